Background: an optimization exercise with open tools, aiming at small area, a short achievable clock period and few clock cycles per item. Do not read the settings as production practice. RTL that was checked went through simulation tests only; none was proved equivalent to the original. The runs stand in the order in which they began. Some may have run side by side, so a run need not build on the results above it, and the first need not be the original design. Some runs may be left out. An edit can pass the tests and still lose a function that they never use. Function not checked in runs 4 to 10, 13 to 16, 18, 21 to 24, 27 and 28: the RTL went through the layout flow alone.

`design/flow/config.mk`:
```
export PLATFORM = sky130hd
export DESIGN_NAME = ysyx_041461_MUL
export DESIGN_NICKNAME = ysyx_041461_MUL
export VERILOG_FILES = /design/flow/design.v
export SDC_FILE = /design/flow/constraint.sdc
export NUM_CORES = 4
export LEC_CHECK = 0
export CAP_MARGIN = 20
export CELL_PAD_IN_SITES_DETAIL_PLACEMENT = 1
export CELL_PAD_IN_SITES_GLOBAL_PLACEMENT = 2
export CORE_MARGIN = 2
export CORE_UTILIZATION = 30
export SLEW_MARGIN = 20
```
`design/flow/constraint.sdc`:
```
create_clock -name core_clock -period 8.0 [get_ports {clk}]
set_input_delay 1.6000 -clock core_clock [delete_from_list [all_inputs] [get_ports {clk}]]
set_output_delay 1.6000 -clock core_clock [all_outputs]
set_load 0.01 [all_outputs]
```
`design/flow/design.v`:
```
module ysyx_041461_CSA(
    input  wire [0:0] a   ,
    input  wire [0:0] b   ,
    input  wire [0:0] cin ,
    output wire [0:0] cout,
    output wire [0:0] s
);
assign s = a ^ b ^ cin;
assign cout = a & b | b & cin | a & cin;
endmodule
module ysyx_041461_Booth_core(
    input  wire  [2:0]    Booth_core_src,
    input  wire  [127:0]  Booth_core_x  ,
    output reg   [127:0]  Booth_core_p  ,
    output reg   [0:0]    Booth_core_c
);
wire [0:0] y_add;
wire [0:0] y;
wire [0:0] y_sub;
wire [0:0] sel_negative;
wire [0:0] sel_double_negative;
wire [0:0] sel_positive;
wire [0:0] sel_double_positive;
assign y_add = Booth_core_src[2:2];
assign y = Booth_core_src[1:1];
assign y_sub = Booth_core_src[0:0];
assign sel_negative =  y_add & (y & ~y_sub | ~y & y_sub);
assign sel_positive = ~y_add & (y & ~y_sub | ~y & y_sub);
assign sel_double_negative =  y_add & ~y & ~y_sub;
assign sel_double_positive = ~y_add &  y &  y_sub;
always@(*) begin
    if(sel_negative == 1'b1) begin
        Booth_core_p = ~Booth_core_x;
        Booth_core_c = 1'b1;
    end
    else if(sel_positive == 1'b1) begin
        Booth_core_p = Booth_core_x;
        Booth_core_c = 1'b0;
    end
    else if(sel_double_negative == 1'b1) begin
        Booth_core_p = ~(Booth_core_x << 1);
        Booth_core_c = 1'b1;
    end
    else if(sel_double_positive == 1'b1) begin
        Booth_core_p = Booth_core_x << 1;
        Booth_core_c = 1'b0;
    end
    else begin
        Booth_core_p = 128'b0;
        Booth_core_c = 1'b0;
    end
end
endmodule
module ysyx_041461_Walloc_33bits(
    input  wire   [0:0]  clk               ,
    input  wire   [0:0]  rst               ,
    input  wire   [32:0] Walloc_33bits_src ,
    input  wire   [10:0] Walloc_33bits_cin2,
    input  wire   [6:0]  Walloc_33bits_cin3,
    input  wire   [4:0]  Walloc_33bits_cin4,
    input  wire   [2:0]  Walloc_33bits_cin5,
    input  wire   [1:0]  Walloc_33bits_cin6,
    input  wire   [1:0]  Walloc_33bits_cin7,
    input  wire   [0:0]  Walloc_33bits_cin8,
    output wire   [10:0] Walloc_33bits_cout1,
    output wire   [6:0]  Walloc_33bits_cout2,
    output wire   [4:0]  Walloc_33bits_cout3,
    output wire   [2:0]  Walloc_33bits_cout4,
    output wire   [1:0]  Walloc_33bits_cout5,
    output wire   [1:0]  Walloc_33bits_cout6,
    output wire   [0:0]  Walloc_33bits_cout7,
    output wire   [0:0]  Walloc_33bits_cout ,
    output wire   [0:0]  Walloc_33bits_sout
);
wire [10:0] sout1;
genvar i;
generate
    for(i = 0; i < 11; i = i + 1) begin: first
        ysyx_041461_CSA CSA(
            .a    (Walloc_33bits_src[3*i:3*i]),
            .b    (Walloc_33bits_src[3*i + 1:3*i + 1]),
            .cin  (Walloc_33bits_src[3*i + 2:3*i + 2]),
            .cout (Walloc_33bits_cout1[i:i]),
            .s    (sout1[i:i])
        );
    end
endgenerate
wire [21:0] src2;
wire [7:0] sout2;
assign src2 = {Walloc_33bits_cin2, sout1};
assign sout2[7:7] = src2[21:21];
genvar j;
generate
    for(j = 0; j < 7; j = j + 1) begin: second
        ysyx_041461_CSA CSA(
            .a    (src2[3*j:3*j]),
            .b    (src2[3*j + 1:3*j + 1]),
            .cin  (src2[3*j + 2:3*j + 2]),
            .cout (Walloc_33bits_cout2[j:j]),
            .s    (sout2[j:j])
        );
    end
endgenerate
reg  [14:0] src3;
wire [4:0] sout3;
always@(posedge clk or posedge rst) begin
    if(rst == 1'b1) begin
        src3 <= 15'b0;
    end
    else begin
        src3 <= {Walloc_33bits_cin3, sout2};
    end
end
genvar k;
generate
    for(k = 0; k < 5; k = k + 1) begin: thrid
        ysyx_041461_CSA CSA(
            .a    (src3[3*k:3*k]),
            .b    (src3[3*k + 1:3*k + 1]),
            .cin  (src3[3*k + 2:3*k + 2]),
            .cout (Walloc_33bits_cout3[k:k]),
            .s    (sout3[k:k])
        );
    end
endgenerate
wire [9:0] src4;
wire [3:0] sout4;
assign src4 = {Walloc_33bits_cin4, sout3};
assign sout4[3:3] = src4[9:9];
genvar m;
generate
    for(m = 0; m < 3; m = m + 1) begin: fourth
        ysyx_041461_CSA CSA(
            .a    (src4[3*m:3*m]),
            .b    (src4[3*m + 1:3*m + 1]),
            .cin  (src4[3*m + 2:3*m + 2]),
            .cout (Walloc_33bits_cout4[m:m]),
            .s    (sout4[m:m])
        );
    end
endgenerate
reg  [6:0] src5;
wire [2:0] sout5;
assign sout5[2:2] = src5[6:6];
always@(posedge clk or posedge rst) begin
    if(rst == 1'b1) begin
        src5 <= 7'b0;
    end
    else begin
        src5 <= {Walloc_33bits_cin5, sout4};
    end
end
genvar n;
generate
    for(n = 0; n < 2; n = n + 1) begin: fifth
        ysyx_041461_CSA CSA(
            .a    (src5[3*n:3*n]),
            .b    (src5[3*n + 1:3*n + 1]),
            .cin  (src5[3*n + 2:3*n + 2]),
            .cout (Walloc_33bits_cout5[n:n]),
            .s    (sout5[n:n])
        );
    end
endgenerate
wire [5:0] src6;
wire [1:0] sout6;
assign src6 = {Walloc_33bits_cin6, sout5, 1'b0};
genvar r;
generate
    for(r = 0; r < 2; r = r + 1) begin: sixth
        ysyx_041461_CSA CSA(
            .a    (src6[3*r:3*r]),
            .b    (src6[3*r + 1:3*r + 1]),
            .cin  (src6[3*r + 2:3*r + 2]),
            .cout (Walloc_33bits_cout6[r:r]),
            .s    (sout6[r:r])
        );
    end
endgenerate
reg  [3:0] src7;
wire [1:0] sout7;
assign sout7[1:1] = src7[3:3];
always@(posedge clk or posedge rst) begin
    if(rst == 1'b1) begin
        src7 <= 4'b0;
    end
    else begin
        src7 <= {Walloc_33bits_cin7, sout6};
    end
end
ysyx_041461_CSA CSA7(
    .a    (src7[0:0]),
    .b    (src7[1:1]),
    .cin  (src7[2:2]),
    .cout (Walloc_33bits_cout7),
    .s    (sout7[0:0])
);
wire [2:0] src8;
assign src8 = {Walloc_33bits_cin8, sout7};
ysyx_041461_CSA CSA8(
    .a    (src8[0:0]),
    .b    (src8[1:1]),
    .cin  (src8[2:2]),
    .cout (Walloc_33bits_cout),
    .s    (Walloc_33bits_sout)
);
endmodule
module ysyx_041461_MUL(
    input  wire   [0:0]  clk             ,
    input  wire   [0:0]  rst             ,
    input  wire   [0:0]  MUL_valid_in    ,
    input  wire   [1:0]  MUL_signed      ,
    input  wire   [63:0] MUL_multiplicand,
    input  wire   [63:0] MUL_multiplier  ,
    output reg    [0:0]  MUL_valid_out   ,
    output wire   [63:0] MUL_result_hi   ,
    output wire   [63:0] MUL_result_lo
);
reg [127:0] multiplicand;
reg [65:0] multiplier;
always@(*) begin
    case(MUL_signed)
        2'b00: begin
            multiplicand = {64'b0, MUL_multiplicand};
            multiplier = {2'b0, MUL_multiplier};
        end
        2'b10: begin
            multiplicand = {{64{MUL_multiplicand[63:63]}}, MUL_multiplicand};
            multiplier = {2'b0, MUL_multiplier};
        end
        2'b11: begin
            multiplicand = {{64{MUL_multiplicand[63:63]}}, MUL_multiplicand};
            multiplier = {{2{MUL_multiplier[63:63]}}, MUL_multiplier};
        end
        default: begin
            multiplicand = 128'b0;
            multiplier = 66'b0;
        end
    endcase
end
wire [127:0] Booth_core_p [32:0];
wire [0:0] Booth_core_c [32:0];
ysyx_041461_Booth_core Booth_core0(
    .Booth_core_src ({multiplier[1:0], 1'b0}),
    .Booth_core_x   (multiplicand),
    .Booth_core_p   (Booth_core_p[0]),
    .Booth_core_c   (Booth_core_c[0])
);
genvar i;
generate  
    for(i = 2; i < 65; i = i + 2) begin: Booth_core
        ysyx_041461_Booth_core Booth_core(
            .Booth_core_src (multiplier[i + 1:i - 1]),
            .Booth_core_x   (multiplicand << i      ),
            .Booth_core_p   (Booth_core_p[i / 2]),
            .Booth_core_c   (Booth_core_c[i / 2])
        );
   	end 
endgenerate
reg [32:0] switch_out [127:0];
reg [32:0] switch_c;
genvar j, k, m;
generate
    for(j = 0; j < 128; j = j + 1) begin: switch1
        for(k = 0; k < 33; k = k + 1) begin: switch2
            always@(posedge clk or posedge rst) begin
                if(rst == 1'b1) begin
                    switch_out[j][k] <= 1'b0;
                end
                else begin
                    switch_out[j][k] <= Booth_core_p[k][j];
                end
            end
        end
    end
endgenerate
generate
    for(m = 0; m < 33; m = m + 1) begin: switch3
        always@(posedge clk or posedge rst) begin
            if(rst == 1'b1) begin
                switch_c[m] <= 1'b0;
            end
            else begin
                switch_c[m] <= Booth_core_c[m];
            end
        end
    end
endgenerate
wire   [10:0] Walloc_33bits_cout1 [127:0];
wire   [6:0]  Walloc_33bits_cout2 [127:0];
wire   [4:0]  Walloc_33bits_cout3 [127:0];
wire   [2:0]  Walloc_33bits_cout4 [127:0];
wire   [1:0]  Walloc_33bits_cout5 [127:0];
wire   [1:0]  Walloc_33bits_cout6 [127:0];
wire   [0:0]  Walloc_33bits_cout7 [127:0];
wire   [0:0]  Walloc_33bits_cout  [127:0];
wire   [0:0]  Walloc_33bits_sout  [127:0];
ysyx_041461_Walloc_33bits Walloc0(
    .clk                 (clk),
    .rst                 (rst),
    .Walloc_33bits_src   (switch_out[0]  ),
    .Walloc_33bits_cin2  (switch_c[10:0] ),
    .Walloc_33bits_cin3  (switch_c[17:11]),
    .Walloc_33bits_cin4  (switch_c[22:18]),
    .Walloc_33bits_cin5  (switch_c[25:23]),
    .Walloc_33bits_cin6  (switch_c[27:26]),
    .Walloc_33bits_cin7  (switch_c[29:28]),
    .Walloc_33bits_cin8  (switch_c[30:30]),
    .Walloc_33bits_cout1 (Walloc_33bits_cout1[0]),
    .Walloc_33bits_cout2 (Walloc_33bits_cout2[0]),
    .Walloc_33bits_cout3 (Walloc_33bits_cout3[0]),
    .Walloc_33bits_cout4 (Walloc_33bits_cout4[0]),
    .Walloc_33bits_cout5 (Walloc_33bits_cout5[0]),
    .Walloc_33bits_cout6 (Walloc_33bits_cout6[0]),
    .Walloc_33bits_cout7 (Walloc_33bits_cout7[0]),
    .Walloc_33bits_cout  (Walloc_33bits_cout [0]),
    .Walloc_33bits_sout  (Walloc_33bits_sout [0])
);
genvar t;
generate  
    for(t = 1; t < 128; t = t + 1) begin: Walloc
        ysyx_041461_Walloc_33bits Walloc(
            .clk                 (clk),
            .rst                 (rst),
            .Walloc_33bits_src   (switch_out[t]  ),
            .Walloc_33bits_cin2  (Walloc_33bits_cout1[t-1]),
            .Walloc_33bits_cin3  (Walloc_33bits_cout2[t-1]),
            .Walloc_33bits_cin4  (Walloc_33bits_cout3[t-1]),
            .Walloc_33bits_cin5  (Walloc_33bits_cout4[t-1]),
            .Walloc_33bits_cin6  (Walloc_33bits_cout5[t-1]),
            .Walloc_33bits_cin7  (Walloc_33bits_cout6[t-1]),
            .Walloc_33bits_cin8  (Walloc_33bits_cout7[t-1]),
            .Walloc_33bits_cout1 (Walloc_33bits_cout1[t]),
            .Walloc_33bits_cout2 (Walloc_33bits_cout2[t]),
            .Walloc_33bits_cout3 (Walloc_33bits_cout3[t]),
            .Walloc_33bits_cout4 (Walloc_33bits_cout4[t]),
            .Walloc_33bits_cout5 (Walloc_33bits_cout5[t]),
            .Walloc_33bits_cout6 (Walloc_33bits_cout6[t]),
            .Walloc_33bits_cout7 (Walloc_33bits_cout7[t]),
            .Walloc_33bits_cout  (Walloc_33bits_cout [t]),
            .Walloc_33bits_sout  (Walloc_33bits_sout [t])
        );
   	end 
endgenerate
reg [127:0] adder_src1;
reg [127:0] adder_src2;
integer r;
always@(posedge clk or posedge rst) begin
    if(rst == 1'b1) begin
        adder_src1 <= 128'b0;
        adder_src2 <= 128'b0;
    end
    else begin
        adder_src1[0:0] <= switch_c[31:31];
        adder_src2[0:0] <= Walloc_33bits_sout[0];
        for(r = 1; r < 128; r = r + 1) begin
            adder_src1[r] <= Walloc_33bits_cout[r - 1];
            adder_src2[r] <= Walloc_33bits_sout[r];
        end
    end
end
assign {MUL_result_hi, MUL_result_lo} = adder_src1 + adder_src2 + {127'b0, switch_c[32:32]};
reg [2:0] state; 
always@(posedge clk or posedge rst) begin
    if(rst == 1'b1) begin
        state <= 3'b0;
    end
    else begin
        if(state == 3'b0) begin
            if(MUL_valid_in == 1'b1) begin
                state <= state + 1'b1;
            end
            else begin
                state <= state;
            end
        end
        else if(state == 3'd5) begin
            state <= 3'b0;
        end
        else begin
            state <= state + 1'b1;
        end
    end
end
always@(*) begin
    if(state == 3'd5) begin
        MUL_valid_out = 1'b1;
    end
    else begin
        MUL_valid_out = 1'b0;
    end
end
endmodule
```
`design/flow/run.sh`:
```
#!/bin/bash
# synth_recipe.tcl (not shown) runs the flow's synth.tcl, then flattens the netlist and writes it again
# the make line also repeats each setting of config.mk as NAME=value (left out here)
make -C /OpenROAD-flow-scripts/flow DESIGN_CONFIG=/design/flow/config.mk WORK_HOME=/design/flow/orfs CLKGATE_MAP_FILE= SYNTH_SCRIPT=/design/flow/synth_recipe.tcl finish
```
==> reports/qor.txt, run 1 <==
# hold bufs at CTS: 0
Async SR Flop Fraction: 1.000
Register bit count reported by yosys: 5201
Drt total wl: 1287 mm
R2R Path Start: switch_c[31]$_DFF_PP0_
Width of the die: 971.5 um
Avg Synthesized Cell Area: 11.17 um2
Tot GR Track Use: 0.2719
CP Capture Point: MUL_result_hi[43]
First-pass DRT Iterations: 6
Netlist cell types: 86
Reg2reg path depth: 5
Crit path max fanout: 3
Post-synth design cell area: 280800 um2
Fin. Hold Viols: 0
Layout cell share with drive strength beyond 1: 0.07458
Fmax: 128.7 MHz
Status: timing/DRC/antenna clean
Initial Util: 0.3008
Clock-pin slew on the worst setup and hold paths: 0.06 ns
Worst-case clock skew: 0.09223 ns
Synth warn: 5
Routed vias: 192200
CTS tree: done
First-pass GRT wire length: 1772 mm
Crit Path Category: flip-flop to output pin
Crit end category: output pin
Slew Limit Headroom: 0.02096
EDFF count, synth: 0
Fin crit share: 0.9716
GRT overflow: 0
Largest net degree at the start of global routing: 168
Count leader, synth: dfrtp_1
DRT antenna net count: 0
WP data required: 6.40 ns
Vias in the first global route: 207000
Hold Crit Class: flip-flop to flip-flop
Synth cell count leaders: dfrtp_1 (5201), inv_1 (4818), nor2_1 (4143)
Placer Congestion: 0.9208
Crit path launch: adder_src1[0]$_DFF_PP0_
Pre-CTS WS: 0.7615 ns
Layout filler cell count: 101500
Minimum clock period: 7.773 ns
Critical Path AT: 6.17 ns
Cell count after synthesis: 25130
Die H: 971.5 um
Sequential area share after synthesis: 0.4635
Synth-to-layout area growth: 13.99%
DP HPWL: 912.4 mm
# nets final: 28110
Setup Buffers After CTS: 0
Drt initial violations: 18570
Core Footprint: 933700 um2
Clock tree sinks: 5201
Worst r2r dst: Walloc[36].Walloc.src3[3]$_DFF_PP0_
# setup viols final: 0
R2R setup slack: 3.97 ns
Ranking of synthesized cells by area: dfrtp_1 (46%), fa_1 (22%), inv_1 (6.4%)
WL/cell: 34.06 um
Number of port buffers: 261
Max-cap viol count: 0
Slew at the pin closest to its max-slew limit: 1.469 ns
Final WS setup: 0.2273 ns
Residual DRC: 0
CTS buffer count: 645
Deepest clock path buffer count: 5
Setup TNS: 0 ns
Vias per cell: 5.087
Final Max Tran Viols: 0
Unrepaired setup endpoints after global routing: no
Setup crit start kind: flip-flop
Final Hold Slack: 0.3842 ns
Area fraction of the dominant cell type after synthesis: 0.4635
Worst Hold Launch: switch_c[12]$_DFF_PP0_
Antenna violations before repair: 285
Io pins: 262
H-tree depth: 6
Later-pin clock latency in the skew report: 1.11 ns
Die ar.: 943700 um2
Leading area contributor after synthesis: dfrtp_1
Num rows: 355
Ys flop type: dfrtp_1
CTS root buffer: clkbuf_16
-- cell type report --
cell class | count | area, um2 | share of cell area
timing repair buffer | 840 | 8315 | 0.02598
clock inverter | 181 | 2266 | 0.007079
tap | 12500 | 15630 | 0.04884
sequential | 5201 | 130200 | 0.4066
antenna | 147 | 367.9 | 0.001149
multi-input combinational | 13180 | 126400 | 0.3950
clock buffer | 922 | 18820 | 0.05881
inverter | 4820 | 18100 | 0.05655
-- metrics by stage --
stage | instance area, um2 | utilization | instances
floorplan | 280800 | - | 25130
global placement | 298500 | 0.3197 | 36530
detailed placement | 298600 | 0.3198 | 36530
CTS | 319700 | 0.3424 | 37640
global route | 319900 | 0.3426 | 37710
finish | 320100 | 0.3428 | 37780
-- flip-flops by register name, indices dropped and copies added, names as in the netlist --
register and flops:
switch_c 33, adder_src2 128, Walloc.Walloc.src5 883, Walloc0.src5 7
Walloc0.src7 4, Walloc.Walloc.src3 1318, Walloc0.src3 13, switch_out 2176
Walloc.Walloc.src7 508, state 3, adder_src1 128
-- cells in the final DEF, fill, tap and decap left out, drive strengths merged, types with 13 or more instances in the layout --
master / n
a211oi: 88
a21boi: 15
a21o: 63
a21oi: 409
a221oi: 1969
a31oi: 19
and3: 62
buf: 678
bufinv: 49
clkbuf: 922
clkdlybuf4s50: 162
clkinv: 111
clkinvlp: 14
dfrtp: 5201
diode: 147
fa: 3042
ha: 254
inv: 4827
nand2: 211
nand3: 30
nand4: 63
nor2: 4143
nor3: 123
nor4: 30
o211ai: 13
o21a: 23
o21ai: 174
o21bai: 41
o22ai: 23
or2: 50
xnor2: 161
xor2: 2038
-- critical path, cell delays in order (launching register included) --
cell and delay (ns):
dfrtp_1 0.38, fa_1 0.51, a211oi_1 0.44, o211ai_2 0.16, nand3b_1 0.21, a21oi_1 0.16, o311ai_4 0.67, a31oi_1 0.41
buf_4 0.30, o21ai_0 0.50, nand2_1 0.21, a21oi_1 0.26, xnor2_1 0.28, clkdlybuf4s50_1 0.63
-- cell families (layout without fill, tap and decap cells) --
logic type / after synthesis / after routing / share of synthesized area
multiplexers: 2 / 2 / 0.00007130
flip-flops: 5201 / 5201 / 0.4635
buffers and inverters: 6756 / 6763 / 0.09049
AO/OA/AOI/OAI: 2913 / 2913 / 0.08221
other: 1 / 148 / 0.00001335
XOR/XNOR: 2199 / 2199 / 0.06859
AND/OR/NAND/NOR: 4765 / 4765 / 0.06694
adder cells (fa/ha/maj): 3296 / 3296 / 0.2282
-- timing repair --
item,4_1_cts,5_1_grt
resized for setup,7,1
pin swaps,0,0
endpoints found under the setup margin,9,2
-- worst min path at each step --
stage	slack [ns]	depth (start not counted)	to
after floorplan	0.35	0	Walloc0.src3[9]$_DFF_PP0_
after global placement	0.38	0	Walloc0.src3[9]$_DFF_PP0_
after detailed placement	0.37	0	Walloc0.src3[9]$_DFF_PP0_
after CTS	0.39	0	Walloc0.src3[9]$_DFF_PP0_
after global routing	0.41	0	Walloc0.src3[9]$_DFF_PP0_
final	0.38	0	Walloc0.src3[9]$_DFF_PP0_
-- routing by layer --
layer	wire length, um	share of wire	GRT usage
met1	557700	0.43	0.3738
met2	561500	0.44	0.4083
met3	96070	0.075	0.06207
met5	999	0.00078	0
met4	70750	0.055	0.1278
Testbench counts, summed over its fixed seeds: cycles 14,400, items 2,400.
Power of run 1 is not shown: the default activity estimate is doubtful for this run.
==> run 2, diff against run 1 <==
==> design/flow/design.v (replaced) <==
module ysyx_041461_MUL(
    input  wire   [0:0]  clk             ,
    input  wire   [0:0]  rst             ,
    input  wire   [0:0]  MUL_valid_in    ,
    input  wire   [1:0]  MUL_signed      ,
    input  wire   [63:0] MUL_multiplicand,
    input  wire   [63:0] MUL_multiplier  ,
    output wire   [0:0]  MUL_valid_out   ,
    output wire   [63:0] MUL_result_hi   ,
    output wire   [63:0] MUL_result_lo
);
reg        idle;
reg [10:1] ph;
always @(posedge clk or posedge rst) begin
    if (rst) begin
        idle <= 1'b1;
        ph   <= 10'b0;
    end else begin
        idle <= (idle & ~MUL_valid_in) | ph[10];
        ph   <= {ph[9:1], idle & MUL_valid_in};
    end
end
assign MUL_valid_out = ph[10];
wire first = ph[1];
wire m01_in = ~MUL_signed[1] & MUL_signed[0];
reg [64:0] X;
reg        m01_r, ext_r;
always @(posedge clk) begin
    X     <= {MUL_signed[1] & MUL_multiplicand[63], MUL_multiplicand};
    m01_r <= m01_in;
    ext_r <= MUL_signed[1] & MUL_signed[0] & MUL_multiplier[63];
end
reg [63:0] Q;
wire [7:0] chunk;
always @(posedge clk) begin
    if (idle) Q <= MUL_multiplier;
    else      Q <= {chunk, Q[63:8]};
end
wire [8:0] win_in = {MUL_multiplier[8:1], 1'b0};
wire [8:0] win_q  = {ph[7] ? ext_r : Q[16], Q[15:8]};
wire [8:0] win    = idle ? win_in : win_q;
wire       mz     = idle ? m01_in : m01_r;
reg [3:0] sel_neg, sel_one, sel_two;
integer e;
always @(posedge clk) begin
    for (e = 0; e < 4; e = e + 1) begin
        sel_neg[e] <= ~mz & win[2*e+2];
        sel_one[e] <= ~mz & (win[2*e+1] ^ win[2*e]);
        sel_two[e] <= ~mz & ((win[2*e+2] & ~win[2*e+1] & ~win[2*e]) |
                             (~win[2*e+2] & win[2*e+1] & win[2*e]));
    end
end
wire [65:0] pp0;
wire [65:0] pp1;
wire [65:0] pp2;
wire [65:0] pp3;
wire [65:0] Xs = {X[64], X};
wire [65:0] X2 = {X, 1'b0};
assign pp0[64:0] = ((Xs[64:0] & {65{sel_one[0]}}) | (X2[64:0] & {65{sel_two[0]}})) ^ {65{sel_neg[0]}};
assign pp0[65] = ~((X[64] & (sel_one[0] | sel_two[0])) ^ sel_neg[0]);
assign pp1[64:0] = ((Xs[64:0] & {65{sel_one[1]}}) | (X2[64:0] & {65{sel_two[1]}})) ^ {65{sel_neg[1]}};
assign pp1[65] = ~((X[64] & (sel_one[1] | sel_two[1])) ^ sel_neg[1]);
assign pp2[64:0] = ((Xs[64:0] & {65{sel_one[2]}}) | (X2[64:0] & {65{sel_two[2]}})) ^ {65{sel_neg[2]}};
assign pp2[65] = ~((X[64] & (sel_one[2] | sel_two[2])) ^ sel_neg[2]);
assign pp3[64:0] = ((Xs[64:0] & {65{sel_one[3]}}) | (X2[64:0] & {65{sel_two[3]}})) ^ {65{sel_neg[3]}};
assign pp3[65] = ~((X[64] & (sel_one[3] | sel_two[3])) ^ sel_neg[3]);
reg [74:0] S, C;
reg        n3, rc;
wire       b0 = Q[0] & ~m01_r;
wire       q0 = b0 & X[64];
wire [66:0] b0row = {~q0, q0, q0, X[63:0] & {64{b0}}};
wire [66:0] s_in = S[74:8] & {67{~first}};
wire [66:0] c_in = first ? b0row : C[74:8];
wire [71:0] A, B;
assign A[6:0] = S[6:0];
assign B[7:0] = {1'b0, C[6:0]};
assign A[7] = S[7] ^ C[7] ^ n3;
assign B[8] = (S[7] & C[7]) | (S[7] & n3) | (C[7] & n3);
assign A[71:8] = S[71:8] ^ C[71:8];
assign B[71:9] = S[70:8] & C[70:8];
wire [71:0] V = A + B + {71'b0, rc};
wire [8:0] low = A[7:0] + B[7:0] + {7'b0, rc};
assign chunk = V[7:0];
wire inj = B[8] & ~first;
reg [63:0] hi;
always @(posedge clk) begin
    hi <= V[71:8];
end
assign MUL_result_hi = hi;
assign MUL_result_lo = Q;
wire t1, t2;
assign t1 = s_in[0] ^ c_in[0];
assign t2 = s_in[0] & c_in[0];
wire t3, t4;
assign t3 = s_in[1] ^ c_in[1] ^ sel_neg[0];
assign t4 = (s_in[1] & c_in[1]) | (s_in[1] & sel_neg[0]) | (c_in[1] & sel_neg[0]);
wire t5, t6;
assign t5 = t2 ^ pp0[0];
assign t6 = t2 & pp0[0];
wire t7, t8;
assign t7 = s_in[2] ^ c_in[2] ^ pp0[1];
assign t8 = (s_in[2] & c_in[2]) | (s_in[2] & pp0[1]) | (c_in[2] & pp0[1]);
wire t9, t10;
assign t9 = t4 ^ t6;
assign t10 = t4 & t6;
wire t11, t12;
assign t11 = s_in[3] ^ c_in[3] ^ sel_neg[1];
assign t12 = (s_in[3] & c_in[3]) | (s_in[3] & sel_neg[1]) | (c_in[3] & sel_neg[1]);
wire t13, t14;
assign t13 = pp0[2] ^ pp1[0] ^ t11;
assign t14 = (pp0[2] & pp1[0]) | (pp0[2] & t11) | (pp1[0] & t11);
wire t15, t16;
assign t15 = t8 ^ t10;
assign t16 = t8 & t10;
wire t17, t18;
assign t17 = s_in[4] ^ c_in[4] ^ pp0[3];
assign t18 = (s_in[4] & c_in[4]) | (s_in[4] & pp0[3]) | (c_in[4] & pp0[3]);
wire t19, t20;
assign t19 = pp1[1] ^ t12 ^ t14;
assign t20 = (pp1[1] & t12) | (pp1[1] & t14) | (t12 & t14);
wire t21, t22;
assign t21 = t17 ^ t16;
assign t22 = t17 & t16;
wire t23, t24;
assign t23 = s_in[5] ^ c_in[5] ^ sel_neg[2];
assign t24 = (s_in[5] & c_in[5]) | (s_in[5] & sel_neg[2]) | (c_in[5] & sel_neg[2]);
wire t25, t26;
assign t25 = pp0[4] ^ pp1[2] ^ pp2[0];
assign t26 = (pp0[4] & pp1[2]) | (pp0[4] & pp2[0]) | (pp1[2] & pp2[0]);
wire t27, t28;
assign t27 = t23 ^ t18 ^ t25;
assign t28 = (t23 & t18) | (t23 & t25) | (t18 & t25);
wire t29, t30;
assign t29 = t20 ^ t22;
assign t30 = t20 & t22;
wire t31, t32;
assign t31 = s_in[6] ^ c_in[6] ^ pp0[5];
assign t32 = (s_in[6] & c_in[6]) | (s_in[6] & pp0[5]) | (c_in[6] & pp0[5]);
wire t33, t34;
assign t33 = pp1[3] ^ pp2[1] ^ t24;
assign t34 = (pp1[3] & pp2[1]) | (pp1[3] & t24) | (pp2[1] & t24);
wire t35, t36;
assign t35 = t26 ^ t31 ^ t33;
assign t36 = (t26 & t31) | (t26 & t33) | (t31 & t33);
wire t37, t38;
assign t37 = t28 ^ t35;
assign t38 = t28 & t35;
wire t39, t40;
assign t39 = s_in[7] ^ c_in[7] ^ pp0[6];
assign t40 = (s_in[7] & c_in[7]) | (s_in[7] & pp0[6]) | (c_in[7] & pp0[6]);
wire t41, t42;
assign t41 = pp1[4] ^ pp2[2] ^ pp3[0];
assign t42 = (pp1[4] & pp2[2]) | (pp1[4] & pp3[0]) | (pp2[2] & pp3[0]);
wire t43, t44;
assign t43 = t32 ^ t34 ^ t39;
assign t44 = (t32 & t34) | (t32 & t39) | (t34 & t39);
wire t45, t46;
assign t45 = t41 ^ t36 ^ t43;
assign t46 = (t41 & t36) | (t41 & t43) | (t36 & t43);
wire t47, t48;
assign t47 = s_in[8] ^ c_in[8] ^ pp0[7];
assign t48 = (s_in[8] & c_in[8]) | (s_in[8] & pp0[7]) | (c_in[8] & pp0[7]);
wire t49, t50;
assign t49 = pp1[5] ^ pp2[3] ^ pp3[1];
assign t50 = (pp1[5] & pp2[3]) | (pp1[5] & pp3[1]) | (pp2[3] & pp3[1]);
wire t51, t52;
assign t51 = t40 ^ t42 ^ t47;
assign t52 = (t40 & t42) | (t40 & t47) | (t42 & t47);
wire t53, t54;
assign t53 = t49 ^ t44 ^ t51;
assign t54 = (t49 & t44) | (t49 & t51) | (t44 & t51);
wire t55, t56;
assign t55 = s_in[9] ^ c_in[9] ^ pp0[8];
assign t56 = (s_in[9] & c_in[9]) | (s_in[9] & pp0[8]) | (c_in[9] & pp0[8]);
wire t57, t58;
assign t57 = pp1[6] ^ pp2[4] ^ pp3[2];
assign t58 = (pp1[6] & pp2[4]) | (pp1[6] & pp3[2]) | (pp2[4] & pp3[2]);
wire t59, t60;
assign t59 = t48 ^ t50 ^ t55;
assign t60 = (t48 & t50) | (t48 & t55) | (t50 & t55);
wire t61, t62;
assign t61 = t57 ^ t52 ^ t59;
assign t62 = (t57 & t52) | (t57 & t59) | (t52 & t59);
wire t63, t64;
assign t63 = s_in[10] ^ c_in[10] ^ pp0[9];
assign t64 = (s_in[10] & c_in[10]) | (s_in[10] & pp0[9]) | (c_in[10] & pp0[9]);
wire t65, t66;
assign t65 = pp1[7] ^ pp2[5] ^ pp3[3];
assign t66 = (pp1[7] & pp2[5]) | (pp1[7] & pp3[3]) | (pp2[5] & pp3[3]);
wire t67, t68;
assign t67 = t56 ^ t58 ^ t63;
assign t68 = (t56 & t58) | (t56 & t63) | (t58 & t63);
wire t69, t70;
assign t69 = t65 ^ t60 ^ t67;
assign t70 = (t65 & t60) | (t65 & t67) | (t60 & t67);
wire t71, t72;
assign t71 = s_in[11] ^ c_in[11] ^ pp0[10];
assign t72 = (s_in[11] & c_in[11]) | (s_in[11] & pp0[10]) | (c_in[11] & pp0[10]);
wire t73, t74;
assign t73 = pp1[8] ^ pp2[6] ^ pp3[4];
assign t74 = (pp1[8] & pp2[6]) | (pp1[8] & pp3[4]) | (pp2[6] & pp3[4]);
wire t75, t76;
assign t75 = t64 ^ t66 ^ t71;
assign t76 = (t64 & t66) | (t64 & t71) | (t66 & t71);
wire t77, t78;
assign t77 = t73 ^ t68 ^ t75;
assign t78 = (t73 & t68) | (t73 & t75) | (t68 & t75);
wire t79, t80;
assign t79 = s_in[12] ^ c_in[12] ^ pp0[11];
assign t80 = (s_in[12] & c_in[12]) | (s_in[12] & pp0[11]) | (c_in[12] & pp0[11]);
wire t81, t82;
assign t81 = pp1[9] ^ pp2[7] ^ pp3[5];
assign t82 = (pp1[9] & pp2[7]) | (pp1[9] & pp3[5]) | (pp2[7] & pp3[5]);
wire t83, t84;
assign t83 = t72 ^ t74 ^ t79;
assign t84 = (t72 & t74) | (t72 & t79) | (t74 & t79);
wire t85, t86;
assign t85 = t81 ^ t76 ^ t83;
assign t86 = (t81 & t76) | (t81 & t83) | (t76 & t83);
wire t87, t88;
assign t87 = s_in[13] ^ c_in[13] ^ pp0[12];
assign t88 = (s_in[13] & c_in[13]) | (s_in[13] & pp0[12]) | (c_in[13] & pp0[12]);
wire t89, t90;
assign t89 = pp1[10] ^ pp2[8] ^ pp3[6];
assign t90 = (pp1[10] & pp2[8]) | (pp1[10] & pp3[6]) | (pp2[8] & pp3[6]);
wire t91, t92;
assign t91 = t80 ^ t82 ^ t87;
assign t92 = (t80 & t82) | (t80 & t87) | (t82 & t87);
wire t93, t94;
assign t93 = t89 ^ t84 ^ t91;
assign t94 = (t89 & t84) | (t89 & t91) | (t84 & t91);
wire t95, t96;
assign t95 = s_in[14] ^ c_in[14] ^ pp0[13];
assign t96 = (s_in[14] & c_in[14]) | (s_in[14] & pp0[13]) | (c_in[14] & pp0[13]);
wire t97, t98;
assign t97 = pp1[11] ^ pp2[9] ^ pp3[7];
assign t98 = (pp1[11] & pp2[9]) | (pp1[11] & pp3[7]) | (pp2[9] & pp3[7]);
wire t99, t100;
assign t99 = t88 ^ t90 ^ t95;
assign t100 = (t88 & t90) | (t88 & t95) | (t90 & t95);
wire t101, t102;
assign t101 = t97 ^ t92 ^ t99;
assign t102 = (t97 & t92) | (t97 & t99) | (t92 & t99);
wire t103, t104;
assign t103 = s_in[15] ^ c_in[15] ^ pp0[14];
assign t104 = (s_in[15] & c_in[15]) | (s_in[15] & pp0[14]) | (c_in[15] & pp0[14]);
wire t105, t106;
assign t105 = pp1[12] ^ pp2[10] ^ pp3[8];
assign t106 = (pp1[12] & pp2[10]) | (pp1[12] & pp3[8]) | (pp2[10] & pp3[8]);
wire t107, t108;
assign t107 = t96 ^ t98 ^ t103;
assign t108 = (t96 & t98) | (t96 & t103) | (t98 & t103);
wire t109, t110;
assign t109 = t105 ^ t100 ^ t107;
assign t110 = (t105 & t100) | (t105 & t107) | (t100 & t107);
wire t111, t112;
assign t111 = s_in[16] ^ c_in[16] ^ pp0[15];
assign t112 = (s_in[16] & c_in[16]) | (s_in[16] & pp0[15]) | (c_in[16] & pp0[15]);
wire t113, t114;
assign t113 = pp1[13] ^ pp2[11] ^ pp3[9];
assign t114 = (pp1[13] & pp2[11]) | (pp1[13] & pp3[9]) | (pp2[11] & pp3[9]);
wire t115, t116;
assign t115 = t104 ^ t106 ^ t111;
assign t116 = (t104 & t106) | (t104 & t111) | (t106 & t111);
wire t117, t118;
assign t117 = t113 ^ t108 ^ t115;
assign t118 = (t113 & t108) | (t113 & t115) | (t108 & t115);
wire t119, t120;
assign t119 = s_in[17] ^ c_in[17] ^ pp0[16];
assign t120 = (s_in[17] & c_in[17]) | (s_in[17] & pp0[16]) | (c_in[17] & pp0[16]);
wire t121, t122;
assign t121 = pp1[14] ^ pp2[12] ^ pp3[10];
assign t122 = (pp1[14] & pp2[12]) | (pp1[14] & pp3[10]) | (pp2[12] & pp3[10]);
wire t123, t124;
assign t123 = t112 ^ t114 ^ t119;
assign t124 = (t112 & t114) | (t112 & t119) | (t114 & t119);
wire t125, t126;
assign t125 = t121 ^ t116 ^ t123;
assign t126 = (t121 & t116) | (t121 & t123) | (t116 & t123);
wire t127, t128;
assign t127 = s_in[18] ^ c_in[18] ^ pp0[17];
assign t128 = (s_in[18] & c_in[18]) | (s_in[18] & pp0[17]) | (c_in[18] & pp0[17]);
wire t129, t130;
assign t129 = pp1[15] ^ pp2[13] ^ pp3[11];
assign t130 = (pp1[15] & pp2[13]) | (pp1[15] & pp3[11]) | (pp2[13] & pp3[11]);
wire t131, t132;
assign t131 = t120 ^ t122 ^ t127;
assign t132 = (t120 & t122) | (t120 & t127) | (t122 & t127);
wire t133, t134;
assign t133 = t129 ^ t124 ^ t131;
assign t134 = (t129 & t124) | (t129 & t131) | (t124 & t131);
wire t135, t136;
assign t135 = s_in[19] ^ c_in[19] ^ pp0[18];
assign t136 = (s_in[19] & c_in[19]) | (s_in[19] & pp0[18]) | (c_in[19] & pp0[18]);
wire t137, t138;
assign t137 = pp1[16] ^ pp2[14] ^ pp3[12];
assign t138 = (pp1[16] & pp2[14]) | (pp1[16] & pp3[12]) | (pp2[14] & pp3[12]);
wire t139, t140;
assign t139 = t128 ^ t130 ^ t135;
assign t140 = (t128 & t130) | (t128 & t135) | (t130 & t135);
wire t141, t142;
assign t141 = t137 ^ t132 ^ t139;
assign t142 = (t137 & t132) | (t137 & t139) | (t132 & t139);
wire t143, t144;
assign t143 = s_in[20] ^ c_in[20] ^ pp0[19];
assign t144 = (s_in[20] & c_in[20]) | (s_in[20] & pp0[19]) | (c_in[20] & pp0[19]);
wire t145, t146;
assign t145 = pp1[17] ^ pp2[15] ^ pp3[13];
assign t146 = (pp1[17] & pp2[15]) | (pp1[17] & pp3[13]) | (pp2[15] & pp3[13]);
wire t147, t148;
assign t147 = t136 ^ t138 ^ t143;
assign t148 = (t136 & t138) | (t136 & t143) | (t138 & t143);
wire t149, t150;
assign t149 = t145 ^ t140 ^ t147;
assign t150 = (t145 & t140) | (t145 & t147) | (t140 & t147);
wire t151, t152;
assign t151 = s_in[21] ^ c_in[21] ^ pp0[20];
assign t152 = (s_in[21] & c_in[21]) | (s_in[21] & pp0[20]) | (c_in[21] & pp0[20]);
wire t153, t154;
assign t153 = pp1[18] ^ pp2[16] ^ pp3[14];
assign t154 = (pp1[18] & pp2[16]) | (pp1[18] & pp3[14]) | (pp2[16] & pp3[14]);
wire t155, t156;
assign t155 = t144 ^ t146 ^ t151;
assign t156 = (t144 & t146) | (t144 & t151) | (t146 & t151);
wire t157, t158;
assign t157 = t153 ^ t148 ^ t155;
assign t158 = (t153 & t148) | (t153 & t155) | (t148 & t155);
wire t159, t160;
assign t159 = s_in[22] ^ c_in[22] ^ pp0[21];
assign t160 = (s_in[22] & c_in[22]) | (s_in[22] & pp0[21]) | (c_in[22] & pp0[21]);
wire t161, t162;
assign t161 = pp1[19] ^ pp2[17] ^ pp3[15];
assign t162 = (pp1[19] & pp2[17]) | (pp1[19] & pp3[15]) | (pp2[17] & pp3[15]);
wire t163, t164;
assign t163 = t152 ^ t154 ^ t159;
assign t164 = (t152 & t154) | (t152 & t159) | (t154 & t159);
wire t165, t166;
assign t165 = t161 ^ t156 ^ t163;
assign t166 = (t161 & t156) | (t161 & t163) | (t156 & t163);
wire t167, t168;
assign t167 = s_in[23] ^ c_in[23] ^ pp0[22];
assign t168 = (s_in[23] & c_in[23]) | (s_in[23] & pp0[22]) | (c_in[23] & pp0[22]);
wire t169, t170;
assign t169 = pp1[20] ^ pp2[18] ^ pp3[16];
assign t170 = (pp1[20] & pp2[18]) | (pp1[20] & pp3[16]) | (pp2[18] & pp3[16]);
wire t171, t172;
assign t171 = t160 ^ t162 ^ t167;
assign t172 = (t160 & t162) | (t160 & t167) | (t162 & t167);
wire t173, t174;
assign t173 = t169 ^ t164 ^ t171;
assign t174 = (t169 & t164) | (t169 & t171) | (t164 & t171);
wire t175, t176;
assign t175 = s_in[24] ^ c_in[24] ^ pp0[23];
assign t176 = (s_in[24] & c_in[24]) | (s_in[24] & pp0[23]) | (c_in[24] & pp0[23]);
wire t177, t178;
assign t177 = pp1[21] ^ pp2[19] ^ pp3[17];
assign t178 = (pp1[21] & pp2[19]) | (pp1[21] & pp3[17]) | (pp2[19] & pp3[17]);
wire t179, t180;
assign t179 = t168 ^ t170 ^ t175;
assign t180 = (t168 & t170) | (t168 & t175) | (t170 & t175);
wire t181, t182;
assign t181 = t177 ^ t172 ^ t179;
assign t182 = (t177 & t172) | (t177 & t179) | (t172 & t179);
wire t183, t184;
assign t183 = s_in[25] ^ c_in[25] ^ pp0[24];
assign t184 = (s_in[25] & c_in[25]) | (s_in[25] & pp0[24]) | (c_in[25] & pp0[24]);
wire t185, t186;
assign t185 = pp1[22] ^ pp2[20] ^ pp3[18];
assign t186 = (pp1[22] & pp2[20]) | (pp1[22] & pp3[18]) | (pp2[20] & pp3[18]);
wire t187, t188;
assign t187 = t176 ^ t178 ^ t183;
assign t188 = (t176 & t178) | (t176 & t183) | (t178 & t183);
wire t189, t190;
assign t189 = t185 ^ t180 ^ t187;
assign t190 = (t185 & t180) | (t185 & t187) | (t180 & t187);
wire t191, t192;
assign t191 = s_in[26] ^ c_in[26] ^ pp0[25];
assign t192 = (s_in[26] & c_in[26]) | (s_in[26] & pp0[25]) | (c_in[26] & pp0[25]);
wire t193, t194;
assign t193 = pp1[23] ^ pp2[21] ^ pp3[19];
assign t194 = (pp1[23] & pp2[21]) | (pp1[23] & pp3[19]) | (pp2[21] & pp3[19]);
wire t195, t196;
assign t195 = t184 ^ t186 ^ t191;
assign t196 = (t184 & t186) | (t184 & t191) | (t186 & t191);
wire t197, t198;
assign t197 = t193 ^ t188 ^ t195;
assign t198 = (t193 & t188) | (t193 & t195) | (t188 & t195);
wire t199, t200;
assign t199 = s_in[27] ^ c_in[27] ^ pp0[26];
assign t200 = (s_in[27] & c_in[27]) | (s_in[27] & pp0[26]) | (c_in[27] & pp0[26]);
wire t201, t202;
assign t201 = pp1[24] ^ pp2[22] ^ pp3[20];
assign t202 = (pp1[24] & pp2[22]) | (pp1[24] & pp3[20]) | (pp2[22] & pp3[20]);
wire t203, t204;
assign t203 = t192 ^ t194 ^ t199;
assign t204 = (t192 & t194) | (t192 & t199) | (t194 & t199);
wire t205, t206;
assign t205 = t201 ^ t196 ^ t203;
assign t206 = (t201 & t196) | (t201 & t203) | (t196 & t203);
wire t207, t208;
assign t207 = s_in[28] ^ c_in[28] ^ pp0[27];
assign t208 = (s_in[28] & c_in[28]) | (s_in[28] & pp0[27]) | (c_in[28] & pp0[27]);
wire t209, t210;
assign t209 = pp1[25] ^ pp2[23] ^ pp3[21];
assign t210 = (pp1[25] & pp2[23]) | (pp1[25] & pp3[21]) | (pp2[23] & pp3[21]);
wire t211, t212;
assign t211 = t200 ^ t202 ^ t207;
assign t212 = (t200 & t202) | (t200 & t207) | (t202 & t207);
wire t213, t214;
assign t213 = t209 ^ t204 ^ t211;
assign t214 = (t209 & t204) | (t209 & t211) | (t204 & t211);
wire t215, t216;
assign t215 = s_in[29] ^ c_in[29] ^ pp0[28];
assign t216 = (s_in[29] & c_in[29]) | (s_in[29] & pp0[28]) | (c_in[29] & pp0[28]);
wire t217, t218;
assign t217 = pp1[26] ^ pp2[24] ^ pp3[22];
assign t218 = (pp1[26] & pp2[24]) | (pp1[26] & pp3[22]) | (pp2[24] & pp3[22]);
wire t219, t220;
assign t219 = t208 ^ t210 ^ t215;
assign t220 = (t208 & t210) | (t208 & t215) | (t210 & t215);
wire t221, t222;
assign t221 = t217 ^ t212 ^ t219;
assign t222 = (t217 & t212) | (t217 & t219) | (t212 & t219);
wire t223, t224;
assign t223 = s_in[30] ^ c_in[30] ^ pp0[29];
assign t224 = (s_in[30] & c_in[30]) | (s_in[30] & pp0[29]) | (c_in[30] & pp0[29]);
wire t225, t226;
assign t225 = pp1[27] ^ pp2[25] ^ pp3[23];
assign t226 = (pp1[27] & pp2[25]) | (pp1[27] & pp3[23]) | (pp2[25] & pp3[23]);
wire t227, t228;
assign t227 = t216 ^ t218 ^ t223;
assign t228 = (t216 & t218) | (t216 & t223) | (t218 & t223);
wire t229, t230;
assign t229 = t225 ^ t220 ^ t227;
assign t230 = (t225 & t220) | (t225 & t227) | (t220 & t227);
wire t231, t232;
assign t231 = s_in[31] ^ c_in[31] ^ pp0[30];
assign t232 = (s_in[31] & c_in[31]) | (s_in[31] & pp0[30]) | (c_in[31] & pp0[30]);
wire t233, t234;
assign t233 = pp1[28] ^ pp2[26] ^ pp3[24];
assign t234 = (pp1[28] & pp2[26]) | (pp1[28] & pp3[24]) | (pp2[26] & pp3[24]);
wire t235, t236;
assign t235 = t224 ^ t226 ^ t231;
assign t236 = (t224 & t226) | (t224 & t231) | (t226 & t231);
wire t237, t238;
assign t237 = t233 ^ t228 ^ t235;
assign t238 = (t233 & t228) | (t233 & t235) | (t228 & t235);
wire t239, t240;
assign t239 = s_in[32] ^ c_in[32] ^ pp0[31];
assign t240 = (s_in[32] & c_in[32]) | (s_in[32] & pp0[31]) | (c_in[32] & pp0[31]);
wire t241, t242;
assign t241 = pp1[29] ^ pp2[27] ^ pp3[25];
assign t242 = (pp1[29] & pp2[27]) | (pp1[29] & pp3[25]) | (pp2[27] & pp3[25]);
wire t243, t244;
assign t243 = t232 ^ t234 ^ t239;
assign t244 = (t232 & t234) | (t232 & t239) | (t234 & t239);
wire t245, t246;
assign t245 = t241 ^ t236 ^ t243;
assign t246 = (t241 & t236) | (t241 & t243) | (t236 & t243);
wire t247, t248;
assign t247 = s_in[33] ^ c_in[33] ^ pp0[32];
assign t248 = (s_in[33] & c_in[33]) | (s_in[33] & pp0[32]) | (c_in[33] & pp0[32]);
wire t249, t250;
assign t249 = pp1[30] ^ pp2[28] ^ pp3[26];
assign t250 = (pp1[30] & pp2[28]) | (pp1[30] & pp3[26]) | (pp2[28] & pp3[26]);
wire t251, t252;
assign t251 = t240 ^ t242 ^ t247;
assign t252 = (t240 & t242) | (t240 & t247) | (t242 & t247);
wire t253, t254;
assign t253 = t249 ^ t244 ^ t251;
assign t254 = (t249 & t244) | (t249 & t251) | (t244 & t251);
wire t255, t256;
assign t255 = s_in[34] ^ c_in[34] ^ pp0[33];
assign t256 = (s_in[34] & c_in[34]) | (s_in[34] & pp0[33]) | (c_in[34] & pp0[33]);
wire t257, t258;
assign t257 = pp1[31] ^ pp2[29] ^ pp3[27];
assign t258 = (pp1[31] & pp2[29]) | (pp1[31] & pp3[27]) | (pp2[29] & pp3[27]);
wire t259, t260;
assign t259 = t248 ^ t250 ^ t255;
assign t260 = (t248 & t250) | (t248 & t255) | (t250 & t255);
wire t261, t262;
assign t261 = t257 ^ t252 ^ t259;
assign t262 = (t257 & t252) | (t257 & t259) | (t252 & t259);
wire t263, t264;
assign t263 = s_in[35] ^ c_in[35] ^ pp0[34];
assign t264 = (s_in[35] & c_in[35]) | (s_in[35] & pp0[34]) | (c_in[35] & pp0[34]);
wire t265, t266;
assign t265 = pp1[32] ^ pp2[30] ^ pp3[28];
assign t266 = (pp1[32] & pp2[30]) | (pp1[32] & pp3[28]) | (pp2[30] & pp3[28]);
wire t267, t268;
assign t267 = t256 ^ t258 ^ t263;
assign t268 = (t256 & t258) | (t256 & t263) | (t258 & t263);
wire t269, t270;
assign t269 = t265 ^ t260 ^ t267;
assign t270 = (t265 & t260) | (t265 & t267) | (t260 & t267);
wire t271, t272;
assign t271 = s_in[36] ^ c_in[36] ^ pp0[35];
assign t272 = (s_in[36] & c_in[36]) | (s_in[36] & pp0[35]) | (c_in[36] & pp0[35]);
wire t273, t274;
assign t273 = pp1[33] ^ pp2[31] ^ pp3[29];
assign t274 = (pp1[33] & pp2[31]) | (pp1[33] & pp3[29]) | (pp2[31] & pp3[29]);
wire t275, t276;
assign t275 = t264 ^ t266 ^ t271;
assign t276 = (t264 & t266) | (t264 & t271) | (t266 & t271);
wire t277, t278;
assign t277 = t273 ^ t268 ^ t275;
assign t278 = (t273 & t268) | (t273 & t275) | (t268 & t275);
wire t279, t280;
assign t279 = s_in[37] ^ c_in[37] ^ pp0[36];
assign t280 = (s_in[37] & c_in[37]) | (s_in[37] & pp0[36]) | (c_in[37] & pp0[36]);
wire t281, t282;
assign t281 = pp1[34] ^ pp2[32] ^ pp3[30];
assign t282 = (pp1[34] & pp2[32]) | (pp1[34] & pp3[30]) | (pp2[32] & pp3[30]);
wire t283, t284;
assign t283 = t272 ^ t274 ^ t279;
assign t284 = (t272 & t274) | (t272 & t279) | (t274 & t279);
wire t285, t286;
assign t285 = t281 ^ t276 ^ t283;
assign t286 = (t281 & t276) | (t281 & t283) | (t276 & t283);
wire t287, t288;
assign t287 = s_in[38] ^ c_in[38] ^ pp0[37];
assign t288 = (s_in[38] & c_in[38]) | (s_in[38] & pp0[37]) | (c_in[38] & pp0[37]);
wire t289, t290;
assign t289 = pp1[35] ^ pp2[33] ^ pp3[31];
assign t290 = (pp1[35] & pp2[33]) | (pp1[35] & pp3[31]) | (pp2[33] & pp3[31]);
wire t291, t292;
assign t291 = t280 ^ t282 ^ t287;
assign t292 = (t280 & t282) | (t280 & t287) | (t282 & t287);
wire t293, t294;
assign t293 = t289 ^ t284 ^ t291;
assign t294 = (t289 & t284) | (t289 & t291) | (t284 & t291);
wire t295, t296;
assign t295 = s_in[39] ^ c_in[39] ^ pp0[38];
assign t296 = (s_in[39] & c_in[39]) | (s_in[39] & pp0[38]) | (c_in[39] & pp0[38]);
wire t297, t298;
assign t297 = pp1[36] ^ pp2[34] ^ pp3[32];
assign t298 = (pp1[36] & pp2[34]) | (pp1[36] & pp3[32]) | (pp2[34] & pp3[32]);
wire t299, t300;
assign t299 = t288 ^ t290 ^ t295;
assign t300 = (t288 & t290) | (t288 & t295) | (t290 & t295);
wire t301, t302;
assign t301 = t297 ^ t292 ^ t299;
assign t302 = (t297 & t292) | (t297 & t299) | (t292 & t299);
wire t303, t304;
assign t303 = s_in[40] ^ c_in[40] ^ pp0[39];
assign t304 = (s_in[40] & c_in[40]) | (s_in[40] & pp0[39]) | (c_in[40] & pp0[39]);
wire t305, t306;
assign t305 = pp1[37] ^ pp2[35] ^ pp3[33];
assign t306 = (pp1[37] & pp2[35]) | (pp1[37] & pp3[33]) | (pp2[35] & pp3[33]);
wire t307, t308;
assign t307 = t296 ^ t298 ^ t303;
assign t308 = (t296 & t298) | (t296 & t303) | (t298 & t303);
wire t309, t310;
assign t309 = t305 ^ t300 ^ t307;
assign t310 = (t305 & t300) | (t305 & t307) | (t300 & t307);
wire t311, t312;
assign t311 = s_in[41] ^ c_in[41] ^ pp0[40];
assign t312 = (s_in[41] & c_in[41]) | (s_in[41] & pp0[40]) | (c_in[41] & pp0[40]);
wire t313, t314;
assign t313 = pp1[38] ^ pp2[36] ^ pp3[34];
assign t314 = (pp1[38] & pp2[36]) | (pp1[38] & pp3[34]) | (pp2[36] & pp3[34]);
wire t315, t316;
assign t315 = t304 ^ t306 ^ t311;
assign t316 = (t304 & t306) | (t304 & t311) | (t306 & t311);
wire t317, t318;
assign t317 = t313 ^ t308 ^ t315;
assign t318 = (t313 & t308) | (t313 & t315) | (t308 & t315);
wire t319, t320;
assign t319 = s_in[42] ^ c_in[42] ^ pp0[41];
assign t320 = (s_in[42] & c_in[42]) | (s_in[42] & pp0[41]) | (c_in[42] & pp0[41]);
wire t321, t322;
assign t321 = pp1[39] ^ pp2[37] ^ pp3[35];
assign t322 = (pp1[39] & pp2[37]) | (pp1[39] & pp3[35]) | (pp2[37] & pp3[35]);
wire t323, t324;
assign t323 = t312 ^ t314 ^ t319;
assign t324 = (t312 & t314) | (t312 & t319) | (t314 & t319);
wire t325, t326;
assign t325 = t321 ^ t316 ^ t323;
assign t326 = (t321 & t316) | (t321 & t323) | (t316 & t323);
wire t327, t328;
assign t327 = s_in[43] ^ c_in[43] ^ pp0[42];
assign t328 = (s_in[43] & c_in[43]) | (s_in[43] & pp0[42]) | (c_in[43] & pp0[42]);
wire t329, t330;
assign t329 = pp1[40] ^ pp2[38] ^ pp3[36];
assign t330 = (pp1[40] & pp2[38]) | (pp1[40] & pp3[36]) | (pp2[38] & pp3[36]);
wire t331, t332;
assign t331 = t320 ^ t322 ^ t327;
assign t332 = (t320 & t322) | (t320 & t327) | (t322 & t327);
wire t333, t334;
assign t333 = t329 ^ t324 ^ t331;
assign t334 = (t329 & t324) | (t329 & t331) | (t324 & t331);
wire t335, t336;
assign t335 = s_in[44] ^ c_in[44] ^ pp0[43];
assign t336 = (s_in[44] & c_in[44]) | (s_in[44] & pp0[43]) | (c_in[44] & pp0[43]);
wire t337, t338;
assign t337 = pp1[41] ^ pp2[39] ^ pp3[37];
assign t338 = (pp1[41] & pp2[39]) | (pp1[41] & pp3[37]) | (pp2[39] & pp3[37]);
wire t339, t340;
assign t339 = t328 ^ t330 ^ t335;
assign t340 = (t328 & t330) | (t328 & t335) | (t330 & t335);
wire t341, t342;
assign t341 = t337 ^ t332 ^ t339;
assign t342 = (t337 & t332) | (t337 & t339) | (t332 & t339);
wire t343, t344;
assign t343 = s_in[45] ^ c_in[45] ^ pp0[44];
assign t344 = (s_in[45] & c_in[45]) | (s_in[45] & pp0[44]) | (c_in[45] & pp0[44]);
wire t345, t346;
assign t345 = pp1[42] ^ pp2[40] ^ pp3[38];
assign t346 = (pp1[42] & pp2[40]) | (pp1[42] & pp3[38]) | (pp2[40] & pp3[38]);
wire t347, t348;
assign t347 = t336 ^ t338 ^ t343;
assign t348 = (t336 & t338) | (t336 & t343) | (t338 & t343);
wire t349, t350;
assign t349 = t345 ^ t340 ^ t347;
assign t350 = (t345 & t340) | (t345 & t347) | (t340 & t347);
wire t351, t352;
assign t351 = s_in[46] ^ c_in[46] ^ pp0[45];
assign t352 = (s_in[46] & c_in[46]) | (s_in[46] & pp0[45]) | (c_in[46] & pp0[45]);
wire t353, t354;
assign t353 = pp1[43] ^ pp2[41] ^ pp3[39];
assign t354 = (pp1[43] & pp2[41]) | (pp1[43] & pp3[39]) | (pp2[41] & pp3[39]);
wire t355, t356;
assign t355 = t344 ^ t346 ^ t351;
assign t356 = (t344 & t346) | (t344 & t351) | (t346 & t351);
wire t357, t358;
assign t357 = t353 ^ t348 ^ t355;
assign t358 = (t353 & t348) | (t353 & t355) | (t348 & t355);
wire t359, t360;
assign t359 = s_in[47] ^ c_in[47] ^ pp0[46];
assign t360 = (s_in[47] & c_in[47]) | (s_in[47] & pp0[46]) | (c_in[47] & pp0[46]);
wire t361, t362;
assign t361 = pp1[44] ^ pp2[42] ^ pp3[40];
assign t362 = (pp1[44] & pp2[42]) | (pp1[44] & pp3[40]) | (pp2[42] & pp3[40]);
wire t363, t364;
assign t363 = t352 ^ t354 ^ t359;
assign t364 = (t352 & t354) | (t352 & t359) | (t354 & t359);
wire t365, t366;
assign t365 = t361 ^ t356 ^ t363;
assign t366 = (t361 & t356) | (t361 & t363) | (t356 & t363);
wire t367, t368;
assign t367 = s_in[48] ^ c_in[48] ^ pp0[47];
assign t368 = (s_in[48] & c_in[48]) | (s_in[48] & pp0[47]) | (c_in[48] & pp0[47]);
wire t369, t370;
assign t369 = pp1[45] ^ pp2[43] ^ pp3[41];
assign t370 = (pp1[45] & pp2[43]) | (pp1[45] & pp3[41]) | (pp2[43] & pp3[41]);
wire t371, t372;
assign t371 = t360 ^ t362 ^ t367;
assign t372 = (t360 & t362) | (t360 & t367) | (t362 & t367);
wire t373, t374;
assign t373 = t369 ^ t364 ^ t371;
assign t374 = (t369 & t364) | (t369 & t371) | (t364 & t371);
wire t375, t376;
assign t375 = s_in[49] ^ c_in[49] ^ pp0[48];
assign t376 = (s_in[49] & c_in[49]) | (s_in[49] & pp0[48]) | (c_in[49] & pp0[48]);
wire t377, t378;
assign t377 = pp1[46] ^ pp2[44] ^ pp3[42];
assign t378 = (pp1[46] & pp2[44]) | (pp1[46] & pp3[42]) | (pp2[44] & pp3[42]);
wire t379, t380;
assign t379 = t368 ^ t370 ^ t375;
assign t380 = (t368 & t370) | (t368 & t375) | (t370 & t375);
wire t381, t382;
assign t381 = t377 ^ t372 ^ t379;
assign t382 = (t377 & t372) | (t377 & t379) | (t372 & t379);
wire t383, t384;
assign t383 = s_in[50] ^ c_in[50] ^ pp0[49];
assign t384 = (s_in[50] & c_in[50]) | (s_in[50] & pp0[49]) | (c_in[50] & pp0[49]);
wire t385, t386;
assign t385 = pp1[47] ^ pp2[45] ^ pp3[43];
assign t386 = (pp1[47] & pp2[45]) | (pp1[47] & pp3[43]) | (pp2[45] & pp3[43]);
wire t387, t388;
assign t387 = t376 ^ t378 ^ t383;
assign t388 = (t376 & t378) | (t376 & t383) | (t378 & t383);
wire t389, t390;
assign t389 = t385 ^ t380 ^ t387;
assign t390 = (t385 & t380) | (t385 & t387) | (t380 & t387);
wire t391, t392;
assign t391 = s_in[51] ^ c_in[51] ^ pp0[50];
assign t392 = (s_in[51] & c_in[51]) | (s_in[51] & pp0[50]) | (c_in[51] & pp0[50]);
wire t393, t394;
assign t393 = pp1[48] ^ pp2[46] ^ pp3[44];
assign t394 = (pp1[48] & pp2[46]) | (pp1[48] & pp3[44]) | (pp2[46] & pp3[44]);
wire t395, t396;
assign t395 = t384 ^ t386 ^ t391;
assign t396 = (t384 & t386) | (t384 & t391) | (t386 & t391);
wire t397, t398;
assign t397 = t393 ^ t388 ^ t395;
assign t398 = (t393 & t388) | (t393 & t395) | (t388 & t395);
wire t399, t400;
assign t399 = s_in[52] ^ c_in[52] ^ pp0[51];
assign t400 = (s_in[52] & c_in[52]) | (s_in[52] & pp0[51]) | (c_in[52] & pp0[51]);
wire t401, t402;
assign t401 = pp1[49] ^ pp2[47] ^ pp3[45];
assign t402 = (pp1[49] & pp2[47]) | (pp1[49] & pp3[45]) | (pp2[47] & pp3[45]);
wire t403, t404;
assign t403 = t392 ^ t394 ^ t399;
assign t404 = (t392 & t394) | (t392 & t399) | (t394 & t399);
wire t405, t406;
assign t405 = t401 ^ t396 ^ t403;
assign t406 = (t401 & t396) | (t401 & t403) | (t396 & t403);
wire t407, t408;
assign t407 = s_in[53] ^ c_in[53] ^ pp0[52];
assign t408 = (s_in[53] & c_in[53]) | (s_in[53] & pp0[52]) | (c_in[53] & pp0[52]);
wire t409, t410;
assign t409 = pp1[50] ^ pp2[48] ^ pp3[46];
assign t410 = (pp1[50] & pp2[48]) | (pp1[50] & pp3[46]) | (pp2[48] & pp3[46]);
wire t411, t412;
assign t411 = t400 ^ t402 ^ t407;
assign t412 = (t400 & t402) | (t400 & t407) | (t402 & t407);
wire t413, t414;
assign t413 = t409 ^ t404 ^ t411;
assign t414 = (t409 & t404) | (t409 & t411) | (t404 & t411);
wire t415, t416;
assign t415 = s_in[54] ^ c_in[54] ^ pp0[53];
assign t416 = (s_in[54] & c_in[54]) | (s_in[54] & pp0[53]) | (c_in[54] & pp0[53]);
wire t417, t418;
assign t417 = pp1[51] ^ pp2[49] ^ pp3[47];
assign t418 = (pp1[51] & pp2[49]) | (pp1[51] & pp3[47]) | (pp2[49] & pp3[47]);
wire t419, t420;
assign t419 = t408 ^ t410 ^ t415;
assign t420 = (t408 & t410) | (t408 & t415) | (t410 & t415);
wire t421, t422;
assign t421 = t417 ^ t412 ^ t419;
assign t422 = (t417 & t412) | (t417 & t419) | (t412 & t419);
wire t423, t424;
assign t423 = s_in[55] ^ c_in[55] ^ pp0[54];
assign t424 = (s_in[55] & c_in[55]) | (s_in[55] & pp0[54]) | (c_in[55] & pp0[54]);
wire t425, t426;
assign t425 = pp1[52] ^ pp2[50] ^ pp3[48];
assign t426 = (pp1[52] & pp2[50]) | (pp1[52] & pp3[48]) | (pp2[50] & pp3[48]);
wire t427, t428;
assign t427 = t416 ^ t418 ^ t423;
assign t428 = (t416 & t418) | (t416 & t423) | (t418 & t423);
wire t429, t430;
assign t429 = t425 ^ t420 ^ t427;
assign t430 = (t425 & t420) | (t425 & t427) | (t420 & t427);
wire t431, t432;
assign t431 = s_in[56] ^ c_in[56] ^ pp0[55];
assign t432 = (s_in[56] & c_in[56]) | (s_in[56] & pp0[55]) | (c_in[56] & pp0[55]);
wire t433, t434;
assign t433 = pp1[53] ^ pp2[51] ^ pp3[49];
assign t434 = (pp1[53] & pp2[51]) | (pp1[53] & pp3[49]) | (pp2[51] & pp3[49]);
wire t435, t436;
assign t435 = t424 ^ t426 ^ t431;
assign t436 = (t424 & t426) | (t424 & t431) | (t426 & t431);
wire t437, t438;
assign t437 = t433 ^ t428 ^ t435;
assign t438 = (t433 & t428) | (t433 & t435) | (t428 & t435);
wire t439, t440;
assign t439 = s_in[57] ^ c_in[57] ^ pp0[56];
assign t440 = (s_in[57] & c_in[57]) | (s_in[57] & pp0[56]) | (c_in[57] & pp0[56]);
wire t441, t442;
assign t441 = pp1[54] ^ pp2[52] ^ pp3[50];
assign t442 = (pp1[54] & pp2[52]) | (pp1[54] & pp3[50]) | (pp2[52] & pp3[50]);
wire t443, t444;
assign t443 = t432 ^ t434 ^ t439;
assign t444 = (t432 & t434) | (t432 & t439) | (t434 & t439);
wire t445, t446;
assign t445 = t441 ^ t436 ^ t443;
assign t446 = (t441 & t436) | (t441 & t443) | (t436 & t443);
wire t447, t448;
assign t447 = s_in[58] ^ c_in[58] ^ pp0[57];
assign t448 = (s_in[58] & c_in[58]) | (s_in[58] & pp0[57]) | (c_in[58] & pp0[57]);
wire t449, t450;
assign t449 = pp1[55] ^ pp2[53] ^ pp3[51];
assign t450 = (pp1[55] & pp2[53]) | (pp1[55] & pp3[51]) | (pp2[53] & pp3[51]);
wire t451, t452;
assign t451 = t440 ^ t442 ^ t447;
assign t452 = (t440 & t442) | (t440 & t447) | (t442 & t447);
wire t453, t454;
assign t453 = t449 ^ t444 ^ t451;
assign t454 = (t449 & t444) | (t449 & t451) | (t444 & t451);
wire t455, t456;
assign t455 = s_in[59] ^ c_in[59] ^ pp0[58];
assign t456 = (s_in[59] & c_in[59]) | (s_in[59] & pp0[58]) | (c_in[59] & pp0[58]);
wire t457, t458;
assign t457 = pp1[56] ^ pp2[54] ^ pp3[52];
assign t458 = (pp1[56] & pp2[54]) | (pp1[56] & pp3[52]) | (pp2[54] & pp3[52]);
wire t459, t460;
assign t459 = t448 ^ t450 ^ t455;
assign t460 = (t448 & t450) | (t448 & t455) | (t450 & t455);
wire t461, t462;
assign t461 = t457 ^ t452 ^ t459;
assign t462 = (t457 & t452) | (t457 & t459) | (t452 & t459);
wire t463, t464;
assign t463 = s_in[60] ^ c_in[60] ^ pp0[59];
assign t464 = (s_in[60] & c_in[60]) | (s_in[60] & pp0[59]) | (c_in[60] & pp0[59]);
wire t465, t466;
assign t465 = pp1[57] ^ pp2[55] ^ pp3[53];
assign t466 = (pp1[57] & pp2[55]) | (pp1[57] & pp3[53]) | (pp2[55] & pp3[53]);
wire t467, t468;
assign t467 = t456 ^ t458 ^ t463;
assign t468 = (t456 & t458) | (t456 & t463) | (t458 & t463);
wire t469, t470;
assign t469 = t465 ^ t460 ^ t467;
assign t470 = (t465 & t460) | (t465 & t467) | (t460 & t467);
wire t471, t472;
assign t471 = s_in[61] ^ c_in[61] ^ pp0[60];
assign t472 = (s_in[61] & c_in[61]) | (s_in[61] & pp0[60]) | (c_in[61] & pp0[60]);
wire t473, t474;
assign t473 = pp1[58] ^ pp2[56] ^ pp3[54];
assign t474 = (pp1[58] & pp2[56]) | (pp1[58] & pp3[54]) | (pp2[56] & pp3[54]);
wire t475, t476;
assign t475 = t464 ^ t466 ^ t471;
assign t476 = (t464 & t466) | (t464 & t471) | (t466 & t471);
wire t477, t478;
assign t477 = t473 ^ t468 ^ t475;
assign t478 = (t473 & t468) | (t473 & t475) | (t468 & t475);
wire t479, t480;
assign t479 = s_in[62] ^ c_in[62] ^ pp0[61];
assign t480 = (s_in[62] & c_in[62]) | (s_in[62] & pp0[61]) | (c_in[62] & pp0[61]);
wire t481, t482;
assign t481 = pp1[59] ^ pp2[57] ^ pp3[55];
assign t482 = (pp1[59] & pp2[57]) | (pp1[59] & pp3[55]) | (pp2[57] & pp3[55]);
wire t483, t484;
assign t483 = t472 ^ t474 ^ t479;
assign t484 = (t472 & t474) | (t472 & t479) | (t474 & t479);
wire t485, t486;
assign t485 = t481 ^ t476 ^ t483;
assign t486 = (t481 & t476) | (t481 & t483) | (t476 & t483);
wire t487, t488;
assign t487 = s_in[63] ^ c_in[63] ^ pp0[62];
assign t488 = (s_in[63] & c_in[63]) | (s_in[63] & pp0[62]) | (c_in[63] & pp0[62]);
wire t489, t490;
assign t489 = pp1[60] ^ pp2[58] ^ pp3[56];
assign t490 = (pp1[60] & pp2[58]) | (pp1[60] & pp3[56]) | (pp2[58] & pp3[56]);
wire t491, t492;
assign t491 = t480 ^ t482 ^ t487;
assign t492 = (t480 & t482) | (t480 & t487) | (t482 & t487);
wire t493, t494;
assign t493 = t489 ^ t484 ^ t491;
assign t494 = (t489 & t484) | (t489 & t491) | (t484 & t491);
wire t495, t496;
assign t495 = s_in[64] ^ c_in[64] ^ pp0[63];
assign t496 = (s_in[64] & c_in[64]) | (s_in[64] & pp0[63]) | (c_in[64] & pp0[63]);
wire t497, t498;
assign t497 = pp1[61] ^ pp2[59] ^ pp3[57];
assign t498 = (pp1[61] & pp2[59]) | (pp1[61] & pp3[57]) | (pp2[59] & pp3[57]);
wire t499, t500;
assign t499 = t488 ^ t490 ^ t495;
assign t500 = (t488 & t490) | (t488 & t495) | (t490 & t495);
wire t501, t502;
assign t501 = t497 ^ t492 ^ t499;
assign t502 = (t497 & t492) | (t497 & t499) | (t492 & t499);
wire t503, t504;
assign t503 = s_in[65] ^ c_in[65] ^ pp0[64];
assign t504 = (s_in[65] & c_in[65]) | (s_in[65] & pp0[64]) | (c_in[65] & pp0[64]);
wire t505, t506;
assign t505 = pp1[62] ^ pp2[60] ^ pp3[58];
assign t506 = (pp1[62] & pp2[60]) | (pp1[62] & pp3[58]) | (pp2[60] & pp3[58]);
wire t507, t508;
assign t507 = t496 ^ t498 ^ t503;
assign t508 = (t496 & t498) | (t496 & t503) | (t498 & t503);
wire t509, t510;
assign t509 = t505 ^ t500 ^ t507;
assign t510 = (t505 & t500) | (t505 & t507) | (t500 & t507);
wire t511, t512;
assign t511 = s_in[66] ^ c_in[66] ^ pp0[65];
assign t512 = (s_in[66] & c_in[66]) | (s_in[66] & pp0[65]) | (c_in[66] & pp0[65]);
wire t513, t514;
assign t513 = pp1[63] ^ pp2[61] ^ pp3[59];
assign t514 = (pp1[63] & pp2[61]) | (pp1[63] & pp3[59]) | (pp2[61] & pp3[59]);
wire t515, t516;
assign t515 = t504 ^ t506 ^ t511;
assign t516 = (t504 & t506) | (t504 & t511) | (t506 & t511);
wire t517, t518;
assign t517 = t513 ^ t508 ^ t515;
assign t518 = (t513 & t508) | (t513 & t515) | (t508 & t515);
wire t519, t520;
assign t519 = 1'b1 ^ pp1[64] ^ pp2[62];
assign t520 = (1'b1 & pp1[64]) | (1'b1 & pp2[62]) | (pp1[64] & pp2[62]);
wire t521, t522;
assign t521 = pp3[60] ^ t512 ^ t514;
assign t522 = (pp3[60] & t512) | (pp3[60] & t514) | (t512 & t514);
wire t523, t524;
assign t523 = t519 ^ t516 ^ t521;
assign t524 = (t519 & t516) | (t519 & t521) | (t516 & t521);
wire t525, t526;
assign t525 = pp1[65] ^ pp2[63] ^ pp3[61];
assign t526 = (pp1[65] & pp2[63]) | (pp1[65] & pp3[61]) | (pp2[63] & pp3[61]);
wire t527, t528;
assign t527 = t520 ^ t525 ^ t522;
assign t528 = (t520 & t525) | (t520 & t522) | (t525 & t522);
wire t529, t530;
assign t529 = 1'b1 ^ pp2[64] ^ pp3[62];
assign t530 = (1'b1 & pp2[64]) | (1'b1 & pp3[62]) | (pp2[64] & pp3[62]);
wire t531, t532;
assign t531 = t526 ^ t529;
assign t532 = t526 & t529;
wire t533, t534;
assign t533 = pp2[65] ^ pp3[63] ^ t530;
assign t534 = (pp2[65] & pp3[63]) | (pp2[65] & t530) | (pp3[63] & t530);
wire t535, t536;
assign t535 = 1'b1 ^ pp3[64];
assign t536 = 1'b1 & pp3[64];
wire [74:0] Sn, Cn;
assign Sn[0] = t1;
assign Cn[0] = inj;
assign Sn[1] = t3;
assign Cn[1] = t5;
assign Sn[2] = t7;
assign Cn[2] = t9;
assign Sn[3] = t13;
assign Cn[3] = t15;
assign Sn[4] = t19;
assign Cn[4] = t21;
assign Sn[5] = t27;
assign Cn[5] = t29;
assign Sn[6] = t30;
assign Cn[6] = t37;
assign Sn[7] = t38;
assign Cn[7] = t45;
assign Sn[8] = t46;
assign Cn[8] = t53;
assign Sn[9] = t54;
assign Cn[9] = t61;
assign Sn[10] = t62;
assign Cn[10] = t69;
assign Sn[11] = t70;
assign Cn[11] = t77;
assign Sn[12] = t78;
assign Cn[12] = t85;
assign Sn[13] = t86;
assign Cn[13] = t93;
assign Sn[14] = t94;
assign Cn[14] = t101;
assign Sn[15] = t102;
assign Cn[15] = t109;
assign Sn[16] = t110;
assign Cn[16] = t117;
assign Sn[17] = t118;
assign Cn[17] = t125;
assign Sn[18] = t126;
assign Cn[18] = t133;
assign Sn[19] = t134;
assign Cn[19] = t141;
assign Sn[20] = t142;
assign Cn[20] = t149;
assign Sn[21] = t150;
assign Cn[21] = t157;
assign Sn[22] = t158;
assign Cn[22] = t165;
assign Sn[23] = t166;
assign Cn[23] = t173;
assign Sn[24] = t174;
assign Cn[24] = t181;
assign Sn[25] = t182;
assign Cn[25] = t189;
assign Sn[26] = t190;
assign Cn[26] = t197;
assign Sn[27] = t198;
assign Cn[27] = t205;
assign Sn[28] = t206;
assign Cn[28] = t213;
assign Sn[29] = t214;
assign Cn[29] = t221;
assign Sn[30] = t222;
assign Cn[30] = t229;
assign Sn[31] = t230;
assign Cn[31] = t237;
assign Sn[32] = t238;
assign Cn[32] = t245;
assign Sn[33] = t246;
assign Cn[33] = t253;
assign Sn[34] = t254;
assign Cn[34] = t261;
assign Sn[35] = t262;
assign Cn[35] = t269;
assign Sn[36] = t270;
assign Cn[36] = t277;
assign Sn[37] = t278;
assign Cn[37] = t285;
assign Sn[38] = t286;
assign Cn[38] = t293;
assign Sn[39] = t294;
assign Cn[39] = t301;
assign Sn[40] = t302;
assign Cn[40] = t309;
assign Sn[41] = t310;
assign Cn[41] = t317;
assign Sn[42] = t318;
assign Cn[42] = t325;
assign Sn[43] = t326;
assign Cn[43] = t333;
assign Sn[44] = t334;
assign Cn[44] = t341;
assign Sn[45] = t342;
assign Cn[45] = t349;
assign Sn[46] = t350;
assign Cn[46] = t357;
assign Sn[47] = t358;
assign Cn[47] = t365;
assign Sn[48] = t366;
assign Cn[48] = t373;
assign Sn[49] = t374;
assign Cn[49] = t381;
assign Sn[50] = t382;
assign Cn[50] = t389;
assign Sn[51] = t390;
assign Cn[51] = t397;
assign Sn[52] = t398;
assign Cn[52] = t405;
assign Sn[53] = t406;
assign Cn[53] = t413;
assign Sn[54] = t414;
assign Cn[54] = t421;
assign Sn[55] = t422;
assign Cn[55] = t429;
assign Sn[56] = t430;
assign Cn[56] = t437;
assign Sn[57] = t438;
assign Cn[57] = t445;
assign Sn[58] = t446;
assign Cn[58] = t453;
assign Sn[59] = t454;
assign Cn[59] = t461;
assign Sn[60] = t462;
assign Cn[60] = t469;
assign Sn[61] = t470;
assign Cn[61] = t477;
assign Sn[62] = t478;
assign Cn[62] = t485;
assign Sn[63] = t486;
assign Cn[63] = t493;
assign Sn[64] = t494;
assign Cn[64] = t501;
assign Sn[65] = t502;
assign Cn[65] = t509;
assign Sn[66] = t510;
assign Cn[66] = t517;
assign Sn[67] = t518;
assign Cn[67] = t523;
assign Sn[68] = t524;
assign Cn[68] = t527;
assign Sn[69] = t531;
assign Cn[69] = t528;
assign Sn[70] = t532;
assign Cn[70] = t533;
assign Sn[71] = t535;
assign Cn[71] = t534;
assign Sn[72] = pp3[65];
assign Cn[72] = t536;
assign Sn[73] = 1'b1;
assign Cn[73] = 1'b0;
assign Sn[74] = 1'b0;
assign Cn[74] = 1'b0;
always @(posedge clk) begin
    S  <= Sn;
    C  <= Cn;
    n3 <= sel_neg[3];
    rc <= low[8] & ~first;
end
endmodule
==> reports/qor.txt, run 2 <==
Final Max Tran Viols: 0
# nets final: 3226
DP HPWL: 68.48 mm
Register bit count reported by yosys: 366
Pre-CTS WS: 3.379 ns
Synth-to-layout area growth: 19.64%
Slew at the pin closest to its max-slew limit: 1.056 ns
Crit path cell chain: ha_1 -> ha_1 -> a21oi_1 -> o21ai_0 -> a211oi_1 -> nand3_1 -> a2111oi_2 -> buf_4 -> nor3_1 -> a31oi_1 -> o21bai_1 -> xor2_1
Num rows: 107
Placed cell areas: 28990 um2
Vias in the first global route: 21900
Drt total wl: 92.77 mm
Ranking of synthesized cells by area: dfxtp_1 (28%), fa_1 (20%), xnor2_1 (8.2%)
Minimum clock period: 4.650 ns
Setup TNS: 0 ns
Cell count after synthesis: 2578
Hold Crit Class: flip-flop to flip-flop
DRT antenna net count: 0
Placed Cells: 3786
WP data required: 8.50 ns
Io pins: 262
# resized after CTS: 0
Deepest clock path buffer count: 3
Core Footprint: 84880 um2
Fin area: 30640 um2
Worst-case clock skew: 0.02677 ns
Leading area contributor after synthesis: dfxtp_1
EDFF count, synth: 0
N_diodes: 0
Post-synth design cell area: 25610 um2
Vias per cell: 5.015
Count leader, synth: dfxtp_1
First-pass GRT wire length: 140.7 mm
Async SR Flop Fraction: 0.03005
Netlist cell types: 75
Clock-pin slew on the worst setup and hold paths: 0.06 ns
First-pass DRT Iterations: 5
Max-cap viol count: 0
Commonest non-fill, non-tap cell in the layout: dfxtp_1
Critical Path AT: 5.15 ns
H-tree depth: 2
Fin crit share: 0.5812
Fmax: 215.1 MHz
Setup crit start kind: flip-flop
# setup viols final: 0
Critical Path Max Stage Delay: 0.86 ns
Fin. Hold Viols: 0
Initial Util: 0.3018
Drt initial violations: 907
Layout cell share with drive strength beyond 1: 0.06664
Synth cell count leaders: dfxtp_1 (355), fa_1 (258), a22oi_1 (257)
Largest net degree at the start of global routing: 89
Layout Cells excl Fill: 3875
Synth warn: 1
Final WS setup: 3.350 ns
Crit end category: flip-flop
R2R setup slack: 3.35 ns
Top flop regs: C (73), S (73), X (65)
Avg Synthesized Cell Area: 9.935 um2
CP max stage cell: a2111oi_2
Clock tree sinks: 366
GRT overflow: 0
Number of port buffers: 261
Crit Path Category: flip-flop to flip-flop
Most frequent CP cell: ha_1
WL/cell: 23.94 um
Most frequent cells in the layout: dfxtp_1 (343), clkdlybuf4s50_1 (261), fa_1 (258)
Crit path max fanout: 6
Die ar.: 87730 um2
Die H: 296.2 um
Antenna violations before repair: 4
Sequential area share after synthesis: 0.2883
Tot GR Track Use: 0.2127
# hold bufs at CTS: 0
CTS tree: done
Setup Buffers After CTS: 0
Ys flop type: dfxtp_1
Slew Limit Headroom: 0.2960
Residual DRC: 0
CTS buffer count: 48
Placer Congestion: 0.9469
Later-pin clock latency in the skew report: 0.62 ns
Width of the die: 296.2 um
Unrepaired setup endpoints after global routing: no
Routed vias: 19440
CTS root buffer: clkbuf_16
Status: timing/DRC/antenna clean
Area fraction of the dominant cell type after synthesis: 0.2775
[run 2: changes by cell type in the layout (fill, tap and decap cells not counted), moves of 529 or more]
cell       previous run  this run
xor2_1             2006        93
inv_1              4804       226
clkbuf_16           655        48
dfrtp_1            5198         9
nor2_1             4111        58
a221oi_1           1969         2
fa_1               3040       258
buf_4               547        18
[run 2: per-layer routing]
metal,vias to the layer above,part of all wire,routed length [um],GRT usage
li1,8860,-,-,-
met1,9958,0.44,40430,0.2719
met2,472,0.50,46210,0.3749
met3,143,0.037,3451,0.02308
met4,2,0.029,2670,0.06553
met5,-,0.00014,13,0
[run 2: worst paths after layout]
path	startpoint	end	cells past startpoint
setup / recovery	C[48]$_DFF_P_	hi[57]$_DFF_P_	12
hold / removal	ph[8]$_DFF_PP0_	ph[9]$_DFF_PP0_	0
setup reg to reg	C[48]$_DFF_P_	hi[57]$_DFF_P_	12
hold reg to reg	ph[8]$_DFF_PP0_	ph[9]$_DFF_PP0_	0
max in group asynchronous	rst[0]	ph[1]$_DFF_PP0_	2
min in group asynchronous	rst[0]	ph[4]$_DFF_PP0_	2
[run 2: cell type report]
type | count | area [um2]
timing repair buffer | 279 | 2748
multi-input combinational | 1769 | 16550
clock inverter | 19 | 256.5
clock buffer | 70 | 1394
inverter | 228 | 855.8
sequential | 366 | 7412
fill | 9455 | 54230
tap | 1144 | 1431
[run 2: worst max-delay path: cells and delay by family, from the launching register on]
kind / cells / cell delay, ns
flip-flops: 1 / 0.31
AO/OA/AOI/OAI: 6 / 2.59
AND/OR/NAND/NOR: 2 / 0.50
adder cells (fa/ha/maj): 2 / 0.70
buffers and inverters: 1 / 0.25
XOR/XNOR: 1 / 0.16
[run 2: metrics by stage]
| step | utilization | hold slack [ns] |
|---|---|---|
| 2_1_floorplan | - | 0.3290 |
| 3_3_place_gp | 0.3415 | 0.3361 |
| 3_5_place_dp | 0.3416 | 0.3363 |
| 4_1_cts | 0.3610 | 0.3575 |
| 5_1_grt | 0.3610 | 0.3638 |
| 6_report | 0.3610 | 0.3541 |
[run 2: logic make-up after synthesis]
logic type / count (synthesis) / share of synthesized area
AND/OR/NAND/NOR: 384 / 0.07933
AO/OA/AOI/OAI: 592 / 0.1554
multiplexers: 59 / 0.02565
buffers and inverters: 443 / 0.06600
adder cells (fa/ha/maj): 401 / 0.2715
XOR/XNOR: 333 / 0.1139
flip-flops: 366 / 0.2883
Testbench counts for the RTL of run 2, summed over its fixed seeds: cycles 26,400, items 2,400.
Power of run 2 is left out: the tool's default activity adds up to more than one toggle a clock period on the data nets, which glitch-free logic cannot reach.
==> run 3, diff against run 2 <==
--- a/design/flow/config.mk
+++ b/design/flow/config.mk
@@ -5,9 +5,11 @@
 export SDC_FILE = /design/flow/constraint.sdc
 export NUM_CORES = 4
 export LEC_CHECK = 0
+export ABC_CLOCK_PERIOD_IN_PS = 1500
 export CAP_MARGIN = 20
 export CELL_PAD_IN_SITES_DETAIL_PLACEMENT = 1
 export CELL_PAD_IN_SITES_GLOBAL_PLACEMENT = 2
 export CORE_MARGIN = 2
 export CORE_UTILIZATION = 30
+export SETUP_SLACK_MARGIN = 5
 export SLEW_MARGIN = 20
==> reports/qor.txt, run 3 <==
Status: timing/DRC/antenna clean
# nets final: 3339
Netlist cell types: 75
Routed vias: 20350
Fin crit share: 0.4345
Placer Congestion: 0.9276
Synth-to-layout area growth: 31.98%
Drt initial violations: 1107
Area fraction of the dominant cell type after synthesis: 0.2775
Layout filler cell count: 9289
Max-cap viol count: 0
Width of the die: 296.2 um
Synth warn: 1
WL/cell: 25.63 um
Slew at the pin closest to its max-slew limit: 0.9892 ns
Count leader, synth: dfxtp_1
Num rows: 107
Clock-pin slew on the worst setup and hold paths: 0.06 ns
Slew Limit Headroom: 0.3405
DP HPWL: 69.37 mm
Post-synth design cell area: 25610 um2
Die H: 296.2 um
DRT antenna net count: 0
Crit path max fanout: 4
Fin. Hold Viols: 0
Worst-case clock skew: 0.05552 ns
# hold bufs at CTS: 0
Critical Path AT: 3.99 ns
Worst r2r dst: hi[62]$_DFF_P_
Cell count after synthesis: 2578
CTS root buffer: clkbuf_16
Minimum clock period: 3.476 ns
Number of port buffers: 261
CTS tree: done
Tot GR Track Use: 0.2272
Initial Util: 0.3018
Deepest clock path buffer count: 3
Ranking of synthesized cells by area: dfxtp_1 (28%), fa_1 (20%), xnor2_1 (8.2%)
H-tree depth: 2
Antenna violations before repair: 3
Synth cell count leaders: dfxtp_1 (355), fa_1 (258), a22oi_1 (257)
Reg2reg path depth: 16
First-pass GRT wire length: 149.1 mm
R2R Path Start: rc$_DFF_P_
Residual DRC: 0
Commonest non-fill, non-tap cell in the layout: dfxtp_1
Sequential area share after synthesis: 0.2883
Avg Synthesized Cell Area: 9.935 um2
Setup TNS: 0 ns
Crit Path Category: flip-flop to flip-flop
Leading area contributor after synthesis: dfxtp_1
Layout cell share with drive strength beyond 1: 0.1964
Setup crit start kind: flip-flop
First-pass DRT Iterations: 5
Die ar.: 87730 um2
Hold EP: ph[9]$_DFF_PP0_
Final Max Tran Viols: 0
Fmax: 287.7 MHz
Vias per cell: 5.098
Ys flop type: dfxtp_1
Register bit count reported by yosys: 366
Core Footprint: 84880 um2
Hold Crit Class: flip-flop to flip-flop
Io pins: 262
Hold-critical path depth: 0
Clock tree sinks: 366
WP data required: 8.52 ns
Largest net degree at the start of global routing: 80
Vias in the first global route: 22350
GRT overflow: 0
CTS buffer count: 49
Crit end category: flip-flop
EDFF count, synth: 0
Unrepaired setup endpoints after global routing: yes
Drt total wl: 102.3 mm
Async SR Flop Fraction: 0.03005
Later-pin clock latency in the skew report: 0.65 ns
# setup viols final: 0
Most frequent cells in the layout: dfxtp_1 (323), a22oi_1 (256), xnor2_1 (237)
R2R setup slack: 4.52 ns
Worst Hold Launch: ph[8]$_DFF_PP0_
Top flop regs: C (73), S (73), X (65)
## run 3: cell types whose count changed in the layout (fill, tap and decap cells not counted), moves of 22 or more
cell / before / now
a21oi_1: 156 / 112
a21oi_2: 1 / 38
buf_12: 0 / 22
buf_4: 18 / 62
buf_6: 0 / 22
clkdlybuf4s50_1: 261 / 132
dlygate4sd2_1: 0 / 126
fa_1: 258 / 230
fa_2: 0 / 28
ha_1: 143 / 97
ha_4: 0 / 37
nor2b_1: 74 / 42
## run 3: worst max-delay path by stage
stage / from / to / slack (ns) / cells past startpoint
after global routing: rc$_DFF_P_ / hi[62]$_DFF_P_ / 4.36 / 16
after global placement: C[22]$_DFF_P_ / hi[61]$_DFF_P_ / 3.35 / 11
after detailed placement: C[22]$_DFF_P_ / hi[61]$_DFF_P_ / 3.32 / 11
after floorplan: ph[1]$_DFF_PP0_ / C[7]$_DFF_P_ / 4.95 / 9
after CTS: S[22]$_DFF_P_ / hi[61]$_DFF_P_ / 4.46 / 14
final: rc$_DFF_P_ / hi[62]$_DFF_P_ / 4.52 / 16
## run 3: cell families (layout without fill, tap and decap cells)
group                      count (synthesis)  in the layout  synth area share
xor gates and xnor gates                 333            333            0.1139
and+or+nand+nor                          384            386           0.07933
DFF                                      366            366            0.2883
adders and majority gates                401            401            0.2715
AOI/OAI and AO/OA                        592            592            0.1554
other                                      0              1                 0
buffers and inverters                    443            709           0.06600
muxes                                     59             59           0.02565
## run 3: per-layer routing
metal  vias up  global-route usage  share of wire
met5         -                   0       0.000088
met4         2             0.06307          0.027
met3       136             0.02825          0.045
met2       550              0.3918           0.49
met1     10550              0.2979           0.43
li1       9107                   -              -
## run 3: timing repair
action                     4_1_cts  5_1_grt
hold endpoints to repair         0        0
pin swaps                       72      117
setup endpoints to repair      306      136
resized for setup              350      196
buffers inserted                64       34
gates cloned                     5       11
## run 3: cell type report
class	count	area, um2	share of cell area
Multi-Input combinational cell	1771	18140	0.5366
Sequential cell	366	7450	0.2204
Timing Repair Buffer	389	4163	0.1231
Tap cell	1144	1431	0.04234
Clock buffer	67	1425	0.04216
Inverter	228	859.6	0.02543
Clock inverter	25	335.3	0.009919
Antenna cell	1	2.502	0.00007402
## run 3: stage by stage
stage | area [um2] | cells | worst slack (ns) | hold WS [ns] | util
after floorplan | 25670 | 2578 | 4.953 | 0.3290 | -
after global placement | 29030 | 3784 | 3.352 | 0.3365 | 0.3420
after detailed placement | 29030 | 3784 | 3.319 | 0.3387 | 0.3420
after CTS | 32420 | 3945 | 4.459 | 0.3492 | 0.3820
after global routing | 33800 | 3991 | 4.358 | 0.3645 | 0.3983
final | 33800 | 3991 | 4.524 | 0.3473 | 0.3983
## run 3: worst max-delay path, stage by stage, from the launching register on
cell and delay (ns):
dfxtp_2 0.32, fa_2 0.39, inv_2 0.06, fa_2 0.23, nor2b_4 0.05, o31a_1 0.31, buf_4 0.17, a21oi_4 0.18
o32ai_4 0.12, buf_12 0.16, a221oi_4 0.26, nand2_4 0.12, a21oi_4 0.24, o41ai_4 0.09, buf_6 0.16, o2111a_1 0.22
a211o_1 0.23
Power of run 3 is left out for the same reason.
## Run 4: large edit since run 3, in outline
design/flow/design.v: 1052 -> 1721 lines; modules unchanged: 0
  ysyx_041461_MUL: edited, 1052 -> 1721 lines, shown in part
==> module ysyx_041461_MUL, changes in run 4, first 48 of 2109 lines <==
@@ -21,7 +21,17 @@
     end
 end
 assign MUL_valid_out = ph[10];
-wire first = ph[1];
+wire [2:0] first;
+assign first[0] = ph[1];
+reg first_r1;
+always @(posedge clk) first_r1 <= idle & MUL_valid_in;
+assign first[1] = first_r1;
+reg first_r2;
+always @(posedge clk or posedge rst) begin
+    if (rst) first_r2 <= {1{1'b1}};
+    else     first_r2 <= idle & MUL_valid_in;
+end
+assign first[2] = first_r2;
 wire m01_in = ~MUL_signed[1] & MUL_signed[0];
 reg [64:0] X;
 reg        m01_r, ext_r;
@@ -40,15 +50,25 @@
 wire [8:0] win_q  = {ph[7] ? ext_r : Q[16], Q[15:8]};
 wire [8:0] win    = idle ? win_in : win_q;
 wire       mz     = idle ? m01_in : m01_r;
-reg [3:0] sel_neg, sel_one, sel_two;
-integer e;
-always @(posedge clk) begin
-    for (e = 0; e < 4; e = e + 1) begin
-        sel_neg[e] <= ~mz & win[2*e+2];
-        sel_one[e] <= ~mz & (win[2*e+1] ^ win[2*e]);
-        sel_two[e] <= ~mz & ((win[2*e+2] & ~win[2*e+1] & ~win[2*e]) |
-                             (~win[2*e+2] & win[2*e+1] & win[2*e]));
-    end
+wire [3:0] enc_neg, enc_one, enc_two;
+genvar e;
+generate for (e = 0; e < 4; e = e + 1) begin : enc
+    assign enc_neg[e] = ~mz & win[2*e+2];
+    assign enc_one[e] = ~mz & (win[2*e+1] ^ win[2*e]);
+    assign enc_two[e] = ~mz & ((win[2*e+2] & ~win[2*e+1] & ~win[2*e]) |
+                               (~win[2*e+2] & win[2*e+1] & win[2*e]));
+end endgenerate
+reg [3:0] sel_neg0, sel_one0, sel_two0;
+always @(posedge clk) {sel_neg0, sel_one0, sel_two0} <= {enc_neg, enc_one, enc_two};
+reg [3:0] sel_neg1, sel_one1, sel_two1;
+always @(posedge clk or posedge rst) begin
+    if (rst) {sel_neg1, sel_one1, sel_two1} <= {12{1'b0}};
+    else     {sel_neg1, sel_one1, sel_two1} <= {enc_neg, enc_one, enc_two};
+end
+reg [3:0] sel_neg2, sel_one2, sel_two2;
==> reports/qor.txt, run 4 <==
Status: timing/DRC/antenna clean
Drt total wl: 107.5 mm
Num rows: 111
Width of the die: 309.0 um
Io pins: 262
Top flop regs: C (73), S (73), X (65)
Minimum clock period: 3.273 ns
Slew Limit Headroom: 0.3998
Sequential area share after synthesis: 0.2876
Most frequent cells in the layout: xnor2_1 (664), dfxtp_1 (292), a22oi_1 (263)
Post-synth design cell area: 27900 um2
First-pass DRT Iterations: 5
Initial Util: 0.3035
Clock tree sinks: 391
Count leader, synth: xnor2_1
Commonest non-fill, non-tap cell in the layout: xnor2_1
Number of port buffers: 261
Crit path max fanout: 5
First-pass GRT wire length: 161.9 mm
Final WS setup: 4.727 ns
Deepest clock path buffer count: 3
Vias per cell: 5.202
Crit end category: flip-flop
Worst-case clock skew: 0.04582 ns
Largest net degree at the start of global routing: 94
Antenna violations before repair: 3
Placer Congestion: 0.8158
DP HPWL: 78.79 mm
Leading area contributor after synthesis: dfxtp_1
Final Core Density: 0.3841
Synth-to-layout area growth: 26.57%
Crit Path Category: flip-flop to flip-flop
Layout filler cell count: 10430
# setup viols final: 0
Busiest layer in global routing: met2
H-tree depth: 2
WL/cell: 23.27 um
Async SR Flop Fraction: 0.09207
# hold bufs at CTS: 0
CTS buffer count: 53
Met3 Resource Use GR: 0.03364
Setup crit start kind: flip-flop
Clock-pin slew on the worst setup and hold paths: 0.06 ns
Setup TNS: 0 ns
Fin. Hold Viols: 0
Layout cell share with drive strength beyond 1: 0.1497
Slew at the pin closest to its max-slew limit: 0.9003 ns
CTS root buffer: clkbuf_16
WP data required: 8.57 ns
Critical Path AT: 3.84 ns
Synth cell count leaders: xnor2_1 (669), dfxtp_1 (355), a22oi_1 (264)
Max-cap viol count: 0
Synth warn: 1
# nets final: 3606
Routed vias: 24020
CTS tree: done
Drt initial violations: 1235
EDFF count, synth: 0
Area fraction of the dominant cell type after synthesis: 0.2547
Ranking of synthesized cells by area: dfxtp_1 (25%), xnor2_1 (21%), a22oi_1 (7.1%)
Register bit count reported by yosys: 391
Hold Crit Class: flip-flop to flip-flop
Final Max Tran Viols: 0
Tot GR Track Use: 0.2215
Netlist cell types: 69
GRT overflow: 0
Cell count after synthesis: 3147
Avg Synthesized Cell Area: 8.867 um2
Fmax: 305.5 MHz
Ys flop type: dfxtp_1
Later-pin clock latency in the skew report: 0.67 ns
Fin crit share: 0.4092
Residual DRC: 0
Global-route met1 utilization: 0.2842
Vias in the first global route: 25720
Die ar.: 95470 um2
Die H: 309.0 um
Core Footprint: 91940 um2
Unrepaired setup endpoints after global routing: yes
Met2 usage: 0.3825
Pre-CTS WS: 3.855 ns
DRT antenna net count: 0
-- run 4: cell count changes in the layout (fill, tap and decap cells not counted), moves of 31 or more --
cell and change:
o21ai_0 +102, xnor2_1 +427, nor2_1 +63, maj3_1 +186, dfxtp_1 -31, inv_1 -184
xor2_1 +78, nand2b_1 -41, nor2b_1 -34, nand3_1 +104, nand2_1 +101, fa_1 -230
-- run 4: worst max-delay path, stage by stage (launching register included) --
cell	delay [ns]
dfxtp_4	0.35
ha_4	0.25
ha_4	0.30
nand2_4	0.07
or4_4	0.53
or4_4	0.51
a21oi_4	0.16
nor2_4	0.09
o31ai_4	0.19
buf_6	0.16
a21oi_4	0.08
o41ai_4	0.35
xor2_1	0.16
-- run 4: final timing paths --
path | start | endpoint | slack [ns] | cells after the start
hold reg to reg | ph[8]$_DFF_PP0_ | ph[9]$_DFF_PP0_ | 0.35 | 0
min in group asynchronous | rst[0] | ph[10]$_DFF_PP0_ | 1.34 | 3
hold / removal | ph[8]$_DFF_PP0_ | ph[9]$_DFF_PP0_ | 0.35 | 0
setup / recovery | S[23]$_DFF_P_ | hi[58]$_DFF_P_ | 4.73 | 12
max in group asynchronous | rst[0] | sel_two1[0]$_DFF_PP0_ | 6.26 | 3
setup reg to reg | S[23]$_DFF_P_ | hi[58]$_DFF_P_ | 4.73 | 12
-- run 4: metal layers --
metal / wire length [um] / part of all wire
met3: 4421 / 0.041
met5: 0 / 0
met1: 48510 / 0.45
met2: 51800 / 0.48
met4: 2720 / 0.025
-- run 4: cells by family (layout without fill, tap and decap cells) --
logic type / after synthesis / in the layout / share of synthesized area
flops: 391 / 391 / 0.2876
mux: 61 / 61 / 0.02430
other cells: 0 / 2 / 0
simple gates: 533 / 534 / 0.08636
compound gates: 727 / 727 / 0.1699
buf+inv: 263 / 488 / 0.03551
fa+ha+maj: 331 / 331 / 0.1323
xor+xnor: 841 / 841 / 0.2640
-- run 4: what timing repair did --
action,in CTS,in global routing
resized for setup,302,130
cloned,1,0
pin swaps,53,53
endpoints found under the setup margin,268,80
buffers inserted,34,33
-- run 4: per-stage QoR --
stage,instance area (um2),cells,hold WS (ns)
2_1_floorplan,28200,3147,0.3290
3_3_place_gp,31710,4448,0.3382
3_5_place_dp,31720,4448,0.3363
4_1_cts,34520,4583,0.3526
5_1_grt,35310,4616,0.3557
6_report,35320,4618,0.3541
-- run 4: area by class of cell --
type	instances	area, um2	area share
clock inverters	33	494.2	0.01399
diodes	2	5.005	0.0001417
inverters	36	135.1	0.003826
repair buffers	352	3218	0.09112
multi-input cells	2494	20250	0.5732
flip-flops and latches	391	8164	0.2312
well taps	1243	1555	0.04404
clock buffers	67	1500	0.04248
Power of run 4 is left out for the same reason.
## Run 5: large edit since run 4, in outline
design/flow/design.v: 1721 -> 1461 lines; modules unchanged: 0
  ysyx_041461_MUL: edited, 1721 -> 1461 lines, shown in part
==> module ysyx_041461_MUL, changes in run 5, first 52 of 1587 lines <==
@@ -499,1066 +499,806 @@
 assign MUL_result_hi = hi;
 assign MUL_result_lo = Q;
 wire t1, t2;
-wire t1x = s_in[0] ^ c_in[0];
-assign t1 = t1x ^ inj;
-assign t2 = t1x ? inj : s_in[0];
+assign t1 = s_in[0] ^ c_in[0] ^ inj;
+assign t2 = (s_in[0] & c_in[0]) | (s_in[0] & inj) | (c_in[0] & inj);
 wire t3, t4;
-wire t3x = s_in[1] ^ c_in[1];
-assign t3 = t3x ^ sel_neg0[0];
-assign t4 = t3x ? sel_neg0[0] : s_in[1];
+assign t3 = s_in[1] ^ c_in[1] ^ sel_neg0[0];
+assign t4 = (s_in[1] & c_in[1]) | (s_in[1] & sel_neg0[0]) | (c_in[1] & sel_neg0[0]);
 wire t5, t6;
 assign t5 = pp0[0] ^ t3;
 assign t6 = pp0[0] & t3;
 wire t7, t8;
-wire t7x = s_in[2] ^ c_in[2];
-assign t7 = t7x ^ pp0[1];
-assign t8 = t7x ? pp0[1] : s_in[2];
+assign t7 = s_in[2] ^ c_in[2] ^ pp0[1];
+assign t8 = (s_in[2] & c_in[2]) | (s_in[2] & pp0[1]) | (c_in[2] & pp0[1]);
 wire t9, t10;
 assign t9 = t4 ^ t6;
 assign t10 = t4 & t6;
 wire t11, t12;
-wire t11x = s_in[3] ^ c_in[3];
-assign t11 = t11x ^ sel_neg0[1];
-assign t12 = t11x ? sel_neg0[1] : s_in[3];
+assign t11 = s_in[3] ^ c_in[3] ^ sel_neg0[1];
+assign t12 = (s_in[3] & c_in[3]) | (s_in[3] & sel_neg0[1]) | (c_in[3] & sel_neg0[1]);
 wire t13, t14;
-wire t13x = pp0[2] ^ pp1[0];
-assign t13 = t13x ^ t11;
-assign t14 = t13x ? t11 : pp0[2];
+assign t13 = pp0[2] ^ pp1[0] ^ t11;
+assign t14 = (pp0[2] & pp1[0]) | (pp0[2] & t11) | (pp1[0] & t11);
 wire t15, t16;
 assign t15 = t8 ^ t10;
 assign t16 = t8 & t10;
 wire t17, t18;
-wire t17x = s_in[4] ^ c_in[4];
-assign t17 = t17x ^ pp0[3];
-assign t18 = t17x ? pp0[3] : s_in[4];
+assign t17 = s_in[4] ^ c_in[4] ^ pp0[3];
+assign t18 = (s_in[4] & c_in[4]) | (s_in[4] & pp0[3]) | (c_in[4] & pp0[3]);
 wire t19, t20;
-wire t19x = pp1[1] ^ t12;
-assign t19 = t19x ^ t14;
-assign t20 = t19x ? t14 : pp1[1];
==> reports/qor.txt, run 5 <==
Status: timing/DRC/antenna clean
Die ar.: 89470 um2
R2R setup slack: 4.96 ns
Final Hold Slack: 0.3477 ns
Sequential area share after synthesis: 0.3071
Initial Util: 0.3021
Die H: 299.1 um
Complex-gate fraction of the synthesized area: 0.1512
Netlist cell types: 70
Avg Synthesized Cell Area: 10.18 um2
Critical Path AT: 3.56 ns
Footprint of the multi-input gates: 17390 um2
Synth warn: 1
Setup TNS: 0 ns
Drt initial violations: 1056
CTS root buffer: clkbuf_16
Ranking of synthesized cells by area: dfxtp_1 (27%), fa_1 (20%), xnor2_1 (8.6%)
DRT antenna net count: 0
Metal2 WL: 42.82 mm
Count leader, synth: dfxtp_1
Most frequent cells in the layout: dfxtp_1 (323), a22oi_1 (256), fa_1 (256)
Commonest non-fill, non-tap cell in the layout: dfxtp_1
Routed vias: 19450
Reg area: 8132 um2
Synth Area in Adders: 0.2661
DP HPWL: 68.54 mm
Vias per cell: 4.958
Clock-pin slew on the worst setup and hold paths: 0.06 ns
Deepest clock path buffer count: 3
Io pins: 262
Placer Congestion: 0.8758
Mux share of post-synthesis cell area: 0.02519
Post-Synth XOR/XNOR Area: 0.1126
Cell count after synthesis: 2567
Unrepaired setup endpoints after global routing: yes
Crit Path Category: flip-flop to flip-flop
Fmax: 328.8 MHz
Fin area: 32510 um2
H-tree depth: 2
Ys flop type: dfxtp_1
Later-pin clock latency in the skew report: 0.63 ns
Tot GR Track Use: 0.2008
Fin. Hold Viols: 0
Vias in the first global route: 21480
Core Footprint: 86480 um2
Met3 WL: 4.106 mm
Leading area contributor after synthesis: dfxtp_1
Layout filler cell count: 9528
# setup viols final: 0
Fin crit share: 0.3801
Top flop regs: C (73), S (73), X (65)
Combinational family with the most area after synthesis: adder cells
# nets final: 3257
Post-synth design cell area: 26130 um2
WL/cell: 23.16 um
Simple-Gate Fraction of Synth Area: 0.07336
CTS tree: done
Async SR Flop Fraction: 0.09207
Worst-case clock skew: 0.02471 ns
CTS buffer count: 51
Area fraction of the dominant cell type after synthesis: 0.2720
Width of the die: 299.1 um
Antenna violations before repair: 8
First-pass GRT wire length: 137.6 mm
Synth-to-layout area growth: 24.41%
Drt total wl: 90.87 mm
Crit end category: flip-flop
Layout cell share with drive strength beyond 1: 0.1403
Minimum clock period: 3.041 ns
Largest net degree at the start of global routing: 80
M1 WL: 42.56 mm
GRT overflow: 0
Final Max Tran Viols: 0
EDFF count, synth: 0
DR top layer: met4
Hold Crit Class: flip-flop to flip-flop
Num rows: 108
First-pass DRT Iterations: 5
Slew Limit Headroom: 0.4177
Placed cell areas: 29480 um2
WP data required: 8.52 ns
Register bit count reported by yosys: 391
Clock tree sinks: 391
Synth cell count leaders: dfxtp_1 (355), fa_1 (258), a22oi_1 (256), xnor2_1 (256), inv_1 (233)
Max-cap viol count: 0
Crit path max fanout: 5
Number of port buffers: 261
Residual DRC: 0
Setup crit start kind: flip-flop
Slew at the pin closest to its max-slew limit: 0.8734 ns
[run 5: cell type report]
| class | count | share of cell area |
|---|---|---|
| clock inverters | 32 | 0.009661 |
| flip-flops and latches | 391 | 0.2502 |
| diodes | 3 | 0.0002309 |
| repair buffers | 311 | 0.09030 |
| inverters | 234 | 0.02710 |
| well taps | 1155 | 0.04446 |
| multi-input cells | 1734 | 0.5350 |
| clock buffers | 63 | 0.04311 |
[run 5: logic make-up after synthesis]
family	Yosys count
and+or+nand+nor	356
AOI/OAI and AO/OA	580
DFF	391
muxes	59
xor gates and xnor gates	336
buffers and inverters	444
adders and majority gates	401
[run 5: final timing paths]
check	start	endpoint	cells past startpoint
worst max-delay path	C[32]$_DFF_P_	hi[62]$_DFF_P_	11
worst min-delay path	ph[2]$_DFF_PP0_	ph[3]$_DFF_PP0_	0
worst max register to register	C[32]$_DFF_P_	hi[62]$_DFF_P_	11
worst min register to register	ph[2]$_DFF_PP0_	ph[3]$_DFF_PP0_	0
max in group asynchronous	rst[0]	sel_one1[3]$_DFF_PP0_	3
min in group asynchronous	rst[0]	sel_two1[1]$_DFF_PP0_	3
[run 5: per-stage QoR]
step | std cells | utilization | setup slack (ns)
detailed placement | 3785 | 0.3408 | 4.167
finish | 3923 | 0.3759 | 4.959
CTS | 3906 | 0.3701 | 4.873
global placement | 3785 | 0.3408 | 4.163
floorplan | 2567 | - | 5.001
global route | 3921 | 0.3758 | 4.842
[run 5: critical path, cell delays in order, from the launching register on]
cell       delay (ns)
dfxtp_1          0.33
ha_1             0.34
ha_4             0.29
buf_4            0.14
nand2_1          0.09
or3_1            0.42
or4_1            0.47
a2bb2oi_4        0.22
o311ai_4         0.24
buf_6            0.16
a31oi_2          0.10
xnor2_1          0.15
[run 5: repair_timing]
| action | 4_1_cts | 5_1_grt |
|---|---|---|
| hold buffers | 0 | 0 |
| pin swaps | 40 | 21 |
| cloned | 1 | 2 |
| setup endpoints to repair | 301 | 99 |
| setup buffers | 25 | 12 |
| resized for setup | 308 | 70 |
[run 5: metal layers]
layer | GRT usage | vias to the layer above
li1 | - | 8908
met1 | 0.2814 | 10040
met2 | 0.3298 | 424
met3 | 0.02979 | 82
met4 | 0.03905 | 0
met5 | 0 | -
Power of run 5 is left out for the same reason.
--- run 6: outline of the changes from run 5 ---
design/flow/design.v: 1461 -> 1473 lines; modules unchanged: 0
  ysyx_041461_MUL: edited, 1461 -> 1473 lines, shown in part
==> module ysyx_041461_MUL, changes in run 6, first 42 of 1905 lines <==
@@ -340,1119 +340,1131 @@
 assign pp3[63] = ((Xs[63] & sel_one2[3]) | (X2[63] & sel_two2[3])) ^ sel_neg2[3];
 assign pp3[64] = ((Xs[64] & sel_one2[3]) | (X2[64] & sel_two2[3])) ^ sel_neg2[3];
 assign pp3[65] = ~((X[64] & (sel_one2[3] | sel_two2[3])) ^ sel_neg2[3]);
-reg [74:0] S, C;
+wire [2:0] neg_in = sel_neg0[2:0];
+reg [75:0] S, C;
 reg        n3;
 wire       b0 = Q[0] & ~m01_r;
 wire       q0 = b0 & X[64];
 wire [66:0] b0row = {~q0, q0, q0, X[63:0] & {64{b0}}};
-wire [66:0] s_in, c_in;
+wire [69:0] s_in, c_in;
 assign s_in[0] = S[8] & ~first[0];
-assign c_in[0] = first[0] ? b0row[0] : C[8];
+assign c_in[0] = first[0] ? 1'b0 : C[8];
 assign s_in[1] = S[9] & ~first[0];
-assign c_in[1] = first[0] ? b0row[1] : C[9];
+assign c_in[1] = first[0] ? 1'b0 : C[9];
 assign s_in[2] = S[10] & ~first[0];
-assign c_in[2] = first[0] ? b0row[2] : C[10];
+assign c_in[2] = first[0] ? b0row[0] : C[10];
 assign s_in[3] = S[11] & ~first[0];
-assign c_in[3] = first[0] ? b0row[3] : C[11];
+assign c_in[3] = first[0] ? b0row[1] : C[11];
 assign s_in[4] = S[12] & ~first[0];
-assign c_in[4] = first[0] ? b0row[4] : C[12];
+assign c_in[4] = first[0] ? b0row[2] : C[12];
 assign s_in[5] = S[13] & ~first[0];
-assign c_in[5] = first[0] ? b0row[5] : C[13];
+assign c_in[5] = first[0] ? b0row[3] : C[13];
 assign s_in[6] = S[14] & ~first[0];
-assign c_in[6] = first[0] ? b0row[6] : C[14];
+assign c_in[6] = first[0] ? b0row[4] : C[14];
 assign s_in[7] = S[15] & ~first[0];
-assign c_in[7] = first[0] ? b0row[7] : C[15];
+assign c_in[7] = first[0] ? b0row[5] : C[15];
 assign s_in[8] = S[16] & ~first[0];
-assign c_in[8] = first[0] ? b0row[8] : C[16];
+assign c_in[8] = first[0] ? b0row[6] : C[16];
 assign s_in[9] = S[17] & ~first[0];
-assign c_in[9] = first[0] ? b0row[9] : C[17];
--- a/design/flow/config.mk
+++ b/design/flow/config.mk
@@ -10,6 +10,6 @@
 export CELL_PAD_IN_SITES_DETAIL_PLACEMENT = 1
 export CELL_PAD_IN_SITES_GLOBAL_PLACEMENT = 2
 export CORE_MARGIN = 2
-export CORE_UTILIZATION = 30
+export CORE_UTILIZATION = 55
 export SETUP_SLACK_MARGIN = 5
 export SLEW_MARGIN = 20
==> reports/qor.txt, run 6 <==
CP max stage cell: a2111oi_1
Pre-CTS WS: 4.225 ns
Width of the die: 225.7 um
Post-synth design cell area: 27030 um2
Deepest clock path buffer count: 3
Clock-pin slew on the worst setup and hold paths: 0.06 ns
# hold bufs at CTS: 0
First-pass DRT Iterations: 7
Later-pin clock latency in the skew report: 0.62 ns
Setup TNS: 0 ns
Most frequent cells in the layout: inv_1 (398), dfxtp_1 (345), a22oi_1 (255)
Minimum clock period: 3.135 ns
Drt total wl: 96.13 mm
Tot GR Track Use: 0.3612
Critical Path AT: 3.68 ns
Register bit count reported by yosys: 396
H-tree depth: 2
Fin. Hold Viols: 0
Final Core Density: 0.6540
CTS root buffer: clkbuf_16
Status: timing/DRC/antenna clean
Number of port buffers: 261
Commonest non-fill, non-tap cell in the layout: inv_1
Max-cap viol count: 0
DRT antenna net count: 0
Largest net degree at the start of global routing: 79
Setup crit start kind: flip-flop
Ranking of synthesized cells by area: dfxtp_1 (27%), fa_1 (19%), a22oi_1 (7.1%)
Avg Synthesized Cell Area: 9.476 um2
Crit Path Category: flip-flop to flip-flop
Num rows: 81
Hold Crit Class: flip-flop to flip-flop
Fin crit share: 0.3919
Vias in the first global route: 23750
Routed vias: 21870
Sequential area share after synthesis: 0.3006
Die ar.: 50940 um2
Final WS setup: 4.865 ns
First-pass GRT wire length: 140.3 mm
Worst r2r dst: hi[61]$_DFF_P_
Count leader, synth: inv_1
Antenna violations before repair: 3
# nets final: 3413
Synth-to-layout area growth: 17.93%
Worst-case clock skew: 0.01896 ns
Slew at the pin closest to its max-slew limit: 0.8972 ns
Area fraction of the dominant cell type after synthesis: 0.2666
Cell count after synthesis: 2853
Residual DRC: 0
Crit path max fanout: 8
Layout cell share with drive strength beyond 1: 0.1116
Critical Path Max Stage Delay: 0.54 ns
Crit path launch: C[40]$_DFF_P_
Core Footprint: 48750 um2
Slew Limit Headroom: 0.4018
Leading area contributor after synthesis: dfxtp_1
Async SR Flop Fraction: 0.09091
WP data required: 8.55 ns
R2R Path Start: C[40]$_DFF_P_
Die H: 225.7 um
CTS buffer count: 47
Layout filler cell count: 5271
Vias per cell: 6.009
Synth cell count leaders: inv_1 (402), dfxtp_1 (360), fa_1 (257)
Crit end category: flip-flop
Top flop regs: C (75), S (75), hi (66)
Initial Util: 0.5546
Reg2reg path depth: 10
WL/cell: 26.41 um
Synth warn: 1
EDFF count, synth: 0
Netlist cell types: 73
Clock tree sinks: 396
# setup viols final: 0
Fmax: 319.0 MHz
Io pins: 262
Final Max Tran Viols: 0
Drt initial violations: 1750
Placer Congestion: 0.9163
CTS tree: done
R2R setup slack: 4.87 ns
Ys flop type: dfxtp_1
Unrepaired setup endpoints after global routing: yes
CP Capture Point: hi[61]$_DFF_P_
GRT overflow: 0
DP HPWL: 65.90 mm
Crit path cell chain: ha_2 -> a21o_1 -> o21bai_1 -> a2111oi_1 -> a2bb2oi_1 -> nor3_4 -> nor3_2 -> nand3b_4 -> a41oi_2 -> xnor2_1
## run 6: cell count changes after synthesis, sizes merged, moves of 13 or more
cell    before  now
nand2b      68   15
nand2       78  149
xor2        80  196
a21o        36   49
xnor2      256  135
a21oi      143  106
ha         143   86
o21ai       60  119
buf         82  128
clkbuf     128  152
inv        234  402
nor2        41   60
## run 6: final cells by class
cell class / instances / area, um2 / share of cell area
timing repair buffer: 314 / 3013 / 0.09450
clock inverter: 21 / 306.5 / 0.009615
clock buffer: 66 / 1378 / 0.04321
inverter: 402 / 1509 / 0.04733
antenna: 1 / 2.502 / 0.00007849
sequential: 396 / 8218 / 0.2578
tap: 664 / 830.8 / 0.02606
multi-input combinational: 1776 / 16620 / 0.5214
## run 6: worst min-delay path by stage
stage	start	to	slack [ns]	depth (start not counted)
finish	ph[8]$_DFF_PP0_	ph[9]$_DFF_PP0_	0.35	0
floorplan	sel_neg0[3]$_DFF_P_	n3$_DFF_P_	0.33	0
CTS	ph[8]$_DFF_PP0_	ph[9]$_DFF_PP0_	0.36	0
detailed placement	ph[9]$_DFF_PP0_	ph[10]$_DFF_PP0_	0.34	0
global placement	ph[8]$_DFF_PP0_	ph[9]$_DFF_PP0_	0.34	0
global route	ph[8]$_DFF_PP0_	ph[9]$_DFF_PP0_	0.37	0
## run 6: critical path: cells and delay by family (launching register included)
family	cells	cell delay [ns]
compound gates	5	1.58
simple gates	3	0.64
flops	1	0.36
fa+ha+maj	1	0.36
xor+xnor	1	0.13
## run 6: per-layer routing
| metal | part of all wire | global-route usage | vias up | wire length (um) |
|---|---|---|---|---|
| li1 | - | - | 9390 | - |
| met2 | 0.49 | 0.6244 | 989 | 47520 |
| met4 | 0.051 | 0.1636 | 4 | 4906 |
| met3 | 0.067 | 0.06831 | 278 | 6412 |
| met1 | 0.39 | 0.4365 | 11210 | 37260 |
| met5 | 0.00028 | 0 | - | 27 |
## run 6: cell families after synthesis
group                      count (synthesis)  synth area share
adders and majority gates                343            0.2301
AOI/OAI and AO/OA                        622            0.1552
and+or+nand+nor                          418           0.07729
buffers and inverters                    682            0.1046
xor gates and xnor gates                 331            0.1072
muxes                                     61           0.02504
DFF                                      396            0.3006
## run 6: through the flow
stage | hold slack [ns] | std cells | instance area, um2
3_5_place_dp | 0.3371 | 3507 | 29240
5_1_grt | 0.3682 | 3639 | 31880
6_report | 0.3541 | 3640 | 31880
2_1_floorplan | 0.3290 | 2853 | 27040
3_3_place_gp | 0.3352 | 3507 | 29230
4_1_cts | 0.3550 | 3616 | 31230
## run 6: repair_timing
item / 4_1_cts / 5_1_grt
cloned: 2 / 3
gates resized for setup: 205 / 116
pin swaps: 17 / 32
buffers inserted: 20 / 20
endpoints found under the setup margin: 289 / 95
Power of run 6 is left out for the same reason.
==> run 7, diff against run 6 <==
--- a/design/flow/config.mk
+++ b/design/flow/config.mk
@@ -10,6 +10,6 @@
 export CELL_PAD_IN_SITES_DETAIL_PLACEMENT = 1
 export CELL_PAD_IN_SITES_GLOBAL_PLACEMENT = 2
 export CORE_MARGIN = 2
-export CORE_UTILIZATION = 55
+export CORE_UTILIZATION = 30
 export SETUP_SLACK_MARGIN = 5
 export SLEW_MARGIN = 20
==> reports/qor.txt, run 7 <==
Status: timing/DRC/antenna clean
Routed vias: 20590
Antenna violations before repair: 3
Critical Path AT: 3.56 ns
# hold bufs at CTS: 0
Netlist cell types: 73
# nets final: 3425
Tot GR Track Use: 0.2106
Layout cell share with drive strength beyond 1: 0.1211
Fin area: 32900 um2
Synth-to-layout area growth: 21.69%
DRT antenna net count: 0
Register bit count reported by yosys: 396
Ys flop type: dfxtp_1
Area fraction of the dominant cell type after synthesis: 0.2666
Most frequent cells in the layout: inv_1 (398), dfxtp_1 (345), a22oi_1 (256)
Crit Path Category: flip-flop to flip-flop
Crit path max fanout: 7
Unrepaired setup endpoints after global routing: yes
Io pins: 262
CTS buffer count: 52
Buf/Inv on CP: 1
CTS tree: done
Post-synth design cell area: 27030 um2
Fin. Hold Viols: 0
Die ar.: 92530 um2
Slew at the pin closest to its max-slew limit: 0.9840 ns
Worst-case clock skew: 0.04413 ns
CP max stage cell: o41ai_2
Largest net degree at the start of global routing: 79
H-tree depth: 2
R2R setup slack: 5.04 ns
Worst Hold Launch: ph[2]$_DFF_PP0_
GRT overflow: 0
CTS root buffer: clkbuf_16
Worst r2r dst: hi[50]$_DFF_P_
Leading area contributor after synthesis: dfxtp_1
Final Hold Slack: 0.3475 ns
Initial Util: 0.3017
Vias in the first global route: 23080
Sequential area share after synthesis: 0.3006
Vias per cell: 4.941
Die H: 304.2 um
Core Footprint: 89600 um2
Clock-pin slew on the worst setup and hold paths: 0.06 ns
Clock tree sinks: 396
DP HPWL: 72.28 mm
Width of the die: 304.2 um
Later-pin clock latency in the skew report: 0.67 ns
First-pass GRT wire length: 149.0 mm
Residual DRC: 0
Drt initial violations: 1122
Critical Path Max Stage Delay: 0.38 ns
Reg2reg path depth: 12
Synth cell count leaders: inv_1 (402), dfxtp_1 (360), fa_1 (257)
Ranking of synthesized cells by area: dfxtp_1 (27%), fa_1 (19%), a22oi_1 (7.1%)
EDFF count, synth: 0
Max-cap viol count: 0
Layout filler cell count: 9948
Async SR Flop Fraction: 0.09091
CP delay by family, top: compound AO/OA/AOI/OAI gates
# setup viols final: 0
Minimum clock period: 2.965 ns
R2R Path Start: C[0]$_DFF_P_
Commonest non-fill, non-tap cell in the layout: inv_1
Synth warn: 1
Drt total wl: 97.51 mm
Fmax: 337.3 MHz
Number of port buffers: 261
Top flop regs: C (75), S (75), hi (66)
Placed cell areas: 29910 um2
Setup TNS: 0 ns
WP data required: 8.59 ns
Count leader, synth: inv_1
Hold-critical path depth: 0
WL/cell: 23.40 um
Hold Crit Class: flip-flop to flip-flop
Deepest clock path buffer count: 3
Num rows: 110
Most frequent CP cell: o31a_1
First-pass DRT Iterations: 5
Crit path cell chain: ha_4 -> inv_2 -> fa_2 -> nor2b_2 -> o31a_1 -> o31a_1 -> a21oi_4 -> o2111ai_4 -> and2_4 -> a31oi_4 -> o41ai_2 -> xor2_1
Final Max Tran Viols: 0
Slew Limit Headroom: 0.3440
Cell count after synthesis: 2853
Crit end category: flip-flop
Avg Synthesized Cell Area: 9.476 um2
Placer Congestion: 0.8303
Hold EP: ph[3]$_DFF_PP0_
Setup crit start kind: flip-flop
Fin crit share: 0.3706
run 7: cell counts after synthesis:
No cell type changed its count.
run 7: final cells by class:
type	instances	area, um2	share of cell area
diodes	2	5.005	0.0001521
flip-flops and latches	396	8212	0.2496
multi-input cells	1776	16810	0.5110
repair buffers	321	3144	0.09558
clock buffers	69	1455	0.04423
inverters	402	1509	0.04587
clock inverters	25	290.3	0.008824
well taps	1176	1471	0.04473
run 7: through the flow:
stage          cells  setup WS, ns    util
2_1_floorplan   2853         5.108       -
3_3_place_gp    4021         4.200  0.3336
3_5_place_dp    4022         4.107  0.3338
4_1_cts         4139         4.914  0.3606
5_1_grt         4165         4.890  0.3671
6_report        4167         5.035  0.3672
run 7: routing by layer:
layer  global-route usage  wire [um]
met5                    0         13
met4              0.07150       2961
met3              0.02904       4275
met2               0.3684      48430
met1               0.2658      41830
run 7: how the worst max path moves through the flow:
stage	start	end	slack (ns)	cells after the start
after global placement	first_r2$_DFF_PP1_	C[59]$_DFF_P_	4.20	8
final	C[0]$_DFF_P_	hi[50]$_DFF_P_	5.04	12
after detailed placement	first_r2$_DFF_PP1_	C[49]$_DFF_P_	4.11	8
after floorplan	Q[0]$_DFF_P_	C[9]$_DFF_P_	5.11	11
after global routing	C[17]$_DFF_P_	hi[46]$_DFF_P_	4.89	10
after CTS	S[0]$_DFF_P_	hi[50]$_DFF_P_	4.91	12
run 7: cells by family after synthesis:
group | Yosys count | synth area share
buffers and inverters | 682 | 0.1046
AOI/OAI and AO/OA | 622 | 0.1552
and+or+nand+nor | 418 | 0.07729
DFF | 396 | 0.3006
adders and majority gates | 343 | 0.2301
xor gates and xnor gates | 331 | 0.1072
muxes | 61 | 0.02504
run 7: repair_timing:
| action | in CTS | in global routing |
|---|---|---|
| pin swaps | 30 | 36 |
| gates cloned | 4 | 0 |
| gates resized for setup | 271 | 78 |
| setup endpoints to repair | 295 | 90 |
| buffers inserted | 19 | 26 |
Power of run 7 is left out for the same reason.
--- run 8: outline of the changes from run 7 ---
design/flow/design.v: 1473 -> 1220 lines; modules unchanged: 0
  ysyx_041461_CSA: new, 10 lines
  ysyx_041461_HA: new, 9 lines
  ysyx_041461_MUL: edited, 1473 -> 1201 lines, shown in part
==> module ysyx_041461_CSA as of run 8 <==
module ysyx_041461_CSA(
    input  wire [0:0] a   ,
    input  wire [0:0] b   ,
    input  wire [0:0] cin ,
    output wire [0:0] cout,
    output wire [0:0] s
);
assign s = a ^ b ^ cin;
assign cout = a & b | b & cin | a & cin;
endmodule
==> module ysyx_041461_HA as of run 8 <==
module ysyx_041461_HA(
    input  wire [0:0] a   ,
    input  wire [0:0] b   ,
    output wire [0:0] cout,
    output wire [0:0] s
);
assign s = a ^ b;
assign cout = a & b;
endmodule
==> module ysyx_041461_MUL, changes in run 8, first 42 of 1094 lines <==
@@ -497,821 +497,549 @@
 assign MUL_result_hi = hi[65:2];
 assign MUL_result_lo = {hi[1:0], Q[63:2]};
 wire t1, t2;
-assign t1 = s_in[0] ^ c_in[0];
-assign t2 = s_in[0] & c_in[0];
+ysyx_041461_HA ut1 (.a(s_in[0]), .b(c_in[0]), .cout(t2), .s(t1));
 wire t3, t4;
-assign t3 = s_in[1] ^ c_in[1] ^ n3_in;
-assign t4 = (s_in[1] & c_in[1]) | (s_in[1] & n3_in) | (c_in[1] & n3_in);
+ysyx_041461_CSA ut3 (.a(s_in[1]), .b(c_in[1]), .cin(n3_in), .cout(t4), .s(t3));
 wire t5, t6;
-assign t5 = s_in[2] ^ c_in[2];
-assign t6 = s_in[2] & c_in[2];
+ysyx_041461_HA ut5 (.a(s_in[2]), .b(c_in[2]), .cout(t6), .s(t5));
 wire t7, t8;
-assign t7 = s_in[3] ^ c_in[3] ^ neg_in[0];
-assign t8 = (s_in[3] & c_in[3]) | (s_in[3] & neg_in[0]) | (c_in[3] & neg_in[0]);
+ysyx_041461_CSA ut7 (.a(s_in[3]), .b(c_in[3]), .cin(neg_in[0]), .cout(t8), .s(t7));
 wire t9, t10;
-assign t9 = t6 ^ pp0[0];
-assign t10 = t6 & pp0[0];
+ysyx_041461_HA ut9 (.a(t6), .b(pp0[0]), .cout(t10), .s(t9));
 wire t11, t12;
-assign t11 = s_in[4] ^ c_in[4] ^ pp0[1];
-assign t12 = (s_in[4] & c_in[4]) | (s_in[4] & pp0[1]) | (c_in[4] & pp0[1]);
+ysyx_041461_CSA ut11 (.a(s_in[4]), .b(c_in[4]), .cin(pp0[1]), .cout(t12), .s(t11));
 wire t13, t14;
-assign t13 = t8 ^ t10;
-assign t14 = t8 & t10;
+ysyx_041461_HA ut13 (.a(t8), .b(t10), .cout(t14), .s(t13));
 wire t15, t16;
-assign t15 = s_in[5] ^ c_in[5] ^ neg_in[1];
-assign t16 = (s_in[5] & c_in[5]) | (s_in[5] & neg_in[1]) | (c_in[5] & neg_in[1]);
+ysyx_041461_CSA ut15 (.a(s_in[5]), .b(c_in[5]), .cin(neg_in[1]), .cout(t16), .s(t15));
 wire t17, t18;
-assign t17 = pp0[2] ^ pp1[0] ^ t15;
-assign t18 = (pp0[2] & pp1[0]) | (pp0[2] & t15) | (pp1[0] & t15);
+ysyx_041461_CSA ut17 (.a(pp0[2]), .b(pp1[0]), .cin(t15), .cout(t18), .s(t17));
 wire t19, t20;
-assign t19 = t12 ^ t14;
-assign t20 = t12 & t14;
--- a/design/flow/config.mk
+++ b/design/flow/config.mk
@@ -13,3 +13,4 @@
 export CORE_UTILIZATION = 30
 export SETUP_SLACK_MARGIN = 5
 export SLEW_MARGIN = 20
+export SYNTH_HIERARCHICAL = 1
==> reports/qor.txt, run 8 <==
Minimum clock period: 3.272 ns
Vias per cell: 5.028
Fin. Hold Viols: 0
Placer Congestion: 0.8477
Sequential area share after synthesis: 0.3166
# setup viols final: 0
Final Max Tran Viols: 0
M1 WL: 41.80 mm
Residual DRC: 0
Slew Limit Headroom: 0.3936
Area fraction of the dominant cell type after synthesis: 0.2809
Netlist cell types: 76
Complex-gate fraction of the synthesized area: 0.1687
DRT antenna net count: 0
WP data required: 8.51 ns
Avg Synthesized Cell Area: 10.44 um2
Mux share of post-synthesis cell area: 0.02521
Clock tree sinks: 396
Io pins: 262
Later-pin clock latency in the skew report: 0.61 ns
WP depth: 16
Layout cell share with drive strength beyond 1: 0.1388
Ranking of synthesized cells by area: dfxtp_1 (28%), fa_1 (21%), xnor2_1 (10%)
Setup TNS: 0 ns
Die ar.: 87890 um2
Hold-critical path depth: 0
Vias in the first global route: 20770
Simple-Gate Fraction of Synth Area: 0.06802
Status: timing/DRC/antenna clean
H-tree depth: 2
Slew at the pin closest to its max-slew limit: 0.9083 ns
Num rows: 107
Synth cell count leaders: dfxtp_1 (360), xnor2_1 (301), fa_1 (263)
Hold Crit Class: flip-flop to flip-flop
Synth Area in Adders: 0.2456
Register bit count reported by yosys: 396
Fin crit share: 0.4089
Final Hold Slack: 0.3495 ns
Unrepaired setup endpoints after global routing: yes
CP delay by family, top: compound AO/OA/AOI/OAI gates
Post-Synth XOR/XNOR Area: 0.1143
Max-cap viol count: 0
Fin area: 31490 um2
Width of the die: 296.5 um
Crit path max fanout: 3
Critical Path AT: 3.78 ns
Drt total wl: 90.50 mm
DP HPWL: 66.80 mm
Top flop regs: C (75), S (75), hi (66)
Routed vias: 18870
Buf/Inv on CP: 4
Core Footprint: 85010 um2
Count leader, synth: dfxtp_1
CTS buffer count: 51
Ys flop type: dfxtp_1
Placed cell areas: 28550 um2
Synth-to-layout area growth: 22.72%
Post-synth design cell area: 25660 um2
Leading area contributor after synthesis: dfxtp_1
Layout filler cell count: 9296
Commonest non-fill, non-tap cell in the layout: dfxtp_1
Die H: 296.5 um
Crit path cell chain: ha_4 -> inv_2 -> fa_2 -> nor2b_2 -> o31a_1 -> o21a_1 -> o211ai_1 -> buf_4 -> a2111oi_4 -> o21ai_2 -> buf_6 -> buf_8 -> nor3_4 -> nor2_2 -> o21ai_1 -> xor2_1
Setup crit start kind: flip-flop
CTS root buffer: clkbuf_16
Crit end category: flip-flop
EDFF count, synth: 0
Async SR Flop Fraction: 0.09091
Synth warn: 7
DR top layer: met4
Tot GR Track Use: 0.2054
Largest net degree at the start of global routing: 80
Drt initial violations: 1054
Cell count after synthesis: 2458
First-pass DRT Iterations: 5
Reg2reg path depth: 16
Worst-case clock skew: 0.01681 ns
WL/cell: 24.12 um
Most frequent cells in the layout: dfxtp_1 (346), xnor2_1 (299), fa_1 (260)
Critical Path Max Stage Delay: 0.40 ns
Clock-pin slew on the worst setup and hold paths: 0.06 ns
First-pass GRT wire length: 136.1 mm
Antenna violations before repair: 4
CTS tree: done
Met3 WL: 4.638 mm
CP max stage cell: a2111oi_4
Combinational family with the most area after synthesis: adder cells
Deepest clock path buffer count: 3
# nets final: 3046
Fmax: 305.7 MHz
Crit Path Category: flip-flop to flip-flop
Initial Util: 0.3018
Metal2 WL: 42.26 mm
GRT overflow: 0
Number of port buffers: 261
N_diodes: 0
==> run 8: cell types whose count changed after synthesis, moves of 11 or more <==
cell and delta:
o21ai_0 -20, nand2_1 -28, inv_1 -327, a21o_1 +23, xnor2_1 +166, nand2b_1 -11
a22o_1 +19, nor2_1 -18, xor2_1 -162
==> run 8: layer usage <==
metal  track usage  vias up
li1              -     8560
met1        0.2869     9747
met2        0.3346      446
met3       0.03205      113
met4       0.04410        0
met5             0        -
==> run 8: metrics by stage <==
| step | instances | utilization | setup WS (ns) |
|---|---|---|---|
| 3_5_place_dp | 3604 | 0.3358 | 4.247 |
| 2_1_floorplan | 2462 | - | 5.159 |
| 3_3_place_gp | 3604 | 0.3358 | 4.225 |
| 5_1_grt | 3752 | 0.3704 | 4.614 |
| 6_report | 3752 | 0.3704 | 4.728 |
| 4_1_cts | 3730 | 0.3645 | 4.529 |
==> run 8: area by class of cell <==
| class | instances | area [um2] | area share |
|---|---|---|---|
| sequential | 396 | 8178 | 0.2597 |
| tap | 1144 | 1431 | 0.04545 |
| timing repair inverter | 1 | 7.507 | 0.0002384 |
| inverter | 75 | 285.3 | 0.009059 |
| clock buffer | 65 | 1390 | 0.04414 |
| clock inverter | 29 | 394.1 | 0.01252 |
| multi-input combinational | 1714 | 16720 | 0.5309 |
| timing repair buffer | 328 | 3087 | 0.09802 |
==> run 8: kinds of logic after synthesis <==
logic type,count (synthesis)
AO/OA/AOI/OAI,622
flip-flops,396
buffers and inverters,353
adder cells (fa/ha/maj),346
AND/OR/NAND/NOR,346
XOR/XNOR,335
multiplexers,58
other,2
==> run 8: final timing paths <==
| check | slack, ns | end | from |
|---|---|---|---|
| min in group asynchronous | 1.44 | sel_one1[1]$_DFF_PP0_ | rst[0] |
| max in group asynchronous | 6.19 | sel_two1[0]$_DFF_PP0_ | rst[0] |
| hold reg to reg | 0.35 | ph[10]$_DFF_PP0_ | ph[9]$_DFF_PP0_ |
| setup / recovery | 4.73 | hi[42]$_DFF_P_ | C[0]$_DFF_P_ |
| hold / removal | 0.35 | ph[10]$_DFF_PP0_ | ph[9]$_DFF_PP0_ |
| setup reg to reg | 4.73 | hi[42]$_DFF_P_ | C[0]$_DFF_P_ |
==> run 8: per-module statistics from Yosys, one instance, submodules excluded <==
module / cells / area (um2) / flops+latches
ysyx_041461_MUL: 2186 / 20290 / 396
ysyx_041461_CSA: 1 / 20.02 / 0
ysyx_041461_HA: 1 / 12.51 / 0
==> run 8: repair_timing <==
item / CTS / global route
hold buffers: 0 / 0
gates cloned: 3 / 1
pin swaps: 45 / 47
buffers inserted: 29 / 21
setup endpoints to repair: 289 / 117
resized for setup: 255 / 76
Power of run 8 is left out for the same reason.
==> run 9, diff against run 8 <==
--- a/design/flow/config.mk
+++ b/design/flow/config.mk
@@ -5,7 +5,7 @@
 export SDC_FILE = /design/flow/constraint.sdc
 export NUM_CORES = 4
 export LEC_CHECK = 0
-export ABC_CLOCK_PERIOD_IN_PS = 1500
+export ABC_CLOCK_PERIOD_IN_PS = 600
 export CAP_MARGIN = 20
 export CELL_PAD_IN_SITES_DETAIL_PLACEMENT = 1
 export CELL_PAD_IN_SITES_GLOBAL_PLACEMENT = 2
==> reports/qor.txt, run 9 <==
Crit Path Category: flip-flop to flip-flop
Residual DRC: 0
Largest net degree at the start of global routing: 80
Cell count after synthesis: 2458
Later-pin clock latency in the skew report: 0.61 ns
Crit end category: flip-flop
Hold Crit Class: flip-flop to flip-flop
Status: timing/DRC/antenna clean
Fin crit share: 0.4089
First-pass DRT Iterations: 5
Synth Area in Adders: 0.2456
DP HPWL: 66.80 mm
Deepest clock path buffer count: 3
Drt initial violations: 1054
Vias per cell: 5.028
Drt total wl: 90.50 mm
Post-Synth XOR/XNOR Area: 0.1143
N_diodes: 0
WL/cell: 24.12 um
Top flop regs: C (75), S (75), hi (66)
Async SR Flop Fraction: 0.09091
Sequential area share after synthesis: 0.3166
Avg Synthesized Cell Area: 10.44 um2
Complex-gate fraction of the synthesized area: 0.1687
Reg2reg path depth: 16
Placer Congestion: 0.8477
Area fraction of the dominant cell type after synthesis: 0.2809
Placed Cells: 3604
First-pass GRT wire length: 136.1 mm
Unrepaired setup endpoints after global routing: yes
# hold bufs at CTS: 0
Leading area contributor after synthesis: dfxtp_1
Die H: 296.5 um
# nets final: 3046
Vias in the first global route: 20770
M1 WL: 41.80 mm
Io pins: 262
Ys flop type: dfxtp_1
Crit path launch: C[0]$_DFF_P_
Post-synth design cell area: 25660 um2
R2R Path Start: C[0]$_DFF_P_
Synth warn: 7
Final Core Density: 0.3704
Worst-case clock skew: 0.01681 ns
Final Hold Slack: 0.3495 ns
Layout cell share with drive strength beyond 1: 0.1388
Most frequent cells in the layout: dfxtp_1 (346), xnor2_1 (299), fa_1 (260)
Max-cap viol count: 0
Commonest non-fill, non-tap cell in the layout: dfxtp_1
GRT overflow: 0
CTS buffer count: 51
Count leader, synth: dfxtp_1
Final Max Tran Viols: 0
Crit path cell chain: ha_4 -> inv_2 -> fa_2 -> nor2b_2 -> o31a_1 -> o21a_1 -> o211ai_1 -> buf_4 -> a2111oi_4 -> o21ai_2 -> buf_6 -> buf_8 -> nor3_4 -> nor2_2 -> o21ai_1 -> xor2_1
Layout Cells excl Fill: 3752
Clock tree sinks: 396
Num rows: 107
Fmax: 305.7 MHz
Worst r2r dst: hi[42]$_DFF_P_
Clock-pin slew on the worst setup and hold paths: 0.06 ns
Reg area: 8178 um2
Met3 WL: 4.638 mm
Antenna violations before repair: 4
Netlist cell types: 76
R2R setup slack: 4.73 ns
# setup viols final: 0
Register bit count reported by yosys: 396
Ranking of synthesized cells by area: dfxtp_1 (28%), fa_1 (21%), xnor2_1 (10%)
Slew Limit Headroom: 0.3936
Width of the die: 296.5 um
Setup TNS: 0 ns
Synth cell count leaders: dfxtp_1 (360), xnor2_1 (301), fa_1 (263)
Synth-to-layout area growth: 22.72%
Critical Path AT: 3.78 ns
CP Capture Point: hi[42]$_DFF_P_
WP data required: 8.51 ns
Layout filler cell count: 9296
Simple-Gate Fraction of Synth Area: 0.06802
Crit path max fanout: 3
CTS tree: done
EDFF count, synth: 0
Minimum clock period: 3.272 ns
Die ar.: 87890 um2
Mux share of post-synthesis cell area: 0.02521
Buf/Inv on CP: 4
Fin. Hold Viols: 0
CTS root buffer: clkbuf_16
Initial Util: 0.3018
Combinational family with the most area after synthesis: adder cells
Tot GR Track Use: 0.2054
CP delay by family, top: compound AO/OA/AOI/OAI gates
H-tree depth: 2
DR top layer: met4
CP max stage cell: a2111oi_4
Routed vias: 18870
Slew at the pin closest to its max-slew limit: 0.9083 ns
DRT antenna net count: 0
Number of port buffers: 261
Metal2 WL: 42.26 mm
Critical Path Max Stage Delay: 0.40 ns
WP depth: 16
Setup crit start kind: flip-flop
Core Footprint: 85010 um2
Footprint of the multi-input gates: 16720 um2
-- run 9: cell counts after synthesis --
No cell type changed its count.
-- run 9: worst min-delay path by stage --
stage	from	to	slack, ns	cells after the start
final	ph[9]$_DFF_PP0_	ph[10]$_DFF_PP0_	0.35	0
after detailed placement	ph[9]$_DFF_PP0_	ph[10]$_DFF_PP0_	0.34	0
after global placement	ph[6]$_DFF_PP0_	ph[7]$_DFF_PP0_	0.34	0
after CTS	ph[9]$_DFF_PP0_	ph[10]$_DFF_PP0_	0.35	0
after floorplan	sel_neg0[3]$_DFF_P_	n3$_DFF_P_	0.33	0
after global routing	ph[9]$_DFF_PP0_	ph[10]$_DFF_PP0_	0.35	0
-- run 9: kinds of logic after synthesis --
logic type | count (synthesis)
fa+ha+maj | 346
other cells | 2
flops | 396
xor+xnor | 335
compound gates | 622
mux | 58
buf+inv | 353
simple gates | 346
-- run 9: final cells by class --
class                           instances  share of cell area
Sequential cell                       396              0.2597
Timing Repair inverter                  1           0.0002384
Tap cell                             1144             0.04545
Clock inverter                         29             0.01252
Multi-Input combinational cell       1714              0.5309
Timing Repair Buffer                  328             0.09802
Clock buffer                           65             0.04414
Inverter                               75            0.009059
-- run 9: Yosys stat by module, one instance, submodules excluded --
module	flip-flops and latches	copies in the design
ysyx_041461_MUL	396	1
ysyx_041461_CSA	0	262
ysyx_041461_HA	0	10
-- run 9: metal layers --
layer | vias up | track usage
met2 | 446 | 0.3346
li1 | 8560 | -
met3 | 113 | 0.03205
met1 | 9747 | 0.2869
met5 | - | 0
met4 | 0 | 0.04410
-- run 9: timing repair --
item / 4_1_cts / 5_1_grt
cloned: 3 / 1
setup endpoints to repair: 289 / 117
pin swaps: 45 / 47
buffers inserted: 29 / 21
resized for setup: 255 / 76
-- run 9: worst reg2reg max path, cell delays in order (launching register included) --
cell       delay [ns]
dfxtp_2          0.34
ha_4             0.14
inv_2            0.04
fa_2             0.34
nor2b_2          0.14
o31a_1           0.19
o21a_1           0.20
o211ai_1         0.10
buf_4            0.19
a2111oi_4        0.40
o21ai_2          0.12
buf_6            0.15
buf_8            0.15
nor3_4           0.24
nor2_2           0.07
o21ai_1          0.15
xor2_1           0.23
-- run 9: stage by stage --
step                setup WS, ns  cell area [um2]
global route               4.614            31490
global placement           4.225            28550
detailed placement         4.247            28550
floorplan                  5.159            25680
CTS                        4.529            30990
finish                     4.728            31490
Power of run 9 is left out for the same reason.
==> run 10, diff against run 9 <==
==> design/flow/design.v: back to that of run 6 <==
--- a/design/flow/config.mk
+++ b/design/flow/config.mk
@@ -13,4 +13,4 @@
 export CORE_UTILIZATION = 30
 export SETUP_SLACK_MARGIN = 5
 export SLEW_MARGIN = 20
-export SYNTH_HIERARCHICAL = 1
+export SYNTH_HIERARCHICAL = 0
==> reports/qor.txt, run 10 <==
# setup viols final: 0
Max-cap viol count: 0
Synth Area in Adders: 0.2301
Fin. Hold Viols: 0
Complex-gate fraction of the synthesized area: 0.1552
Crit Path Category: flip-flop to flip-flop
Number of port buffers: 261
H-tree depth: 2
Synth warn: 1
Crit path launch: C[0]$_DFF_P_
CP max stage cell: o41ai_2
Critical Path Max Stage Delay: 0.38 ns
Minimum clock period: 2.965 ns
Vias per cell: 4.941
Register bit count reported by yosys: 396
First-pass GRT wire length: 149.0 mm
Antenna violations before repair: 3
Synth cell count leaders: inv_1 (402), dfxtp_1 (360), fa_1 (257)
Die H: 304.2 um
Num rows: 110
Io pins: 262
Ranking of synthesized cells by area: dfxtp_1 (27%), fa_1 (19%), a22oi_1 (7.1%)
Area fraction of the dominant cell type after synthesis: 0.2666
Final Hold Slack: 0.3475 ns
Initial Util: 0.3017
EDFF count, synth: 0
Layout filler cell count: 9948
Fin crit share: 0.3706
Crit path max fanout: 7
CP delay by family, top: compound AO/OA/AOI/OAI gates
# nets final: 3425
Combinational family with the most area after synthesis: adder cells
CTS buffer count: 52
Avg Synthesized Cell Area: 9.476 um2
CTS tree: done
Netlist cell types: 73
Count leader, synth: inv_1
Worst Hold Launch: ph[2]$_DFF_PP0_
WL/cell: 23.40 um
Final WS setup: 5.035 ns
WP data required: 8.59 ns
Top flop regs: C (75), S (75), hi (66)
Post-Synth XOR/XNOR Area: 0.1072
Post-synth design cell area: 27030 um2
Deepest clock path buffer count: 3
First-pass DRT Iterations: 5
Core Footprint: 89600 um2
Setup TNS: 0 ns
Setup crit start kind: flip-flop
Vias in the first global route: 23080
Unrepaired setup endpoints after global routing: yes
Sequential area share after synthesis: 0.3006
Worst-case clock skew: 0.04413 ns
CTS root buffer: clkbuf_16
Clock-pin slew on the worst setup and hold paths: 0.06 ns
Critical Path AT: 3.56 ns
Layout cell share with drive strength beyond 1: 0.1211
DP HPWL: 72.28 mm
Tot GR Track Use: 0.2106
DRT antenna net count: 0
Drt initial violations: 1122
Async SR Flop Fraction: 0.09091
Later-pin clock latency in the skew report: 0.67 ns
Slew at the pin closest to its max-slew limit: 0.9840 ns
Residual DRC: 0
Commonest non-fill, non-tap cell in the layout: inv_1
Status: timing/DRC/antenna clean
Synth-to-layout area growth: 21.69%
Mux share of post-synthesis cell area: 0.02504
Routed vias: 20590
Buf/Inv on CP: 1
Pre-CTS WS: 4.107 ns
Die ar.: 92530 um2
Cell count after synthesis: 2853
Hold Crit Class: flip-flop to flip-flop
Width of the die: 304.2 um
R2R Path Start: C[0]$_DFF_P_
Largest net degree at the start of global routing: 79
Placer Congestion: 0.8303
Drt total wl: 97.51 mm
Crit end category: flip-flop
GRT overflow: 0
Slew Limit Headroom: 0.3440
Crit path cell chain: ha_4 -> inv_2 -> fa_2 -> nor2b_2 -> o31a_1 -> o31a_1 -> a21oi_4 -> o2111ai_4 -> and2_4 -> a31oi_4 -> o41ai_2 -> xor2_1
Fmax: 337.3 MHz
Most frequent CP cell: o31a_1
Ys flop type: dfxtp_1
Most frequent cells in the layout: inv_1 (398), dfxtp_1 (345), a22oi_1 (256)
Clock tree sinks: 396
Leading area contributor after synthesis: dfxtp_1
Final Max Tran Viols: 0
Simple-Gate Fraction of Synth Area: 0.07729
## run 10: kinds of logic (layout without fill, tap and decap cells)
family	count (synthesis)	after routing
buf+inv	682	817
compound gates	622	622
other cells	0	2
xor+xnor	331	331
fa+ha+maj	343	343
simple gates	418	419
mux	61	61
flops	396	396
## run 10: area by class of cell
class / count / area, um2 / share of cell area
Tap cell: 1176 / 1471 / 0.04473
Multi-Input combinational cell: 1776 / 16810 / 0.5110
Antenna cell: 2 / 5.005 / 0.0001521
Inverter: 402 / 1509 / 0.04587
Timing Repair Buffer: 321 / 3144 / 0.09558
Sequential cell: 396 / 8212 / 0.2496
Clock buffer: 69 / 1455 / 0.04423
Clock inverter: 25 / 290.3 / 0.008824
## run 10: repair_timing
| item | 4_1_cts | 5_1_grt |
|---|---|---|
| hold buffers | 0 | 0 |
| pin swaps | 30 | 36 |
| setup endpoints to repair | 295 | 90 |
| gates resized for setup | 271 | 78 |
| buffers inserted | 19 | 26 |
| gates cloned | 4 | 0 |
## run 10: final timing paths
kind	to	cells after the start	slack [ns]
min reg2reg	ph[3]$_DFF_PP0_	0	0.35
min in group asynchronous	ph[8]$_DFF_PP0_	3	1.40
max reg2reg	hi[50]$_DFF_P_	12	5.04
max in group asynchronous	sel_two1[0]$_DFF_PP0_	3	6.24
max	hi[50]$_DFF_P_	12	5.04
min	ph[3]$_DFF_PP0_	0	0.35
## run 10: per-layer routing
layer  wire length [um]  vias to the layer above  share of wire  track usage
li1                   -                     9408              -            -
met1              41830                    10500           0.43       0.2658
met2              48430                      544           0.50       0.3684
met3               4275                      137          0.044      0.02904
met4               2961                        2          0.030      0.07150
met5                 13                        -        0.00013            0
## run 10: stage by stage
step | instance area, um2 | utilization | std cells
5_1_grt | 32890 | 0.3671 | 4165
3_3_place_gp | 29890 | 0.3336 | 4021
6_report | 32900 | 0.3672 | 4167
2_1_floorplan | 27040 | - | 2853
3_5_place_dp | 29910 | 0.3338 | 4022
4_1_cts | 32310 | 0.3606 | 4139
Power of run 10 is left out for the same reason.
==> run 11: too many edits to list; what changed since run 10 <==
design/flow/design.v: 1473 -> 1855 lines; modules unchanged: 0
  ysyx_041461_CSA: new, 10 lines
  ysyx_041461_PGn: new, 11 lines
  ysyx_041461_PGp: new, 11 lines
  ysyx_041461_HA: new, 9 lines
  ysyx_041461_MUL: edited, 1473 -> 1814 lines, not shown
==> module ysyx_041461_CSA as of run 11 <==
module ysyx_041461_CSA(
    input  wire [0:0] a   ,
    input  wire [0:0] b   ,
    input  wire [0:0] cin ,
    output wire [0:0] cout,
    output wire [0:0] s
);
assign s = a ^ b ^ cin;
assign cout = a & b | b & cin | a & cin;
endmodule
==> module ysyx_041461_PGn as of run 11 <==
module ysyx_041461_PGn(
    input  wire [0:0] gh,
    input  wire [0:0] ph,
    input  wire [0:0] gl,
    input  wire [0:0] pl,
    output wire [0:0] g ,
    output wire [0:0] p
);
assign g = ~(gh | ph & gl);
assign p = ~(ph & pl);
endmodule
==> module ysyx_041461_PGp as of run 11 <==
module ysyx_041461_PGp(
    input  wire [0:0] gh,
    input  wire [0:0] ph,
    input  wire [0:0] gl,
    input  wire [0:0] pl,
    output wire [0:0] g ,
    output wire [0:0] p
);
assign g = ~(gh & (ph | gl));
assign p = ~(ph | pl);
endmodule
==> module ysyx_041461_HA as of run 11 <==
module ysyx_041461_HA(
    input  wire [0:0] a   ,
    input  wire [0:0] b   ,
    output wire [0:0] cout,
    output wire [0:0] s
);
assign s = a ^ b;
assign cout = a & b;
endmodule
--- a/design/flow/config.mk
+++ b/design/flow/config.mk
@@ -5,7 +5,6 @@
 export SDC_FILE = /design/flow/constraint.sdc
 export NUM_CORES = 4
 export LEC_CHECK = 0
-export ABC_CLOCK_PERIOD_IN_PS = 600
 export CAP_MARGIN = 20
 export CELL_PAD_IN_SITES_DETAIL_PLACEMENT = 1
 export CELL_PAD_IN_SITES_GLOBAL_PLACEMENT = 2
@@ -13,4 +12,4 @@
 export CORE_UTILIZATION = 30
 export SETUP_SLACK_MARGIN = 5
 export SLEW_MARGIN = 20
-export SYNTH_HIERARCHICAL = 0
+export SYNTH_HIERARCHICAL = 1
==> reports/qor.txt, run 11 <==
Cell count after synthesis: 2248
Number of port buffers: 261
Placed Cells: 3362
Initial Util: 0.3018
Final Hold Slack: 0.3484 ns
Synth-to-layout area growth: 19.13%
Fin area: 29990 um2
Setup crit start kind: flip-flop
Slew Limit Headroom: 0.3869
Num rows: 106
Top flop regs: C (75), S (75), hi (66)
Die ar.: 86260 um2
Critical Path AT: 1.33 ns
Crit path cell chain: dlygate4sd2_1
Layout Cells excl Fill: 3480
Width of the die: 293.7 um
Commonest non-fill, non-tap cell in the layout: dfxtp_1
CP delay by family, top: flip-flops
Placed cell areas: 28040 um2
WP data required: 6.40 ns
Fmax: 341.6 MHz
DRT antenna net count: 0
GRT overflow: 0
Worst-case clock skew: 0.04638 ns
Synth warn: 7
Fin. Hold Viols: 0
Hold-critical path depth: 0
Final Max Tran Viols: 0
Antenna violations before repair: 6
Fin crit share: 0.3659
CTS root buffer: clkbuf_16
Hold Crit Class: flip-flop to flip-flop
# nets final: 2835
Tot GR Track Use: 0.1984
Critical Path Max Stage Delay: 0.40 ns
Minimum clock period: 2.927 ns
Clock-pin slew on the worst setup and hold paths: 0.06 ns
Drt initial violations: 891
WL/cell: 24.66 um
Crit Path Category: flip-flop to output pin
# setup viols final: 0
First-pass GRT wire length: 128.8 mm
Later-pin clock latency in the skew report: 0.62 ns
Crit path max fanout: 2
WP depth: 1
Layout cell share with drive strength beyond 1: 0.1822
Clock tree sinks: 396
Core Footprint: 83420 um2
Buf/Inv on CP: 1
Avg Synthesized Cell Area: 11.20 um2
Io pins: 262
Layout filler cell count: 9011
Placer Congestion: 0.8408
Residual DRC: 0
Crit end category: output pin
DP HPWL: 66.02 mm
Deepest clock path buffer count: 3
Unrepaired setup endpoints after global routing: no
Vias in the first global route: 19360
Die H: 293.7 um
CP max stage cell: dfxtp_1
H-tree depth: 2
Vias per cell: 4.990
Setup TNS: 0 ns
Slew at the pin closest to its max-slew limit: 0.9196 ns
Routed vias: 17370
Reg2reg path depth: 5
Most frequent cells in the layout: dfxtp_1 (346), xnor2_1 (309), fa_1 (259)
Largest net degree at the start of global routing: 80
First-pass DRT Iterations: 5
CTS buffer count: 51
Drt total wl: 85.82 mm
Max-cap viol count: 0
Status: timing/DRC/antenna clean
Post-synth design cell area: 25180 um2
CTS tree: done
run 11: layout make-up:
class / count / area (um2) / share of cell area
clock buffers: 75 / 1466 / 0.04889
repair buffers: 288 / 2729 / 0.09099
well taps: 1080 / 1351 / 0.04505
diodes: 2 / 5.005 / 0.0001669
flip-flops and latches: 396 / 8178 / 0.2727
clock inverters: 20 / 297.8 / 0.009929
multi-input cells: 1584 / 15810 / 0.5272
inverters: 32 / 131.4 / 0.004380
repair inverters: 3 / 22.52 / 0.0007509
run 11: what timing repair did:
item                                    in CTS  in global routing
hold buffers                                 0                  0
cloned                                       6                  0
buffers inserted                            11                  4
pin swaps                                    2                  1
resized for setup                          176                 10
endpoints found under the setup margin     259                 42
run 11: per-stage QoR:
step	utilization	setup slack, ns
after global routing	0.3595	5.001
after CTS	0.3585	4.956
after global placement	0.3362	4.471
final	0.3595	5.073
after floorplan	-	5.116
after detailed placement	0.3362	4.350
run 11: path summary, 6_finish.rpt:
path | start | end | slack, ns
worst max-delay path | Q[40]$_DFF_P_ | MUL_result_lo[38] | 5.07
worst min-delay path | ph[4]$_DFF_PP0_ | ph[5]$_DFF_PP0_ | 0.35
worst max register to register | sel_one2[2]$_DFF_PP1_ | C[56]$_DFF_P_ | 5.08
worst min register to register | ph[4]$_DFF_PP0_ | ph[5]$_DFF_PP0_ | 0.35
max in group asynchronous | rst[0] | sel_neg2[1]$_DFF_PP1_ | 6.26
min in group asynchronous | rst[0] | ph[7]$_DFF_PP0_ | 1.39
run 11: layer usage:
layer	global-route usage	part of all wire	vias up
met2	0.3503	0.51	345
met4	0.04455	0.019	0
li1	-	-	7809
met5	0	0	-
met3	0.02243	0.031	91
met1	0.2594	0.44	9120
Testbench counts for the RTL of run 11, summed over its fixed seeds: cycles 26,400, items 2,400.
Power of run 11 is left out for the same reason.
==> run 12, diff against run 11 <==
--- a/design/flow/config.mk
+++ b/design/flow/config.mk
@@ -10,6 +10,8 @@
 export CELL_PAD_IN_SITES_GLOBAL_PLACEMENT = 2
 export CORE_MARGIN = 2
 export CORE_UTILIZATION = 30
+export CTS_CLUSTER_DIAMETER = 100
+export CTS_CLUSTER_SIZE = 25
 export SETUP_SLACK_MARGIN = 5
 export SLEW_MARGIN = 20
 export SYNTH_HIERARCHICAL = 1
==> reports/qor.txt, run 12 <==
Status: timing/DRC/antenna clean
Worst Hold Launch: ph[2]$_DFF_PP0_
Placer Congestion: 0.8408
Fmax: 339.7 MHz
Vias per cell: 5.006
Crit path max fanout: 2
Die H: 293.7 um
CP delay by family, top: flip-flops
DP HPWL: 66.02 mm
Number of port buffers: 261
Critical Path Max Stage Delay: 0.41 ns
Crit Path Category: flip-flop to output pin
Crit path cell chain: dlygate4sd2_1
CTS tree: done
Clock-pin slew on the worst setup and hold paths: 0.10 ns
Crit end category: output pin
First-pass GRT wire length: 127.3 mm
Critical Path AT: 1.34 ns
CTS root buffer: clkbuf_16
Layout cell share with drive strength beyond 1: 0.1695
Io pins: 262
First-pass DRT Iterations: 5
Initial Util: 0.3018
WP data required: 6.40 ns
Max-cap viol count: 0
GRT overflow: 0
Avg Synthesized Cell Area: 11.20 um2
DRT antenna net count: 0
Slew at the pin closest to its max-slew limit: 0.9086 ns
Deepest clock path buffer count: 3
Setup crit start kind: flip-flop
Width of the die: 293.7 um
Synth warn: 7
Hold Crit Class: flip-flop to flip-flop
Vias in the first global route: 19060
Synth-to-layout area growth: 15.61%
Post-synth design cell area: 25180 um2
Slew Limit Headroom: 0.3943
Die ar.: 86260 um2
Drt total wl: 85.13 mm
Final Max Tran Viols: 0
WL/cell: 24.82 um
Later-pin clock latency in the skew report: 0.63 ns
# hold bufs at CTS: 0
# setup viols final: 0
Worst-case clock skew: 0.04755 ns
Clock tree sinks: 396
Minimum clock period: 2.944 ns
Residual DRC: 0
Placed Cells: 3362
Setup TNS: 0 ns
CP max stage cell: dfxtp_1
Top flop regs: C (75), S (75), hi (66)
Drt initial violations: 1094
Core Footprint: 83420 um2
Crit path launch: Q[40]$_DFF_P_
R2R Path Start: ph[1]$_DFF_PP0_
Most frequent cells in the layout: dfxtp_1 (346), xnor2_1 (309), fa_1 (259)
Fin. Hold Viols: 0
Buf/Inv on CP: 1
# nets final: 2808
CTS buffer count: 26
Largest net degree at the start of global routing: 80
H-tree depth: 1
Fin crit share: 0.3680
Tot GR Track Use: 0.1958
Commonest non-fill, non-tap cell in the layout: dfxtp_1
Layout Cells excl Fill: 3430
Cell count after synthesis: 2248
Routed vias: 17170
Num rows: 106
Antenna violations before repair: 6
Unrepaired setup endpoints after global routing: yes
-- run 12: routing by layer --
| layer | part of all wire | up-vias | GRT usage |
|---|---|---|---|
| met2 | 0.51 | 371 | 0.3477 |
| li1 | - | 7731 | - |
| met3 | 0.032 | 78 | 0.01828 |
| met1 | 0.44 | 8991 | 0.2586 |
| met5 | 0 | - | 0 |
| met4 | 0.020 | 0 | 0.03982 |
-- run 12: area by class of cell --
cell class	count	area [um2]
inverter	32	131.4
multi-input combinational	1584	15800
clock inverter	18	237.7
timing repair inverter	3	22.52
sequential	396	8178
fill	9066	54320
tap	1080	1351
timing repair buffer	286	2715
antenna	2	5.005
clock buffer	29	661.9
-- run 12: final timing paths --
check / end / slack [ns] / cells after the start
max: MUL_result_lo[38] / 5.06 / 1
min: ph[3]$_DFF_PP0_ / 0.35 / 0
max reg2reg: C[9]$_DFF_P_ / 5.06 / 8
min reg2reg: ph[3]$_DFF_PP0_ / 0.35 / 0
max in group asynchronous: sel_two2[2]$_DFF_PP1_ / 6.26 / 3
min in group asynchronous: ph[10]$_DFF_PP0_ / 1.38 / 3
-- run 12: per-stage QoR --
step,area (um2),util,hold WS [ns],worst slack [ns]
2_1_floorplan,25190,-,0.3290,5.116
3_3_place_gp,28040,0.3362,0.3331,4.471
3_5_place_dp,28040,0.3362,0.3357,4.350
4_1_cts,29030,0.3480,0.3595,4.987
5_1_grt,29100,0.3489,0.3699,4.963
6_report,29110,0.3489,0.3545,5.056
-- run 12: what timing repair did --
| action | CTS | global route |
|---|---|---|
| buffers inserted | 10 | 3 |
| endpoints found under the setup margin | 259 | 30 |
| gates cloned | 6 | 0 |
| pin swaps | 2 | 2 |
| gates resized for setup | 177 | 8 |
-- run 12: worst reg2reg max path, delay by kind of cell (launching register included) --
family | cells | cell delay, ns
buffers and inverters | 2 | 0.30
adder cells (fa/ha/maj) | 4 | 1.66
AO/OA/AOI/OAI | 1 | 0.22
flip-flops | 1 | 0.43
AND/OR/NAND/NOR | 1 | 0.17
Power of run 12 is left out for the same reason.
==> run 13, diff against run 12 <==
--- a/design/flow/design.v
+++ b/design/flow/design.v
@@ -75,22 +75,29 @@
 assign first[2] = first_r2;
 wire m01_in = ~MUL_signed[1] & MUL_signed[0];
 reg [64:0] X;
-reg        m01_r, ext_r;
+reg        m01_r, ext_r, b0_r;
 always @(posedge clk) begin
     X     <= {MUL_signed[1] & MUL_multiplicand[63], MUL_multiplicand};
     m01_r <= m01_in;
+    b0_r  <= MUL_multiplier[0] & ~m01_in;
     ext_r <= MUL_signed[1] & MUL_signed[0] & MUL_multiplier[63];
 end
 reg [63:0] Q;
 wire [7:0] chunk;
 always @(posedge clk) begin
-    if (idle) Q <= MUL_multiplier;
-    else      Q <= {chunk, Q[63:8]};
+    Q <= {chunk, Q[63:8]};
 end
 wire [8:0] win_in = {MUL_multiplier[8:1], 1'b0};
-wire [8:0] win_q  = {ph[7] ? ext_r : Q[16], Q[15:8]};
-wire [8:0] win    = idle ? win_in : win_q;
-wire       mz     = idle ? m01_in : m01_r;
+wire [64:0] Bx = {MUL_signed[1] & MUL_signed[0] & MUL_multiplier[63], MUL_multiplier};
+wire [8:0] win    = ({9{idle}} & win_in) |
+                     ({9{ph[1]}} & Bx[16:8]) |
+                     ({9{ph[2]}} & Bx[24:16]) |
+                     ({9{ph[3]}} & Bx[32:24]) |
+                     ({9{ph[4]}} & Bx[40:32]) |
+                     ({9{ph[5]}} & Bx[48:40]) |
+                     ({9{ph[6]}} & Bx[56:48]) |
+                     ({9{ph[7]}} & Bx[64:56]);
+wire       mz     = m01_in;
 wire [3:0] enc_neg, enc_one, enc_two;
 genvar e;
 generate for (e = 0; e < 4; e = e + 1) begin : enc
@@ -384,7 +391,7 @@
 wire [2:0] neg_in = sel_neg0[2:0];
 reg [75:0] S, C;
 reg        n3;
-wire       b0 = Q[0] & ~m01_r;
+wire       b0 = b0_r;
 wire       q0 = b0 & X[64];
 wire [66:0] b0row = {~q0, q0, q0, X[63:0] & {64{b0}}};
 wire [69:0] s_in, c_in;
--- a/design/flow/config.mk
+++ b/design/flow/config.mk
@@ -10,8 +10,6 @@
 export CELL_PAD_IN_SITES_GLOBAL_PLACEMENT = 2
 export CORE_MARGIN = 2
 export CORE_UTILIZATION = 30
-export CTS_CLUSTER_DIAMETER = 100
-export CTS_CLUSTER_SIZE = 25
 export SETUP_SLACK_MARGIN = 5
 export SLEW_MARGIN = 20
 export SYNTH_HIERARCHICAL = 1
==> reports/qor.txt, run 13 <==
Status: timing/DRC/antenna clean
Largest net degree at the start of global routing: 62
# setup viols final: 0
Fin. Hold Viols: 0
WL/cell: 24.01 um
Minimum clock period: 2.903 ns
Die H: 289.5 um
CP delay by family, top: adder cells
Layout cell share with drive strength beyond 1: 0.1518
Later-pin clock latency in the skew report: 0.59 ns
Clock-pin slew on the worst setup and hold paths: 0.06 ns
H-tree depth: 2
Crit end category: flip-flop
Antenna violations before repair: 1
Crit path max fanout: 22
Placer Congestion: 0.8109
Vias per cell: 4.983
Critical Path AT: 3.36 ns
Cell count after synthesis: 2233
Footprint of the multi-input gates: 15380 um2
Core Footprint: 80680 um2
Crit path cell chain: a22oi_1 -> xnor2_1 -> fa_1 -> fa_1 -> fa_1
Drt total wl: 83.83 mm
Synth-to-layout area growth: 20.51%
Top flop regs: C (75), S (75), hi (66)
DP HPWL: 64.82 mm
Synth warn: 7
Deepest clock path buffer count: 3
CTS buffer count: 49
Final WS setup: 5.097 ns
Most frequent cells in the layout: dfxtp_1 (357), xnor2_1 (315), a22oi_1 (287)
Tot GR Track Use: 0.1999
Residual DRC: 0
Post-synth design cell area: 24460 um2
First-pass GRT wire length: 126.5 mm
Final Hold Slack: 0.3443 ns
Reg area: 8145 um2
Max-cap viol count: 0
Fmax: 344.5 MHz
Routed vias: 17400
Slew Limit Headroom: 0.4664
Final Max Tran Viols: 0
DRT antenna net count: 0
Clock tree sinks: 395
GRT overflow: 0
Num rows: 104
Slew at the pin closest to its max-slew limit: 0.8005 ns
Setup crit start kind: flip-flop
Io pins: 262
Critical Path Max Stage Delay: 0.85 ns
CTS tree: done
WP data required: 8.46 ns
Setup TNS: 0 ns
Commonest non-fill, non-tap cell in the layout: dfxtp_1
Final Core Density: 0.3653
Initial Util: 0.3032
First-pass DRT Iterations: 5
Pre-CTS WS: 4.503 ns
Crit Path Category: flip-flop to flip-flop
Layout filler cell count: 8795
Number of port buffers: 261
Hold Crit Class: flip-flop to flip-flop
CP max stage cell: dfstp_2
Drt initial violations: 850
Avg Synthesized Cell Area: 10.95 um2
Die ar.: 83830 um2
CTS root buffer: clkbuf_16
Width of the die: 289.5 um
Worst-case clock skew: 0.01513 ns
Fin crit share: 0.3628
# hold bufs at CTS: 0
Most frequent CP cell: fa_1
Buf/Inv on CP: 0
Unrepaired setup endpoints after global routing: yes
# nets final: 2869
Vias in the first global route: 19280
run 13: per-layer routing:
layer | global-route usage | up-vias | share of wire
met5 | 0 | - | 0
met3 | 0.03061 | 83 | 0.048
met1 | 0.2627 | 9008 | 0.44
li1 | - | 7864 | -
met4 | 0.04218 | 0 | 0.018
met2 | 0.3475 | 446 | 0.50
run 13: path summary, 6_finish.rpt:
check	to	slack (ns)	start	cells after the start
min in group asynchronous	ph[9]$_DFF_PP0_	1.41	rst[0]	3
min	Q[37]$_DFF_P_	0.34	Q[45]$_DFF_P_	0
max in group asynchronous	sel_one1[1]$_DFF_PP0_	6.19	rst[0]	3
min reg2reg	Q[37]$_DFF_P_	0.34	Q[45]$_DFF_P_	0
max	C[62]$_DFF_P_	5.10	sel_two2[3]$_DFF_PP1_	5
max reg2reg	C[62]$_DFF_P_	5.10	sel_two2[3]$_DFF_PP1_	5
run 13: repair_timing:
item,4_1_cts,5_1_grt
setup buffers,0,0
endpoints found under the setup margin,250,56
gates cloned,0,2
pin swaps,0,2
resized for setup,148,13
run 13: worst reg2reg max path, stage by stage (launching register included):
cell	delay [ns]
dfstp_2	0.85
a22oi_1	0.20
xnor2_1	0.19
fa_1	0.49
fa_1	0.59
fa_1	0.46
run 13: through the flow:
step                      std cells  instance area (um2)
after floorplan                2237                24470
after global placement         3396                27780
after detailed placement       3397                27800
after CTS                      3489                29390
after global routing           3491                29470
final                          3492                29470
run 13: area by class of cell:
type	instances	area share
Timing Repair Buffer	281	0.08991
Multi-Input combinational cell	1595	0.5219
Clock inverter	34	0.01214
Inverter	68	0.008745
Antenna cell	1	0.00008490
Tap cell	1060	0.04500
Clock buffer	58	0.04589
Sequential cell	395	0.2764
Power of run 13 is not shown: the default activity estimate is doubtful for this run.
==> run 14, diff against run 13 <==
--- a/design/flow/config.mk
+++ b/design/flow/config.mk
@@ -10,6 +10,8 @@
 export CELL_PAD_IN_SITES_GLOBAL_PLACEMENT = 2
 export CORE_MARGIN = 2
 export CORE_UTILIZATION = 30
+export CTS_CLUSTER_DIAMETER = 100
+export CTS_CLUSTER_SIZE = 30
 export SETUP_SLACK_MARGIN = 5
 export SLEW_MARGIN = 20
 export SYNTH_HIERARCHICAL = 1
==> reports/qor.txt, run 14 <==
Cell count after synthesis: 2233
Slew Limit Headroom: 0.4527
Clock tree sinks: 395
Fin. Hold Viols: 0
Vias in the first global route: 18910
Initial Util: 0.3032
Clock-pin slew on the worst setup and hold paths: 0.11 ns
# nets final: 2847
Final Core Density: 0.3572
Setup crit start kind: flip-flop
Worst-case clock skew: 0.02632 ns
Most frequent CP cell: fa_1
WP data required: 8.47 ns
Later-pin clock latency in the skew report: 0.62 ns
Vias per cell: 4.988
Crit Path Category: flip-flop to flip-flop
Core Footprint: 80680 um2
Largest net degree at the start of global routing: 62
Critical Path AT: 3.40 ns
Top flop regs: C (75), S (75), hi (66)
Die ar.: 83830 um2
Crit path cell chain: a22oi_1 -> xnor2_1 -> fa_2 -> fa_1 -> fa_1
Drt total wl: 83.16 mm
Max-cap viol count: 0
Placer Congestion: 0.8109
H-tree depth: 1
Fin crit share: 0.3658
Crit end category: flip-flop
Fmax: 341.7 MHz
Hold Crit Class: flip-flop to flip-flop
Minimum clock period: 2.927 ns
Avg Synthesized Cell Area: 10.95 um2
Deepest clock path buffer count: 3
Num rows: 104
Die H: 289.5 um
Placed cell areas: 27800 um2
Fin area: 28820 um2
Io pins: 262
CTS root buffer: clkbuf_16
Post-synth design cell area: 24460 um2
CP delay by family, top: adder cells
Drt initial violations: 965
# hold bufs at CTS: 0
Antenna violations before repair: 1
DP HPWL: 64.82 mm
CTS buffer count: 27
Buf/Inv on CP: 0
First-pass DRT Iterations: 6
Commonest non-fill, non-tap cell in the layout: dfxtp_1
Critical Path Max Stage Delay: 0.85 ns
Width of the die: 289.5 um
Synth-to-layout area growth: 17.83%
First-pass GRT wire length: 125.0 mm
Crit path max fanout: 22
Setup TNS: 0 ns
GRT overflow: 0
# setup viols final: 0
CP max stage cell: dfxtp_2
Synth warn: 7
Unrepaired setup endpoints after global routing: no
Setup Buffers After CTS: 0
Final Max Tran Viols: 0
DRT antenna net count: 0
WL/cell: 24.11 um
Slew at the pin closest to its max-slew limit: 0.8209 ns
CTS tree: done
Most frequent cells in the layout: dfxtp_1 (357), xnor2_1 (315), a22oi_1 (287)
Routed vias: 17200
Tot GR Track Use: 0.1968
Layout cell share with drive strength beyond 1: 0.1366
Number of port buffers: 261
Status: timing/DRC/antenna clean
Residual DRC: 0
run 14: cell types whose count changed in the layout (fill, tap and decap cells not counted), sizes merged:
cell,change
clkbuf,-30
inv,+8
diode,+1
clkinvlp,-9
clkinv,-9
bufinv,-4
run 14: timing repair:
| item | 4_1_cts | 5_1_grt |
|---|---|---|
| cloned | 0 | 2 |
| gates resized for setup | 147 | 14 |
| endpoints found under the setup margin | 252 | 59 |
| pin swaps | 0 | 1 |
run 14: final timing paths:
path                                     startpoint                    end  slack [ns]  cells past startpoint
min in group asynchronous                    rst[0]        ph[9]$_DFF_PP0_        1.39                      3
worst max-delay path            sel_one0[2]$_DFF_P_           C[9]$_DFF_P_        5.07                      5
max in group asynchronous                    rst[0]  sel_one1[0]$_DFF_PP0_        6.24                      3
worst min-delay path                  Q[59]$_DFF_P_          Q[51]$_DFF_P_        0.34                      0
worst min register to register        Q[59]$_DFF_P_          Q[51]$_DFF_P_        0.34                      0
worst max register to register  sel_one0[2]$_DFF_P_           C[9]$_DFF_P_        5.07                      5
run 14: worst register-to-register path, cell delays in order, from the launching register on:
cell     delay, ns
dfxtp_2       0.85
a22oi_1       0.27
xnor2_1       0.25
fa_2          0.49
fa_1          0.40
fa_1          0.53
run 14: final cells by class:
type	instances	area, um2
fillers	8825	51860
multi-input cells	1595	15380
flip-flops and latches	395	8142
repair buffers	281	2650
well taps	1060	1326
clock buffers	28	689.4
clock inverters	20	365.4
inverters	68	257.7
diodes	2	5.005
run 14: stage by stage:
step / hold WS [ns] / std cells / setup WS [ns]
after floorplan: 0.3290 / 2237 / 5.038
after global placement: 0.3359 / 3396 / 4.523
after global routing: 0.3549 / 3447 / 5.000
final: 0.3432 / 3449 / 5.073
after detailed placement: 0.3371 / 3397 / 4.503
after CTS: 0.3461 / 3445 / 5.004
run 14: metal layers:
metal / wire length, um / GRT usage / part of all wire
met1: 36990 / 0.2616 / 0.44
met2: 41520 / 0.3455 / 0.50
met3: 3315 / 0.02520 / 0.040
met4: 1333 / 0.03423 / 0.016
met5: 0 / 0 / 0
Power of run 14 is not shown: the default activity estimate is doubtful for this run.
==> run 15, diff against run 14 <==
--- a/design/flow/config.mk
+++ b/design/flow/config.mk
@@ -11,7 +11,7 @@
 export CORE_MARGIN = 2
 export CORE_UTILIZATION = 30
 export CTS_CLUSTER_DIAMETER = 100
-export CTS_CLUSTER_SIZE = 30
+export CTS_CLUSTER_SIZE = 25
 export SETUP_SLACK_MARGIN = 5
 export SLEW_MARGIN = 20
 export SYNTH_HIERARCHICAL = 1
==> reports/qor.txt, run 15 <==
Most frequent CP cell: fa_1
Minimum clock period: 2.922 ns
Routed vias: 17240
Later-pin clock latency in the skew report: 0.62 ns
CTS root buffer: clkbuf_16
Max-cap viol count: 0
Num rows: 104
Slew Limit Headroom: 0.4639
First-pass DRT Iterations: 5
Critical Path Max Stage Delay: 1.04 ns
Placed Cells: 3397
Placer Congestion: 0.8109
Fin crit share: 0.3652
First-pass GRT wire length: 125.1 mm
Residual DRC: 0
Setup crit start kind: flip-flop
Clock tree sinks: 395
Die ar.: 83830 um2
Antenna violations before repair: 1
Crit path max fanout: 22
Number of port buffers: 261
Synth warn: 7
Drt initial violations: 845
Crit end category: flip-flop
Cell count after synthesis: 2233
Crit Path Category: flip-flop to flip-flop
CTS tree: done
Buf/Inv on CP: 0
CP max stage cell: dfstp_2
Initial Util: 0.3032
Io pins: 262
Most frequent cells in the layout: dfxtp_1 (357), xnor2_1 (315), a22oi_1 (287)
Unrepaired setup endpoints after global routing: yes
Tot GR Track Use: 0.1970
H-tree depth: 1
Placed cell areas: 27800 um2
Hold Crit Class: flip-flop to flip-flop
Crit path cell chain: xnor2_1 -> fa_1 -> fa_1 -> fa_1
DP HPWL: 64.82 mm
DRT antenna net count: 0
Top flop regs: C (75), S (75), hi (66)
Largest net degree at the start of global routing: 62
Slew at the pin closest to its max-slew limit: 0.8042 ns
Global-route met1 utilization: 0.2614
Vias per cell: 4.996
CTS buffer count: 27
Deepest clock path buffer count: 3
Final Max Tran Viols: 0
WP data required: 8.49 ns
WL/cell: 24.19 um
Fin area: 28800 um2
Met3 Resource Use GR: 0.02457
Width of the die: 289.5 um
Commonest non-fill, non-tap cell in the layout: dfxtp_1
Core Footprint: 80680 um2
Layout Cells excl Fill: 3450
Fmax: 342.2 MHz
Critical Path AT: 3.41 ns
Final Hold Slack: 0.3513 ns
Status: timing/DRC/antenna clean
Busiest layer in global routing: met2
Drt total wl: 83.45 mm
Fin. Hold Viols: 0
CP delay by family, top: adder cells
# setup viols final: 0
Die H: 289.5 um
Synth-to-layout area growth: 17.76%
Setup TNS: 0 ns
Post-synth design cell area: 24460 um2
# nets final: 2848
Avg Synthesized Cell Area: 10.95 um2
Vias in the first global route: 18930
Layout cell share with drive strength beyond 1: 0.1365
Worst-case clock skew: 0.02044 ns
GRT overflow: 0
Met2 usage: 0.3475
Clock-pin slew on the worst setup and hold paths: 0.10 ns
-- run 15: cell types whose count changed in the layout (fill, tap and decap cells not counted) --
cell / delta
and2_2: +1
bufinv_16: +1
clkbuf_1: +1
clkbuf_16: +1
clkinv_16: -1
clkinv_8: +4
inv_16: -6
inv_4: -1
inv_6: +2
inv_8: -1
-- run 15: layer usage --
metal  vias up  part of all wire
met1      9001              0.45
met2       373              0.50
met5         -                 0
met3        58             0.040
met4         0             0.013
li1       7803                 -
-- run 15: worst reg2reg max path, cell delays in order (launching register included) --
cell and delay [ns]:
dfstp_2 1.04, xnor2_1 0.24, fa_1 0.52, fa_1 0.58, fa_1 0.42
-- run 15: layout make-up --
type                       instances  area (um2)
fill                            8832       51880
clock inverter                    18       310.3
timing repair buffer             281        2650
tap                             1060        1326
multi-input combinational       1596       15390
inverter                          68       257.7
antenna                            2       5.005
clock buffer                      30       718.2
sequential                       395        8142
-- run 15: repair_timing --
action | 4_1_cts | 5_1_grt
pin swaps | 0 | 2
setup endpoints to repair | 250 | 71
gates resized for setup | 145 | 16
buffers inserted | 0 | 0
cloned | 0 | 3
hold buffers | 0 | 0
hold endpoints to repair | 0 | 0
-- run 15: path summary, 6_finish.rpt --
kind,slack (ns),endpoint,depth (start not counted),from
hold reg to reg,0.35,Q[29]$_DFF_P_,0,Q[37]$_DFF_P_
max in group asynchronous,6.23,sel_one1[0]$_DFF_PP0_,3,rst[0]
min in group asynchronous,1.38,ph[9]$_DFF_PP0_,3,rst[0]
setup / recovery,5.08,C[62]$_DFF_P_,4,sel_neg2[2]$_DFF_PP1_
hold / removal,0.35,Q[29]$_DFF_P_,0,Q[37]$_DFF_P_
setup reg to reg,5.08,C[62]$_DFF_P_,4,sel_neg2[2]$_DFF_PP1_
-- run 15: per-stage QoR --
stage,util,setup slack [ns]
after floorplan,-,5.038
after global placement,0.3443,4.523
after detailed placement,0.3445,4.503
after CTS,0.3557,4.992
after global routing,0.3569,4.960
final,0.3570,5.078
Power of run 15 is not shown: the default activity estimate is doubtful for this run.
==> run 16, diff against run 15 <==
--- a/design/flow/design.v
+++ b/design/flow/design.v
@@ -62,17 +62,11 @@
     end
 end
 assign MUL_valid_out = ph[10];
-wire [2:0] first;
+wire [1:0] first;
 assign first[0] = ph[1];
 reg first_r1;
 always @(posedge clk) first_r1 <= idle & MUL_valid_in;
 assign first[1] = first_r1;
-reg first_r2;
-always @(posedge clk or posedge rst) begin
-    if (rst) first_r2 <= {1{1'b1}};
-    else     first_r2 <= idle & MUL_valid_in;
-end
-assign first[2] = first_r2;
 wire m01_in = ~MUL_signed[1] & MUL_signed[0];
 reg [64:0] X;
 reg        m01_r, ext_r, b0_r;
@@ -113,11 +107,6 @@
     if (rst) {sel_neg1, sel_one1, sel_two1} <= {12{1'b0}};
     else     {sel_neg1, sel_one1, sel_two1} <= {enc_neg, enc_one, enc_two};
 end
-reg [3:0] sel_neg2, sel_one2, sel_two2;
-always @(posedge clk or posedge rst) begin
-    if (rst) {sel_neg2, sel_one2, sel_two2} <= {12{1'b1}};
-    else     {sel_neg2, sel_one2, sel_two2} <= {enc_neg, enc_one, enc_two};
-end
 wire [65:0] pp0;
 wire [65:0] pp1;
 wire [65:0] pp2;
@@ -146,17 +135,17 @@
 assign pp0[19] = ((Xs[19] & sel_one0[0]) | (X2[19] & sel_two0[0])) ^ sel_neg0[0];
 assign pp0[20] = ((Xs[20] & sel_one0[0]) | (X2[20] & sel_two0[0])) ^ sel_neg0[0];
 assign pp0[21] = ((Xs[21] & sel_one0[0]) | (X2[21] & sel_two0[0])) ^ sel_neg0[0];
-assign pp0[22] = ((Xs[22] & sel_one1[0]) | (X2[22] & sel_two1[0])) ^ sel_neg1[0];
-assign pp0[23] = ((Xs[23] & sel_one1[0]) | (X2[23] & sel_two1[0])) ^ sel_neg1[0];
-assign pp0[24] = ((Xs[24] & sel_one1[0]) | (X2[24] & sel_two1[0])) ^ sel_neg1[0];
-assign pp0[25] = ((Xs[25] & sel_one1[0]) | (X2[25] & sel_two1[0])) ^ sel_neg1[0];
-assign pp0[26] = ((Xs[26] & sel_one1[0]) | (X2[26] & sel_two1[0])) ^ sel_neg1[0];
-assign pp0[27] = ((Xs[27] & sel_one1[0]) | (X2[27] & sel_two1[0])) ^ sel_neg1[0];
-assign pp0[28] = ((Xs[28] & sel_one1[0]) | (X2[28] & sel_two1[0])) ^ sel_neg1[0];
-assign pp0[29] = ((Xs[29] & sel_one1[0]) | (X2[29] & sel_two1[0])) ^ sel_neg1[0];
-assign pp0[30] = ((Xs[30] & sel_one1[0]) | (X2[30] & sel_two1[0])) ^ sel_neg1[0];
-assign pp0[31] = ((Xs[31] & sel_one1[0]) | (X2[31] & sel_two1[0])) ^ sel_neg1[0];
-assign pp0[32] = ((Xs[32] & sel_one1[0]) | (X2[32] & sel_two1[0])) ^ sel_neg1[0];
+assign pp0[22] = ((Xs[22] & sel_one0[0]) | (X2[22] & sel_two0[0])) ^ sel_neg0[0];
+assign pp0[23] = ((Xs[23] & sel_one0[0]) | (X2[23] & sel_two0[0])) ^ sel_neg0[0];
+assign pp0[24] = ((Xs[24] & sel_one0[0]) | (X2[24] & sel_two0[0])) ^ sel_neg0[0];
+assign pp0[25] = ((Xs[25] & sel_one0[0]) | (X2[25] & sel_two0[0])) ^ sel_neg0[0];
+assign pp0[26] = ((Xs[26] & sel_one0[0]) | (X2[26] & sel_two0[0])) ^ sel_neg0[0];
+assign pp0[27] = ((Xs[27] & sel_one0[0]) | (X2[27] & sel_two0[0])) ^ sel_neg0[0];
+assign pp0[28] = ((Xs[28] & sel_one0[0]) | (X2[28] & sel_two0[0])) ^ sel_neg0[0];
+assign pp0[29] = ((Xs[29] & sel_one0[0]) | (X2[29] & sel_two0[0])) ^ sel_neg0[0];
+assign pp0[30] = ((Xs[30] & sel_one0[0]) | (X2[30] & sel_two0[0])) ^ sel_neg0[0];
+assign pp0[31] = ((Xs[31] & sel_one0[0]) | (X2[31] & sel_two0[0])) ^ sel_neg0[0];
+assign pp0[32] = ((Xs[32] & sel_one0[0]) | (X2[32] & sel_two0[0])) ^ sel_neg0[0];
 assign pp0[33] = ((Xs[33] & sel_one1[0]) | (X2[33] & sel_two1[0])) ^ sel_neg1[0];
 assign pp0[34] = ((Xs[34] & sel_one1[0]) | (X2[34] & sel_two1[0])) ^ sel_neg1[0];
 assign pp0[35] = ((Xs[35] & sel_one1[0]) | (X2[35] & sel_two1[0])) ^ sel_neg1[0];
@@ -168,28 +157,28 @@
 assign pp0[41] = ((Xs[41] & sel_one1[0]) | (X2[41] & sel_two1[0])) ^ sel_neg1[0];
 assign pp0[42] = ((Xs[42] & sel_one1[0]) | (X2[42] & sel_two1[0])) ^ sel_neg1[0];
 assign pp0[43] = ((Xs[43] & sel_one1[0]) | (X2[43] & sel_two1[0])) ^ sel_neg1[0];
-assign pp0[44] = ((Xs[44] & sel_one2[0]) | (X2[44] & sel_two2[0])) ^ sel_neg2[0];
-assign pp0[45] = ((Xs[45] & sel_one2[0]) | (X2[45] & sel_two2[0])) ^ sel_neg2[0];
-assign pp0[46] = ((Xs[46] & sel_one2[0]) | (X2[46] & sel_two2[0])) ^ sel_neg2[0];
-assign pp0[47] = ((Xs[47] & sel_one2[0]) | (X2[47] & sel_two2[0])) ^ sel_neg2[0];
-assign pp0[48] = ((Xs[48] & sel_one2[0]) | (X2[48] & sel_two2[0])) ^ sel_neg2[0];
-assign pp0[49] = ((Xs[49] & sel_one2[0]) | (X2[49] & sel_two2[0])) ^ sel_neg2[0];
-assign pp0[50] = ((Xs[50] & sel_one2[0]) | (X2[50] & sel_two2[0])) ^ sel_neg2[0];
-assign pp0[51] = ((Xs[51] & sel_one2[0]) | (X2[51] & sel_two2[0])) ^ sel_neg2[0];
-assign pp0[52] = ((Xs[52] & sel_one2[0]) | (X2[52] & sel_two2[0])) ^ sel_neg2[0];
-assign pp0[53] = ((Xs[53] & sel_one2[0]) | (X2[53] & sel_two2[0])) ^ sel_neg2[0];
-assign pp0[54] = ((Xs[54] & sel_one2[0]) | (X2[54] & sel_two2[0])) ^ sel_neg2[0];
-assign pp0[55] = ((Xs[55] & sel_one2[0]) | (X2[55] & sel_two2[0])) ^ sel_neg2[0];
-assign pp0[56] = ((Xs[56] & sel_one2[0]) | (X2[56] & sel_two2[0])) ^ sel_neg2[0];
-assign pp0[57] = ((Xs[57] & sel_one2[0]) | (X2[57] & sel_two2[0])) ^ sel_neg2[0];
-assign pp0[58] = ((Xs[58] & sel_one2[0]) | (X2[58] & sel_two2[0])) ^ sel_neg2[0];
-assign pp0[59] = ((Xs[59] & sel_one2[0]) | (X2[59] & sel_two2[0])) ^ sel_neg2[0];
-assign pp0[60] = ((Xs[60] & sel_one2[0]) | (X2[60] & sel_two2[0])) ^ sel_neg2[0];
-assign pp0[61] = ((Xs[61] & sel_one2[0]) | (X2[61] & sel_two2[0])) ^ sel_neg2[0];
-assign pp0[62] = ((Xs[62] & sel_one2[0]) | (X2[62] & sel_two2[0])) ^ sel_neg2[0];
-assign pp0[63] = ((Xs[63] & sel_one2[0]) | (X2[63] & sel_two2[0])) ^ sel_neg2[0];
-assign pp0[64] = ((Xs[64] & sel_one2[0]) | (X2[64] & sel_two2[0])) ^ sel_neg2[0];
-assign pp0[65] = ~((X[64] & (sel_one2[0] | sel_two2[0])) ^ sel_neg2[0]);
+assign pp0[44] = ((Xs[44] & sel_one1[0]) | (X2[44] & sel_two1[0])) ^ sel_neg1[0];
+assign pp0[45] = ((Xs[45] & sel_one1[0]) | (X2[45] & sel_two1[0])) ^ sel_neg1[0];
+assign pp0[46] = ((Xs[46] & sel_one1[0]) | (X2[46] & sel_two1[0])) ^ sel_neg1[0];
+assign pp0[47] = ((Xs[47] & sel_one1[0]) | (X2[47] & sel_two1[0])) ^ sel_neg1[0];
+assign pp0[48] = ((Xs[48] & sel_one1[0]) | (X2[48] & sel_two1[0])) ^ sel_neg1[0];
+assign pp0[49] = ((Xs[49] & sel_one1[0]) | (X2[49] & sel_two1[0])) ^ sel_neg1[0];
+assign pp0[50] = ((Xs[50] & sel_one1[0]) | (X2[50] & sel_two1[0])) ^ sel_neg1[0];
+assign pp0[51] = ((Xs[51] & sel_one1[0]) | (X2[51] & sel_two1[0])) ^ sel_neg1[0];
+assign pp0[52] = ((Xs[52] & sel_one1[0]) | (X2[52] & sel_two1[0])) ^ sel_neg1[0];
+assign pp0[53] = ((Xs[53] & sel_one1[0]) | (X2[53] & sel_two1[0])) ^ sel_neg1[0];
+assign pp0[54] = ((Xs[54] & sel_one1[0]) | (X2[54] & sel_two1[0])) ^ sel_neg1[0];
+assign pp0[55] = ((Xs[55] & sel_one1[0]) | (X2[55] & sel_two1[0])) ^ sel_neg1[0];
+assign pp0[56] = ((Xs[56] & sel_one1[0]) | (X2[56] & sel_two1[0])) ^ sel_neg1[0];
+assign pp0[57] = ((Xs[57] & sel_one1[0]) | (X2[57] & sel_two1[0])) ^ sel_neg1[0];
+assign pp0[58] = ((Xs[58] & sel_one1[0]) | (X2[58] & sel_two1[0])) ^ sel_neg1[0];
+assign pp0[59] = ((Xs[59] & sel_one1[0]) | (X2[59] & sel_two1[0])) ^ sel_neg1[0];
+assign pp0[60] = ((Xs[60] & sel_one1[0]) | (X2[60] & sel_two1[0])) ^ sel_neg1[0];
+assign pp0[61] = ((Xs[61] & sel_one1[0]) | (X2[61] & sel_two1[0])) ^ sel_neg1[0];
+assign pp0[62] = ((Xs[62] & sel_one1[0]) | (X2[62] & sel_two1[0])) ^ sel_neg1[0];
+assign pp0[63] = ((Xs[63] & sel_one1[0]) | (X2[63] & sel_two1[0])) ^ sel_neg1[0];
+assign pp0[64] = ((Xs[64] & sel_one1[0]) | (X2[64] & sel_two1[0])) ^ sel_neg1[0];
+assign pp0[65] = ~((X[64] & (sel_one1[0] | sel_two1[0])) ^ sel_neg1[0]);
 assign pp1[0] = ((Xs[0] & sel_one0[1]) | (X2[0] & sel_two0[1])) ^ sel_neg0[1];
 assign pp1[1] = ((Xs[1] & sel_one0[1]) | (X2[1] & sel_two0[1])) ^ sel_neg0[1];
 assign pp1[2] = ((Xs[2] & sel_one0[1]) | (X2[2] & sel_two0[1])) ^ sel_neg0[1];
@@ -212,17 +201,17 @@
 assign pp1[19] = ((Xs[19] & sel_one0[1]) | (X2[19] & sel_two0[1])) ^ sel_neg0[1];
 assign pp1[20] = ((Xs[20] & sel_one0[1]) | (X2[20] & sel_two0[1])) ^ sel_neg0[1];
 assign pp1[21] = ((Xs[21] & sel_one0[1]) | (X2[21] & sel_two0[1])) ^ sel_neg0[1];
-assign pp1[22] = ((Xs[22] & sel_one1[1]) | (X2[22] & sel_two1[1])) ^ sel_neg1[1];
-assign pp1[23] = ((Xs[23] & sel_one1[1]) | (X2[23] & sel_two1[1])) ^ sel_neg1[1];
-assign pp1[24] = ((Xs[24] & sel_one1[1]) | (X2[24] & sel_two1[1])) ^ sel_neg1[1];
-assign pp1[25] = ((Xs[25] & sel_one1[1]) | (X2[25] & sel_two1[1])) ^ sel_neg1[1];
-assign pp1[26] = ((Xs[26] & sel_one1[1]) | (X2[26] & sel_two1[1])) ^ sel_neg1[1];
-assign pp1[27] = ((Xs[27] & sel_one1[1]) | (X2[27] & sel_two1[1])) ^ sel_neg1[1];
-assign pp1[28] = ((Xs[28] & sel_one1[1]) | (X2[28] & sel_two1[1])) ^ sel_neg1[1];
-assign pp1[29] = ((Xs[29] & sel_one1[1]) | (X2[29] & sel_two1[1])) ^ sel_neg1[1];
-assign pp1[30] = ((Xs[30] & sel_one1[1]) | (X2[30] & sel_two1[1])) ^ sel_neg1[1];
-assign pp1[31] = ((Xs[31] & sel_one1[1]) | (X2[31] & sel_two1[1])) ^ sel_neg1[1];
-assign pp1[32] = ((Xs[32] & sel_one1[1]) | (X2[32] & sel_two1[1])) ^ sel_neg1[1];
+assign pp1[22] = ((Xs[22] & sel_one0[1]) | (X2[22] & sel_two0[1])) ^ sel_neg0[1];
+assign pp1[23] = ((Xs[23] & sel_one0[1]) | (X2[23] & sel_two0[1])) ^ sel_neg0[1];
+assign pp1[24] = ((Xs[24] & sel_one0[1]) | (X2[24] & sel_two0[1])) ^ sel_neg0[1];
+assign pp1[25] = ((Xs[25] & sel_one0[1]) | (X2[25] & sel_two0[1])) ^ sel_neg0[1];
+assign pp1[26] = ((Xs[26] & sel_one0[1]) | (X2[26] & sel_two0[1])) ^ sel_neg0[1];
+assign pp1[27] = ((Xs[27] & sel_one0[1]) | (X2[27] & sel_two0[1])) ^ sel_neg0[1];
+assign pp1[28] = ((Xs[28] & sel_one0[1]) | (X2[28] & sel_two0[1])) ^ sel_neg0[1];
+assign pp1[29] = ((Xs[29] & sel_one0[1]) | (X2[29] & sel_two0[1])) ^ sel_neg0[1];
+assign pp1[30] = ((Xs[30] & sel_one0[1]) | (X2[30] & sel_two0[1])) ^ sel_neg0[1];
+assign pp1[31] = ((Xs[31] & sel_one0[1]) | (X2[31] & sel_two0[1])) ^ sel_neg0[1];
+assign pp1[32] = ((Xs[32] & sel_one0[1]) | (X2[32] & sel_two0[1])) ^ sel_neg0[1];
 assign pp1[33] = ((Xs[33] & sel_one1[1]) | (X2[33] & sel_two1[1])) ^ sel_neg1[1];
 assign pp1[34] = ((Xs[34] & sel_one1[1]) | (X2[34] & sel_two1[1])) ^ sel_neg1[1];
 assign pp1[35] = ((Xs[35] & sel_one1[1]) | (X2[35] & sel_two1[1])) ^ sel_neg1[1];
@@ -234,28 +223,28 @@
 assign pp1[41] = ((Xs[41] & sel_one1[1]) | (X2[41] & sel_two1[1])) ^ sel_neg1[1];
 assign pp1[42] = ((Xs[42] & sel_one1[1]) | (X2[42] & sel_two1[1])) ^ sel_neg1[1];
 assign pp1[43] = ((Xs[43] & sel_one1[1]) | (X2[43] & sel_two1[1])) ^ sel_neg1[1];
-assign pp1[44] = ((Xs[44] & sel_one2[1]) | (X2[44] & sel_two2[1])) ^ sel_neg2[1];
-assign pp1[45] = ((Xs[45] & sel_one2[1]) | (X2[45] & sel_two2[1])) ^ sel_neg2[1];
-assign pp1[46] = ((Xs[46] & sel_one2[1]) | (X2[46] & sel_two2[1])) ^ sel_neg2[1];
-assign pp1[47] = ((Xs[47] & sel_one2[1]) | (X2[47] & sel_two2[1])) ^ sel_neg2[1];
-assign pp1[48] = ((Xs[48] & sel_one2[1]) | (X2[48] & sel_two2[1])) ^ sel_neg2[1];
-assign pp1[49] = ((Xs[49] & sel_one2[1]) | (X2[49] & sel_two2[1])) ^ sel_neg2[1];
-assign pp1[50] = ((Xs[50] & sel_one2[1]) | (X2[50] & sel_two2[1])) ^ sel_neg2[1];
-assign pp1[51] = ((Xs[51] & sel_one2[1]) | (X2[51] & sel_two2[1])) ^ sel_neg2[1];
-assign pp1[52] = ((Xs[52] & sel_one2[1]) | (X2[52] & sel_two2[1])) ^ sel_neg2[1];
-assign pp1[53] = ((Xs[53] & sel_one2[1]) | (X2[53] & sel_two2[1])) ^ sel_neg2[1];
-assign pp1[54] = ((Xs[54] & sel_one2[1]) | (X2[54] & sel_two2[1])) ^ sel_neg2[1];
-assign pp1[55] = ((Xs[55] & sel_one2[1]) | (X2[55] & sel_two2[1])) ^ sel_neg2[1];
-assign pp1[56] = ((Xs[56] & sel_one2[1]) | (X2[56] & sel_two2[1])) ^ sel_neg2[1];
-assign pp1[57] = ((Xs[57] & sel_one2[1]) | (X2[57] & sel_two2[1])) ^ sel_neg2[1];
-assign pp1[58] = ((Xs[58] & sel_one2[1]) | (X2[58] & sel_two2[1])) ^ sel_neg2[1];
-assign pp1[59] = ((Xs[59] & sel_one2[1]) | (X2[59] & sel_two2[1])) ^ sel_neg2[1];
-assign pp1[60] = ((Xs[60] & sel_one2[1]) | (X2[60] & sel_two2[1])) ^ sel_neg2[1];
-assign pp1[61] = ((Xs[61] & sel_one2[1]) | (X2[61] & sel_two2[1])) ^ sel_neg2[1];
-assign pp1[62] = ((Xs[62] & sel_one2[1]) | (X2[62] & sel_two2[1])) ^ sel_neg2[1];
-assign pp1[63] = ((Xs[63] & sel_one2[1]) | (X2[63] & sel_two2[1])) ^ sel_neg2[1];
-assign pp1[64] = ((Xs[64] & sel_one2[1]) | (X2[64] & sel_two2[1])) ^ sel_neg2[1];
-assign pp1[65] = ~((X[64] & (sel_one2[1] | sel_two2[1])) ^ sel_neg2[1]);
+assign pp1[44] = ((Xs[44] & sel_one1[1]) | (X2[44] & sel_two1[1])) ^ sel_neg1[1];
+assign pp1[45] = ((Xs[45] & sel_one1[1]) | (X2[45] & sel_two1[1])) ^ sel_neg1[1];
+assign pp1[46] = ((Xs[46] & sel_one1[1]) | (X2[46] & sel_two1[1])) ^ sel_neg1[1];
+assign pp1[47] = ((Xs[47] & sel_one1[1]) | (X2[47] & sel_two1[1])) ^ sel_neg1[1];
+assign pp1[48] = ((Xs[48] & sel_one1[1]) | (X2[48] & sel_two1[1])) ^ sel_neg1[1];
+assign pp1[49] = ((Xs[49] & sel_one1[1]) | (X2[49] & sel_two1[1])) ^ sel_neg1[1];
+assign pp1[50] = ((Xs[50] & sel_one1[1]) | (X2[50] & sel_two1[1])) ^ sel_neg1[1];
+assign pp1[51] = ((Xs[51] & sel_one1[1]) | (X2[51] & sel_two1[1])) ^ sel_neg1[1];
+assign pp1[52] = ((Xs[52] & sel_one1[1]) | (X2[52] & sel_two1[1])) ^ sel_neg1[1];
+assign pp1[53] = ((Xs[53] & sel_one1[1]) | (X2[53] & sel_two1[1])) ^ sel_neg1[1];
+assign pp1[54] = ((Xs[54] & sel_one1[1]) | (X2[54] & sel_two1[1])) ^ sel_neg1[1];
+assign pp1[55] = ((Xs[55] & sel_one1[1]) | (X2[55] & sel_two1[1])) ^ sel_neg1[1];
+assign pp1[56] = ((Xs[56] & sel_one1[1]) | (X2[56] & sel_two1[1])) ^ sel_neg1[1];
+assign pp1[57] = ((Xs[57] & sel_one1[1]) | (X2[57] & sel_two1[1])) ^ sel_neg1[1];
+assign pp1[58] = ((Xs[58] & sel_one1[1]) | (X2[58] & sel_two1[1])) ^ sel_neg1[1];
+assign pp1[59] = ((Xs[59] & sel_one1[1]) | (X2[59] & sel_two1[1])) ^ sel_neg1[1];
+assign pp1[60] = ((Xs[60] & sel_one1[1]) | (X2[60] & sel_two1[1])) ^ sel_neg1[1];
+assign pp1[61] = ((Xs[61] & sel_one1[1]) | (X2[61] & sel_two1[1])) ^ sel_neg1[1];
+assign pp1[62] = ((Xs[62] & sel_one1[1]) | (X2[62] & sel_two1[1])) ^ sel_neg1[1];
+assign pp1[63] = ((Xs[63] & sel_one1[1]) | (X2[63] & sel_two1[1])) ^ sel_neg1[1];
+assign pp1[64] = ((Xs[64] & sel_one1[1]) | (X2[64] & sel_two1[1])) ^ sel_neg1[1];
+assign pp1[65] = ~((X[64] & (sel_one1[1] | sel_two1[1])) ^ sel_neg1[1]);
 assign pp2[0] = ((Xs[0] & sel_one0[2]) | (X2[0] & sel_two0[2])) ^ sel_neg0[2];
 assign pp2[1] = ((Xs[1] & sel_one0[2]) | (X2[1] & sel_two0[2])) ^ sel_neg0[2];
 assign pp2[2] = ((Xs[2] & sel_one0[2]) | (X2[2] & sel_two0[2])) ^ sel_neg0[2];
@@ -278,17 +267,17 @@
 assign pp2[19] = ((Xs[19] & sel_one0[2]) | (X2[19] & sel_two0[2])) ^ sel_neg0[2];
 assign pp2[20] = ((Xs[20] & sel_one0[2]) | (X2[20] & sel_two0[2])) ^ sel_neg0[2];
 assign pp2[21] = ((Xs[21] & sel_one0[2]) | (X2[21] & sel_two0[2])) ^ sel_neg0[2];
-assign pp2[22] = ((Xs[22] & sel_one1[2]) | (X2[22] & sel_two1[2])) ^ sel_neg1[2];
-assign pp2[23] = ((Xs[23] & sel_one1[2]) | (X2[23] & sel_two1[2])) ^ sel_neg1[2];
-assign pp2[24] = ((Xs[24] & sel_one1[2]) | (X2[24] & sel_two1[2])) ^ sel_neg1[2];
-assign pp2[25] = ((Xs[25] & sel_one1[2]) | (X2[25] & sel_two1[2])) ^ sel_neg1[2];
-assign pp2[26] = ((Xs[26] & sel_one1[2]) | (X2[26] & sel_two1[2])) ^ sel_neg1[2];
-assign pp2[27] = ((Xs[27] & sel_one1[2]) | (X2[27] & sel_two1[2])) ^ sel_neg1[2];
-assign pp2[28] = ((Xs[28] & sel_one1[2]) | (X2[28] & sel_two1[2])) ^ sel_neg1[2];
-assign pp2[29] = ((Xs[29] & sel_one1[2]) | (X2[29] & sel_two1[2])) ^ sel_neg1[2];
-assign pp2[30] = ((Xs[30] & sel_one1[2]) | (X2[30] & sel_two1[2])) ^ sel_neg1[2];
-assign pp2[31] = ((Xs[31] & sel_one1[2]) | (X2[31] & sel_two1[2])) ^ sel_neg1[2];
-assign pp2[32] = ((Xs[32] & sel_one1[2]) | (X2[32] & sel_two1[2])) ^ sel_neg1[2];
+assign pp2[22] = ((Xs[22] & sel_one0[2]) | (X2[22] & sel_two0[2])) ^ sel_neg0[2];
+assign pp2[23] = ((Xs[23] & sel_one0[2]) | (X2[23] & sel_two0[2])) ^ sel_neg0[2];
+assign pp2[24] = ((Xs[24] & sel_one0[2]) | (X2[24] & sel_two0[2])) ^ sel_neg0[2];
+assign pp2[25] = ((Xs[25] & sel_one0[2]) | (X2[25] & sel_two0[2])) ^ sel_neg0[2];
+assign pp2[26] = ((Xs[26] & sel_one0[2]) | (X2[26] & sel_two0[2])) ^ sel_neg0[2];
+assign pp2[27] = ((Xs[27] & sel_one0[2]) | (X2[27] & sel_two0[2])) ^ sel_neg0[2];
+assign pp2[28] = ((Xs[28] & sel_one0[2]) | (X2[28] & sel_two0[2])) ^ sel_neg0[2];
+assign pp2[29] = ((Xs[29] & sel_one0[2]) | (X2[29] & sel_two0[2])) ^ sel_neg0[2];
+assign pp2[30] = ((Xs[30] & sel_one0[2]) | (X2[30] & sel_two0[2])) ^ sel_neg0[2];
+assign pp2[31] = ((Xs[31] & sel_one0[2]) | (X2[31] & sel_two0[2])) ^ sel_neg0[2];
+assign pp2[32] = ((Xs[32] & sel_one0[2]) | (X2[32] & sel_two0[2])) ^ sel_neg0[2];
 assign pp2[33] = ((Xs[33] & sel_one1[2]) | (X2[33] & sel_two1[2])) ^ sel_neg1[2];
 assign pp2[34] = ((Xs[34] & sel_one1[2]) | (X2[34] & sel_two1[2])) ^ sel_neg1[2];
 assign pp2[35] = ((Xs[35] & sel_one1[2]) | (X2[35] & sel_two1[2])) ^ sel_neg1[2];
@@ -300,28 +289,28 @@
 assign pp2[41] = ((Xs[41] & sel_one1[2]) | (X2[41] & sel_two1[2])) ^ sel_neg1[2];
 assign pp2[42] = ((Xs[42] & sel_one1[2]) | (X2[42] & sel_two1[2])) ^ sel_neg1[2];
 assign pp2[43] = ((Xs[43] & sel_one1[2]) | (X2[43] & sel_two1[2])) ^ sel_neg1[2];
-assign pp2[44] = ((Xs[44] & sel_one2[2]) | (X2[44] & sel_two2[2])) ^ sel_neg2[2];
-assign pp2[45] = ((Xs[45] & sel_one2[2]) | (X2[45] & sel_two2[2])) ^ sel_neg2[2];
-assign pp2[46] = ((Xs[46] & sel_one2[2]) | (X2[46] & sel_two2[2])) ^ sel_neg2[2];
-assign pp2[47] = ((Xs[47] & sel_one2[2]) | (X2[47] & sel_two2[2])) ^ sel_neg2[2];
-assign pp2[48] = ((Xs[48] & sel_one2[2]) | (X2[48] & sel_two2[2])) ^ sel_neg2[2];
-assign pp2[49] = ((Xs[49] & sel_one2[2]) | (X2[49] & sel_two2[2])) ^ sel_neg2[2];
-assign pp2[50] = ((Xs[50] & sel_one2[2]) | (X2[50] & sel_two2[2])) ^ sel_neg2[2];
-assign pp2[51] = ((Xs[51] & sel_one2[2]) | (X2[51] & sel_two2[2])) ^ sel_neg2[2];
-assign pp2[52] = ((Xs[52] & sel_one2[2]) | (X2[52] & sel_two2[2])) ^ sel_neg2[2];
-assign pp2[53] = ((Xs[53] & sel_one2[2]) | (X2[53] & sel_two2[2])) ^ sel_neg2[2];
-assign pp2[54] = ((Xs[54] & sel_one2[2]) | (X2[54] & sel_two2[2])) ^ sel_neg2[2];
-assign pp2[55] = ((Xs[55] & sel_one2[2]) | (X2[55] & sel_two2[2])) ^ sel_neg2[2];
-assign pp2[56] = ((Xs[56] & sel_one2[2]) | (X2[56] & sel_two2[2])) ^ sel_neg2[2];
-assign pp2[57] = ((Xs[57] & sel_one2[2]) | (X2[57] & sel_two2[2])) ^ sel_neg2[2];
-assign pp2[58] = ((Xs[58] & sel_one2[2]) | (X2[58] & sel_two2[2])) ^ sel_neg2[2];
-assign pp2[59] = ((Xs[59] & sel_one2[2]) | (X2[59] & sel_two2[2])) ^ sel_neg2[2];
-assign pp2[60] = ((Xs[60] & sel_one2[2]) | (X2[60] & sel_two2[2])) ^ sel_neg2[2];
-assign pp2[61] = ((Xs[61] & sel_one2[2]) | (X2[61] & sel_two2[2])) ^ sel_neg2[2];
-assign pp2[62] = ((Xs[62] & sel_one2[2]) | (X2[62] & sel_two2[2])) ^ sel_neg2[2];
-assign pp2[63] = ((Xs[63] & sel_one2[2]) | (X2[63] & sel_two2[2])) ^ sel_neg2[2];
-assign pp2[64] = ((Xs[64] & sel_one2[2]) | (X2[64] & sel_two2[2])) ^ sel_neg2[2];
-assign pp2[65] = ~((X[64] & (sel_one2[2] | sel_two2[2])) ^ sel_neg2[2]);
+assign pp2[44] = ((Xs[44] & sel_one1[2]) | (X2[44] & sel_two1[2])) ^ sel_neg1[2];
+assign pp2[45] = ((Xs[45] & sel_one1[2]) | (X2[45] & sel_two1[2])) ^ sel_neg1[2];
+assign pp2[46] = ((Xs[46] & sel_one1[2]) | (X2[46] & sel_two1[2])) ^ sel_neg1[2];
+assign pp2[47] = ((Xs[47] & sel_one1[2]) | (X2[47] & sel_two1[2])) ^ sel_neg1[2];
+assign pp2[48] = ((Xs[48] & sel_one1[2]) | (X2[48] & sel_two1[2])) ^ sel_neg1[2];
+assign pp2[49] = ((Xs[49] & sel_one1[2]) | (X2[49] & sel_two1[2])) ^ sel_neg1[2];
+assign pp2[50] = ((Xs[50] & sel_one1[2]) | (X2[50] & sel_two1[2])) ^ sel_neg1[2];
+assign pp2[51] = ((Xs[51] & sel_one1[2]) | (X2[51] & sel_two1[2])) ^ sel_neg1[2];
+assign pp2[52] = ((Xs[52] & sel_one1[2]) | (X2[52] & sel_two1[2])) ^ sel_neg1[2];
+assign pp2[53] = ((Xs[53] & sel_one1[2]) | (X2[53] & sel_two1[2])) ^ sel_neg1[2];
+assign pp2[54] = ((Xs[54] & sel_one1[2]) | (X2[54] & sel_two1[2])) ^ sel_neg1[2];
+assign pp2[55] = ((Xs[55] & sel_one1[2]) | (X2[55] & sel_two1[2])) ^ sel_neg1[2];
+assign pp2[56] = ((Xs[56] & sel_one1[2]) | (X2[56] & sel_two1[2])) ^ sel_neg1[2];
+assign pp2[57] = ((Xs[57] & sel_one1[2]) | (X2[57] & sel_two1[2])) ^ sel_neg1[2];
+assign pp2[58] = ((Xs[58] & sel_one1[2]) | (X2[58] & sel_two1[2])) ^ sel_neg1[2];
+assign pp2[59] = ((Xs[59] & sel_one1[2]) | (X2[59] & sel_two1[2])) ^ sel_neg1[2];
+assign pp2[60] = ((Xs[60] & sel_one1[2]) | (X2[60] & sel_two1[2])) ^ sel_neg1[2];
+assign pp2[61] = ((Xs[61] & sel_one1[2]) | (X2[61] & sel_two1[2])) ^ sel_neg1[2];
+assign pp2[62] = ((Xs[62] & sel_one1[2]) | (X2[62] & sel_two1[2])) ^ sel_neg1[2];
+assign pp2[63] = ((Xs[63] & sel_one1[2]) | (X2[63] & sel_two1[2])) ^ sel_neg1[2];
+assign pp2[64] = ((Xs[64] & sel_one1[2]) | (X2[64] & sel_two1[2])) ^ sel_neg1[2];
+assign pp2[65] = ~((X[64] & (sel_one1[2] | sel_two1[2])) ^ sel_neg1[2]);
 assign pp3[0] = ((Xs[0] & sel_one0[3]) | (X2[0] & sel_two0[3])) ^ sel_neg0[3];
 assign pp3[1] = ((Xs[1] & sel_one0[3]) | (X2[1] & sel_two0[3])) ^ sel_neg0[3];
 assign pp3[2] = ((Xs[2] & sel_one0[3]) | (X2[2] & sel_two0[3])) ^ sel_neg0[3];
@@ -344,17 +333,17 @@
 assign pp3[19] = ((Xs[19] & sel_one0[3]) | (X2[19] & sel_two0[3])) ^ sel_neg0[3];
 assign pp3[20] = ((Xs[20] & sel_one0[3]) | (X2[20] & sel_two0[3])) ^ sel_neg0[3];
 assign pp3[21] = ((Xs[21] & sel_one0[3]) | (X2[21] & sel_two0[3])) ^ sel_neg0[3];
-assign pp3[22] = ((Xs[22] & sel_one1[3]) | (X2[22] & sel_two1[3])) ^ sel_neg1[3];
-assign pp3[23] = ((Xs[23] & sel_one1[3]) | (X2[23] & sel_two1[3])) ^ sel_neg1[3];
-assign pp3[24] = ((Xs[24] & sel_one1[3]) | (X2[24] & sel_two1[3])) ^ sel_neg1[3];
-assign pp3[25] = ((Xs[25] & sel_one1[3]) | (X2[25] & sel_two1[3])) ^ sel_neg1[3];
-assign pp3[26] = ((Xs[26] & sel_one1[3]) | (X2[26] & sel_two1[3])) ^ sel_neg1[3];
-assign pp3[27] = ((Xs[27] & sel_one1[3]) | (X2[27] & sel_two1[3])) ^ sel_neg1[3];
-assign pp3[28] = ((Xs[28] & sel_one1[3]) | (X2[28] & sel_two1[3])) ^ sel_neg1[3];
-assign pp3[29] = ((Xs[29] & sel_one1[3]) | (X2[29] & sel_two1[3])) ^ sel_neg1[3];
-assign pp3[30] = ((Xs[30] & sel_one1[3]) | (X2[30] & sel_two1[3])) ^ sel_neg1[3];
-assign pp3[31] = ((Xs[31] & sel_one1[3]) | (X2[31] & sel_two1[3])) ^ sel_neg1[3];
-assign pp3[32] = ((Xs[32] & sel_one1[3]) | (X2[32] & sel_two1[3])) ^ sel_neg1[3];
+assign pp3[22] = ((Xs[22] & sel_one0[3]) | (X2[22] & sel_two0[3])) ^ sel_neg0[3];
+assign pp3[23] = ((Xs[23] & sel_one0[3]) | (X2[23] & sel_two0[3])) ^ sel_neg0[3];
+assign pp3[24] = ((Xs[24] & sel_one0[3]) | (X2[24] & sel_two0[3])) ^ sel_neg0[3];
+assign pp3[25] = ((Xs[25] & sel_one0[3]) | (X2[25] & sel_two0[3])) ^ sel_neg0[3];
+assign pp3[26] = ((Xs[26] & sel_one0[3]) | (X2[26] & sel_two0[3])) ^ sel_neg0[3];
+assign pp3[27] = ((Xs[27] & sel_one0[3]) | (X2[27] & sel_two0[3])) ^ sel_neg0[3];
+assign pp3[28] = ((Xs[28] & sel_one0[3]) | (X2[28] & sel_two0[3])) ^ sel_neg0[3];
+assign pp3[29] = ((Xs[29] & sel_one0[3]) | (X2[29] & sel_two0[3])) ^ sel_neg0[3];
+assign pp3[30] = ((Xs[30] & sel_one0[3]) | (X2[30] & sel_two0[3])) ^ sel_neg0[3];
+assign pp3[31] = ((Xs[31] & sel_one0[3]) | (X2[31] & sel_two0[3])) ^ sel_neg0[3];
+assign pp3[32] = ((Xs[32] & sel_one0[3]) | (X2[32] & sel_two0[3])) ^ sel_neg0[3];
 assign pp3[33] = ((Xs[33] & sel_one1[3]) | (X2[33] & sel_two1[3])) ^ sel_neg1[3];
 assign pp3[34] = ((Xs[34] & sel_one1[3]) | (X2[34] & sel_two1[3])) ^ sel_neg1[3];
 assign pp3[35] = ((Xs[35] & sel_one1[3]) | (X2[35] & sel_two1[3])) ^ sel_neg1[3];
@@ -366,28 +355,28 @@
 assign pp3[41] = ((Xs[41] & sel_one1[3]) | (X2[41] & sel_two1[3])) ^ sel_neg1[3];
 assign pp3[42] = ((Xs[42] & sel_one1[3]) | (X2[42] & sel_two1[3])) ^ sel_neg1[3];
 assign pp3[43] = ((Xs[43] & sel_one1[3]) | (X2[43] & sel_two1[3])) ^ sel_neg1[3];
-assign pp3[44] = ((Xs[44] & sel_one2[3]) | (X2[44] & sel_two2[3])) ^ sel_neg2[3];
-assign pp3[45] = ((Xs[45] & sel_one2[3]) | (X2[45] & sel_two2[3])) ^ sel_neg2[3];
-assign pp3[46] = ((Xs[46] & sel_one2[3]) | (X2[46] & sel_two2[3])) ^ sel_neg2[3];
-assign pp3[47] = ((Xs[47] & sel_one2[3]) | (X2[47] & sel_two2[3])) ^ sel_neg2[3];
-assign pp3[48] = ((Xs[48] & sel_one2[3]) | (X2[48] & sel_two2[3])) ^ sel_neg2[3];
-assign pp3[49] = ((Xs[49] & sel_one2[3]) | (X2[49] & sel_two2[3])) ^ sel_neg2[3];
-assign pp3[50] = ((Xs[50] & sel_one2[3]) | (X2[50] & sel_two2[3])) ^ sel_neg2[3];
-assign pp3[51] = ((Xs[51] & sel_one2[3]) | (X2[51] & sel_two2[3])) ^ sel_neg2[3];
-assign pp3[52] = ((Xs[52] & sel_one2[3]) | (X2[52] & sel_two2[3])) ^ sel_neg2[3];
-assign pp3[53] = ((Xs[53] & sel_one2[3]) | (X2[53] & sel_two2[3])) ^ sel_neg2[3];
-assign pp3[54] = ((Xs[54] & sel_one2[3]) | (X2[54] & sel_two2[3])) ^ sel_neg2[3];
-assign pp3[55] = ((Xs[55] & sel_one2[3]) | (X2[55] & sel_two2[3])) ^ sel_neg2[3];
-assign pp3[56] = ((Xs[56] & sel_one2[3]) | (X2[56] & sel_two2[3])) ^ sel_neg2[3];
-assign pp3[57] = ((Xs[57] & sel_one2[3]) | (X2[57] & sel_two2[3])) ^ sel_neg2[3];
-assign pp3[58] = ((Xs[58] & sel_one2[3]) | (X2[58] & sel_two2[3])) ^ sel_neg2[3];
-assign pp3[59] = ((Xs[59] & sel_one2[3]) | (X2[59] & sel_two2[3])) ^ sel_neg2[3];
-assign pp3[60] = ((Xs[60] & sel_one2[3]) | (X2[60] & sel_two2[3])) ^ sel_neg2[3];
-assign pp3[61] = ((Xs[61] & sel_one2[3]) | (X2[61] & sel_two2[3])) ^ sel_neg2[3];
-assign pp3[62] = ((Xs[62] & sel_one2[3]) | (X2[62] & sel_two2[3])) ^ sel_neg2[3];
-assign pp3[63] = ((Xs[63] & sel_one2[3]) | (X2[63] & sel_two2[3])) ^ sel_neg2[3];
-assign pp3[64] = ((Xs[64] & sel_one2[3]) | (X2[64] & sel_two2[3])) ^ sel_neg2[3];
-assign pp3[65] = ~((X[64] & (sel_one2[3] | sel_two2[3])) ^ sel_neg2[3]);
+assign pp3[44] = ((Xs[44] & sel_one1[3]) | (X2[44] & sel_two1[3])) ^ sel_neg1[3];
+assign pp3[45] = ((Xs[45] & sel_one1[3]) | (X2[45] & sel_two1[3])) ^ sel_neg1[3];
+assign pp3[46] = ((Xs[46] & sel_one1[3]) | (X2[46] & sel_two1[3])) ^ sel_neg1[3];
+assign pp3[47] = ((Xs[47] & sel_one1[3]) | (X2[47] & sel_two1[3])) ^ sel_neg1[3];
+assign pp3[48] = ((Xs[48] & sel_one1[3]) | (X2[48] & sel_two1[3])) ^ sel_neg1[3];
+assign pp3[49] = ((Xs[49] & sel_one1[3]) | (X2[49] & sel_two1[3])) ^ sel_neg1[3];
+assign pp3[50] = ((Xs[50] & sel_one1[3]) | (X2[50] & sel_two1[3])) ^ sel_neg1[3];
+assign pp3[51] = ((Xs[51] & sel_one1[3]) | (X2[51] & sel_two1[3])) ^ sel_neg1[3];
+assign pp3[52] = ((Xs[52] & sel_one1[3]) | (X2[52] & sel_two1[3])) ^ sel_neg1[3];
+assign pp3[53] = ((Xs[53] & sel_one1[3]) | (X2[53] & sel_two1[3])) ^ sel_neg1[3];
+assign pp3[54] = ((Xs[54] & sel_one1[3]) | (X2[54] & sel_two1[3])) ^ sel_neg1[3];
+assign pp3[55] = ((Xs[55] & sel_one1[3]) | (X2[55] & sel_two1[3])) ^ sel_neg1[3];
+assign pp3[56] = ((Xs[56] & sel_one1[3]) | (X2[56] & sel_two1[3])) ^ sel_neg1[3];
+assign pp3[57] = ((Xs[57] & sel_one1[3]) | (X2[57] & sel_two1[3])) ^ sel_neg1[3];
+assign pp3[58] = ((Xs[58] & sel_one1[3]) | (X2[58] & sel_two1[3])) ^ sel_neg1[3];
+assign pp3[59] = ((Xs[59] & sel_one1[3]) | (X2[59] & sel_two1[3])) ^ sel_neg1[3];
+assign pp3[60] = ((Xs[60] & sel_one1[3]) | (X2[60] & sel_two1[3])) ^ sel_neg1[3];
+assign pp3[61] = ((Xs[61] & sel_one1[3]) | (X2[61] & sel_two1[3])) ^ sel_neg1[3];
+assign pp3[62] = ((Xs[62] & sel_one1[3]) | (X2[62] & sel_two1[3])) ^ sel_neg1[3];
+assign pp3[63] = ((Xs[63] & sel_one1[3]) | (X2[63] & sel_two1[3])) ^ sel_neg1[3];
+assign pp3[64] = ((Xs[64] & sel_one1[3]) | (X2[64] & sel_two1[3])) ^ sel_neg1[3];
+assign pp3[65] = ~((X[64] & (sel_one1[3] | sel_two1[3])) ^ sel_neg1[3]);
 wire [2:0] neg_in = sel_neg0[2:0];
 reg [75:0] S, C;
 reg        n3;
@@ -443,28 +432,28 @@
 assign c_in[22] = first[0] ? b0row[20] : C[30];
 assign s_in[23] = S[31] & ~first[0];
 assign c_in[23] = first[0] ? b0row[21] : C[31];
-assign s_in[24] = S[32] & ~first[1];
-assign c_in[24] = first[1] ? b0row[22] : C[32];
-assign s_in[25] = S[33] & ~first[1];
-assign c_in[25] = first[1] ? b0row[23] : C[33];
-assign s_in[26] = S[34] & ~first[1];
-assign c_in[26] = first[1] ? b0row[24] : C[34];
-assign s_in[27] = S[35] & ~first[1];
-assign c_in[27] = first[1] ? b0row[25] : C[35];
-assign s_in[28] = S[36] & ~first[1];
-assign c_in[28] = first[1] ? b0row[26] : C[36];
-assign s_in[29] = S[37] & ~first[1];
-assign c_in[29] = first[1] ? b0row[27] : C[37];
-assign s_in[30] = S[38] & ~first[1];
-assign c_in[30] = first[1] ? b0row[28] : C[38];
-assign s_in[31] = S[39] & ~first[1];
-assign c_in[31] = first[1] ? b0row[29] : C[39];
-assign s_in[32] = S[40] & ~first[1];
-assign c_in[32] = first[1] ? b0row[30] : C[40];
-assign s_in[33] = S[41] & ~first[1];
-assign c_in[33] = first[1] ? b0row[31] : C[41];
-assign s_in[34] = S[42] & ~first[1];
-assign c_in[34] = first[1] ? b0row[32] : C[42];
+assign s_in[24] = S[32] & ~first[0];
+assign c_in[24] = first[0] ? b0row[22] : C[32];
+assign s_in[25] = S[33] & ~first[0];
+assign c_in[25] = first[0] ? b0row[23] : C[33];
+assign s_in[26] = S[34] & ~first[0];
+assign c_in[26] = first[0] ? b0row[24] : C[34];
+assign s_in[27] = S[35] & ~first[0];
+assign c_in[27] = first[0] ? b0row[25] : C[35];
+assign s_in[28] = S[36] & ~first[0];
+assign c_in[28] = first[0] ? b0row[26] : C[36];
+assign s_in[29] = S[37] & ~first[0];
+assign c_in[29] = first[0] ? b0row[27] : C[37];
+assign s_in[30] = S[38] & ~first[0];
+assign c_in[30] = first[0] ? b0row[28] : C[38];
+assign s_in[31] = S[39] & ~first[0];
+assign c_in[31] = first[0] ? b0row[29] : C[39];
+assign s_in[32] = S[40] & ~first[0];
+assign c_in[32] = first[0] ? b0row[30] : C[40];
+assign s_in[33] = S[41] & ~first[0];
+assign c_in[33] = first[0] ? b0row[31] : C[41];
+assign s_in[34] = S[42] & ~first[0];
+assign c_in[34] = first[0] ? b0row[32] : C[42];
 assign s_in[35] = S[43] & ~first[1];
 assign c_in[35] = first[1] ? b0row[33] : C[43];
 assign s_in[36] = S[44] & ~first[1];
@@ -489,52 +478,52 @@
 assign c_in[45] = first[1] ? b0row[43] : C[53];
 assign s_in[46] = S[54] & ~first[1];
 assign c_in[46] = first[1] ? b0row[44] : C[54];
-assign s_in[47] = S[55] & ~first[2];
-assign c_in[47] = first[2] ? b0row[45] : C[55];
-assign s_in[48] = S[56] & ~first[2];
-assign c_in[48] = first[2] ? b0row[46] : C[56];
-assign s_in[49] = S[57] & ~first[2];
-assign c_in[49] = first[2] ? b0row[47] : C[57];
-assign s_in[50] = S[58] & ~first[2];
-assign c_in[50] = first[2] ? b0row[48] : C[58];
-assign s_in[51] = S[59] & ~first[2];
-assign c_in[51] = first[2] ? b0row[49] : C[59];
-assign s_in[52] = S[60] & ~first[2];
-assign c_in[52] = first[2] ? b0row[50] : C[60];
-assign s_in[53] = S[61] & ~first[2];
-assign c_in[53] = first[2] ? b0row[51] : C[61];
-assign s_in[54] = S[62] & ~first[2];
-assign c_in[54] = first[2] ? b0row[52] : C[62];
-assign s_in[55] = S[63] & ~first[2];
-assign c_in[55] = first[2] ? b0row[53] : C[63];
-assign s_in[56] = S[64] & ~first[2];
-assign c_in[56] = first[2] ? b0row[54] : C[64];
-assign s_in[57] = S[65] & ~first[2];
-assign c_in[57] = first[2] ? b0row[55] : C[65];
-assign s_in[58] = S[66] & ~first[2];
-assign c_in[58] = first[2] ? b0row[56] : C[66];
-assign s_in[59] = S[67] & ~first[2];
-assign c_in[59] = first[2] ? b0row[57] : C[67];
-assign s_in[60] = S[68] & ~first[2];
-assign c_in[60] = first[2] ? b0row[58] : C[68];
-assign s_in[61] = S[69] & ~first[2];
-assign c_in[61] = first[2] ? b0row[59] : C[69];
-assign s_in[62] = S[70] & ~first[2];
-assign c_in[62] = first[2] ? b0row[60] : C[70];
-assign s_in[63] = S[71] & ~first[2];
-assign c_in[63] = first[2] ? b0row[61] : C[71];
-assign s_in[64] = S[72] & ~first[2];
-assign c_in[64] = first[2] ? b0row[62] : C[72];
-assign s_in[65] = first[2] ? ext_r : S[73];
-assign c_in[65] = first[2] ? b0row[63] : C[73];
-assign s_in[66] = S[74] & ~first[2];
-assign c_in[66] = first[2] ? b0row[64] : C[74];
-assign s_in[67] = S[75] & ~first[2];
-assign c_in[67] = first[2] ? b0row[65] : C[75];
-assign s_in[68] = 1'b0 & ~first[2];
-assign c_in[68] = first[2] ? b0row[66] : 1'b0;
-assign s_in[69] = 1'b0 & ~first[2];
-assign c_in[69] = first[2] ? 1'b0 : 1'b0;
+assign s_in[47] = S[55] & ~first[1];
+assign c_in[47] = first[1] ? b0row[45] : C[55];
+assign s_in[48] = S[56] & ~first[1];
+assign c_in[48] = first[1] ? b0row[46] : C[56];
+assign s_in[49] = S[57] & ~first[1];
+assign c_in[49] = first[1] ? b0row[47] : C[57];
+assign s_in[50] = S[58] & ~first[1];
+assign c_in[50] = first[1] ? b0row[48] : C[58];
+assign s_in[51] = S[59] & ~first[1];
+assign c_in[51] = first[1] ? b0row[49] : C[59];
+assign s_in[52] = S[60] & ~first[1];
+assign c_in[52] = first[1] ? b0row[50] : C[60];
+assign s_in[53] = S[61] & ~first[1];
+assign c_in[53] = first[1] ? b0row[51] : C[61];
+assign s_in[54] = S[62] & ~first[1];
+assign c_in[54] = first[1] ? b0row[52] : C[62];
+assign s_in[55] = S[63] & ~first[1];
+assign c_in[55] = first[1] ? b0row[53] : C[63];
+assign s_in[56] = S[64] & ~first[1];
+assign c_in[56] = first[1] ? b0row[54] : C[64];
+assign s_in[57] = S[65] & ~first[1];
+assign c_in[57] = first[1] ? b0row[55] : C[65];
+assign s_in[58] = S[66] & ~first[1];
+assign c_in[58] = first[1] ? b0row[56] : C[66];
+assign s_in[59] = S[67] & ~first[1];
+assign c_in[59] = first[1] ? b0row[57] : C[67];
+assign s_in[60] = S[68] & ~first[1];
+assign c_in[60] = first[1] ? b0row[58] : C[68];
+assign s_in[61] = S[69] & ~first[1];
+assign c_in[61] = first[1] ? b0row[59] : C[69];
+assign s_in[62] = S[70] & ~first[1];
+assign c_in[62] = first[1] ? b0row[60] : C[70];
+assign s_in[63] = S[71] & ~first[1];
+assign c_in[63] = first[1] ? b0row[61] : C[71];
+assign s_in[64] = S[72] & ~first[1];
+assign c_in[64] = first[1] ? b0row[62] : C[72];
+assign s_in[65] = first[1] ? ext_r : S[73];
+assign c_in[65] = first[1] ? b0row[63] : C[73];
+assign s_in[66] = S[74] & ~first[1];
+assign c_in[66] = first[1] ? b0row[64] : C[74];
+assign s_in[67] = S[75] & ~first[1];
+assign c_in[67] = first[1] ? b0row[65] : C[75];
+assign s_in[68] = 1'b0 & ~first[1];
+assign c_in[68] = first[1] ? b0row[66] : 1'b0;
+assign s_in[69] = 1'b0 & ~first[1];
+assign c_in[69] = first[1] ? 1'b0 : 1'b0;
 wire n3_in = n3 & ~first[0];
 wire [73:0] hp, hg;
 ysyx_041461_HA uh0 (.a(S[0]), .b(C[0]), .cout(hg[0]), .s(hp[0]));
==> reports/qor.txt, run 16 <==
GRT overflow: 0
Fin crit share: 0.3664
Die ar.: 82480 um2
Critical Path Max Stage Delay: 0.56 ns
Reg2reg path depth: 8
Setup TNS: 0 ns
Max-cap viol count: 0
Synth-to-layout area growth: 17.73%
# nets final: 2814
Crit Path Category: flip-flop to flip-flop
Clock tree sinks: 382
First-pass DRT Iterations: 7
DP HPWL: 62.96 mm
Residual DRC: 0
Deepest clock path buffer count: 3
Initial Util: 0.3041
Buf/Inv on CP: 1
Die H: 287.2 um
Final Max Tran Viols: 0
Largest net degree at the start of global routing: 50
CP max stage cell: dfrtp_4
Later-pin clock latency in the skew report: 0.61 ns
Slew at the pin closest to its max-slew limit: 0.9052 ns
Vias per cell: 4.988
Placer Congestion: 0.8154
First-pass GRT wire length: 122.3 mm
Routed vias: 16970
Hold-critical path depth: 0
Post-synth design cell area: 24060 um2
Io pins: 262
Core Footprint: 79130 um2
R2R Path Start: ph[1]$_DFF_PP0_
Drt initial violations: 825
Num rows: 103
Minimum clock period: 2.931 ns
CTS tree: done
Number of port buffers: 261
Crit end category: flip-flop
Cell count after synthesis: 2203
Fmax: 341.1 MHz
DRT antenna net count: 0
CTS buffer count: 27
H-tree depth: 1
Antenna violations before repair: 1
Layout Cells excl Fill: 3403
Setup crit start kind: flip-flop
Critical Path AT: 3.41 ns
Clock-pin slew on the worst setup and hold paths: 0.10 ns
R2R setup slack: 5.07 ns
Worst r2r dst: C[9]$_DFF_P_
Most frequent cells in the layout: dfxtp_1 (354), xnor2_1 (315), a22oi_1 (288)
Synth warn: 7
Crit path max fanout: 32
WP data required: 8.48 ns
CP delay by family, top: adder cells
Placed Cells: 3353
Top flop regs: C (75), S (75), hi (66)
Layout cell share with drive strength beyond 1: 0.1331
Unrepaired setup endpoints after global routing: yes
Tot GR Track Use: 0.1932
Status: timing/DRC/antenna clean
Slew Limit Headroom: 0.3959
WL/cell: 23.53 um
# hold bufs at CTS: 0
Commonest non-fill, non-tap cell in the layout: dfxtp_1
Crit path cell chain: and2_1 -> buf_12 -> nand2_1 -> o21ai_1 -> fa_1 -> fa_2 -> fa_1 -> fa_1
Hold EP: Q[49]$_DFF_P_
Avg Synthesized Cell Area: 10.92 um2
Drt total wl: 80.08 mm
Footprint of the multi-input gates: 15360 um2
Most frequent CP cell: fa_1
Fin. Hold Viols: 0
Width of the die: 287.2 um
Worst Hold Launch: Q[57]$_DFF_P_
# setup viols final: 0
Reg area: 7791 um2
CTS root buffer: clkbuf_16
Worst-case clock skew: 0.02699 ns
Layout filler cell count: 8640
Vias in the first global route: 19090
Hold Crit Class: flip-flop to flip-flop
[run 16: cell count changes in the layout (fill, tap and decap cells not counted), sizes merged, moves of 2 or more]
| cell | previous run | this run |
|---|---|---|
| dfstp | 14 | 1 |
| a22o | 19 | 31 |
| nand2 | 135 | 123 |
| o21ai | 136 | 124 |
| inv | 75 | 64 |
| buf | 19 | 26 |
| and2 | 7 | 4 |
| clkbuf | 31 | 29 |
[run 16: per-layer routing]
layer,up-vias,track usage,wire length [um]
li1,7724,-,-
met1,8823,0.2488,35050
met4,0,0.03802,1413
met5,-,0,0
met3,70,0.02357,2908
met2,356,0.3469,40710
[run 16: worst register-to-register path, cell delays in order, from the launching register on]
cell	delay [ns]
dfrtp_4	0.56
and2_1	0.20
buf_12	0.17
nand2_1	0.10
o21ai_1	0.09
fa_1	0.41
fa_2	0.36
fa_1	0.52
fa_1	0.41
[run 16: through the flow]
step | hold WS (ns) | setup slack (ns) | cell area [um2] | utilization
floorplan | 0.3290 | 5.031 | 24080 | -
global placement | 0.3339 | 4.165 | 27420 | 0.3465
detailed placement | 0.3364 | 4.565 | 27420 | 0.3466
CTS | 0.3525 | 5.007 | 28300 | 0.3576
global route | 0.3585 | 4.960 | 28320 | 0.3579
finish | 0.3505 | 5.069 | 28330 | 0.3580
[run 16: cell type report]
type                       count  area share
multi-input combinational   1581      0.5422
sequential                   382      0.2751
timing repair buffer         287     0.09484
tap                         1050     0.04638
clock buffer                  29     0.02447
clock inverter                17    0.009409
inverter                      56    0.007597
antenna                        1  0.00008834
[run 16: worst max path at each step]
stage / start / endpoint / slack [ns] / depth (start not counted)
final: ph[1]$_DFF_PP0_ / C[9]$_DFF_P_ / 5.07 / 8
after CTS: ph[1]$_DFF_PP0_ / C[9]$_DFF_P_ / 5.01 / 8
after global placement: first_r1$_DFF_P_ / C[46]$_DFF_P_ / 4.17 / 6
after floorplan: ph[1]$_DFF_PP0_ / C[9]$_DFF_P_ / 5.03 / 10
after global routing: ph[1]$_DFF_PP0_ / C[19]$_DFF_P_ / 4.96 / 6
after detailed placement: ph[1]$_DFF_PP0_ / C[9]$_DFF_P_ / 4.57 / 8
[run 16: repair_timing]
action                                  4_1_cts  5_1_grt
gates resized for setup                     147        4
endpoints found under the setup margin      257       25
buffers inserted                              2        1
Power of run 16 is not shown: the default activity estimate is doubtful for this run.
==> run 17, diff against run 16 <==
--- a/design/flow/design.v
+++ b/design/flow/design.v
@@ -62,11 +62,8 @@
     end
 end
 assign MUL_valid_out = ph[10];
-wire [1:0] first;
+wire [0:0] first;
 assign first[0] = ph[1];
-reg first_r1;
-always @(posedge clk) first_r1 <= idle & MUL_valid_in;
-assign first[1] = first_r1;
 wire m01_in = ~MUL_signed[1] & MUL_signed[0];
 reg [64:0] X;
 reg        m01_r, ext_r, b0_r;
@@ -102,11 +99,6 @@
 end endgenerate
 reg [3:0] sel_neg0, sel_one0, sel_two0;
 always @(posedge clk) {sel_neg0, sel_one0, sel_two0} <= {enc_neg, enc_one, enc_two};
-reg [3:0] sel_neg1, sel_one1, sel_two1;
-always @(posedge clk or posedge rst) begin
-    if (rst) {sel_neg1, sel_one1, sel_two1} <= {12{1'b0}};
-    else     {sel_neg1, sel_one1, sel_two1} <= {enc_neg, enc_one, enc_two};
-end
 wire [65:0] pp0;
 wire [65:0] pp1;
 wire [65:0] pp2;
@@ -146,39 +138,39 @@
 assign pp0[30] = ((Xs[30] & sel_one0[0]) | (X2[30] & sel_two0[0])) ^ sel_neg0[0];
 assign pp0[31] = ((Xs[31] & sel_one0[0]) | (X2[31] & sel_two0[0])) ^ sel_neg0[0];
 assign pp0[32] = ((Xs[32] & sel_one0[0]) | (X2[32] & sel_two0[0])) ^ sel_neg0[0];
-assign pp0[33] = ((Xs[33] & sel_one1[0]) | (X2[33] & sel_two1[0])) ^ sel_neg1[0];
-assign pp0[34] = ((Xs[34] & sel_one1[0]) | (X2[34] & sel_two1[0])) ^ sel_neg1[0];
-assign pp0[35] = ((Xs[35] & sel_one1[0]) | (X2[35] & sel_two1[0])) ^ sel_neg1[0];
-assign pp0[36] = ((Xs[36] & sel_one1[0]) | (X2[36] & sel_two1[0])) ^ sel_neg1[0];
-assign pp0[37] = ((Xs[37] & sel_one1[0]) | (X2[37] & sel_two1[0])) ^ sel_neg1[0];
-assign pp0[38] = ((Xs[38] & sel_one1[0]) | (X2[38] & sel_two1[0])) ^ sel_neg1[0];
-assign pp0[39] = ((Xs[39] & sel_one1[0]) | (X2[39] & sel_two1[0])) ^ sel_neg1[0];
-assign pp0[40] = ((Xs[40] & sel_one1[0]) | (X2[40] & sel_two1[0])) ^ sel_neg1[0];
-assign pp0[41] = ((Xs[41] & sel_one1[0]) | (X2[41] & sel_two1[0])) ^ sel_neg1[0];
-assign pp0[42] = ((Xs[42] & sel_one1[0]) | (X2[42] & sel_two1[0])) ^ sel_neg1[0];
-assign pp0[43] = ((Xs[43] & sel_one1[0]) | (X2[43] & sel_two1[0])) ^ sel_neg1[0];
-assign pp0[44] = ((Xs[44] & sel_one1[0]) | (X2[44] & sel_two1[0])) ^ sel_neg1[0];
-assign pp0[45] = ((Xs[45] & sel_one1[0]) | (X2[45] & sel_two1[0])) ^ sel_neg1[0];
-assign pp0[46] = ((Xs[46] & sel_one1[0]) | (X2[46] & sel_two1[0])) ^ sel_neg1[0];
-assign pp0[47] = ((Xs[47] & sel_one1[0]) | (X2[47] & sel_two1[0])) ^ sel_neg1[0];
-assign pp0[48] = ((Xs[48] & sel_one1[0]) | (X2[48] & sel_two1[0])) ^ sel_neg1[0];
-assign pp0[49] = ((Xs[49] & sel_one1[0]) | (X2[49] & sel_two1[0])) ^ sel_neg1[0];
-assign pp0[50] = ((Xs[50] & sel_one1[0]) | (X2[50] & sel_two1[0])) ^ sel_neg1[0];
-assign pp0[51] = ((Xs[51] & sel_one1[0]) | (X2[51] & sel_two1[0])) ^ sel_neg1[0];
-assign pp0[52] = ((Xs[52] & sel_one1[0]) | (X2[52] & sel_two1[0])) ^ sel_neg1[0];
-assign pp0[53] = ((Xs[53] & sel_one1[0]) | (X2[53] & sel_two1[0])) ^ sel_neg1[0];
-assign pp0[54] = ((Xs[54] & sel_one1[0]) | (X2[54] & sel_two1[0])) ^ sel_neg1[0];
-assign pp0[55] = ((Xs[55] & sel_one1[0]) | (X2[55] & sel_two1[0])) ^ sel_neg1[0];
-assign pp0[56] = ((Xs[56] & sel_one1[0]) | (X2[56] & sel_two1[0])) ^ sel_neg1[0];
-assign pp0[57] = ((Xs[57] & sel_one1[0]) | (X2[57] & sel_two1[0])) ^ sel_neg1[0];
-assign pp0[58] = ((Xs[58] & sel_one1[0]) | (X2[58] & sel_two1[0])) ^ sel_neg1[0];
-assign pp0[59] = ((Xs[59] & sel_one1[0]) | (X2[59] & sel_two1[0])) ^ sel_neg1[0];
-assign pp0[60] = ((Xs[60] & sel_one1[0]) | (X2[60] & sel_two1[0])) ^ sel_neg1[0];
-assign pp0[61] = ((Xs[61] & sel_one1[0]) | (X2[61] & sel_two1[0])) ^ sel_neg1[0];
-assign pp0[62] = ((Xs[62] & sel_one1[0]) | (X2[62] & sel_two1[0])) ^ sel_neg1[0];
-assign pp0[63] = ((Xs[63] & sel_one1[0]) | (X2[63] & sel_two1[0])) ^ sel_neg1[0];
-assign pp0[64] = ((Xs[64] & sel_one1[0]) | (X2[64] & sel_two1[0])) ^ sel_neg1[0];
-assign pp0[65] = ~((X[64] & (sel_one1[0] | sel_two1[0])) ^ sel_neg1[0]);
+assign pp0[33] = ((Xs[33] & sel_one0[0]) | (X2[33] & sel_two0[0])) ^ sel_neg0[0];
+assign pp0[34] = ((Xs[34] & sel_one0[0]) | (X2[34] & sel_two0[0])) ^ sel_neg0[0];
+assign pp0[35] = ((Xs[35] & sel_one0[0]) | (X2[35] & sel_two0[0])) ^ sel_neg0[0];
+assign pp0[36] = ((Xs[36] & sel_one0[0]) | (X2[36] & sel_two0[0])) ^ sel_neg0[0];
+assign pp0[37] = ((Xs[37] & sel_one0[0]) | (X2[37] & sel_two0[0])) ^ sel_neg0[0];
+assign pp0[38] = ((Xs[38] & sel_one0[0]) | (X2[38] & sel_two0[0])) ^ sel_neg0[0];
+assign pp0[39] = ((Xs[39] & sel_one0[0]) | (X2[39] & sel_two0[0])) ^ sel_neg0[0];
+assign pp0[40] = ((Xs[40] & sel_one0[0]) | (X2[40] & sel_two0[0])) ^ sel_neg0[0];
+assign pp0[41] = ((Xs[41] & sel_one0[0]) | (X2[41] & sel_two0[0])) ^ sel_neg0[0];
+assign pp0[42] = ((Xs[42] & sel_one0[0]) | (X2[42] & sel_two0[0])) ^ sel_neg0[0];
+assign pp0[43] = ((Xs[43] & sel_one0[0]) | (X2[43] & sel_two0[0])) ^ sel_neg0[0];
+assign pp0[44] = ((Xs[44] & sel_one0[0]) | (X2[44] & sel_two0[0])) ^ sel_neg0[0];
+assign pp0[45] = ((Xs[45] & sel_one0[0]) | (X2[45] & sel_two0[0])) ^ sel_neg0[0];
+assign pp0[46] = ((Xs[46] & sel_one0[0]) | (X2[46] & sel_two0[0])) ^ sel_neg0[0];
+assign pp0[47] = ((Xs[47] & sel_one0[0]) | (X2[47] & sel_two0[0])) ^ sel_neg0[0];
+assign pp0[48] = ((Xs[48] & sel_one0[0]) | (X2[48] & sel_two0[0])) ^ sel_neg0[0];
+assign pp0[49] = ((Xs[49] & sel_one0[0]) | (X2[49] & sel_two0[0])) ^ sel_neg0[0];
+assign pp0[50] = ((Xs[50] & sel_one0[0]) | (X2[50] & sel_two0[0])) ^ sel_neg0[0];
+assign pp0[51] = ((Xs[51] & sel_one0[0]) | (X2[51] & sel_two0[0])) ^ sel_neg0[0];
+assign pp0[52] = ((Xs[52] & sel_one0[0]) | (X2[52] & sel_two0[0])) ^ sel_neg0[0];
+assign pp0[53] = ((Xs[53] & sel_one0[0]) | (X2[53] & sel_two0[0])) ^ sel_neg0[0];
+assign pp0[54] = ((Xs[54] & sel_one0[0]) | (X2[54] & sel_two0[0])) ^ sel_neg0[0];
+assign pp0[55] = ((Xs[55] & sel_one0[0]) | (X2[55] & sel_two0[0])) ^ sel_neg0[0];
+assign pp0[56] = ((Xs[56] & sel_one0[0]) | (X2[56] & sel_two0[0])) ^ sel_neg0[0];
+assign pp0[57] = ((Xs[57] & sel_one0[0]) | (X2[57] & sel_two0[0])) ^ sel_neg0[0];
+assign pp0[58] = ((Xs[58] & sel_one0[0]) | (X2[58] & sel_two0[0])) ^ sel_neg0[0];
+assign pp0[59] = ((Xs[59] & sel_one0[0]) | (X2[59] & sel_two0[0])) ^ sel_neg0[0];
+assign pp0[60] = ((Xs[60] & sel_one0[0]) | (X2[60] & sel_two0[0])) ^ sel_neg0[0];
+assign pp0[61] = ((Xs[61] & sel_one0[0]) | (X2[61] & sel_two0[0])) ^ sel_neg0[0];
+assign pp0[62] = ((Xs[62] & sel_one0[0]) | (X2[62] & sel_two0[0])) ^ sel_neg0[0];
+assign pp0[63] = ((Xs[63] & sel_one0[0]) | (X2[63] & sel_two0[0])) ^ sel_neg0[0];
+assign pp0[64] = ((Xs[64] & sel_one0[0]) | (X2[64] & sel_two0[0])) ^ sel_neg0[0];
+assign pp0[65] = ~((X[64] & (sel_one0[0] | sel_two0[0])) ^ sel_neg0[0]);
 assign pp1[0] = ((Xs[0] & sel_one0[1]) | (X2[0] & sel_two0[1])) ^ sel_neg0[1];
 assign pp1[1] = ((Xs[1] & sel_one0[1]) | (X2[1] & sel_two0[1])) ^ sel_neg0[1];
 assign pp1[2] = ((Xs[2] & sel_one0[1]) | (X2[2] & sel_two0[1])) ^ sel_neg0[1];
@@ -212,39 +204,39 @@
 assign pp1[30] = ((Xs[30] & sel_one0[1]) | (X2[30] & sel_two0[1])) ^ sel_neg0[1];
 assign pp1[31] = ((Xs[31] & sel_one0[1]) | (X2[31] & sel_two0[1])) ^ sel_neg0[1];
 assign pp1[32] = ((Xs[32] & sel_one0[1]) | (X2[32] & sel_two0[1])) ^ sel_neg0[1];
-assign pp1[33] = ((Xs[33] & sel_one1[1]) | (X2[33] & sel_two1[1])) ^ sel_neg1[1];
-assign pp1[34] = ((Xs[34] & sel_one1[1]) | (X2[34] & sel_two1[1])) ^ sel_neg1[1];
-assign pp1[35] = ((Xs[35] & sel_one1[1]) | (X2[35] & sel_two1[1])) ^ sel_neg1[1];
-assign pp1[36] = ((Xs[36] & sel_one1[1]) | (X2[36] & sel_two1[1])) ^ sel_neg1[1];
-assign pp1[37] = ((Xs[37] & sel_one1[1]) | (X2[37] & sel_two1[1])) ^ sel_neg1[1];
-assign pp1[38] = ((Xs[38] & sel_one1[1]) | (X2[38] & sel_two1[1])) ^ sel_neg1[1];
-assign pp1[39] = ((Xs[39] & sel_one1[1]) | (X2[39] & sel_two1[1])) ^ sel_neg1[1];
-assign pp1[40] = ((Xs[40] & sel_one1[1]) | (X2[40] & sel_two1[1])) ^ sel_neg1[1];
-assign pp1[41] = ((Xs[41] & sel_one1[1]) | (X2[41] & sel_two1[1])) ^ sel_neg1[1];
-assign pp1[42] = ((Xs[42] & sel_one1[1]) | (X2[42] & sel_two1[1])) ^ sel_neg1[1];
-assign pp1[43] = ((Xs[43] & sel_one1[1]) | (X2[43] & sel_two1[1])) ^ sel_neg1[1];
-assign pp1[44] = ((Xs[44] & sel_one1[1]) | (X2[44] & sel_two1[1])) ^ sel_neg1[1];
-assign pp1[45] = ((Xs[45] & sel_one1[1]) | (X2[45] & sel_two1[1])) ^ sel_neg1[1];
-assign pp1[46] = ((Xs[46] & sel_one1[1]) | (X2[46] & sel_two1[1])) ^ sel_neg1[1];
-assign pp1[47] = ((Xs[47] & sel_one1[1]) | (X2[47] & sel_two1[1])) ^ sel_neg1[1];
-assign pp1[48] = ((Xs[48] & sel_one1[1]) | (X2[48] & sel_two1[1])) ^ sel_neg1[1];
-assign pp1[49] = ((Xs[49] & sel_one1[1]) | (X2[49] & sel_two1[1])) ^ sel_neg1[1];
-assign pp1[50] = ((Xs[50] & sel_one1[1]) | (X2[50] & sel_two1[1])) ^ sel_neg1[1];
-assign pp1[51] = ((Xs[51] & sel_one1[1]) | (X2[51] & sel_two1[1])) ^ sel_neg1[1];
-assign pp1[52] = ((Xs[52] & sel_one1[1]) | (X2[52] & sel_two1[1])) ^ sel_neg1[1];
-assign pp1[53] = ((Xs[53] & sel_one1[1]) | (X2[53] & sel_two1[1])) ^ sel_neg1[1];
-assign pp1[54] = ((Xs[54] & sel_one1[1]) | (X2[54] & sel_two1[1])) ^ sel_neg1[1];
-assign pp1[55] = ((Xs[55] & sel_one1[1]) | (X2[55] & sel_two1[1])) ^ sel_neg1[1];
-assign pp1[56] = ((Xs[56] & sel_one1[1]) | (X2[56] & sel_two1[1])) ^ sel_neg1[1];
-assign pp1[57] = ((Xs[57] & sel_one1[1]) | (X2[57] & sel_two1[1])) ^ sel_neg1[1];
-assign pp1[58] = ((Xs[58] & sel_one1[1]) | (X2[58] & sel_two1[1])) ^ sel_neg1[1];
-assign pp1[59] = ((Xs[59] & sel_one1[1]) | (X2[59] & sel_two1[1])) ^ sel_neg1[1];
-assign pp1[60] = ((Xs[60] & sel_one1[1]) | (X2[60] & sel_two1[1])) ^ sel_neg1[1];
-assign pp1[61] = ((Xs[61] & sel_one1[1]) | (X2[61] & sel_two1[1])) ^ sel_neg1[1];
-assign pp1[62] = ((Xs[62] & sel_one1[1]) | (X2[62] & sel_two1[1])) ^ sel_neg1[1];
-assign pp1[63] = ((Xs[63] & sel_one1[1]) | (X2[63] & sel_two1[1])) ^ sel_neg1[1];
-assign pp1[64] = ((Xs[64] & sel_one1[1]) | (X2[64] & sel_two1[1])) ^ sel_neg1[1];
-assign pp1[65] = ~((X[64] & (sel_one1[1] | sel_two1[1])) ^ sel_neg1[1]);
+assign pp1[33] = ((Xs[33] & sel_one0[1]) | (X2[33] & sel_two0[1])) ^ sel_neg0[1];
+assign pp1[34] = ((Xs[34] & sel_one0[1]) | (X2[34] & sel_two0[1])) ^ sel_neg0[1];
+assign pp1[35] = ((Xs[35] & sel_one0[1]) | (X2[35] & sel_two0[1])) ^ sel_neg0[1];
+assign pp1[36] = ((Xs[36] & sel_one0[1]) | (X2[36] & sel_two0[1])) ^ sel_neg0[1];
+assign pp1[37] = ((Xs[37] & sel_one0[1]) | (X2[37] & sel_two0[1])) ^ sel_neg0[1];
+assign pp1[38] = ((Xs[38] & sel_one0[1]) | (X2[38] & sel_two0[1])) ^ sel_neg0[1];
+assign pp1[39] = ((Xs[39] & sel_one0[1]) | (X2[39] & sel_two0[1])) ^ sel_neg0[1];
+assign pp1[40] = ((Xs[40] & sel_one0[1]) | (X2[40] & sel_two0[1])) ^ sel_neg0[1];
+assign pp1[41] = ((Xs[41] & sel_one0[1]) | (X2[41] & sel_two0[1])) ^ sel_neg0[1];
+assign pp1[42] = ((Xs[42] & sel_one0[1]) | (X2[42] & sel_two0[1])) ^ sel_neg0[1];
+assign pp1[43] = ((Xs[43] & sel_one0[1]) | (X2[43] & sel_two0[1])) ^ sel_neg0[1];
+assign pp1[44] = ((Xs[44] & sel_one0[1]) | (X2[44] & sel_two0[1])) ^ sel_neg0[1];
+assign pp1[45] = ((Xs[45] & sel_one0[1]) | (X2[45] & sel_two0[1])) ^ sel_neg0[1];
+assign pp1[46] = ((Xs[46] & sel_one0[1]) | (X2[46] & sel_two0[1])) ^ sel_neg0[1];
+assign pp1[47] = ((Xs[47] & sel_one0[1]) | (X2[47] & sel_two0[1])) ^ sel_neg0[1];
+assign pp1[48] = ((Xs[48] & sel_one0[1]) | (X2[48] & sel_two0[1])) ^ sel_neg0[1];
+assign pp1[49] = ((Xs[49] & sel_one0[1]) | (X2[49] & sel_two0[1])) ^ sel_neg0[1];
+assign pp1[50] = ((Xs[50] & sel_one0[1]) | (X2[50] & sel_two0[1])) ^ sel_neg0[1];
+assign pp1[51] = ((Xs[51] & sel_one0[1]) | (X2[51] & sel_two0[1])) ^ sel_neg0[1];
+assign pp1[52] = ((Xs[52] & sel_one0[1]) | (X2[52] & sel_two0[1])) ^ sel_neg0[1];
+assign pp1[53] = ((Xs[53] & sel_one0[1]) | (X2[53] & sel_two0[1])) ^ sel_neg0[1];
+assign pp1[54] = ((Xs[54] & sel_one0[1]) | (X2[54] & sel_two0[1])) ^ sel_neg0[1];
+assign pp1[55] = ((Xs[55] & sel_one0[1]) | (X2[55] & sel_two0[1])) ^ sel_neg0[1];
+assign pp1[56] = ((Xs[56] & sel_one0[1]) | (X2[56] & sel_two0[1])) ^ sel_neg0[1];
+assign pp1[57] = ((Xs[57] & sel_one0[1]) | (X2[57] & sel_two0[1])) ^ sel_neg0[1];
+assign pp1[58] = ((Xs[58] & sel_one0[1]) | (X2[58] & sel_two0[1])) ^ sel_neg0[1];
+assign pp1[59] = ((Xs[59] & sel_one0[1]) | (X2[59] & sel_two0[1])) ^ sel_neg0[1];
+assign pp1[60] = ((Xs[60] & sel_one0[1]) | (X2[60] & sel_two0[1])) ^ sel_neg0[1];
+assign pp1[61] = ((Xs[61] & sel_one0[1]) | (X2[61] & sel_two0[1])) ^ sel_neg0[1];
+assign pp1[62] = ((Xs[62] & sel_one0[1]) | (X2[62] & sel_two0[1])) ^ sel_neg0[1];
+assign pp1[63] = ((Xs[63] & sel_one0[1]) | (X2[63] & sel_two0[1])) ^ sel_neg0[1];
+assign pp1[64] = ((Xs[64] & sel_one0[1]) | (X2[64] & sel_two0[1])) ^ sel_neg0[1];
+assign pp1[65] = ~((X[64] & (sel_one0[1] | sel_two0[1])) ^ sel_neg0[1]);
 assign pp2[0] = ((Xs[0] & sel_one0[2]) | (X2[0] & sel_two0[2])) ^ sel_neg0[2];
 assign pp2[1] = ((Xs[1] & sel_one0[2]) | (X2[1] & sel_two0[2])) ^ sel_neg0[2];
 assign pp2[2] = ((Xs[2] & sel_one0[2]) | (X2[2] & sel_two0[2])) ^ sel_neg0[2];
@@ -278,39 +270,39 @@
 assign pp2[30] = ((Xs[30] & sel_one0[2]) | (X2[30] & sel_two0[2])) ^ sel_neg0[2];
 assign pp2[31] = ((Xs[31] & sel_one0[2]) | (X2[31] & sel_two0[2])) ^ sel_neg0[2];
 assign pp2[32] = ((Xs[32] & sel_one0[2]) | (X2[32] & sel_two0[2])) ^ sel_neg0[2];
-assign pp2[33] = ((Xs[33] & sel_one1[2]) | (X2[33] & sel_two1[2])) ^ sel_neg1[2];
-assign pp2[34] = ((Xs[34] & sel_one1[2]) | (X2[34] & sel_two1[2])) ^ sel_neg1[2];
-assign pp2[35] = ((Xs[35] & sel_one1[2]) | (X2[35] & sel_two1[2])) ^ sel_neg1[2];
-assign pp2[36] = ((Xs[36] & sel_one1[2]) | (X2[36] & sel_two1[2])) ^ sel_neg1[2];
-assign pp2[37] = ((Xs[37] & sel_one1[2]) | (X2[37] & sel_two1[2])) ^ sel_neg1[2];
-assign pp2[38] = ((Xs[38] & sel_one1[2]) | (X2[38] & sel_two1[2])) ^ sel_neg1[2];
-assign pp2[39] = ((Xs[39] & sel_one1[2]) | (X2[39] & sel_two1[2])) ^ sel_neg1[2];
-assign pp2[40] = ((Xs[40] & sel_one1[2]) | (X2[40] & sel_two1[2])) ^ sel_neg1[2];
-assign pp2[41] = ((Xs[41] & sel_one1[2]) | (X2[41] & sel_two1[2])) ^ sel_neg1[2];
-assign pp2[42] = ((Xs[42] & sel_one1[2]) | (X2[42] & sel_two1[2])) ^ sel_neg1[2];
-assign pp2[43] = ((Xs[43] & sel_one1[2]) | (X2[43] & sel_two1[2])) ^ sel_neg1[2];
-assign pp2[44] = ((Xs[44] & sel_one1[2]) | (X2[44] & sel_two1[2])) ^ sel_neg1[2];
-assign pp2[45] = ((Xs[45] & sel_one1[2]) | (X2[45] & sel_two1[2])) ^ sel_neg1[2];
-assign pp2[46] = ((Xs[46] & sel_one1[2]) | (X2[46] & sel_two1[2])) ^ sel_neg1[2];
-assign pp2[47] = ((Xs[47] & sel_one1[2]) | (X2[47] & sel_two1[2])) ^ sel_neg1[2];
-assign pp2[48] = ((Xs[48] & sel_one1[2]) | (X2[48] & sel_two1[2])) ^ sel_neg1[2];
-assign pp2[49] = ((Xs[49] & sel_one1[2]) | (X2[49] & sel_two1[2])) ^ sel_neg1[2];
-assign pp2[50] = ((Xs[50] & sel_one1[2]) | (X2[50] & sel_two1[2])) ^ sel_neg1[2];
-assign pp2[51] = ((Xs[51] & sel_one1[2]) | (X2[51] & sel_two1[2])) ^ sel_neg1[2];
-assign pp2[52] = ((Xs[52] & sel_one1[2]) | (X2[52] & sel_two1[2])) ^ sel_neg1[2];
-assign pp2[53] = ((Xs[53] & sel_one1[2]) | (X2[53] & sel_two1[2])) ^ sel_neg1[2];
-assign pp2[54] = ((Xs[54] & sel_one1[2]) | (X2[54] & sel_two1[2])) ^ sel_neg1[2];
-assign pp2[55] = ((Xs[55] & sel_one1[2]) | (X2[55] & sel_two1[2])) ^ sel_neg1[2];
-assign pp2[56] = ((Xs[56] & sel_one1[2]) | (X2[56] & sel_two1[2])) ^ sel_neg1[2];
-assign pp2[57] = ((Xs[57] & sel_one1[2]) | (X2[57] & sel_two1[2])) ^ sel_neg1[2];
-assign pp2[58] = ((Xs[58] & sel_one1[2]) | (X2[58] & sel_two1[2])) ^ sel_neg1[2];
-assign pp2[59] = ((Xs[59] & sel_one1[2]) | (X2[59] & sel_two1[2])) ^ sel_neg1[2];
-assign pp2[60] = ((Xs[60] & sel_one1[2]) | (X2[60] & sel_two1[2])) ^ sel_neg1[2];
-assign pp2[61] = ((Xs[61] & sel_one1[2]) | (X2[61] & sel_two1[2])) ^ sel_neg1[2];
-assign pp2[62] = ((Xs[62] & sel_one1[2]) | (X2[62] & sel_two1[2])) ^ sel_neg1[2];
-assign pp2[63] = ((Xs[63] & sel_one1[2]) | (X2[63] & sel_two1[2])) ^ sel_neg1[2];
-assign pp2[64] = ((Xs[64] & sel_one1[2]) | (X2[64] & sel_two1[2])) ^ sel_neg1[2];
-assign pp2[65] = ~((X[64] & (sel_one1[2] | sel_two1[2])) ^ sel_neg1[2]);
+assign pp2[33] = ((Xs[33] & sel_one0[2]) | (X2[33] & sel_two0[2])) ^ sel_neg0[2];
+assign pp2[34] = ((Xs[34] & sel_one0[2]) | (X2[34] & sel_two0[2])) ^ sel_neg0[2];
+assign pp2[35] = ((Xs[35] & sel_one0[2]) | (X2[35] & sel_two0[2])) ^ sel_neg0[2];
+assign pp2[36] = ((Xs[36] & sel_one0[2]) | (X2[36] & sel_two0[2])) ^ sel_neg0[2];
+assign pp2[37] = ((Xs[37] & sel_one0[2]) | (X2[37] & sel_two0[2])) ^ sel_neg0[2];
+assign pp2[38] = ((Xs[38] & sel_one0[2]) | (X2[38] & sel_two0[2])) ^ sel_neg0[2];
+assign pp2[39] = ((Xs[39] & sel_one0[2]) | (X2[39] & sel_two0[2])) ^ sel_neg0[2];
+assign pp2[40] = ((Xs[40] & sel_one0[2]) | (X2[40] & sel_two0[2])) ^ sel_neg0[2];
+assign pp2[41] = ((Xs[41] & sel_one0[2]) | (X2[41] & sel_two0[2])) ^ sel_neg0[2];
+assign pp2[42] = ((Xs[42] & sel_one0[2]) | (X2[42] & sel_two0[2])) ^ sel_neg0[2];
+assign pp2[43] = ((Xs[43] & sel_one0[2]) | (X2[43] & sel_two0[2])) ^ sel_neg0[2];
+assign pp2[44] = ((Xs[44] & sel_one0[2]) | (X2[44] & sel_two0[2])) ^ sel_neg0[2];
+assign pp2[45] = ((Xs[45] & sel_one0[2]) | (X2[45] & sel_two0[2])) ^ sel_neg0[2];
+assign pp2[46] = ((Xs[46] & sel_one0[2]) | (X2[46] & sel_two0[2])) ^ sel_neg0[2];
+assign pp2[47] = ((Xs[47] & sel_one0[2]) | (X2[47] & sel_two0[2])) ^ sel_neg0[2];
+assign pp2[48] = ((Xs[48] & sel_one0[2]) | (X2[48] & sel_two0[2])) ^ sel_neg0[2];
+assign pp2[49] = ((Xs[49] & sel_one0[2]) | (X2[49] & sel_two0[2])) ^ sel_neg0[2];
+assign pp2[50] = ((Xs[50] & sel_one0[2]) | (X2[50] & sel_two0[2])) ^ sel_neg0[2];
+assign pp2[51] = ((Xs[51] & sel_one0[2]) | (X2[51] & sel_two0[2])) ^ sel_neg0[2];
+assign pp2[52] = ((Xs[52] & sel_one0[2]) | (X2[52] & sel_two0[2])) ^ sel_neg0[2];
+assign pp2[53] = ((Xs[53] & sel_one0[2]) | (X2[53] & sel_two0[2])) ^ sel_neg0[2];
+assign pp2[54] = ((Xs[54] & sel_one0[2]) | (X2[54] & sel_two0[2])) ^ sel_neg0[2];
+assign pp2[55] = ((Xs[55] & sel_one0[2]) | (X2[55] & sel_two0[2])) ^ sel_neg0[2];
+assign pp2[56] = ((Xs[56] & sel_one0[2]) | (X2[56] & sel_two0[2])) ^ sel_neg0[2];
+assign pp2[57] = ((Xs[57] & sel_one0[2]) | (X2[57] & sel_two0[2])) ^ sel_neg0[2];
+assign pp2[58] = ((Xs[58] & sel_one0[2]) | (X2[58] & sel_two0[2])) ^ sel_neg0[2];
+assign pp2[59] = ((Xs[59] & sel_one0[2]) | (X2[59] & sel_two0[2])) ^ sel_neg0[2];
+assign pp2[60] = ((Xs[60] & sel_one0[2]) | (X2[60] & sel_two0[2])) ^ sel_neg0[2];
+assign pp2[61] = ((Xs[61] & sel_one0[2]) | (X2[61] & sel_two0[2])) ^ sel_neg0[2];
+assign pp2[62] = ((Xs[62] & sel_one0[2]) | (X2[62] & sel_two0[2])) ^ sel_neg0[2];
+assign pp2[63] = ((Xs[63] & sel_one0[2]) | (X2[63] & sel_two0[2])) ^ sel_neg0[2];
+assign pp2[64] = ((Xs[64] & sel_one0[2]) | (X2[64] & sel_two0[2])) ^ sel_neg0[2];
+assign pp2[65] = ~((X[64] & (sel_one0[2] | sel_two0[2])) ^ sel_neg0[2]);
 assign pp3[0] = ((Xs[0] & sel_one0[3]) | (X2[0] & sel_two0[3])) ^ sel_neg0[3];
 assign pp3[1] = ((Xs[1] & sel_one0[3]) | (X2[1] & sel_two0[3])) ^ sel_neg0[3];
 assign pp3[2] = ((Xs[2] & sel_one0[3]) | (X2[2] & sel_two0[3])) ^ sel_neg0[3];
@@ -344,39 +336,39 @@
 assign pp3[30] = ((Xs[30] & sel_one0[3]) | (X2[30] & sel_two0[3])) ^ sel_neg0[3];
 assign pp3[31] = ((Xs[31] & sel_one0[3]) | (X2[31] & sel_two0[3])) ^ sel_neg0[3];
 assign pp3[32] = ((Xs[32] & sel_one0[3]) | (X2[32] & sel_two0[3])) ^ sel_neg0[3];
-assign pp3[33] = ((Xs[33] & sel_one1[3]) | (X2[33] & sel_two1[3])) ^ sel_neg1[3];
-assign pp3[34] = ((Xs[34] & sel_one1[3]) | (X2[34] & sel_two1[3])) ^ sel_neg1[3];
-assign pp3[35] = ((Xs[35] & sel_one1[3]) | (X2[35] & sel_two1[3])) ^ sel_neg1[3];
-assign pp3[36] = ((Xs[36] & sel_one1[3]) | (X2[36] & sel_two1[3])) ^ sel_neg1[3];
-assign pp3[37] = ((Xs[37] & sel_one1[3]) | (X2[37] & sel_two1[3])) ^ sel_neg1[3];
-assign pp3[38] = ((Xs[38] & sel_one1[3]) | (X2[38] & sel_two1[3])) ^ sel_neg1[3];
-assign pp3[39] = ((Xs[39] & sel_one1[3]) | (X2[39] & sel_two1[3])) ^ sel_neg1[3];
-assign pp3[40] = ((Xs[40] & sel_one1[3]) | (X2[40] & sel_two1[3])) ^ sel_neg1[3];
-assign pp3[41] = ((Xs[41] & sel_one1[3]) | (X2[41] & sel_two1[3])) ^ sel_neg1[3];
-assign pp3[42] = ((Xs[42] & sel_one1[3]) | (X2[42] & sel_two1[3])) ^ sel_neg1[3];
-assign pp3[43] = ((Xs[43] & sel_one1[3]) | (X2[43] & sel_two1[3])) ^ sel_neg1[3];
-assign pp3[44] = ((Xs[44] & sel_one1[3]) | (X2[44] & sel_two1[3])) ^ sel_neg1[3];
-assign pp3[45] = ((Xs[45] & sel_one1[3]) | (X2[45] & sel_two1[3])) ^ sel_neg1[3];
-assign pp3[46] = ((Xs[46] & sel_one1[3]) | (X2[46] & sel_two1[3])) ^ sel_neg1[3];
-assign pp3[47] = ((Xs[47] & sel_one1[3]) | (X2[47] & sel_two1[3])) ^ sel_neg1[3];
-assign pp3[48] = ((Xs[48] & sel_one1[3]) | (X2[48] & sel_two1[3])) ^ sel_neg1[3];
-assign pp3[49] = ((Xs[49] & sel_one1[3]) | (X2[49] & sel_two1[3])) ^ sel_neg1[3];
-assign pp3[50] = ((Xs[50] & sel_one1[3]) | (X2[50] & sel_two1[3])) ^ sel_neg1[3];
-assign pp3[51] = ((Xs[51] & sel_one1[3]) | (X2[51] & sel_two1[3])) ^ sel_neg1[3];
-assign pp3[52] = ((Xs[52] & sel_one1[3]) | (X2[52] & sel_two1[3])) ^ sel_neg1[3];
-assign pp3[53] = ((Xs[53] & sel_one1[3]) | (X2[53] & sel_two1[3])) ^ sel_neg1[3];
-assign pp3[54] = ((Xs[54] & sel_one1[3]) | (X2[54] & sel_two1[3])) ^ sel_neg1[3];
-assign pp3[55] = ((Xs[55] & sel_one1[3]) | (X2[55] & sel_two1[3])) ^ sel_neg1[3];
-assign pp3[56] = ((Xs[56] & sel_one1[3]) | (X2[56] & sel_two1[3])) ^ sel_neg1[3];
-assign pp3[57] = ((Xs[57] & sel_one1[3]) | (X2[57] & sel_two1[3])) ^ sel_neg1[3];
-assign pp3[58] = ((Xs[58] & sel_one1[3]) | (X2[58] & sel_two1[3])) ^ sel_neg1[3];
-assign pp3[59] = ((Xs[59] & sel_one1[3]) | (X2[59] & sel_two1[3])) ^ sel_neg1[3];
-assign pp3[60] = ((Xs[60] & sel_one1[3]) | (X2[60] & sel_two1[3])) ^ sel_neg1[3];
-assign pp3[61] = ((Xs[61] & sel_one1[3]) | (X2[61] & sel_two1[3])) ^ sel_neg1[3];
-assign pp3[62] = ((Xs[62] & sel_one1[3]) | (X2[62] & sel_two1[3])) ^ sel_neg1[3];
-assign pp3[63] = ((Xs[63] & sel_one1[3]) | (X2[63] & sel_two1[3])) ^ sel_neg1[3];
-assign pp3[64] = ((Xs[64] & sel_one1[3]) | (X2[64] & sel_two1[3])) ^ sel_neg1[3];
-assign pp3[65] = ~((X[64] & (sel_one1[3] | sel_two1[3])) ^ sel_neg1[3]);
+assign pp3[33] = ((Xs[33] & sel_one0[3]) | (X2[33] & sel_two0[3])) ^ sel_neg0[3];
+assign pp3[34] = ((Xs[34] & sel_one0[3]) | (X2[34] & sel_two0[3])) ^ sel_neg0[3];
+assign pp3[35] = ((Xs[35] & sel_one0[3]) | (X2[35] & sel_two0[3])) ^ sel_neg0[3];
+assign pp3[36] = ((Xs[36] & sel_one0[3]) | (X2[36] & sel_two0[3])) ^ sel_neg0[3];
+assign pp3[37] = ((Xs[37] & sel_one0[3]) | (X2[37] & sel_two0[3])) ^ sel_neg0[3];
+assign pp3[38] = ((Xs[38] & sel_one0[3]) | (X2[38] & sel_two0[3])) ^ sel_neg0[3];
+assign pp3[39] = ((Xs[39] & sel_one0[3]) | (X2[39] & sel_two0[3])) ^ sel_neg0[3];
+assign pp3[40] = ((Xs[40] & sel_one0[3]) | (X2[40] & sel_two0[3])) ^ sel_neg0[3];
+assign pp3[41] = ((Xs[41] & sel_one0[3]) | (X2[41] & sel_two0[3])) ^ sel_neg0[3];
+assign pp3[42] = ((Xs[42] & sel_one0[3]) | (X2[42] & sel_two0[3])) ^ sel_neg0[3];
+assign pp3[43] = ((Xs[43] & sel_one0[3]) | (X2[43] & sel_two0[3])) ^ sel_neg0[3];
+assign pp3[44] = ((Xs[44] & sel_one0[3]) | (X2[44] & sel_two0[3])) ^ sel_neg0[3];
+assign pp3[45] = ((Xs[45] & sel_one0[3]) | (X2[45] & sel_two0[3])) ^ sel_neg0[3];
+assign pp3[46] = ((Xs[46] & sel_one0[3]) | (X2[46] & sel_two0[3])) ^ sel_neg0[3];
+assign pp3[47] = ((Xs[47] & sel_one0[3]) | (X2[47] & sel_two0[3])) ^ sel_neg0[3];
+assign pp3[48] = ((Xs[48] & sel_one0[3]) | (X2[48] & sel_two0[3])) ^ sel_neg0[3];
+assign pp3[49] = ((Xs[49] & sel_one0[3]) | (X2[49] & sel_two0[3])) ^ sel_neg0[3];
+assign pp3[50] = ((Xs[50] & sel_one0[3]) | (X2[50] & sel_two0[3])) ^ sel_neg0[3];
+assign pp3[51] = ((Xs[51] & sel_one0[3]) | (X2[51] & sel_two0[3])) ^ sel_neg0[3];
+assign pp3[52] = ((Xs[52] & sel_one0[3]) | (X2[52] & sel_two0[3])) ^ sel_neg0[3];
+assign pp3[53] = ((Xs[53] & sel_one0[3]) | (X2[53] & sel_two0[3])) ^ sel_neg0[3];
+assign pp3[54] = ((Xs[54] & sel_one0[3]) | (X2[54] & sel_two0[3])) ^ sel_neg0[3];
+assign pp3[55] = ((Xs[55] & sel_one0[3]) | (X2[55] & sel_two0[3])) ^ sel_neg0[3];
+assign pp3[56] = ((Xs[56] & sel_one0[3]) | (X2[56] & sel_two0[3])) ^ sel_neg0[3];
+assign pp3[57] = ((Xs[57] & sel_one0[3]) | (X2[57] & sel_two0[3])) ^ sel_neg0[3];
+assign pp3[58] = ((Xs[58] & sel_one0[3]) | (X2[58] & sel_two0[3])) ^ sel_neg0[3];
+assign pp3[59] = ((Xs[59] & sel_one0[3]) | (X2[59] & sel_two0[3])) ^ sel_neg0[3];
+assign pp3[60] = ((Xs[60] & sel_one0[3]) | (X2[60] & sel_two0[3])) ^ sel_neg0[3];
+assign pp3[61] = ((Xs[61] & sel_one0[3]) | (X2[61] & sel_two0[3])) ^ sel_neg0[3];
+assign pp3[62] = ((Xs[62] & sel_one0[3]) | (X2[62] & sel_two0[3])) ^ sel_neg0[3];
+assign pp3[63] = ((Xs[63] & sel_one0[3]) | (X2[63] & sel_two0[3])) ^ sel_neg0[3];
+assign pp3[64] = ((Xs[64] & sel_one0[3]) | (X2[64] & sel_two0[3])) ^ sel_neg0[3];
+assign pp3[65] = ~((X[64] & (sel_one0[3] | sel_two0[3])) ^ sel_neg0[3]);
 wire [2:0] neg_in = sel_neg0[2:0];
 reg [75:0] S, C;
 reg        n3;
@@ -454,76 +446,76 @@
 assign c_in[33] = first[0] ? b0row[31] : C[41];
 assign s_in[34] = S[42] & ~first[0];
 assign c_in[34] = first[0] ? b0row[32] : C[42];
-assign s_in[35] = S[43] & ~first[1];
-assign c_in[35] = first[1] ? b0row[33] : C[43];
-assign s_in[36] = S[44] & ~first[1];
-assign c_in[36] = first[1] ? b0row[34] : C[44];
-assign s_in[37] = S[45] & ~first[1];
-assign c_in[37] = first[1] ? b0row[35] : C[45];
-assign s_in[38] = S[46] & ~first[1];
-assign c_in[38] = first[1] ? b0row[36] : C[46];
-assign s_in[39] = S[47] & ~first[1];
-assign c_in[39] = first[1] ? b0row[37] : C[47];
-assign s_in[40] = S[48] & ~first[1];
-assign c_in[40] = first[1] ? b0row[38] : C[48];
-assign s_in[41] = S[49] & ~first[1];
-assign c_in[41] = first[1] ? b0row[39] : C[49];
-assign s_in[42] = S[50] & ~first[1];
-assign c_in[42] = first[1] ? b0row[40] : C[50];
-assign s_in[43] = S[51] & ~first[1];
-assign c_in[43] = first[1] ? b0row[41] : C[51];
-assign s_in[44] = S[52] & ~first[1];
-assign c_in[44] = first[1] ? b0row[42] : C[52];
-assign s_in[45] = S[53] & ~first[1];
-assign c_in[45] = first[1] ? b0row[43] : C[53];
-assign s_in[46] = S[54] & ~first[1];
-assign c_in[46] = first[1] ? b0row[44] : C[54];
-assign s_in[47] = S[55] & ~first[1];
-assign c_in[47] = first[1] ? b0row[45] : C[55];
-assign s_in[48] = S[56] & ~first[1];
-assign c_in[48] = first[1] ? b0row[46] : C[56];
-assign s_in[49] = S[57] & ~first[1];
-assign c_in[49] = first[1] ? b0row[47] : C[57];
-assign s_in[50] = S[58] & ~first[1];
-assign c_in[50] = first[1] ? b0row[48] : C[58];
-assign s_in[51] = S[59] & ~first[1];
-assign c_in[51] = first[1] ? b0row[49] : C[59];
-assign s_in[52] = S[60] & ~first[1];
-assign c_in[52] = first[1] ? b0row[50] : C[60];
-assign s_in[53] = S[61] & ~first[1];
-assign c_in[53] = first[1] ? b0row[51] : C[61];
-assign s_in[54] = S[62] & ~first[1];
-assign c_in[54] = first[1] ? b0row[52] : C[62];
-assign s_in[55] = S[63] & ~first[1];
-assign c_in[55] = first[1] ? b0row[53] : C[63];
-assign s_in[56] = S[64] & ~first[1];
-assign c_in[56] = first[1] ? b0row[54] : C[64];
-assign s_in[57] = S[65] & ~first[1];
-assign c_in[57] = first[1] ? b0row[55] : C[65];
-assign s_in[58] = S[66] & ~first[1];
-assign c_in[58] = first[1] ? b0row[56] : C[66];
-assign s_in[59] = S[67] & ~first[1];
-assign c_in[59] = first[1] ? b0row[57] : C[67];
-assign s_in[60] = S[68] & ~first[1];
-assign c_in[60] = first[1] ? b0row[58] : C[68];
-assign s_in[61] = S[69] & ~first[1];
-assign c_in[61] = first[1] ? b0row[59] : C[69];
-assign s_in[62] = S[70] & ~first[1];
-assign c_in[62] = first[1] ? b0row[60] : C[70];
-assign s_in[63] = S[71] & ~first[1];
-assign c_in[63] = first[1] ? b0row[61] : C[71];
-assign s_in[64] = S[72] & ~first[1];
-assign c_in[64] = first[1] ? b0row[62] : C[72];
-assign s_in[65] = first[1] ? ext_r : S[73];
-assign c_in[65] = first[1] ? b0row[63] : C[73];
-assign s_in[66] = S[74] & ~first[1];
-assign c_in[66] = first[1] ? b0row[64] : C[74];
-assign s_in[67] = S[75] & ~first[1];
-assign c_in[67] = first[1] ? b0row[65] : C[75];
-assign s_in[68] = 1'b0 & ~first[1];
-assign c_in[68] = first[1] ? b0row[66] : 1'b0;
-assign s_in[69] = 1'b0 & ~first[1];
-assign c_in[69] = first[1] ? 1'b0 : 1'b0;
+assign s_in[35] = S[43] & ~first[0];
+assign c_in[35] = first[0] ? b0row[33] : C[43];
+assign s_in[36] = S[44] & ~first[0];
+assign c_in[36] = first[0] ? b0row[34] : C[44];
+assign s_in[37] = S[45] & ~first[0];
+assign c_in[37] = first[0] ? b0row[35] : C[45];
+assign s_in[38] = S[46] & ~first[0];
+assign c_in[38] = first[0] ? b0row[36] : C[46];
+assign s_in[39] = S[47] & ~first[0];
+assign c_in[39] = first[0] ? b0row[37] : C[47];
+assign s_in[40] = S[48] & ~first[0];
+assign c_in[40] = first[0] ? b0row[38] : C[48];
+assign s_in[41] = S[49] & ~first[0];
+assign c_in[41] = first[0] ? b0row[39] : C[49];
+assign s_in[42] = S[50] & ~first[0];
+assign c_in[42] = first[0] ? b0row[40] : C[50];
+assign s_in[43] = S[51] & ~first[0];
+assign c_in[43] = first[0] ? b0row[41] : C[51];
+assign s_in[44] = S[52] & ~first[0];
+assign c_in[44] = first[0] ? b0row[42] : C[52];
+assign s_in[45] = S[53] & ~first[0];
+assign c_in[45] = first[0] ? b0row[43] : C[53];
+assign s_in[46] = S[54] & ~first[0];
+assign c_in[46] = first[0] ? b0row[44] : C[54];
+assign s_in[47] = S[55] & ~first[0];
+assign c_in[47] = first[0] ? b0row[45] : C[55];
+assign s_in[48] = S[56] & ~first[0];
+assign c_in[48] = first[0] ? b0row[46] : C[56];
+assign s_in[49] = S[57] & ~first[0];
+assign c_in[49] = first[0] ? b0row[47] : C[57];
+assign s_in[50] = S[58] & ~first[0];
+assign c_in[50] = first[0] ? b0row[48] : C[58];
+assign s_in[51] = S[59] & ~first[0];
+assign c_in[51] = first[0] ? b0row[49] : C[59];
+assign s_in[52] = S[60] & ~first[0];
+assign c_in[52] = first[0] ? b0row[50] : C[60];
+assign s_in[53] = S[61] & ~first[0];
+assign c_in[53] = first[0] ? b0row[51] : C[61];
+assign s_in[54] = S[62] & ~first[0];
+assign c_in[54] = first[0] ? b0row[52] : C[62];
+assign s_in[55] = S[63] & ~first[0];
+assign c_in[55] = first[0] ? b0row[53] : C[63];
+assign s_in[56] = S[64] & ~first[0];
+assign c_in[56] = first[0] ? b0row[54] : C[64];
+assign s_in[57] = S[65] & ~first[0];
+assign c_in[57] = first[0] ? b0row[55] : C[65];
+assign s_in[58] = S[66] & ~first[0];
+assign c_in[58] = first[0] ? b0row[56] : C[66];
+assign s_in[59] = S[67] & ~first[0];
+assign c_in[59] = first[0] ? b0row[57] : C[67];
+assign s_in[60] = S[68] & ~first[0];
+assign c_in[60] = first[0] ? b0row[58] : C[68];
+assign s_in[61] = S[69] & ~first[0];
+assign c_in[61] = first[0] ? b0row[59] : C[69];
+assign s_in[62] = S[70] & ~first[0];
+assign c_in[62] = first[0] ? b0row[60] : C[70];
+assign s_in[63] = S[71] & ~first[0];
+assign c_in[63] = first[0] ? b0row[61] : C[71];
+assign s_in[64] = S[72] & ~first[0];
+assign c_in[64] = first[0] ? b0row[62] : C[72];
+assign s_in[65] = first[0] ? ext_r : S[73];
+assign c_in[65] = first[0] ? b0row[63] : C[73];
+assign s_in[66] = S[74] & ~first[0];
+assign c_in[66] = first[0] ? b0row[64] : C[74];
+assign s_in[67] = S[75] & ~first[0];
+assign c_in[67] = first[0] ? b0row[65] : C[75];
+assign s_in[68] = 1'b0 & ~first[0];
+assign c_in[68] = first[0] ? b0row[66] : 1'b0;
+assign s_in[69] = 1'b0 & ~first[0];
+assign c_in[69] = first[0] ? 1'b0 : 1'b0;
 wire n3_in = n3 & ~first[0];
 wire [73:0] hp, hg;
 ysyx_041461_HA uh0 (.a(S[0]), .b(C[0]), .cout(hg[0]), .s(hp[0]));
--- a/design/flow/config.mk
+++ b/design/flow/config.mk
@@ -5,6 +5,7 @@
 export SDC_FILE = /design/flow/constraint.sdc
 export NUM_CORES = 4
 export LEC_CHECK = 0
+export ABC_AREA = 1
 export CAP_MARGIN = 20
 export CELL_PAD_IN_SITES_DETAIL_PLACEMENT = 1
 export CELL_PAD_IN_SITES_GLOBAL_PLACEMENT = 2
==> reports/qor.txt, run 17 <==
Synth warn: 7
Worst r2r dst: C[69]$_DFF_P_
Routed vias: 17690
CTS tree: done
Most frequent cells in the layout: dfxtp_1 (351), xor2_1 (282), nand2_1 (279)
Worst Hold Launch: Q[35]$_DFF_P_
Setup crit start kind: flip-flop
# setup viols final: 0
First-pass DRT Iterations: 5
Setup TNS: 0 ns
Die ar.: 81410 um2
Reg area: 7466 um2
Hold-critical path depth: 0
Residual DRC: 0
DP HPWL: 62.16 mm
Fin. Hold Viols: 0
Synth-to-layout area growth: 19.99%
GRT overflow: 0
WP data required: 8.47 ns
WL/cell: 23.10 um
Slew Limit Headroom: 0.6359
Cell count after synthesis: 2354
Avg Synthesized Cell Area: 10.09 um2
Commonest non-fill, non-tap cell in the layout: dfxtp_1
Clock-pin slew on the worst setup and hold paths: 0.09 ns
Minimum clock period: 2.964 ns
Number of port buffers: 261
Hold Crit Class: flip-flop to flip-flop
H-tree depth: 1
Clock tree sinks: 369
# nets final: 3047
Max-cap viol count: 0
Width of the die: 285.3 um
Num rows: 103
Crit path max fanout: 36
Io pins: 262
Deepest clock path buffer count: 3
Top flop regs: C (75), S (75), hi (66)
Drt initial violations: 686
DRT antenna net count: 0
Layout cell share with drive strength beyond 1: 0.1318
Critical Path AT: 3.44 ns
First-pass GRT wire length: 126.5 mm
Status: timing/DRC/antenna clean
R2R Path Start: sel_one0[3]$_DFF_P_
Drt total wl: 84.03 mm
Final Max Tran Viols: 0
CTS buffer count: 25
Later-pin clock latency in the skew report: 0.61 ns
Die H: 285.3 um
Reg2reg path depth: 7
Unrepaired setup endpoints after global routing: yes
Largest net degree at the start of global routing: 65
Tot GR Track Use: 0.2028
Vias in the first global route: 19900
Final Hold Slack: 0.3443 ns
Antenna violations before repair: 2
Worst-case clock skew: 0.03254 ns
Fmax: 337.4 MHz
Fin crit share: 0.3705
Layout filler cell count: 8927
Hold EP: Q[27]$_DFF_P_
Crit Path Category: flip-flop to flip-flop
Core Footprint: 78610 um2
R2R setup slack: 5.04 ns
CTS root buffer: clkbuf_16
Vias per cell: 4.865
Slew at the pin closest to its max-slew limit: 0.5462 ns
Placer Congestion: 0.8427
Initial Util: 0.3020
N_diodes: 0
Footprint of the multi-input gates: 15110 um2
Crit end category: flip-flop
Post-synth design cell area: 23740 um2
[run 17: layout make-up]
| type | count | area share |
|---|---|---|
| Multi-Input combinational cell | 1709 | 0.5305 |
| Sequential cell | 369 | 0.2621 |
| Timing Repair Buffer | 291 | 0.1046 |
| Tap cell | 1050 | 0.04611 |
| Inverter | 172 | 0.02473 |
| Clock buffer | 29 | 0.02249 |
| Clock inverter | 17 | 0.009486 |
[run 17: worst max-delay path, stage by stage, from the launching register on]
cell and delay (ns):
dfxtp_1 0.43, inv_8 0.23, buf_8 0.30, o22ai_1 0.15
xor2_1 0.18, fa_1 0.45, fa_1 0.55, fa_1 0.43
[run 17: metal layers]
metal  up-vias  GRT usage  wire length [um]  part of all wire
met4         0    0.03861              1775             0.021
met3        83    0.02616              3119             0.037
met1      9063     0.2758             38370              0.46
met5         -          0                 0                 0
li1       8195          -                 -                 -
met2       353     0.3461             40760              0.49
[run 17: metrics by stage]
step           cells  instance area (um2)  worst slack, ns  utilization
2_1_floorplan   2358                23760            5.274            -
3_3_place_gp    3573                27170            3.754       0.3457
3_5_place_dp    3573                27180            3.667       0.3457
4_1_cts         3631                28340            4.971       0.3605
5_1_grt         3637                28490            4.968       0.3624
6_report        3637                28490            5.036       0.3624
[run 17: worst max path at each step]
| stage | startpoint | endpoint | slack, ns | depth (start not counted) |
|---|---|---|---|---|
| finish | sel_one0[3]$_DFF_P_ | C[69]$_DFF_P_ | 5.04 | 7 |
| global route | sel_one0[2]$_DFF_P_ | C[69]$_DFF_P_ | 4.97 | 7 |
| CTS | ph[1]$_DFF_PP0_ | C[66]$_DFF_P_ | 4.97 | 8 |
| detailed placement | ph[1]$_DFF_PP0_ | C[67]$_DFF_P_ | 3.67 | 8 |
| global placement | ph[1]$_DFF_PP0_ | C[67]$_DFF_P_ | 3.75 | 8 |
| floorplan | ph[1]$_DFF_PP0_ | C[9]$_DFF_P_ | 5.27 | 8 |
[run 17: what timing repair did]
action | CTS | global route
gates cloned | 4 | 3
setup buffers | 8 | 3
resized for setup | 182 | 33
setup endpoints to repair | 268 | 56
hold buffers | 0 | 0
pin swaps | 1 | 2
Testbench counts for the RTL of run 17, summed over its fixed seeds: cycles 26,400, items 2,400.
Power of run 17 is not shown: the default activity estimate is doubtful for this run.
==> run 18, diff against run 17 <==
==> design/flow/design.v: back to that of run 16 <==
==> reports/qor.txt, run 18 <==
Status: timing/DRC/antenna clean
Fin. Hold Viols: 0
Drt total wl: 82.62 mm
Later-pin clock latency in the skew report: 0.63 ns
GRT overflow: 0
Placer Congestion: 0.8490
Crit path max fanout: 2
Post-synth design cell area: 24190 um2
Vias per cell: 4.845
Fmax: 342.9 MHz
Avg Synthesized Cell Area: 10.19 um2
Top flop regs: C (75), S (75), hi (66)
Worst Hold Launch: Q[21]$_DFF_P_
# hold bufs at CTS: 0
Setup crit start kind: flip-flop
Critical Path Max Stage Delay: 0.40 ns
Synth warn: 7
CTS root buffer: clkbuf_16
Deepest clock path buffer count: 3
Number of port buffers: 261
Most frequent cells in the layout: dfxtp_1 (352), o22ai_1 (289), xor2_1 (282)
Final Max Tran Viols: 0
H-tree depth: 1
Unrepaired setup endpoints after global routing: yes
CP delay by family, top: flip-flops
Residual DRC: 0
DRT antenna net count: 0
DP HPWL: 64.75 mm
Crit path launch: ph[10]$_DFF_PP0_
Antenna violations before repair: 2
Minimum clock period: 2.917 ns
First-pass GRT wire length: 125.9 mm
CP max stage cell: dfrtp_1
Hold Crit Class: flip-flop to flip-flop
Core Footprint: 80160 um2
Crit Path Category: flip-flop to output pin
Max-cap viol count: 0
Crit end category: output pin
Cell count after synthesis: 2374
WL/cell: 22.48 um
Setup TNS: 0 ns
Clock-pin slew on the worst setup and hold paths: 0.09 ns
Initial Util: 0.3017
Drt initial violations: 1012
CTS buffer count: 29
Fin crit share: 0.3646
Tot GR Track Use: 0.1990
# nets final: 3072
Reg area: 7790 um2
Largest net degree at the start of global routing: 63
Die H: 287.9 um
Die ar.: 82910 um2
# setup viols final: 0
Crit path cell chain: dlygate4sd2_1
Worst-case clock skew: 0.04036 ns
Num rows: 104
Footprint of the multi-input gates: 15040 um2
Slew Limit Headroom: 0.3900
Layout cell share with drive strength beyond 1: 0.1377
Layout filler cell count: 9053
CTS tree: done
Width of the die: 287.9 um
Buf/Inv on CP: 1
R2R Path Start: first_r1$_DFF_P_
Commonest non-fill, non-tap cell in the layout: dfxtp_1
Routed vias: 17810
WP data required: 6.40 ns
Io pins: 262
Critical Path AT: 1.32 ns
Clock tree sinks: 382
Vias in the first global route: 19950
First-pass DRT Iterations: 4
Synth-to-layout area growth: 19.26%
Slew at the pin closest to its max-slew limit: 0.9141 ns
==> run 18: metal layers <==
layer  vias up  share of wire  GRT usage
met3        88          0.036    0.02322
li1       8267              -          -
met2       386           0.50     0.3502
met4         0          0.026    0.05065
met1      9064           0.44     0.2581
met5         -              0          0
==> run 18: final timing paths <==
kind / end / slack [ns] / cells after the start
setup / recovery: MUL_valid_out[0] / 5.08 / 1
hold / removal: Q[13]$_DFF_P_ / 0.35 / 0
setup reg to reg: C[67]$_DFF_P_ / 5.10 / 7
hold reg to reg: Q[13]$_DFF_P_ / 0.35 / 0
max in group asynchronous: ph[1]$_DFF_PP0_ / 5.85 / 2
min in group asynchronous: sel_two1[2]$_DFF_PP0_ / 1.48 / 2
==> run 18: area by class of cell <==
cell class | count | share of cell area
inverter | 212 | 0.02876
clock inverter | 21 | 0.01063
sequential | 382 | 0.2701
multi-input combinational | 1675 | 0.5213
clock buffer | 31 | 0.02542
tap | 1060 | 0.04598
timing repair buffer | 293 | 0.09773
antenna | 1 | 0.00008675
==> run 18: timing repair <==
action / 4_1_cts / 5_1_grt
gates cloned: 0 / 2
endpoints found under the setup margin: 252 / 68
buffers inserted: 3 / 11
resized for setup: 149 / 18
==> run 18: stage by stage <==
stage | area (um2) | setup WS, ns | util | hold slack (ns) | cells
global placement | 27620 | 3.978 | 0.3446 | 0.3343 | 3604
floorplan | 24200 | 5.162 | - | 0.3258 | 2378
CTS | 28650 | 4.965 | 0.3574 | 0.3513 | 3661
finish | 28850 | 5.083 | 0.3599 | 0.3503 | 3675
global route | 28840 | 4.983 | 0.3598 | 0.3559 | 3674
detailed placement | 27670 | 4.411 | 0.3452 | 0.3368 | 3606
Power of run 18 is not shown: the default activity estimate is doubtful for this run.
==> run 19, diff against run 18 <==
==> design/flow/design.v: back to that of run 17 <==
--- a/design/flow/config.mk
+++ b/design/flow/config.mk
@@ -5,7 +5,6 @@
 export SDC_FILE = /design/flow/constraint.sdc
 export NUM_CORES = 4
 export LEC_CHECK = 0
-export ABC_AREA = 1
 export CAP_MARGIN = 20
 export CELL_PAD_IN_SITES_DETAIL_PLACEMENT = 1
 export CELL_PAD_IN_SITES_GLOBAL_PLACEMENT = 2
==> reports/qor.txt, run 19 <==
Placer Congestion: 0.8049
M1 WL: 36.63 mm
Commonest non-fill, non-tap cell in the layout: dfxtp_1
Metal2 WL: 40.43 mm
DRT antenna net count: 0
Later-pin clock latency in the skew report: 0.61 ns
Crit path max fanout: 65
Num rows: 102
Slew at the pin closest to its max-slew limit: 0.9626 ns
DP HPWL: 59.91 mm
# hold bufs at CTS: 0
Most frequent cells in the layout: dfxtp_1 (346), xnor2_1 (315), a22oi_1 (288)
First-pass GRT wire length: 123.9 mm
Hold Crit Class: flip-flop to flip-flop
Io pins: 262
Synth-to-layout area growth: 18.46%
Setup crit start kind: flip-flop
Reg area: 7472 um2
Fmax: 340.6 MHz
Number of port buffers: 261
Met3 WL: 2.813 mm
Drt total wl: 81.61 mm
CTS tree: done
Routed vias: 16670
Vias in the first global route: 19020
Worst-case clock skew: 0.02806 ns
Unrepaired setup endpoints after global routing: yes
Minimum clock period: 2.936 ns
Setup TNS: 0 ns
Pre-CTS WS: 4.581 ns
Initial Util: 0.3039
Avg Synthesized Cell Area: 11.12 um2
Slew Limit Headroom: 0.3570
Top flop regs: C (75), S (75), hi (66)
Clock tree sinks: 369
Tot GR Track Use: 0.1999
WP data required: 8.47 ns
Final Max Tran Viols: 0
Max-cap viol count: 0
Residual DRC: 0
First-pass DRT Iterations: 4
# nets final: 2735
Fin. Hold Viols: 0
Post-synth design cell area: 23580 um2
Width of the die: 284.3 um
Final Hold Slack: 0.3404 ns
Core Footprint: 77590 um2
GRT overflow: 0
H-tree depth: 1
Crit Path Category: flip-flop to flip-flop
Final WS setup: 5.064 ns
Layout cell share with drive strength beyond 1: 0.1373
Die ar.: 80850 um2
Drt initial violations: 875
Die H: 284.3 um
Antenna violations before repair: 3
Largest net degree at the start of global routing: 85
CTS buffer count: 25
Clock-pin slew on the worst setup and hold paths: 0.10 ns
WL/cell: 24.62 um
Vias per cell: 5.028
CTS root buffer: clkbuf_16
# setup viols final: 0
Critical Path AT: 3.41 ns
Status: timing/DRC/antenna clean
Layout filler cell count: 8505
Footprint of the multi-input gates: 15360 um2
Cell count after synthesis: 2121
Fin crit share: 0.3670
Synth warn: 7
Deepest clock path buffer count: 3
DR top layer: met4
Crit end category: flip-flop
## run 19: critical path, stage by stage (launching register included)
cell	delay [ns]
dfxtp_2	0.33
buf_6	0.41
a22oi_1	0.23
xnor2_1	0.19
fa_1	0.45
fa_1	0.62
fa_1	0.44
## run 19: path summary, 6_finish.rpt
path	start	end	slack (ns)	cells past startpoint
setup reg to reg	sel_two0[0]$_DFF_P_	C[19]$_DFF_P_	5.06	6
hold reg to reg	Q[32]$_DFF_P_	Q[24]$_DFF_P_	0.34	0
hold / removal	Q[32]$_DFF_P_	Q[24]$_DFF_P_	0.34	0
max in group asynchronous	rst[0]	idle$_DFF_PP1_	6.33	2
setup / recovery	sel_two0[0]$_DFF_P_	C[19]$_DFF_P_	5.06	6
min in group asynchronous	rst[0]	ph[1]$_DFF_PP0_	1.32	2
## run 19: stage by stage
stage	util	std cells	area [um2]
after CTS	0.3591	3309	27860
after global placement	0.3468	3256	26910
after detailed placement	0.3468	3256	26910
after floorplan	-	2125	23600
after global routing	0.3599	3313	27930
final	0.3600	3315	27930
## run 19: timing repair
action                                  in CTS  in global routing
endpoints found under the setup margin     261                 57
cloned                                       1                  0
hold endpoints to repair                     0                  0
gates resized for setup                    152                  6
setup buffers                                8                  4
## run 19: metal layers
metal / up-vias / track usage
li1: 7554 / -
met1: 8737 / 0.2664
met2: 301 / 0.3461
met3: 75 / 0.02432
met4: 0 / 0.04342
met5: - / 0
## run 19: area by class of cell
type                            instances  area share
Inverter                               24    0.003225
Tap cell                             1040     0.04659
Sequential cell                       369      0.2675
Clock buffer                           28     0.02316
Multi-Input combinational cell       1549      0.5499
Timing Repair Buffer                  287      0.1014
Antenna cell                            2   0.0001792
Clock inverter                         16    0.007974
Testbench counts for the RTL of run 19, summed over its fixed seeds: cycles 26,400, items 2,400.
Power of run 19 is not shown: the default activity estimate is doubtful for this run.
==> run 20, diff against run 19 <==
--- a/design/flow/config.mk
+++ b/design/flow/config.mk
@@ -5,6 +5,7 @@
 export SDC_FILE = /design/flow/constraint.sdc
 export NUM_CORES = 4
 export LEC_CHECK = 0
+export ABC_CLOCK_PERIOD_IN_PS = 2000
 export CAP_MARGIN = 20
 export CELL_PAD_IN_SITES_DETAIL_PLACEMENT = 1
 export CELL_PAD_IN_SITES_GLOBAL_PLACEMENT = 2
==> reports/qor.txt, run 20 <==
DR top layer: met4
Reg2reg path depth: 6
Antenna violations before repair: 3
Final WS setup: 5.064 ns
R2R Path Start: sel_two0[0]$_DFF_P_
Drt total wl: 81.61 mm
Most frequent cells in the layout: dfxtp_1 (346), xnor2_1 (315), a22oi_1 (288)
First-pass GRT wire length: 123.9 mm
Width of the die: 284.3 um
Synth warn: 7
Vias per cell: 5.028
Later-pin clock latency in the skew report: 0.61 ns
# setup viols final: 0
Vias in the first global route: 19020
Status: timing/DRC/antenna clean
# hold bufs at CTS: 0
Crit path launch: sel_two0[0]$_DFF_P_
Cell count after synthesis: 2121
Num rows: 102
Residual DRC: 0
H-tree depth: 1
Hold Crit Class: flip-flop to flip-flop
Die ar.: 80850 um2
GRT overflow: 0
Clock tree sinks: 369
Max-cap viol count: 0
Critical Path Max Stage Delay: 0.62 ns
First-pass DRT Iterations: 4
Commonest non-fill, non-tap cell in the layout: dfxtp_1
Crit end category: flip-flop
Core Footprint: 77590 um2
Critical Path AT: 3.41 ns
Worst Hold Launch: Q[32]$_DFF_P_
# nets final: 2735
Fmax: 340.6 MHz
Layout cell share with drive strength beyond 1: 0.1373
M1 WL: 36.63 mm
Crit path max fanout: 65
Post-synth design cell area: 23580 um2
Final Core Density: 0.3600
Crit path cell chain: buf_6 -> a22oi_1 -> xnor2_1 -> fa_1 -> fa_1 -> fa_1
Crit Path Category: flip-flop to flip-flop
DP HPWL: 59.91 mm
Slew at the pin closest to its max-slew limit: 0.9626 ns
Tot GR Track Use: 0.1999
Number of port buffers: 261
Top flop regs: C (75), S (75), hi (66)
Hold-critical path depth: 0
Drt initial violations: 875
Fin crit share: 0.3670
Deepest clock path buffer count: 3
Die H: 284.3 um
Unrepaired setup endpoints after global routing: yes
Routed vias: 16670
CTS tree: done
CTS root buffer: clkbuf_16
Setup crit start kind: flip-flop
Fin. Hold Viols: 0
Pre-CTS WS: 4.581 ns
Io pins: 262
Largest net degree at the start of global routing: 85
Setup TNS: 0 ns
Clock-pin slew on the worst setup and hold paths: 0.10 ns
Met3 WL: 2.813 mm
Metal2 WL: 40.43 mm
CTS buffer count: 25
Final Hold Slack: 0.3404 ns
WL/cell: 24.62 um
Placer Congestion: 0.8049
Synth-to-layout area growth: 18.46%
DRT antenna net count: 0
Slew Limit Headroom: 0.3570
Most frequent CP cell: fa_1
WP data required: 8.47 ns
Minimum clock period: 2.936 ns
Worst-case clock skew: 0.02806 ns
Final Max Tran Viols: 0
Initial Util: 0.3039
Avg Synthesized Cell Area: 11.12 um2
CP max stage cell: fa_1
==> run 20: repair_timing <==
item	4_1_cts	5_1_grt
gates resized for setup	152	6
pin swaps	0	0
setup buffers	8	4
endpoints found under the setup margin	261	57
cloned	1	0
hold endpoints to repair	0	0
==> run 20: layout make-up <==
class | instances | area (um2)
fillers | 8505 | 49660
multi-input cells | 1549 | 15360
repair buffers | 287 | 2833
clock inverters | 16 | 222.7
diodes | 2 | 5.005
well taps | 1040 | 1301
flip-flops and latches | 369 | 7472
inverters | 24 | 90.09
clock buffers | 28 | 646.9
==> run 20: metal layers <==
metal  GRT usage  vias up
met2      0.3461      301
met5           0        -
met3     0.02432       75
met1      0.2664     8737
met4     0.04342        0
li1            -     7554
==> run 20: path summary, 6_finish.rpt <==
path / endpoint / slack (ns)
hold reg to reg: Q[24]$_DFF_P_ / 0.34
min in group asynchronous: ph[1]$_DFF_PP0_ / 1.32
hold / removal: Q[24]$_DFF_P_ / 0.34
setup reg to reg: C[19]$_DFF_P_ / 5.06
setup / recovery: C[19]$_DFF_P_ / 5.06
max in group asynchronous: idle$_DFF_PP1_ / 6.33
==> run 20: critical path, delay by kind of cell (launching register included) <==
kind	cells	cell delay, ns
AOI/OAI and AO/OA	1	0.23
xor gates and xnor gates	1	0.19
adders and majority gates	3	1.51
buffers and inverters	1	0.41
DFF	1	0.33
==> run 20: stage by stage <==
step                std cells  area (um2)
global placement         3256       26910
CTS                      3309       27860
detailed placement       3256       26910
finish                   3315       27930
global route             3313       27930
floorplan                2125       23600
Power of run 20 is not shown: the default activity estimate is doubtful for this run.
==> run 21, diff against run 20 <==
--- a/design/flow/design.v
+++ b/design/flow/design.v
@@ -65,10 +65,9 @@
 wire [0:0] first;
 assign first[0] = ph[1];
 wire m01_in = ~MUL_signed[1] & MUL_signed[0];
-reg [64:0] X;
+wire [64:0] X = {MUL_signed[1] & MUL_multiplicand[63], MUL_multiplicand};
 reg        m01_r, ext_r, b0_r;
 always @(posedge clk) begin
-    X     <= {MUL_signed[1] & MUL_multiplicand[63], MUL_multiplicand};
     m01_r <= m01_in;
     b0_r  <= MUL_multiplier[0] & ~m01_in;
     ext_r <= MUL_signed[1] & MUL_signed[0] & MUL_multiplier[63];
--- a/design/flow/config.mk
+++ b/design/flow/config.mk
@@ -5,7 +5,6 @@
 export SDC_FILE = /design/flow/constraint.sdc
 export NUM_CORES = 4
 export LEC_CHECK = 0
-export ABC_CLOCK_PERIOD_IN_PS = 2000
 export CAP_MARGIN = 20
 export CELL_PAD_IN_SITES_DETAIL_PLACEMENT = 1
 export CELL_PAD_IN_SITES_GLOBAL_PLACEMENT = 2
==> reports/qor.txt, run 21 <==
Status: timing/DRC/antenna clean
Vias in the first global route: 19240
Slew Limit Headroom: 0.3989
CTS tree: done
Vias per cell: 5.206
Number of port buffers: 261
Setup crit start kind: primary input
# setup viols final: 0
Cell count after synthesis: 2061
Hold Crit Class: flip-flop to flip-flop
Crit path max fanout: 3
Layout cell share with drive strength beyond 1: 0.3662
WL/cell: 26.45 um
Io pins: 262
CTS root buffer: clkbuf_16
Fmax: 313.0 MHz
Most frequent cells in the layout: dfxtp_1 (279), xnor2_1 (265), a22oi_2 (170)
Drt total wl: 85.24 mm
Final Core Density: 0.3991
Worst Hold Launch: Q[48]$_DFF_P_
Hold EP: Q[40]$_DFF_P_
First-pass DRT Iterations: 4
Largest net degree at the start of global routing: 67
Reg2reg path depth: 8
Final Max Tran Viols: 0
Layout filler cell count: 7739
Width of the die: 276.7 um
Max-cap viol count: 0
Num rows: 99
Avg Synthesized Cell Area: 10.82 um2
Die ar.: 76550 um2
Residual DRC: 0
Routed vias: 16780
N_diodes: 0
Layout Cells excl Fill: 3223
Placed cell areas: 26410 um2
Worst-case clock skew: 0.04758 ns
WP data required: 8.56 ns
DRT antenna net count: 0
Clock-pin slew on the worst setup and hold paths: 0.10 ns
Placer Congestion: 0.7935
Commonest non-fill, non-tap cell in the layout: dfxtp_1
R2R Path Start: ph[1]$_DFF_PP0_
Initial Util: 0.3042
GRT overflow: 0
CTS buffer count: 24
# nets final: 2727
Slew at the pin closest to its max-slew limit: 0.8997 ns
Crit Path Category: primary input to flip-flop
First-pass GRT wire length: 127.9 mm
Unrepaired setup endpoints after global routing: yes
Post-synth design cell area: 22310 um2
R2R setup slack: 4.91 ns
Minimum clock period: 3.194 ns
Top flop regs: C (75), S (75), hi (66)
Later-pin clock latency in the skew report: 0.61 ns
Tot GR Track Use: 0.2202
Antenna violations before repair: 2
Crit end category: flip-flop
Worst r2r dst: C[9]$_DFF_P_
Fin area: 29270 um2
Die H: 276.7 um
Drt initial violations: 899
H-tree depth: 1
Placed Cells: 3118
Core Footprint: 73330 um2
Setup TNS: 0 ns
DP HPWL: 60.52 mm
Fin crit share: 0.3993
Fin. Hold Viols: 0
Critical Path AT: 3.76 ns
Synth warn: 7
Synth-to-layout area growth: 31.21%
Deepest clock path buffer count: 3
Hold-critical path depth: 0
Clock tree sinks: 304
run 21: final cells by class:
type                       count  area [um2]  share of cell area
tap                          959        1200             0.04100
clock buffer                  25       614.3             0.02099
inverter                      25       106.4            0.003634
multi-input combinational   1555       17130              0.5851
clock inverter                17       261.5            0.008934
sequential                   304        6183              0.2113
timing repair buffer         338        3779              0.1291
run 21: how the worst max path moves through the flow:
stage	endpoint	start	slack, ns
5_1_grt	C[66]$_DFF_P_	MUL_signed[1]	4.81
3_3_place_gp	C[9]$_DFF_P_	ph[1]$_DFF_PP0_	3.43
4_1_cts	C[66]$_DFF_P_	MUL_signed[1]	4.79
2_1_floorplan	C[66]$_DFF_P_	MUL_multiplicand[63]	4.27
6_report	C[66]$_DFF_P_	MUL_signed[1]	4.81
3_5_place_dp	C[9]$_DFF_P_	ph[1]$_DFF_PP0_	3.34
run 21: stage by stage:
stage          hold WS [ns]  setup slack [ns]
2_1_floorplan        0.3290             4.266
3_3_place_gp         0.3314             3.430
3_5_place_dp         0.3385             3.339
6_report             0.3441             4.806
4_1_cts              0.3418             4.791
5_1_grt              0.3418             4.813
run 21: what timing repair did:
item,CTS,global route
hold buffers,0,0
setup buffers,47,6
resized for setup,751,105
cloned,8,2
endpoints found under the setup margin,275,84
pin swaps,179,126
run 21: worst max-delay path, cell delays in order:
cell and delay [ns]:
buf_8 0.10, and2_4 0.16, and3_4 0.18, a21o_1 0.19, fa_2 0.56, fa_2 0.45
fa_2 0.53
run 21: layer usage:
layer,GRT usage,share of wire
met1,0.2923,0.45
met2,0.3820,0.49
met3,0.02793,0.036
met4,0.04891,0.021
met5,0,0
Power of run 21 is not shown: the default activity estimate is doubtful for this run.
==> run 22, diff against run 21 <==
--- a/design/flow/design.v
+++ b/design/flow/design.v
@@ -65,9 +65,10 @@
 wire [0:0] first;
 assign first[0] = ph[1];
 wire m01_in = ~MUL_signed[1] & MUL_signed[0];
-wire [64:0] X = {MUL_signed[1] & MUL_multiplicand[63], MUL_multiplicand};
+reg [64:0] X;
 reg        m01_r, ext_r, b0_r;
 always @(posedge clk) begin
+    X     <= ph[9] ? V[72:8] : {MUL_signed[1] & MUL_multiplicand[63], MUL_multiplicand};
     m01_r <= m01_in;
     b0_r  <= MUL_multiplier[0] & ~m01_in;
     ext_r <= MUL_signed[1] & MUL_signed[0] & MUL_multiplier[63];
@@ -1133,8 +1134,9 @@
 wire c8_raw = ~pg_g75;
 assign chunk = V[7:0];
 wire c8 = c8_raw & ~first[0];
-reg [65:0] hi;
-always @(posedge clk) hi <= V[73:8];
+reg hi_top;
+always @(posedge clk) hi_top <= V[73];
+wire [65:0] hi = {hi_top, X};
 assign MUL_result_hi = hi[65:2];
 assign MUL_result_lo = {hi[1:0], Q[63:2]};
 wire t1, t2;
==> reports/qor.txt, run 22 <==
Vias per cell: 5.157
Crit path max fanout: 13
N_diodes: 0
Residual DRC: 0
Die H: 280.9 um
H-tree depth: 1
WP data required: 8.43 ns
Die ar.: 78900 um2
Top flop regs: C (75), S (75), X (65)
Antenna violations before repair: 0
Routed vias: 17320
Crit Path Category: flip-flop to flip-flop
DP HPWL: 60.42 mm
Fin crit share: 0.3711
Drt initial violations: 865
CTS tree: done
CP delay by family, top: adder cells
Io pins: 262
Post-synth design cell area: 23000 um2
Max-cap viol count: 0
Placer Congestion: 0.8271
Later-pin clock latency in the skew report: 0.58 ns
Hold Crit Class: flip-flop to flip-flop
Most frequent cells in the layout: xnor2_1 (334), a22oi_1 (288), fa_1 (256)
Tot GR Track Use: 0.2113
CTS root buffer: clkbuf_16
Drt total wl: 84.65 mm
Unrepaired setup endpoints after global routing: no
# hold bufs at CTS: 0
Minimum clock period: 2.969 ns
Vias in the first global route: 19370
# setup viols final: 0
Cell count after synthesis: 2153
Crit path cell chain: buf_12 -> and2_4 -> buf_16 -> buf_4 -> a22o_1 -> fa_1 -> fa_1 -> fa_1
Clock tree sinks: 304
Setup crit start kind: flip-flop
First-pass GRT wire length: 126.7 mm
Critical Path Max Stage Delay: 0.53 ns
Number of port buffers: 261
Slew Limit Headroom: 0.4084
Synth-to-layout area growth: 21.51%
Largest net degree at the start of global routing: 67
WL/cell: 25.21 um
Synth warn: 7
Fmax: 336.8 MHz
CTS buffer count: 23
Fin. Hold Viols: 0
First-pass DRT Iterations: 5
Avg Synthesized Cell Area: 10.68 um2
Status: timing/DRC/antenna clean
Setup TNS: 0 ns
Critical Path AT: 3.40 ns
Crit end category: flip-flop
Initial Util: 0.3029
DRT antenna net count: 0
Slew at the pin closest to its max-slew limit: 0.8855 ns
Layout cell share with drive strength beyond 1: 0.1997
Width of the die: 280.9 um
GRT overflow: 0
Worst-case clock skew: 0.03104 ns
Clock-pin slew on the worst setup and hold paths: 0.10 ns
Final Max Tran Viols: 0
# nets final: 2793
Commonest non-fill, non-tap cell in the layout: xnor2_1
CP max stage cell: fa_1
Core Footprint: 75950 um2
Most frequent CP cell: fa_1
Num rows: 101
Buf/Inv on CP: 3
Deepest clock path buffer count: 3
[run 22: timing repair]
action | CTS | global route
pin swaps | 0 | 7
gates resized for setup | 290 | 20
setup buffers | 30 | 13
gates cloned | 3 | 3
setup endpoints to repair | 274 | 63
[run 22: path summary, 6_finish.rpt]
kind	startpoint	end	slack, ns	cells past startpoint
worst min register to register	Q[49]$_DFF_P_	Q[41]$_DFF_P_	0.33	0
max in group asynchronous	rst[0]	ph[9]$_DFF_PP0_	6.29	2
worst max-delay path	ph[1]$_DFF_PP0_	C[55]$_DFF_P_	5.03	8
worst max register to register	ph[1]$_DFF_PP0_	C[55]$_DFF_P_	5.03	8
worst min-delay path	Q[49]$_DFF_P_	Q[41]$_DFF_P_	0.33	0
min in group asynchronous	rst[0]	ph[2]$_DFF_PP0_	1.34	2
[run 22: through the flow]
| stage | hold WS (ns) | instance area, um2 | setup slack, ns | utilization | std cells |
|---|---|---|---|---|---|
| global route | 0.3397 | 27950 | 4.995 | 0.3680 | 3358 |
| finish | 0.3271 | 27950 | 5.031 | 0.3680 | 3358 |
| floorplan | 0.3290 | 23020 | 5.039 | - | 2157 |
| global placement | 0.3332 | 26300 | 4.196 | 0.3462 | 3270 |
| detailed placement | 0.3368 | 26300 | 4.187 | 0.3462 | 3270 |
| CTS | 0.3420 | 27700 | 4.918 | 0.3647 | 3342 |
[run 22: cell type report]
cell class	instances	area, um2
clock buffer	23	575.6
clock inverter	16	240.2
fill	8286	48000
inverter	24	93.84
multi-input combinational	1634	16060
sequential	304	6416
tap	1030	1289
timing repair buffer	327	3271
[run 22: routing by layer]
metal / track usage / wire, um
met1: 0.2808 / 37710
met2: 0.3704 / 42210
met3: 0.01779 / 2636
met5: 0 / 0
met4: 0.04923 / 2095
Power of run 22 is not shown: the default activity estimate is doubtful for this run.
==> run 23: too many edits to list; what changed since run 22 <==
design/flow/design.v: 1844 -> 1715 lines; modules unchanged: 4
  ysyx_041461_MUL: edited, 1803 -> 1674 lines, shown in part
==> module ysyx_041461_MUL, changes in run 23, first 29 of 690 lines <==
@@ -27,7 +27,7 @@
 reg [64:0] X;
 reg        m01_r, ext_r, b0_r;
 always @(posedge clk) begin
-    X     <= ph[9] ? V[72:8] : {MUL_signed[1] & MUL_multiplicand[63], MUL_multiplicand};
+    X     <= {MUL_signed[1] & MUL_multiplicand[63], MUL_multiplicand};
     m01_r <= m01_in;
     b0_r  <= MUL_multiplier[0] & ~m01_in;
     ext_r <= MUL_signed[1] & MUL_signed[0] & MUL_multiplier[63];
@@ -626,476 +626,347 @@
 wire pg_g37, pg_p37;
 ysyx_041461_PGn up37 (.gh(hg[73]), .ph(hp[73]), .gl(hg[72]), .pl(hp[72]), .g(pg_g37), .p(pg_p37));
 wire pg_g38, pg_p38;
-ysyx_041461_PGp up38 (.gh(pg_g2), .ph(pg_p2), .gl(pg_g1), .pl(1'b0), .g(pg_g38), .p(pg_p38));
+ysyx_041461_PGp up38 (.gh(pg_g2), .ph(pg_p2), .gl(pg_g1), .pl(pg_p1), .g(pg_g38), .p(pg_p38));
 wire pg_g39, pg_p39;
-ysyx_041461_PGp up39 (.gh(pg_g3), .ph(pg_p3), .gl(pg_g2), .pl(pg_p2), .g(pg_g39), .p(pg_p39));
+ysyx_041461_PGp up39 (.gh(pg_g4), .ph(pg_p4), .gl(pg_g3), .pl(pg_p3), .g(pg_g39), .p(pg_p39));
 wire pg_g40, pg_p40;
-ysyx_041461_PGp up40 (.gh(pg_g4), .ph(pg_p4), .gl(pg_g3), .pl(pg_p3), .g(pg_g40), .p(pg_p40));
+ysyx_041461_PGp up40 (.gh(pg_g6), .ph(pg_p6), .gl(pg_g5), .pl(pg_p5), .g(pg_g40), .p(pg_p40));
 wire pg_g41, pg_p41;
-ysyx_041461_PGp up41 (.gh(pg_g5), .ph(pg_p5), .gl(pg_g4), .pl(pg_p4), .g(pg_g41), .p(pg_p41));
+ysyx_041461_PGp up41 (.gh(pg_g8), .ph(pg_p8), .gl(pg_g7), .pl(pg_p7), .g(pg_g41), .p(pg_p41));
 wire pg_g42, pg_p42;
-ysyx_041461_PGp up42 (.gh(pg_g6), .ph(pg_p6), .gl(pg_g5), .pl(pg_p5), .g(pg_g42), .p(pg_p42));
+ysyx_041461_PGp up42 (.gh(pg_g10), .ph(pg_p10), .gl(pg_g9), .pl(pg_p9), .g(pg_g42), .p(pg_p42));
 wire pg_g43, pg_p43;
-ysyx_041461_PGp up43 (.gh(pg_g7), .ph(pg_p7), .gl(pg_g6), .pl(pg_p6), .g(pg_g43), .p(pg_p43));
--- a/design/flow/config.mk
+++ b/design/flow/config.mk
@@ -9,7 +9,7 @@
 export CELL_PAD_IN_SITES_DETAIL_PLACEMENT = 1
 export CELL_PAD_IN_SITES_GLOBAL_PLACEMENT = 2
 export CORE_MARGIN = 2
-export CORE_UTILIZATION = 30
+export CORE_UTILIZATION = 40
 export CTS_CLUSTER_DIAMETER = 100
 export CTS_CLUSTER_SIZE = 25
 export SETUP_SLACK_MARGIN = 5
==> reports/qor.txt, run 23 <==
GRT overflow: 0
# setup viols final: 0
Crit path max fanout: 31
Synth-to-layout area growth: 18.41%
Synth warn: 7
Vias per cell: 5.633
Layout Cells excl Fill: 2915
Residual DRC: 0
Later-pin clock latency in the skew report: 0.58 ns
Die H: 243.2 um
Hold Crit Class: flip-flop to flip-flop
Fin. Hold Viols: 0
Final Max Tran Viols: 0
Drt total wl: 80.44 mm
Number of port buffers: 261
N_diodes: 0
Width of the die: 243.2 um
Layout cell share with drive strength beyond 1: 0.1339
DRT antenna net count: 0
Placer Congestion: 0.8216
Core Footprint: 56500 um2
Unrepaired setup endpoints after global routing: yes
Worst-case clock skew: 0.02191 ns
Routed vias: 16420
Largest net degree at the start of global routing: 67
Crit Path Category: flip-flop to flip-flop
Setup crit start kind: flip-flop
CTS root buffer: clkbuf_16
CTS buffer count: 22
Initial Util: 0.4052
WP data required: 8.51 ns
Hold-critical path depth: 0
First-pass GRT wire length: 118.0 mm
Deepest clock path buffer count: 3
Layout filler cell count: 5923
Tot GR Track Use: 0.2643
Drt initial violations: 1130
Minimum clock period: 3.031 ns
Most frequent cells in the layout: dfxtp_1 (346), xnor2_1 (307), a22oi_1 (288)
Final Hold Slack: 0.3469 ns
Crit end category: flip-flop
Critical Path AT: 3.54 ns
Clock-pin slew on the worst setup and hold paths: 0.09 ns
Die ar.: 59160 um2
WL/cell: 27.59 um
Fmax: 329.9 MHz
# nets final: 2627
First-pass DRT Iterations: 5
Vias in the first global route: 17830
Antenna violations before repair: 1
R2R setup slack: 4.97 ns
Placed Cells: 2848
Max-cap viol count: 0
H-tree depth: 1
Reg2reg path depth: 7
Post-synth design cell area: 22890 um2
Clock tree sinks: 369
Io pins: 262
Setup TNS: 0 ns
Commonest non-fill, non-tap cell in the layout: dfxtp_1
CTS tree: done
Cell count after synthesis: 2002
Top flop regs: C (75), S (75), hi (66)
Fin crit share: 0.3789
# hold bufs at CTS: 0
Avg Synthesized Cell Area: 11.44 um2
DP HPWL: 50.90 mm
Num rows: 87
Slew at the pin closest to its max-slew limit: 0.6747 ns
Slew Limit Headroom: 0.5502
Status: timing/DRC/antenna clean
## run 23: worst paths after layout
check	from	end
max reg2reg	ph[1]$_DFF_PP0_	C[38]$_DFF_P_
max in group asynchronous	rst[0]	idle$_DFF_PP1_
min reg2reg	Q[50]$_DFF_P_	Q[42]$_DFF_P_
min	Q[50]$_DFF_P_	Q[42]$_DFF_P_
max	ph[1]$_DFF_PP0_	C[38]$_DFF_P_
min in group asynchronous	rst[0]	ph[4]$_DFF_PP0_
## run 23: metrics by stage
step	worst slack [ns]	util	cell area [um2]
floorplan	5.007	-	22910
global placement	4.384	0.4564	25790
detailed placement	4.357	0.4564	25790
CTS	4.950	0.4758	26880
global route	4.924	0.4798	27110
finish	4.969	0.4798	27110
## run 23: layer usage
layer | global-route usage | vias up | wire length (um)
met5 | 0 | - | 0
met4 | 0.07019 | 0 | 2302
met3 | 0.03107 | 108 | 4421
met2 | 0.4392 | 507 | 38810
met1 | 0.3647 | 8654 | 34900
li1 | - | 7151 | -
## run 23: area by class of cell
| type | count | area, um2 | area share |
|---|---|---|---|
| inverter | 23 | 90.09 | 0.003323 |
| clock inverter | 10 | 127.6 | 0.004708 |
| clock buffer | 25 | 593.1 | 0.02188 |
| timing repair buffer | 302 | 3154 | 0.1164 |
| sequential | 369 | 7487 | 0.2762 |
| multi-input combinational | 1430 | 14710 | 0.5426 |
| tap | 756 | 945.9 | 0.03489 |
## run 23: worst max-delay path: stages (launching register included)
cell and delay, ns:
dfrtp_4 0.56, and2_4 0.18, buf_4 0.15, bufbuf_16 0.31
a22o_1 0.23, fa_2 0.55, fa_1 0.43, fa_2 0.53
## run 23: what timing repair did
action	in CTS	in global routing
setup endpoints to repair	274	58
buffers inserted	22	8
cloned	2	0
resized for setup	152	34
pin swaps	1	6
Power of run 23 is not shown: the default activity estimate is doubtful for this run.
==> run 24, diff against run 23 <==
--- a/design/flow/config.mk
+++ b/design/flow/config.mk
@@ -9,7 +9,7 @@
 export CELL_PAD_IN_SITES_DETAIL_PLACEMENT = 1
 export CELL_PAD_IN_SITES_GLOBAL_PLACEMENT = 2
 export CORE_MARGIN = 2
-export CORE_UTILIZATION = 40
+export CORE_UTILIZATION = 30
 export CTS_CLUSTER_DIAMETER = 100
 export CTS_CLUSTER_SIZE = 25
 export SETUP_SLACK_MARGIN = 5
==> reports/qor.txt, run 24 <==
Status: timing/DRC/antenna clean
# nets final: 2638
Crit path launch: ph[1]$_DFF_PP0_
Critical Path Max Stage Delay: 0.56 ns
# setup viols final: 0
Width of the die: 280.2 um
Crit path cell chain: and2_4 -> buf_12 -> a22o_1 -> fa_2 -> fa_2 -> fa_2 -> fa_1
CTS root buffer: clkbuf_16
CTS tree: done
Fin crit share: 0.3757
Most frequent CP cell: fa_2
WL/cell: 27.06 um
Minimum clock period: 3.006 ns
Drt total wl: 85.44 mm
Setup TNS: 0 ns
Antenna violations before repair: 5
Worst Hold Launch: Q[40]$_DFF_P_
Residual DRC: 0
Initial Util: 0.3024
Hold-critical path depth: 0
Drt initial violations: 1083
Critical Path AT: 3.51 ns
Worst-case clock skew: 0.04486 ns
Clock-pin slew on the worst setup and hold paths: 0.10 ns
Core Footprint: 75700 um2
Later-pin clock latency in the skew report: 0.64 ns
R2R Path Start: ph[1]$_DFF_PP0_
Tot GR Track Use: 0.2113
CTS buffer count: 28
Clock tree sinks: 369
Routed vias: 16460
Max-cap viol count: 0
DRT antenna net count: 0
Die ar.: 78540 um2
Hold Crit Class: flip-flop to flip-flop
First-pass GRT wire length: 123.2 mm
Synth warn: 7
Fin. Hold Viols: 0
Slew Limit Headroom: 0.5995
Post-synth design cell area: 22890 um2
WP data required: 8.50 ns
Largest net degree at the start of global routing: 66
Vias in the first global route: 18230
Placer Congestion: 0.7973
First-pass DRT Iterations: 5
Unrepaired setup endpoints after global routing: yes
Crit Path Category: flip-flop to flip-flop
Slew at the pin closest to its max-slew limit: 0.6008 ns
GRT overflow: 0
Fmax: 332.7 MHz
DP HPWL: 55.20 mm
Deepest clock path buffer count: 3
Final Max Tran Viols: 0
Crit path max fanout: 11
Layout cell share with drive strength beyond 1: 0.1368
Vias per cell: 5.211
Setup crit start kind: flip-flop
Die H: 280.2 um
Cell count after synthesis: 2002
CP max stage cell: dfrtp_4
Crit end category: flip-flop
Number of port buffers: 261
Avg Synthesized Cell Area: 11.44 um2
Io pins: 262
Synth-to-layout area growth: 21.28%
Reg2reg path depth: 7
Commonest non-fill, non-tap cell in the layout: dfxtp_1
Num rows: 101
Top flop regs: C (75), S (75), hi (66)
H-tree depth: 1
Most frequent cells in the layout: dfxtp_1 (342), xnor2_1 (305), a22oi_1 (288)
## run 24: final cells by class
| cell class | count | area (um2) |
|---|---|---|
| clock inverter | 22 | 337.8 |
| antenna | 1 | 2.502 |
| timing repair buffer | 306 | 3191 |
| tap | 978 | 1224 |
| fill | 8084 | 47930 |
| inverter | 23 | 95.09 |
| clock buffer | 28 | 700.7 |
| sequential | 369 | 7495 |
| multi-input combinational | 1431 | 14720 |
## run 24: worst paths after layout
check                                  endpoint  slack (ns)
worst min-delay path              Q[32]$_DFF_P_        0.33
worst min register to register    Q[32]$_DFF_P_        0.33
min in group asynchronous       ph[3]$_DFF_PP0_        1.26
max in group asynchronous        idle$_DFF_PP1_        6.42
worst max-delay path               C[9]$_DFF_P_        4.99
worst max register to register     C[9]$_DFF_P_        4.99
## run 24: per-layer routing
layer	share of wire	wire [um]	GRT usage
met1	0.43	36500	0.2749
met2	0.49	41810	0.3626
met5	0.00014	12	0
met3	0.051	4357	0.03006
met4	0.032	2771	0.06335
## run 24: timing repair
action / in CTS / in global routing
setup buffers: 21 / 14
setup endpoints to repair: 278 / 83
pin swaps: 2 / 4
hold buffers: 0 / 0
hold endpoints to repair: 0 / 0
cloned: 2 / 1
gates resized for setup: 159 / 22
## run 24: worst max-delay path: cells and delay by family (launching register included)
| kind | cells | cell delay [ns] |
|---|---|---|
| flops | 1 | 0.56 |
| fa+ha+maj | 4 | 1.75 |
| buf+inv | 1 | 0.15 |
| simple gates | 1 | 0.22 |
| compound gates | 1 | 0.21 |
## run 24: through the flow
step	area (um2)	worst slack, ns	hold slack, ns	utilization	instances
2_1_floorplan	22910	5.007	0.3290	-	2006
6_report	27760	4.994	0.3332	0.3668	3158
3_3_place_gp	26060	4.098	0.3333	0.3443	3069
5_1_grt	27760	4.927	0.3400	0.3668	3157
3_5_place_dp	26060	4.064	0.3375	0.3443	3069
4_1_cts	27460	4.906	0.3318	0.3628	3142
Power of run 24 is not shown: the default activity estimate is doubtful for this run.
==> run 25, diff against run 24 <==
==> design/flow/design.v: back to that of run 17 <==
--- a/design/flow/config.mk
+++ b/design/flow/config.mk
@@ -12,6 +12,7 @@
 export CORE_UTILIZATION = 30
 export CTS_CLUSTER_DIAMETER = 100
 export CTS_CLUSTER_SIZE = 25
+export PLACE_DENSITY = 0.75
 export SETUP_SLACK_MARGIN = 5
 export SLEW_MARGIN = 20
 export SYNTH_HIERARCHICAL = 1
==> reports/qor.txt, run 25 <==
Worst Hold Launch: Q[37]$_DFF_P_
Clock-pin slew on the worst setup and hold paths: 0.10 ns
Fmax: 331.6 MHz
WP data required: 8.47 ns
DR top layer: met4
Slew at the pin closest to its max-slew limit: 0.9022 ns
Placer Congestion: 0.8312
Residual DRC: 0
Width of the die: 284.3 um
Antenna violations before repair: 5
Top flop regs: C (75), S (75), hi (66)
Cell count after synthesis: 2121
Unrepaired setup endpoints after global routing: yes
First-pass DRT Iterations: 5
# nets final: 2729
Crit end category: flip-flop
Drt total wl: 76.54 mm
Io pins: 262
CTS root buffer: clkbuf_16
Final Core Density: 0.3587
Die H: 284.3 um
Worst-case clock skew: 0.02995 ns
H-tree depth: 1
Slew Limit Headroom: 0.3986
Metal2 WL: 38.47 mm
Most frequent cells in the layout: dfxtp_1 (345), xnor2_1 (315), a22oi_1 (288)
Number of port buffers: 261
Vias per cell: 5.099
Vias in the first global route: 19050
Deepest clock path buffer count: 3
WL/cell: 23.15 um
Drt initial violations: 1054
Layout filler cell count: 8485
Setup crit start kind: flip-flop
Post-synth design cell area: 23580 um2
Status: timing/DRC/antenna clean
Commonest non-fill, non-tap cell in the layout: dfxtp_1
Die ar.: 80850 um2
Met3 WL: 3.269 mm
R2R Path Start: ph[1]$_DFF_PP0_
Hold-critical path depth: 0
# hold bufs at CTS: 0
Worst r2r dst: C[9]$_DFF_P_
Max-cap viol count: 0
Num rows: 102
Setup TNS: 0 ns
Hold Crit Class: flip-flop to flip-flop
Clock tree sinks: 369
Reg2reg path depth: 7
R2R setup slack: 4.98 ns
Tot GR Track Use: 0.1872
GRT overflow: 0
Later-pin clock latency in the skew report: 0.60 ns
Routed vias: 16860
M1 WL: 33.32 mm
Critical Path AT: 3.49 ns
DP HPWL: 56.51 mm
Fin. Hold Viols: 0
Largest net degree at the start of global routing: 75
Final Max Tran Viols: 0
DRT antenna net count: 0
Minimum clock period: 3.016 ns
# setup viols final: 0
CTS tree: done
Crit Path Category: flip-flop to flip-flop
Core Footprint: 77590 um2
Placed Cells: 3257
First-pass GRT wire length: 118.5 mm
Initial Util: 0.3039
Synth warn: 7
Hold EP: Q[29]$_DFF_P_
CTS buffer count: 24
Synth-to-layout area growth: 18.04%
Avg Synthesized Cell Area: 11.12 um2
Crit path max fanout: 66
Layout cell share with drive strength beyond 1: 0.1355
Layout Cells excl Fill: 3306
Fin crit share: 0.3769
[run 25: changes by cell type in the layout (fill, tap and decap cells not counted), sizes merged, moves of 3 or more]
| cell | before | now |
|---|---|---|
| nor2 | 42 | 75 |
| nand2 | 65 | 91 |
| clkbuf | 30 | 27 |
| inv | 36 | 30 |
| xnor2 | 308 | 315 |
| xor2 | 33 | 26 |
| buf | 42 | 21 |
| a21oi | 110 | 143 |
| o21ai | 66 | 92 |
[run 25: worst max-delay path, stage by stage, from the launching register on]
cell,delay [ns]
dfrtp_2,0.45
inv_2,0.06
buf_8,0.22
a22o_1,0.32
fa_1,0.43
fa_2,0.36
fa_1,0.54
fa_1,0.43
[run 25: repair_timing]
item | in CTS | in global routing
buffers inserted | 4 | 2
setup endpoints to repair | 259 | 81
cloned | 0 | 1
resized for setup | 149 | 10
[run 25: routing by layer]
layer / global-route usage / vias to the layer above
met5: 0 / -
met4: 0.04079 / 0
met3: 0.02047 / 88
met2: 0.3262 / 441
met1: 0.2493 / 8803
li1: - / 7525
[run 25: worst max-delay path by stage]
stage,cells after the start,start,to,slack [ns]
floorplan,9,ph[1]$_DFF_PP0_,C[9]$_DFF_P_,5.04
global placement,6,ph[1]$_DFF_PP0_,C[9]$_DFF_P_,4.65
detailed placement,5,sel_neg0[1]$_DFF_P_,C[63]$_DFF_P_,4.60
CTS,5,sel_neg0[1]$_DFF_P_,C[63]$_DFF_P_,5.00
global route,6,sel_two0[2]$_DFF_P_,C[63]$_DFF_P_,4.96
finish,7,ph[1]$_DFF_PP0_,C[9]$_DFF_P_,4.98
[run 25: layout make-up]
type	instances	area [um2]	area share
Antenna cell	1	2.502	0.00008992
Clock buffer	26	629.4	0.02261
Clock inverter	15	229.0	0.008227
Inverter	24	90.09	0.003237
Multi-Input combinational cell	1548	15350	0.5515
Sequential cell	369	7471	0.2684
Tap cell	1040	1301	0.04676
Timing Repair Buffer	283	2760	0.09918
[run 25: per-stage QoR]
| stage | hold WS, ns | worst slack [ns] | area [um2] |
|---|---|---|---|
| final | 0.3480 | 4.984 | 27830 |
| after CTS | 0.3493 | 4.996 | 27760 |
| after global routing | 0.3464 | 4.964 | 27830 |
| after global placement | 0.3325 | 4.648 | 26910 |
| after detailed placement | 0.3374 | 4.604 | 26910 |
| after floorplan | 0.3290 | 5.039 | 23600 |
Testbench counts for the RTL of run 25, summed over its fixed seeds: cycles 26,400, items 2,400.
Power of run 25 is not shown: the default activity estimate is doubtful for this run.
==> run 26, diff against run 25 <==
--- a/design/flow/config.mk
+++ b/design/flow/config.mk
@@ -10,9 +10,8 @@
 export CELL_PAD_IN_SITES_GLOBAL_PLACEMENT = 2
 export CORE_MARGIN = 2
 export CORE_UTILIZATION = 30
-export CTS_CLUSTER_DIAMETER = 100
-export CTS_CLUSTER_SIZE = 25
-export PLACE_DENSITY = 0.75
+export CTS_CLUSTER_DIAMETER = 80
+export CTS_CLUSTER_SIZE = 20
 export SETUP_SLACK_MARGIN = 5
 export SLEW_MARGIN = 20
 export SYNTH_HIERARCHICAL = 1
==> reports/qor.txt, run 26 <==
Placed cell areas: 26910 um2
Worst r2r dst: C[18]$_DFF_P_
Fin. Hold Viols: 0
Crit path launch: sel_neg0[3]$_DFF_P_
Hold Crit Class: flip-flop to flip-flop
CP Capture Point: C[18]$_DFF_P_
Die ar.: 80850 um2
Critical Path Max Stage Delay: 0.64 ns
Width of the die: 284.3 um
Largest net degree at the start of global routing: 85
Number of port buffers: 261
Io pins: 262
# hold bufs at CTS: 0
Reg area: 7472 um2
Layout cell share with drive strength beyond 1: 0.1417
Synth warn: 7
DRT antenna net count: 0
Crit end category: flip-flop
R2R setup slack: 5.08 ns
Commonest non-fill, non-tap cell in the layout: dfxtp_1
Deepest clock path buffer count: 3
# nets final: 2742
Num rows: 102
Pre-CTS WS: 4.581 ns
Fmax: 342.0 MHz
Setup crit start kind: flip-flop
Post-synth design cell area: 23580 um2
Drt initial violations: 877
WP data required: 8.50 ns
First-pass DRT Iterations: 5
First-pass GRT wire length: 123.5 mm
WL/cell: 24.61 um
Tot GR Track Use: 0.1989
Later-pin clock latency in the skew report: 0.63 ns
CP max stage cell: dfxtp_4
Fin crit share: 0.3655
Final WS setup: 5.076 ns
H-tree depth: 1
Clock-pin slew on the worst setup and hold paths: 0.09 ns
Slew at the pin closest to its max-slew limit: 0.9272 ns
DP HPWL: 59.91 mm
Unrepaired setup endpoints after global routing: no
Status: timing/DRC/antenna clean
Critical Path AT: 3.42 ns
Final Core Density: 0.3636
Die H: 284.3 um
CTS tree: done
Crit path max fanout: 32
Slew Limit Headroom: 0.3806
GRT overflow: 0
Core Footprint: 77590 um2
CTS root buffer: clkbuf_16
Crit Path Category: flip-flop to flip-flop
Drt total wl: 81.89 mm
Most frequent CP cell: fa_1
# setup viols final: 0
Initial Util: 0.3039
Minimum clock period: 2.924 ns
Antenna violations before repair: 3
Placer Congestion: 0.8049
Layout filler cell count: 8503
Residual DRC: 0
Routed vias: 16710
Footprint of the multi-input gates: 15360 um2
Crit path cell chain: buf_6 -> xnor2_1 -> fa_1 -> fa_1 -> fa_1
Most frequent cells in the layout: dfxtp_1 (346), xnor2_1 (315), a22oi_1 (288)
Avg Synthesized Cell Area: 11.12 um2
Fin area: 28210 um2
Final Max Tran Viols: 0
Cell count after synthesis: 2121
Max-cap viol count: 0
R2R Path Start: sel_neg0[3]$_DFF_P_
Reg2reg path depth: 5
Worst-case clock skew: 0.02420 ns
Synth-to-layout area growth: 19.66%
Vias per cell: 5.021
CTS buffer count: 31
Clock tree sinks: 369
Top flop regs: C (75), S (75), hi (66)
Setup TNS: 0 ns
Vias in the first global route: 19110
## run 26: repair_timing
action / CTS / global route
pin swaps: 0 / 1
endpoints found under the setup margin: 263 / 77
gates cloned: 0 / 1
resized for setup: 150 / 12
hold endpoints to repair: 0 / 0
buffers inserted: 5 / 8
## run 26: critical path: cells and delay by family, from the launching register on
kind	cells	cell delay (ns)
flip-flops	1	0.64
XOR/XNOR	1	0.18
adder cells (fa/ha/maj)	3	1.48
buffers and inverters	1	0.44
## run 26: cell type report
class / count / area share
sequential: 369 / 0.2649
clock buffer: 35 / 0.02878
clock inverter: 21 / 0.01175
timing repair buffer: 288 / 0.1007
antenna: 2 / 0.0001774
multi-input combinational: 1549 / 0.5444
tap: 1040 / 0.04612
inverter: 24 / 0.003193
## run 26: worst min-delay path by stage
stage	slack [ns]	from	to	cells after the start
global placement	0.33	ph[8]$_DFF_PP0_	ph[9]$_DFF_PP0_	0
detailed placement	0.34	Q[54]$_DFF_P_	Q[46]$_DFF_P_	0
global route	0.34	Q[32]$_DFF_P_	Q[24]$_DFF_P_	0
CTS	0.35	Q[32]$_DFF_P_	Q[24]$_DFF_P_	0
floorplan	0.33	sel_neg0[3]$_DFF_P_	n3$_DFF_P_	0
finish	0.34	Q[32]$_DFF_P_	Q[24]$_DFF_P_	0
## run 26: through the flow
stage                     instances  hold WS (ns)
after floorplan                2125        0.3290
after global placement         3256        0.3337
after detailed placement       3256        0.3351
after CTS                      3317        0.3463
after global routing           3326        0.3435
final                          3328        0.3369
## run 26: per-layer routing
metal	global-route usage	up-vias	part of all wire
li1	-	7584	-
met1	0.2658	8706	0.45
met2	0.3416	342	0.49
met3	0.02536	78	0.036
met4	0.04553	0	0.022
met5	0	-	0
Power of run 26 is not shown: the default activity estimate is doubtful for this run.
==> run 27, diff against run 26 <==
--- a/design/flow/design.v
+++ b/design/flow/design.v
@@ -99,6 +99,11 @@
 end endgenerate
 reg [3:0] sel_neg0, sel_one0, sel_two0;
 always @(posedge clk) {sel_neg0, sel_one0, sel_two0} <= {enc_neg, enc_one, enc_two};
+reg [3:0] sel_neg1, sel_one1, sel_two1;
+always @(posedge clk or posedge rst) begin
+    if (rst) {sel_neg1, sel_one1, sel_two1} <= {12{1'b0}};
+    else     {sel_neg1, sel_one1, sel_two1} <= {enc_neg, enc_one, enc_two};
+end
 wire [65:0] pp0;
 wire [65:0] pp1;
 wire [65:0] pp2;
@@ -138,39 +143,39 @@
 assign pp0[30] = ((Xs[30] & sel_one0[0]) | (X2[30] & sel_two0[0])) ^ sel_neg0[0];
 assign pp0[31] = ((Xs[31] & sel_one0[0]) | (X2[31] & sel_two0[0])) ^ sel_neg0[0];
 assign pp0[32] = ((Xs[32] & sel_one0[0]) | (X2[32] & sel_two0[0])) ^ sel_neg0[0];
-assign pp0[33] = ((Xs[33] & sel_one0[0]) | (X2[33] & sel_two0[0])) ^ sel_neg0[0];
-assign pp0[34] = ((Xs[34] & sel_one0[0]) | (X2[34] & sel_two0[0])) ^ sel_neg0[0];
-assign pp0[35] = ((Xs[35] & sel_one0[0]) | (X2[35] & sel_two0[0])) ^ sel_neg0[0];
-assign pp0[36] = ((Xs[36] & sel_one0[0]) | (X2[36] & sel_two0[0])) ^ sel_neg0[0];
-assign pp0[37] = ((Xs[37] & sel_one0[0]) | (X2[37] & sel_two0[0])) ^ sel_neg0[0];
-assign pp0[38] = ((Xs[38] & sel_one0[0]) | (X2[38] & sel_two0[0])) ^ sel_neg0[0];
-assign pp0[39] = ((Xs[39] & sel_one0[0]) | (X2[39] & sel_two0[0])) ^ sel_neg0[0];
-assign pp0[40] = ((Xs[40] & sel_one0[0]) | (X2[40] & sel_two0[0])) ^ sel_neg0[0];
-assign pp0[41] = ((Xs[41] & sel_one0[0]) | (X2[41] & sel_two0[0])) ^ sel_neg0[0];
-assign pp0[42] = ((Xs[42] & sel_one0[0]) | (X2[42] & sel_two0[0])) ^ sel_neg0[0];
-assign pp0[43] = ((Xs[43] & sel_one0[0]) | (X2[43] & sel_two0[0])) ^ sel_neg0[0];
-assign pp0[44] = ((Xs[44] & sel_one0[0]) | (X2[44] & sel_two0[0])) ^ sel_neg0[0];
-assign pp0[45] = ((Xs[45] & sel_one0[0]) | (X2[45] & sel_two0[0])) ^ sel_neg0[0];
-assign pp0[46] = ((Xs[46] & sel_one0[0]) | (X2[46] & sel_two0[0])) ^ sel_neg0[0];
-assign pp0[47] = ((Xs[47] & sel_one0[0]) | (X2[47] & sel_two0[0])) ^ sel_neg0[0];
-assign pp0[48] = ((Xs[48] & sel_one0[0]) | (X2[48] & sel_two0[0])) ^ sel_neg0[0];
-assign pp0[49] = ((Xs[49] & sel_one0[0]) | (X2[49] & sel_two0[0])) ^ sel_neg0[0];
-assign pp0[50] = ((Xs[50] & sel_one0[0]) | (X2[50] & sel_two0[0])) ^ sel_neg0[0];
-assign pp0[51] = ((Xs[51] & sel_one0[0]) | (X2[51] & sel_two0[0])) ^ sel_neg0[0];
-assign pp0[52] = ((Xs[52] & sel_one0[0]) | (X2[52] & sel_two0[0])) ^ sel_neg0[0];
-assign pp0[53] = ((Xs[53] & sel_one0[0]) | (X2[53] & sel_two0[0])) ^ sel_neg0[0];
-assign pp0[54] = ((Xs[54] & sel_one0[0]) | (X2[54] & sel_two0[0])) ^ sel_neg0[0];
-assign pp0[55] = ((Xs[55] & sel_one0[0]) | (X2[55] & sel_two0[0])) ^ sel_neg0[0];
-assign pp0[56] = ((Xs[56] & sel_one0[0]) | (X2[56] & sel_two0[0])) ^ sel_neg0[0];
-assign pp0[57] = ((Xs[57] & sel_one0[0]) | (X2[57] & sel_two0[0])) ^ sel_neg0[0];
-assign pp0[58] = ((Xs[58] & sel_one0[0]) | (X2[58] & sel_two0[0])) ^ sel_neg0[0];
-assign pp0[59] = ((Xs[59] & sel_one0[0]) | (X2[59] & sel_two0[0])) ^ sel_neg0[0];
-assign pp0[60] = ((Xs[60] & sel_one0[0]) | (X2[60] & sel_two0[0])) ^ sel_neg0[0];
-assign pp0[61] = ((Xs[61] & sel_one0[0]) | (X2[61] & sel_two0[0])) ^ sel_neg0[0];
-assign pp0[62] = ((Xs[62] & sel_one0[0]) | (X2[62] & sel_two0[0])) ^ sel_neg0[0];
-assign pp0[63] = ((Xs[63] & sel_one0[0]) | (X2[63] & sel_two0[0])) ^ sel_neg0[0];
-assign pp0[64] = ((Xs[64] & sel_one0[0]) | (X2[64] & sel_two0[0])) ^ sel_neg0[0];
-assign pp0[65] = ~((X[64] & (sel_one0[0] | sel_two0[0])) ^ sel_neg0[0]);
+assign pp0[33] = ((Xs[33] & sel_one1[0]) | (X2[33] & sel_two1[0])) ^ sel_neg1[0];
+assign pp0[34] = ((Xs[34] & sel_one1[0]) | (X2[34] & sel_two1[0])) ^ sel_neg1[0];
+assign pp0[35] = ((Xs[35] & sel_one1[0]) | (X2[35] & sel_two1[0])) ^ sel_neg1[0];
+assign pp0[36] = ((Xs[36] & sel_one1[0]) | (X2[36] & sel_two1[0])) ^ sel_neg1[0];
+assign pp0[37] = ((Xs[37] & sel_one1[0]) | (X2[37] & sel_two1[0])) ^ sel_neg1[0];
+assign pp0[38] = ((Xs[38] & sel_one1[0]) | (X2[38] & sel_two1[0])) ^ sel_neg1[0];
+assign pp0[39] = ((Xs[39] & sel_one1[0]) | (X2[39] & sel_two1[0])) ^ sel_neg1[0];
+assign pp0[40] = ((Xs[40] & sel_one1[0]) | (X2[40] & sel_two1[0])) ^ sel_neg1[0];
+assign pp0[41] = ((Xs[41] & sel_one1[0]) | (X2[41] & sel_two1[0])) ^ sel_neg1[0];
+assign pp0[42] = ((Xs[42] & sel_one1[0]) | (X2[42] & sel_two1[0])) ^ sel_neg1[0];
+assign pp0[43] = ((Xs[43] & sel_one1[0]) | (X2[43] & sel_two1[0])) ^ sel_neg1[0];
+assign pp0[44] = ((Xs[44] & sel_one1[0]) | (X2[44] & sel_two1[0])) ^ sel_neg1[0];
+assign pp0[45] = ((Xs[45] & sel_one1[0]) | (X2[45] & sel_two1[0])) ^ sel_neg1[0];
+assign pp0[46] = ((Xs[46] & sel_one1[0]) | (X2[46] & sel_two1[0])) ^ sel_neg1[0];
+assign pp0[47] = ((Xs[47] & sel_one1[0]) | (X2[47] & sel_two1[0])) ^ sel_neg1[0];
+assign pp0[48] = ((Xs[48] & sel_one1[0]) | (X2[48] & sel_two1[0])) ^ sel_neg1[0];
+assign pp0[49] = ((Xs[49] & sel_one1[0]) | (X2[49] & sel_two1[0])) ^ sel_neg1[0];
+assign pp0[50] = ((Xs[50] & sel_one1[0]) | (X2[50] & sel_two1[0])) ^ sel_neg1[0];
+assign pp0[51] = ((Xs[51] & sel_one1[0]) | (X2[51] & sel_two1[0])) ^ sel_neg1[0];
+assign pp0[52] = ((Xs[52] & sel_one1[0]) | (X2[52] & sel_two1[0])) ^ sel_neg1[0];
+assign pp0[53] = ((Xs[53] & sel_one1[0]) | (X2[53] & sel_two1[0])) ^ sel_neg1[0];
+assign pp0[54] = ((Xs[54] & sel_one1[0]) | (X2[54] & sel_two1[0])) ^ sel_neg1[0];
+assign pp0[55] = ((Xs[55] & sel_one1[0]) | (X2[55] & sel_two1[0])) ^ sel_neg1[0];
+assign pp0[56] = ((Xs[56] & sel_one1[0]) | (X2[56] & sel_two1[0])) ^ sel_neg1[0];
+assign pp0[57] = ((Xs[57] & sel_one1[0]) | (X2[57] & sel_two1[0])) ^ sel_neg1[0];
+assign pp0[58] = ((Xs[58] & sel_one1[0]) | (X2[58] & sel_two1[0])) ^ sel_neg1[0];
+assign pp0[59] = ((Xs[59] & sel_one1[0]) | (X2[59] & sel_two1[0])) ^ sel_neg1[0];
+assign pp0[60] = ((Xs[60] & sel_one1[0]) | (X2[60] & sel_two1[0])) ^ sel_neg1[0];
+assign pp0[61] = ((Xs[61] & sel_one1[0]) | (X2[61] & sel_two1[0])) ^ sel_neg1[0];
+assign pp0[62] = ((Xs[62] & sel_one1[0]) | (X2[62] & sel_two1[0])) ^ sel_neg1[0];
+assign pp0[63] = ((Xs[63] & sel_one1[0]) | (X2[63] & sel_two1[0])) ^ sel_neg1[0];
+assign pp0[64] = ((Xs[64] & sel_one1[0]) | (X2[64] & sel_two1[0])) ^ sel_neg1[0];
+assign pp0[65] = ~((X[64] & (sel_one1[0] | sel_two1[0])) ^ sel_neg1[0]);
 assign pp1[0] = ((Xs[0] & sel_one0[1]) | (X2[0] & sel_two0[1])) ^ sel_neg0[1];
 assign pp1[1] = ((Xs[1] & sel_one0[1]) | (X2[1] & sel_two0[1])) ^ sel_neg0[1];
 assign pp1[2] = ((Xs[2] & sel_one0[1]) | (X2[2] & sel_two0[1])) ^ sel_neg0[1];
@@ -204,39 +209,39 @@
 assign pp1[30] = ((Xs[30] & sel_one0[1]) | (X2[30] & sel_two0[1])) ^ sel_neg0[1];
 assign pp1[31] = ((Xs[31] & sel_one0[1]) | (X2[31] & sel_two0[1])) ^ sel_neg0[1];
 assign pp1[32] = ((Xs[32] & sel_one0[1]) | (X2[32] & sel_two0[1])) ^ sel_neg0[1];
-assign pp1[33] = ((Xs[33] & sel_one0[1]) | (X2[33] & sel_two0[1])) ^ sel_neg0[1];
-assign pp1[34] = ((Xs[34] & sel_one0[1]) | (X2[34] & sel_two0[1])) ^ sel_neg0[1];
-assign pp1[35] = ((Xs[35] & sel_one0[1]) | (X2[35] & sel_two0[1])) ^ sel_neg0[1];
-assign pp1[36] = ((Xs[36] & sel_one0[1]) | (X2[36] & sel_two0[1])) ^ sel_neg0[1];
-assign pp1[37] = ((Xs[37] & sel_one0[1]) | (X2[37] & sel_two0[1])) ^ sel_neg0[1];
-assign pp1[38] = ((Xs[38] & sel_one0[1]) | (X2[38] & sel_two0[1])) ^ sel_neg0[1];
-assign pp1[39] = ((Xs[39] & sel_one0[1]) | (X2[39] & sel_two0[1])) ^ sel_neg0[1];
-assign pp1[40] = ((Xs[40] & sel_one0[1]) | (X2[40] & sel_two0[1])) ^ sel_neg0[1];
-assign pp1[41] = ((Xs[41] & sel_one0[1]) | (X2[41] & sel_two0[1])) ^ sel_neg0[1];
-assign pp1[42] = ((Xs[42] & sel_one0[1]) | (X2[42] & sel_two0[1])) ^ sel_neg0[1];
-assign pp1[43] = ((Xs[43] & sel_one0[1]) | (X2[43] & sel_two0[1])) ^ sel_neg0[1];
-assign pp1[44] = ((Xs[44] & sel_one0[1]) | (X2[44] & sel_two0[1])) ^ sel_neg0[1];
-assign pp1[45] = ((Xs[45] & sel_one0[1]) | (X2[45] & sel_two0[1])) ^ sel_neg0[1];
-assign pp1[46] = ((Xs[46] & sel_one0[1]) | (X2[46] & sel_two0[1])) ^ sel_neg0[1];
-assign pp1[47] = ((Xs[47] & sel_one0[1]) | (X2[47] & sel_two0[1])) ^ sel_neg0[1];
-assign pp1[48] = ((Xs[48] & sel_one0[1]) | (X2[48] & sel_two0[1])) ^ sel_neg0[1];
-assign pp1[49] = ((Xs[49] & sel_one0[1]) | (X2[49] & sel_two0[1])) ^ sel_neg0[1];
-assign pp1[50] = ((Xs[50] & sel_one0[1]) | (X2[50] & sel_two0[1])) ^ sel_neg0[1];
-assign pp1[51] = ((Xs[51] & sel_one0[1]) | (X2[51] & sel_two0[1])) ^ sel_neg0[1];
-assign pp1[52] = ((Xs[52] & sel_one0[1]) | (X2[52] & sel_two0[1])) ^ sel_neg0[1];
-assign pp1[53] = ((Xs[53] & sel_one0[1]) | (X2[53] & sel_two0[1])) ^ sel_neg0[1];
-assign pp1[54] = ((Xs[54] & sel_one0[1]) | (X2[54] & sel_two0[1])) ^ sel_neg0[1];
-assign pp1[55] = ((Xs[55] & sel_one0[1]) | (X2[55] & sel_two0[1])) ^ sel_neg0[1];
-assign pp1[56] = ((Xs[56] & sel_one0[1]) | (X2[56] & sel_two0[1])) ^ sel_neg0[1];
-assign pp1[57] = ((Xs[57] & sel_one0[1]) | (X2[57] & sel_two0[1])) ^ sel_neg0[1];
-assign pp1[58] = ((Xs[58] & sel_one0[1]) | (X2[58] & sel_two0[1])) ^ sel_neg0[1];
-assign pp1[59] = ((Xs[59] & sel_one0[1]) | (X2[59] & sel_two0[1])) ^ sel_neg0[1];
-assign pp1[60] = ((Xs[60] & sel_one0[1]) | (X2[60] & sel_two0[1])) ^ sel_neg0[1];
-assign pp1[61] = ((Xs[61] & sel_one0[1]) | (X2[61] & sel_two0[1])) ^ sel_neg0[1];
-assign pp1[62] = ((Xs[62] & sel_one0[1]) | (X2[62] & sel_two0[1])) ^ sel_neg0[1];
-assign pp1[63] = ((Xs[63] & sel_one0[1]) | (X2[63] & sel_two0[1])) ^ sel_neg0[1];
-assign pp1[64] = ((Xs[64] & sel_one0[1]) | (X2[64] & sel_two0[1])) ^ sel_neg0[1];
-assign pp1[65] = ~((X[64] & (sel_one0[1] | sel_two0[1])) ^ sel_neg0[1]);
+assign pp1[33] = ((Xs[33] & sel_one1[1]) | (X2[33] & sel_two1[1])) ^ sel_neg1[1];
+assign pp1[34] = ((Xs[34] & sel_one1[1]) | (X2[34] & sel_two1[1])) ^ sel_neg1[1];
+assign pp1[35] = ((Xs[35] & sel_one1[1]) | (X2[35] & sel_two1[1])) ^ sel_neg1[1];
+assign pp1[36] = ((Xs[36] & sel_one1[1]) | (X2[36] & sel_two1[1])) ^ sel_neg1[1];
+assign pp1[37] = ((Xs[37] & sel_one1[1]) | (X2[37] & sel_two1[1])) ^ sel_neg1[1];
+assign pp1[38] = ((Xs[38] & sel_one1[1]) | (X2[38] & sel_two1[1])) ^ sel_neg1[1];
+assign pp1[39] = ((Xs[39] & sel_one1[1]) | (X2[39] & sel_two1[1])) ^ sel_neg1[1];
+assign pp1[40] = ((Xs[40] & sel_one1[1]) | (X2[40] & sel_two1[1])) ^ sel_neg1[1];
+assign pp1[41] = ((Xs[41] & sel_one1[1]) | (X2[41] & sel_two1[1])) ^ sel_neg1[1];
+assign pp1[42] = ((Xs[42] & sel_one1[1]) | (X2[42] & sel_two1[1])) ^ sel_neg1[1];
+assign pp1[43] = ((Xs[43] & sel_one1[1]) | (X2[43] & sel_two1[1])) ^ sel_neg1[1];
+assign pp1[44] = ((Xs[44] & sel_one1[1]) | (X2[44] & sel_two1[1])) ^ sel_neg1[1];
+assign pp1[45] = ((Xs[45] & sel_one1[1]) | (X2[45] & sel_two1[1])) ^ sel_neg1[1];
+assign pp1[46] = ((Xs[46] & sel_one1[1]) | (X2[46] & sel_two1[1])) ^ sel_neg1[1];
+assign pp1[47] = ((Xs[47] & sel_one1[1]) | (X2[47] & sel_two1[1])) ^ sel_neg1[1];
+assign pp1[48] = ((Xs[48] & sel_one1[1]) | (X2[48] & sel_two1[1])) ^ sel_neg1[1];
+assign pp1[49] = ((Xs[49] & sel_one1[1]) | (X2[49] & sel_two1[1])) ^ sel_neg1[1];
+assign pp1[50] = ((Xs[50] & sel_one1[1]) | (X2[50] & sel_two1[1])) ^ sel_neg1[1];
+assign pp1[51] = ((Xs[51] & sel_one1[1]) | (X2[51] & sel_two1[1])) ^ sel_neg1[1];
+assign pp1[52] = ((Xs[52] & sel_one1[1]) | (X2[52] & sel_two1[1])) ^ sel_neg1[1];
+assign pp1[53] = ((Xs[53] & sel_one1[1]) | (X2[53] & sel_two1[1])) ^ sel_neg1[1];
+assign pp1[54] = ((Xs[54] & sel_one1[1]) | (X2[54] & sel_two1[1])) ^ sel_neg1[1];
+assign pp1[55] = ((Xs[55] & sel_one1[1]) | (X2[55] & sel_two1[1])) ^ sel_neg1[1];
+assign pp1[56] = ((Xs[56] & sel_one1[1]) | (X2[56] & sel_two1[1])) ^ sel_neg1[1];
+assign pp1[57] = ((Xs[57] & sel_one1[1]) | (X2[57] & sel_two1[1])) ^ sel_neg1[1];
+assign pp1[58] = ((Xs[58] & sel_one1[1]) | (X2[58] & sel_two1[1])) ^ sel_neg1[1];
+assign pp1[59] = ((Xs[59] & sel_one1[1]) | (X2[59] & sel_two1[1])) ^ sel_neg1[1];
+assign pp1[60] = ((Xs[60] & sel_one1[1]) | (X2[60] & sel_two1[1])) ^ sel_neg1[1];
+assign pp1[61] = ((Xs[61] & sel_one1[1]) | (X2[61] & sel_two1[1])) ^ sel_neg1[1];
+assign pp1[62] = ((Xs[62] & sel_one1[1]) | (X2[62] & sel_two1[1])) ^ sel_neg1[1];
+assign pp1[63] = ((Xs[63] & sel_one1[1]) | (X2[63] & sel_two1[1])) ^ sel_neg1[1];
+assign pp1[64] = ((Xs[64] & sel_one1[1]) | (X2[64] & sel_two1[1])) ^ sel_neg1[1];
+assign pp1[65] = ~((X[64] & (sel_one1[1] | sel_two1[1])) ^ sel_neg1[1]);
 assign pp2[0] = ((Xs[0] & sel_one0[2]) | (X2[0] & sel_two0[2])) ^ sel_neg0[2];
 assign pp2[1] = ((Xs[1] & sel_one0[2]) | (X2[1] & sel_two0[2])) ^ sel_neg0[2];
 assign pp2[2] = ((Xs[2] & sel_one0[2]) | (X2[2] & sel_two0[2])) ^ sel_neg0[2];
@@ -270,39 +275,39 @@
 assign pp2[30] = ((Xs[30] & sel_one0[2]) | (X2[30] & sel_two0[2])) ^ sel_neg0[2];
 assign pp2[31] = ((Xs[31] & sel_one0[2]) | (X2[31] & sel_two0[2])) ^ sel_neg0[2];
 assign pp2[32] = ((Xs[32] & sel_one0[2]) | (X2[32] & sel_two0[2])) ^ sel_neg0[2];
-assign pp2[33] = ((Xs[33] & sel_one0[2]) | (X2[33] & sel_two0[2])) ^ sel_neg0[2];
-assign pp2[34] = ((Xs[34] & sel_one0[2]) | (X2[34] & sel_two0[2])) ^ sel_neg0[2];
-assign pp2[35] = ((Xs[35] & sel_one0[2]) | (X2[35] & sel_two0[2])) ^ sel_neg0[2];
-assign pp2[36] = ((Xs[36] & sel_one0[2]) | (X2[36] & sel_two0[2])) ^ sel_neg0[2];
-assign pp2[37] = ((Xs[37] & sel_one0[2]) | (X2[37] & sel_two0[2])) ^ sel_neg0[2];
-assign pp2[38] = ((Xs[38] & sel_one0[2]) | (X2[38] & sel_two0[2])) ^ sel_neg0[2];
-assign pp2[39] = ((Xs[39] & sel_one0[2]) | (X2[39] & sel_two0[2])) ^ sel_neg0[2];
-assign pp2[40] = ((Xs[40] & sel_one0[2]) | (X2[40] & sel_two0[2])) ^ sel_neg0[2];
-assign pp2[41] = ((Xs[41] & sel_one0[2]) | (X2[41] & sel_two0[2])) ^ sel_neg0[2];
-assign pp2[42] = ((Xs[42] & sel_one0[2]) | (X2[42] & sel_two0[2])) ^ sel_neg0[2];
-assign pp2[43] = ((Xs[43] & sel_one0[2]) | (X2[43] & sel_two0[2])) ^ sel_neg0[2];
-assign pp2[44] = ((Xs[44] & sel_one0[2]) | (X2[44] & sel_two0[2])) ^ sel_neg0[2];
-assign pp2[45] = ((Xs[45] & sel_one0[2]) | (X2[45] & sel_two0[2])) ^ sel_neg0[2];
-assign pp2[46] = ((Xs[46] & sel_one0[2]) | (X2[46] & sel_two0[2])) ^ sel_neg0[2];
-assign pp2[47] = ((Xs[47] & sel_one0[2]) | (X2[47] & sel_two0[2])) ^ sel_neg0[2];
-assign pp2[48] = ((Xs[48] & sel_one0[2]) | (X2[48] & sel_two0[2])) ^ sel_neg0[2];
-assign pp2[49] = ((Xs[49] & sel_one0[2]) | (X2[49] & sel_two0[2])) ^ sel_neg0[2];
-assign pp2[50] = ((Xs[50] & sel_one0[2]) | (X2[50] & sel_two0[2])) ^ sel_neg0[2];
-assign pp2[51] = ((Xs[51] & sel_one0[2]) | (X2[51] & sel_two0[2])) ^ sel_neg0[2];
-assign pp2[52] = ((Xs[52] & sel_one0[2]) | (X2[52] & sel_two0[2])) ^ sel_neg0[2];
-assign pp2[53] = ((Xs[53] & sel_one0[2]) | (X2[53] & sel_two0[2])) ^ sel_neg0[2];
-assign pp2[54] = ((Xs[54] & sel_one0[2]) | (X2[54] & sel_two0[2])) ^ sel_neg0[2];
-assign pp2[55] = ((Xs[55] & sel_one0[2]) | (X2[55] & sel_two0[2])) ^ sel_neg0[2];
-assign pp2[56] = ((Xs[56] & sel_one0[2]) | (X2[56] & sel_two0[2])) ^ sel_neg0[2];
-assign pp2[57] = ((Xs[57] & sel_one0[2]) | (X2[57] & sel_two0[2])) ^ sel_neg0[2];
-assign pp2[58] = ((Xs[58] & sel_one0[2]) | (X2[58] & sel_two0[2])) ^ sel_neg0[2];
-assign pp2[59] = ((Xs[59] & sel_one0[2]) | (X2[59] & sel_two0[2])) ^ sel_neg0[2];
-assign pp2[60] = ((Xs[60] & sel_one0[2]) | (X2[60] & sel_two0[2])) ^ sel_neg0[2];
-assign pp2[61] = ((Xs[61] & sel_one0[2]) | (X2[61] & sel_two0[2])) ^ sel_neg0[2];
-assign pp2[62] = ((Xs[62] & sel_one0[2]) | (X2[62] & sel_two0[2])) ^ sel_neg0[2];
-assign pp2[63] = ((Xs[63] & sel_one0[2]) | (X2[63] & sel_two0[2])) ^ sel_neg0[2];
-assign pp2[64] = ((Xs[64] & sel_one0[2]) | (X2[64] & sel_two0[2])) ^ sel_neg0[2];
-assign pp2[65] = ~((X[64] & (sel_one0[2] | sel_two0[2])) ^ sel_neg0[2]);
+assign pp2[33] = ((Xs[33] & sel_one1[2]) | (X2[33] & sel_two1[2])) ^ sel_neg1[2];
+assign pp2[34] = ((Xs[34] & sel_one1[2]) | (X2[34] & sel_two1[2])) ^ sel_neg1[2];
+assign pp2[35] = ((Xs[35] & sel_one1[2]) | (X2[35] & sel_two1[2])) ^ sel_neg1[2];
+assign pp2[36] = ((Xs[36] & sel_one1[2]) | (X2[36] & sel_two1[2])) ^ sel_neg1[2];
+assign pp2[37] = ((Xs[37] & sel_one1[2]) | (X2[37] & sel_two1[2])) ^ sel_neg1[2];
+assign pp2[38] = ((Xs[38] & sel_one1[2]) | (X2[38] & sel_two1[2])) ^ sel_neg1[2];
+assign pp2[39] = ((Xs[39] & sel_one1[2]) | (X2[39] & sel_two1[2])) ^ sel_neg1[2];
+assign pp2[40] = ((Xs[40] & sel_one1[2]) | (X2[40] & sel_two1[2])) ^ sel_neg1[2];
+assign pp2[41] = ((Xs[41] & sel_one1[2]) | (X2[41] & sel_two1[2])) ^ sel_neg1[2];
+assign pp2[42] = ((Xs[42] & sel_one1[2]) | (X2[42] & sel_two1[2])) ^ sel_neg1[2];
+assign pp2[43] = ((Xs[43] & sel_one1[2]) | (X2[43] & sel_two1[2])) ^ sel_neg1[2];
+assign pp2[44] = ((Xs[44] & sel_one1[2]) | (X2[44] & sel_two1[2])) ^ sel_neg1[2];
+assign pp2[45] = ((Xs[45] & sel_one1[2]) | (X2[45] & sel_two1[2])) ^ sel_neg1[2];
+assign pp2[46] = ((Xs[46] & sel_one1[2]) | (X2[46] & sel_two1[2])) ^ sel_neg1[2];
+assign pp2[47] = ((Xs[47] & sel_one1[2]) | (X2[47] & sel_two1[2])) ^ sel_neg1[2];
+assign pp2[48] = ((Xs[48] & sel_one1[2]) | (X2[48] & sel_two1[2])) ^ sel_neg1[2];
+assign pp2[49] = ((Xs[49] & sel_one1[2]) | (X2[49] & sel_two1[2])) ^ sel_neg1[2];
+assign pp2[50] = ((Xs[50] & sel_one1[2]) | (X2[50] & sel_two1[2])) ^ sel_neg1[2];
+assign pp2[51] = ((Xs[51] & sel_one1[2]) | (X2[51] & sel_two1[2])) ^ sel_neg1[2];
+assign pp2[52] = ((Xs[52] & sel_one1[2]) | (X2[52] & sel_two1[2])) ^ sel_neg1[2];
+assign pp2[53] = ((Xs[53] & sel_one1[2]) | (X2[53] & sel_two1[2])) ^ sel_neg1[2];
+assign pp2[54] = ((Xs[54] & sel_one1[2]) | (X2[54] & sel_two1[2])) ^ sel_neg1[2];
+assign pp2[55] = ((Xs[55] & sel_one1[2]) | (X2[55] & sel_two1[2])) ^ sel_neg1[2];
+assign pp2[56] = ((Xs[56] & sel_one1[2]) | (X2[56] & sel_two1[2])) ^ sel_neg1[2];
+assign pp2[57] = ((Xs[57] & sel_one1[2]) | (X2[57] & sel_two1[2])) ^ sel_neg1[2];
+assign pp2[58] = ((Xs[58] & sel_one1[2]) | (X2[58] & sel_two1[2])) ^ sel_neg1[2];
+assign pp2[59] = ((Xs[59] & sel_one1[2]) | (X2[59] & sel_two1[2])) ^ sel_neg1[2];
+assign pp2[60] = ((Xs[60] & sel_one1[2]) | (X2[60] & sel_two1[2])) ^ sel_neg1[2];
+assign pp2[61] = ((Xs[61] & sel_one1[2]) | (X2[61] & sel_two1[2])) ^ sel_neg1[2];
+assign pp2[62] = ((Xs[62] & sel_one1[2]) | (X2[62] & sel_two1[2])) ^ sel_neg1[2];
+assign pp2[63] = ((Xs[63] & sel_one1[2]) | (X2[63] & sel_two1[2])) ^ sel_neg1[2];
+assign pp2[64] = ((Xs[64] & sel_one1[2]) | (X2[64] & sel_two1[2])) ^ sel_neg1[2];
+assign pp2[65] = ~((X[64] & (sel_one1[2] | sel_two1[2])) ^ sel_neg1[2]);
 assign pp3[0] = ((Xs[0] & sel_one0[3]) | (X2[0] & sel_two0[3])) ^ sel_neg0[3];
 assign pp3[1] = ((Xs[1] & sel_one0[3]) | (X2[1] & sel_two0[3])) ^ sel_neg0[3];
 assign pp3[2] = ((Xs[2] & sel_one0[3]) | (X2[2] & sel_two0[3])) ^ sel_neg0[3];
@@ -336,39 +341,39 @@
 assign pp3[30] = ((Xs[30] & sel_one0[3]) | (X2[30] & sel_two0[3])) ^ sel_neg0[3];
 assign pp3[31] = ((Xs[31] & sel_one0[3]) | (X2[31] & sel_two0[3])) ^ sel_neg0[3];
 assign pp3[32] = ((Xs[32] & sel_one0[3]) | (X2[32] & sel_two0[3])) ^ sel_neg0[3];
-assign pp3[33] = ((Xs[33] & sel_one0[3]) | (X2[33] & sel_two0[3])) ^ sel_neg0[3];
-assign pp3[34] = ((Xs[34] & sel_one0[3]) | (X2[34] & sel_two0[3])) ^ sel_neg0[3];
-assign pp3[35] = ((Xs[35] & sel_one0[3]) | (X2[35] & sel_two0[3])) ^ sel_neg0[3];
-assign pp3[36] = ((Xs[36] & sel_one0[3]) | (X2[36] & sel_two0[3])) ^ sel_neg0[3];
-assign pp3[37] = ((Xs[37] & sel_one0[3]) | (X2[37] & sel_two0[3])) ^ sel_neg0[3];
-assign pp3[38] = ((Xs[38] & sel_one0[3]) | (X2[38] & sel_two0[3])) ^ sel_neg0[3];
-assign pp3[39] = ((Xs[39] & sel_one0[3]) | (X2[39] & sel_two0[3])) ^ sel_neg0[3];
-assign pp3[40] = ((Xs[40] & sel_one0[3]) | (X2[40] & sel_two0[3])) ^ sel_neg0[3];
-assign pp3[41] = ((Xs[41] & sel_one0[3]) | (X2[41] & sel_two0[3])) ^ sel_neg0[3];
-assign pp3[42] = ((Xs[42] & sel_one0[3]) | (X2[42] & sel_two0[3])) ^ sel_neg0[3];
-assign pp3[43] = ((Xs[43] & sel_one0[3]) | (X2[43] & sel_two0[3])) ^ sel_neg0[3];
-assign pp3[44] = ((Xs[44] & sel_one0[3]) | (X2[44] & sel_two0[3])) ^ sel_neg0[3];
-assign pp3[45] = ((Xs[45] & sel_one0[3]) | (X2[45] & sel_two0[3])) ^ sel_neg0[3];
-assign pp3[46] = ((Xs[46] & sel_one0[3]) | (X2[46] & sel_two0[3])) ^ sel_neg0[3];
-assign pp3[47] = ((Xs[47] & sel_one0[3]) | (X2[47] & sel_two0[3])) ^ sel_neg0[3];
-assign pp3[48] = ((Xs[48] & sel_one0[3]) | (X2[48] & sel_two0[3])) ^ sel_neg0[3];
-assign pp3[49] = ((Xs[49] & sel_one0[3]) | (X2[49] & sel_two0[3])) ^ sel_neg0[3];
-assign pp3[50] = ((Xs[50] & sel_one0[3]) | (X2[50] & sel_two0[3])) ^ sel_neg0[3];
-assign pp3[51] = ((Xs[51] & sel_one0[3]) | (X2[51] & sel_two0[3])) ^ sel_neg0[3];
-assign pp3[52] = ((Xs[52] & sel_one0[3]) | (X2[52] & sel_two0[3])) ^ sel_neg0[3];
-assign pp3[53] = ((Xs[53] & sel_one0[3]) | (X2[53] & sel_two0[3])) ^ sel_neg0[3];
-assign pp3[54] = ((Xs[54] & sel_one0[3]) | (X2[54] & sel_two0[3])) ^ sel_neg0[3];
-assign pp3[55] = ((Xs[55] & sel_one0[3]) | (X2[55] & sel_two0[3])) ^ sel_neg0[3];
-assign pp3[56] = ((Xs[56] & sel_one0[3]) | (X2[56] & sel_two0[3])) ^ sel_neg0[3];
-assign pp3[57] = ((Xs[57] & sel_one0[3]) | (X2[57] & sel_two0[3])) ^ sel_neg0[3];
-assign pp3[58] = ((Xs[58] & sel_one0[3]) | (X2[58] & sel_two0[3])) ^ sel_neg0[3];
-assign pp3[59] = ((Xs[59] & sel_one0[3]) | (X2[59] & sel_two0[3])) ^ sel_neg0[3];
-assign pp3[60] = ((Xs[60] & sel_one0[3]) | (X2[60] & sel_two0[3])) ^ sel_neg0[3];
-assign pp3[61] = ((Xs[61] & sel_one0[3]) | (X2[61] & sel_two0[3])) ^ sel_neg0[3];
-assign pp3[62] = ((Xs[62] & sel_one0[3]) | (X2[62] & sel_two0[3])) ^ sel_neg0[3];
-assign pp3[63] = ((Xs[63] & sel_one0[3]) | (X2[63] & sel_two0[3])) ^ sel_neg0[3];
-assign pp3[64] = ((Xs[64] & sel_one0[3]) | (X2[64] & sel_two0[3])) ^ sel_neg0[3];
-assign pp3[65] = ~((X[64] & (sel_one0[3] | sel_two0[3])) ^ sel_neg0[3]);
+assign pp3[33] = ((Xs[33] & sel_one1[3]) | (X2[33] & sel_two1[3])) ^ sel_neg1[3];
+assign pp3[34] = ((Xs[34] & sel_one1[3]) | (X2[34] & sel_two1[3])) ^ sel_neg1[3];
+assign pp3[35] = ((Xs[35] & sel_one1[3]) | (X2[35] & sel_two1[3])) ^ sel_neg1[3];
+assign pp3[36] = ((Xs[36] & sel_one1[3]) | (X2[36] & sel_two1[3])) ^ sel_neg1[3];
+assign pp3[37] = ((Xs[37] & sel_one1[3]) | (X2[37] & sel_two1[3])) ^ sel_neg1[3];
+assign pp3[38] = ((Xs[38] & sel_one1[3]) | (X2[38] & sel_two1[3])) ^ sel_neg1[3];
+assign pp3[39] = ((Xs[39] & sel_one1[3]) | (X2[39] & sel_two1[3])) ^ sel_neg1[3];
+assign pp3[40] = ((Xs[40] & sel_one1[3]) | (X2[40] & sel_two1[3])) ^ sel_neg1[3];
+assign pp3[41] = ((Xs[41] & sel_one1[3]) | (X2[41] & sel_two1[3])) ^ sel_neg1[3];
+assign pp3[42] = ((Xs[42] & sel_one1[3]) | (X2[42] & sel_two1[3])) ^ sel_neg1[3];
+assign pp3[43] = ((Xs[43] & sel_one1[3]) | (X2[43] & sel_two1[3])) ^ sel_neg1[3];
+assign pp3[44] = ((Xs[44] & sel_one1[3]) | (X2[44] & sel_two1[3])) ^ sel_neg1[3];
+assign pp3[45] = ((Xs[45] & sel_one1[3]) | (X2[45] & sel_two1[3])) ^ sel_neg1[3];
+assign pp3[46] = ((Xs[46] & sel_one1[3]) | (X2[46] & sel_two1[3])) ^ sel_neg1[3];
+assign pp3[47] = ((Xs[47] & sel_one1[3]) | (X2[47] & sel_two1[3])) ^ sel_neg1[3];
+assign pp3[48] = ((Xs[48] & sel_one1[3]) | (X2[48] & sel_two1[3])) ^ sel_neg1[3];
+assign pp3[49] = ((Xs[49] & sel_one1[3]) | (X2[49] & sel_two1[3])) ^ sel_neg1[3];
+assign pp3[50] = ((Xs[50] & sel_one1[3]) | (X2[50] & sel_two1[3])) ^ sel_neg1[3];
+assign pp3[51] = ((Xs[51] & sel_one1[3]) | (X2[51] & sel_two1[3])) ^ sel_neg1[3];
+assign pp3[52] = ((Xs[52] & sel_one1[3]) | (X2[52] & sel_two1[3])) ^ sel_neg1[3];
+assign pp3[53] = ((Xs[53] & sel_one1[3]) | (X2[53] & sel_two1[3])) ^ sel_neg1[3];
+assign pp3[54] = ((Xs[54] & sel_one1[3]) | (X2[54] & sel_two1[3])) ^ sel_neg1[3];
+assign pp3[55] = ((Xs[55] & sel_one1[3]) | (X2[55] & sel_two1[3])) ^ sel_neg1[3];
+assign pp3[56] = ((Xs[56] & sel_one1[3]) | (X2[56] & sel_two1[3])) ^ sel_neg1[3];
+assign pp3[57] = ((Xs[57] & sel_one1[3]) | (X2[57] & sel_two1[3])) ^ sel_neg1[3];
+assign pp3[58] = ((Xs[58] & sel_one1[3]) | (X2[58] & sel_two1[3])) ^ sel_neg1[3];
+assign pp3[59] = ((Xs[59] & sel_one1[3]) | (X2[59] & sel_two1[3])) ^ sel_neg1[3];
+assign pp3[60] = ((Xs[60] & sel_one1[3]) | (X2[60] & sel_two1[3])) ^ sel_neg1[3];
+assign pp3[61] = ((Xs[61] & sel_one1[3]) | (X2[61] & sel_two1[3])) ^ sel_neg1[3];
+assign pp3[62] = ((Xs[62] & sel_one1[3]) | (X2[62] & sel_two1[3])) ^ sel_neg1[3];
+assign pp3[63] = ((Xs[63] & sel_one1[3]) | (X2[63] & sel_two1[3])) ^ sel_neg1[3];
+assign pp3[64] = ((Xs[64] & sel_one1[3]) | (X2[64] & sel_two1[3])) ^ sel_neg1[3];
+assign pp3[65] = ~((X[64] & (sel_one1[3] | sel_two1[3])) ^ sel_neg1[3]);
 wire [2:0] neg_in = sel_neg0[2:0];
 reg [75:0] S, C;
 reg        n3;
--- a/design/flow/config.mk
+++ b/design/flow/config.mk
@@ -10,8 +10,8 @@
 export CELL_PAD_IN_SITES_GLOBAL_PLACEMENT = 2
 export CORE_MARGIN = 2
 export CORE_UTILIZATION = 30
-export CTS_CLUSTER_DIAMETER = 80
-export CTS_CLUSTER_SIZE = 20
+export CTS_CLUSTER_DIAMETER = 100
+export CTS_CLUSTER_SIZE = 25
 export SETUP_SLACK_MARGIN = 5
 export SLEW_MARGIN = 20
 export SYNTH_HIERARCHICAL = 1
==> reports/qor.txt, run 27 <==
Status: timing/DRC/antenna clean
Fin. Hold Viols: 0
Minimum clock period: 2.918 ns
Num rows: 103
Crit Path Category: flip-flop to flip-flop
Commonest non-fill, non-tap cell in the layout: dfxtp_1
Drt total wl: 81.65 mm
Post-synth design cell area: 23950 um2
Vias in the first global route: 18910
Vias per cell: 5.086
Layout Cells excl Fill: 3344
Most frequent cells in the layout: dfxtp_1 (354), xnor2_1 (315), a22oi_1 (288)
Later-pin clock latency in the skew report: 0.64 ns
# hold bufs at CTS: 0
WP data required: 8.51 ns
Fin area: 28360 um2
# setup viols final: 0
Crit path max fanout: 65
Fin crit share: 0.3648
Die ar.: 82120 um2
Synth warn: 7
Top flop regs: C (75), S (75), hi (66)
Final Hold Slack: 0.3510 ns
Hold Crit Class: flip-flop to flip-flop
Layout cell share with drive strength beyond 1: 0.1387
Die H: 286.6 um
Avg Synthesized Cell Area: 11.21 um2
CTS buffer count: 28
Fmax: 342.6 MHz
Slew Limit Headroom: 0.3650
Initial Util: 0.3032
Largest net degree at the start of global routing: 66
First-pass DRT Iterations: 5
Cell count after synthesis: 2137
Setup TNS: 0 ns
Synth-to-layout area growth: 18.39%
Placed Cells: 3285
Unrepaired setup endpoints after global routing: yes
Layout filler cell count: 8591
CTS tree: done
WL/cell: 24.42 um
Number of port buffers: 261
Antenna violations before repair: 2
Placer Congestion: 0.8276
Slew at the pin closest to its max-slew limit: 0.9466 ns
First-pass GRT wire length: 123.4 mm
H-tree depth: 1
Drt initial violations: 941
Residual DRC: 0
Final Max Tran Viols: 0
DRT antenna net count: 0
Setup crit start kind: flip-flop
Routed vias: 17010
DP HPWL: 62.73 mm
Clock-pin slew on the worst setup and hold paths: 0.09 ns
Max-cap viol count: 0
# nets final: 2751
Core Footprint: 79000 um2
Width of the die: 286.6 um
CTS root buffer: clkbuf_16
Crit end category: flip-flop
Clock tree sinks: 381
Worst-case clock skew: 0.03533 ns
Io pins: 262
Tot GR Track Use: 0.1968
Placed cell areas: 27260 um2
Deepest clock path buffer count: 3
GRT overflow: 0
Critical Path AT: 3.42 ns
==> run 27: final timing paths <==
path | start | end | slack [ns] | depth (start not counted)
setup / recovery | ph[1]$_DFF_PP0_ | C[56]$_DFF_P_ | 5.08 | 6
hold / removal | Q[36]$_DFF_P_ | Q[28]$_DFF_P_ | 0.35 | 0
setup reg to reg | ph[1]$_DFF_PP0_ | C[56]$_DFF_P_ | 5.08 | 6
hold reg to reg | Q[36]$_DFF_P_ | Q[28]$_DFF_P_ | 0.35 | 0
max in group asynchronous | rst[0] | sel_neg1[3]$_DFF_PP0_ | 6.09 | 2
min in group asynchronous | rst[0] | ph[1]$_DFF_PP0_ | 1.40 | 2
==> run 27: layout make-up <==
class | count | area (um2) | share of cell area
antenna | 1 | 2.502 | 0.00008825
clock buffer | 30 | 739.5 | 0.02608
clock inverter | 21 | 331.6 | 0.01169
inverter | 24 | 90.09 | 0.003177
multi-input combinational | 1549 | 15370 | 0.5420
sequential | 381 | 7772 | 0.2741
tap | 1050 | 1314 | 0.04633
timing repair buffer | 288 | 2736 | 0.09650
==> run 27: timing repair <==
action                                  4_1_cts  5_1_grt
pin swaps                                     1        0
resized for setup                           145        6
cloned                                        1        2
endpoints found under the setup margin      262       40
setup buffers                                 2        2
==> run 27: through the flow <==
step	setup WS (ns)	utilization
final	5.082	0.3590
after global routing	4.996	0.3589
after CTS	4.843	0.3577
after detailed placement	4.354	0.3451
after global placement	4.388	0.3450
after floorplan	5.007	-
==> run 27: layer usage <==
| layer | track usage | vias up | wire length [um] | part of all wire |
|---|---|---|---|---|
| met2 | 0.3412 | 459 | 40250 | 0.49 |
| met5 | 0 | - | 0 | 0 |
| met1 | 0.2619 | 8872 | 36340 | 0.45 |
| met4 | 0.04542 | 0 | 1753 | 0.021 |
| li1 | - | 7602 | - | - |
| met3 | 0.02234 | 73 | 3304 | 0.040 |
==> run 27: critical path, stage by stage, from the launching register on <==
cell and delay [ns]:
dfrtp_2 0.47, inv_2 0.13, buf_8 0.35, a22o_1 0.28
fa_1 0.47, fa_1 0.52, fa_1 0.42
Power of run 27 is not shown: the default activity estimate is doubtful for this run.
==> run 28, diff against run 27 <==
--- a/design/flow/design.v
+++ b/design/flow/design.v
@@ -62,8 +62,11 @@
     end
 end
 assign MUL_valid_out = ph[10];
-wire [0:0] first;
+wire [1:0] first;
 assign first[0] = ph[1];
+reg first_r1;
+always @(posedge clk) first_r1 <= idle & MUL_valid_in;
+assign first[1] = first_r1;
 wire m01_in = ~MUL_signed[1] & MUL_signed[0];
 reg [64:0] X;
 reg        m01_r, ext_r, b0_r;
@@ -99,11 +102,6 @@
 end endgenerate
 reg [3:0] sel_neg0, sel_one0, sel_two0;
 always @(posedge clk) {sel_neg0, sel_one0, sel_two0} <= {enc_neg, enc_one, enc_two};
-reg [3:0] sel_neg1, sel_one1, sel_two1;
-always @(posedge clk or posedge rst) begin
-    if (rst) {sel_neg1, sel_one1, sel_two1} <= {12{1'b0}};
-    else     {sel_neg1, sel_one1, sel_two1} <= {enc_neg, enc_one, enc_two};
-end
 wire [65:0] pp0;
 wire [65:0] pp1;
 wire [65:0] pp2;
@@ -143,39 +141,39 @@
 assign pp0[30] = ((Xs[30] & sel_one0[0]) | (X2[30] & sel_two0[0])) ^ sel_neg0[0];
 assign pp0[31] = ((Xs[31] & sel_one0[0]) | (X2[31] & sel_two0[0])) ^ sel_neg0[0];
 assign pp0[32] = ((Xs[32] & sel_one0[0]) | (X2[32] & sel_two0[0])) ^ sel_neg0[0];
-assign pp0[33] = ((Xs[33] & sel_one1[0]) | (X2[33] & sel_two1[0])) ^ sel_neg1[0];
-assign pp0[34] = ((Xs[34] & sel_one1[0]) | (X2[34] & sel_two1[0])) ^ sel_neg1[0];
-assign pp0[35] = ((Xs[35] & sel_one1[0]) | (X2[35] & sel_two1[0])) ^ sel_neg1[0];
-assign pp0[36] = ((Xs[36] & sel_one1[0]) | (X2[36] & sel_two1[0])) ^ sel_neg1[0];
-assign pp0[37] = ((Xs[37] & sel_one1[0]) | (X2[37] & sel_two1[0])) ^ sel_neg1[0];
-assign pp0[38] = ((Xs[38] & sel_one1[0]) | (X2[38] & sel_two1[0])) ^ sel_neg1[0];
-assign pp0[39] = ((Xs[39] & sel_one1[0]) | (X2[39] & sel_two1[0])) ^ sel_neg1[0];
-assign pp0[40] = ((Xs[40] & sel_one1[0]) | (X2[40] & sel_two1[0])) ^ sel_neg1[0];
-assign pp0[41] = ((Xs[41] & sel_one1[0]) | (X2[41] & sel_two1[0])) ^ sel_neg1[0];
-assign pp0[42] = ((Xs[42] & sel_one1[0]) | (X2[42] & sel_two1[0])) ^ sel_neg1[0];
-assign pp0[43] = ((Xs[43] & sel_one1[0]) | (X2[43] & sel_two1[0])) ^ sel_neg1[0];
-assign pp0[44] = ((Xs[44] & sel_one1[0]) | (X2[44] & sel_two1[0])) ^ sel_neg1[0];
-assign pp0[45] = ((Xs[45] & sel_one1[0]) | (X2[45] & sel_two1[0])) ^ sel_neg1[0];
-assign pp0[46] = ((Xs[46] & sel_one1[0]) | (X2[46] & sel_two1[0])) ^ sel_neg1[0];
-assign pp0[47] = ((Xs[47] & sel_one1[0]) | (X2[47] & sel_two1[0])) ^ sel_neg1[0];
-assign pp0[48] = ((Xs[48] & sel_one1[0]) | (X2[48] & sel_two1[0])) ^ sel_neg1[0];
-assign pp0[49] = ((Xs[49] & sel_one1[0]) | (X2[49] & sel_two1[0])) ^ sel_neg1[0];
-assign pp0[50] = ((Xs[50] & sel_one1[0]) | (X2[50] & sel_two1[0])) ^ sel_neg1[0];
-assign pp0[51] = ((Xs[51] & sel_one1[0]) | (X2[51] & sel_two1[0])) ^ sel_neg1[0];
-assign pp0[52] = ((Xs[52] & sel_one1[0]) | (X2[52] & sel_two1[0])) ^ sel_neg1[0];
-assign pp0[53] = ((Xs[53] & sel_one1[0]) | (X2[53] & sel_two1[0])) ^ sel_neg1[0];
-assign pp0[54] = ((Xs[54] & sel_one1[0]) | (X2[54] & sel_two1[0])) ^ sel_neg1[0];
-assign pp0[55] = ((Xs[55] & sel_one1[0]) | (X2[55] & sel_two1[0])) ^ sel_neg1[0];
-assign pp0[56] = ((Xs[56] & sel_one1[0]) | (X2[56] & sel_two1[0])) ^ sel_neg1[0];
-assign pp0[57] = ((Xs[57] & sel_one1[0]) | (X2[57] & sel_two1[0])) ^ sel_neg1[0];
-assign pp0[58] = ((Xs[58] & sel_one1[0]) | (X2[58] & sel_two1[0])) ^ sel_neg1[0];
-assign pp0[59] = ((Xs[59] & sel_one1[0]) | (X2[59] & sel_two1[0])) ^ sel_neg1[0];
-assign pp0[60] = ((Xs[60] & sel_one1[0]) | (X2[60] & sel_two1[0])) ^ sel_neg1[0];
-assign pp0[61] = ((Xs[61] & sel_one1[0]) | (X2[61] & sel_two1[0])) ^ sel_neg1[0];
-assign pp0[62] = ((Xs[62] & sel_one1[0]) | (X2[62] & sel_two1[0])) ^ sel_neg1[0];
-assign pp0[63] = ((Xs[63] & sel_one1[0]) | (X2[63] & sel_two1[0])) ^ sel_neg1[0];
-assign pp0[64] = ((Xs[64] & sel_one1[0]) | (X2[64] & sel_two1[0])) ^ sel_neg1[0];
-assign pp0[65] = ~((X[64] & (sel_one1[0] | sel_two1[0])) ^ sel_neg1[0]);
+assign pp0[33] = ((Xs[33] & sel_one0[0]) | (X2[33] & sel_two0[0])) ^ sel_neg0[0];
+assign pp0[34] = ((Xs[34] & sel_one0[0]) | (X2[34] & sel_two0[0])) ^ sel_neg0[0];
+assign pp0[35] = ((Xs[35] & sel_one0[0]) | (X2[35] & sel_two0[0])) ^ sel_neg0[0];
+assign pp0[36] = ((Xs[36] & sel_one0[0]) | (X2[36] & sel_two0[0])) ^ sel_neg0[0];
+assign pp0[37] = ((Xs[37] & sel_one0[0]) | (X2[37] & sel_two0[0])) ^ sel_neg0[0];
+assign pp0[38] = ((Xs[38] & sel_one0[0]) | (X2[38] & sel_two0[0])) ^ sel_neg0[0];
+assign pp0[39] = ((Xs[39] & sel_one0[0]) | (X2[39] & sel_two0[0])) ^ sel_neg0[0];
+assign pp0[40] = ((Xs[40] & sel_one0[0]) | (X2[40] & sel_two0[0])) ^ sel_neg0[0];
+assign pp0[41] = ((Xs[41] & sel_one0[0]) | (X2[41] & sel_two0[0])) ^ sel_neg0[0];
+assign pp0[42] = ((Xs[42] & sel_one0[0]) | (X2[42] & sel_two0[0])) ^ sel_neg0[0];
+assign pp0[43] = ((Xs[43] & sel_one0[0]) | (X2[43] & sel_two0[0])) ^ sel_neg0[0];
+assign pp0[44] = ((Xs[44] & sel_one0[0]) | (X2[44] & sel_two0[0])) ^ sel_neg0[0];
+assign pp0[45] = ((Xs[45] & sel_one0[0]) | (X2[45] & sel_two0[0])) ^ sel_neg0[0];
+assign pp0[46] = ((Xs[46] & sel_one0[0]) | (X2[46] & sel_two0[0])) ^ sel_neg0[0];
+assign pp0[47] = ((Xs[47] & sel_one0[0]) | (X2[47] & sel_two0[0])) ^ sel_neg0[0];
+assign pp0[48] = ((Xs[48] & sel_one0[0]) | (X2[48] & sel_two0[0])) ^ sel_neg0[0];
+assign pp0[49] = ((Xs[49] & sel_one0[0]) | (X2[49] & sel_two0[0])) ^ sel_neg0[0];
+assign pp0[50] = ((Xs[50] & sel_one0[0]) | (X2[50] & sel_two0[0])) ^ sel_neg0[0];
+assign pp0[51] = ((Xs[51] & sel_one0[0]) | (X2[51] & sel_two0[0])) ^ sel_neg0[0];
+assign pp0[52] = ((Xs[52] & sel_one0[0]) | (X2[52] & sel_two0[0])) ^ sel_neg0[0];
+assign pp0[53] = ((Xs[53] & sel_one0[0]) | (X2[53] & sel_two0[0])) ^ sel_neg0[0];
+assign pp0[54] = ((Xs[54] & sel_one0[0]) | (X2[54] & sel_two0[0])) ^ sel_neg0[0];
+assign pp0[55] = ((Xs[55] & sel_one0[0]) | (X2[55] & sel_two0[0])) ^ sel_neg0[0];
+assign pp0[56] = ((Xs[56] & sel_one0[0]) | (X2[56] & sel_two0[0])) ^ sel_neg0[0];
+assign pp0[57] = ((Xs[57] & sel_one0[0]) | (X2[57] & sel_two0[0])) ^ sel_neg0[0];
+assign pp0[58] = ((Xs[58] & sel_one0[0]) | (X2[58] & sel_two0[0])) ^ sel_neg0[0];
+assign pp0[59] = ((Xs[59] & sel_one0[0]) | (X2[59] & sel_two0[0])) ^ sel_neg0[0];
+assign pp0[60] = ((Xs[60] & sel_one0[0]) | (X2[60] & sel_two0[0])) ^ sel_neg0[0];
+assign pp0[61] = ((Xs[61] & sel_one0[0]) | (X2[61] & sel_two0[0])) ^ sel_neg0[0];
+assign pp0[62] = ((Xs[62] & sel_one0[0]) | (X2[62] & sel_two0[0])) ^ sel_neg0[0];
+assign pp0[63] = ((Xs[63] & sel_one0[0]) | (X2[63] & sel_two0[0])) ^ sel_neg0[0];
+assign pp0[64] = ((Xs[64] & sel_one0[0]) | (X2[64] & sel_two0[0])) ^ sel_neg0[0];
+assign pp0[65] = ~((X[64] & (sel_one0[0] | sel_two0[0])) ^ sel_neg0[0]);
 assign pp1[0] = ((Xs[0] & sel_one0[1]) | (X2[0] & sel_two0[1])) ^ sel_neg0[1];
 assign pp1[1] = ((Xs[1] & sel_one0[1]) | (X2[1] & sel_two0[1])) ^ sel_neg0[1];
 assign pp1[2] = ((Xs[2] & sel_one0[1]) | (X2[2] & sel_two0[1])) ^ sel_neg0[1];
@@ -209,39 +207,39 @@
 assign pp1[30] = ((Xs[30] & sel_one0[1]) | (X2[30] & sel_two0[1])) ^ sel_neg0[1];
 assign pp1[31] = ((Xs[31] & sel_one0[1]) | (X2[31] & sel_two0[1])) ^ sel_neg0[1];
 assign pp1[32] = ((Xs[32] & sel_one0[1]) | (X2[32] & sel_two0[1])) ^ sel_neg0[1];
-assign pp1[33] = ((Xs[33] & sel_one1[1]) | (X2[33] & sel_two1[1])) ^ sel_neg1[1];
-assign pp1[34] = ((Xs[34] & sel_one1[1]) | (X2[34] & sel_two1[1])) ^ sel_neg1[1];
-assign pp1[35] = ((Xs[35] & sel_one1[1]) | (X2[35] & sel_two1[1])) ^ sel_neg1[1];
-assign pp1[36] = ((Xs[36] & sel_one1[1]) | (X2[36] & sel_two1[1])) ^ sel_neg1[1];
-assign pp1[37] = ((Xs[37] & sel_one1[1]) | (X2[37] & sel_two1[1])) ^ sel_neg1[1];
-assign pp1[38] = ((Xs[38] & sel_one1[1]) | (X2[38] & sel_two1[1])) ^ sel_neg1[1];
-assign pp1[39] = ((Xs[39] & sel_one1[1]) | (X2[39] & sel_two1[1])) ^ sel_neg1[1];
-assign pp1[40] = ((Xs[40] & sel_one1[1]) | (X2[40] & sel_two1[1])) ^ sel_neg1[1];
-assign pp1[41] = ((Xs[41] & sel_one1[1]) | (X2[41] & sel_two1[1])) ^ sel_neg1[1];
-assign pp1[42] = ((Xs[42] & sel_one1[1]) | (X2[42] & sel_two1[1])) ^ sel_neg1[1];
-assign pp1[43] = ((Xs[43] & sel_one1[1]) | (X2[43] & sel_two1[1])) ^ sel_neg1[1];
-assign pp1[44] = ((Xs[44] & sel_one1[1]) | (X2[44] & sel_two1[1])) ^ sel_neg1[1];
-assign pp1[45] = ((Xs[45] & sel_one1[1]) | (X2[45] & sel_two1[1])) ^ sel_neg1[1];
-assign pp1[46] = ((Xs[46] & sel_one1[1]) | (X2[46] & sel_two1[1])) ^ sel_neg1[1];
-assign pp1[47] = ((Xs[47] & sel_one1[1]) | (X2[47] & sel_two1[1])) ^ sel_neg1[1];
-assign pp1[48] = ((Xs[48] & sel_one1[1]) | (X2[48] & sel_two1[1])) ^ sel_neg1[1];
-assign pp1[49] = ((Xs[49] & sel_one1[1]) | (X2[49] & sel_two1[1])) ^ sel_neg1[1];
-assign pp1[50] = ((Xs[50] & sel_one1[1]) | (X2[50] & sel_two1[1])) ^ sel_neg1[1];
-assign pp1[51] = ((Xs[51] & sel_one1[1]) | (X2[51] & sel_two1[1])) ^ sel_neg1[1];
-assign pp1[52] = ((Xs[52] & sel_one1[1]) | (X2[52] & sel_two1[1])) ^ sel_neg1[1];
-assign pp1[53] = ((Xs[53] & sel_one1[1]) | (X2[53] & sel_two1[1])) ^ sel_neg1[1];
-assign pp1[54] = ((Xs[54] & sel_one1[1]) | (X2[54] & sel_two1[1])) ^ sel_neg1[1];
-assign pp1[55] = ((Xs[55] & sel_one1[1]) | (X2[55] & sel_two1[1])) ^ sel_neg1[1];
-assign pp1[56] = ((Xs[56] & sel_one1[1]) | (X2[56] & sel_two1[1])) ^ sel_neg1[1];
-assign pp1[57] = ((Xs[57] & sel_one1[1]) | (X2[57] & sel_two1[1])) ^ sel_neg1[1];
-assign pp1[58] = ((Xs[58] & sel_one1[1]) | (X2[58] & sel_two1[1])) ^ sel_neg1[1];
-assign pp1[59] = ((Xs[59] & sel_one1[1]) | (X2[59] & sel_two1[1])) ^ sel_neg1[1];
-assign pp1[60] = ((Xs[60] & sel_one1[1]) | (X2[60] & sel_two1[1])) ^ sel_neg1[1];
-assign pp1[61] = ((Xs[61] & sel_one1[1]) | (X2[61] & sel_two1[1])) ^ sel_neg1[1];
-assign pp1[62] = ((Xs[62] & sel_one1[1]) | (X2[62] & sel_two1[1])) ^ sel_neg1[1];
-assign pp1[63] = ((Xs[63] & sel_one1[1]) | (X2[63] & sel_two1[1])) ^ sel_neg1[1];
-assign pp1[64] = ((Xs[64] & sel_one1[1]) | (X2[64] & sel_two1[1])) ^ sel_neg1[1];
-assign pp1[65] = ~((X[64] & (sel_one1[1] | sel_two1[1])) ^ sel_neg1[1]);
+assign pp1[33] = ((Xs[33] & sel_one0[1]) | (X2[33] & sel_two0[1])) ^ sel_neg0[1];
+assign pp1[34] = ((Xs[34] & sel_one0[1]) | (X2[34] & sel_two0[1])) ^ sel_neg0[1];
+assign pp1[35] = ((Xs[35] & sel_one0[1]) | (X2[35] & sel_two0[1])) ^ sel_neg0[1];
+assign pp1[36] = ((Xs[36] & sel_one0[1]) | (X2[36] & sel_two0[1])) ^ sel_neg0[1];
+assign pp1[37] = ((Xs[37] & sel_one0[1]) | (X2[37] & sel_two0[1])) ^ sel_neg0[1];
+assign pp1[38] = ((Xs[38] & sel_one0[1]) | (X2[38] & sel_two0[1])) ^ sel_neg0[1];
+assign pp1[39] = ((Xs[39] & sel_one0[1]) | (X2[39] & sel_two0[1])) ^ sel_neg0[1];
+assign pp1[40] = ((Xs[40] & sel_one0[1]) | (X2[40] & sel_two0[1])) ^ sel_neg0[1];
+assign pp1[41] = ((Xs[41] & sel_one0[1]) | (X2[41] & sel_two0[1])) ^ sel_neg0[1];
+assign pp1[42] = ((Xs[42] & sel_one0[1]) | (X2[42] & sel_two0[1])) ^ sel_neg0[1];
+assign pp1[43] = ((Xs[43] & sel_one0[1]) | (X2[43] & sel_two0[1])) ^ sel_neg0[1];
+assign pp1[44] = ((Xs[44] & sel_one0[1]) | (X2[44] & sel_two0[1])) ^ sel_neg0[1];
+assign pp1[45] = ((Xs[45] & sel_one0[1]) | (X2[45] & sel_two0[1])) ^ sel_neg0[1];
+assign pp1[46] = ((Xs[46] & sel_one0[1]) | (X2[46] & sel_two0[1])) ^ sel_neg0[1];
+assign pp1[47] = ((Xs[47] & sel_one0[1]) | (X2[47] & sel_two0[1])) ^ sel_neg0[1];
+assign pp1[48] = ((Xs[48] & sel_one0[1]) | (X2[48] & sel_two0[1])) ^ sel_neg0[1];
+assign pp1[49] = ((Xs[49] & sel_one0[1]) | (X2[49] & sel_two0[1])) ^ sel_neg0[1];
+assign pp1[50] = ((Xs[50] & sel_one0[1]) | (X2[50] & sel_two0[1])) ^ sel_neg0[1];
+assign pp1[51] = ((Xs[51] & sel_one0[1]) | (X2[51] & sel_two0[1])) ^ sel_neg0[1];
+assign pp1[52] = ((Xs[52] & sel_one0[1]) | (X2[52] & sel_two0[1])) ^ sel_neg0[1];
+assign pp1[53] = ((Xs[53] & sel_one0[1]) | (X2[53] & sel_two0[1])) ^ sel_neg0[1];
+assign pp1[54] = ((Xs[54] & sel_one0[1]) | (X2[54] & sel_two0[1])) ^ sel_neg0[1];
+assign pp1[55] = ((Xs[55] & sel_one0[1]) | (X2[55] & sel_two0[1])) ^ sel_neg0[1];
+assign pp1[56] = ((Xs[56] & sel_one0[1]) | (X2[56] & sel_two0[1])) ^ sel_neg0[1];
+assign pp1[57] = ((Xs[57] & sel_one0[1]) | (X2[57] & sel_two0[1])) ^ sel_neg0[1];
+assign pp1[58] = ((Xs[58] & sel_one0[1]) | (X2[58] & sel_two0[1])) ^ sel_neg0[1];
+assign pp1[59] = ((Xs[59] & sel_one0[1]) | (X2[59] & sel_two0[1])) ^ sel_neg0[1];
+assign pp1[60] = ((Xs[60] & sel_one0[1]) | (X2[60] & sel_two0[1])) ^ sel_neg0[1];
+assign pp1[61] = ((Xs[61] & sel_one0[1]) | (X2[61] & sel_two0[1])) ^ sel_neg0[1];
+assign pp1[62] = ((Xs[62] & sel_one0[1]) | (X2[62] & sel_two0[1])) ^ sel_neg0[1];
+assign pp1[63] = ((Xs[63] & sel_one0[1]) | (X2[63] & sel_two0[1])) ^ sel_neg0[1];
+assign pp1[64] = ((Xs[64] & sel_one0[1]) | (X2[64] & sel_two0[1])) ^ sel_neg0[1];
+assign pp1[65] = ~((X[64] & (sel_one0[1] | sel_two0[1])) ^ sel_neg0[1]);
 assign pp2[0] = ((Xs[0] & sel_one0[2]) | (X2[0] & sel_two0[2])) ^ sel_neg0[2];
 assign pp2[1] = ((Xs[1] & sel_one0[2]) | (X2[1] & sel_two0[2])) ^ sel_neg0[2];
 assign pp2[2] = ((Xs[2] & sel_one0[2]) | (X2[2] & sel_two0[2])) ^ sel_neg0[2];
@@ -275,39 +273,39 @@
 assign pp2[30] = ((Xs[30] & sel_one0[2]) | (X2[30] & sel_two0[2])) ^ sel_neg0[2];
 assign pp2[31] = ((Xs[31] & sel_one0[2]) | (X2[31] & sel_two0[2])) ^ sel_neg0[2];
 assign pp2[32] = ((Xs[32] & sel_one0[2]) | (X2[32] & sel_two0[2])) ^ sel_neg0[2];
-assign pp2[33] = ((Xs[33] & sel_one1[2]) | (X2[33] & sel_two1[2])) ^ sel_neg1[2];
-assign pp2[34] = ((Xs[34] & sel_one1[2]) | (X2[34] & sel_two1[2])) ^ sel_neg1[2];
-assign pp2[35] = ((Xs[35] & sel_one1[2]) | (X2[35] & sel_two1[2])) ^ sel_neg1[2];
-assign pp2[36] = ((Xs[36] & sel_one1[2]) | (X2[36] & sel_two1[2])) ^ sel_neg1[2];
-assign pp2[37] = ((Xs[37] & sel_one1[2]) | (X2[37] & sel_two1[2])) ^ sel_neg1[2];
-assign pp2[38] = ((Xs[38] & sel_one1[2]) | (X2[38] & sel_two1[2])) ^ sel_neg1[2];
-assign pp2[39] = ((Xs[39] & sel_one1[2]) | (X2[39] & sel_two1[2])) ^ sel_neg1[2];
-assign pp2[40] = ((Xs[40] & sel_one1[2]) | (X2[40] & sel_two1[2])) ^ sel_neg1[2];
-assign pp2[41] = ((Xs[41] & sel_one1[2]) | (X2[41] & sel_two1[2])) ^ sel_neg1[2];
-assign pp2[42] = ((Xs[42] & sel_one1[2]) | (X2[42] & sel_two1[2])) ^ sel_neg1[2];
-assign pp2[43] = ((Xs[43] & sel_one1[2]) | (X2[43] & sel_two1[2])) ^ sel_neg1[2];
-assign pp2[44] = ((Xs[44] & sel_one1[2]) | (X2[44] & sel_two1[2])) ^ sel_neg1[2];
-assign pp2[45] = ((Xs[45] & sel_one1[2]) | (X2[45] & sel_two1[2])) ^ sel_neg1[2];
-assign pp2[46] = ((Xs[46] & sel_one1[2]) | (X2[46] & sel_two1[2])) ^ sel_neg1[2];
-assign pp2[47] = ((Xs[47] & sel_one1[2]) | (X2[47] & sel_two1[2])) ^ sel_neg1[2];
-assign pp2[48] = ((Xs[48] & sel_one1[2]) | (X2[48] & sel_two1[2])) ^ sel_neg1[2];
-assign pp2[49] = ((Xs[49] & sel_one1[2]) | (X2[49] & sel_two1[2])) ^ sel_neg1[2];
-assign pp2[50] = ((Xs[50] & sel_one1[2]) | (X2[50] & sel_two1[2])) ^ sel_neg1[2];
-assign pp2[51] = ((Xs[51] & sel_one1[2]) | (X2[51] & sel_two1[2])) ^ sel_neg1[2];
-assign pp2[52] = ((Xs[52] & sel_one1[2]) | (X2[52] & sel_two1[2])) ^ sel_neg1[2];
-assign pp2[53] = ((Xs[53] & sel_one1[2]) | (X2[53] & sel_two1[2])) ^ sel_neg1[2];
-assign pp2[54] = ((Xs[54] & sel_one1[2]) | (X2[54] & sel_two1[2])) ^ sel_neg1[2];
-assign pp2[55] = ((Xs[55] & sel_one1[2]) | (X2[55] & sel_two1[2])) ^ sel_neg1[2];
-assign pp2[56] = ((Xs[56] & sel_one1[2]) | (X2[56] & sel_two1[2])) ^ sel_neg1[2];
-assign pp2[57] = ((Xs[57] & sel_one1[2]) | (X2[57] & sel_two1[2])) ^ sel_neg1[2];
-assign pp2[58] = ((Xs[58] & sel_one1[2]) | (X2[58] & sel_two1[2])) ^ sel_neg1[2];
-assign pp2[59] = ((Xs[59] & sel_one1[2]) | (X2[59] & sel_two1[2])) ^ sel_neg1[2];
-assign pp2[60] = ((Xs[60] & sel_one1[2]) | (X2[60] & sel_two1[2])) ^ sel_neg1[2];
-assign pp2[61] = ((Xs[61] & sel_one1[2]) | (X2[61] & sel_two1[2])) ^ sel_neg1[2];
-assign pp2[62] = ((Xs[62] & sel_one1[2]) | (X2[62] & sel_two1[2])) ^ sel_neg1[2];
-assign pp2[63] = ((Xs[63] & sel_one1[2]) | (X2[63] & sel_two1[2])) ^ sel_neg1[2];
-assign pp2[64] = ((Xs[64] & sel_one1[2]) | (X2[64] & sel_two1[2])) ^ sel_neg1[2];
-assign pp2[65] = ~((X[64] & (sel_one1[2] | sel_two1[2])) ^ sel_neg1[2]);
+assign pp2[33] = ((Xs[33] & sel_one0[2]) | (X2[33] & sel_two0[2])) ^ sel_neg0[2];
+assign pp2[34] = ((Xs[34] & sel_one0[2]) | (X2[34] & sel_two0[2])) ^ sel_neg0[2];
+assign pp2[35] = ((Xs[35] & sel_one0[2]) | (X2[35] & sel_two0[2])) ^ sel_neg0[2];
+assign pp2[36] = ((Xs[36] & sel_one0[2]) | (X2[36] & sel_two0[2])) ^ sel_neg0[2];
+assign pp2[37] = ((Xs[37] & sel_one0[2]) | (X2[37] & sel_two0[2])) ^ sel_neg0[2];
+assign pp2[38] = ((Xs[38] & sel_one0[2]) | (X2[38] & sel_two0[2])) ^ sel_neg0[2];
+assign pp2[39] = ((Xs[39] & sel_one0[2]) | (X2[39] & sel_two0[2])) ^ sel_neg0[2];
+assign pp2[40] = ((Xs[40] & sel_one0[2]) | (X2[40] & sel_two0[2])) ^ sel_neg0[2];
+assign pp2[41] = ((Xs[41] & sel_one0[2]) | (X2[41] & sel_two0[2])) ^ sel_neg0[2];
+assign pp2[42] = ((Xs[42] & sel_one0[2]) | (X2[42] & sel_two0[2])) ^ sel_neg0[2];
+assign pp2[43] = ((Xs[43] & sel_one0[2]) | (X2[43] & sel_two0[2])) ^ sel_neg0[2];
+assign pp2[44] = ((Xs[44] & sel_one0[2]) | (X2[44] & sel_two0[2])) ^ sel_neg0[2];
+assign pp2[45] = ((Xs[45] & sel_one0[2]) | (X2[45] & sel_two0[2])) ^ sel_neg0[2];
+assign pp2[46] = ((Xs[46] & sel_one0[2]) | (X2[46] & sel_two0[2])) ^ sel_neg0[2];
+assign pp2[47] = ((Xs[47] & sel_one0[2]) | (X2[47] & sel_two0[2])) ^ sel_neg0[2];
+assign pp2[48] = ((Xs[48] & sel_one0[2]) | (X2[48] & sel_two0[2])) ^ sel_neg0[2];
+assign pp2[49] = ((Xs[49] & sel_one0[2]) | (X2[49] & sel_two0[2])) ^ sel_neg0[2];
+assign pp2[50] = ((Xs[50] & sel_one0[2]) | (X2[50] & sel_two0[2])) ^ sel_neg0[2];
+assign pp2[51] = ((Xs[51] & sel_one0[2]) | (X2[51] & sel_two0[2])) ^ sel_neg0[2];
+assign pp2[52] = ((Xs[52] & sel_one0[2]) | (X2[52] & sel_two0[2])) ^ sel_neg0[2];
+assign pp2[53] = ((Xs[53] & sel_one0[2]) | (X2[53] & sel_two0[2])) ^ sel_neg0[2];
+assign pp2[54] = ((Xs[54] & sel_one0[2]) | (X2[54] & sel_two0[2])) ^ sel_neg0[2];
+assign pp2[55] = ((Xs[55] & sel_one0[2]) | (X2[55] & sel_two0[2])) ^ sel_neg0[2];
+assign pp2[56] = ((Xs[56] & sel_one0[2]) | (X2[56] & sel_two0[2])) ^ sel_neg0[2];
+assign pp2[57] = ((Xs[57] & sel_one0[2]) | (X2[57] & sel_two0[2])) ^ sel_neg0[2];
+assign pp2[58] = ((Xs[58] & sel_one0[2]) | (X2[58] & sel_two0[2])) ^ sel_neg0[2];
+assign pp2[59] = ((Xs[59] & sel_one0[2]) | (X2[59] & sel_two0[2])) ^ sel_neg0[2];
+assign pp2[60] = ((Xs[60] & sel_one0[2]) | (X2[60] & sel_two0[2])) ^ sel_neg0[2];
+assign pp2[61] = ((Xs[61] & sel_one0[2]) | (X2[61] & sel_two0[2])) ^ sel_neg0[2];
+assign pp2[62] = ((Xs[62] & sel_one0[2]) | (X2[62] & sel_two0[2])) ^ sel_neg0[2];
+assign pp2[63] = ((Xs[63] & sel_one0[2]) | (X2[63] & sel_two0[2])) ^ sel_neg0[2];
+assign pp2[64] = ((Xs[64] & sel_one0[2]) | (X2[64] & sel_two0[2])) ^ sel_neg0[2];
+assign pp2[65] = ~((X[64] & (sel_one0[2] | sel_two0[2])) ^ sel_neg0[2]);
 assign pp3[0] = ((Xs[0] & sel_one0[3]) | (X2[0] & sel_two0[3])) ^ sel_neg0[3];
 assign pp3[1] = ((Xs[1] & sel_one0[3]) | (X2[1] & sel_two0[3])) ^ sel_neg0[3];
 assign pp3[2] = ((Xs[2] & sel_one0[3]) | (X2[2] & sel_two0[3])) ^ sel_neg0[3];
@@ -341,39 +339,39 @@
 assign pp3[30] = ((Xs[30] & sel_one0[3]) | (X2[30] & sel_two0[3])) ^ sel_neg0[3];
 assign pp3[31] = ((Xs[31] & sel_one0[3]) | (X2[31] & sel_two0[3])) ^ sel_neg0[3];
 assign pp3[32] = ((Xs[32] & sel_one0[3]) | (X2[32] & sel_two0[3])) ^ sel_neg0[3];
-assign pp3[33] = ((Xs[33] & sel_one1[3]) | (X2[33] & sel_two1[3])) ^ sel_neg1[3];
-assign pp3[34] = ((Xs[34] & sel_one1[3]) | (X2[34] & sel_two1[3])) ^ sel_neg1[3];
-assign pp3[35] = ((Xs[35] & sel_one1[3]) | (X2[35] & sel_two1[3])) ^ sel_neg1[3];
-assign pp3[36] = ((Xs[36] & sel_one1[3]) | (X2[36] & sel_two1[3])) ^ sel_neg1[3];
-assign pp3[37] = ((Xs[37] & sel_one1[3]) | (X2[37] & sel_two1[3])) ^ sel_neg1[3];
-assign pp3[38] = ((Xs[38] & sel_one1[3]) | (X2[38] & sel_two1[3])) ^ sel_neg1[3];
-assign pp3[39] = ((Xs[39] & sel_one1[3]) | (X2[39] & sel_two1[3])) ^ sel_neg1[3];
-assign pp3[40] = ((Xs[40] & sel_one1[3]) | (X2[40] & sel_two1[3])) ^ sel_neg1[3];
-assign pp3[41] = ((Xs[41] & sel_one1[3]) | (X2[41] & sel_two1[3])) ^ sel_neg1[3];
-assign pp3[42] = ((Xs[42] & sel_one1[3]) | (X2[42] & sel_two1[3])) ^ sel_neg1[3];
-assign pp3[43] = ((Xs[43] & sel_one1[3]) | (X2[43] & sel_two1[3])) ^ sel_neg1[3];
-assign pp3[44] = ((Xs[44] & sel_one1[3]) | (X2[44] & sel_two1[3])) ^ sel_neg1[3];
-assign pp3[45] = ((Xs[45] & sel_one1[3]) | (X2[45] & sel_two1[3])) ^ sel_neg1[3];
-assign pp3[46] = ((Xs[46] & sel_one1[3]) | (X2[46] & sel_two1[3])) ^ sel_neg1[3];
-assign pp3[47] = ((Xs[47] & sel_one1[3]) | (X2[47] & sel_two1[3])) ^ sel_neg1[3];
-assign pp3[48] = ((Xs[48] & sel_one1[3]) | (X2[48] & sel_two1[3])) ^ sel_neg1[3];
-assign pp3[49] = ((Xs[49] & sel_one1[3]) | (X2[49] & sel_two1[3])) ^ sel_neg1[3];
-assign pp3[50] = ((Xs[50] & sel_one1[3]) | (X2[50] & sel_two1[3])) ^ sel_neg1[3];
-assign pp3[51] = ((Xs[51] & sel_one1[3]) | (X2[51] & sel_two1[3])) ^ sel_neg1[3];
-assign pp3[52] = ((Xs[52] & sel_one1[3]) | (X2[52] & sel_two1[3])) ^ sel_neg1[3];
-assign pp3[53] = ((Xs[53] & sel_one1[3]) | (X2[53] & sel_two1[3])) ^ sel_neg1[3];
-assign pp3[54] = ((Xs[54] & sel_one1[3]) | (X2[54] & sel_two1[3])) ^ sel_neg1[3];
-assign pp3[55] = ((Xs[55] & sel_one1[3]) | (X2[55] & sel_two1[3])) ^ sel_neg1[3];
-assign pp3[56] = ((Xs[56] & sel_one1[3]) | (X2[56] & sel_two1[3])) ^ sel_neg1[3];
-assign pp3[57] = ((Xs[57] & sel_one1[3]) | (X2[57] & sel_two1[3])) ^ sel_neg1[3];
-assign pp3[58] = ((Xs[58] & sel_one1[3]) | (X2[58] & sel_two1[3])) ^ sel_neg1[3];
-assign pp3[59] = ((Xs[59] & sel_one1[3]) | (X2[59] & sel_two1[3])) ^ sel_neg1[3];
-assign pp3[60] = ((Xs[60] & sel_one1[3]) | (X2[60] & sel_two1[3])) ^ sel_neg1[3];
-assign pp3[61] = ((Xs[61] & sel_one1[3]) | (X2[61] & sel_two1[3])) ^ sel_neg1[3];
-assign pp3[62] = ((Xs[62] & sel_one1[3]) | (X2[62] & sel_two1[3])) ^ sel_neg1[3];
-assign pp3[63] = ((Xs[63] & sel_one1[3]) | (X2[63] & sel_two1[3])) ^ sel_neg1[3];
-assign pp3[64] = ((Xs[64] & sel_one1[3]) | (X2[64] & sel_two1[3])) ^ sel_neg1[3];
-assign pp3[65] = ~((X[64] & (sel_one1[3] | sel_two1[3])) ^ sel_neg1[3]);
+assign pp3[33] = ((Xs[33] & sel_one0[3]) | (X2[33] & sel_two0[3])) ^ sel_neg0[3];
+assign pp3[34] = ((Xs[34] & sel_one0[3]) | (X2[34] & sel_two0[3])) ^ sel_neg0[3];
+assign pp3[35] = ((Xs[35] & sel_one0[3]) | (X2[35] & sel_two0[3])) ^ sel_neg0[3];
+assign pp3[36] = ((Xs[36] & sel_one0[3]) | (X2[36] & sel_two0[3])) ^ sel_neg0[3];
+assign pp3[37] = ((Xs[37] & sel_one0[3]) | (X2[37] & sel_two0[3])) ^ sel_neg0[3];
+assign pp3[38] = ((Xs[38] & sel_one0[3]) | (X2[38] & sel_two0[3])) ^ sel_neg0[3];
+assign pp3[39] = ((Xs[39] & sel_one0[3]) | (X2[39] & sel_two0[3])) ^ sel_neg0[3];
+assign pp3[40] = ((Xs[40] & sel_one0[3]) | (X2[40] & sel_two0[3])) ^ sel_neg0[3];
+assign pp3[41] = ((Xs[41] & sel_one0[3]) | (X2[41] & sel_two0[3])) ^ sel_neg0[3];
+assign pp3[42] = ((Xs[42] & sel_one0[3]) | (X2[42] & sel_two0[3])) ^ sel_neg0[3];
+assign pp3[43] = ((Xs[43] & sel_one0[3]) | (X2[43] & sel_two0[3])) ^ sel_neg0[3];
+assign pp3[44] = ((Xs[44] & sel_one0[3]) | (X2[44] & sel_two0[3])) ^ sel_neg0[3];
+assign pp3[45] = ((Xs[45] & sel_one0[3]) | (X2[45] & sel_two0[3])) ^ sel_neg0[3];
+assign pp3[46] = ((Xs[46] & sel_one0[3]) | (X2[46] & sel_two0[3])) ^ sel_neg0[3];
+assign pp3[47] = ((Xs[47] & sel_one0[3]) | (X2[47] & sel_two0[3])) ^ sel_neg0[3];
+assign pp3[48] = ((Xs[48] & sel_one0[3]) | (X2[48] & sel_two0[3])) ^ sel_neg0[3];
+assign pp3[49] = ((Xs[49] & sel_one0[3]) | (X2[49] & sel_two0[3])) ^ sel_neg0[3];
+assign pp3[50] = ((Xs[50] & sel_one0[3]) | (X2[50] & sel_two0[3])) ^ sel_neg0[3];
+assign pp3[51] = ((Xs[51] & sel_one0[3]) | (X2[51] & sel_two0[3])) ^ sel_neg0[3];
+assign pp3[52] = ((Xs[52] & sel_one0[3]) | (X2[52] & sel_two0[3])) ^ sel_neg0[3];
+assign pp3[53] = ((Xs[53] & sel_one0[3]) | (X2[53] & sel_two0[3])) ^ sel_neg0[3];
+assign pp3[54] = ((Xs[54] & sel_one0[3]) | (X2[54] & sel_two0[3])) ^ sel_neg0[3];
+assign pp3[55] = ((Xs[55] & sel_one0[3]) | (X2[55] & sel_two0[3])) ^ sel_neg0[3];
+assign pp3[56] = ((Xs[56] & sel_one0[3]) | (X2[56] & sel_two0[3])) ^ sel_neg0[3];
+assign pp3[57] = ((Xs[57] & sel_one0[3]) | (X2[57] & sel_two0[3])) ^ sel_neg0[3];
+assign pp3[58] = ((Xs[58] & sel_one0[3]) | (X2[58] & sel_two0[3])) ^ sel_neg0[3];
+assign pp3[59] = ((Xs[59] & sel_one0[3]) | (X2[59] & sel_two0[3])) ^ sel_neg0[3];
+assign pp3[60] = ((Xs[60] & sel_one0[3]) | (X2[60] & sel_two0[3])) ^ sel_neg0[3];
+assign pp3[61] = ((Xs[61] & sel_one0[3]) | (X2[61] & sel_two0[3])) ^ sel_neg0[3];
+assign pp3[62] = ((Xs[62] & sel_one0[3]) | (X2[62] & sel_two0[3])) ^ sel_neg0[3];
+assign pp3[63] = ((Xs[63] & sel_one0[3]) | (X2[63] & sel_two0[3])) ^ sel_neg0[3];
+assign pp3[64] = ((Xs[64] & sel_one0[3]) | (X2[64] & sel_two0[3])) ^ sel_neg0[3];
+assign pp3[65] = ~((X[64] & (sel_one0[3] | sel_two0[3])) ^ sel_neg0[3]);
 wire [2:0] neg_in = sel_neg0[2:0];
 reg [75:0] S, C;
 reg        n3;
@@ -451,76 +449,76 @@
 assign c_in[33] = first[0] ? b0row[31] : C[41];
 assign s_in[34] = S[42] & ~first[0];
 assign c_in[34] = first[0] ? b0row[32] : C[42];
-assign s_in[35] = S[43] & ~first[0];
-assign c_in[35] = first[0] ? b0row[33] : C[43];
-assign s_in[36] = S[44] & ~first[0];
-assign c_in[36] = first[0] ? b0row[34] : C[44];
-assign s_in[37] = S[45] & ~first[0];
-assign c_in[37] = first[0] ? b0row[35] : C[45];
-assign s_in[38] = S[46] & ~first[0];
-assign c_in[38] = first[0] ? b0row[36] : C[46];
-assign s_in[39] = S[47] & ~first[0];
-assign c_in[39] = first[0] ? b0row[37] : C[47];
-assign s_in[40] = S[48] & ~first[0];
-assign c_in[40] = first[0] ? b0row[38] : C[48];
-assign s_in[41] = S[49] & ~first[0];
-assign c_in[41] = first[0] ? b0row[39] : C[49];
-assign s_in[42] = S[50] & ~first[0];
-assign c_in[42] = first[0] ? b0row[40] : C[50];
-assign s_in[43] = S[51] & ~first[0];
-assign c_in[43] = first[0] ? b0row[41] : C[51];
-assign s_in[44] = S[52] & ~first[0];
-assign c_in[44] = first[0] ? b0row[42] : C[52];
-assign s_in[45] = S[53] & ~first[0];
-assign c_in[45] = first[0] ? b0row[43] : C[53];
-assign s_in[46] = S[54] & ~first[0];
-assign c_in[46] = first[0] ? b0row[44] : C[54];
-assign s_in[47] = S[55] & ~first[0];
-assign c_in[47] = first[0] ? b0row[45] : C[55];
-assign s_in[48] = S[56] & ~first[0];
-assign c_in[48] = first[0] ? b0row[46] : C[56];
-assign s_in[49] = S[57] & ~first[0];
-assign c_in[49] = first[0] ? b0row[47] : C[57];
-assign s_in[50] = S[58] & ~first[0];
-assign c_in[50] = first[0] ? b0row[48] : C[58];
-assign s_in[51] = S[59] & ~first[0];
-assign c_in[51] = first[0] ? b0row[49] : C[59];
-assign s_in[52] = S[60] & ~first[0];
-assign c_in[52] = first[0] ? b0row[50] : C[60];
-assign s_in[53] = S[61] & ~first[0];
-assign c_in[53] = first[0] ? b0row[51] : C[61];
-assign s_in[54] = S[62] & ~first[0];
-assign c_in[54] = first[0] ? b0row[52] : C[62];
-assign s_in[55] = S[63] & ~first[0];
-assign c_in[55] = first[0] ? b0row[53] : C[63];
-assign s_in[56] = S[64] & ~first[0];
-assign c_in[56] = first[0] ? b0row[54] : C[64];
-assign s_in[57] = S[65] & ~first[0];
-assign c_in[57] = first[0] ? b0row[55] : C[65];
-assign s_in[58] = S[66] & ~first[0];
-assign c_in[58] = first[0] ? b0row[56] : C[66];
-assign s_in[59] = S[67] & ~first[0];
-assign c_in[59] = first[0] ? b0row[57] : C[67];
-assign s_in[60] = S[68] & ~first[0];
-assign c_in[60] = first[0] ? b0row[58] : C[68];
-assign s_in[61] = S[69] & ~first[0];
-assign c_in[61] = first[0] ? b0row[59] : C[69];
-assign s_in[62] = S[70] & ~first[0];
-assign c_in[62] = first[0] ? b0row[60] : C[70];
-assign s_in[63] = S[71] & ~first[0];
-assign c_in[63] = first[0] ? b0row[61] : C[71];
-assign s_in[64] = S[72] & ~first[0];
-assign c_in[64] = first[0] ? b0row[62] : C[72];
-assign s_in[65] = first[0] ? ext_r : S[73];
-assign c_in[65] = first[0] ? b0row[63] : C[73];
-assign s_in[66] = S[74] & ~first[0];
-assign c_in[66] = first[0] ? b0row[64] : C[74];
-assign s_in[67] = S[75] & ~first[0];
-assign c_in[67] = first[0] ? b0row[65] : C[75];
-assign s_in[68] = 1'b0 & ~first[0];
-assign c_in[68] = first[0] ? b0row[66] : 1'b0;
-assign s_in[69] = 1'b0 & ~first[0];
-assign c_in[69] = first[0] ? 1'b0 : 1'b0;
+assign s_in[35] = S[43] & ~first[1];
+assign c_in[35] = first[1] ? b0row[33] : C[43];
+assign s_in[36] = S[44] & ~first[1];
+assign c_in[36] = first[1] ? b0row[34] : C[44];
+assign s_in[37] = S[45] & ~first[1];
+assign c_in[37] = first[1] ? b0row[35] : C[45];
+assign s_in[38] = S[46] & ~first[1];
+assign c_in[38] = first[1] ? b0row[36] : C[46];
+assign s_in[39] = S[47] & ~first[1];
+assign c_in[39] = first[1] ? b0row[37] : C[47];
+assign s_in[40] = S[48] & ~first[1];
+assign c_in[40] = first[1] ? b0row[38] : C[48];
+assign s_in[41] = S[49] & ~first[1];
+assign c_in[41] = first[1] ? b0row[39] : C[49];
+assign s_in[42] = S[50] & ~first[1];
+assign c_in[42] = first[1] ? b0row[40] : C[50];
+assign s_in[43] = S[51] & ~first[1];
+assign c_in[43] = first[1] ? b0row[41] : C[51];
+assign s_in[44] = S[52] & ~first[1];
+assign c_in[44] = first[1] ? b0row[42] : C[52];
+assign s_in[45] = S[53] & ~first[1];
+assign c_in[45] = first[1] ? b0row[43] : C[53];
+assign s_in[46] = S[54] & ~first[1];
+assign c_in[46] = first[1] ? b0row[44] : C[54];
+assign s_in[47] = S[55] & ~first[1];
+assign c_in[47] = first[1] ? b0row[45] : C[55];
+assign s_in[48] = S[56] & ~first[1];
+assign c_in[48] = first[1] ? b0row[46] : C[56];
+assign s_in[49] = S[57] & ~first[1];
+assign c_in[49] = first[1] ? b0row[47] : C[57];
+assign s_in[50] = S[58] & ~first[1];
+assign c_in[50] = first[1] ? b0row[48] : C[58];
+assign s_in[51] = S[59] & ~first[1];
+assign c_in[51] = first[1] ? b0row[49] : C[59];
+assign s_in[52] = S[60] & ~first[1];
+assign c_in[52] = first[1] ? b0row[50] : C[60];
+assign s_in[53] = S[61] & ~first[1];
+assign c_in[53] = first[1] ? b0row[51] : C[61];
+assign s_in[54] = S[62] & ~first[1];
+assign c_in[54] = first[1] ? b0row[52] : C[62];
+assign s_in[55] = S[63] & ~first[1];
+assign c_in[55] = first[1] ? b0row[53] : C[63];
+assign s_in[56] = S[64] & ~first[1];
+assign c_in[56] = first[1] ? b0row[54] : C[64];
+assign s_in[57] = S[65] & ~first[1];
+assign c_in[57] = first[1] ? b0row[55] : C[65];
+assign s_in[58] = S[66] & ~first[1];
+assign c_in[58] = first[1] ? b0row[56] : C[66];
+assign s_in[59] = S[67] & ~first[1];
+assign c_in[59] = first[1] ? b0row[57] : C[67];
+assign s_in[60] = S[68] & ~first[1];
+assign c_in[60] = first[1] ? b0row[58] : C[68];
+assign s_in[61] = S[69] & ~first[1];
+assign c_in[61] = first[1] ? b0row[59] : C[69];
+assign s_in[62] = S[70] & ~first[1];
+assign c_in[62] = first[1] ? b0row[60] : C[70];
+assign s_in[63] = S[71] & ~first[1];
+assign c_in[63] = first[1] ? b0row[61] : C[71];
+assign s_in[64] = S[72] & ~first[1];
+assign c_in[64] = first[1] ? b0row[62] : C[72];
+assign s_in[65] = first[1] ? ext_r : S[73];
+assign c_in[65] = first[1] ? b0row[63] : C[73];
+assign s_in[66] = S[74] & ~first[1];
+assign c_in[66] = first[1] ? b0row[64] : C[74];
+assign s_in[67] = S[75] & ~first[1];
+assign c_in[67] = first[1] ? b0row[65] : C[75];
+assign s_in[68] = 1'b0 & ~first[1];
+assign c_in[68] = first[1] ? b0row[66] : 1'b0;
+assign s_in[69] = 1'b0 & ~first[1];
+assign c_in[69] = first[1] ? 1'b0 : 1'b0;
 wire n3_in = n3 & ~first[0];
 wire [73:0] hp, hg;
 ysyx_041461_HA uh0 (.a(S[0]), .b(C[0]), .cout(hg[0]), .s(hp[0]));
==> reports/qor.txt, run 28 <==
Fin crit share: 0.3777
Width of the die: 285.4 um
Clock-pin slew on the worst setup and hold paths: 0.10 ns
Most frequent cells in the layout: dfxtp_1 (344), xnor2_1 (315), a22oi_1 (287)
Clock tree sinks: 370
Vias in the first global route: 19170
Layout cell share with drive strength beyond 1: 0.1410
WL/cell: 24.31 um
Commonest non-fill, non-tap cell in the layout: dfxtp_1
CTS buffer count: 28
Hold Crit Class: flip-flop to flip-flop
Later-pin clock latency in the skew report: 0.62 ns
Synth warn: 7
Residual DRC: 0
Antenna violations before repair: 1
CTS root buffer: clkbuf_16
Post-synth design cell area: 23750 um2
Status: timing/DRC/antenna clean
First-pass GRT wire length: 124.6 mm
WP data required: 8.49 ns
DRT antenna net count: 0
Top flop regs: C (75), S (75), hi (66)
Fmax: 330.9 MHz
Crit Path Category: flip-flop to flip-flop
Hold EP: Q[22]$_DFF_P_
Setup crit start kind: flip-flop
Number of port buffers: 261
Cell count after synthesis: 2187
Max-cap viol count: 0
Critical Path AT: 3.51 ns
Worst r2r dst: C[65]$_DFF_P_
R2R setup slack: 4.98 ns
Worst Hold Launch: Q[30]$_DFF_P_
Slew Limit Headroom: 0.3194
Buf/Inv on CP: 1
# nets final: 2813
Core Footprint: 78740 um2
First-pass DRT Iterations: 6
Setup TNS: 0 ns
CP delay by family, top: adder cells
Vias per cell: 5.017
Crit path cell chain: buf_8 -> xnor2_1 -> fa_1 -> fa_1 -> fa_1
Die H: 285.4 um
Unrepaired setup endpoints after global routing: yes
Io pins: 262
Placer Congestion: 0.8105
CP max stage cell: dfxtp_4
Slew at the pin closest to its max-slew limit: 1.019 ns
Die ar.: 81430 um2
Critical Path Max Stage Delay: 0.64 ns
Deepest clock path buffer count: 3
Drt total wl: 82.86 mm
H-tree depth: 1
Reg2reg path depth: 5
Tot GR Track Use: 0.1991
R2R Path Start: sel_neg0[2]$_DFF_P_
Layout filler cell count: 8623
Initial Util: 0.3016
Routed vias: 17100
Most frequent CP cell: fa_1
# setup viols final: 0
Minimum clock period: 3.022 ns
Footprint of the multi-input gates: 15360 um2
Final Max Tran Viols: 0
Reg area: 7501 um2
Worst-case clock skew: 0.03038 ns
Synth-to-layout area growth: 19.29%
Num rows: 103
Fin. Hold Viols: 0
Drt initial violations: 1040
Crit end category: flip-flop
CTS tree: done
WP depth: 5
Crit path max fanout: 38
GRT overflow: 0
DP HPWL: 59.36 mm
Hold-critical path depth: 0
Avg Synthesized Cell Area: 10.86 um2
Largest net degree at the start of global routing: 84
==> run 28: cell count changes in the layout (fill, tap and decap cells not counted), sizes merged, moves of 7 or more <==
cell,delta
inv,+38
buf,+7
nand2,+32
a22o,-32
dfrtp,-12
o21ai,+32
==> run 28: layout make-up <==
class / count / share of cell area
Inverter: 56 / 0.007508
Tap cell: 1050 / 0.04637
Antenna cell: 3 / 0.0002650
Sequential cell: 370 / 0.2647
Multi-Input combinational cell: 1581 / 0.5423
Clock inverter: 20 / 0.008302
Timing Repair Buffer: 297 / 0.1046
Clock buffer: 31 / 0.02588
==> run 28: repair_timing <==
| item | in CTS | in global routing |
|---|---|---|
| gates cloned | 0 | 1 |
| hold buffers | 0 | 0 |
| setup endpoints to repair | 264 | 76 |
| pin swaps | 0 | 0 |
| gates resized for setup | 153 | 17 |
| setup buffers | 6 | 15 |
==> run 28: worst register-to-register path: stages, from the launching register on <==
cell and delay, ns:
dfxtp_4 0.64, buf_8 0.46, xnor2_1 0.28, fa_1 0.49, fa_1 0.59, fa_1 0.44
==> run 28: per-layer routing <==
| metal | GRT usage | wire, um |
|---|---|---|
| met3 | 0.02248 | 3623 |
| met4 | 0.03599 | 1288 |
| met2 | 0.3383 | 40430 |
| met5 | 0 | 0 |
| met1 | 0.2749 | 37520 |
==> run 28: worst max path at each step <==
stage / start / endpoint / slack (ns)
floorplan: ph[1]$_DFF_PP0_ / C[9]$_DFF_P_ / 5.04
global placement: sel_neg0[1]$_DFF_P_ / C[65]$_DFF_P_ / 4.56
detailed placement: sel_neg0[2]$_DFF_P_ / C[65]$_DFF_P_ / 4.54
CTS: sel_neg0[2]$_DFF_P_ / C[65]$_DFF_P_ / 4.95
global route: sel_neg0[2]$_DFF_P_ / C[65]$_DFF_P_ / 4.95
finish: sel_neg0[2]$_DFF_P_ / C[65]$_DFF_P_ / 4.98
==> run 28: stage by stage <==
step           instance area, um2    util  setup WS (ns)  std cells  hold WS [ns]
5_1_grt                     28330  0.3597          4.953       3406        0.3590
2_1_floorplan               23770       -          5.035       2191        0.3290
4_1_cts                     28110  0.3570          4.946       3389        0.3521
6_report                    28330  0.3598          4.978       3408        0.3481
3_5_place_dp                27080  0.3439          4.540       3332        0.3351
3_3_place_gp                27080  0.3439          4.559       3332        0.3336
Power of run 28 is not shown: the default activity estimate is doubtful for this run.
